This design comes from an exercise in tuning for small area and a short achievable clock period on the open sky130 flow, not from production work.
At most, simulation tests tie the RTL to the original design; equivalence was not proved.
Order is by start time. A run may have started before the one above it ended, and the first run may already hold edits.
Not every run is shown, and edits may drop behaviour that the tests do not exercise.
The RTL of runs 2, 12, 13, 19 and 20 was laid out without a check of its function.
Power and IR drop assume default switching activity.

==> design/flow/design.v <==
module SAD_cal(rstn,clk,din,refi,cal_en,sad,sad_val);
input rstn;
input clk;
input [1023:0] din;
input [1023:0] refi;
input cal_en;
output [15:0] sad;
output sad_val;
wire [7:0] p0 = din[7:0] ^ ~refi[7:0];
wire [7:0] g0 = din[7:0] & ~refi[7:0];
wire G10_0 = g0[1] | p0[1] & g0[0];
wire G32_0 = g0[3] | p0[3] & g0[2];  wire P32_0 = p0[3] & p0[2];
wire G54_0 = g0[5] | p0[5] & g0[4];  wire P54_0 = p0[5] & p0[4];
wire G76_0 = g0[7] | p0[7] & g0[6];  wire P76_0 = p0[7] & p0[6];
wire G20_0 = g0[2] | p0[2] & G10_0;
wire G30_0 = G32_0 | P32_0 & G10_0;
wire G64_0 = g0[6] | p0[6] & G54_0;  wire P64_0 = p0[6] & P54_0;
wire G74_0 = G76_0 | P76_0 & G54_0;  wire P74_0 = P76_0 & P54_0;
wire G40_0 = g0[4] | p0[4] & G30_0;
wire G50_0 = G54_0 | P54_0 & G30_0;
wire G60_0 = G64_0 | P64_0 & G30_0;
wire gt0 = G74_0 | P74_0 & G30_0;
wire [7:0] t0 = p0 ^ {G60_0, G50_0, G40_0, G30_0, G20_0, G10_0, g0[0], 1'b0};
wire [7:0] e0 = t0 ^ {8{~gt0}};
wire [7:0] p1 = din[15:8] ^ ~refi[15:8];
wire [7:0] g1 = din[15:8] & ~refi[15:8];
wire G10_1 = g1[1] | p1[1] & g1[0];
wire G32_1 = g1[3] | p1[3] & g1[2];  wire P32_1 = p1[3] & p1[2];
wire G54_1 = g1[5] | p1[5] & g1[4];  wire P54_1 = p1[5] & p1[4];
wire G76_1 = g1[7] | p1[7] & g1[6];  wire P76_1 = p1[7] & p1[6];
wire G20_1 = g1[2] | p1[2] & G10_1;
wire G30_1 = G32_1 | P32_1 & G10_1;
wire G64_1 = g1[6] | p1[6] & G54_1;  wire P64_1 = p1[6] & P54_1;
wire G74_1 = G76_1 | P76_1 & G54_1;  wire P74_1 = P76_1 & P54_1;
wire G40_1 = g1[4] | p1[4] & G30_1;
wire G50_1 = G54_1 | P54_1 & G30_1;
wire G60_1 = G64_1 | P64_1 & G30_1;
wire gt1 = G74_1 | P74_1 & G30_1;
wire [7:0] t1 = p1 ^ {G60_1, G50_1, G40_1, G30_1, G20_1, G10_1, g1[0], 1'b0};
wire [7:0] e1 = t1 ^ {8{~gt1}};
wire m1 = p1[0] & gt1;
wire x1 = ~p1[0];
wire [7:0] p2 = din[23:16] ^ ~refi[23:16];
wire [7:0] g2 = din[23:16] & ~refi[23:16];
wire G10_2 = g2[1] | p2[1] & g2[0];
wire G32_2 = g2[3] | p2[3] & g2[2];  wire P32_2 = p2[3] & p2[2];
wire G54_2 = g2[5] | p2[5] & g2[4];  wire P54_2 = p2[5] & p2[4];
wire G76_2 = g2[7] | p2[7] & g2[6];  wire P76_2 = p2[7] & p2[6];
wire G20_2 = g2[2] | p2[2] & G10_2;
wire G30_2 = G32_2 | P32_2 & G10_2;
wire G64_2 = g2[6] | p2[6] & G54_2;  wire P64_2 = p2[6] & P54_2;
wire G74_2 = G76_2 | P76_2 & G54_2;  wire P74_2 = P76_2 & P54_2;
wire G40_2 = g2[4] | p2[4] & G30_2;
wire G50_2 = G54_2 | P54_2 & G30_2;
wire G60_2 = G64_2 | P64_2 & G30_2;
wire gt2 = G74_2 | P74_2 & G30_2;
wire [7:0] t2 = p2 ^ {G60_2, G50_2, G40_2, G30_2, G20_2, G10_2, g2[0], 1'b0};
wire [7:0] e2 = t2 ^ {8{~gt2}};
wire [7:0] p3 = din[31:24] ^ ~refi[31:24];
wire [7:0] g3 = din[31:24] & ~refi[31:24];
wire G10_3 = g3[1] | p3[1] & g3[0];
wire G32_3 = g3[3] | p3[3] & g3[2];  wire P32_3 = p3[3] & p3[2];
wire G54_3 = g3[5] | p3[5] & g3[4];  wire P54_3 = p3[5] & p3[4];
wire G76_3 = g3[7] | p3[7] & g3[6];  wire P76_3 = p3[7] & p3[6];
wire G20_3 = g3[2] | p3[2] & G10_3;
wire G30_3 = G32_3 | P32_3 & G10_3;
wire G64_3 = g3[6] | p3[6] & G54_3;  wire P64_3 = p3[6] & P54_3;
wire G74_3 = G76_3 | P76_3 & G54_3;  wire P74_3 = P76_3 & P54_3;
wire G40_3 = g3[4] | p3[4] & G30_3;
wire G50_3 = G54_3 | P54_3 & G30_3;
wire G60_3 = G64_3 | P64_3 & G30_3;
wire gt3 = G74_3 | P74_3 & G30_3;
wire [7:0] t3 = p3 ^ {G60_3, G50_3, G40_3, G30_3, G20_3, G10_3, g3[0], 1'b0};
wire [7:0] e3 = t3 ^ {8{~gt3}};
wire m3 = p3[0] & gt3;
wire x3 = ~p3[0];
wire [7:0] p4 = din[39:32] ^ ~refi[39:32];
wire [7:0] g4 = din[39:32] & ~refi[39:32];
wire G10_4 = g4[1] | p4[1] & g4[0];
wire G32_4 = g4[3] | p4[3] & g4[2];  wire P32_4 = p4[3] & p4[2];
wire G54_4 = g4[5] | p4[5] & g4[4];  wire P54_4 = p4[5] & p4[4];
wire G76_4 = g4[7] | p4[7] & g4[6];  wire P76_4 = p4[7] & p4[6];
wire G20_4 = g4[2] | p4[2] & G10_4;
wire G30_4 = G32_4 | P32_4 & G10_4;
wire G64_4 = g4[6] | p4[6] & G54_4;  wire P64_4 = p4[6] & P54_4;
wire G74_4 = G76_4 | P76_4 & G54_4;  wire P74_4 = P76_4 & P54_4;
wire G40_4 = g4[4] | p4[4] & G30_4;
wire G50_4 = G54_4 | P54_4 & G30_4;
wire G60_4 = G64_4 | P64_4 & G30_4;
wire gt4 = G74_4 | P74_4 & G30_4;
wire [7:0] t4 = p4 ^ {G60_4, G50_4, G40_4, G30_4, G20_4, G10_4, g4[0], 1'b0};
wire [7:0] e4 = t4 ^ {8{~gt4}};
wire [7:0] p5 = din[47:40] ^ ~refi[47:40];
wire [7:0] g5 = din[47:40] & ~refi[47:40];
wire G10_5 = g5[1] | p5[1] & g5[0];
wire G32_5 = g5[3] | p5[3] & g5[2];  wire P32_5 = p5[3] & p5[2];
wire G54_5 = g5[5] | p5[5] & g5[4];  wire P54_5 = p5[5] & p5[4];
wire G76_5 = g5[7] | p5[7] & g5[6];  wire P76_5 = p5[7] & p5[6];
wire G20_5 = g5[2] | p5[2] & G10_5;
wire G30_5 = G32_5 | P32_5 & G10_5;
wire G64_5 = g5[6] | p5[6] & G54_5;  wire P64_5 = p5[6] & P54_5;
wire G74_5 = G76_5 | P76_5 & G54_5;  wire P74_5 = P76_5 & P54_5;
wire G40_5 = g5[4] | p5[4] & G30_5;
wire G50_5 = G54_5 | P54_5 & G30_5;
wire G60_5 = G64_5 | P64_5 & G30_5;
wire gt5 = G74_5 | P74_5 & G30_5;
wire [7:0] t5 = p5 ^ {G60_5, G50_5, G40_5, G30_5, G20_5, G10_5, g5[0], 1'b0};
wire [7:0] e5 = t5 ^ {8{~gt5}};
wire m5 = p5[0] & gt5;
wire x5 = ~p5[0];
wire [7:0] p6 = din[55:48] ^ ~refi[55:48];
wire [7:0] g6 = din[55:48] & ~refi[55:48];
wire G10_6 = g6[1] | p6[1] & g6[0];
wire G32_6 = g6[3] | p6[3] & g6[2];  wire P32_6 = p6[3] & p6[2];
wire G54_6 = g6[5] | p6[5] & g6[4];  wire P54_6 = p6[5] & p6[4];
wire G76_6 = g6[7] | p6[7] & g6[6];  wire P76_6 = p6[7] & p6[6];
wire G20_6 = g6[2] | p6[2] & G10_6;
wire G30_6 = G32_6 | P32_6 & G10_6;
wire G64_6 = g6[6] | p6[6] & G54_6;  wire P64_6 = p6[6] & P54_6;
wire G74_6 = G76_6 | P76_6 & G54_6;  wire P74_6 = P76_6 & P54_6;
wire G40_6 = g6[4] | p6[4] & G30_6;
wire G50_6 = G54_6 | P54_6 & G30_6;
wire G60_6 = G64_6 | P64_6 & G30_6;
wire gt6 = G74_6 | P74_6 & G30_6;
wire [7:0] t6 = p6 ^ {G60_6, G50_6, G40_6, G30_6, G20_6, G10_6, g6[0], 1'b0};
wire [7:0] e6 = t6 ^ {8{~gt6}};
wire [7:0] p7 = din[63:56] ^ ~refi[63:56];
wire [7:0] g7 = din[63:56] & ~refi[63:56];
wire G10_7 = g7[1] | p7[1] & g7[0];
wire G32_7 = g7[3] | p7[3] & g7[2];  wire P32_7 = p7[3] & p7[2];
wire G54_7 = g7[5] | p7[5] & g7[4];  wire P54_7 = p7[5] & p7[4];
wire G76_7 = g7[7] | p7[7] & g7[6];  wire P76_7 = p7[7] & p7[6];
wire G20_7 = g7[2] | p7[2] & G10_7;
wire G30_7 = G32_7 | P32_7 & G10_7;
wire G64_7 = g7[6] | p7[6] & G54_7;  wire P64_7 = p7[6] & P54_7;
wire G74_7 = G76_7 | P76_7 & G54_7;  wire P74_7 = P76_7 & P54_7;
wire G40_7 = g7[4] | p7[4] & G30_7;
wire G50_7 = G54_7 | P54_7 & G30_7;
wire G60_7 = G64_7 | P64_7 & G30_7;
wire gt7 = G74_7 | P74_7 & G30_7;
wire [7:0] t7 = p7 ^ {G60_7, G50_7, G40_7, G30_7, G20_7, G10_7, g7[0], 1'b0};
wire [7:0] e7 = t7 ^ {8{~gt7}};
wire m7 = p7[0] & gt7;
wire x7 = ~p7[0];
wire [7:0] p8 = din[71:64] ^ ~refi[71:64];
wire [7:0] g8 = din[71:64] & ~refi[71:64];
wire G10_8 = g8[1] | p8[1] & g8[0];
wire G32_8 = g8[3] | p8[3] & g8[2];  wire P32_8 = p8[3] & p8[2];
wire G54_8 = g8[5] | p8[5] & g8[4];  wire P54_8 = p8[5] & p8[4];
wire G76_8 = g8[7] | p8[7] & g8[6];  wire P76_8 = p8[7] & p8[6];
wire G20_8 = g8[2] | p8[2] & G10_8;
wire G30_8 = G32_8 | P32_8 & G10_8;
wire G64_8 = g8[6] | p8[6] & G54_8;  wire P64_8 = p8[6] & P54_8;
wire G74_8 = G76_8 | P76_8 & G54_8;  wire P74_8 = P76_8 & P54_8;
wire G40_8 = g8[4] | p8[4] & G30_8;
wire G50_8 = G54_8 | P54_8 & G30_8;
wire G60_8 = G64_8 | P64_8 & G30_8;
wire gt8 = G74_8 | P74_8 & G30_8;
wire [7:0] t8 = p8 ^ {G60_8, G50_8, G40_8, G30_8, G20_8, G10_8, g8[0], 1'b0};
wire [7:0] e8 = t8 ^ {8{~gt8}};
wire [7:0] p9 = din[79:72] ^ ~refi[79:72];
wire [7:0] g9 = din[79:72] & ~refi[79:72];
wire G10_9 = g9[1] | p9[1] & g9[0];
wire G32_9 = g9[3] | p9[3] & g9[2];  wire P32_9 = p9[3] & p9[2];
wire G54_9 = g9[5] | p9[5] & g9[4];  wire P54_9 = p9[5] & p9[4];
wire G76_9 = g9[7] | p9[7] & g9[6];  wire P76_9 = p9[7] & p9[6];
wire G20_9 = g9[2] | p9[2] & G10_9;
wire G30_9 = G32_9 | P32_9 & G10_9;
wire G64_9 = g9[6] | p9[6] & G54_9;  wire P64_9 = p9[6] & P54_9;
wire G74_9 = G76_9 | P76_9 & G54_9;  wire P74_9 = P76_9 & P54_9;
wire G40_9 = g9[4] | p9[4] & G30_9;
wire G50_9 = G54_9 | P54_9 & G30_9;
wire G60_9 = G64_9 | P64_9 & G30_9;
wire gt9 = G74_9 | P74_9 & G30_9;
wire [7:0] t9 = p9 ^ {G60_9, G50_9, G40_9, G30_9, G20_9, G10_9, g9[0], 1'b0};
wire [7:0] e9 = t9 ^ {8{~gt9}};
wire m9 = p9[0] & gt9;
wire x9 = ~p9[0];
wire [7:0] p10 = din[87:80] ^ ~refi[87:80];
wire [7:0] g10 = din[87:80] & ~refi[87:80];
wire G10_10 = g10[1] | p10[1] & g10[0];
wire G32_10 = g10[3] | p10[3] & g10[2];  wire P32_10 = p10[3] & p10[2];
wire G54_10 = g10[5] | p10[5] & g10[4];  wire P54_10 = p10[5] & p10[4];
wire G76_10 = g10[7] | p10[7] & g10[6];  wire P76_10 = p10[7] & p10[6];
wire G20_10 = g10[2] | p10[2] & G10_10;
wire G30_10 = G32_10 | P32_10 & G10_10;
wire G64_10 = g10[6] | p10[6] & G54_10;  wire P64_10 = p10[6] & P54_10;
wire G74_10 = G76_10 | P76_10 & G54_10;  wire P74_10 = P76_10 & P54_10;
wire G40_10 = g10[4] | p10[4] & G30_10;
wire G50_10 = G54_10 | P54_10 & G30_10;
wire G60_10 = G64_10 | P64_10 & G30_10;
wire gt10 = G74_10 | P74_10 & G30_10;
wire [7:0] t10 = p10 ^ {G60_10, G50_10, G40_10, G30_10, G20_10, G10_10, g10[0], 1'b0};
wire [7:0] e10 = t10 ^ {8{~gt10}};
wire [7:0] p11 = din[95:88] ^ ~refi[95:88];
wire [7:0] g11 = din[95:88] & ~refi[95:88];
wire G10_11 = g11[1] | p11[1] & g11[0];
wire G32_11 = g11[3] | p11[3] & g11[2];  wire P32_11 = p11[3] & p11[2];
wire G54_11 = g11[5] | p11[5] & g11[4];  wire P54_11 = p11[5] & p11[4];
wire G76_11 = g11[7] | p11[7] & g11[6];  wire P76_11 = p11[7] & p11[6];
wire G20_11 = g11[2] | p11[2] & G10_11;
wire G30_11 = G32_11 | P32_11 & G10_11;
wire G64_11 = g11[6] | p11[6] & G54_11;  wire P64_11 = p11[6] & P54_11;
wire G74_11 = G76_11 | P76_11 & G54_11;  wire P74_11 = P76_11 & P54_11;
wire G40_11 = g11[4] | p11[4] & G30_11;
wire G50_11 = G54_11 | P54_11 & G30_11;
wire G60_11 = G64_11 | P64_11 & G30_11;
wire gt11 = G74_11 | P74_11 & G30_11;
wire [7:0] t11 = p11 ^ {G60_11, G50_11, G40_11, G30_11, G20_11, G10_11, g11[0], 1'b0};
wire [7:0] e11 = t11 ^ {8{~gt11}};
wire m11 = p11[0] & gt11;
wire x11 = ~p11[0];
wire [7:0] p12 = din[103:96] ^ ~refi[103:96];
wire [7:0] g12 = din[103:96] & ~refi[103:96];
wire G10_12 = g12[1] | p12[1] & g12[0];
wire G32_12 = g12[3] | p12[3] & g12[2];  wire P32_12 = p12[3] & p12[2];
wire G54_12 = g12[5] | p12[5] & g12[4];  wire P54_12 = p12[5] & p12[4];
wire G76_12 = g12[7] | p12[7] & g12[6];  wire P76_12 = p12[7] & p12[6];
wire G20_12 = g12[2] | p12[2] & G10_12;
wire G30_12 = G32_12 | P32_12 & G10_12;
wire G64_12 = g12[6] | p12[6] & G54_12;  wire P64_12 = p12[6] & P54_12;
wire G74_12 = G76_12 | P76_12 & G54_12;  wire P74_12 = P76_12 & P54_12;
wire G40_12 = g12[4] | p12[4] & G30_12;
wire G50_12 = G54_12 | P54_12 & G30_12;
wire G60_12 = G64_12 | P64_12 & G30_12;
wire gt12 = G74_12 | P74_12 & G30_12;
wire [7:0] t12 = p12 ^ {G60_12, G50_12, G40_12, G30_12, G20_12, G10_12, g12[0], 1'b0};
wire [7:0] e12 = t12 ^ {8{~gt12}};
wire [7:0] p13 = din[111:104] ^ ~refi[111:104];
wire [7:0] g13 = din[111:104] & ~refi[111:104];
wire G10_13 = g13[1] | p13[1] & g13[0];
wire G32_13 = g13[3] | p13[3] & g13[2];  wire P32_13 = p13[3] & p13[2];
wire G54_13 = g13[5] | p13[5] & g13[4];  wire P54_13 = p13[5] & p13[4];
wire G76_13 = g13[7] | p13[7] & g13[6];  wire P76_13 = p13[7] & p13[6];
wire G20_13 = g13[2] | p13[2] & G10_13;
wire G30_13 = G32_13 | P32_13 & G10_13;
wire G64_13 = g13[6] | p13[6] & G54_13;  wire P64_13 = p13[6] & P54_13;
wire G74_13 = G76_13 | P76_13 & G54_13;  wire P74_13 = P76_13 & P54_13;
wire G40_13 = g13[4] | p13[4] & G30_13;
wire G50_13 = G54_13 | P54_13 & G30_13;
wire G60_13 = G64_13 | P64_13 & G30_13;
wire gt13 = G74_13 | P74_13 & G30_13;
wire [7:0] t13 = p13 ^ {G60_13, G50_13, G40_13, G30_13, G20_13, G10_13, g13[0], 1'b0};
wire [7:0] e13 = t13 ^ {8{~gt13}};
wire m13 = p13[0] & gt13;
wire x13 = ~p13[0];
wire [7:0] p14 = din[119:112] ^ ~refi[119:112];
wire [7:0] g14 = din[119:112] & ~refi[119:112];
wire G10_14 = g14[1] | p14[1] & g14[0];
wire G32_14 = g14[3] | p14[3] & g14[2];  wire P32_14 = p14[3] & p14[2];
wire G54_14 = g14[5] | p14[5] & g14[4];  wire P54_14 = p14[5] & p14[4];
wire G76_14 = g14[7] | p14[7] & g14[6];  wire P76_14 = p14[7] & p14[6];
wire G20_14 = g14[2] | p14[2] & G10_14;
wire G30_14 = G32_14 | P32_14 & G10_14;
wire G64_14 = g14[6] | p14[6] & G54_14;  wire P64_14 = p14[6] & P54_14;
wire G74_14 = G76_14 | P76_14 & G54_14;  wire P74_14 = P76_14 & P54_14;
wire G40_14 = g14[4] | p14[4] & G30_14;
wire G50_14 = G54_14 | P54_14 & G30_14;
wire G60_14 = G64_14 | P64_14 & G30_14;
wire gt14 = G74_14 | P74_14 & G30_14;
wire [7:0] t14 = p14 ^ {G60_14, G50_14, G40_14, G30_14, G20_14, G10_14, g14[0], 1'b0};
wire [7:0] e14 = t14 ^ {8{~gt14}};
wire [7:0] p15 = din[127:120] ^ ~refi[127:120];
wire [7:0] g15 = din[127:120] & ~refi[127:120];
wire G10_15 = g15[1] | p15[1] & g15[0];
wire G32_15 = g15[3] | p15[3] & g15[2];  wire P32_15 = p15[3] & p15[2];
wire G54_15 = g15[5] | p15[5] & g15[4];  wire P54_15 = p15[5] & p15[4];
wire G76_15 = g15[7] | p15[7] & g15[6];  wire P76_15 = p15[7] & p15[6];
wire G20_15 = g15[2] | p15[2] & G10_15;
wire G30_15 = G32_15 | P32_15 & G10_15;
wire G64_15 = g15[6] | p15[6] & G54_15;  wire P64_15 = p15[6] & P54_15;
wire G74_15 = G76_15 | P76_15 & G54_15;  wire P74_15 = P76_15 & P54_15;
wire G40_15 = g15[4] | p15[4] & G30_15;
wire G50_15 = G54_15 | P54_15 & G30_15;
wire G60_15 = G64_15 | P64_15 & G30_15;
wire gt15 = G74_15 | P74_15 & G30_15;
wire [7:0] t15 = p15 ^ {G60_15, G50_15, G40_15, G30_15, G20_15, G10_15, g15[0], 1'b0};
wire [7:0] e15 = t15 ^ {8{~gt15}};
wire m15 = p15[0] & gt15;
wire x15 = ~p15[0];
wire [7:0] p16 = din[135:128] ^ ~refi[135:128];
wire [7:0] g16 = din[135:128] & ~refi[135:128];
wire G10_16 = g16[1] | p16[1] & g16[0];
wire G32_16 = g16[3] | p16[3] & g16[2];  wire P32_16 = p16[3] & p16[2];
wire G54_16 = g16[5] | p16[5] & g16[4];  wire P54_16 = p16[5] & p16[4];
wire G76_16 = g16[7] | p16[7] & g16[6];  wire P76_16 = p16[7] & p16[6];
wire G20_16 = g16[2] | p16[2] & G10_16;
wire G30_16 = G32_16 | P32_16 & G10_16;
wire G64_16 = g16[6] | p16[6] & G54_16;  wire P64_16 = p16[6] & P54_16;
wire G74_16 = G76_16 | P76_16 & G54_16;  wire P74_16 = P76_16 & P54_16;
wire G40_16 = g16[4] | p16[4] & G30_16;
wire G50_16 = G54_16 | P54_16 & G30_16;
wire G60_16 = G64_16 | P64_16 & G30_16;
wire gt16 = G74_16 | P74_16 & G30_16;
wire [7:0] t16 = p16 ^ {G60_16, G50_16, G40_16, G30_16, G20_16, G10_16, g16[0], 1'b0};
wire [7:0] e16 = t16 ^ {8{~gt16}};
wire [7:0] p17 = din[143:136] ^ ~refi[143:136];
wire [7:0] g17 = din[143:136] & ~refi[143:136];
wire G10_17 = g17[1] | p17[1] & g17[0];
wire G32_17 = g17[3] | p17[3] & g17[2];  wire P32_17 = p17[3] & p17[2];
wire G54_17 = g17[5] | p17[5] & g17[4];  wire P54_17 = p17[5] & p17[4];
wire G76_17 = g17[7] | p17[7] & g17[6];  wire P76_17 = p17[7] & p17[6];
wire G20_17 = g17[2] | p17[2] & G10_17;
wire G30_17 = G32_17 | P32_17 & G10_17;
wire G64_17 = g17[6] | p17[6] & G54_17;  wire P64_17 = p17[6] & P54_17;
wire G74_17 = G76_17 | P76_17 & G54_17;  wire P74_17 = P76_17 & P54_17;
wire G40_17 = g17[4] | p17[4] & G30_17;
wire G50_17 = G54_17 | P54_17 & G30_17;
wire G60_17 = G64_17 | P64_17 & G30_17;
wire gt17 = G74_17 | P74_17 & G30_17;
wire [7:0] t17 = p17 ^ {G60_17, G50_17, G40_17, G30_17, G20_17, G10_17, g17[0], 1'b0};
wire [7:0] e17 = t17 ^ {8{~gt17}};
wire m17 = p17[0] & gt17;
wire x17 = ~p17[0];
wire [7:0] p18 = din[151:144] ^ ~refi[151:144];
wire [7:0] g18 = din[151:144] & ~refi[151:144];
wire G10_18 = g18[1] | p18[1] & g18[0];
wire G32_18 = g18[3] | p18[3] & g18[2];  wire P32_18 = p18[3] & p18[2];
wire G54_18 = g18[5] | p18[5] & g18[4];  wire P54_18 = p18[5] & p18[4];
wire G76_18 = g18[7] | p18[7] & g18[6];  wire P76_18 = p18[7] & p18[6];
wire G20_18 = g18[2] | p18[2] & G10_18;
wire G30_18 = G32_18 | P32_18 & G10_18;
wire G64_18 = g18[6] | p18[6] & G54_18;  wire P64_18 = p18[6] & P54_18;
wire G74_18 = G76_18 | P76_18 & G54_18;  wire P74_18 = P76_18 & P54_18;
wire G40_18 = g18[4] | p18[4] & G30_18;
wire G50_18 = G54_18 | P54_18 & G30_18;
wire G60_18 = G64_18 | P64_18 & G30_18;
wire gt18 = G74_18 | P74_18 & G30_18;
wire [7:0] t18 = p18 ^ {G60_18, G50_18, G40_18, G30_18, G20_18, G10_18, g18[0], 1'b0};
wire [7:0] e18 = t18 ^ {8{~gt18}};
wire [7:0] p19 = din[159:152] ^ ~refi[159:152];
wire [7:0] g19 = din[159:152] & ~refi[159:152];
wire G10_19 = g19[1] | p19[1] & g19[0];
wire G32_19 = g19[3] | p19[3] & g19[2];  wire P32_19 = p19[3] & p19[2];
wire G54_19 = g19[5] | p19[5] & g19[4];  wire P54_19 = p19[5] & p19[4];
wire G76_19 = g19[7] | p19[7] & g19[6];  wire P76_19 = p19[7] & p19[6];
wire G20_19 = g19[2] | p19[2] & G10_19;
wire G30_19 = G32_19 | P32_19 & G10_19;
wire G64_19 = g19[6] | p19[6] & G54_19;  wire P64_19 = p19[6] & P54_19;
wire G74_19 = G76_19 | P76_19 & G54_19;  wire P74_19 = P76_19 & P54_19;
wire G40_19 = g19[4] | p19[4] & G30_19;
wire G50_19 = G54_19 | P54_19 & G30_19;
wire G60_19 = G64_19 | P64_19 & G30_19;
wire gt19 = G74_19 | P74_19 & G30_19;
wire [7:0] t19 = p19 ^ {G60_19, G50_19, G40_19, G30_19, G20_19, G10_19, g19[0], 1'b0};
wire [7:0] e19 = t19 ^ {8{~gt19}};
wire m19 = p19[0] & gt19;
wire x19 = ~p19[0];
wire [7:0] p20 = din[167:160] ^ ~refi[167:160];
wire [7:0] g20 = din[167:160] & ~refi[167:160];
wire G10_20 = g20[1] | p20[1] & g20[0];
wire G32_20 = g20[3] | p20[3] & g20[2];  wire P32_20 = p20[3] & p20[2];
wire G54_20 = g20[5] | p20[5] & g20[4];  wire P54_20 = p20[5] & p20[4];
wire G76_20 = g20[7] | p20[7] & g20[6];  wire P76_20 = p20[7] & p20[6];
wire G20_20 = g20[2] | p20[2] & G10_20;
wire G30_20 = G32_20 | P32_20 & G10_20;
wire G64_20 = g20[6] | p20[6] & G54_20;  wire P64_20 = p20[6] & P54_20;
wire G74_20 = G76_20 | P76_20 & G54_20;  wire P74_20 = P76_20 & P54_20;
wire G40_20 = g20[4] | p20[4] & G30_20;
wire G50_20 = G54_20 | P54_20 & G30_20;
wire G60_20 = G64_20 | P64_20 & G30_20;
wire gt20 = G74_20 | P74_20 & G30_20;
wire [7:0] t20 = p20 ^ {G60_20, G50_20, G40_20, G30_20, G20_20, G10_20, g20[0], 1'b0};
wire [7:0] e20 = t20 ^ {8{~gt20}};
wire [7:0] p21 = din[175:168] ^ ~refi[175:168];
wire [7:0] g21 = din[175:168] & ~refi[175:168];
wire G10_21 = g21[1] | p21[1] & g21[0];
wire G32_21 = g21[3] | p21[3] & g21[2];  wire P32_21 = p21[3] & p21[2];
wire G54_21 = g21[5] | p21[5] & g21[4];  wire P54_21 = p21[5] & p21[4];
wire G76_21 = g21[7] | p21[7] & g21[6];  wire P76_21 = p21[7] & p21[6];
wire G20_21 = g21[2] | p21[2] & G10_21;
wire G30_21 = G32_21 | P32_21 & G10_21;
wire G64_21 = g21[6] | p21[6] & G54_21;  wire P64_21 = p21[6] & P54_21;
wire G74_21 = G76_21 | P76_21 & G54_21;  wire P74_21 = P76_21 & P54_21;
wire G40_21 = g21[4] | p21[4] & G30_21;
wire G50_21 = G54_21 | P54_21 & G30_21;
wire G60_21 = G64_21 | P64_21 & G30_21;
wire gt21 = G74_21 | P74_21 & G30_21;
wire [7:0] t21 = p21 ^ {G60_21, G50_21, G40_21, G30_21, G20_21, G10_21, g21[0], 1'b0};
wire [7:0] e21 = t21 ^ {8{~gt21}};
wire m21 = p21[0] & gt21;
wire x21 = ~p21[0];
wire [7:0] p22 = din[183:176] ^ ~refi[183:176];
wire [7:0] g22 = din[183:176] & ~refi[183:176];
wire G10_22 = g22[1] | p22[1] & g22[0];
wire G32_22 = g22[3] | p22[3] & g22[2];  wire P32_22 = p22[3] & p22[2];
wire G54_22 = g22[5] | p22[5] & g22[4];  wire P54_22 = p22[5] & p22[4];
wire G76_22 = g22[7] | p22[7] & g22[6];  wire P76_22 = p22[7] & p22[6];
wire G20_22 = g22[2] | p22[2] & G10_22;
wire G30_22 = G32_22 | P32_22 & G10_22;
wire G64_22 = g22[6] | p22[6] & G54_22;  wire P64_22 = p22[6] & P54_22;
wire G74_22 = G76_22 | P76_22 & G54_22;  wire P74_22 = P76_22 & P54_22;
wire G40_22 = g22[4] | p22[4] & G30_22;
wire G50_22 = G54_22 | P54_22 & G30_22;
wire G60_22 = G64_22 | P64_22 & G30_22;
wire gt22 = G74_22 | P74_22 & G30_22;
wire [7:0] t22 = p22 ^ {G60_22, G50_22, G40_22, G30_22, G20_22, G10_22, g22[0], 1'b0};
wire [7:0] e22 = t22 ^ {8{~gt22}};
wire [7:0] p23 = din[191:184] ^ ~refi[191:184];
wire [7:0] g23 = din[191:184] & ~refi[191:184];
wire G10_23 = g23[1] | p23[1] & g23[0];
wire G32_23 = g23[3] | p23[3] & g23[2];  wire P32_23 = p23[3] & p23[2];
wire G54_23 = g23[5] | p23[5] & g23[4];  wire P54_23 = p23[5] & p23[4];
wire G76_23 = g23[7] | p23[7] & g23[6];  wire P76_23 = p23[7] & p23[6];
wire G20_23 = g23[2] | p23[2] & G10_23;
wire G30_23 = G32_23 | P32_23 & G10_23;
wire G64_23 = g23[6] | p23[6] & G54_23;  wire P64_23 = p23[6] & P54_23;
wire G74_23 = G76_23 | P76_23 & G54_23;  wire P74_23 = P76_23 & P54_23;
wire G40_23 = g23[4] | p23[4] & G30_23;
wire G50_23 = G54_23 | P54_23 & G30_23;
wire G60_23 = G64_23 | P64_23 & G30_23;
wire gt23 = G74_23 | P74_23 & G30_23;
wire [7:0] t23 = p23 ^ {G60_23, G50_23, G40_23, G30_23, G20_23, G10_23, g23[0], 1'b0};
wire [7:0] e23 = t23 ^ {8{~gt23}};
wire m23 = p23[0] & gt23;
wire x23 = ~p23[0];
wire [7:0] p24 = din[199:192] ^ ~refi[199:192];
wire [7:0] g24 = din[199:192] & ~refi[199:192];
wire G10_24 = g24[1] | p24[1] & g24[0];
wire G32_24 = g24[3] | p24[3] & g24[2];  wire P32_24 = p24[3] & p24[2];
wire G54_24 = g24[5] | p24[5] & g24[4];  wire P54_24 = p24[5] & p24[4];
wire G76_24 = g24[7] | p24[7] & g24[6];  wire P76_24 = p24[7] & p24[6];
wire G20_24 = g24[2] | p24[2] & G10_24;
wire G30_24 = G32_24 | P32_24 & G10_24;
wire G64_24 = g24[6] | p24[6] & G54_24;  wire P64_24 = p24[6] & P54_24;
wire G74_24 = G76_24 | P76_24 & G54_24;  wire P74_24 = P76_24 & P54_24;
wire G40_24 = g24[4] | p24[4] & G30_24;
wire G50_24 = G54_24 | P54_24 & G30_24;
wire G60_24 = G64_24 | P64_24 & G30_24;
wire gt24 = G74_24 | P74_24 & G30_24;
wire [7:0] t24 = p24 ^ {G60_24, G50_24, G40_24, G30_24, G20_24, G10_24, g24[0], 1'b0};
wire [7:0] e24 = t24 ^ {8{~gt24}};
wire [7:0] p25 = din[207:200] ^ ~refi[207:200];
wire [7:0] g25 = din[207:200] & ~refi[207:200];
wire G10_25 = g25[1] | p25[1] & g25[0];
wire G32_25 = g25[3] | p25[3] & g25[2];  wire P32_25 = p25[3] & p25[2];
wire G54_25 = g25[5] | p25[5] & g25[4];  wire P54_25 = p25[5] & p25[4];
wire G76_25 = g25[7] | p25[7] & g25[6];  wire P76_25 = p25[7] & p25[6];
wire G20_25 = g25[2] | p25[2] & G10_25;
wire G30_25 = G32_25 | P32_25 & G10_25;
wire G64_25 = g25[6] | p25[6] & G54_25;  wire P64_25 = p25[6] & P54_25;
wire G74_25 = G76_25 | P76_25 & G54_25;  wire P74_25 = P76_25 & P54_25;
wire G40_25 = g25[4] | p25[4] & G30_25;
wire G50_25 = G54_25 | P54_25 & G30_25;
wire G60_25 = G64_25 | P64_25 & G30_25;
wire gt25 = G74_25 | P74_25 & G30_25;
wire [7:0] t25 = p25 ^ {G60_25, G50_25, G40_25, G30_25, G20_25, G10_25, g25[0], 1'b0};
wire [7:0] e25 = t25 ^ {8{~gt25}};
wire m25 = p25[0] & gt25;
wire x25 = ~p25[0];
wire [7:0] p26 = din[215:208] ^ ~refi[215:208];
wire [7:0] g26 = din[215:208] & ~refi[215:208];
wire G10_26 = g26[1] | p26[1] & g26[0];
wire G32_26 = g26[3] | p26[3] & g26[2];  wire P32_26 = p26[3] & p26[2];
wire G54_26 = g26[5] | p26[5] & g26[4];  wire P54_26 = p26[5] & p26[4];
wire G76_26 = g26[7] | p26[7] & g26[6];  wire P76_26 = p26[7] & p26[6];
wire G20_26 = g26[2] | p26[2] & G10_26;
wire G30_26 = G32_26 | P32_26 & G10_26;
wire G64_26 = g26[6] | p26[6] & G54_26;  wire P64_26 = p26[6] & P54_26;
wire G74_26 = G76_26 | P76_26 & G54_26;  wire P74_26 = P76_26 & P54_26;
wire G40_26 = g26[4] | p26[4] & G30_26;
wire G50_26 = G54_26 | P54_26 & G30_26;
wire G60_26 = G64_26 | P64_26 & G30_26;
wire gt26 = G74_26 | P74_26 & G30_26;
wire [7:0] t26 = p26 ^ {G60_26, G50_26, G40_26, G30_26, G20_26, G10_26, g26[0], 1'b0};
wire [7:0] e26 = t26 ^ {8{~gt26}};
wire [7:0] p27 = din[223:216] ^ ~refi[223:216];
wire [7:0] g27 = din[223:216] & ~refi[223:216];
wire G10_27 = g27[1] | p27[1] & g27[0];
wire G32_27 = g27[3] | p27[3] & g27[2];  wire P32_27 = p27[3] & p27[2];
wire G54_27 = g27[5] | p27[5] & g27[4];  wire P54_27 = p27[5] & p27[4];
wire G76_27 = g27[7] | p27[7] & g27[6];  wire P76_27 = p27[7] & p27[6];
wire G20_27 = g27[2] | p27[2] & G10_27;
wire G30_27 = G32_27 | P32_27 & G10_27;
wire G64_27 = g27[6] | p27[6] & G54_27;  wire P64_27 = p27[6] & P54_27;
wire G74_27 = G76_27 | P76_27 & G54_27;  wire P74_27 = P76_27 & P54_27;
wire G40_27 = g27[4] | p27[4] & G30_27;
wire G50_27 = G54_27 | P54_27 & G30_27;
wire G60_27 = G64_27 | P64_27 & G30_27;
wire gt27 = G74_27 | P74_27 & G30_27;
wire [7:0] t27 = p27 ^ {G60_27, G50_27, G40_27, G30_27, G20_27, G10_27, g27[0], 1'b0};
wire [7:0] e27 = t27 ^ {8{~gt27}};
wire m27 = p27[0] & gt27;
wire x27 = ~p27[0];
wire [7:0] p28 = din[231:224] ^ ~refi[231:224];
wire [7:0] g28 = din[231:224] & ~refi[231:224];
wire G10_28 = g28[1] | p28[1] & g28[0];
wire G32_28 = g28[3] | p28[3] & g28[2];  wire P32_28 = p28[3] & p28[2];
wire G54_28 = g28[5] | p28[5] & g28[4];  wire P54_28 = p28[5] & p28[4];
wire G76_28 = g28[7] | p28[7] & g28[6];  wire P76_28 = p28[7] & p28[6];
wire G20_28 = g28[2] | p28[2] & G10_28;
wire G30_28 = G32_28 | P32_28 & G10_28;
wire G64_28 = g28[6] | p28[6] & G54_28;  wire P64_28 = p28[6] & P54_28;
wire G74_28 = G76_28 | P76_28 & G54_28;  wire P74_28 = P76_28 & P54_28;
wire G40_28 = g28[4] | p28[4] & G30_28;
wire G50_28 = G54_28 | P54_28 & G30_28;
wire G60_28 = G64_28 | P64_28 & G30_28;
wire gt28 = G74_28 | P74_28 & G30_28;
wire [7:0] t28 = p28 ^ {G60_28, G50_28, G40_28, G30_28, G20_28, G10_28, g28[0], 1'b0};
wire [7:0] e28 = t28 ^ {8{~gt28}};
wire [7:0] p29 = din[239:232] ^ ~refi[239:232];
wire [7:0] g29 = din[239:232] & ~refi[239:232];
wire G10_29 = g29[1] | p29[1] & g29[0];
wire G32_29 = g29[3] | p29[3] & g29[2];  wire P32_29 = p29[3] & p29[2];
wire G54_29 = g29[5] | p29[5] & g29[4];  wire P54_29 = p29[5] & p29[4];
wire G76_29 = g29[7] | p29[7] & g29[6];  wire P76_29 = p29[7] & p29[6];
wire G20_29 = g29[2] | p29[2] & G10_29;
wire G30_29 = G32_29 | P32_29 & G10_29;
wire G64_29 = g29[6] | p29[6] & G54_29;  wire P64_29 = p29[6] & P54_29;
wire G74_29 = G76_29 | P76_29 & G54_29;  wire P74_29 = P76_29 & P54_29;
wire G40_29 = g29[4] | p29[4] & G30_29;
wire G50_29 = G54_29 | P54_29 & G30_29;
wire G60_29 = G64_29 | P64_29 & G30_29;
wire gt29 = G74_29 | P74_29 & G30_29;
wire [7:0] t29 = p29 ^ {G60_29, G50_29, G40_29, G30_29, G20_29, G10_29, g29[0], 1'b0};
wire [7:0] e29 = t29 ^ {8{~gt29}};
wire m29 = p29[0] & gt29;
wire x29 = ~p29[0];
wire [7:0] p30 = din[247:240] ^ ~refi[247:240];
wire [7:0] g30 = din[247:240] & ~refi[247:240];
wire G10_30 = g30[1] | p30[1] & g30[0];
wire G32_30 = g30[3] | p30[3] & g30[2];  wire P32_30 = p30[3] & p30[2];
wire G54_30 = g30[5] | p30[5] & g30[4];  wire P54_30 = p30[5] & p30[4];
wire G76_30 = g30[7] | p30[7] & g30[6];  wire P76_30 = p30[7] & p30[6];
wire G20_30 = g30[2] | p30[2] & G10_30;
wire G30_30 = G32_30 | P32_30 & G10_30;
wire G64_30 = g30[6] | p30[6] & G54_30;  wire P64_30 = p30[6] & P54_30;
wire G74_30 = G76_30 | P76_30 & G54_30;  wire P74_30 = P76_30 & P54_30;
wire G40_30 = g30[4] | p30[4] & G30_30;
wire G50_30 = G54_30 | P54_30 & G30_30;
wire G60_30 = G64_30 | P64_30 & G30_30;
wire gt30 = G74_30 | P74_30 & G30_30;
wire [7:0] t30 = p30 ^ {G60_30, G50_30, G40_30, G30_30, G20_30, G10_30, g30[0], 1'b0};
wire [7:0] e30 = t30 ^ {8{~gt30}};
wire [7:0] p31 = din[255:248] ^ ~refi[255:248];
wire [7:0] g31 = din[255:248] & ~refi[255:248];
wire G10_31 = g31[1] | p31[1] & g31[0];
wire G32_31 = g31[3] | p31[3] & g31[2];  wire P32_31 = p31[3] & p31[2];
wire G54_31 = g31[5] | p31[5] & g31[4];  wire P54_31 = p31[5] & p31[4];
wire G76_31 = g31[7] | p31[7] & g31[6];  wire P76_31 = p31[7] & p31[6];
wire G20_31 = g31[2] | p31[2] & G10_31;
wire G30_31 = G32_31 | P32_31 & G10_31;
wire G64_31 = g31[6] | p31[6] & G54_31;  wire P64_31 = p31[6] & P54_31;
wire G74_31 = G76_31 | P76_31 & G54_31;  wire P74_31 = P76_31 & P54_31;
wire G40_31 = g31[4] | p31[4] & G30_31;
wire G50_31 = G54_31 | P54_31 & G30_31;
wire G60_31 = G64_31 | P64_31 & G30_31;
wire gt31 = G74_31 | P74_31 & G30_31;
wire [7:0] t31 = p31 ^ {G60_31, G50_31, G40_31, G30_31, G20_31, G10_31, g31[0], 1'b0};
wire [7:0] e31 = t31 ^ {8{~gt31}};
wire m31 = p31[0] & gt31;
wire x31 = ~p31[0];
wire [7:0] p32 = din[263:256] ^ ~refi[263:256];
wire [7:0] g32 = din[263:256] & ~refi[263:256];
wire G10_32 = g32[1] | p32[1] & g32[0];
wire G32_32 = g32[3] | p32[3] & g32[2];  wire P32_32 = p32[3] & p32[2];
wire G54_32 = g32[5] | p32[5] & g32[4];  wire P54_32 = p32[5] & p32[4];
wire G76_32 = g32[7] | p32[7] & g32[6];  wire P76_32 = p32[7] & p32[6];
wire G20_32 = g32[2] | p32[2] & G10_32;
wire G30_32 = G32_32 | P32_32 & G10_32;
wire G64_32 = g32[6] | p32[6] & G54_32;  wire P64_32 = p32[6] & P54_32;
wire G74_32 = G76_32 | P76_32 & G54_32;  wire P74_32 = P76_32 & P54_32;
wire G40_32 = g32[4] | p32[4] & G30_32;
wire G50_32 = G54_32 | P54_32 & G30_32;
wire G60_32 = G64_32 | P64_32 & G30_32;
wire gt32 = G74_32 | P74_32 & G30_32;
wire [7:0] t32 = p32 ^ {G60_32, G50_32, G40_32, G30_32, G20_32, G10_32, g32[0], 1'b0};
wire [7:0] e32 = t32 ^ {8{~gt32}};
wire [7:0] p33 = din[271:264] ^ ~refi[271:264];
wire [7:0] g33 = din[271:264] & ~refi[271:264];
wire G10_33 = g33[1] | p33[1] & g33[0];
wire G32_33 = g33[3] | p33[3] & g33[2];  wire P32_33 = p33[3] & p33[2];
wire G54_33 = g33[5] | p33[5] & g33[4];  wire P54_33 = p33[5] & p33[4];
wire G76_33 = g33[7] | p33[7] & g33[6];  wire P76_33 = p33[7] & p33[6];
wire G20_33 = g33[2] | p33[2] & G10_33;
wire G30_33 = G32_33 | P32_33 & G10_33;
wire G64_33 = g33[6] | p33[6] & G54_33;  wire P64_33 = p33[6] & P54_33;
wire G74_33 = G76_33 | P76_33 & G54_33;  wire P74_33 = P76_33 & P54_33;
wire G40_33 = g33[4] | p33[4] & G30_33;
wire G50_33 = G54_33 | P54_33 & G30_33;
wire G60_33 = G64_33 | P64_33 & G30_33;
wire gt33 = G74_33 | P74_33 & G30_33;
wire [7:0] t33 = p33 ^ {G60_33, G50_33, G40_33, G30_33, G20_33, G10_33, g33[0], 1'b0};
wire [7:0] e33 = t33 ^ {8{~gt33}};
wire m33 = p33[0] & gt33;
wire x33 = ~p33[0];
wire [7:0] p34 = din[279:272] ^ ~refi[279:272];
wire [7:0] g34 = din[279:272] & ~refi[279:272];
wire G10_34 = g34[1] | p34[1] & g34[0];
wire G32_34 = g34[3] | p34[3] & g34[2];  wire P32_34 = p34[3] & p34[2];
wire G54_34 = g34[5] | p34[5] & g34[4];  wire P54_34 = p34[5] & p34[4];
wire G76_34 = g34[7] | p34[7] & g34[6];  wire P76_34 = p34[7] & p34[6];
wire G20_34 = g34[2] | p34[2] & G10_34;
wire G30_34 = G32_34 | P32_34 & G10_34;
wire G64_34 = g34[6] | p34[6] & G54_34;  wire P64_34 = p34[6] & P54_34;
wire G74_34 = G76_34 | P76_34 & G54_34;  wire P74_34 = P76_34 & P54_34;
wire G40_34 = g34[4] | p34[4] & G30_34;
wire G50_34 = G54_34 | P54_34 & G30_34;
wire G60_34 = G64_34 | P64_34 & G30_34;
wire gt34 = G74_34 | P74_34 & G30_34;
wire [7:0] t34 = p34 ^ {G60_34, G50_34, G40_34, G30_34, G20_34, G10_34, g34[0], 1'b0};
wire [7:0] e34 = t34 ^ {8{~gt34}};
wire [7:0] p35 = din[287:280] ^ ~refi[287:280];
wire [7:0] g35 = din[287:280] & ~refi[287:280];
wire G10_35 = g35[1] | p35[1] & g35[0];
wire G32_35 = g35[3] | p35[3] & g35[2];  wire P32_35 = p35[3] & p35[2];
wire G54_35 = g35[5] | p35[5] & g35[4];  wire P54_35 = p35[5] & p35[4];
wire G76_35 = g35[7] | p35[7] & g35[6];  wire P76_35 = p35[7] & p35[6];
wire G20_35 = g35[2] | p35[2] & G10_35;
wire G30_35 = G32_35 | P32_35 & G10_35;
wire G64_35 = g35[6] | p35[6] & G54_35;  wire P64_35 = p35[6] & P54_35;
wire G74_35 = G76_35 | P76_35 & G54_35;  wire P74_35 = P76_35 & P54_35;
wire G40_35 = g35[4] | p35[4] & G30_35;
wire G50_35 = G54_35 | P54_35 & G30_35;
wire G60_35 = G64_35 | P64_35 & G30_35;
wire gt35 = G74_35 | P74_35 & G30_35;
wire [7:0] t35 = p35 ^ {G60_35, G50_35, G40_35, G30_35, G20_35, G10_35, g35[0], 1'b0};
wire [7:0] e35 = t35 ^ {8{~gt35}};
wire m35 = p35[0] & gt35;
wire x35 = ~p35[0];
wire [7:0] p36 = din[295:288] ^ ~refi[295:288];
wire [7:0] g36 = din[295:288] & ~refi[295:288];
wire G10_36 = g36[1] | p36[1] & g36[0];
wire G32_36 = g36[3] | p36[3] & g36[2];  wire P32_36 = p36[3] & p36[2];
wire G54_36 = g36[5] | p36[5] & g36[4];  wire P54_36 = p36[5] & p36[4];
wire G76_36 = g36[7] | p36[7] & g36[6];  wire P76_36 = p36[7] & p36[6];
wire G20_36 = g36[2] | p36[2] & G10_36;
wire G30_36 = G32_36 | P32_36 & G10_36;
wire G64_36 = g36[6] | p36[6] & G54_36;  wire P64_36 = p36[6] & P54_36;
wire G74_36 = G76_36 | P76_36 & G54_36;  wire P74_36 = P76_36 & P54_36;
wire G40_36 = g36[4] | p36[4] & G30_36;
wire G50_36 = G54_36 | P54_36 & G30_36;
wire G60_36 = G64_36 | P64_36 & G30_36;
wire gt36 = G74_36 | P74_36 & G30_36;
wire [7:0] t36 = p36 ^ {G60_36, G50_36, G40_36, G30_36, G20_36, G10_36, g36[0], 1'b0};
wire [7:0] e36 = t36 ^ {8{~gt36}};
wire [7:0] p37 = din[303:296] ^ ~refi[303:296];
wire [7:0] g37 = din[303:296] & ~refi[303:296];
wire G10_37 = g37[1] | p37[1] & g37[0];
wire G32_37 = g37[3] | p37[3] & g37[2];  wire P32_37 = p37[3] & p37[2];
wire G54_37 = g37[5] | p37[5] & g37[4];  wire P54_37 = p37[5] & p37[4];
wire G76_37 = g37[7] | p37[7] & g37[6];  wire P76_37 = p37[7] & p37[6];
wire G20_37 = g37[2] | p37[2] & G10_37;
wire G30_37 = G32_37 | P32_37 & G10_37;
wire G64_37 = g37[6] | p37[6] & G54_37;  wire P64_37 = p37[6] & P54_37;
wire G74_37 = G76_37 | P76_37 & G54_37;  wire P74_37 = P76_37 & P54_37;
wire G40_37 = g37[4] | p37[4] & G30_37;
wire G50_37 = G54_37 | P54_37 & G30_37;
wire G60_37 = G64_37 | P64_37 & G30_37;
wire gt37 = G74_37 | P74_37 & G30_37;
wire [7:0] t37 = p37 ^ {G60_37, G50_37, G40_37, G30_37, G20_37, G10_37, g37[0], 1'b0};
wire [7:0] e37 = t37 ^ {8{~gt37}};
wire m37 = p37[0] & gt37;
wire x37 = ~p37[0];
wire [7:0] p38 = din[311:304] ^ ~refi[311:304];
wire [7:0] g38 = din[311:304] & ~refi[311:304];
wire G10_38 = g38[1] | p38[1] & g38[0];
wire G32_38 = g38[3] | p38[3] & g38[2];  wire P32_38 = p38[3] & p38[2];
wire G54_38 = g38[5] | p38[5] & g38[4];  wire P54_38 = p38[5] & p38[4];
wire G76_38 = g38[7] | p38[7] & g38[6];  wire P76_38 = p38[7] & p38[6];
wire G20_38 = g38[2] | p38[2] & G10_38;
wire G30_38 = G32_38 | P32_38 & G10_38;
wire G64_38 = g38[6] | p38[6] & G54_38;  wire P64_38 = p38[6] & P54_38;
wire G74_38 = G76_38 | P76_38 & G54_38;  wire P74_38 = P76_38 & P54_38;
wire G40_38 = g38[4] | p38[4] & G30_38;
wire G50_38 = G54_38 | P54_38 & G30_38;
wire G60_38 = G64_38 | P64_38 & G30_38;
wire gt38 = G74_38 | P74_38 & G30_38;
wire [7:0] t38 = p38 ^ {G60_38, G50_38, G40_38, G30_38, G20_38, G10_38, g38[0], 1'b0};
wire [7:0] e38 = t38 ^ {8{~gt38}};
wire [7:0] p39 = din[319:312] ^ ~refi[319:312];
wire [7:0] g39 = din[319:312] & ~refi[319:312];
wire G10_39 = g39[1] | p39[1] & g39[0];
wire G32_39 = g39[3] | p39[3] & g39[2];  wire P32_39 = p39[3] & p39[2];
wire G54_39 = g39[5] | p39[5] & g39[4];  wire P54_39 = p39[5] & p39[4];
wire G76_39 = g39[7] | p39[7] & g39[6];  wire P76_39 = p39[7] & p39[6];
wire G20_39 = g39[2] | p39[2] & G10_39;
wire G30_39 = G32_39 | P32_39 & G10_39;
wire G64_39 = g39[6] | p39[6] & G54_39;  wire P64_39 = p39[6] & P54_39;
wire G74_39 = G76_39 | P76_39 & G54_39;  wire P74_39 = P76_39 & P54_39;
wire G40_39 = g39[4] | p39[4] & G30_39;
wire G50_39 = G54_39 | P54_39 & G30_39;
wire G60_39 = G64_39 | P64_39 & G30_39;
wire gt39 = G74_39 | P74_39 & G30_39;
wire [7:0] t39 = p39 ^ {G60_39, G50_39, G40_39, G30_39, G20_39, G10_39, g39[0], 1'b0};
wire [7:0] e39 = t39 ^ {8{~gt39}};
wire m39 = p39[0] & gt39;
wire x39 = ~p39[0];
wire [7:0] p40 = din[327:320] ^ ~refi[327:320];
wire [7:0] g40 = din[327:320] & ~refi[327:320];
wire G10_40 = g40[1] | p40[1] & g40[0];
wire G32_40 = g40[3] | p40[3] & g40[2];  wire P32_40 = p40[3] & p40[2];
wire G54_40 = g40[5] | p40[5] & g40[4];  wire P54_40 = p40[5] & p40[4];
wire G76_40 = g40[7] | p40[7] & g40[6];  wire P76_40 = p40[7] & p40[6];
wire G20_40 = g40[2] | p40[2] & G10_40;
wire G30_40 = G32_40 | P32_40 & G10_40;
wire G64_40 = g40[6] | p40[6] & G54_40;  wire P64_40 = p40[6] & P54_40;
wire G74_40 = G76_40 | P76_40 & G54_40;  wire P74_40 = P76_40 & P54_40;
wire G40_40 = g40[4] | p40[4] & G30_40;
wire G50_40 = G54_40 | P54_40 & G30_40;
wire G60_40 = G64_40 | P64_40 & G30_40;
wire gt40 = G74_40 | P74_40 & G30_40;
wire [7:0] t40 = p40 ^ {G60_40, G50_40, G40_40, G30_40, G20_40, G10_40, g40[0], 1'b0};
wire [7:0] e40 = t40 ^ {8{~gt40}};
wire [7:0] p41 = din[335:328] ^ ~refi[335:328];
wire [7:0] g41 = din[335:328] & ~refi[335:328];
wire G10_41 = g41[1] | p41[1] & g41[0];
wire G32_41 = g41[3] | p41[3] & g41[2];  wire P32_41 = p41[3] & p41[2];
wire G54_41 = g41[5] | p41[5] & g41[4];  wire P54_41 = p41[5] & p41[4];
wire G76_41 = g41[7] | p41[7] & g41[6];  wire P76_41 = p41[7] & p41[6];
wire G20_41 = g41[2] | p41[2] & G10_41;
wire G30_41 = G32_41 | P32_41 & G10_41;
wire G64_41 = g41[6] | p41[6] & G54_41;  wire P64_41 = p41[6] & P54_41;
wire G74_41 = G76_41 | P76_41 & G54_41;  wire P74_41 = P76_41 & P54_41;
wire G40_41 = g41[4] | p41[4] & G30_41;
wire G50_41 = G54_41 | P54_41 & G30_41;
wire G60_41 = G64_41 | P64_41 & G30_41;
wire gt41 = G74_41 | P74_41 & G30_41;
wire [7:0] t41 = p41 ^ {G60_41, G50_41, G40_41, G30_41, G20_41, G10_41, g41[0], 1'b0};
wire [7:0] e41 = t41 ^ {8{~gt41}};
wire m41 = p41[0] & gt41;
wire x41 = ~p41[0];
wire [7:0] p42 = din[343:336] ^ ~refi[343:336];
wire [7:0] g42 = din[343:336] & ~refi[343:336];
wire G10_42 = g42[1] | p42[1] & g42[0];
wire G32_42 = g42[3] | p42[3] & g42[2];  wire P32_42 = p42[3] & p42[2];
wire G54_42 = g42[5] | p42[5] & g42[4];  wire P54_42 = p42[5] & p42[4];
wire G76_42 = g42[7] | p42[7] & g42[6];  wire P76_42 = p42[7] & p42[6];
wire G20_42 = g42[2] | p42[2] & G10_42;
wire G30_42 = G32_42 | P32_42 & G10_42;
wire G64_42 = g42[6] | p42[6] & G54_42;  wire P64_42 = p42[6] & P54_42;
wire G74_42 = G76_42 | P76_42 & G54_42;  wire P74_42 = P76_42 & P54_42;
wire G40_42 = g42[4] | p42[4] & G30_42;
wire G50_42 = G54_42 | P54_42 & G30_42;
wire G60_42 = G64_42 | P64_42 & G30_42;
wire gt42 = G74_42 | P74_42 & G30_42;
wire [7:0] t42 = p42 ^ {G60_42, G50_42, G40_42, G30_42, G20_42, G10_42, g42[0], 1'b0};
wire [7:0] e42 = t42 ^ {8{~gt42}};
wire [7:0] p43 = din[351:344] ^ ~refi[351:344];
wire [7:0] g43 = din[351:344] & ~refi[351:344];
wire G10_43 = g43[1] | p43[1] & g43[0];
wire G32_43 = g43[3] | p43[3] & g43[2];  wire P32_43 = p43[3] & p43[2];
wire G54_43 = g43[5] | p43[5] & g43[4];  wire P54_43 = p43[5] & p43[4];
wire G76_43 = g43[7] | p43[7] & g43[6];  wire P76_43 = p43[7] & p43[6];
wire G20_43 = g43[2] | p43[2] & G10_43;
wire G30_43 = G32_43 | P32_43 & G10_43;
wire G64_43 = g43[6] | p43[6] & G54_43;  wire P64_43 = p43[6] & P54_43;
wire G74_43 = G76_43 | P76_43 & G54_43;  wire P74_43 = P76_43 & P54_43;
wire G40_43 = g43[4] | p43[4] & G30_43;
wire G50_43 = G54_43 | P54_43 & G30_43;
wire G60_43 = G64_43 | P64_43 & G30_43;
wire gt43 = G74_43 | P74_43 & G30_43;
wire [7:0] t43 = p43 ^ {G60_43, G50_43, G40_43, G30_43, G20_43, G10_43, g43[0], 1'b0};
wire [7:0] e43 = t43 ^ {8{~gt43}};
wire m43 = p43[0] & gt43;
wire x43 = ~p43[0];
wire [7:0] p44 = din[359:352] ^ ~refi[359:352];
wire [7:0] g44 = din[359:352] & ~refi[359:352];
wire G10_44 = g44[1] | p44[1] & g44[0];
wire G32_44 = g44[3] | p44[3] & g44[2];  wire P32_44 = p44[3] & p44[2];
wire G54_44 = g44[5] | p44[5] & g44[4];  wire P54_44 = p44[5] & p44[4];
wire G76_44 = g44[7] | p44[7] & g44[6];  wire P76_44 = p44[7] & p44[6];
wire G20_44 = g44[2] | p44[2] & G10_44;
wire G30_44 = G32_44 | P32_44 & G10_44;
wire G64_44 = g44[6] | p44[6] & G54_44;  wire P64_44 = p44[6] & P54_44;
wire G74_44 = G76_44 | P76_44 & G54_44;  wire P74_44 = P76_44 & P54_44;
wire G40_44 = g44[4] | p44[4] & G30_44;
wire G50_44 = G54_44 | P54_44 & G30_44;
wire G60_44 = G64_44 | P64_44 & G30_44;
wire gt44 = G74_44 | P74_44 & G30_44;
wire [7:0] t44 = p44 ^ {G60_44, G50_44, G40_44, G30_44, G20_44, G10_44, g44[0], 1'b0};
wire [7:0] e44 = t44 ^ {8{~gt44}};
wire [7:0] p45 = din[367:360] ^ ~refi[367:360];
wire [7:0] g45 = din[367:360] & ~refi[367:360];
wire G10_45 = g45[1] | p45[1] & g45[0];
wire G32_45 = g45[3] | p45[3] & g45[2];  wire P32_45 = p45[3] & p45[2];
wire G54_45 = g45[5] | p45[5] & g45[4];  wire P54_45 = p45[5] & p45[4];
wire G76_45 = g45[7] | p45[7] & g45[6];  wire P76_45 = p45[7] & p45[6];
wire G20_45 = g45[2] | p45[2] & G10_45;
wire G30_45 = G32_45 | P32_45 & G10_45;
wire G64_45 = g45[6] | p45[6] & G54_45;  wire P64_45 = p45[6] & P54_45;
wire G74_45 = G76_45 | P76_45 & G54_45;  wire P74_45 = P76_45 & P54_45;
wire G40_45 = g45[4] | p45[4] & G30_45;
wire G50_45 = G54_45 | P54_45 & G30_45;
wire G60_45 = G64_45 | P64_45 & G30_45;
wire gt45 = G74_45 | P74_45 & G30_45;
wire [7:0] t45 = p45 ^ {G60_45, G50_45, G40_45, G30_45, G20_45, G10_45, g45[0], 1'b0};
wire [7:0] e45 = t45 ^ {8{~gt45}};
wire m45 = p45[0] & gt45;
wire x45 = ~p45[0];
wire [7:0] p46 = din[375:368] ^ ~refi[375:368];
wire [7:0] g46 = din[375:368] & ~refi[375:368];
wire G10_46 = g46[1] | p46[1] & g46[0];
wire G32_46 = g46[3] | p46[3] & g46[2];  wire P32_46 = p46[3] & p46[2];
wire G54_46 = g46[5] | p46[5] & g46[4];  wire P54_46 = p46[5] & p46[4];
wire G76_46 = g46[7] | p46[7] & g46[6];  wire P76_46 = p46[7] & p46[6];
wire G20_46 = g46[2] | p46[2] & G10_46;
wire G30_46 = G32_46 | P32_46 & G10_46;
wire G64_46 = g46[6] | p46[6] & G54_46;  wire P64_46 = p46[6] & P54_46;
wire G74_46 = G76_46 | P76_46 & G54_46;  wire P74_46 = P76_46 & P54_46;
wire G40_46 = g46[4] | p46[4] & G30_46;
wire G50_46 = G54_46 | P54_46 & G30_46;
wire G60_46 = G64_46 | P64_46 & G30_46;
wire gt46 = G74_46 | P74_46 & G30_46;
wire [7:0] t46 = p46 ^ {G60_46, G50_46, G40_46, G30_46, G20_46, G10_46, g46[0], 1'b0};
wire [7:0] e46 = t46 ^ {8{~gt46}};
wire [7:0] p47 = din[383:376] ^ ~refi[383:376];
wire [7:0] g47 = din[383:376] & ~refi[383:376];
wire G10_47 = g47[1] | p47[1] & g47[0];
wire G32_47 = g47[3] | p47[3] & g47[2];  wire P32_47 = p47[3] & p47[2];
wire G54_47 = g47[5] | p47[5] & g47[4];  wire P54_47 = p47[5] & p47[4];
wire G76_47 = g47[7] | p47[7] & g47[6];  wire P76_47 = p47[7] & p47[6];
wire G20_47 = g47[2] | p47[2] & G10_47;
wire G30_47 = G32_47 | P32_47 & G10_47;
wire G64_47 = g47[6] | p47[6] & G54_47;  wire P64_47 = p47[6] & P54_47;
wire G74_47 = G76_47 | P76_47 & G54_47;  wire P74_47 = P76_47 & P54_47;
wire G40_47 = g47[4] | p47[4] & G30_47;
wire G50_47 = G54_47 | P54_47 & G30_47;
wire G60_47 = G64_47 | P64_47 & G30_47;
wire gt47 = G74_47 | P74_47 & G30_47;
wire [7:0] t47 = p47 ^ {G60_47, G50_47, G40_47, G30_47, G20_47, G10_47, g47[0], 1'b0};
wire [7:0] e47 = t47 ^ {8{~gt47}};
wire m47 = p47[0] & gt47;
wire x47 = ~p47[0];
wire [7:0] p48 = din[391:384] ^ ~refi[391:384];
wire [7:0] g48 = din[391:384] & ~refi[391:384];
wire G10_48 = g48[1] | p48[1] & g48[0];
wire G32_48 = g48[3] | p48[3] & g48[2];  wire P32_48 = p48[3] & p48[2];
wire G54_48 = g48[5] | p48[5] & g48[4];  wire P54_48 = p48[5] & p48[4];
wire G76_48 = g48[7] | p48[7] & g48[6];  wire P76_48 = p48[7] & p48[6];
wire G20_48 = g48[2] | p48[2] & G10_48;
wire G30_48 = G32_48 | P32_48 & G10_48;
wire G64_48 = g48[6] | p48[6] & G54_48;  wire P64_48 = p48[6] & P54_48;
wire G74_48 = G76_48 | P76_48 & G54_48;  wire P74_48 = P76_48 & P54_48;
wire G40_48 = g48[4] | p48[4] & G30_48;
wire G50_48 = G54_48 | P54_48 & G30_48;
wire G60_48 = G64_48 | P64_48 & G30_48;
wire gt48 = G74_48 | P74_48 & G30_48;
wire [7:0] t48 = p48 ^ {G60_48, G50_48, G40_48, G30_48, G20_48, G10_48, g48[0], 1'b0};
wire [7:0] e48 = t48 ^ {8{~gt48}};
wire [7:0] p49 = din[399:392] ^ ~refi[399:392];
wire [7:0] g49 = din[399:392] & ~refi[399:392];
wire G10_49 = g49[1] | p49[1] & g49[0];
wire G32_49 = g49[3] | p49[3] & g49[2];  wire P32_49 = p49[3] & p49[2];
wire G54_49 = g49[5] | p49[5] & g49[4];  wire P54_49 = p49[5] & p49[4];
wire G76_49 = g49[7] | p49[7] & g49[6];  wire P76_49 = p49[7] & p49[6];
wire G20_49 = g49[2] | p49[2] & G10_49;
wire G30_49 = G32_49 | P32_49 & G10_49;
wire G64_49 = g49[6] | p49[6] & G54_49;  wire P64_49 = p49[6] & P54_49;
wire G74_49 = G76_49 | P76_49 & G54_49;  wire P74_49 = P76_49 & P54_49;
wire G40_49 = g49[4] | p49[4] & G30_49;
wire G50_49 = G54_49 | P54_49 & G30_49;
wire G60_49 = G64_49 | P64_49 & G30_49;
wire gt49 = G74_49 | P74_49 & G30_49;
wire [7:0] t49 = p49 ^ {G60_49, G50_49, G40_49, G30_49, G20_49, G10_49, g49[0], 1'b0};
wire [7:0] e49 = t49 ^ {8{~gt49}};
wire m49 = p49[0] & gt49;
wire x49 = ~p49[0];
wire [7:0] p50 = din[407:400] ^ ~refi[407:400];
wire [7:0] g50 = din[407:400] & ~refi[407:400];
wire G10_50 = g50[1] | p50[1] & g50[0];
wire G32_50 = g50[3] | p50[3] & g50[2];  wire P32_50 = p50[3] & p50[2];
wire G54_50 = g50[5] | p50[5] & g50[4];  wire P54_50 = p50[5] & p50[4];
wire G76_50 = g50[7] | p50[7] & g50[6];  wire P76_50 = p50[7] & p50[6];
wire G20_50 = g50[2] | p50[2] & G10_50;
wire G30_50 = G32_50 | P32_50 & G10_50;
wire G64_50 = g50[6] | p50[6] & G54_50;  wire P64_50 = p50[6] & P54_50;
wire G74_50 = G76_50 | P76_50 & G54_50;  wire P74_50 = P76_50 & P54_50;
wire G40_50 = g50[4] | p50[4] & G30_50;
wire G50_50 = G54_50 | P54_50 & G30_50;
wire G60_50 = G64_50 | P64_50 & G30_50;
wire gt50 = G74_50 | P74_50 & G30_50;
wire [7:0] t50 = p50 ^ {G60_50, G50_50, G40_50, G30_50, G20_50, G10_50, g50[0], 1'b0};
wire [7:0] e50 = t50 ^ {8{~gt50}};
wire [7:0] p51 = din[415:408] ^ ~refi[415:408];
wire [7:0] g51 = din[415:408] & ~refi[415:408];
wire G10_51 = g51[1] | p51[1] & g51[0];
wire G32_51 = g51[3] | p51[3] & g51[2];  wire P32_51 = p51[3] & p51[2];
wire G54_51 = g51[5] | p51[5] & g51[4];  wire P54_51 = p51[5] & p51[4];
wire G76_51 = g51[7] | p51[7] & g51[6];  wire P76_51 = p51[7] & p51[6];
wire G20_51 = g51[2] | p51[2] & G10_51;
wire G30_51 = G32_51 | P32_51 & G10_51;
wire G64_51 = g51[6] | p51[6] & G54_51;  wire P64_51 = p51[6] & P54_51;
wire G74_51 = G76_51 | P76_51 & G54_51;  wire P74_51 = P76_51 & P54_51;
wire G40_51 = g51[4] | p51[4] & G30_51;
wire G50_51 = G54_51 | P54_51 & G30_51;
wire G60_51 = G64_51 | P64_51 & G30_51;
wire gt51 = G74_51 | P74_51 & G30_51;
wire [7:0] t51 = p51 ^ {G60_51, G50_51, G40_51, G30_51, G20_51, G10_51, g51[0], 1'b0};
wire [7:0] e51 = t51 ^ {8{~gt51}};
wire m51 = p51[0] & gt51;
wire x51 = ~p51[0];
wire [7:0] p52 = din[423:416] ^ ~refi[423:416];
wire [7:0] g52 = din[423:416] & ~refi[423:416];
wire G10_52 = g52[1] | p52[1] & g52[0];
wire G32_52 = g52[3] | p52[3] & g52[2];  wire P32_52 = p52[3] & p52[2];
wire G54_52 = g52[5] | p52[5] & g52[4];  wire P54_52 = p52[5] & p52[4];
wire G76_52 = g52[7] | p52[7] & g52[6];  wire P76_52 = p52[7] & p52[6];
wire G20_52 = g52[2] | p52[2] & G10_52;
wire G30_52 = G32_52 | P32_52 & G10_52;
wire G64_52 = g52[6] | p52[6] & G54_52;  wire P64_52 = p52[6] & P54_52;
wire G74_52 = G76_52 | P76_52 & G54_52;  wire P74_52 = P76_52 & P54_52;
wire G40_52 = g52[4] | p52[4] & G30_52;
wire G50_52 = G54_52 | P54_52 & G30_52;
wire G60_52 = G64_52 | P64_52 & G30_52;
wire gt52 = G74_52 | P74_52 & G30_52;
wire [7:0] t52 = p52 ^ {G60_52, G50_52, G40_52, G30_52, G20_52, G10_52, g52[0], 1'b0};
wire [7:0] e52 = t52 ^ {8{~gt52}};
wire [7:0] p53 = din[431:424] ^ ~refi[431:424];
wire [7:0] g53 = din[431:424] & ~refi[431:424];
wire G10_53 = g53[1] | p53[1] & g53[0];
wire G32_53 = g53[3] | p53[3] & g53[2];  wire P32_53 = p53[3] & p53[2];
wire G54_53 = g53[5] | p53[5] & g53[4];  wire P54_53 = p53[5] & p53[4];
wire G76_53 = g53[7] | p53[7] & g53[6];  wire P76_53 = p53[7] & p53[6];
wire G20_53 = g53[2] | p53[2] & G10_53;
wire G30_53 = G32_53 | P32_53 & G10_53;
wire G64_53 = g53[6] | p53[6] & G54_53;  wire P64_53 = p53[6] & P54_53;
wire G74_53 = G76_53 | P76_53 & G54_53;  wire P74_53 = P76_53 & P54_53;
wire G40_53 = g53[4] | p53[4] & G30_53;
wire G50_53 = G54_53 | P54_53 & G30_53;
wire G60_53 = G64_53 | P64_53 & G30_53;
wire gt53 = G74_53 | P74_53 & G30_53;
wire [7:0] t53 = p53 ^ {G60_53, G50_53, G40_53, G30_53, G20_53, G10_53, g53[0], 1'b0};
wire [7:0] e53 = t53 ^ {8{~gt53}};
wire m53 = p53[0] & gt53;
wire x53 = ~p53[0];
wire [7:0] p54 = din[439:432] ^ ~refi[439:432];
wire [7:0] g54 = din[439:432] & ~refi[439:432];
wire G10_54 = g54[1] | p54[1] & g54[0];
wire G32_54 = g54[3] | p54[3] & g54[2];  wire P32_54 = p54[3] & p54[2];
wire G54_54 = g54[5] | p54[5] & g54[4];  wire P54_54 = p54[5] & p54[4];
wire G76_54 = g54[7] | p54[7] & g54[6];  wire P76_54 = p54[7] & p54[6];
wire G20_54 = g54[2] | p54[2] & G10_54;
wire G30_54 = G32_54 | P32_54 & G10_54;
wire G64_54 = g54[6] | p54[6] & G54_54;  wire P64_54 = p54[6] & P54_54;
wire G74_54 = G76_54 | P76_54 & G54_54;  wire P74_54 = P76_54 & P54_54;
wire G40_54 = g54[4] | p54[4] & G30_54;
wire G50_54 = G54_54 | P54_54 & G30_54;
wire G60_54 = G64_54 | P64_54 & G30_54;
wire gt54 = G74_54 | P74_54 & G30_54;
wire [7:0] t54 = p54 ^ {G60_54, G50_54, G40_54, G30_54, G20_54, G10_54, g54[0], 1'b0};
wire [7:0] e54 = t54 ^ {8{~gt54}};
wire [7:0] p55 = din[447:440] ^ ~refi[447:440];
wire [7:0] g55 = din[447:440] & ~refi[447:440];
wire G10_55 = g55[1] | p55[1] & g55[0];
wire G32_55 = g55[3] | p55[3] & g55[2];  wire P32_55 = p55[3] & p55[2];
wire G54_55 = g55[5] | p55[5] & g55[4];  wire P54_55 = p55[5] & p55[4];
wire G76_55 = g55[7] | p55[7] & g55[6];  wire P76_55 = p55[7] & p55[6];
wire G20_55 = g55[2] | p55[2] & G10_55;
wire G30_55 = G32_55 | P32_55 & G10_55;
wire G64_55 = g55[6] | p55[6] & G54_55;  wire P64_55 = p55[6] & P54_55;
wire G74_55 = G76_55 | P76_55 & G54_55;  wire P74_55 = P76_55 & P54_55;
wire G40_55 = g55[4] | p55[4] & G30_55;
wire G50_55 = G54_55 | P54_55 & G30_55;
wire G60_55 = G64_55 | P64_55 & G30_55;
wire gt55 = G74_55 | P74_55 & G30_55;
wire [7:0] t55 = p55 ^ {G60_55, G50_55, G40_55, G30_55, G20_55, G10_55, g55[0], 1'b0};
wire [7:0] e55 = t55 ^ {8{~gt55}};
wire m55 = p55[0] & gt55;
wire x55 = ~p55[0];
wire [7:0] p56 = din[455:448] ^ ~refi[455:448];
wire [7:0] g56 = din[455:448] & ~refi[455:448];
wire G10_56 = g56[1] | p56[1] & g56[0];
wire G32_56 = g56[3] | p56[3] & g56[2];  wire P32_56 = p56[3] & p56[2];
wire G54_56 = g56[5] | p56[5] & g56[4];  wire P54_56 = p56[5] & p56[4];
wire G76_56 = g56[7] | p56[7] & g56[6];  wire P76_56 = p56[7] & p56[6];
wire G20_56 = g56[2] | p56[2] & G10_56;
wire G30_56 = G32_56 | P32_56 & G10_56;
wire G64_56 = g56[6] | p56[6] & G54_56;  wire P64_56 = p56[6] & P54_56;
wire G74_56 = G76_56 | P76_56 & G54_56;  wire P74_56 = P76_56 & P54_56;
wire G40_56 = g56[4] | p56[4] & G30_56;
wire G50_56 = G54_56 | P54_56 & G30_56;
wire G60_56 = G64_56 | P64_56 & G30_56;
wire gt56 = G74_56 | P74_56 & G30_56;
wire [7:0] t56 = p56 ^ {G60_56, G50_56, G40_56, G30_56, G20_56, G10_56, g56[0], 1'b0};
wire [7:0] e56 = t56 ^ {8{~gt56}};
wire [7:0] p57 = din[463:456] ^ ~refi[463:456];
wire [7:0] g57 = din[463:456] & ~refi[463:456];
wire G10_57 = g57[1] | p57[1] & g57[0];
wire G32_57 = g57[3] | p57[3] & g57[2];  wire P32_57 = p57[3] & p57[2];
wire G54_57 = g57[5] | p57[5] & g57[4];  wire P54_57 = p57[5] & p57[4];
wire G76_57 = g57[7] | p57[7] & g57[6];  wire P76_57 = p57[7] & p57[6];
wire G20_57 = g57[2] | p57[2] & G10_57;
wire G30_57 = G32_57 | P32_57 & G10_57;
wire G64_57 = g57[6] | p57[6] & G54_57;  wire P64_57 = p57[6] & P54_57;
wire G74_57 = G76_57 | P76_57 & G54_57;  wire P74_57 = P76_57 & P54_57;
wire G40_57 = g57[4] | p57[4] & G30_57;
wire G50_57 = G54_57 | P54_57 & G30_57;
wire G60_57 = G64_57 | P64_57 & G30_57;
wire gt57 = G74_57 | P74_57 & G30_57;
wire [7:0] t57 = p57 ^ {G60_57, G50_57, G40_57, G30_57, G20_57, G10_57, g57[0], 1'b0};
wire [7:0] e57 = t57 ^ {8{~gt57}};
wire m57 = p57[0] & gt57;
wire x57 = ~p57[0];
wire [7:0] p58 = din[471:464] ^ ~refi[471:464];
wire [7:0] g58 = din[471:464] & ~refi[471:464];
wire G10_58 = g58[1] | p58[1] & g58[0];
wire G32_58 = g58[3] | p58[3] & g58[2];  wire P32_58 = p58[3] & p58[2];
wire G54_58 = g58[5] | p58[5] & g58[4];  wire P54_58 = p58[5] & p58[4];
wire G76_58 = g58[7] | p58[7] & g58[6];  wire P76_58 = p58[7] & p58[6];
wire G20_58 = g58[2] | p58[2] & G10_58;
wire G30_58 = G32_58 | P32_58 & G10_58;
wire G64_58 = g58[6] | p58[6] & G54_58;  wire P64_58 = p58[6] & P54_58;
wire G74_58 = G76_58 | P76_58 & G54_58;  wire P74_58 = P76_58 & P54_58;
wire G40_58 = g58[4] | p58[4] & G30_58;
wire G50_58 = G54_58 | P54_58 & G30_58;
wire G60_58 = G64_58 | P64_58 & G30_58;
wire gt58 = G74_58 | P74_58 & G30_58;
wire [7:0] t58 = p58 ^ {G60_58, G50_58, G40_58, G30_58, G20_58, G10_58, g58[0], 1'b0};
wire [7:0] e58 = t58 ^ {8{~gt58}};
wire [7:0] p59 = din[479:472] ^ ~refi[479:472];
wire [7:0] g59 = din[479:472] & ~refi[479:472];
wire G10_59 = g59[1] | p59[1] & g59[0];
wire G32_59 = g59[3] | p59[3] & g59[2];  wire P32_59 = p59[3] & p59[2];
wire G54_59 = g59[5] | p59[5] & g59[4];  wire P54_59 = p59[5] & p59[4];
wire G76_59 = g59[7] | p59[7] & g59[6];  wire P76_59 = p59[7] & p59[6];
wire G20_59 = g59[2] | p59[2] & G10_59;
wire G30_59 = G32_59 | P32_59 & G10_59;
wire G64_59 = g59[6] | p59[6] & G54_59;  wire P64_59 = p59[6] & P54_59;
wire G74_59 = G76_59 | P76_59 & G54_59;  wire P74_59 = P76_59 & P54_59;
wire G40_59 = g59[4] | p59[4] & G30_59;
wire G50_59 = G54_59 | P54_59 & G30_59;
wire G60_59 = G64_59 | P64_59 & G30_59;
wire gt59 = G74_59 | P74_59 & G30_59;
wire [7:0] t59 = p59 ^ {G60_59, G50_59, G40_59, G30_59, G20_59, G10_59, g59[0], 1'b0};
wire [7:0] e59 = t59 ^ {8{~gt59}};
wire m59 = p59[0] & gt59;
wire x59 = ~p59[0];
wire [7:0] p60 = din[487:480] ^ ~refi[487:480];
wire [7:0] g60 = din[487:480] & ~refi[487:480];
wire G10_60 = g60[1] | p60[1] & g60[0];
wire G32_60 = g60[3] | p60[3] & g60[2];  wire P32_60 = p60[3] & p60[2];
wire G54_60 = g60[5] | p60[5] & g60[4];  wire P54_60 = p60[5] & p60[4];
wire G76_60 = g60[7] | p60[7] & g60[6];  wire P76_60 = p60[7] & p60[6];
wire G20_60 = g60[2] | p60[2] & G10_60;
wire G30_60 = G32_60 | P32_60 & G10_60;
wire G64_60 = g60[6] | p60[6] & G54_60;  wire P64_60 = p60[6] & P54_60;
wire G74_60 = G76_60 | P76_60 & G54_60;  wire P74_60 = P76_60 & P54_60;
wire G40_60 = g60[4] | p60[4] & G30_60;
wire G50_60 = G54_60 | P54_60 & G30_60;
wire G60_60 = G64_60 | P64_60 & G30_60;
wire gt60 = G74_60 | P74_60 & G30_60;
wire [7:0] t60 = p60 ^ {G60_60, G50_60, G40_60, G30_60, G20_60, G10_60, g60[0], 1'b0};
wire [7:0] e60 = t60 ^ {8{~gt60}};
wire [7:0] p61 = din[495:488] ^ ~refi[495:488];
wire [7:0] g61 = din[495:488] & ~refi[495:488];
wire G10_61 = g61[1] | p61[1] & g61[0];
wire G32_61 = g61[3] | p61[3] & g61[2];  wire P32_61 = p61[3] & p61[2];
wire G54_61 = g61[5] | p61[5] & g61[4];  wire P54_61 = p61[5] & p61[4];
wire G76_61 = g61[7] | p61[7] & g61[6];  wire P76_61 = p61[7] & p61[6];
wire G20_61 = g61[2] | p61[2] & G10_61;
wire G30_61 = G32_61 | P32_61 & G10_61;
wire G64_61 = g61[6] | p61[6] & G54_61;  wire P64_61 = p61[6] & P54_61;
wire G74_61 = G76_61 | P76_61 & G54_61;  wire P74_61 = P76_61 & P54_61;
wire G40_61 = g61[4] | p61[4] & G30_61;
wire G50_61 = G54_61 | P54_61 & G30_61;
wire G60_61 = G64_61 | P64_61 & G30_61;
wire gt61 = G74_61 | P74_61 & G30_61;
wire [7:0] t61 = p61 ^ {G60_61, G50_61, G40_61, G30_61, G20_61, G10_61, g61[0], 1'b0};
wire [7:0] e61 = t61 ^ {8{~gt61}};
wire m61 = p61[0] & gt61;
wire x61 = ~p61[0];
wire [7:0] p62 = din[503:496] ^ ~refi[503:496];
wire [7:0] g62 = din[503:496] & ~refi[503:496];
wire G10_62 = g62[1] | p62[1] & g62[0];
wire G32_62 = g62[3] | p62[3] & g62[2];  wire P32_62 = p62[3] & p62[2];
wire G54_62 = g62[5] | p62[5] & g62[4];  wire P54_62 = p62[5] & p62[4];
wire G76_62 = g62[7] | p62[7] & g62[6];  wire P76_62 = p62[7] & p62[6];
wire G20_62 = g62[2] | p62[2] & G10_62;
wire G30_62 = G32_62 | P32_62 & G10_62;
wire G64_62 = g62[6] | p62[6] & G54_62;  wire P64_62 = p62[6] & P54_62;
wire G74_62 = G76_62 | P76_62 & G54_62;  wire P74_62 = P76_62 & P54_62;
wire G40_62 = g62[4] | p62[4] & G30_62;
wire G50_62 = G54_62 | P54_62 & G30_62;
wire G60_62 = G64_62 | P64_62 & G30_62;
wire gt62 = G74_62 | P74_62 & G30_62;
wire [7:0] t62 = p62 ^ {G60_62, G50_62, G40_62, G30_62, G20_62, G10_62, g62[0], 1'b0};
wire [7:0] e62 = t62 ^ {8{~gt62}};
wire [7:0] p63 = din[511:504] ^ ~refi[511:504];
wire [7:0] g63 = din[511:504] & ~refi[511:504];
wire G10_63 = g63[1] | p63[1] & g63[0];
wire G32_63 = g63[3] | p63[3] & g63[2];  wire P32_63 = p63[3] & p63[2];
wire G54_63 = g63[5] | p63[5] & g63[4];  wire P54_63 = p63[5] & p63[4];
wire G76_63 = g63[7] | p63[7] & g63[6];  wire P76_63 = p63[7] & p63[6];
wire G20_63 = g63[2] | p63[2] & G10_63;
wire G30_63 = G32_63 | P32_63 & G10_63;
wire G64_63 = g63[6] | p63[6] & G54_63;  wire P64_63 = p63[6] & P54_63;
wire G74_63 = G76_63 | P76_63 & G54_63;  wire P74_63 = P76_63 & P54_63;
wire G40_63 = g63[4] | p63[4] & G30_63;
wire G50_63 = G54_63 | P54_63 & G30_63;
wire G60_63 = G64_63 | P64_63 & G30_63;
wire gt63 = G74_63 | P74_63 & G30_63;
wire [7:0] t63 = p63 ^ {G60_63, G50_63, G40_63, G30_63, G20_63, G10_63, g63[0], 1'b0};
wire [7:0] e63 = t63 ^ {8{~gt63}};
wire m63 = p63[0] & gt63;
wire x63 = ~p63[0];
wire [7:0] p64 = din[519:512] ^ ~refi[519:512];
wire [7:0] g64 = din[519:512] & ~refi[519:512];
wire G10_64 = g64[1] | p64[1] & g64[0];
wire G32_64 = g64[3] | p64[3] & g64[2];  wire P32_64 = p64[3] & p64[2];
wire G54_64 = g64[5] | p64[5] & g64[4];  wire P54_64 = p64[5] & p64[4];
wire G76_64 = g64[7] | p64[7] & g64[6];  wire P76_64 = p64[7] & p64[6];
wire G20_64 = g64[2] | p64[2] & G10_64;
wire G30_64 = G32_64 | P32_64 & G10_64;
wire G64_64 = g64[6] | p64[6] & G54_64;  wire P64_64 = p64[6] & P54_64;
wire G74_64 = G76_64 | P76_64 & G54_64;  wire P74_64 = P76_64 & P54_64;
wire G40_64 = g64[4] | p64[4] & G30_64;
wire G50_64 = G54_64 | P54_64 & G30_64;
wire G60_64 = G64_64 | P64_64 & G30_64;
wire gt64 = G74_64 | P74_64 & G30_64;
wire [7:0] t64 = p64 ^ {G60_64, G50_64, G40_64, G30_64, G20_64, G10_64, g64[0], 1'b0};
wire [7:0] e64 = t64 ^ {8{~gt64}};
wire [7:0] p65 = din[527:520] ^ ~refi[527:520];
wire [7:0] g65 = din[527:520] & ~refi[527:520];
wire G10_65 = g65[1] | p65[1] & g65[0];
wire G32_65 = g65[3] | p65[3] & g65[2];  wire P32_65 = p65[3] & p65[2];
wire G54_65 = g65[5] | p65[5] & g65[4];  wire P54_65 = p65[5] & p65[4];
wire G76_65 = g65[7] | p65[7] & g65[6];  wire P76_65 = p65[7] & p65[6];
wire G20_65 = g65[2] | p65[2] & G10_65;
wire G30_65 = G32_65 | P32_65 & G10_65;
wire G64_65 = g65[6] | p65[6] & G54_65;  wire P64_65 = p65[6] & P54_65;
wire G74_65 = G76_65 | P76_65 & G54_65;  wire P74_65 = P76_65 & P54_65;
wire G40_65 = g65[4] | p65[4] & G30_65;
wire G50_65 = G54_65 | P54_65 & G30_65;
wire G60_65 = G64_65 | P64_65 & G30_65;
wire gt65 = G74_65 | P74_65 & G30_65;
wire [7:0] t65 = p65 ^ {G60_65, G50_65, G40_65, G30_65, G20_65, G10_65, g65[0], 1'b0};
wire [7:0] e65 = t65 ^ {8{~gt65}};
wire m65 = p65[0] & gt65;
wire x65 = ~p65[0];
wire [7:0] p66 = din[535:528] ^ ~refi[535:528];
wire [7:0] g66 = din[535:528] & ~refi[535:528];
wire G10_66 = g66[1] | p66[1] & g66[0];
wire G32_66 = g66[3] | p66[3] & g66[2];  wire P32_66 = p66[3] & p66[2];
wire G54_66 = g66[5] | p66[5] & g66[4];  wire P54_66 = p66[5] & p66[4];
wire G76_66 = g66[7] | p66[7] & g66[6];  wire P76_66 = p66[7] & p66[6];
wire G20_66 = g66[2] | p66[2] & G10_66;
wire G30_66 = G32_66 | P32_66 & G10_66;
wire G64_66 = g66[6] | p66[6] & G54_66;  wire P64_66 = p66[6] & P54_66;
wire G74_66 = G76_66 | P76_66 & G54_66;  wire P74_66 = P76_66 & P54_66;
wire G40_66 = g66[4] | p66[4] & G30_66;
wire G50_66 = G54_66 | P54_66 & G30_66;
wire G60_66 = G64_66 | P64_66 & G30_66;
wire gt66 = G74_66 | P74_66 & G30_66;
wire [7:0] t66 = p66 ^ {G60_66, G50_66, G40_66, G30_66, G20_66, G10_66, g66[0], 1'b0};
wire [7:0] e66 = t66 ^ {8{~gt66}};
wire [7:0] p67 = din[543:536] ^ ~refi[543:536];
wire [7:0] g67 = din[543:536] & ~refi[543:536];
wire G10_67 = g67[1] | p67[1] & g67[0];
wire G32_67 = g67[3] | p67[3] & g67[2];  wire P32_67 = p67[3] & p67[2];
wire G54_67 = g67[5] | p67[5] & g67[4];  wire P54_67 = p67[5] & p67[4];
wire G76_67 = g67[7] | p67[7] & g67[6];  wire P76_67 = p67[7] & p67[6];
wire G20_67 = g67[2] | p67[2] & G10_67;
wire G30_67 = G32_67 | P32_67 & G10_67;
wire G64_67 = g67[6] | p67[6] & G54_67;  wire P64_67 = p67[6] & P54_67;
wire G74_67 = G76_67 | P76_67 & G54_67;  wire P74_67 = P76_67 & P54_67;
wire G40_67 = g67[4] | p67[4] & G30_67;
wire G50_67 = G54_67 | P54_67 & G30_67;
wire G60_67 = G64_67 | P64_67 & G30_67;
wire gt67 = G74_67 | P74_67 & G30_67;
wire [7:0] t67 = p67 ^ {G60_67, G50_67, G40_67, G30_67, G20_67, G10_67, g67[0], 1'b0};
wire [7:0] e67 = t67 ^ {8{~gt67}};
wire m67 = p67[0] & gt67;
wire x67 = ~p67[0];
wire [7:0] p68 = din[551:544] ^ ~refi[551:544];
wire [7:0] g68 = din[551:544] & ~refi[551:544];
wire G10_68 = g68[1] | p68[1] & g68[0];
wire G32_68 = g68[3] | p68[3] & g68[2];  wire P32_68 = p68[3] & p68[2];
wire G54_68 = g68[5] | p68[5] & g68[4];  wire P54_68 = p68[5] & p68[4];
wire G76_68 = g68[7] | p68[7] & g68[6];  wire P76_68 = p68[7] & p68[6];
wire G20_68 = g68[2] | p68[2] & G10_68;
wire G30_68 = G32_68 | P32_68 & G10_68;
wire G64_68 = g68[6] | p68[6] & G54_68;  wire P64_68 = p68[6] & P54_68;
wire G74_68 = G76_68 | P76_68 & G54_68;  wire P74_68 = P76_68 & P54_68;
wire G40_68 = g68[4] | p68[4] & G30_68;
wire G50_68 = G54_68 | P54_68 & G30_68;
wire G60_68 = G64_68 | P64_68 & G30_68;
wire gt68 = G74_68 | P74_68 & G30_68;
wire [7:0] t68 = p68 ^ {G60_68, G50_68, G40_68, G30_68, G20_68, G10_68, g68[0], 1'b0};
wire [7:0] e68 = t68 ^ {8{~gt68}};
wire [7:0] p69 = din[559:552] ^ ~refi[559:552];
wire [7:0] g69 = din[559:552] & ~refi[559:552];
wire G10_69 = g69[1] | p69[1] & g69[0];
wire G32_69 = g69[3] | p69[3] & g69[2];  wire P32_69 = p69[3] & p69[2];
wire G54_69 = g69[5] | p69[5] & g69[4];  wire P54_69 = p69[5] & p69[4];
wire G76_69 = g69[7] | p69[7] & g69[6];  wire P76_69 = p69[7] & p69[6];
wire G20_69 = g69[2] | p69[2] & G10_69;
wire G30_69 = G32_69 | P32_69 & G10_69;
wire G64_69 = g69[6] | p69[6] & G54_69;  wire P64_69 = p69[6] & P54_69;
wire G74_69 = G76_69 | P76_69 & G54_69;  wire P74_69 = P76_69 & P54_69;
wire G40_69 = g69[4] | p69[4] & G30_69;
wire G50_69 = G54_69 | P54_69 & G30_69;
wire G60_69 = G64_69 | P64_69 & G30_69;
wire gt69 = G74_69 | P74_69 & G30_69;
wire [7:0] t69 = p69 ^ {G60_69, G50_69, G40_69, G30_69, G20_69, G10_69, g69[0], 1'b0};
wire [7:0] e69 = t69 ^ {8{~gt69}};
wire m69 = p69[0] & gt69;
wire x69 = ~p69[0];
wire [7:0] p70 = din[567:560] ^ ~refi[567:560];
wire [7:0] g70 = din[567:560] & ~refi[567:560];
wire G10_70 = g70[1] | p70[1] & g70[0];
wire G32_70 = g70[3] | p70[3] & g70[2];  wire P32_70 = p70[3] & p70[2];
wire G54_70 = g70[5] | p70[5] & g70[4];  wire P54_70 = p70[5] & p70[4];
wire G76_70 = g70[7] | p70[7] & g70[6];  wire P76_70 = p70[7] & p70[6];
wire G20_70 = g70[2] | p70[2] & G10_70;
wire G30_70 = G32_70 | P32_70 & G10_70;
wire G64_70 = g70[6] | p70[6] & G54_70;  wire P64_70 = p70[6] & P54_70;
wire G74_70 = G76_70 | P76_70 & G54_70;  wire P74_70 = P76_70 & P54_70;
wire G40_70 = g70[4] | p70[4] & G30_70;
wire G50_70 = G54_70 | P54_70 & G30_70;
wire G60_70 = G64_70 | P64_70 & G30_70;
wire gt70 = G74_70 | P74_70 & G30_70;
wire [7:0] t70 = p70 ^ {G60_70, G50_70, G40_70, G30_70, G20_70, G10_70, g70[0], 1'b0};
wire [7:0] e70 = t70 ^ {8{~gt70}};
wire [7:0] p71 = din[575:568] ^ ~refi[575:568];
wire [7:0] g71 = din[575:568] & ~refi[575:568];
wire G10_71 = g71[1] | p71[1] & g71[0];
wire G32_71 = g71[3] | p71[3] & g71[2];  wire P32_71 = p71[3] & p71[2];
wire G54_71 = g71[5] | p71[5] & g71[4];  wire P54_71 = p71[5] & p71[4];
wire G76_71 = g71[7] | p71[7] & g71[6];  wire P76_71 = p71[7] & p71[6];
wire G20_71 = g71[2] | p71[2] & G10_71;
wire G30_71 = G32_71 | P32_71 & G10_71;
wire G64_71 = g71[6] | p71[6] & G54_71;  wire P64_71 = p71[6] & P54_71;
wire G74_71 = G76_71 | P76_71 & G54_71;  wire P74_71 = P76_71 & P54_71;
wire G40_71 = g71[4] | p71[4] & G30_71;
wire G50_71 = G54_71 | P54_71 & G30_71;
wire G60_71 = G64_71 | P64_71 & G30_71;
wire gt71 = G74_71 | P74_71 & G30_71;
wire [7:0] t71 = p71 ^ {G60_71, G50_71, G40_71, G30_71, G20_71, G10_71, g71[0], 1'b0};
wire [7:0] e71 = t71 ^ {8{~gt71}};
wire m71 = p71[0] & gt71;
wire x71 = ~p71[0];
wire [7:0] p72 = din[583:576] ^ ~refi[583:576];
wire [7:0] g72 = din[583:576] & ~refi[583:576];
wire G10_72 = g72[1] | p72[1] & g72[0];
wire G32_72 = g72[3] | p72[3] & g72[2];  wire P32_72 = p72[3] & p72[2];
wire G54_72 = g72[5] | p72[5] & g72[4];  wire P54_72 = p72[5] & p72[4];
wire G76_72 = g72[7] | p72[7] & g72[6];  wire P76_72 = p72[7] & p72[6];
wire G20_72 = g72[2] | p72[2] & G10_72;
wire G30_72 = G32_72 | P32_72 & G10_72;
wire G64_72 = g72[6] | p72[6] & G54_72;  wire P64_72 = p72[6] & P54_72;
wire G74_72 = G76_72 | P76_72 & G54_72;  wire P74_72 = P76_72 & P54_72;
wire G40_72 = g72[4] | p72[4] & G30_72;
wire G50_72 = G54_72 | P54_72 & G30_72;
wire G60_72 = G64_72 | P64_72 & G30_72;
wire gt72 = G74_72 | P74_72 & G30_72;
wire [7:0] t72 = p72 ^ {G60_72, G50_72, G40_72, G30_72, G20_72, G10_72, g72[0], 1'b0};
wire [7:0] e72 = t72 ^ {8{~gt72}};
wire [7:0] p73 = din[591:584] ^ ~refi[591:584];
wire [7:0] g73 = din[591:584] & ~refi[591:584];
wire G10_73 = g73[1] | p73[1] & g73[0];
wire G32_73 = g73[3] | p73[3] & g73[2];  wire P32_73 = p73[3] & p73[2];
wire G54_73 = g73[5] | p73[5] & g73[4];  wire P54_73 = p73[5] & p73[4];
wire G76_73 = g73[7] | p73[7] & g73[6];  wire P76_73 = p73[7] & p73[6];
wire G20_73 = g73[2] | p73[2] & G10_73;
wire G30_73 = G32_73 | P32_73 & G10_73;
wire G64_73 = g73[6] | p73[6] & G54_73;  wire P64_73 = p73[6] & P54_73;
wire G74_73 = G76_73 | P76_73 & G54_73;  wire P74_73 = P76_73 & P54_73;
wire G40_73 = g73[4] | p73[4] & G30_73;
wire G50_73 = G54_73 | P54_73 & G30_73;
wire G60_73 = G64_73 | P64_73 & G30_73;
wire gt73 = G74_73 | P74_73 & G30_73;
wire [7:0] t73 = p73 ^ {G60_73, G50_73, G40_73, G30_73, G20_73, G10_73, g73[0], 1'b0};
wire [7:0] e73 = t73 ^ {8{~gt73}};
wire m73 = p73[0] & gt73;
wire x73 = ~p73[0];
wire [7:0] p74 = din[599:592] ^ ~refi[599:592];
wire [7:0] g74 = din[599:592] & ~refi[599:592];
wire G10_74 = g74[1] | p74[1] & g74[0];
wire G32_74 = g74[3] | p74[3] & g74[2];  wire P32_74 = p74[3] & p74[2];
wire G54_74 = g74[5] | p74[5] & g74[4];  wire P54_74 = p74[5] & p74[4];
wire G76_74 = g74[7] | p74[7] & g74[6];  wire P76_74 = p74[7] & p74[6];
wire G20_74 = g74[2] | p74[2] & G10_74;
wire G30_74 = G32_74 | P32_74 & G10_74;
wire G64_74 = g74[6] | p74[6] & G54_74;  wire P64_74 = p74[6] & P54_74;
wire G74_74 = G76_74 | P76_74 & G54_74;  wire P74_74 = P76_74 & P54_74;
wire G40_74 = g74[4] | p74[4] & G30_74;
wire G50_74 = G54_74 | P54_74 & G30_74;
wire G60_74 = G64_74 | P64_74 & G30_74;
wire gt74 = G74_74 | P74_74 & G30_74;
wire [7:0] t74 = p74 ^ {G60_74, G50_74, G40_74, G30_74, G20_74, G10_74, g74[0], 1'b0};
wire [7:0] e74 = t74 ^ {8{~gt74}};
wire [7:0] p75 = din[607:600] ^ ~refi[607:600];
wire [7:0] g75 = din[607:600] & ~refi[607:600];
wire G10_75 = g75[1] | p75[1] & g75[0];
wire G32_75 = g75[3] | p75[3] & g75[2];  wire P32_75 = p75[3] & p75[2];
wire G54_75 = g75[5] | p75[5] & g75[4];  wire P54_75 = p75[5] & p75[4];
wire G76_75 = g75[7] | p75[7] & g75[6];  wire P76_75 = p75[7] & p75[6];
wire G20_75 = g75[2] | p75[2] & G10_75;
wire G30_75 = G32_75 | P32_75 & G10_75;
wire G64_75 = g75[6] | p75[6] & G54_75;  wire P64_75 = p75[6] & P54_75;
wire G74_75 = G76_75 | P76_75 & G54_75;  wire P74_75 = P76_75 & P54_75;
wire G40_75 = g75[4] | p75[4] & G30_75;
wire G50_75 = G54_75 | P54_75 & G30_75;
wire G60_75 = G64_75 | P64_75 & G30_75;
wire gt75 = G74_75 | P74_75 & G30_75;
wire [7:0] t75 = p75 ^ {G60_75, G50_75, G40_75, G30_75, G20_75, G10_75, g75[0], 1'b0};
wire [7:0] e75 = t75 ^ {8{~gt75}};
wire m75 = p75[0] & gt75;
wire x75 = ~p75[0];
wire [7:0] p76 = din[615:608] ^ ~refi[615:608];
wire [7:0] g76 = din[615:608] & ~refi[615:608];
wire G10_76 = g76[1] | p76[1] & g76[0];
wire G32_76 = g76[3] | p76[3] & g76[2];  wire P32_76 = p76[3] & p76[2];
wire G54_76 = g76[5] | p76[5] & g76[4];  wire P54_76 = p76[5] & p76[4];
wire G76_76 = g76[7] | p76[7] & g76[6];  wire P76_76 = p76[7] & p76[6];
wire G20_76 = g76[2] | p76[2] & G10_76;
wire G30_76 = G32_76 | P32_76 & G10_76;
wire G64_76 = g76[6] | p76[6] & G54_76;  wire P64_76 = p76[6] & P54_76;
wire G74_76 = G76_76 | P76_76 & G54_76;  wire P74_76 = P76_76 & P54_76;
wire G40_76 = g76[4] | p76[4] & G30_76;
wire G50_76 = G54_76 | P54_76 & G30_76;
wire G60_76 = G64_76 | P64_76 & G30_76;
wire gt76 = G74_76 | P74_76 & G30_76;
wire [7:0] t76 = p76 ^ {G60_76, G50_76, G40_76, G30_76, G20_76, G10_76, g76[0], 1'b0};
wire [7:0] e76 = t76 ^ {8{~gt76}};
wire [7:0] p77 = din[623:616] ^ ~refi[623:616];
wire [7:0] g77 = din[623:616] & ~refi[623:616];
wire G10_77 = g77[1] | p77[1] & g77[0];
wire G32_77 = g77[3] | p77[3] & g77[2];  wire P32_77 = p77[3] & p77[2];
wire G54_77 = g77[5] | p77[5] & g77[4];  wire P54_77 = p77[5] & p77[4];
wire G76_77 = g77[7] | p77[7] & g77[6];  wire P76_77 = p77[7] & p77[6];
wire G20_77 = g77[2] | p77[2] & G10_77;
wire G30_77 = G32_77 | P32_77 & G10_77;
wire G64_77 = g77[6] | p77[6] & G54_77;  wire P64_77 = p77[6] & P54_77;
wire G74_77 = G76_77 | P76_77 & G54_77;  wire P74_77 = P76_77 & P54_77;
wire G40_77 = g77[4] | p77[4] & G30_77;
wire G50_77 = G54_77 | P54_77 & G30_77;
wire G60_77 = G64_77 | P64_77 & G30_77;
wire gt77 = G74_77 | P74_77 & G30_77;
wire [7:0] t77 = p77 ^ {G60_77, G50_77, G40_77, G30_77, G20_77, G10_77, g77[0], 1'b0};
wire [7:0] e77 = t77 ^ {8{~gt77}};
wire m77 = p77[0] & gt77;
wire x77 = ~p77[0];
wire [7:0] p78 = din[631:624] ^ ~refi[631:624];
wire [7:0] g78 = din[631:624] & ~refi[631:624];
wire G10_78 = g78[1] | p78[1] & g78[0];
wire G32_78 = g78[3] | p78[3] & g78[2];  wire P32_78 = p78[3] & p78[2];
wire G54_78 = g78[5] | p78[5] & g78[4];  wire P54_78 = p78[5] & p78[4];
wire G76_78 = g78[7] | p78[7] & g78[6];  wire P76_78 = p78[7] & p78[6];
wire G20_78 = g78[2] | p78[2] & G10_78;
wire G30_78 = G32_78 | P32_78 & G10_78;
wire G64_78 = g78[6] | p78[6] & G54_78;  wire P64_78 = p78[6] & P54_78;
wire G74_78 = G76_78 | P76_78 & G54_78;  wire P74_78 = P76_78 & P54_78;
wire G40_78 = g78[4] | p78[4] & G30_78;
wire G50_78 = G54_78 | P54_78 & G30_78;
wire G60_78 = G64_78 | P64_78 & G30_78;
wire gt78 = G74_78 | P74_78 & G30_78;
wire [7:0] t78 = p78 ^ {G60_78, G50_78, G40_78, G30_78, G20_78, G10_78, g78[0], 1'b0};
wire [7:0] e78 = t78 ^ {8{~gt78}};
wire [7:0] p79 = din[639:632] ^ ~refi[639:632];
wire [7:0] g79 = din[639:632] & ~refi[639:632];
wire G10_79 = g79[1] | p79[1] & g79[0];
wire G32_79 = g79[3] | p79[3] & g79[2];  wire P32_79 = p79[3] & p79[2];
wire G54_79 = g79[5] | p79[5] & g79[4];  wire P54_79 = p79[5] & p79[4];
wire G76_79 = g79[7] | p79[7] & g79[6];  wire P76_79 = p79[7] & p79[6];
wire G20_79 = g79[2] | p79[2] & G10_79;
wire G30_79 = G32_79 | P32_79 & G10_79;
wire G64_79 = g79[6] | p79[6] & G54_79;  wire P64_79 = p79[6] & P54_79;
wire G74_79 = G76_79 | P76_79 & G54_79;  wire P74_79 = P76_79 & P54_79;
wire G40_79 = g79[4] | p79[4] & G30_79;
wire G50_79 = G54_79 | P54_79 & G30_79;
wire G60_79 = G64_79 | P64_79 & G30_79;
wire gt79 = G74_79 | P74_79 & G30_79;
wire [7:0] t79 = p79 ^ {G60_79, G50_79, G40_79, G30_79, G20_79, G10_79, g79[0], 1'b0};
wire [7:0] e79 = t79 ^ {8{~gt79}};
wire m79 = p79[0] & gt79;
wire x79 = ~p79[0];
wire [7:0] p80 = din[647:640] ^ ~refi[647:640];
wire [7:0] g80 = din[647:640] & ~refi[647:640];
wire G10_80 = g80[1] | p80[1] & g80[0];
wire G32_80 = g80[3] | p80[3] & g80[2];  wire P32_80 = p80[3] & p80[2];
wire G54_80 = g80[5] | p80[5] & g80[4];  wire P54_80 = p80[5] & p80[4];
wire G76_80 = g80[7] | p80[7] & g80[6];  wire P76_80 = p80[7] & p80[6];
wire G20_80 = g80[2] | p80[2] & G10_80;
wire G30_80 = G32_80 | P32_80 & G10_80;
wire G64_80 = g80[6] | p80[6] & G54_80;  wire P64_80 = p80[6] & P54_80;
wire G74_80 = G76_80 | P76_80 & G54_80;  wire P74_80 = P76_80 & P54_80;
wire G40_80 = g80[4] | p80[4] & G30_80;
wire G50_80 = G54_80 | P54_80 & G30_80;
wire G60_80 = G64_80 | P64_80 & G30_80;
wire gt80 = G74_80 | P74_80 & G30_80;
wire [7:0] t80 = p80 ^ {G60_80, G50_80, G40_80, G30_80, G20_80, G10_80, g80[0], 1'b0};
wire [7:0] e80 = t80 ^ {8{~gt80}};
wire [7:0] p81 = din[655:648] ^ ~refi[655:648];
wire [7:0] g81 = din[655:648] & ~refi[655:648];
wire G10_81 = g81[1] | p81[1] & g81[0];
wire G32_81 = g81[3] | p81[3] & g81[2];  wire P32_81 = p81[3] & p81[2];
wire G54_81 = g81[5] | p81[5] & g81[4];  wire P54_81 = p81[5] & p81[4];
wire G76_81 = g81[7] | p81[7] & g81[6];  wire P76_81 = p81[7] & p81[6];
wire G20_81 = g81[2] | p81[2] & G10_81;
wire G30_81 = G32_81 | P32_81 & G10_81;
wire G64_81 = g81[6] | p81[6] & G54_81;  wire P64_81 = p81[6] & P54_81;
wire G74_81 = G76_81 | P76_81 & G54_81;  wire P74_81 = P76_81 & P54_81;
wire G40_81 = g81[4] | p81[4] & G30_81;
wire G50_81 = G54_81 | P54_81 & G30_81;
wire G60_81 = G64_81 | P64_81 & G30_81;
wire gt81 = G74_81 | P74_81 & G30_81;
wire [7:0] t81 = p81 ^ {G60_81, G50_81, G40_81, G30_81, G20_81, G10_81, g81[0], 1'b0};
wire [7:0] e81 = t81 ^ {8{~gt81}};
wire m81 = p81[0] & gt81;
wire x81 = ~p81[0];
wire [7:0] p82 = din[663:656] ^ ~refi[663:656];
wire [7:0] g82 = din[663:656] & ~refi[663:656];
wire G10_82 = g82[1] | p82[1] & g82[0];
wire G32_82 = g82[3] | p82[3] & g82[2];  wire P32_82 = p82[3] & p82[2];
wire G54_82 = g82[5] | p82[5] & g82[4];  wire P54_82 = p82[5] & p82[4];
wire G76_82 = g82[7] | p82[7] & g82[6];  wire P76_82 = p82[7] & p82[6];
wire G20_82 = g82[2] | p82[2] & G10_82;
wire G30_82 = G32_82 | P32_82 & G10_82;
wire G64_82 = g82[6] | p82[6] & G54_82;  wire P64_82 = p82[6] & P54_82;
wire G74_82 = G76_82 | P76_82 & G54_82;  wire P74_82 = P76_82 & P54_82;
wire G40_82 = g82[4] | p82[4] & G30_82;
wire G50_82 = G54_82 | P54_82 & G30_82;
wire G60_82 = G64_82 | P64_82 & G30_82;
wire gt82 = G74_82 | P74_82 & G30_82;
wire [7:0] t82 = p82 ^ {G60_82, G50_82, G40_82, G30_82, G20_82, G10_82, g82[0], 1'b0};
wire [7:0] e82 = t82 ^ {8{~gt82}};
wire [7:0] p83 = din[671:664] ^ ~refi[671:664];
wire [7:0] g83 = din[671:664] & ~refi[671:664];
wire G10_83 = g83[1] | p83[1] & g83[0];
wire G32_83 = g83[3] | p83[3] & g83[2];  wire P32_83 = p83[3] & p83[2];
wire G54_83 = g83[5] | p83[5] & g83[4];  wire P54_83 = p83[5] & p83[4];
wire G76_83 = g83[7] | p83[7] & g83[6];  wire P76_83 = p83[7] & p83[6];
wire G20_83 = g83[2] | p83[2] & G10_83;
wire G30_83 = G32_83 | P32_83 & G10_83;
wire G64_83 = g83[6] | p83[6] & G54_83;  wire P64_83 = p83[6] & P54_83;
wire G74_83 = G76_83 | P76_83 & G54_83;  wire P74_83 = P76_83 & P54_83;
wire G40_83 = g83[4] | p83[4] & G30_83;
wire G50_83 = G54_83 | P54_83 & G30_83;
wire G60_83 = G64_83 | P64_83 & G30_83;
wire gt83 = G74_83 | P74_83 & G30_83;
wire [7:0] t83 = p83 ^ {G60_83, G50_83, G40_83, G30_83, G20_83, G10_83, g83[0], 1'b0};
wire [7:0] e83 = t83 ^ {8{~gt83}};
wire m83 = p83[0] & gt83;
wire x83 = ~p83[0];
wire [7:0] p84 = din[679:672] ^ ~refi[679:672];
wire [7:0] g84 = din[679:672] & ~refi[679:672];
wire G10_84 = g84[1] | p84[1] & g84[0];
wire G32_84 = g84[3] | p84[3] & g84[2];  wire P32_84 = p84[3] & p84[2];
wire G54_84 = g84[5] | p84[5] & g84[4];  wire P54_84 = p84[5] & p84[4];
wire G76_84 = g84[7] | p84[7] & g84[6];  wire P76_84 = p84[7] & p84[6];
wire G20_84 = g84[2] | p84[2] & G10_84;
wire G30_84 = G32_84 | P32_84 & G10_84;
wire G64_84 = g84[6] | p84[6] & G54_84;  wire P64_84 = p84[6] & P54_84;
wire G74_84 = G76_84 | P76_84 & G54_84;  wire P74_84 = P76_84 & P54_84;
wire G40_84 = g84[4] | p84[4] & G30_84;
wire G50_84 = G54_84 | P54_84 & G30_84;
wire G60_84 = G64_84 | P64_84 & G30_84;
wire gt84 = G74_84 | P74_84 & G30_84;
wire [7:0] t84 = p84 ^ {G60_84, G50_84, G40_84, G30_84, G20_84, G10_84, g84[0], 1'b0};
wire [7:0] e84 = t84 ^ {8{~gt84}};
wire [7:0] p85 = din[687:680] ^ ~refi[687:680];
wire [7:0] g85 = din[687:680] & ~refi[687:680];
wire G10_85 = g85[1] | p85[1] & g85[0];
wire G32_85 = g85[3] | p85[3] & g85[2];  wire P32_85 = p85[3] & p85[2];
wire G54_85 = g85[5] | p85[5] & g85[4];  wire P54_85 = p85[5] & p85[4];
wire G76_85 = g85[7] | p85[7] & g85[6];  wire P76_85 = p85[7] & p85[6];
wire G20_85 = g85[2] | p85[2] & G10_85;
wire G30_85 = G32_85 | P32_85 & G10_85;
wire G64_85 = g85[6] | p85[6] & G54_85;  wire P64_85 = p85[6] & P54_85;
wire G74_85 = G76_85 | P76_85 & G54_85;  wire P74_85 = P76_85 & P54_85;
wire G40_85 = g85[4] | p85[4] & G30_85;
wire G50_85 = G54_85 | P54_85 & G30_85;
wire G60_85 = G64_85 | P64_85 & G30_85;
wire gt85 = G74_85 | P74_85 & G30_85;
wire [7:0] t85 = p85 ^ {G60_85, G50_85, G40_85, G30_85, G20_85, G10_85, g85[0], 1'b0};
wire [7:0] e85 = t85 ^ {8{~gt85}};
wire m85 = p85[0] & gt85;
wire x85 = ~p85[0];
wire [7:0] p86 = din[695:688] ^ ~refi[695:688];
wire [7:0] g86 = din[695:688] & ~refi[695:688];
wire G10_86 = g86[1] | p86[1] & g86[0];
wire G32_86 = g86[3] | p86[3] & g86[2];  wire P32_86 = p86[3] & p86[2];
wire G54_86 = g86[5] | p86[5] & g86[4];  wire P54_86 = p86[5] & p86[4];
wire G76_86 = g86[7] | p86[7] & g86[6];  wire P76_86 = p86[7] & p86[6];
wire G20_86 = g86[2] | p86[2] & G10_86;
wire G30_86 = G32_86 | P32_86 & G10_86;
wire G64_86 = g86[6] | p86[6] & G54_86;  wire P64_86 = p86[6] & P54_86;
wire G74_86 = G76_86 | P76_86 & G54_86;  wire P74_86 = P76_86 & P54_86;
wire G40_86 = g86[4] | p86[4] & G30_86;
wire G50_86 = G54_86 | P54_86 & G30_86;
wire G60_86 = G64_86 | P64_86 & G30_86;
wire gt86 = G74_86 | P74_86 & G30_86;
wire [7:0] t86 = p86 ^ {G60_86, G50_86, G40_86, G30_86, G20_86, G10_86, g86[0], 1'b0};
wire [7:0] e86 = t86 ^ {8{~gt86}};
wire [7:0] p87 = din[703:696] ^ ~refi[703:696];
wire [7:0] g87 = din[703:696] & ~refi[703:696];
wire G10_87 = g87[1] | p87[1] & g87[0];
wire G32_87 = g87[3] | p87[3] & g87[2];  wire P32_87 = p87[3] & p87[2];
wire G54_87 = g87[5] | p87[5] & g87[4];  wire P54_87 = p87[5] & p87[4];
wire G76_87 = g87[7] | p87[7] & g87[6];  wire P76_87 = p87[7] & p87[6];
wire G20_87 = g87[2] | p87[2] & G10_87;
wire G30_87 = G32_87 | P32_87 & G10_87;
wire G64_87 = g87[6] | p87[6] & G54_87;  wire P64_87 = p87[6] & P54_87;
wire G74_87 = G76_87 | P76_87 & G54_87;  wire P74_87 = P76_87 & P54_87;
wire G40_87 = g87[4] | p87[4] & G30_87;
wire G50_87 = G54_87 | P54_87 & G30_87;
wire G60_87 = G64_87 | P64_87 & G30_87;
wire gt87 = G74_87 | P74_87 & G30_87;
wire [7:0] t87 = p87 ^ {G60_87, G50_87, G40_87, G30_87, G20_87, G10_87, g87[0], 1'b0};
wire [7:0] e87 = t87 ^ {8{~gt87}};
wire m87 = p87[0] & gt87;
wire x87 = ~p87[0];
wire [7:0] p88 = din[711:704] ^ ~refi[711:704];
wire [7:0] g88 = din[711:704] & ~refi[711:704];
wire G10_88 = g88[1] | p88[1] & g88[0];
wire G32_88 = g88[3] | p88[3] & g88[2];  wire P32_88 = p88[3] & p88[2];
wire G54_88 = g88[5] | p88[5] & g88[4];  wire P54_88 = p88[5] & p88[4];
wire G76_88 = g88[7] | p88[7] & g88[6];  wire P76_88 = p88[7] & p88[6];
wire G20_88 = g88[2] | p88[2] & G10_88;
wire G30_88 = G32_88 | P32_88 & G10_88;
wire G64_88 = g88[6] | p88[6] & G54_88;  wire P64_88 = p88[6] & P54_88;
wire G74_88 = G76_88 | P76_88 & G54_88;  wire P74_88 = P76_88 & P54_88;
wire G40_88 = g88[4] | p88[4] & G30_88;
wire G50_88 = G54_88 | P54_88 & G30_88;
wire G60_88 = G64_88 | P64_88 & G30_88;
wire gt88 = G74_88 | P74_88 & G30_88;
wire [7:0] t88 = p88 ^ {G60_88, G50_88, G40_88, G30_88, G20_88, G10_88, g88[0], 1'b0};
wire [7:0] e88 = t88 ^ {8{~gt88}};
wire [7:0] p89 = din[719:712] ^ ~refi[719:712];
wire [7:0] g89 = din[719:712] & ~refi[719:712];
wire G10_89 = g89[1] | p89[1] & g89[0];
wire G32_89 = g89[3] | p89[3] & g89[2];  wire P32_89 = p89[3] & p89[2];
wire G54_89 = g89[5] | p89[5] & g89[4];  wire P54_89 = p89[5] & p89[4];
wire G76_89 = g89[7] | p89[7] & g89[6];  wire P76_89 = p89[7] & p89[6];
wire G20_89 = g89[2] | p89[2] & G10_89;
wire G30_89 = G32_89 | P32_89 & G10_89;
wire G64_89 = g89[6] | p89[6] & G54_89;  wire P64_89 = p89[6] & P54_89;
wire G74_89 = G76_89 | P76_89 & G54_89;  wire P74_89 = P76_89 & P54_89;
wire G40_89 = g89[4] | p89[4] & G30_89;
wire G50_89 = G54_89 | P54_89 & G30_89;
wire G60_89 = G64_89 | P64_89 & G30_89;
wire gt89 = G74_89 | P74_89 & G30_89;
wire [7:0] t89 = p89 ^ {G60_89, G50_89, G40_89, G30_89, G20_89, G10_89, g89[0], 1'b0};
wire [7:0] e89 = t89 ^ {8{~gt89}};
wire m89 = p89[0] & gt89;
wire x89 = ~p89[0];
wire [7:0] p90 = din[727:720] ^ ~refi[727:720];
wire [7:0] g90 = din[727:720] & ~refi[727:720];
wire G10_90 = g90[1] | p90[1] & g90[0];
wire G32_90 = g90[3] | p90[3] & g90[2];  wire P32_90 = p90[3] & p90[2];
wire G54_90 = g90[5] | p90[5] & g90[4];  wire P54_90 = p90[5] & p90[4];
wire G76_90 = g90[7] | p90[7] & g90[6];  wire P76_90 = p90[7] & p90[6];
wire G20_90 = g90[2] | p90[2] & G10_90;
wire G30_90 = G32_90 | P32_90 & G10_90;
wire G64_90 = g90[6] | p90[6] & G54_90;  wire P64_90 = p90[6] & P54_90;
wire G74_90 = G76_90 | P76_90 & G54_90;  wire P74_90 = P76_90 & P54_90;
wire G40_90 = g90[4] | p90[4] & G30_90;
wire G50_90 = G54_90 | P54_90 & G30_90;
wire G60_90 = G64_90 | P64_90 & G30_90;
wire gt90 = G74_90 | P74_90 & G30_90;
wire [7:0] t90 = p90 ^ {G60_90, G50_90, G40_90, G30_90, G20_90, G10_90, g90[0], 1'b0};
wire [7:0] e90 = t90 ^ {8{~gt90}};
wire [7:0] p91 = din[735:728] ^ ~refi[735:728];
wire [7:0] g91 = din[735:728] & ~refi[735:728];
wire G10_91 = g91[1] | p91[1] & g91[0];
wire G32_91 = g91[3] | p91[3] & g91[2];  wire P32_91 = p91[3] & p91[2];
wire G54_91 = g91[5] | p91[5] & g91[4];  wire P54_91 = p91[5] & p91[4];
wire G76_91 = g91[7] | p91[7] & g91[6];  wire P76_91 = p91[7] & p91[6];
wire G20_91 = g91[2] | p91[2] & G10_91;
wire G30_91 = G32_91 | P32_91 & G10_91;
wire G64_91 = g91[6] | p91[6] & G54_91;  wire P64_91 = p91[6] & P54_91;
wire G74_91 = G76_91 | P76_91 & G54_91;  wire P74_91 = P76_91 & P54_91;
wire G40_91 = g91[4] | p91[4] & G30_91;
wire G50_91 = G54_91 | P54_91 & G30_91;
wire G60_91 = G64_91 | P64_91 & G30_91;
wire gt91 = G74_91 | P74_91 & G30_91;
wire [7:0] t91 = p91 ^ {G60_91, G50_91, G40_91, G30_91, G20_91, G10_91, g91[0], 1'b0};
wire [7:0] e91 = t91 ^ {8{~gt91}};
wire m91 = p91[0] & gt91;
wire x91 = ~p91[0];
wire [7:0] p92 = din[743:736] ^ ~refi[743:736];
wire [7:0] g92 = din[743:736] & ~refi[743:736];
wire G10_92 = g92[1] | p92[1] & g92[0];
wire G32_92 = g92[3] | p92[3] & g92[2];  wire P32_92 = p92[3] & p92[2];
wire G54_92 = g92[5] | p92[5] & g92[4];  wire P54_92 = p92[5] & p92[4];
wire G76_92 = g92[7] | p92[7] & g92[6];  wire P76_92 = p92[7] & p92[6];
wire G20_92 = g92[2] | p92[2] & G10_92;
wire G30_92 = G32_92 | P32_92 & G10_92;
wire G64_92 = g92[6] | p92[6] & G54_92;  wire P64_92 = p92[6] & P54_92;
wire G74_92 = G76_92 | P76_92 & G54_92;  wire P74_92 = P76_92 & P54_92;
wire G40_92 = g92[4] | p92[4] & G30_92;
wire G50_92 = G54_92 | P54_92 & G30_92;
wire G60_92 = G64_92 | P64_92 & G30_92;
wire gt92 = G74_92 | P74_92 & G30_92;
wire [7:0] t92 = p92 ^ {G60_92, G50_92, G40_92, G30_92, G20_92, G10_92, g92[0], 1'b0};
wire [7:0] e92 = t92 ^ {8{~gt92}};
wire [7:0] p93 = din[751:744] ^ ~refi[751:744];
wire [7:0] g93 = din[751:744] & ~refi[751:744];
wire G10_93 = g93[1] | p93[1] & g93[0];
wire G32_93 = g93[3] | p93[3] & g93[2];  wire P32_93 = p93[3] & p93[2];
wire G54_93 = g93[5] | p93[5] & g93[4];  wire P54_93 = p93[5] & p93[4];
wire G76_93 = g93[7] | p93[7] & g93[6];  wire P76_93 = p93[7] & p93[6];
wire G20_93 = g93[2] | p93[2] & G10_93;
wire G30_93 = G32_93 | P32_93 & G10_93;
wire G64_93 = g93[6] | p93[6] & G54_93;  wire P64_93 = p93[6] & P54_93;
wire G74_93 = G76_93 | P76_93 & G54_93;  wire P74_93 = P76_93 & P54_93;
wire G40_93 = g93[4] | p93[4] & G30_93;
wire G50_93 = G54_93 | P54_93 & G30_93;
wire G60_93 = G64_93 | P64_93 & G30_93;
wire gt93 = G74_93 | P74_93 & G30_93;
wire [7:0] t93 = p93 ^ {G60_93, G50_93, G40_93, G30_93, G20_93, G10_93, g93[0], 1'b0};
wire [7:0] e93 = t93 ^ {8{~gt93}};
wire m93 = p93[0] & gt93;
wire x93 = ~p93[0];
wire [7:0] p94 = din[759:752] ^ ~refi[759:752];
wire [7:0] g94 = din[759:752] & ~refi[759:752];
wire G10_94 = g94[1] | p94[1] & g94[0];
wire G32_94 = g94[3] | p94[3] & g94[2];  wire P32_94 = p94[3] & p94[2];
wire G54_94 = g94[5] | p94[5] & g94[4];  wire P54_94 = p94[5] & p94[4];
wire G76_94 = g94[7] | p94[7] & g94[6];  wire P76_94 = p94[7] & p94[6];
wire G20_94 = g94[2] | p94[2] & G10_94;
wire G30_94 = G32_94 | P32_94 & G10_94;
wire G64_94 = g94[6] | p94[6] & G54_94;  wire P64_94 = p94[6] & P54_94;
wire G74_94 = G76_94 | P76_94 & G54_94;  wire P74_94 = P76_94 & P54_94;
wire G40_94 = g94[4] | p94[4] & G30_94;
wire G50_94 = G54_94 | P54_94 & G30_94;
wire G60_94 = G64_94 | P64_94 & G30_94;
wire gt94 = G74_94 | P74_94 & G30_94;
wire [7:0] t94 = p94 ^ {G60_94, G50_94, G40_94, G30_94, G20_94, G10_94, g94[0], 1'b0};
wire [7:0] e94 = t94 ^ {8{~gt94}};
wire [7:0] p95 = din[767:760] ^ ~refi[767:760];
wire [7:0] g95 = din[767:760] & ~refi[767:760];
wire G10_95 = g95[1] | p95[1] & g95[0];
wire G32_95 = g95[3] | p95[3] & g95[2];  wire P32_95 = p95[3] & p95[2];
wire G54_95 = g95[5] | p95[5] & g95[4];  wire P54_95 = p95[5] & p95[4];
wire G76_95 = g95[7] | p95[7] & g95[6];  wire P76_95 = p95[7] & p95[6];
wire G20_95 = g95[2] | p95[2] & G10_95;
wire G30_95 = G32_95 | P32_95 & G10_95;
wire G64_95 = g95[6] | p95[6] & G54_95;  wire P64_95 = p95[6] & P54_95;
wire G74_95 = G76_95 | P76_95 & G54_95;  wire P74_95 = P76_95 & P54_95;
wire G40_95 = g95[4] | p95[4] & G30_95;
wire G50_95 = G54_95 | P54_95 & G30_95;
wire G60_95 = G64_95 | P64_95 & G30_95;
wire gt95 = G74_95 | P74_95 & G30_95;
wire [7:0] t95 = p95 ^ {G60_95, G50_95, G40_95, G30_95, G20_95, G10_95, g95[0], 1'b0};
wire [7:0] e95 = t95 ^ {8{~gt95}};
wire m95 = p95[0] & gt95;
wire x95 = ~p95[0];
wire [7:0] p96 = din[775:768] ^ ~refi[775:768];
wire [7:0] g96 = din[775:768] & ~refi[775:768];
wire G10_96 = g96[1] | p96[1] & g96[0];
wire G32_96 = g96[3] | p96[3] & g96[2];  wire P32_96 = p96[3] & p96[2];
wire G54_96 = g96[5] | p96[5] & g96[4];  wire P54_96 = p96[5] & p96[4];
wire G76_96 = g96[7] | p96[7] & g96[6];  wire P76_96 = p96[7] & p96[6];
wire G20_96 = g96[2] | p96[2] & G10_96;
wire G30_96 = G32_96 | P32_96 & G10_96;
wire G64_96 = g96[6] | p96[6] & G54_96;  wire P64_96 = p96[6] & P54_96;
wire G74_96 = G76_96 | P76_96 & G54_96;  wire P74_96 = P76_96 & P54_96;
wire G40_96 = g96[4] | p96[4] & G30_96;
wire G50_96 = G54_96 | P54_96 & G30_96;
wire G60_96 = G64_96 | P64_96 & G30_96;
wire gt96 = G74_96 | P74_96 & G30_96;
wire [7:0] t96 = p96 ^ {G60_96, G50_96, G40_96, G30_96, G20_96, G10_96, g96[0], 1'b0};
wire [7:0] e96 = t96 ^ {8{~gt96}};
wire [7:0] p97 = din[783:776] ^ ~refi[783:776];
wire [7:0] g97 = din[783:776] & ~refi[783:776];
wire G10_97 = g97[1] | p97[1] & g97[0];
wire G32_97 = g97[3] | p97[3] & g97[2];  wire P32_97 = p97[3] & p97[2];
wire G54_97 = g97[5] | p97[5] & g97[4];  wire P54_97 = p97[5] & p97[4];
wire G76_97 = g97[7] | p97[7] & g97[6];  wire P76_97 = p97[7] & p97[6];
wire G20_97 = g97[2] | p97[2] & G10_97;
wire G30_97 = G32_97 | P32_97 & G10_97;
wire G64_97 = g97[6] | p97[6] & G54_97;  wire P64_97 = p97[6] & P54_97;
wire G74_97 = G76_97 | P76_97 & G54_97;  wire P74_97 = P76_97 & P54_97;
wire G40_97 = g97[4] | p97[4] & G30_97;
wire G50_97 = G54_97 | P54_97 & G30_97;
wire G60_97 = G64_97 | P64_97 & G30_97;
wire gt97 = G74_97 | P74_97 & G30_97;
wire [7:0] t97 = p97 ^ {G60_97, G50_97, G40_97, G30_97, G20_97, G10_97, g97[0], 1'b0};
wire [7:0] e97 = t97 ^ {8{~gt97}};
wire m97 = p97[0] & gt97;
wire x97 = ~p97[0];
wire [7:0] p98 = din[791:784] ^ ~refi[791:784];
wire [7:0] g98 = din[791:784] & ~refi[791:784];
wire G10_98 = g98[1] | p98[1] & g98[0];
wire G32_98 = g98[3] | p98[3] & g98[2];  wire P32_98 = p98[3] & p98[2];
wire G54_98 = g98[5] | p98[5] & g98[4];  wire P54_98 = p98[5] & p98[4];
wire G76_98 = g98[7] | p98[7] & g98[6];  wire P76_98 = p98[7] & p98[6];
wire G20_98 = g98[2] | p98[2] & G10_98;
wire G30_98 = G32_98 | P32_98 & G10_98;
wire G64_98 = g98[6] | p98[6] & G54_98;  wire P64_98 = p98[6] & P54_98;
wire G74_98 = G76_98 | P76_98 & G54_98;  wire P74_98 = P76_98 & P54_98;
wire G40_98 = g98[4] | p98[4] & G30_98;
wire G50_98 = G54_98 | P54_98 & G30_98;
wire G60_98 = G64_98 | P64_98 & G30_98;
wire gt98 = G74_98 | P74_98 & G30_98;
wire [7:0] t98 = p98 ^ {G60_98, G50_98, G40_98, G30_98, G20_98, G10_98, g98[0], 1'b0};
wire [7:0] e98 = t98 ^ {8{~gt98}};
wire [7:0] p99 = din[799:792] ^ ~refi[799:792];
wire [7:0] g99 = din[799:792] & ~refi[799:792];
wire G10_99 = g99[1] | p99[1] & g99[0];
wire G32_99 = g99[3] | p99[3] & g99[2];  wire P32_99 = p99[3] & p99[2];
wire G54_99 = g99[5] | p99[5] & g99[4];  wire P54_99 = p99[5] & p99[4];
wire G76_99 = g99[7] | p99[7] & g99[6];  wire P76_99 = p99[7] & p99[6];
wire G20_99 = g99[2] | p99[2] & G10_99;
wire G30_99 = G32_99 | P32_99 & G10_99;
wire G64_99 = g99[6] | p99[6] & G54_99;  wire P64_99 = p99[6] & P54_99;
wire G74_99 = G76_99 | P76_99 & G54_99;  wire P74_99 = P76_99 & P54_99;
wire G40_99 = g99[4] | p99[4] & G30_99;
wire G50_99 = G54_99 | P54_99 & G30_99;
wire G60_99 = G64_99 | P64_99 & G30_99;
wire gt99 = G74_99 | P74_99 & G30_99;
wire [7:0] t99 = p99 ^ {G60_99, G50_99, G40_99, G30_99, G20_99, G10_99, g99[0], 1'b0};
wire [7:0] e99 = t99 ^ {8{~gt99}};
wire m99 = p99[0] & gt99;
wire x99 = ~p99[0];
wire [7:0] p100 = din[807:800] ^ ~refi[807:800];
wire [7:0] g100 = din[807:800] & ~refi[807:800];
wire G10_100 = g100[1] | p100[1] & g100[0];
wire G32_100 = g100[3] | p100[3] & g100[2];  wire P32_100 = p100[3] & p100[2];
wire G54_100 = g100[5] | p100[5] & g100[4];  wire P54_100 = p100[5] & p100[4];
wire G76_100 = g100[7] | p100[7] & g100[6];  wire P76_100 = p100[7] & p100[6];
wire G20_100 = g100[2] | p100[2] & G10_100;
wire G30_100 = G32_100 | P32_100 & G10_100;
wire G64_100 = g100[6] | p100[6] & G54_100;  wire P64_100 = p100[6] & P54_100;
wire G74_100 = G76_100 | P76_100 & G54_100;  wire P74_100 = P76_100 & P54_100;
wire G40_100 = g100[4] | p100[4] & G30_100;
wire G50_100 = G54_100 | P54_100 & G30_100;
wire G60_100 = G64_100 | P64_100 & G30_100;
wire gt100 = G74_100 | P74_100 & G30_100;
wire [7:0] t100 = p100 ^ {G60_100, G50_100, G40_100, G30_100, G20_100, G10_100, g100[0], 1'b0};
wire [7:0] e100 = t100 ^ {8{~gt100}};
wire [7:0] p101 = din[815:808] ^ ~refi[815:808];
wire [7:0] g101 = din[815:808] & ~refi[815:808];
wire G10_101 = g101[1] | p101[1] & g101[0];
wire G32_101 = g101[3] | p101[3] & g101[2];  wire P32_101 = p101[3] & p101[2];
wire G54_101 = g101[5] | p101[5] & g101[4];  wire P54_101 = p101[5] & p101[4];
wire G76_101 = g101[7] | p101[7] & g101[6];  wire P76_101 = p101[7] & p101[6];
wire G20_101 = g101[2] | p101[2] & G10_101;
wire G30_101 = G32_101 | P32_101 & G10_101;
wire G64_101 = g101[6] | p101[6] & G54_101;  wire P64_101 = p101[6] & P54_101;
wire G74_101 = G76_101 | P76_101 & G54_101;  wire P74_101 = P76_101 & P54_101;
wire G40_101 = g101[4] | p101[4] & G30_101;
wire G50_101 = G54_101 | P54_101 & G30_101;
wire G60_101 = G64_101 | P64_101 & G30_101;
wire gt101 = G74_101 | P74_101 & G30_101;
wire [7:0] t101 = p101 ^ {G60_101, G50_101, G40_101, G30_101, G20_101, G10_101, g101[0], 1'b0};
wire [7:0] e101 = t101 ^ {8{~gt101}};
wire m101 = p101[0] & gt101;
wire x101 = ~p101[0];
wire [7:0] p102 = din[823:816] ^ ~refi[823:816];
wire [7:0] g102 = din[823:816] & ~refi[823:816];
wire G10_102 = g102[1] | p102[1] & g102[0];
wire G32_102 = g102[3] | p102[3] & g102[2];  wire P32_102 = p102[3] & p102[2];
wire G54_102 = g102[5] | p102[5] & g102[4];  wire P54_102 = p102[5] & p102[4];
wire G76_102 = g102[7] | p102[7] & g102[6];  wire P76_102 = p102[7] & p102[6];
wire G20_102 = g102[2] | p102[2] & G10_102;
wire G30_102 = G32_102 | P32_102 & G10_102;
wire G64_102 = g102[6] | p102[6] & G54_102;  wire P64_102 = p102[6] & P54_102;
wire G74_102 = G76_102 | P76_102 & G54_102;  wire P74_102 = P76_102 & P54_102;
wire G40_102 = g102[4] | p102[4] & G30_102;
wire G50_102 = G54_102 | P54_102 & G30_102;
wire G60_102 = G64_102 | P64_102 & G30_102;
wire gt102 = G74_102 | P74_102 & G30_102;
wire [7:0] t102 = p102 ^ {G60_102, G50_102, G40_102, G30_102, G20_102, G10_102, g102[0], 1'b0};
wire [7:0] e102 = t102 ^ {8{~gt102}};
wire [7:0] p103 = din[831:824] ^ ~refi[831:824];
wire [7:0] g103 = din[831:824] & ~refi[831:824];
wire G10_103 = g103[1] | p103[1] & g103[0];
wire G32_103 = g103[3] | p103[3] & g103[2];  wire P32_103 = p103[3] & p103[2];
wire G54_103 = g103[5] | p103[5] & g103[4];  wire P54_103 = p103[5] & p103[4];
wire G76_103 = g103[7] | p103[7] & g103[6];  wire P76_103 = p103[7] & p103[6];
wire G20_103 = g103[2] | p103[2] & G10_103;
wire G30_103 = G32_103 | P32_103 & G10_103;
wire G64_103 = g103[6] | p103[6] & G54_103;  wire P64_103 = p103[6] & P54_103;
wire G74_103 = G76_103 | P76_103 & G54_103;  wire P74_103 = P76_103 & P54_103;
wire G40_103 = g103[4] | p103[4] & G30_103;
wire G50_103 = G54_103 | P54_103 & G30_103;
wire G60_103 = G64_103 | P64_103 & G30_103;
wire gt103 = G74_103 | P74_103 & G30_103;
wire [7:0] t103 = p103 ^ {G60_103, G50_103, G40_103, G30_103, G20_103, G10_103, g103[0], 1'b0};
wire [7:0] e103 = t103 ^ {8{~gt103}};
wire m103 = p103[0] & gt103;
wire x103 = ~p103[0];
wire [7:0] p104 = din[839:832] ^ ~refi[839:832];
wire [7:0] g104 = din[839:832] & ~refi[839:832];
wire G10_104 = g104[1] | p104[1] & g104[0];
wire G32_104 = g104[3] | p104[3] & g104[2];  wire P32_104 = p104[3] & p104[2];
wire G54_104 = g104[5] | p104[5] & g104[4];  wire P54_104 = p104[5] & p104[4];
wire G76_104 = g104[7] | p104[7] & g104[6];  wire P76_104 = p104[7] & p104[6];
wire G20_104 = g104[2] | p104[2] & G10_104;
wire G30_104 = G32_104 | P32_104 & G10_104;
wire G64_104 = g104[6] | p104[6] & G54_104;  wire P64_104 = p104[6] & P54_104;
wire G74_104 = G76_104 | P76_104 & G54_104;  wire P74_104 = P76_104 & P54_104;
wire G40_104 = g104[4] | p104[4] & G30_104;
wire G50_104 = G54_104 | P54_104 & G30_104;
wire G60_104 = G64_104 | P64_104 & G30_104;
wire gt104 = G74_104 | P74_104 & G30_104;
wire [7:0] t104 = p104 ^ {G60_104, G50_104, G40_104, G30_104, G20_104, G10_104, g104[0], 1'b0};
wire [7:0] e104 = t104 ^ {8{~gt104}};
wire [7:0] p105 = din[847:840] ^ ~refi[847:840];
wire [7:0] g105 = din[847:840] & ~refi[847:840];
wire G10_105 = g105[1] | p105[1] & g105[0];
wire G32_105 = g105[3] | p105[3] & g105[2];  wire P32_105 = p105[3] & p105[2];
wire G54_105 = g105[5] | p105[5] & g105[4];  wire P54_105 = p105[5] & p105[4];
wire G76_105 = g105[7] | p105[7] & g105[6];  wire P76_105 = p105[7] & p105[6];
wire G20_105 = g105[2] | p105[2] & G10_105;
wire G30_105 = G32_105 | P32_105 & G10_105;
wire G64_105 = g105[6] | p105[6] & G54_105;  wire P64_105 = p105[6] & P54_105;
wire G74_105 = G76_105 | P76_105 & G54_105;  wire P74_105 = P76_105 & P54_105;
wire G40_105 = g105[4] | p105[4] & G30_105;
wire G50_105 = G54_105 | P54_105 & G30_105;
wire G60_105 = G64_105 | P64_105 & G30_105;
wire gt105 = G74_105 | P74_105 & G30_105;
wire [7:0] t105 = p105 ^ {G60_105, G50_105, G40_105, G30_105, G20_105, G10_105, g105[0], 1'b0};
wire [7:0] e105 = t105 ^ {8{~gt105}};
wire m105 = p105[0] & gt105;
wire x105 = ~p105[0];
wire [7:0] p106 = din[855:848] ^ ~refi[855:848];
wire [7:0] g106 = din[855:848] & ~refi[855:848];
wire G10_106 = g106[1] | p106[1] & g106[0];
wire G32_106 = g106[3] | p106[3] & g106[2];  wire P32_106 = p106[3] & p106[2];
wire G54_106 = g106[5] | p106[5] & g106[4];  wire P54_106 = p106[5] & p106[4];
wire G76_106 = g106[7] | p106[7] & g106[6];  wire P76_106 = p106[7] & p106[6];
wire G20_106 = g106[2] | p106[2] & G10_106;
wire G30_106 = G32_106 | P32_106 & G10_106;
wire G64_106 = g106[6] | p106[6] & G54_106;  wire P64_106 = p106[6] & P54_106;
wire G74_106 = G76_106 | P76_106 & G54_106;  wire P74_106 = P76_106 & P54_106;
wire G40_106 = g106[4] | p106[4] & G30_106;
wire G50_106 = G54_106 | P54_106 & G30_106;
wire G60_106 = G64_106 | P64_106 & G30_106;
wire gt106 = G74_106 | P74_106 & G30_106;
wire [7:0] t106 = p106 ^ {G60_106, G50_106, G40_106, G30_106, G20_106, G10_106, g106[0], 1'b0};
wire [7:0] e106 = t106 ^ {8{~gt106}};
wire [7:0] p107 = din[863:856] ^ ~refi[863:856];
wire [7:0] g107 = din[863:856] & ~refi[863:856];
wire G10_107 = g107[1] | p107[1] & g107[0];
wire G32_107 = g107[3] | p107[3] & g107[2];  wire P32_107 = p107[3] & p107[2];
wire G54_107 = g107[5] | p107[5] & g107[4];  wire P54_107 = p107[5] & p107[4];
wire G76_107 = g107[7] | p107[7] & g107[6];  wire P76_107 = p107[7] & p107[6];
wire G20_107 = g107[2] | p107[2] & G10_107;
wire G30_107 = G32_107 | P32_107 & G10_107;
wire G64_107 = g107[6] | p107[6] & G54_107;  wire P64_107 = p107[6] & P54_107;
wire G74_107 = G76_107 | P76_107 & G54_107;  wire P74_107 = P76_107 & P54_107;
wire G40_107 = g107[4] | p107[4] & G30_107;
wire G50_107 = G54_107 | P54_107 & G30_107;
wire G60_107 = G64_107 | P64_107 & G30_107;
wire gt107 = G74_107 | P74_107 & G30_107;
wire [7:0] t107 = p107 ^ {G60_107, G50_107, G40_107, G30_107, G20_107, G10_107, g107[0], 1'b0};
wire [7:0] e107 = t107 ^ {8{~gt107}};
wire m107 = p107[0] & gt107;
wire x107 = ~p107[0];
wire [7:0] p108 = din[871:864] ^ ~refi[871:864];
wire [7:0] g108 = din[871:864] & ~refi[871:864];
wire G10_108 = g108[1] | p108[1] & g108[0];
wire G32_108 = g108[3] | p108[3] & g108[2];  wire P32_108 = p108[3] & p108[2];
wire G54_108 = g108[5] | p108[5] & g108[4];  wire P54_108 = p108[5] & p108[4];
wire G76_108 = g108[7] | p108[7] & g108[6];  wire P76_108 = p108[7] & p108[6];
wire G20_108 = g108[2] | p108[2] & G10_108;
wire G30_108 = G32_108 | P32_108 & G10_108;
wire G64_108 = g108[6] | p108[6] & G54_108;  wire P64_108 = p108[6] & P54_108;
wire G74_108 = G76_108 | P76_108 & G54_108;  wire P74_108 = P76_108 & P54_108;
wire G40_108 = g108[4] | p108[4] & G30_108;
wire G50_108 = G54_108 | P54_108 & G30_108;
wire G60_108 = G64_108 | P64_108 & G30_108;
wire gt108 = G74_108 | P74_108 & G30_108;
wire [7:0] t108 = p108 ^ {G60_108, G50_108, G40_108, G30_108, G20_108, G10_108, g108[0], 1'b0};
wire [7:0] e108 = t108 ^ {8{~gt108}};
wire [7:0] p109 = din[879:872] ^ ~refi[879:872];
wire [7:0] g109 = din[879:872] & ~refi[879:872];
wire G10_109 = g109[1] | p109[1] & g109[0];
wire G32_109 = g109[3] | p109[3] & g109[2];  wire P32_109 = p109[3] & p109[2];
wire G54_109 = g109[5] | p109[5] & g109[4];  wire P54_109 = p109[5] & p109[4];
wire G76_109 = g109[7] | p109[7] & g109[6];  wire P76_109 = p109[7] & p109[6];
wire G20_109 = g109[2] | p109[2] & G10_109;
wire G30_109 = G32_109 | P32_109 & G10_109;
wire G64_109 = g109[6] | p109[6] & G54_109;  wire P64_109 = p109[6] & P54_109;
wire G74_109 = G76_109 | P76_109 & G54_109;  wire P74_109 = P76_109 & P54_109;
wire G40_109 = g109[4] | p109[4] & G30_109;
wire G50_109 = G54_109 | P54_109 & G30_109;
wire G60_109 = G64_109 | P64_109 & G30_109;
wire gt109 = G74_109 | P74_109 & G30_109;
wire [7:0] t109 = p109 ^ {G60_109, G50_109, G40_109, G30_109, G20_109, G10_109, g109[0], 1'b0};
wire [7:0] e109 = t109 ^ {8{~gt109}};
wire m109 = p109[0] & gt109;
wire x109 = ~p109[0];
wire [7:0] p110 = din[887:880] ^ ~refi[887:880];
wire [7:0] g110 = din[887:880] & ~refi[887:880];
wire G10_110 = g110[1] | p110[1] & g110[0];
wire G32_110 = g110[3] | p110[3] & g110[2];  wire P32_110 = p110[3] & p110[2];
wire G54_110 = g110[5] | p110[5] & g110[4];  wire P54_110 = p110[5] & p110[4];
wire G76_110 = g110[7] | p110[7] & g110[6];  wire P76_110 = p110[7] & p110[6];
wire G20_110 = g110[2] | p110[2] & G10_110;
wire G30_110 = G32_110 | P32_110 & G10_110;
wire G64_110 = g110[6] | p110[6] & G54_110;  wire P64_110 = p110[6] & P54_110;
wire G74_110 = G76_110 | P76_110 & G54_110;  wire P74_110 = P76_110 & P54_110;
wire G40_110 = g110[4] | p110[4] & G30_110;
wire G50_110 = G54_110 | P54_110 & G30_110;
wire G60_110 = G64_110 | P64_110 & G30_110;
wire gt110 = G74_110 | P74_110 & G30_110;
wire [7:0] t110 = p110 ^ {G60_110, G50_110, G40_110, G30_110, G20_110, G10_110, g110[0], 1'b0};
wire [7:0] e110 = t110 ^ {8{~gt110}};
wire [7:0] p111 = din[895:888] ^ ~refi[895:888];
wire [7:0] g111 = din[895:888] & ~refi[895:888];
wire G10_111 = g111[1] | p111[1] & g111[0];
wire G32_111 = g111[3] | p111[3] & g111[2];  wire P32_111 = p111[3] & p111[2];
wire G54_111 = g111[5] | p111[5] & g111[4];  wire P54_111 = p111[5] & p111[4];
wire G76_111 = g111[7] | p111[7] & g111[6];  wire P76_111 = p111[7] & p111[6];
wire G20_111 = g111[2] | p111[2] & G10_111;
wire G30_111 = G32_111 | P32_111 & G10_111;
wire G64_111 = g111[6] | p111[6] & G54_111;  wire P64_111 = p111[6] & P54_111;
wire G74_111 = G76_111 | P76_111 & G54_111;  wire P74_111 = P76_111 & P54_111;
wire G40_111 = g111[4] | p111[4] & G30_111;
wire G50_111 = G54_111 | P54_111 & G30_111;
wire G60_111 = G64_111 | P64_111 & G30_111;
wire gt111 = G74_111 | P74_111 & G30_111;
wire [7:0] t111 = p111 ^ {G60_111, G50_111, G40_111, G30_111, G20_111, G10_111, g111[0], 1'b0};
wire [7:0] e111 = t111 ^ {8{~gt111}};
wire m111 = p111[0] & gt111;
wire x111 = ~p111[0];
wire [7:0] p112 = din[903:896] ^ ~refi[903:896];
wire [7:0] g112 = din[903:896] & ~refi[903:896];
wire G10_112 = g112[1] | p112[1] & g112[0];
wire G32_112 = g112[3] | p112[3] & g112[2];  wire P32_112 = p112[3] & p112[2];
wire G54_112 = g112[5] | p112[5] & g112[4];  wire P54_112 = p112[5] & p112[4];
wire G76_112 = g112[7] | p112[7] & g112[6];  wire P76_112 = p112[7] & p112[6];
wire G20_112 = g112[2] | p112[2] & G10_112;
wire G30_112 = G32_112 | P32_112 & G10_112;
wire G64_112 = g112[6] | p112[6] & G54_112;  wire P64_112 = p112[6] & P54_112;
wire G74_112 = G76_112 | P76_112 & G54_112;  wire P74_112 = P76_112 & P54_112;
wire G40_112 = g112[4] | p112[4] & G30_112;
wire G50_112 = G54_112 | P54_112 & G30_112;
wire G60_112 = G64_112 | P64_112 & G30_112;
wire gt112 = G74_112 | P74_112 & G30_112;
wire [7:0] t112 = p112 ^ {G60_112, G50_112, G40_112, G30_112, G20_112, G10_112, g112[0], 1'b0};
wire [7:0] e112 = t112 ^ {8{~gt112}};
wire [7:0] p113 = din[911:904] ^ ~refi[911:904];
wire [7:0] g113 = din[911:904] & ~refi[911:904];
wire G10_113 = g113[1] | p113[1] & g113[0];
wire G32_113 = g113[3] | p113[3] & g113[2];  wire P32_113 = p113[3] & p113[2];
wire G54_113 = g113[5] | p113[5] & g113[4];  wire P54_113 = p113[5] & p113[4];
wire G76_113 = g113[7] | p113[7] & g113[6];  wire P76_113 = p113[7] & p113[6];
wire G20_113 = g113[2] | p113[2] & G10_113;
wire G30_113 = G32_113 | P32_113 & G10_113;
wire G64_113 = g113[6] | p113[6] & G54_113;  wire P64_113 = p113[6] & P54_113;
wire G74_113 = G76_113 | P76_113 & G54_113;  wire P74_113 = P76_113 & P54_113;
wire G40_113 = g113[4] | p113[4] & G30_113;
wire G50_113 = G54_113 | P54_113 & G30_113;
wire G60_113 = G64_113 | P64_113 & G30_113;
wire gt113 = G74_113 | P74_113 & G30_113;
wire [7:0] t113 = p113 ^ {G60_113, G50_113, G40_113, G30_113, G20_113, G10_113, g113[0], 1'b0};
wire [7:0] e113 = t113 ^ {8{~gt113}};
wire m113 = p113[0] & gt113;
wire x113 = ~p113[0];
wire [7:0] p114 = din[919:912] ^ ~refi[919:912];
wire [7:0] g114 = din[919:912] & ~refi[919:912];
wire G10_114 = g114[1] | p114[1] & g114[0];
wire G32_114 = g114[3] | p114[3] & g114[2];  wire P32_114 = p114[3] & p114[2];
wire G54_114 = g114[5] | p114[5] & g114[4];  wire P54_114 = p114[5] & p114[4];
wire G76_114 = g114[7] | p114[7] & g114[6];  wire P76_114 = p114[7] & p114[6];
wire G20_114 = g114[2] | p114[2] & G10_114;
wire G30_114 = G32_114 | P32_114 & G10_114;
wire G64_114 = g114[6] | p114[6] & G54_114;  wire P64_114 = p114[6] & P54_114;
wire G74_114 = G76_114 | P76_114 & G54_114;  wire P74_114 = P76_114 & P54_114;
wire G40_114 = g114[4] | p114[4] & G30_114;
wire G50_114 = G54_114 | P54_114 & G30_114;
wire G60_114 = G64_114 | P64_114 & G30_114;
wire gt114 = G74_114 | P74_114 & G30_114;
wire [7:0] t114 = p114 ^ {G60_114, G50_114, G40_114, G30_114, G20_114, G10_114, g114[0], 1'b0};
wire [7:0] e114 = t114 ^ {8{~gt114}};
wire [7:0] p115 = din[927:920] ^ ~refi[927:920];
wire [7:0] g115 = din[927:920] & ~refi[927:920];
wire G10_115 = g115[1] | p115[1] & g115[0];
wire G32_115 = g115[3] | p115[3] & g115[2];  wire P32_115 = p115[3] & p115[2];
wire G54_115 = g115[5] | p115[5] & g115[4];  wire P54_115 = p115[5] & p115[4];
wire G76_115 = g115[7] | p115[7] & g115[6];  wire P76_115 = p115[7] & p115[6];
wire G20_115 = g115[2] | p115[2] & G10_115;
wire G30_115 = G32_115 | P32_115 & G10_115;
wire G64_115 = g115[6] | p115[6] & G54_115;  wire P64_115 = p115[6] & P54_115;
wire G74_115 = G76_115 | P76_115 & G54_115;  wire P74_115 = P76_115 & P54_115;
wire G40_115 = g115[4] | p115[4] & G30_115;
wire G50_115 = G54_115 | P54_115 & G30_115;
wire G60_115 = G64_115 | P64_115 & G30_115;
wire gt115 = G74_115 | P74_115 & G30_115;
wire [7:0] t115 = p115 ^ {G60_115, G50_115, G40_115, G30_115, G20_115, G10_115, g115[0], 1'b0};
wire [7:0] e115 = t115 ^ {8{~gt115}};
wire m115 = p115[0] & gt115;
wire x115 = ~p115[0];
wire [7:0] p116 = din[935:928] ^ ~refi[935:928];
wire [7:0] g116 = din[935:928] & ~refi[935:928];
wire G10_116 = g116[1] | p116[1] & g116[0];
wire G32_116 = g116[3] | p116[3] & g116[2];  wire P32_116 = p116[3] & p116[2];
wire G54_116 = g116[5] | p116[5] & g116[4];  wire P54_116 = p116[5] & p116[4];
wire G76_116 = g116[7] | p116[7] & g116[6];  wire P76_116 = p116[7] & p116[6];
wire G20_116 = g116[2] | p116[2] & G10_116;
wire G30_116 = G32_116 | P32_116 & G10_116;
wire G64_116 = g116[6] | p116[6] & G54_116;  wire P64_116 = p116[6] & P54_116;
wire G74_116 = G76_116 | P76_116 & G54_116;  wire P74_116 = P76_116 & P54_116;
wire G40_116 = g116[4] | p116[4] & G30_116;
wire G50_116 = G54_116 | P54_116 & G30_116;
wire G60_116 = G64_116 | P64_116 & G30_116;
wire gt116 = G74_116 | P74_116 & G30_116;
wire [7:0] t116 = p116 ^ {G60_116, G50_116, G40_116, G30_116, G20_116, G10_116, g116[0], 1'b0};
wire [7:0] e116 = t116 ^ {8{~gt116}};
wire [7:0] p117 = din[943:936] ^ ~refi[943:936];
wire [7:0] g117 = din[943:936] & ~refi[943:936];
wire G10_117 = g117[1] | p117[1] & g117[0];
wire G32_117 = g117[3] | p117[3] & g117[2];  wire P32_117 = p117[3] & p117[2];
wire G54_117 = g117[5] | p117[5] & g117[4];  wire P54_117 = p117[5] & p117[4];
wire G76_117 = g117[7] | p117[7] & g117[6];  wire P76_117 = p117[7] & p117[6];
wire G20_117 = g117[2] | p117[2] & G10_117;
wire G30_117 = G32_117 | P32_117 & G10_117;
wire G64_117 = g117[6] | p117[6] & G54_117;  wire P64_117 = p117[6] & P54_117;
wire G74_117 = G76_117 | P76_117 & G54_117;  wire P74_117 = P76_117 & P54_117;
wire G40_117 = g117[4] | p117[4] & G30_117;
wire G50_117 = G54_117 | P54_117 & G30_117;
wire G60_117 = G64_117 | P64_117 & G30_117;
wire gt117 = G74_117 | P74_117 & G30_117;
wire [7:0] t117 = p117 ^ {G60_117, G50_117, G40_117, G30_117, G20_117, G10_117, g117[0], 1'b0};
wire [7:0] e117 = t117 ^ {8{~gt117}};
wire m117 = p117[0] & gt117;
wire x117 = ~p117[0];
wire [7:0] p118 = din[951:944] ^ ~refi[951:944];
wire [7:0] g118 = din[951:944] & ~refi[951:944];
wire G10_118 = g118[1] | p118[1] & g118[0];
wire G32_118 = g118[3] | p118[3] & g118[2];  wire P32_118 = p118[3] & p118[2];
wire G54_118 = g118[5] | p118[5] & g118[4];  wire P54_118 = p118[5] & p118[4];
wire G76_118 = g118[7] | p118[7] & g118[6];  wire P76_118 = p118[7] & p118[6];
wire G20_118 = g118[2] | p118[2] & G10_118;
wire G30_118 = G32_118 | P32_118 & G10_118;
wire G64_118 = g118[6] | p118[6] & G54_118;  wire P64_118 = p118[6] & P54_118;
wire G74_118 = G76_118 | P76_118 & G54_118;  wire P74_118 = P76_118 & P54_118;
wire G40_118 = g118[4] | p118[4] & G30_118;
wire G50_118 = G54_118 | P54_118 & G30_118;
wire G60_118 = G64_118 | P64_118 & G30_118;
wire gt118 = G74_118 | P74_118 & G30_118;
wire [7:0] t118 = p118 ^ {G60_118, G50_118, G40_118, G30_118, G20_118, G10_118, g118[0], 1'b0};
wire [7:0] e118 = t118 ^ {8{~gt118}};
wire [7:0] p119 = din[959:952] ^ ~refi[959:952];
wire [7:0] g119 = din[959:952] & ~refi[959:952];
wire G10_119 = g119[1] | p119[1] & g119[0];
wire G32_119 = g119[3] | p119[3] & g119[2];  wire P32_119 = p119[3] & p119[2];
wire G54_119 = g119[5] | p119[5] & g119[4];  wire P54_119 = p119[5] & p119[4];
wire G76_119 = g119[7] | p119[7] & g119[6];  wire P76_119 = p119[7] & p119[6];
wire G20_119 = g119[2] | p119[2] & G10_119;
wire G30_119 = G32_119 | P32_119 & G10_119;
wire G64_119 = g119[6] | p119[6] & G54_119;  wire P64_119 = p119[6] & P54_119;
wire G74_119 = G76_119 | P76_119 & G54_119;  wire P74_119 = P76_119 & P54_119;
wire G40_119 = g119[4] | p119[4] & G30_119;
wire G50_119 = G54_119 | P54_119 & G30_119;
wire G60_119 = G64_119 | P64_119 & G30_119;
wire gt119 = G74_119 | P74_119 & G30_119;
wire [7:0] t119 = p119 ^ {G60_119, G50_119, G40_119, G30_119, G20_119, G10_119, g119[0], 1'b0};
wire [7:0] e119 = t119 ^ {8{~gt119}};
wire m119 = p119[0] & gt119;
wire x119 = ~p119[0];
wire [7:0] p120 = din[967:960] ^ ~refi[967:960];
wire [7:0] g120 = din[967:960] & ~refi[967:960];
wire G10_120 = g120[1] | p120[1] & g120[0];
wire G32_120 = g120[3] | p120[3] & g120[2];  wire P32_120 = p120[3] & p120[2];
wire G54_120 = g120[5] | p120[5] & g120[4];  wire P54_120 = p120[5] & p120[4];
wire G76_120 = g120[7] | p120[7] & g120[6];  wire P76_120 = p120[7] & p120[6];
wire G20_120 = g120[2] | p120[2] & G10_120;
wire G30_120 = G32_120 | P32_120 & G10_120;
wire G64_120 = g120[6] | p120[6] & G54_120;  wire P64_120 = p120[6] & P54_120;
wire G74_120 = G76_120 | P76_120 & G54_120;  wire P74_120 = P76_120 & P54_120;
wire G40_120 = g120[4] | p120[4] & G30_120;
wire G50_120 = G54_120 | P54_120 & G30_120;
wire G60_120 = G64_120 | P64_120 & G30_120;
wire gt120 = G74_120 | P74_120 & G30_120;
wire [7:0] t120 = p120 ^ {G60_120, G50_120, G40_120, G30_120, G20_120, G10_120, g120[0], 1'b0};
wire [7:0] e120 = t120 ^ {8{~gt120}};
wire [7:0] p121 = din[975:968] ^ ~refi[975:968];
wire [7:0] g121 = din[975:968] & ~refi[975:968];
wire G10_121 = g121[1] | p121[1] & g121[0];
wire G32_121 = g121[3] | p121[3] & g121[2];  wire P32_121 = p121[3] & p121[2];
wire G54_121 = g121[5] | p121[5] & g121[4];  wire P54_121 = p121[5] & p121[4];
wire G76_121 = g121[7] | p121[7] & g121[6];  wire P76_121 = p121[7] & p121[6];
wire G20_121 = g121[2] | p121[2] & G10_121;
wire G30_121 = G32_121 | P32_121 & G10_121;
wire G64_121 = g121[6] | p121[6] & G54_121;  wire P64_121 = p121[6] & P54_121;
wire G74_121 = G76_121 | P76_121 & G54_121;  wire P74_121 = P76_121 & P54_121;
wire G40_121 = g121[4] | p121[4] & G30_121;
wire G50_121 = G54_121 | P54_121 & G30_121;
wire G60_121 = G64_121 | P64_121 & G30_121;
wire gt121 = G74_121 | P74_121 & G30_121;
wire [7:0] t121 = p121 ^ {G60_121, G50_121, G40_121, G30_121, G20_121, G10_121, g121[0], 1'b0};
wire [7:0] e121 = t121 ^ {8{~gt121}};
wire m121 = p121[0] & gt121;
wire x121 = ~p121[0];
wire [7:0] p122 = din[983:976] ^ ~refi[983:976];
wire [7:0] g122 = din[983:976] & ~refi[983:976];
wire G10_122 = g122[1] | p122[1] & g122[0];
wire G32_122 = g122[3] | p122[3] & g122[2];  wire P32_122 = p122[3] & p122[2];
wire G54_122 = g122[5] | p122[5] & g122[4];  wire P54_122 = p122[5] & p122[4];
wire G76_122 = g122[7] | p122[7] & g122[6];  wire P76_122 = p122[7] & p122[6];
wire G20_122 = g122[2] | p122[2] & G10_122;
wire G30_122 = G32_122 | P32_122 & G10_122;
wire G64_122 = g122[6] | p122[6] & G54_122;  wire P64_122 = p122[6] & P54_122;
wire G74_122 = G76_122 | P76_122 & G54_122;  wire P74_122 = P76_122 & P54_122;
wire G40_122 = g122[4] | p122[4] & G30_122;
wire G50_122 = G54_122 | P54_122 & G30_122;
wire G60_122 = G64_122 | P64_122 & G30_122;
wire gt122 = G74_122 | P74_122 & G30_122;
wire [7:0] t122 = p122 ^ {G60_122, G50_122, G40_122, G30_122, G20_122, G10_122, g122[0], 1'b0};
wire [7:0] e122 = t122 ^ {8{~gt122}};
wire [7:0] p123 = din[991:984] ^ ~refi[991:984];
wire [7:0] g123 = din[991:984] & ~refi[991:984];
wire G10_123 = g123[1] | p123[1] & g123[0];
wire G32_123 = g123[3] | p123[3] & g123[2];  wire P32_123 = p123[3] & p123[2];
wire G54_123 = g123[5] | p123[5] & g123[4];  wire P54_123 = p123[5] & p123[4];
wire G76_123 = g123[7] | p123[7] & g123[6];  wire P76_123 = p123[7] & p123[6];
wire G20_123 = g123[2] | p123[2] & G10_123;
wire G30_123 = G32_123 | P32_123 & G10_123;
wire G64_123 = g123[6] | p123[6] & G54_123;  wire P64_123 = p123[6] & P54_123;
wire G74_123 = G76_123 | P76_123 & G54_123;  wire P74_123 = P76_123 & P54_123;
wire G40_123 = g123[4] | p123[4] & G30_123;
wire G50_123 = G54_123 | P54_123 & G30_123;
wire G60_123 = G64_123 | P64_123 & G30_123;
wire gt123 = G74_123 | P74_123 & G30_123;
wire [7:0] t123 = p123 ^ {G60_123, G50_123, G40_123, G30_123, G20_123, G10_123, g123[0], 1'b0};
wire [7:0] e123 = t123 ^ {8{~gt123}};
wire m123 = p123[0] & gt123;
wire x123 = ~p123[0];
wire [7:0] p124 = din[999:992] ^ ~refi[999:992];
wire [7:0] g124 = din[999:992] & ~refi[999:992];
wire G10_124 = g124[1] | p124[1] & g124[0];
wire G32_124 = g124[3] | p124[3] & g124[2];  wire P32_124 = p124[3] & p124[2];
wire G54_124 = g124[5] | p124[5] & g124[4];  wire P54_124 = p124[5] & p124[4];
wire G76_124 = g124[7] | p124[7] & g124[6];  wire P76_124 = p124[7] & p124[6];
wire G20_124 = g124[2] | p124[2] & G10_124;
wire G30_124 = G32_124 | P32_124 & G10_124;
wire G64_124 = g124[6] | p124[6] & G54_124;  wire P64_124 = p124[6] & P54_124;
wire G74_124 = G76_124 | P76_124 & G54_124;  wire P74_124 = P76_124 & P54_124;
wire G40_124 = g124[4] | p124[4] & G30_124;
wire G50_124 = G54_124 | P54_124 & G30_124;
wire G60_124 = G64_124 | P64_124 & G30_124;
wire gt124 = G74_124 | P74_124 & G30_124;
wire [7:0] t124 = p124 ^ {G60_124, G50_124, G40_124, G30_124, G20_124, G10_124, g124[0], 1'b0};
wire [7:0] e124 = t124 ^ {8{~gt124}};
wire [7:0] p125 = din[1007:1000] ^ ~refi[1007:1000];
wire [7:0] g125 = din[1007:1000] & ~refi[1007:1000];
wire G10_125 = g125[1] | p125[1] & g125[0];
wire G32_125 = g125[3] | p125[3] & g125[2];  wire P32_125 = p125[3] & p125[2];
wire G54_125 = g125[5] | p125[5] & g125[4];  wire P54_125 = p125[5] & p125[4];
wire G76_125 = g125[7] | p125[7] & g125[6];  wire P76_125 = p125[7] & p125[6];
wire G20_125 = g125[2] | p125[2] & G10_125;
wire G30_125 = G32_125 | P32_125 & G10_125;
wire G64_125 = g125[6] | p125[6] & G54_125;  wire P64_125 = p125[6] & P54_125;
wire G74_125 = G76_125 | P76_125 & G54_125;  wire P74_125 = P76_125 & P54_125;
wire G40_125 = g125[4] | p125[4] & G30_125;
wire G50_125 = G54_125 | P54_125 & G30_125;
wire G60_125 = G64_125 | P64_125 & G30_125;
wire gt125 = G74_125 | P74_125 & G30_125;
wire [7:0] t125 = p125 ^ {G60_125, G50_125, G40_125, G30_125, G20_125, G10_125, g125[0], 1'b0};
wire [7:0] e125 = t125 ^ {8{~gt125}};
wire m125 = p125[0] & gt125;
wire x125 = ~p125[0];
wire [7:0] p126 = din[1015:1008] ^ ~refi[1015:1008];
wire [7:0] g126 = din[1015:1008] & ~refi[1015:1008];
wire G10_126 = g126[1] | p126[1] & g126[0];
wire G32_126 = g126[3] | p126[3] & g126[2];  wire P32_126 = p126[3] & p126[2];
wire G54_126 = g126[5] | p126[5] & g126[4];  wire P54_126 = p126[5] & p126[4];
wire G76_126 = g126[7] | p126[7] & g126[6];  wire P76_126 = p126[7] & p126[6];
wire G20_126 = g126[2] | p126[2] & G10_126;
wire G30_126 = G32_126 | P32_126 & G10_126;
wire G64_126 = g126[6] | p126[6] & G54_126;  wire P64_126 = p126[6] & P54_126;
wire G74_126 = G76_126 | P76_126 & G54_126;  wire P74_126 = P76_126 & P54_126;
wire G40_126 = g126[4] | p126[4] & G30_126;
wire G50_126 = G54_126 | P54_126 & G30_126;
wire G60_126 = G64_126 | P64_126 & G30_126;
wire gt126 = G74_126 | P74_126 & G30_126;
wire [7:0] t126 = p126 ^ {G60_126, G50_126, G40_126, G30_126, G20_126, G10_126, g126[0], 1'b0};
wire [7:0] e126 = t126 ^ {8{~gt126}};
wire [7:0] p127 = din[1023:1016] ^ ~refi[1023:1016];
wire [7:0] g127 = din[1023:1016] & ~refi[1023:1016];
wire G10_127 = g127[1] | p127[1] & g127[0];
wire G32_127 = g127[3] | p127[3] & g127[2];  wire P32_127 = p127[3] & p127[2];
wire G54_127 = g127[5] | p127[5] & g127[4];  wire P54_127 = p127[5] & p127[4];
wire G76_127 = g127[7] | p127[7] & g127[6];  wire P76_127 = p127[7] & p127[6];
wire G20_127 = g127[2] | p127[2] & G10_127;
wire G30_127 = G32_127 | P32_127 & G10_127;
wire G64_127 = g127[6] | p127[6] & G54_127;  wire P64_127 = p127[6] & P54_127;
wire G74_127 = G76_127 | P76_127 & G54_127;  wire P74_127 = P76_127 & P54_127;
wire G40_127 = g127[4] | p127[4] & G30_127;
wire G50_127 = G54_127 | P54_127 & G30_127;
wire G60_127 = G64_127 | P64_127 & G30_127;
wire gt127 = G74_127 | P74_127 & G30_127;
wire [7:0] t127 = p127 ^ {G60_127, G50_127, G40_127, G30_127, G20_127, G10_127, g127[0], 1'b0};
wire [7:0] e127 = t127 ^ {8{~gt127}};
wire m127 = p127[0] & gt127;
wire x127 = ~p127[0];
wire s1, c2;
wire s3, c4;
wire s5, c6;
wire s7, c8;
wire s9, c10;
wire s11, c12;
wire s13, c14;
wire s15, c16;
wire s17, c18;
wire s19, c20;
wire s21, c22;
wire s23, c24;
wire s25, c26;
wire s27, c28;
wire s29, c30;
wire s31, c32;
wire s33, c34;
wire s35, c36;
wire s37, c38;
wire s39, c40;
wire s41, c42;
wire s43, c44;
wire s45, c46;
wire s47, c48;
wire s49, c50;
wire s51, c52;
wire s53, c54;
wire s55, c56;
wire s57, c58;
wire s59, c60;
wire s61, c62;
wire s63, c64;
wire s65, c66;
wire s67, c68;
wire s69, c70;
wire s71, c72;
wire s73, c74;
wire s75, c76;
wire s77, c78;
wire s79, c80;
wire s81, c82;
wire s83, c84;
wire s85, c86;
wire s87, c88;
wire s89, c90;
wire s91, c92;
wire s93, c94;
wire s95, c96;
wire s97, c98;
wire s99, c100;
wire s101, c102;
wire s103, c104;
wire s105, c106;
wire s107, c108;
wire s109, c110;
wire s111, c112;
wire s113, c114;
wire s115, c116;
wire s117, c118;
wire s119, c120;
wire s121, c122;
wire s123, c124;
wire s125, c126;
wire s127, c128;
wire s129, c130;
wire s131, c132;
wire s133, c134;
wire s135, c136;
wire s137, c138;
wire s139, c140;
wire s141, c142;
wire s143, c144;
wire s145, c146;
wire s147, c148;
wire s149, c150;
wire s151, c152;
wire s153, c154;
wire s155, c156;
wire s157, c158;
wire s159, c160;
wire s161, c162;
wire s163, c164;
wire s165, c166;
wire s167, c168;
wire s169, c170;
wire s171, c172;
wire s173, c174;
wire s175, c176;
wire s177, c178;
wire s179, c180;
wire s181, c182;
wire s183, c184;
wire s185, c186;
wire s187, c188;
wire s189, c190;
wire s191, c192;
wire s193, c194;
wire s195, c196;
wire s197, c198;
wire s199, c200;
wire s201, c202;
wire s203, c204;
wire s205, c206;
wire s207, c208;
wire s209, c210;
wire s211, c212;
wire s213, c214;
wire s215, c216;
wire s217, c218;
wire s219, c220;
wire s221, c222;
wire s223, c224;
wire s225, c226;
wire s227, c228;
wire s229, c230;
wire s231, c232;
wire s233, c234;
wire s235, c236;
wire s237, c238;
wire s239, c240;
wire s241, c242;
wire s243, c244;
wire s245, c246;
wire s247, c248;
wire s249, c250;
wire s251, c252;
wire s253, c254;
wire s255, c256;
wire s257, c258;
wire s259, c260;
wire s261, c262;
wire s263, c264;
wire s265, c266;
wire s267, c268;
wire s269, c270;
wire s271, c272;
wire s273, c274;
wire s275, c276;
wire s277, c278;
wire s279, c280;
wire s281, c282;
wire s283, c284;
wire s285, c286;
wire s287, c288;
wire s289, c290;
wire s291, c292;
wire s293, c294;
wire s295, c296;
wire s297, c298;
wire s299, c300;
wire s301, c302;
wire s303, c304;
wire s305, c306;
wire s307, c308;
wire s309, c310;
wire s311, c312;
wire s313, c314;
wire s315, c316;
wire s317, c318;
wire s319, c320;
wire s321, c322;
wire s323, c324;
wire s325, c326;
wire s327, c328;
wire s329, c330;
wire s331, c332;
wire s333, c334;
wire s335, c336;
wire s337, c338;
wire s339, c340;
wire s341, c342;
wire s343, c344;
wire s345, c346;
wire s347, c348;
wire s349, c350;
wire s351, c352;
wire s353, c354;
wire s355, c356;
wire s357, c358;
wire s359, c360;
wire s361, c362;
wire s363, c364;
wire s365, c366;
wire s367, c368;
wire s369, c370;
wire s371, c372;
wire s373, c374;
wire s375, c376;
wire s377, c378;
wire s379, c380;
wire s381, c382;
wire s383, c384;
wire s385, c386;
wire s387, c388;
wire s389, c390;
wire s391, c392;
wire s393, c394;
wire s395, c396;
wire s397, c398;
wire s399, c400;
wire s401, c402;
wire s403, c404;
wire s405, c406;
wire s407, c408;
wire s409, c410;
wire s411, c412;
wire s413, c414;
wire s415, c416;
wire s417, c418;
wire s419, c420;
wire s421, c422;
wire s423, c424;
wire s425, c426;
wire s427, c428;
wire s429, c430;
wire s431, c432;
wire s433, c434;
wire s435, c436;
wire s437, c438;
wire s439, c440;
wire s441, c442;
wire s443, c444;
wire s445, c446;
wire s447, c448;
wire s449, c450;
wire s451, c452;
wire s453, c454;
wire s455, c456;
wire s457, c458;
wire s459, c460;
wire s461, c462;
wire s463, c464;
wire s465, c466;
wire s467, c468;
wire s469, c470;
wire s471, c472;
wire s473, c474;
wire s475, c476;
wire s477, c478;
wire s479, c480;
wire s481, c482;
wire s483, c484;
wire s485, c486;
wire s487, c488;
wire s489, c490;
wire s491, c492;
wire s493, c494;
wire s495, c496;
wire s497, c498;
wire s499, c500;
wire s501, c502;
wire s503, c504;
wire s505, c506;
wire s507, c508;
wire s509, c510;
wire s511, c512;
wire s513, c514;
wire s515, c516;
wire s517, c518;
wire s519, c520;
wire s521, c522;
wire s523, c524;
wire s525, c526;
wire s527, c528;
wire s529, c530;
wire s531, c532;
wire s533, c534;
wire s535, c536;
wire s537, c538;
wire s539, c540;
wire s541, c542;
wire s543, c544;
wire s545, c546;
wire s547, c548;
wire s549, c550;
wire s551, c552;
wire s553, c554;
wire s555, c556;
wire s557, c558;
wire s559, c560;
wire s561, c562;
wire s563, c564;
wire s565, c566;
wire s567, c568;
wire s569, c570;
wire s571, c572;
wire s573, c574;
wire s575, c576;
wire s577, c578;
wire s579, c580;
wire s581, c582;
wire s583, c584;
wire s585, c586;
wire s587, c588;
wire s589, c590;
wire s591, c592;
wire s593, c594;
wire s595, c596;
wire s597, c598;
wire s599, c600;
wire s601, c602;
wire s603, c604;
wire s605, c606;
wire s607, c608;
wire s609, c610;
wire s611, c612;
wire s613, c614;
wire s615, c616;
wire s617, c618;
wire s619, c620;
wire s621, c622;
wire s623, c624;
wire s625, c626;
wire s627, c628;
wire s629, c630;
wire s631, c632;
wire s633, c634;
wire s635, c636;
wire s637, c638;
wire s639, c640;
wire s641, c642;
wire s643, c644;
wire s645, c646;
wire s647, c648;
wire s649, c650;
wire s651, c652;
wire s653, c654;
wire s655, c656;
wire s657, c658;
wire s659, c660;
wire s661, c662;
wire s663, c664;
wire s665, c666;
wire s667, c668;
wire s669, c670;
wire s671, c672;
wire s673, c674;
wire s675, c676;
wire s677, c678;
wire s679, c680;
wire s681, c682;
wire s683, c684;
wire s685, c686;
wire s687, c688;
wire s689, c690;
wire s691, c692;
wire s693, c694;
wire s695, c696;
wire s697, c698;
wire s699, c700;
wire s701, c702;
wire s703, c704;
wire s705, c706;
wire s707, c708;
wire s709, c710;
wire s711, c712;
wire s713, c714;
wire s715, c716;
wire s717, c718;
wire s719, c720;
wire s721, c722;
wire s723, c724;
wire s725, c726;
wire s727, c728;
wire s729, c730;
wire s731, c732;
wire s733, c734;
wire s735, c736;
wire s737, c738;
wire s739, c740;
wire s741, c742;
wire s743, c744;
wire s745, c746;
wire s747, c748;
wire s749, c750;
wire s751, c752;
wire s753, c754;
wire s755, c756;
wire s757, c758;
wire s759, c760;
wire s761, c762;
wire s763, c764;
wire s765, c766;
wire s767, c768;
wire s769, c770;
wire s771, c772;
wire s773, c774;
wire s775, c776;
wire s777, c778;
wire s779, c780;
wire s781, c782;
wire s783, c784;
wire s785, c786;
wire s787, c788;
wire s789, c790;
wire s791, c792;
wire s793, c794;
wire s795, c796;
wire s797, c798;
wire s799, c800;
wire s801, c802;
wire s803, c804;
wire s805, c806;
wire s807, c808;
wire s809, c810;
wire s811, c812;
wire s813, c814;
wire s815, c816;
wire s817, c818;
wire s819, c820;
wire s821, c822;
wire s823, c824;
wire s825, c826;
wire s827, c828;
wire s829, c830;
wire s831, c832;
wire s833, c834;
wire s835, c836;
wire s837, c838;
wire s839, c840;
wire s841, c842;
wire s843, c844;
wire s845, c846;
wire s847, c848;
wire s849, c850;
wire s851, c852;
wire s853, c854;
wire s855, c856;
wire s857, c858;
wire s859, c860;
wire s861, c862;
wire s863, c864;
wire s865, c866;
wire s867, c868;
wire s869, c870;
wire s871, c872;
wire s873, c874;
wire s875, c876;
wire s877, c878;
wire s879, c880;
wire s881, c882;
wire s883, c884;
wire s885, c886;
wire s887, c888;
wire s889, c890;
wire s891, c892;
wire s893, c894;
wire s895, c896;
wire s897, c898;
wire s899, c900;
wire s901, c902;
wire s903, c904;
wire s905, c906;
wire s907, c908;
wire s909, c910;
wire s911, c912;
wire s913, c914;
wire s915, c916;
wire s917, c918;
wire s919, c920;
wire s921, c922;
wire s923, c924;
wire s925, c926;
wire s927, c928;
wire s929, c930;
wire s931, c932;
wire s933, c934;
wire s935, c936;
wire s937, c938;
wire s939, c940;
wire s941, c942;
wire s943, c944;
wire s945, c946;
wire s947, c948;
wire s949, c950;
wire s951, c952;
wire s953, c954;
wire s955, c956;
wire s957, c958;
wire s959, c960;
wire s961, c962;
wire s963, c964;
wire s965, c966;
wire s967, c968;
wire s969, c970;
wire s971, c972;
wire s973, c974;
wire s975, c976;
wire s977, c978;
wire s979, c980;
wire s981, c982;
wire s983, c984;
wire s985, c986;
wire s987, c988;
wire s989, c990;
wire s991, c992;
wire s993, c994;
wire s995, c996;
wire s997, c998;
wire s999, c1000;
wire s1001, c1002;
wire s1003, c1004;
wire s1005, c1006;
wire s1007, c1008;
wire s1009, c1010;
wire s1011, c1012;
wire s1013, c1014;
wire s1015, c1016;
wire s1017, c1018;
wire s1019, c1020;
wire s1021, c1022;
wire s1023, c1024;
wire s1025, c1026;
wire s1027, c1028;
wire s1029, c1030;
wire s1031, c1032;
wire s1033, c1034;
wire s1035, c1036;
wire s1037, c1038;
wire s1039, c1040;
wire s1041, c1042;
wire s1043, c1044;
wire s1045, c1046;
wire s1047, c1048;
wire s1049, c1050;
wire s1051, c1052;
wire s1053, c1054;
wire s1055, c1056;
wire s1057, c1058;
wire s1059, c1060;
wire s1061, c1062;
wire s1063, c1064;
wire s1065, c1066;
wire s1067, c1068;
wire s1069, c1070;
wire s1071, c1072;
wire s1073, c1074;
wire s1075, c1076;
wire s1077, c1078;
wire s1079, c1080;
wire s1081, c1082;
wire s1083, c1084;
wire s1085, c1086;
wire s1087, c1088;
wire s1089, c1090;
wire s1091, c1092;
wire s1093, c1094;
wire s1095, c1096;
wire s1097, c1098;
wire s1099, c1100;
wire s1101, c1102;
wire s1103, c1104;
wire s1105, c1106;
wire s1107, c1108;
wire s1109, c1110;
wire s1111, c1112;
wire s1113, c1114;
wire s1115, c1116;
wire s1117, c1118;
wire s1119, c1120;
wire s1121, c1122;
wire s1123, c1124;
wire s1125, c1126;
wire s1127, c1128;
wire s1129, c1130;
wire s1131, c1132;
wire s1133, c1134;
wire s1135, c1136;
wire s1137, c1138;
wire s1139, c1140;
wire s1141, c1142;
wire s1143, c1144;
wire s1145, c1146;
wire s1147, c1148;
wire s1149, c1150;
wire s1151, c1152;
wire s1153, c1154;
wire s1155, c1156;
wire s1157, c1158;
wire s1159, c1160;
wire s1161, c1162;
wire s1163, c1164;
wire s1165, c1166;
wire s1167, c1168;
wire s1169, c1170;
wire s1171, c1172;
wire s1173, c1174;
wire s1175, c1176;
wire s1177, c1178;
wire s1179, c1180;
wire s1181, c1182;
wire s1183, c1184;
wire s1185, c1186;
wire s1187, c1188;
wire s1189, c1190;
wire s1191, c1192;
wire s1193, c1194;
wire s1195, c1196;
wire s1197, c1198;
wire s1199, c1200;
wire s1201, c1202;
wire s1203, c1204;
wire s1205, c1206;
wire s1207, c1208;
wire s1209, c1210;
wire s1211, c1212;
wire s1213, c1214;
wire s1215, c1216;
wire s1217, c1218;
wire s1219, c1220;
wire s1221, c1222;
wire s1223, c1224;
wire s1225, c1226;
wire s1227, c1228;
wire s1229, c1230;
wire s1231, c1232;
wire s1233, c1234;
wire s1235, c1236;
wire s1237, c1238;
wire s1239, c1240;
wire s1241, c1242;
wire s1243, c1244;
wire s1245, c1246;
wire s1247, c1248;
wire s1249, c1250;
wire s1251, c1252;
wire s1253, c1254;
wire s1255, c1256;
wire s1257, c1258;
wire s1259, c1260;
wire s1261, c1262;
wire s1263, c1264;
wire s1265, c1266;
wire s1786, c1787;
wire s1788, c1789;
wire s1790, c1791;
wire s1792, c1793;
wire s1794, c1795;
wire s1796, c1797;
wire s1798, c1799;
wire s1800, c1801;
wire s1802, c1803;
wire s1804, c1805;
wire s1806, c1807;
wire s1808, c1809;
wire s1810, c1811;
wire s1812, c1813;
wire s1814, c1815;
wire s1816, c1817;
wire s1818, c1819;
wire s1820, c1821;
wire s1822, c1823;
wire s1824, c1825;
wire s1826, c1827;
wire s1828, c1829;
wire s1830, c1831;
wire s1832, c1833;
wire s1834, c1835;
wire s1836, c1837;
wire s1838, c1839;
wire s1840, c1841;
wire s1842, c1843;
wire s1844, c1845;
wire s1846, c1847;
wire s1848, c1849;
wire s1850, c1851;
wire s1852, c1853;
wire s1854, c1855;
wire s1856, c1857;
wire s1858, c1859;
wire s1860, c1861;
wire s1862, c1863;
wire s1864, c1865;
wire s1866, c1867;
wire s1868, c1869;
wire s1870, c1871;
wire s1872, c1873;
wire s1874, c1875;
wire s1876, c1877;
wire s1878, c1879;
wire s1880, c1881;
wire s1882, c1883;
wire s1884, c1885;
wire s1886, c1887;
wire s1888, c1889;
wire s1890, c1891;
wire s1892, c1893;
wire s1894, c1895;
wire s1896, c1897;
wire s1898, c1899;
wire s1900, c1901;
wire s1902, c1903;
wire s1904, c1905;
wire s1906, c1907;
wire s1908, c1909;
wire s1910, c1911;
wire s1912, c1913;
wire s1914, c1915;
wire s1916, c1917;
wire s1918, c1919;
wire s1920, c1921;
wire s1922, c1923;
wire s1924, c1925;
wire s1926, c1927;
wire s1928, c1929;
wire s1930, c1931;
wire s1932, c1933;
wire s1934, c1935;
wire s1936, c1937;
wire s1938, c1939;
wire s1940, c1941;
wire s1942, c1943;
wire s1944, c1945;
wire s1946, c1947;
wire s1948, c1949;
wire s1950, c1951;
wire s1952, c1953;
wire s1954, c1955;
wire s1956, c1957;
wire s1958, c1959;
wire s1960, c1961;
wire s1962, c1963;
wire s1964, c1965;
wire s1966, c1967;
wire s1968, c1969;
wire s1970, c1971;
wire s1972, c1973;
wire s1974, c1975;
wire s1976, c1977;
wire s1978, c1979;
wire s1980, c1981;
wire s1982, c1983;
wire s1984, c1985;
wire s1986, c1987;
wire s1988, c1989;
wire s1990, c1991;
wire s1992, c1993;
wire s1994, c1995;
wire s1996, c1997;
wire s1998, c1999;
wire s2000, c2001;
wire s2002, c2003;
wire s2004, c2005;
wire s2006, c2007;
wire s2008, c2009;
wire s2010, c2011;
wire s2012, c2013;
wire s2014, c2015;
wire s2016, c2017;
wire s2018, c2019;
wire s2020, c2021;
wire s2022, c2023;
wire s2024, c2025;
wire s2026, c2027;
wire s2028, c2029;
wire s2030, c2031;
wire s2032, c2033;
wire s2034, c2035;
wire s2036, c2037;
wire s2038, c2039;
wire s2040, c2041;
wire s2042, c2043;
wire s2044, c2045;
wire s2046, c2047;
wire s2048, c2049;
wire s2050, c2051;
wire s2052, c2053;
wire s2054, c2055;
wire s2056, c2057;
wire s2058, c2059;
wire s2060, c2061;
wire s2062, c2063;
wire s2064, c2065;
wire s2066, c2067;
wire s2068, c2069;
wire s2070, c2071;
wire s2072, c2073;
wire s2074, c2075;
wire s2076, c2077;
wire s2078, c2079;
wire s2080, c2081;
wire s2082, c2083;
wire s2084, c2085;
wire s2086, c2087;
wire s2088, c2089;
wire s2090, c2091;
wire s2092, c2093;
wire s2094, c2095;
wire s2096, c2097;
wire s2098, c2099;
wire s2100, c2101;
wire s2102, c2103;
wire s2104, c2105;
wire s2106, c2107;
wire s2108, c2109;
wire s2110, c2111;
wire s2112, c2113;
wire s2114, c2115;
wire s2116, c2117;
wire s2118, c2119;
wire s2120, c2121;
wire s2122, c2123;
wire s2124, c2125;
wire s2126, c2127;
wire s2128, c2129;
wire s2130, c2131;
wire s2132, c2133;
wire s2134, c2135;
wire s2136, c2137;
wire s2138, c2139;
wire s2140, c2141;
wire s2142, c2143;
wire s2144, c2145;
wire s2146, c2147;
wire s2148, c2149;
wire s2150, c2151;
wire s2152, c2153;
wire s2154, c2155;
wire s2156, c2157;
wire s2158, c2159;
wire s2160, c2161;
wire s2162, c2163;
wire s2164, c2165;
wire s2166, c2167;
wire s2168, c2169;
wire s2170, c2171;
wire s2172, c2173;
wire s2174, c2175;
wire s2176, c2177;
wire s2178, c2179;
wire s2180, c2181;
wire s2182, c2183;
wire s2184, c2185;
wire s2186, c2187;
wire s2188, c2189;
wire s2190, c2191;
wire s2192, c2193;
wire s2194, c2195;
wire s2196, c2197;
wire s2198, c2199;
wire s2200, c2201;
wire s2202, c2203;
wire s2204, c2205;
wire s2206, c2207;
wire s2208, c2209;
wire s2210, c2211;
wire s2212, c2213;
wire s2214, c2215;
wire s2216, c2217;
wire s2218, c2219;
wire s2220, c2221;
wire s2222, c2223;
wire s2224, c2225;
wire s2226, c2227;
wire s2228, c2229;
wire s2230, c2231;
wire s2232, c2233;
wire s2234, c2235;
wire s2236, c2237;
wire s2238, c2239;
wire s2240, c2241;
wire s2242, c2243;
wire s2244, c2245;
wire s2246, c2247;
wire s2248, c2249;
wire s2250, c2251;
wire s2252, c2253;
wire s2254, c2255;
wire s2256, c2257;
wire s2258, c2259;
wire s2260, c2261;
wire s2262, c2263;
wire s2264, c2265;
wire s2266, c2267;
wire s2268, c2269;
wire s2270, c2271;
wire s2272, c2273;
wire s2274, c2275;
wire s2276, c2277;
wire s2278, c2279;
wire s2280, c2281;
wire s2282, c2283;
wire s2284, c2285;
wire s2286, c2287;
wire s2288, c2289;
wire s2290, c2291;
wire s2292, c2293;
wire s2294, c2295;
wire s2296, c2297;
wire s2298, c2299;
wire s2300, c2301;
wire s2302, c2303;
wire s2304, c2305;
wire s2306, c2307;
wire s2308, c2309;
wire s2310, c2311;
wire s2312, c2313;
wire s2314, c2315;
wire s2316, c2317;
wire s2318, c2319;
wire s2320, c2321;
wire s2322, c2323;
wire s2324, c2325;
wire s2326, c2327;
wire s2328, c2329;
wire s2330, c2331;
wire s2332, c2333;
wire s2334, c2335;
wire s2336, c2337;
wire s2338, c2339;
wire s2340, c2341;
wire s2342, c2343;
wire s2344, c2345;
wire s2346, c2347;
wire s2348, c2349;
wire s2350, c2351;
wire s2352, c2353;
wire s2354, c2355;
wire s2356, c2357;
wire s2358, c2359;
wire s2360, c2361;
wire s2362, c2363;
wire s2364, c2365;
wire s2366, c2367;
wire s2368, c2369;
wire s2370, c2371;
wire s2372, c2373;
wire s2374, c2375;
wire s2376, c2377;
wire s2378, c2379;
wire s2380, c2381;
wire s2382, c2383;
wire s2384, c2385;
wire s2386, c2387;
wire s2388, c2389;
wire s2390, c2391;
wire s2392, c2393;
wire s2394, c2395;
wire s2396, c2397;
wire s2398, c2399;
wire s2400, c2401;
wire s2402, c2403;
wire s2404, c2405;
wire s2406, c2407;
wire s2408, c2409;
wire s2410, c2411;
wire s2412, c2413;
wire s2414, c2415;
wire s2416, c2417;
wire s2418, c2419;
wire s2420, c2421;
wire s2422, c2423;
wire s2424, c2425;
wire s2426, c2427;
wire s2428, c2429;
wire s2430, c2431;
wire s2432, c2433;
wire s2434, c2435;
wire s2436, c2437;
wire s2438, c2439;
wire s2440, c2441;
wire s2442, c2443;
wire s2444, c2445;
wire s2446, c2447;
wire s2448, c2449;
wire s2450, c2451;
wire s2452, c2453;
wire s2454, c2455;
wire s2456, c2457;
wire s2458, c2459;
wire s2460, c2461;
wire s2462, c2463;
wire s2464, c2465;
wire s2466, c2467;
wire s2468, c2469;
wire s2470, c2471;
wire s2472, c2473;
wire s2474, c2475;
wire s2476, c2477;
wire s2478, c2479;
wire s2480, c2481;
wire s2482, c2483;
wire s2484, c2485;
wire s2486, c2487;
wire s2488, c2489;
wire s2490, c2491;
wire s2492, c2493;
wire s2494, c2495;
wire s2496, c2497;
wire s2498, c2499;
wire s2500, c2501;
wire s2502, c2503;
wire s2504, c2505;
wire s2506, c2507;
wire s2508, c2509;
wire s2510, c2511;
wire s2512, c2513;
wire s2514, c2515;
wire s2516, c2517;
wire s2518, c2519;
wire s2520, c2521;
wire s2522, c2523;
wire s2524, c2525;
wire s2526, c2527;
wire s2528, c2529;
wire s2530, c2531;
wire s2532, c2533;
wire s2534, c2535;
wire s2536, c2537;
wire s2538, c2539;
wire s2540, c2541;
wire s2542, c2543;
wire s2544, c2545;
wire s2546, c2547;
wire s2548, c2549;
wire s2550, c2551;
wire s2552, c2553;
wire s2554, c2555;
wire s2556, c2557;
wire s2558, c2559;
wire s2560, c2561;
wire s2562, c2563;
wire s2564, c2565;
wire s2566, c2567;
wire s2568, c2569;
wire s2570, c2571;
wire s2572, c2573;
wire s2574, c2575;
wire s2576, c2577;
wire s2578, c2579;
wire s2580, c2581;
wire s2582, c2583;
wire s2584, c2585;
wire s2586, c2587;
wire s2588, c2589;
wire s2590, c2591;
wire s2592, c2593;
wire s2594, c2595;
wire s2596, c2597;
wire s2598, c2599;
wire s2600, c2601;
wire s2602, c2603;
wire s2604, c2605;
wire s2606, c2607;
wire s2608, c2609;
wire s2610, c2611;
wire s2612, c2613;
wire s2614, c2615;
wire s2616, c2617;
wire s2618, c2619;
wire s2620, c2621;
wire s2622, c2623;
wire s2624, c2625;
wire s2626, c2627;
wire s2628, c2629;
wire s2630, c2631;
wire s2632, c2633;
wire s2634, c2635;
wire s2636, c2637;
wire s2638, c2639;
wire s2640, c2641;
wire s2642, c2643;
wire s2644, c2645;
wire s2646, c2647;
wire s2648, c2649;
wire s2650, c2651;
wire s2652, c2653;
wire s2654, c2655;
wire s2656, c2657;
wire s2658, c2659;
wire s2660, c2661;
wire s2662, c2663;
wire s2664, c2665;
wire s2666, c2667;
wire s2668, c2669;
wire s2670, c2671;
wire s2672, c2673;
wire s2674, c2675;
wire s2676, c2677;
wire s2678, c2679;
wire s2680, c2681;
wire s2682, c2683;
wire s2684, c2685;
wire s2686, c2687;
wire s2688, c2689;
wire s2690, c2691;
wire s2692, c2693;
wire s2694, c2695;
wire s2696, c2697;
wire s2698, c2699;
wire s2700, c2701;
wire s2702, c2703;
wire s2704, c2705;
wire s2706, c2707;
wire s2708, c2709;
wire s2710, c2711;
wire s2768, c2769;
wire s2770, c2771;
wire s2772, c2773;
wire s2774, c2775;
wire s2776, c2777;
wire s2778, c2779;
wire s2780, c2781;
wire s2782, c2783;
wire s2784, c2785;
wire s2786, c2787;
wire s2788, c2789;
wire s2790, c2791;
wire s2792, c2793;
wire s2794, c2795;
wire s2796, c2797;
wire s2798, c2799;
wire s2800, c2801;
wire s2802, c2803;
wire s2804, c2805;
wire s2806, c2807;
wire s2808, c2809;
wire s2810, c2811;
wire s2812, c2813;
wire s2814, c2815;
wire s2816, c2817;
wire s2818, c2819;
wire s2820, c2821;
wire s2822, c2823;
wire s2824, c2825;
wire s2826, c2827;
wire s2828, c2829;
wire s2830, c2831;
wire s2832, c2833;
wire s2834, c2835;
wire s2836, c2837;
wire s2838, c2839;
wire s2840, c2841;
wire s2842, c2843;
wire s2844, c2845;
assign {c2, s1} = e0[0] + gt0 + x1;
assign {c4, s3} = e2[0] + gt2 + x3;
assign {c6, s5} = e4[0] + gt4 + x5;
assign {c8, s7} = e6[0] + gt6 + x7;
assign {c10, s9} = e8[0] + gt8 + x9;
assign {c12, s11} = e10[0] + gt10 + x11;
assign {c14, s13} = e12[0] + gt12 + x13;
assign {c16, s15} = e14[0] + gt14 + x15;
assign {c18, s17} = e16[0] + gt16 + x17;
assign {c20, s19} = e18[0] + gt18 + x19;
assign {c22, s21} = e20[0] + gt20 + x21;
assign {c24, s23} = e22[0] + gt22 + x23;
assign {c26, s25} = e24[0] + gt24 + x25;
assign {c28, s27} = e26[0] + gt26 + x27;
assign {c30, s29} = e28[0] + gt28 + x29;
assign {c32, s31} = e30[0] + gt30 + x31;
assign {c34, s33} = e32[0] + gt32 + x33;
assign {c36, s35} = e34[0] + gt34 + x35;
assign {c38, s37} = e36[0] + gt36 + x37;
assign {c40, s39} = e38[0] + gt38 + x39;
assign {c42, s41} = e40[0] + gt40 + x41;
assign {c44, s43} = e42[0] + gt42 + x43;
assign {c46, s45} = e44[0] + gt44 + x45;
assign {c48, s47} = e46[0] + gt46 + x47;
assign {c50, s49} = e48[0] + gt48 + x49;
assign {c52, s51} = e50[0] + gt50 + x51;
assign {c54, s53} = e52[0] + gt52 + x53;
assign {c56, s55} = e54[0] + gt54 + x55;
assign {c58, s57} = e56[0] + gt56 + x57;
assign {c60, s59} = e58[0] + gt58 + x59;
assign {c62, s61} = e60[0] + gt60 + x61;
assign {c64, s63} = e62[0] + gt62 + x63;
assign {c66, s65} = e64[0] + gt64 + x65;
assign {c68, s67} = e66[0] + gt66 + x67;
assign {c70, s69} = e68[0] + gt68 + x69;
assign {c72, s71} = e70[0] + gt70 + x71;
assign {c74, s73} = e72[0] + gt72 + x73;
assign {c76, s75} = e74[0] + gt74 + x75;
assign {c78, s77} = e76[0] + gt76 + x77;
assign {c80, s79} = e78[0] + gt78 + x79;
assign {c82, s81} = e80[0] + gt80 + x81;
assign {c84, s83} = e82[0] + gt82 + x83;
assign {c86, s85} = e84[0] + gt84 + x85;
assign {c88, s87} = e86[0] + gt86 + x87;
assign {c90, s89} = e88[0] + gt88 + x89;
assign {c92, s91} = e90[0] + gt90 + x91;
assign {c94, s93} = e92[0] + gt92 + x93;
assign {c96, s95} = e94[0] + gt94 + x95;
assign {c98, s97} = e96[0] + gt96 + x97;
assign {c100, s99} = e98[0] + gt98 + x99;
assign {c102, s101} = e100[0] + gt100 + x101;
assign {c104, s103} = e102[0] + gt102 + x103;
assign {c106, s105} = e104[0] + gt104 + x105;
assign {c108, s107} = e106[0] + gt106 + x107;
assign {c110, s109} = e108[0] + gt108 + x109;
assign {c112, s111} = e110[0] + gt110 + x111;
assign {c114, s113} = e112[0] + gt112 + x113;
assign {c116, s115} = e114[0] + gt114 + x115;
assign {c118, s117} = e116[0] + gt116 + x117;
assign {c120, s119} = e118[0] + gt118 + x119;
assign {c122, s121} = e120[0] + gt120 + x121;
assign {c124, s123} = e122[0] + gt122 + x123;
assign {c126, s125} = e124[0] + gt124 + x125;
assign {c128, s127} = e126[0] + gt126 + x127;
assign {c130, s129} = e0[1] + m1 + e1[1];
assign {c132, s131} = e2[1] + m3 + e3[1];
assign {c134, s133} = e4[1] + m5 + e5[1];
assign {c136, s135} = e6[1] + m7 + e7[1];
assign {c138, s137} = e8[1] + m9 + e9[1];
assign {c140, s139} = e10[1] + m11 + e11[1];
assign {c142, s141} = e12[1] + m13 + e13[1];
assign {c144, s143} = e14[1] + m15 + e15[1];
assign {c146, s145} = e16[1] + m17 + e17[1];
assign {c148, s147} = e18[1] + m19 + e19[1];
assign {c150, s149} = e20[1] + m21 + e21[1];
assign {c152, s151} = e22[1] + m23 + e23[1];
assign {c154, s153} = e24[1] + m25 + e25[1];
assign {c156, s155} = e26[1] + m27 + e27[1];
assign {c158, s157} = e28[1] + m29 + e29[1];
assign {c160, s159} = e30[1] + m31 + e31[1];
assign {c162, s161} = e32[1] + m33 + e33[1];
assign {c164, s163} = e34[1] + m35 + e35[1];
assign {c166, s165} = e36[1] + m37 + e37[1];
assign {c168, s167} = e38[1] + m39 + e39[1];
assign {c170, s169} = e40[1] + m41 + e41[1];
assign {c172, s171} = e42[1] + m43 + e43[1];
assign {c174, s173} = e44[1] + m45 + e45[1];
assign {c176, s175} = e46[1] + m47 + e47[1];
assign {c178, s177} = e48[1] + m49 + e49[1];
assign {c180, s179} = e50[1] + m51 + e51[1];
assign {c182, s181} = e52[1] + m53 + e53[1];
assign {c184, s183} = e54[1] + m55 + e55[1];
assign {c186, s185} = e56[1] + m57 + e57[1];
assign {c188, s187} = e58[1] + m59 + e59[1];
assign {c190, s189} = e60[1] + m61 + e61[1];
assign {c192, s191} = e62[1] + m63 + e63[1];
assign {c194, s193} = e64[1] + m65 + e65[1];
assign {c196, s195} = e66[1] + m67 + e67[1];
assign {c198, s197} = e68[1] + m69 + e69[1];
assign {c200, s199} = e70[1] + m71 + e71[1];
assign {c202, s201} = e72[1] + m73 + e73[1];
assign {c204, s203} = e74[1] + m75 + e75[1];
assign {c206, s205} = e76[1] + m77 + e77[1];
assign {c208, s207} = e78[1] + m79 + e79[1];
assign {c210, s209} = e80[1] + m81 + e81[1];
assign {c212, s211} = e82[1] + m83 + e83[1];
assign {c214, s213} = e84[1] + m85 + e85[1];
assign {c216, s215} = e86[1] + m87 + e87[1];
assign {c218, s217} = e88[1] + m89 + e89[1];
assign {c220, s219} = e90[1] + m91 + e91[1];
assign {c222, s221} = e92[1] + m93 + e93[1];
assign {c224, s223} = e94[1] + m95 + e95[1];
assign {c226, s225} = e96[1] + m97 + e97[1];
assign {c228, s227} = e98[1] + m99 + e99[1];
assign {c230, s229} = e100[1] + m101 + e101[1];
assign {c232, s231} = e102[1] + m103 + e103[1];
assign {c234, s233} = e104[1] + m105 + e105[1];
assign {c236, s235} = e106[1] + m107 + e107[1];
assign {c238, s237} = e108[1] + m109 + e109[1];
assign {c240, s239} = e110[1] + m111 + e111[1];
assign {c242, s241} = e112[1] + m113 + e113[1];
assign {c244, s243} = e114[1] + m115 + e115[1];
assign {c246, s245} = e116[1] + m117 + e117[1];
assign {c248, s247} = e118[1] + m119 + e119[1];
assign {c250, s249} = e120[1] + m121 + e121[1];
assign {c252, s251} = e122[1] + m123 + e123[1];
assign {c254, s253} = e124[1] + m125 + e125[1];
assign {c256, s255} = e126[1] + m127 + e127[1];
assign {c258, s257} = e0[2] + e1[2] + e2[2];
assign {c260, s259} = e3[2] + e4[2] + e5[2];
assign {c262, s261} = e6[2] + e7[2] + e8[2];
assign {c264, s263} = e9[2] + e10[2] + e11[2];
assign {c266, s265} = e12[2] + e13[2] + e14[2];
assign {c268, s267} = e15[2] + e16[2] + e17[2];
assign {c270, s269} = e18[2] + e19[2] + e20[2];
assign {c272, s271} = e21[2] + e22[2] + e23[2];
assign {c274, s273} = e24[2] + e25[2] + e26[2];
assign {c276, s275} = e27[2] + e28[2] + e29[2];
assign {c278, s277} = e30[2] + e31[2] + e32[2];
assign {c280, s279} = e33[2] + e34[2] + e35[2];
assign {c282, s281} = e36[2] + e37[2] + e38[2];
assign {c284, s283} = e39[2] + e40[2] + e41[2];
assign {c286, s285} = e42[2] + e43[2] + e44[2];
assign {c288, s287} = e45[2] + e46[2] + e47[2];
assign {c290, s289} = e48[2] + e49[2] + e50[2];
assign {c292, s291} = e51[2] + e52[2] + e53[2];
assign {c294, s293} = e54[2] + e55[2] + e56[2];
assign {c296, s295} = e57[2] + e58[2] + e59[2];
assign {c298, s297} = e60[2] + e61[2] + e62[2];
assign {c300, s299} = e63[2] + e64[2] + e65[2];
assign {c302, s301} = e66[2] + e67[2] + e68[2];
assign {c304, s303} = e69[2] + e70[2] + e71[2];
assign {c306, s305} = e72[2] + e73[2] + e74[2];
assign {c308, s307} = e75[2] + e76[2] + e77[2];
assign {c310, s309} = e78[2] + e79[2] + e80[2];
assign {c312, s311} = e81[2] + e82[2] + e83[2];
assign {c314, s313} = e84[2] + e85[2] + e86[2];
assign {c316, s315} = e87[2] + e88[2] + e89[2];
assign {c318, s317} = e90[2] + e91[2] + e92[2];
assign {c320, s319} = e93[2] + e94[2] + e95[2];
assign {c322, s321} = e96[2] + e97[2] + e98[2];
assign {c324, s323} = e99[2] + e100[2] + e101[2];
assign {c326, s325} = e102[2] + e103[2] + e104[2];
assign {c328, s327} = e105[2] + e106[2] + e107[2];
assign {c330, s329} = e108[2] + e109[2] + e110[2];
assign {c332, s331} = e111[2] + e112[2] + e113[2];
assign {c334, s333} = e114[2] + e115[2] + e116[2];
assign {c336, s335} = e117[2] + e118[2] + e119[2];
assign {c338, s337} = e120[2] + e121[2] + e122[2];
assign {c340, s339} = e123[2] + e124[2] + e125[2];
assign {c342, s341} = e0[3] + e1[3] + e2[3];
assign {c344, s343} = e3[3] + e4[3] + e5[3];
assign {c346, s345} = e6[3] + e7[3] + e8[3];
assign {c348, s347} = e9[3] + e10[3] + e11[3];
assign {c350, s349} = e12[3] + e13[3] + e14[3];
assign {c352, s351} = e15[3] + e16[3] + e17[3];
assign {c354, s353} = e18[3] + e19[3] + e20[3];
assign {c356, s355} = e21[3] + e22[3] + e23[3];
assign {c358, s357} = e24[3] + e25[3] + e26[3];
assign {c360, s359} = e27[3] + e28[3] + e29[3];
assign {c362, s361} = e30[3] + e31[3] + e32[3];
assign {c364, s363} = e33[3] + e34[3] + e35[3];
assign {c366, s365} = e36[3] + e37[3] + e38[3];
assign {c368, s367} = e39[3] + e40[3] + e41[3];
assign {c370, s369} = e42[3] + e43[3] + e44[3];
assign {c372, s371} = e45[3] + e46[3] + e47[3];
assign {c374, s373} = e48[3] + e49[3] + e50[3];
assign {c376, s375} = e51[3] + e52[3] + e53[3];
assign {c378, s377} = e54[3] + e55[3] + e56[3];
assign {c380, s379} = e57[3] + e58[3] + e59[3];
assign {c382, s381} = e60[3] + e61[3] + e62[3];
assign {c384, s383} = e63[3] + e64[3] + e65[3];
assign {c386, s385} = e66[3] + e67[3] + e68[3];
assign {c388, s387} = e69[3] + e70[3] + e71[3];
assign {c390, s389} = e72[3] + e73[3] + e74[3];
assign {c392, s391} = e75[3] + e76[3] + e77[3];
assign {c394, s393} = e78[3] + e79[3] + e80[3];
assign {c396, s395} = e81[3] + e82[3] + e83[3];
assign {c398, s397} = e84[3] + e85[3] + e86[3];
assign {c400, s399} = e87[3] + e88[3] + e89[3];
assign {c402, s401} = e90[3] + e91[3] + e92[3];
assign {c404, s403} = e93[3] + e94[3] + e95[3];
assign {c406, s405} = e96[3] + e97[3] + e98[3];
assign {c408, s407} = e99[3] + e100[3] + e101[3];
assign {c410, s409} = e102[3] + e103[3] + e104[3];
assign {c412, s411} = e105[3] + e106[3] + e107[3];
assign {c414, s413} = e108[3] + e109[3] + e110[3];
assign {c416, s415} = e111[3] + e112[3] + e113[3];
assign {c418, s417} = e114[3] + e115[3] + e116[3];
assign {c420, s419} = e117[3] + e118[3] + e119[3];
assign {c422, s421} = e120[3] + e121[3] + e122[3];
assign {c424, s423} = e123[3] + e124[3] + e125[3];
assign {c426, s425} = e0[4] + e1[4] + e2[4];
assign {c428, s427} = e3[4] + e4[4] + e5[4];
assign {c430, s429} = e6[4] + e7[4] + e8[4];
assign {c432, s431} = e9[4] + e10[4] + e11[4];
assign {c434, s433} = e12[4] + e13[4] + e14[4];
assign {c436, s435} = e15[4] + e16[4] + e17[4];
assign {c438, s437} = e18[4] + e19[4] + e20[4];
assign {c440, s439} = e21[4] + e22[4] + e23[4];
assign {c442, s441} = e24[4] + e25[4] + e26[4];
assign {c444, s443} = e27[4] + e28[4] + e29[4];
assign {c446, s445} = e30[4] + e31[4] + e32[4];
assign {c448, s447} = e33[4] + e34[4] + e35[4];
assign {c450, s449} = e36[4] + e37[4] + e38[4];
assign {c452, s451} = e39[4] + e40[4] + e41[4];
assign {c454, s453} = e42[4] + e43[4] + e44[4];
assign {c456, s455} = e45[4] + e46[4] + e47[4];
assign {c458, s457} = e48[4] + e49[4] + e50[4];
assign {c460, s459} = e51[4] + e52[4] + e53[4];
assign {c462, s461} = e54[4] + e55[4] + e56[4];
assign {c464, s463} = e57[4] + e58[4] + e59[4];
assign {c466, s465} = e60[4] + e61[4] + e62[4];
assign {c468, s467} = e63[4] + e64[4] + e65[4];
assign {c470, s469} = e66[4] + e67[4] + e68[4];
assign {c472, s471} = e69[4] + e70[4] + e71[4];
assign {c474, s473} = e72[4] + e73[4] + e74[4];
assign {c476, s475} = e75[4] + e76[4] + e77[4];
assign {c478, s477} = e78[4] + e79[4] + e80[4];
assign {c480, s479} = e81[4] + e82[4] + e83[4];
assign {c482, s481} = e84[4] + e85[4] + e86[4];
assign {c484, s483} = e87[4] + e88[4] + e89[4];
assign {c486, s485} = e90[4] + e91[4] + e92[4];
assign {c488, s487} = e93[4] + e94[4] + e95[4];
assign {c490, s489} = e96[4] + e97[4] + e98[4];
assign {c492, s491} = e99[4] + e100[4] + e101[4];
assign {c494, s493} = e102[4] + e103[4] + e104[4];
assign {c496, s495} = e105[4] + e106[4] + e107[4];
assign {c498, s497} = e108[4] + e109[4] + e110[4];
assign {c500, s499} = e111[4] + e112[4] + e113[4];
assign {c502, s501} = e114[4] + e115[4] + e116[4];
assign {c504, s503} = e117[4] + e118[4] + e119[4];
assign {c506, s505} = e120[4] + e121[4] + e122[4];
assign {c508, s507} = e123[4] + e124[4] + e125[4];
assign {c510, s509} = e0[5] + e1[5] + e2[5];
assign {c512, s511} = e3[5] + e4[5] + e5[5];
assign {c514, s513} = e6[5] + e7[5] + e8[5];
assign {c516, s515} = e9[5] + e10[5] + e11[5];
assign {c518, s517} = e12[5] + e13[5] + e14[5];
assign {c520, s519} = e15[5] + e16[5] + e17[5];
assign {c522, s521} = e18[5] + e19[5] + e20[5];
assign {c524, s523} = e21[5] + e22[5] + e23[5];
assign {c526, s525} = e24[5] + e25[5] + e26[5];
assign {c528, s527} = e27[5] + e28[5] + e29[5];
assign {c530, s529} = e30[5] + e31[5] + e32[5];
assign {c532, s531} = e33[5] + e34[5] + e35[5];
assign {c534, s533} = e36[5] + e37[5] + e38[5];
assign {c536, s535} = e39[5] + e40[5] + e41[5];
assign {c538, s537} = e42[5] + e43[5] + e44[5];
assign {c540, s539} = e45[5] + e46[5] + e47[5];
assign {c542, s541} = e48[5] + e49[5] + e50[5];
assign {c544, s543} = e51[5] + e52[5] + e53[5];
assign {c546, s545} = e54[5] + e55[5] + e56[5];
assign {c548, s547} = e57[5] + e58[5] + e59[5];
assign {c550, s549} = e60[5] + e61[5] + e62[5];
assign {c552, s551} = e63[5] + e64[5] + e65[5];
assign {c554, s553} = e66[5] + e67[5] + e68[5];
assign {c556, s555} = e69[5] + e70[5] + e71[5];
assign {c558, s557} = e72[5] + e73[5] + e74[5];
assign {c560, s559} = e75[5] + e76[5] + e77[5];
assign {c562, s561} = e78[5] + e79[5] + e80[5];
assign {c564, s563} = e81[5] + e82[5] + e83[5];
assign {c566, s565} = e84[5] + e85[5] + e86[5];
assign {c568, s567} = e87[5] + e88[5] + e89[5];
assign {c570, s569} = e90[5] + e91[5] + e92[5];
assign {c572, s571} = e93[5] + e94[5] + e95[5];
assign {c574, s573} = e96[5] + e97[5] + e98[5];
assign {c576, s575} = e99[5] + e100[5] + e101[5];
assign {c578, s577} = e102[5] + e103[5] + e104[5];
assign {c580, s579} = e105[5] + e106[5] + e107[5];
assign {c582, s581} = e108[5] + e109[5] + e110[5];
assign {c584, s583} = e111[5] + e112[5] + e113[5];
assign {c586, s585} = e114[5] + e115[5] + e116[5];
assign {c588, s587} = e117[5] + e118[5] + e119[5];
assign {c590, s589} = e120[5] + e121[5] + e122[5];
assign {c592, s591} = e123[5] + e124[5] + e125[5];
assign {c594, s593} = e0[6] + e1[6] + e2[6];
assign {c596, s595} = e3[6] + e4[6] + e5[6];
assign {c598, s597} = e6[6] + e7[6] + e8[6];
assign {c600, s599} = e9[6] + e10[6] + e11[6];
assign {c602, s601} = e12[6] + e13[6] + e14[6];
assign {c604, s603} = e15[6] + e16[6] + e17[6];
assign {c606, s605} = e18[6] + e19[6] + e20[6];
assign {c608, s607} = e21[6] + e22[6] + e23[6];
assign {c610, s609} = e24[6] + e25[6] + e26[6];
assign {c612, s611} = e27[6] + e28[6] + e29[6];
assign {c614, s613} = e30[6] + e31[6] + e32[6];
assign {c616, s615} = e33[6] + e34[6] + e35[6];
assign {c618, s617} = e36[6] + e37[6] + e38[6];
assign {c620, s619} = e39[6] + e40[6] + e41[6];
assign {c622, s621} = e42[6] + e43[6] + e44[6];
assign {c624, s623} = e45[6] + e46[6] + e47[6];
assign {c626, s625} = e48[6] + e49[6] + e50[6];
assign {c628, s627} = e51[6] + e52[6] + e53[6];
assign {c630, s629} = e54[6] + e55[6] + e56[6];
assign {c632, s631} = e57[6] + e58[6] + e59[6];
assign {c634, s633} = e60[6] + e61[6] + e62[6];
assign {c636, s635} = e63[6] + e64[6] + e65[6];
assign {c638, s637} = e66[6] + e67[6] + e68[6];
assign {c640, s639} = e69[6] + e70[6] + e71[6];
assign {c642, s641} = e72[6] + e73[6] + e74[6];
assign {c644, s643} = e75[6] + e76[6] + e77[6];
assign {c646, s645} = e78[6] + e79[6] + e80[6];
assign {c648, s647} = e81[6] + e82[6] + e83[6];
assign {c650, s649} = e84[6] + e85[6] + e86[6];
assign {c652, s651} = e87[6] + e88[6] + e89[6];
assign {c654, s653} = e90[6] + e91[6] + e92[6];
assign {c656, s655} = e93[6] + e94[6] + e95[6];
assign {c658, s657} = e96[6] + e97[6] + e98[6];
assign {c660, s659} = e99[6] + e100[6] + e101[6];
assign {c662, s661} = e102[6] + e103[6] + e104[6];
assign {c664, s663} = e105[6] + e106[6] + e107[6];
assign {c666, s665} = e108[6] + e109[6] + e110[6];
assign {c668, s667} = e111[6] + e112[6] + e113[6];
assign {c670, s669} = e114[6] + e115[6] + e116[6];
assign {c672, s671} = e117[6] + e118[6] + e119[6];
assign {c674, s673} = e120[6] + e121[6] + e122[6];
assign {c676, s675} = e123[6] + e124[6] + e125[6];
assign {c678, s677} = e0[7] + e1[7] + e2[7];
assign {c680, s679} = e3[7] + e4[7] + e5[7];
assign {c682, s681} = e6[7] + e7[7] + e8[7];
assign {c684, s683} = e9[7] + e10[7] + e11[7];
assign {c686, s685} = e12[7] + e13[7] + e14[7];
assign {c688, s687} = e15[7] + e16[7] + e17[7];
assign {c690, s689} = e18[7] + e19[7] + e20[7];
assign {c692, s691} = e21[7] + e22[7] + e23[7];
assign {c694, s693} = e24[7] + e25[7] + e26[7];
assign {c696, s695} = e27[7] + e28[7] + e29[7];
assign {c698, s697} = e30[7] + e31[7] + e32[7];
assign {c700, s699} = e33[7] + e34[7] + e35[7];
assign {c702, s701} = e36[7] + e37[7] + e38[7];
assign {c704, s703} = e39[7] + e40[7] + e41[7];
assign {c706, s705} = e42[7] + e43[7] + e44[7];
assign {c708, s707} = e45[7] + e46[7] + e47[7];
assign {c710, s709} = e48[7] + e49[7] + e50[7];
assign {c712, s711} = e51[7] + e52[7] + e53[7];
assign {c714, s713} = e54[7] + e55[7] + e56[7];
assign {c716, s715} = e57[7] + e58[7] + e59[7];
assign {c718, s717} = e60[7] + e61[7] + e62[7];
assign {c720, s719} = e63[7] + e64[7] + e65[7];
assign {c722, s721} = e66[7] + e67[7] + e68[7];
assign {c724, s723} = e69[7] + e70[7] + e71[7];
assign {c726, s725} = e72[7] + e73[7] + e74[7];
assign {c728, s727} = e75[7] + e76[7] + e77[7];
assign {c730, s729} = e78[7] + e79[7] + e80[7];
assign {c732, s731} = e81[7] + e82[7] + e83[7];
assign {c734, s733} = e84[7] + e85[7] + e86[7];
assign {c736, s735} = e87[7] + e88[7] + e89[7];
assign {c738, s737} = e90[7] + e91[7] + e92[7];
assign {c740, s739} = e93[7] + e94[7] + e95[7];
assign {c742, s741} = e96[7] + e97[7] + e98[7];
assign {c744, s743} = e99[7] + e100[7] + e101[7];
assign {c746, s745} = e102[7] + e103[7] + e104[7];
assign {c748, s747} = e105[7] + e106[7] + e107[7];
assign {c750, s749} = e108[7] + e109[7] + e110[7];
assign {c752, s751} = e111[7] + e112[7] + e113[7];
assign {c754, s753} = e114[7] + e115[7] + e116[7];
assign {c756, s755} = e117[7] + e118[7] + e119[7];
assign {c758, s757} = e120[7] + e121[7] + e122[7];
assign {c760, s759} = e123[7] + e124[7] + e125[7];
assign {c762, s761} = s1 + s3 + s5;
assign {c764, s763} = s7 + s9 + s11;
assign {c766, s765} = s13 + s15 + s17;
assign {c768, s767} = s19 + s21 + s23;
assign {c770, s769} = s25 + s27 + s29;
assign {c772, s771} = s31 + s33 + s35;
assign {c774, s773} = s37 + s39 + s41;
assign {c776, s775} = s43 + s45 + s47;
assign {c778, s777} = s49 + s51 + s53;
assign {c780, s779} = s55 + s57 + s59;
assign {c782, s781} = s61 + s63 + s65;
assign {c784, s783} = s67 + s69 + s71;
assign {c786, s785} = s73 + s75 + s77;
assign {c788, s787} = s79 + s81 + s83;
assign {c790, s789} = s85 + s87 + s89;
assign {c792, s791} = s91 + s93 + s95;
assign {c794, s793} = s97 + s99 + s101;
assign {c796, s795} = s103 + s105 + s107;
assign {c798, s797} = s109 + s111 + s113;
assign {c800, s799} = s115 + s117 + s119;
assign {c802, s801} = s121 + s123 + s125;
assign {c804, s803} = c2 + c4 + c6;
assign {c806, s805} = c8 + c10 + c12;
assign {c808, s807} = c14 + c16 + c18;
assign {c810, s809} = c20 + c22 + c24;
assign {c812, s811} = c26 + c28 + c30;
assign {c814, s813} = c32 + c34 + c36;
assign {c816, s815} = c38 + c40 + c42;
assign {c818, s817} = c44 + c46 + c48;
assign {c820, s819} = c50 + c52 + c54;
assign {c822, s821} = c56 + c58 + c60;
assign {c824, s823} = c62 + c64 + c66;
assign {c826, s825} = c68 + c70 + c72;
assign {c828, s827} = c74 + c76 + c78;
assign {c830, s829} = c80 + c82 + c84;
assign {c832, s831} = c86 + c88 + c90;
assign {c834, s833} = c92 + c94 + c96;
assign {c836, s835} = c98 + c100 + c102;
assign {c838, s837} = c104 + c106 + c108;
assign {c840, s839} = c110 + c112 + c114;
assign {c842, s841} = c116 + c118 + c120;
assign {c844, s843} = c122 + c124 + c126;
assign {c846, s845} = c128 + s129 + s131;
assign {c848, s847} = s133 + s135 + s137;
assign {c850, s849} = s139 + s141 + s143;
assign {c852, s851} = s145 + s147 + s149;
assign {c854, s853} = s151 + s153 + s155;
assign {c856, s855} = s157 + s159 + s161;
assign {c858, s857} = s163 + s165 + s167;
assign {c860, s859} = s169 + s171 + s173;
assign {c862, s861} = s175 + s177 + s179;
assign {c864, s863} = s181 + s183 + s185;
assign {c866, s865} = s187 + s189 + s191;
assign {c868, s867} = s193 + s195 + s197;
assign {c870, s869} = s199 + s201 + s203;
assign {c872, s871} = s205 + s207 + s209;
assign {c874, s873} = s211 + s213 + s215;
assign {c876, s875} = s217 + s219 + s221;
assign {c878, s877} = s223 + s225 + s227;
assign {c880, s879} = s229 + s231 + s233;
assign {c882, s881} = s235 + s237 + s239;
assign {c884, s883} = s241 + s243 + s245;
assign {c886, s885} = s247 + s249 + s251;
assign {c888, s887} = e126[2] + e127[2] + c130;
assign {c890, s889} = c132 + c134 + c136;
assign {c892, s891} = c138 + c140 + c142;
assign {c894, s893} = c144 + c146 + c148;
assign {c896, s895} = c150 + c152 + c154;
assign {c898, s897} = c156 + c158 + c160;
assign {c900, s899} = c162 + c164 + c166;
assign {c902, s901} = c168 + c170 + c172;
assign {c904, s903} = c174 + c176 + c178;
assign {c906, s905} = c180 + c182 + c184;
assign {c908, s907} = c186 + c188 + c190;
assign {c910, s909} = c192 + c194 + c196;
assign {c912, s911} = c198 + c200 + c202;
assign {c914, s913} = c204 + c206 + c208;
assign {c916, s915} = c210 + c212 + c214;
assign {c918, s917} = c216 + c218 + c220;
assign {c920, s919} = c222 + c224 + c226;
assign {c922, s921} = c228 + c230 + c232;
assign {c924, s923} = c234 + c236 + c238;
assign {c926, s925} = c240 + c242 + c244;
assign {c928, s927} = c246 + c248 + c250;
assign {c930, s929} = c252 + c254 + c256;
assign {c932, s931} = s257 + s259 + s261;
assign {c934, s933} = s263 + s265 + s267;
assign {c936, s935} = s269 + s271 + s273;
assign {c938, s937} = s275 + s277 + s279;
assign {c940, s939} = s281 + s283 + s285;
assign {c942, s941} = s287 + s289 + s291;
assign {c944, s943} = s293 + s295 + s297;
assign {c946, s945} = s299 + s301 + s303;
assign {c948, s947} = s305 + s307 + s309;
assign {c950, s949} = s311 + s313 + s315;
assign {c952, s951} = s317 + s319 + s321;
assign {c954, s953} = s323 + s325 + s327;
assign {c956, s955} = s329 + s331 + s333;
assign {c958, s957} = s335 + s337 + s339;
assign {c960, s959} = e126[3] + e127[3] + c258;
assign {c962, s961} = c260 + c262 + c264;
assign {c964, s963} = c266 + c268 + c270;
assign {c966, s965} = c272 + c274 + c276;
assign {c968, s967} = c278 + c280 + c282;
assign {c970, s969} = c284 + c286 + c288;
assign {c972, s971} = c290 + c292 + c294;
assign {c974, s973} = c296 + c298 + c300;
assign {c976, s975} = c302 + c304 + c306;
assign {c978, s977} = c308 + c310 + c312;
assign {c980, s979} = c314 + c316 + c318;
assign {c982, s981} = c320 + c322 + c324;
assign {c984, s983} = c326 + c328 + c330;
assign {c986, s985} = c332 + c334 + c336;
assign {c988, s987} = c338 + c340 + s341;
assign {c990, s989} = s343 + s345 + s347;
assign {c992, s991} = s349 + s351 + s353;
assign {c994, s993} = s355 + s357 + s359;
assign {c996, s995} = s361 + s363 + s365;
assign {c998, s997} = s367 + s369 + s371;
assign {c1000, s999} = s373 + s375 + s377;
assign {c1002, s1001} = s379 + s381 + s383;
assign {c1004, s1003} = s385 + s387 + s389;
assign {c1006, s1005} = s391 + s393 + s395;
assign {c1008, s1007} = s397 + s399 + s401;
assign {c1010, s1009} = s403 + s405 + s407;
assign {c1012, s1011} = s409 + s411 + s413;
assign {c1014, s1013} = s415 + s417 + s419;
assign {c1016, s1015} = e126[4] + e127[4] + c342;
assign {c1018, s1017} = c344 + c346 + c348;
assign {c1020, s1019} = c350 + c352 + c354;
assign {c1022, s1021} = c356 + c358 + c360;
assign {c1024, s1023} = c362 + c364 + c366;
assign {c1026, s1025} = c368 + c370 + c372;
assign {c1028, s1027} = c374 + c376 + c378;
assign {c1030, s1029} = c380 + c382 + c384;
assign {c1032, s1031} = c386 + c388 + c390;
assign {c1034, s1033} = c392 + c394 + c396;
assign {c1036, s1035} = c398 + c400 + c402;
assign {c1038, s1037} = c404 + c406 + c408;
assign {c1040, s1039} = c410 + c412 + c414;
assign {c1042, s1041} = c416 + c418 + c420;
assign {c1044, s1043} = c422 + c424 + s425;
assign {c1046, s1045} = s427 + s429 + s431;
assign {c1048, s1047} = s433 + s435 + s437;
assign {c1050, s1049} = s439 + s441 + s443;
assign {c1052, s1051} = s445 + s447 + s449;
assign {c1054, s1053} = s451 + s453 + s455;
assign {c1056, s1055} = s457 + s459 + s461;
assign {c1058, s1057} = s463 + s465 + s467;
assign {c1060, s1059} = s469 + s471 + s473;
assign {c1062, s1061} = s475 + s477 + s479;
assign {c1064, s1063} = s481 + s483 + s485;
assign {c1066, s1065} = s487 + s489 + s491;
assign {c1068, s1067} = s493 + s495 + s497;
assign {c1070, s1069} = s499 + s501 + s503;
assign {c1072, s1071} = e126[5] + e127[5] + c426;
assign {c1074, s1073} = c428 + c430 + c432;
assign {c1076, s1075} = c434 + c436 + c438;
assign {c1078, s1077} = c440 + c442 + c444;
assign {c1080, s1079} = c446 + c448 + c450;
assign {c1082, s1081} = c452 + c454 + c456;
assign {c1084, s1083} = c458 + c460 + c462;
assign {c1086, s1085} = c464 + c466 + c468;
assign {c1088, s1087} = c470 + c472 + c474;
assign {c1090, s1089} = c476 + c478 + c480;
assign {c1092, s1091} = c482 + c484 + c486;
assign {c1094, s1093} = c488 + c490 + c492;
assign {c1096, s1095} = c494 + c496 + c498;
assign {c1098, s1097} = c500 + c502 + c504;
assign {c1100, s1099} = c506 + c508 + s509;
assign {c1102, s1101} = s511 + s513 + s515;
assign {c1104, s1103} = s517 + s519 + s521;
assign {c1106, s1105} = s523 + s525 + s527;
assign {c1108, s1107} = s529 + s531 + s533;
assign {c1110, s1109} = s535 + s537 + s539;
assign {c1112, s1111} = s541 + s543 + s545;
assign {c1114, s1113} = s547 + s549 + s551;
assign {c1116, s1115} = s553 + s555 + s557;
assign {c1118, s1117} = s559 + s561 + s563;
assign {c1120, s1119} = s565 + s567 + s569;
assign {c1122, s1121} = s571 + s573 + s575;
assign {c1124, s1123} = s577 + s579 + s581;
assign {c1126, s1125} = s583 + s585 + s587;
assign {c1128, s1127} = e126[6] + e127[6] + c510;
assign {c1130, s1129} = c512 + c514 + c516;
assign {c1132, s1131} = c518 + c520 + c522;
assign {c1134, s1133} = c524 + c526 + c528;
assign {c1136, s1135} = c530 + c532 + c534;
assign {c1138, s1137} = c536 + c538 + c540;
assign {c1140, s1139} = c542 + c544 + c546;
assign {c1142, s1141} = c548 + c550 + c552;
assign {c1144, s1143} = c554 + c556 + c558;
assign {c1146, s1145} = c560 + c562 + c564;
assign {c1148, s1147} = c566 + c568 + c570;
assign {c1150, s1149} = c572 + c574 + c576;
assign {c1152, s1151} = c578 + c580 + c582;
assign {c1154, s1153} = c584 + c586 + c588;
assign {c1156, s1155} = c590 + c592 + s593;
assign {c1158, s1157} = s595 + s597 + s599;
assign {c1160, s1159} = s601 + s603 + s605;
assign {c1162, s1161} = s607 + s609 + s611;
assign {c1164, s1163} = s613 + s615 + s617;
assign {c1166, s1165} = s619 + s621 + s623;
assign {c1168, s1167} = s625 + s627 + s629;
assign {c1170, s1169} = s631 + s633 + s635;
assign {c1172, s1171} = s637 + s639 + s641;
assign {c1174, s1173} = s643 + s645 + s647;
assign {c1176, s1175} = s649 + s651 + s653;
assign {c1178, s1177} = s655 + s657 + s659;
assign {c1180, s1179} = s661 + s663 + s665;
assign {c1182, s1181} = s667 + s669 + s671;
assign {c1184, s1183} = e126[7] + e127[7] + c594;
assign {c1186, s1185} = c596 + c598 + c600;
assign {c1188, s1187} = c602 + c604 + c606;
assign {c1190, s1189} = c608 + c610 + c612;
assign {c1192, s1191} = c614 + c616 + c618;
assign {c1194, s1193} = c620 + c622 + c624;
assign {c1196, s1195} = c626 + c628 + c630;
assign {c1198, s1197} = c632 + c634 + c636;
assign {c1200, s1199} = c638 + c640 + c642;
assign {c1202, s1201} = c644 + c646 + c648;
assign {c1204, s1203} = c650 + c652 + c654;
assign {c1206, s1205} = c656 + c658 + c660;
assign {c1208, s1207} = c662 + c664 + c666;
assign {c1210, s1209} = c668 + c670 + c672;
assign {c1212, s1211} = c674 + c676 + s677;
assign {c1214, s1213} = s679 + s681 + s683;
assign {c1216, s1215} = s685 + s687 + s689;
assign {c1218, s1217} = s691 + s693 + s695;
assign {c1220, s1219} = s697 + s699 + s701;
assign {c1222, s1221} = s703 + s705 + s707;
assign {c1224, s1223} = s709 + s711 + s713;
assign {c1226, s1225} = s715 + s717 + s719;
assign {c1228, s1227} = s721 + s723 + s725;
assign {c1230, s1229} = s727 + s729 + s731;
assign {c1232, s1231} = s733 + s735 + s737;
assign {c1234, s1233} = s739 + s741 + s743;
assign {c1236, s1235} = s745 + s747 + s749;
assign {c1238, s1237} = s751 + s753 + s755;
assign {c1240, s1239} = c678 + c680 + c682;
assign {c1242, s1241} = c684 + c686 + c688;
assign {c1244, s1243} = c690 + c692 + c694;
assign {c1246, s1245} = c696 + c698 + c700;
assign {c1248, s1247} = c702 + c704 + c706;
assign {c1250, s1249} = c708 + c710 + c712;
assign {c1252, s1251} = c714 + c716 + c718;
assign {c1254, s1253} = c720 + c722 + c724;
assign {c1256, s1255} = c726 + c728 + c730;
assign {c1258, s1257} = c732 + c734 + c736;
assign {c1260, s1259} = c738 + c740 + c742;
assign {c1262, s1261} = c744 + c746 + c748;
assign {c1264, s1263} = c750 + c752 + c754;
assign {c1266, s1265} = c756 + c758 + c760;
assign {c1787, s1786} = r1267 + r1268 + r1269;
assign {c1789, s1788} = r1270 + r1271 + r1272;
assign {c1791, s1790} = r1273 + r1274 + r1275;
assign {c1793, s1792} = r1276 + r1277 + r1278;
assign {c1795, s1794} = r1279 + r1280 + r1281;
assign {c1797, s1796} = r1282 + r1283 + r1284;
assign {c1799, s1798} = r1285 + r1286 + r1287;
assign {c1801, s1800} = r1289 + r1290 + r1291;
assign {c1803, s1802} = r1292 + r1293 + r1294;
assign {c1805, s1804} = r1295 + r1296 + r1297;
assign {c1807, s1806} = r1298 + r1299 + r1300;
assign {c1809, s1808} = r1301 + r1302 + r1303;
assign {c1811, s1810} = r1304 + r1305 + r1306;
assign {c1813, s1812} = r1307 + r1308 + r1309;
assign {c1815, s1814} = r1310 + r1311 + r1312;
assign {c1817, s1816} = r1313 + r1314 + r1315;
assign {c1819, s1818} = r1316 + r1317 + r1318;
assign {c1821, s1820} = r1319 + r1320 + r1321;
assign {c1823, s1822} = r1322 + r1323 + r1324;
assign {c1825, s1824} = r1325 + r1326 + r1327;
assign {c1827, s1826} = r1328 + r1329 + r1330;
assign {c1829, s1828} = r1331 + r1332 + r1333;
assign {c1831, s1830} = r1334 + r1335 + r1336;
assign {c1833, s1832} = r1337 + r1338 + r1339;
assign {c1835, s1834} = r1340 + r1341 + r1342;
assign {c1837, s1836} = r1343 + r1344 + r1345;
assign {c1839, s1838} = r1346 + r1347 + r1348;
assign {c1841, s1840} = r1349 + r1350 + r1351;
assign {c1843, s1842} = r1354 + r1355 + r1356;
assign {c1845, s1844} = r1357 + r1358 + r1359;
assign {c1847, s1846} = r1360 + r1361 + r1362;
assign {c1849, s1848} = r1363 + r1364 + r1365;
assign {c1851, s1850} = r1366 + r1367 + r1368;
assign {c1853, s1852} = r1369 + r1370 + r1371;
assign {c1855, s1854} = r1372 + r1373 + r1374;
assign {c1857, s1856} = r1375 + r1376 + r1377;
assign {c1859, s1858} = r1378 + r1379 + r1380;
assign {c1861, s1860} = r1381 + r1382 + r1383;
assign {c1863, s1862} = r1384 + r1385 + r1386;
assign {c1865, s1864} = r1387 + r1388 + r1389;
assign {c1867, s1866} = r1390 + r1391 + r1392;
assign {c1869, s1868} = r1393 + r1394 + r1395;
assign {c1871, s1870} = r1396 + r1397 + r1398;
assign {c1873, s1872} = r1399 + r1400 + r1401;
assign {c1875, s1874} = r1402 + r1403 + r1404;
assign {c1877, s1876} = r1405 + r1406 + r1407;
assign {c1879, s1878} = r1408 + r1409 + r1410;
assign {c1881, s1880} = r1411 + r1412 + r1413;
assign {c1883, s1882} = r1414 + r1415 + r1416;
assign {c1885, s1884} = r1417 + r1418 + r1419;
assign {c1887, s1886} = r1420 + r1421 + r1422;
assign {c1889, s1888} = r1423 + r1424 + r1425;
assign {c1891, s1890} = r1426 + r1427 + r1428;
assign {c1893, s1892} = r1429 + r1430 + r1431;
assign {c1895, s1894} = r1432 + r1433 + r1434;
assign {c1897, s1896} = r1435 + r1436 + r1437;
assign {c1899, s1898} = r1438 + r1439 + r1440;
assign {c1901, s1900} = r1441 + r1442 + r1443;
assign {c1903, s1902} = r1444 + r1445 + r1446;
assign {c1905, s1904} = r1447 + r1448 + r1449;
assign {c1907, s1906} = r1450 + r1451 + r1452;
assign {c1909, s1908} = r1453 + r1454 + r1455;
assign {c1911, s1910} = r1456 + r1457 + r1458;
assign {c1913, s1912} = r1459 + r1460 + r1461;
assign {c1915, s1914} = r1462 + r1463 + r1464;
assign {c1917, s1916} = r1465 + r1466 + r1467;
assign {c1919, s1918} = r1468 + r1469 + r1470;
assign {c1921, s1920} = r1471 + r1472 + r1473;
assign {c1923, s1922} = r1474 + r1475 + r1476;
assign {c1925, s1924} = r1477 + r1478 + r1479;
assign {c1927, s1926} = r1480 + r1481 + r1482;
assign {c1929, s1928} = r1483 + r1484 + r1485;
assign {c1931, s1930} = r1486 + r1487 + r1488;
assign {c1933, s1932} = r1489 + r1490 + r1491;
assign {c1935, s1934} = r1492 + r1493 + r1494;
assign {c1937, s1936} = r1495 + r1496 + r1497;
assign {c1939, s1938} = r1498 + r1499 + r1500;
assign {c1941, s1940} = r1501 + r1502 + r1503;
assign {c1943, s1942} = r1504 + r1505 + r1506;
assign {c1945, s1944} = r1507 + r1508 + r1509;
assign {c1947, s1946} = r1510 + r1511 + r1512;
assign {c1949, s1948} = r1513 + r1514 + r1515;
assign {c1951, s1950} = r1516 + r1517 + r1518;
assign {c1953, s1952} = r1519 + r1520 + r1521;
assign {c1955, s1954} = r1522 + r1523 + r1524;
assign {c1957, s1956} = r1525 + r1526 + r1527;
assign {c1959, s1958} = r1528 + r1529 + r1530;
assign {c1961, s1960} = r1531 + r1532 + r1533;
assign {c1963, s1962} = r1534 + r1535 + r1536;
assign {c1965, s1964} = r1537 + r1538 + r1539;
assign {c1967, s1966} = r1540 + r1541 + r1542;
assign {c1969, s1968} = r1543 + r1544 + r1545;
assign {c1971, s1970} = r1546 + r1547 + r1548;
assign {c1973, s1972} = r1549 + r1550 + r1551;
assign {c1975, s1974} = r1552 + r1553 + r1554;
assign {c1977, s1976} = r1556 + r1557 + r1558;
assign {c1979, s1978} = r1559 + r1560 + r1561;
assign {c1981, s1980} = r1562 + r1563 + r1564;
assign {c1983, s1982} = r1565 + r1566 + r1567;
assign {c1985, s1984} = r1568 + r1569 + r1570;
assign {c1987, s1986} = r1571 + r1572 + r1573;
assign {c1989, s1988} = r1574 + r1575 + r1576;
assign {c1991, s1990} = r1577 + r1578 + r1579;
assign {c1993, s1992} = r1580 + r1581 + r1582;
assign {c1995, s1994} = r1583 + r1584 + r1585;
assign {c1997, s1996} = r1586 + r1587 + r1588;
assign {c1999, s1998} = r1589 + r1590 + r1591;
assign {c2001, s2000} = r1592 + r1593 + r1594;
assign {c2003, s2002} = r1595 + r1596 + r1597;
assign {c2005, s2004} = r1598 + r1599 + r1600;
assign {c2007, s2006} = r1601 + r1602 + r1603;
assign {c2009, s2008} = r1604 + r1605 + r1606;
assign {c2011, s2010} = r1607 + r1608 + r1609;
assign {c2013, s2012} = r1610 + r1611 + r1612;
assign {c2015, s2014} = r1614 + r1615 + r1616;
assign {c2017, s2016} = r1617 + r1618 + r1619;
assign {c2019, s2018} = r1620 + r1621 + r1622;
assign {c2021, s2020} = r1623 + r1624 + r1625;
assign {c2023, s2022} = r1626 + r1627 + r1628;
assign {c2025, s2024} = r1629 + r1630 + r1631;
assign {c2027, s2026} = r1632 + r1633 + r1634;
assign {c2029, s2028} = r1635 + r1636 + r1637;
assign {c2031, s2030} = r1638 + r1639 + r1640;
assign {c2033, s2032} = r1641 + r1642 + r1643;
assign {c2035, s2034} = r1644 + r1645 + r1646;
assign {c2037, s2036} = r1647 + r1648 + r1649;
assign {c2039, s2038} = r1650 + r1651 + r1652;
assign {c2041, s2040} = r1653 + r1654 + r1655;
assign {c2043, s2042} = r1656 + r1657 + r1658;
assign {c2045, s2044} = r1659 + r1660 + r1661;
assign {c2047, s2046} = r1662 + r1663 + r1664;
assign {c2049, s2048} = r1665 + r1666 + r1667;
assign {c2051, s2050} = r1668 + r1669 + r1670;
assign {c2053, s2052} = r1672 + r1673 + r1674;
assign {c2055, s2054} = r1675 + r1676 + r1677;
assign {c2057, s2056} = r1678 + r1679 + r1680;
assign {c2059, s2058} = r1681 + r1682 + r1683;
assign {c2061, s2060} = r1684 + r1685 + r1686;
assign {c2063, s2062} = r1687 + r1688 + r1689;
assign {c2065, s2064} = r1690 + r1691 + r1692;
assign {c2067, s2066} = r1693 + r1694 + r1695;
assign {c2069, s2068} = r1696 + r1697 + r1698;
assign {c2071, s2070} = r1699 + r1700 + r1701;
assign {c2073, s2072} = r1702 + r1703 + r1704;
assign {c2075, s2074} = r1705 + r1706 + r1707;
assign {c2077, s2076} = r1708 + r1709 + r1710;
assign {c2079, s2078} = r1711 + r1712 + r1713;
assign {c2081, s2080} = r1714 + r1715 + r1716;
assign {c2083, s2082} = r1717 + r1718 + r1719;
assign {c2085, s2084} = r1720 + r1721 + r1722;
assign {c2087, s2086} = r1723 + r1724 + r1725;
assign {c2089, s2088} = r1726 + r1727 + r1728;
assign {c2091, s2090} = r1730 + r1731 + r1732;
assign {c2093, s2092} = r1733 + r1734 + r1735;
assign {c2095, s2094} = r1736 + r1737 + r1738;
assign {c2097, s2096} = r1739 + r1740 + r1741;
assign {c2099, s2098} = r1742 + r1743 + r1744;
assign {c2101, s2100} = r1745 + r1746 + r1747;
assign {c2103, s2102} = r1748 + r1749 + r1750;
assign {c2105, s2104} = r1751 + r1752 + r1753;
assign {c2107, s2106} = r1754 + r1755 + r1756;
assign {c2109, s2108} = r1757 + r1758 + r1759;
assign {c2111, s2110} = r1760 + r1761 + r1762;
assign {c2113, s2112} = r1763 + r1764 + r1765;
assign {c2115, s2114} = r1766 + r1767 + r1768;
assign {c2117, s2116} = r1769 + r1770 + r1771;
assign {c2119, s2118} = r1772 + r1773 + r1774;
assign {c2121, s2120} = r1775 + r1776 + r1777;
assign {c2123, s2122} = r1778 + r1779 + r1780;
assign {c2125, s2124} = r1781 + r1782 + r1783;
assign {c2127, s2126} = r1288 + s1786 + s1788;
assign {c2129, s2128} = s1790 + s1792 + s1794;
assign {c2131, s2130} = r1352 + r1353 + c1787;
assign {c2133, s2132} = c1789 + c1791 + c1793;
assign {c2135, s2134} = c1795 + c1797 + c1799;
assign {c2137, s2136} = s1800 + s1802 + s1804;
assign {c2139, s2138} = s1806 + s1808 + s1810;
assign {c2141, s2140} = s1812 + s1814 + s1816;
assign {c2143, s2142} = s1818 + s1820 + s1822;
assign {c2145, s2144} = s1824 + s1826 + s1828;
assign {c2147, s2146} = s1830 + s1832 + s1834;
assign {c2149, s2148} = s1836 + s1838 + s1840;
assign {c2151, s2150} = c1801 + c1803 + c1805;
assign {c2153, s2152} = c1807 + c1809 + c1811;
assign {c2155, s2154} = c1813 + c1815 + c1817;
assign {c2157, s2156} = c1819 + c1821 + c1823;
assign {c2159, s2158} = c1825 + c1827 + c1829;
assign {c2161, s2160} = c1831 + c1833 + c1835;
assign {c2163, s2162} = c1837 + c1839 + c1841;
assign {c2165, s2164} = s1842 + s1844 + s1846;
assign {c2167, s2166} = s1848 + s1850 + s1852;
assign {c2169, s2168} = s1854 + s1856 + s1858;
assign {c2171, s2170} = s1860 + s1862 + s1864;
assign {c2173, s2172} = s1866 + s1868 + s1870;
assign {c2175, s2174} = s1872 + s1874 + s1876;
assign {c2177, s2176} = s1878 + s1880 + s1882;
assign {c2179, s2178} = s1884 + s1886 + s1888;
assign {c2181, s2180} = c1843 + c1845 + c1847;
assign {c2183, s2182} = c1849 + c1851 + c1853;
assign {c2185, s2184} = c1855 + c1857 + c1859;
assign {c2187, s2186} = c1861 + c1863 + c1865;
assign {c2189, s2188} = c1867 + c1869 + c1871;
assign {c2191, s2190} = c1873 + c1875 + c1877;
assign {c2193, s2192} = c1879 + c1881 + c1883;
assign {c2195, s2194} = c1885 + c1887 + c1889;
assign {c2197, s2196} = c1891 + c1893 + s1894;
assign {c2199, s2198} = s1896 + s1898 + s1900;
assign {c2201, s2200} = s1902 + s1904 + s1906;
assign {c2203, s2202} = s1908 + s1910 + s1912;
assign {c2205, s2204} = s1914 + s1916 + s1918;
assign {c2207, s2206} = s1920 + s1922 + s1924;
assign {c2209, s2208} = s1926 + s1928 + s1930;
assign {c2211, s2210} = s1932 + s1934 + s1936;
assign {c2213, s2212} = r1555 + c1895 + c1897;
assign {c2215, s2214} = c1899 + c1901 + c1903;
assign {c2217, s2216} = c1905 + c1907 + c1909;
assign {c2219, s2218} = c1911 + c1913 + c1915;
assign {c2221, s2220} = c1917 + c1919 + c1921;
assign {c2223, s2222} = c1923 + c1925 + c1927;
assign {c2225, s2224} = c1929 + c1931 + c1933;
assign {c2227, s2226} = c1935 + c1937 + s1938;
assign {c2229, s2228} = s1940 + s1942 + s1944;
assign {c2231, s2230} = s1946 + s1948 + s1950;
assign {c2233, s2232} = s1952 + s1954 + s1956;
assign {c2235, s2234} = s1958 + s1960 + s1962;
assign {c2237, s2236} = s1964 + s1966 + s1968;
assign {c2239, s2238} = s1970 + s1972 + s1974;
assign {c2241, s2240} = r1613 + c1939 + c1941;
assign {c2243, s2242} = c1943 + c1945 + c1947;
assign {c2245, s2244} = c1949 + c1951 + c1953;
assign {c2247, s2246} = c1955 + c1957 + c1959;
assign {c2249, s2248} = c1961 + c1963 + c1965;
assign {c2251, s2250} = c1967 + c1969 + c1971;
assign {c2253, s2252} = c1973 + c1975 + s1976;
assign {c2255, s2254} = s1978 + s1980 + s1982;
assign {c2257, s2256} = s1984 + s1986 + s1988;
assign {c2259, s2258} = s1990 + s1992 + s1994;
assign {c2261, s2260} = s1996 + s1998 + s2000;
assign {c2263, s2262} = s2002 + s2004 + s2006;
assign {c2265, s2264} = s2008 + s2010 + s2012;
assign {c2267, s2266} = r1671 + c1977 + c1979;
assign {c2269, s2268} = c1981 + c1983 + c1985;
assign {c2271, s2270} = c1987 + c1989 + c1991;
assign {c2273, s2272} = c1993 + c1995 + c1997;
assign {c2275, s2274} = c1999 + c2001 + c2003;
assign {c2277, s2276} = c2005 + c2007 + c2009;
assign {c2279, s2278} = c2011 + c2013 + s2014;
assign {c2281, s2280} = s2016 + s2018 + s2020;
assign {c2283, s2282} = s2022 + s2024 + s2026;
assign {c2285, s2284} = s2028 + s2030 + s2032;
assign {c2287, s2286} = s2034 + s2036 + s2038;
assign {c2289, s2288} = s2040 + s2042 + s2044;
assign {c2291, s2290} = s2046 + s2048 + s2050;
assign {c2293, s2292} = r1729 + c2015 + c2017;
assign {c2295, s2294} = c2019 + c2021 + c2023;
assign {c2297, s2296} = c2025 + c2027 + c2029;
assign {c2299, s2298} = c2031 + c2033 + c2035;
assign {c2301, s2300} = c2037 + c2039 + c2041;
assign {c2303, s2302} = c2043 + c2045 + c2047;
assign {c2305, s2304} = c2049 + c2051 + s2052;
assign {c2307, s2306} = s2054 + s2056 + s2058;
assign {c2309, s2308} = s2060 + s2062 + s2064;
assign {c2311, s2310} = s2066 + s2068 + s2070;
assign {c2313, s2312} = s2072 + s2074 + s2076;
assign {c2315, s2314} = s2078 + s2080 + s2082;
assign {c2317, s2316} = s2084 + s2086 + s2088;
assign {c2319, s2318} = c2053 + c2055 + c2057;
assign {c2321, s2320} = c2059 + c2061 + c2063;
assign {c2323, s2322} = c2065 + c2067 + c2069;
assign {c2325, s2324} = c2071 + c2073 + c2075;
assign {c2327, s2326} = c2077 + c2079 + c2081;
assign {c2329, s2328} = c2083 + c2085 + c2087;
assign {c2331, s2330} = c2089 + s2090 + s2092;
assign {c2333, s2332} = s2094 + s2096 + s2098;
assign {c2335, s2334} = s2100 + s2102 + s2104;
assign {c2337, s2336} = s2106 + s2108 + s2110;
assign {c2339, s2338} = s2112 + s2114 + s2116;
assign {c2341, s2340} = r1784 + r1785 + c2091;
assign {c2343, s2342} = c2093 + c2095 + c2097;
assign {c2345, s2344} = c2099 + c2101 + c2103;
assign {c2347, s2346} = c2105 + c2107 + c2109;
assign {c2349, s2348} = c2111 + c2113 + c2115;
assign {c2351, s2350} = c2117 + s2118 + s2120;
assign {c2353, s2352} = c2119 + c2121 + c2123;
assign {c2355, s2354} = s1796 + s1798 + s2126;
assign {c2357, s2356} = c2127 + c2129 + s2130;
assign {c2359, s2358} = s2132 + s2134 + s2136;
assign {c2361, s2360} = s2138 + s2140 + s2142;
assign {c2363, s2362} = s2144 + s2146 + s2148;
assign {c2365, s2364} = s1890 + s1892 + c2131;
assign {c2367, s2366} = c2133 + c2135 + c2137;
assign {c2369, s2368} = c2139 + c2141 + c2143;
assign {c2371, s2370} = c2145 + c2147 + c2149;
assign {c2373, s2372} = s2150 + s2152 + s2154;
assign {c2375, s2374} = s2156 + s2158 + s2160;
assign {c2377, s2376} = s2162 + s2164 + s2166;
assign {c2379, s2378} = s2168 + s2170 + s2172;
assign {c2381, s2380} = s2174 + s2176 + s2178;
assign {c2383, s2382} = c2151 + c2153 + c2155;
assign {c2385, s2384} = c2157 + c2159 + c2161;
assign {c2387, s2386} = c2163 + c2165 + c2167;
assign {c2389, s2388} = c2169 + c2171 + c2173;
assign {c2391, s2390} = c2175 + c2177 + c2179;
assign {c2393, s2392} = s2180 + s2182 + s2184;
assign {c2395, s2394} = s2186 + s2188 + s2190;
assign {c2397, s2396} = s2192 + s2194 + s2196;
assign {c2399, s2398} = s2198 + s2200 + s2202;
assign {c2401, s2400} = s2204 + s2206 + s2208;
assign {c2403, s2402} = c2181 + c2183 + c2185;
assign {c2405, s2404} = c2187 + c2189 + c2191;
assign {c2407, s2406} = c2193 + c2195 + c2197;
assign {c2409, s2408} = c2199 + c2201 + c2203;
assign {c2411, s2410} = c2205 + c2207 + c2209;
assign {c2413, s2412} = c2211 + s2212 + s2214;
assign {c2415, s2414} = s2216 + s2218 + s2220;
assign {c2417, s2416} = s2222 + s2224 + s2226;
assign {c2419, s2418} = s2228 + s2230 + s2232;
assign {c2421, s2420} = s2234 + s2236 + s2238;
assign {c2423, s2422} = c2213 + c2215 + c2217;
assign {c2425, s2424} = c2219 + c2221 + c2223;
assign {c2427, s2426} = c2225 + c2227 + c2229;
assign {c2429, s2428} = c2231 + c2233 + c2235;
assign {c2431, s2430} = c2237 + c2239 + s2240;
assign {c2433, s2432} = s2242 + s2244 + s2246;
assign {c2435, s2434} = s2248 + s2250 + s2252;
assign {c2437, s2436} = s2254 + s2256 + s2258;
assign {c2439, s2438} = s2260 + s2262 + s2264;
assign {c2441, s2440} = c2241 + c2243 + c2245;
assign {c2443, s2442} = c2247 + c2249 + c2251;
assign {c2445, s2444} = c2253 + c2255 + c2257;
assign {c2447, s2446} = c2259 + c2261 + c2263;
assign {c2449, s2448} = c2265 + s2266 + s2268;
assign {c2451, s2450} = s2270 + s2272 + s2274;
assign {c2453, s2452} = s2276 + s2278 + s2280;
assign {c2455, s2454} = s2282 + s2284 + s2286;
assign {c2457, s2456} = c2267 + c2269 + c2271;
assign {c2459, s2458} = c2273 + c2275 + c2277;
assign {c2461, s2460} = c2279 + c2281 + c2283;
assign {c2463, s2462} = c2285 + c2287 + c2289;
assign {c2465, s2464} = c2291 + s2292 + s2294;
assign {c2467, s2466} = s2296 + s2298 + s2300;
assign {c2469, s2468} = s2302 + s2304 + s2306;
assign {c2471, s2470} = s2308 + s2310 + s2312;
assign {c2473, s2472} = c2293 + c2295 + c2297;
assign {c2475, s2474} = c2299 + c2301 + c2303;
assign {c2477, s2476} = c2305 + c2307 + c2309;
assign {c2479, s2478} = c2311 + c2313 + c2315;
assign {c2481, s2480} = c2317 + s2318 + s2320;
assign {c2483, s2482} = s2322 + s2324 + s2326;
assign {c2485, s2484} = s2328 + s2330 + s2332;
assign {c2487, s2486} = s2334 + s2336 + s2338;
assign {c2489, s2488} = s2122 + s2124 + c2319;
assign {c2491, s2490} = c2321 + c2323 + c2325;
assign {c2493, s2492} = c2327 + c2329 + c2331;
assign {c2495, s2494} = c2333 + c2335 + c2337;
assign {c2497, s2496} = c2339 + s2340 + s2342;
assign {c2499, s2498} = s2344 + s2346 + s2348;
assign {c2501, s2500} = c2125 + c2341 + c2343;
assign {c2503, s2502} = c2345 + c2347 + c2349;
assign {c2505, s2504} = c2355 + s2356 + s2358;
assign {c2507, s2506} = c2357 + c2359 + c2361;
assign {c2509, s2508} = c2363 + s2364 + s2366;
assign {c2511, s2510} = s2368 + s2370 + s2372;
assign {c2513, s2512} = s2374 + s2376 + s2378;
assign {c2515, s2514} = s2210 + c2365 + c2367;
assign {c2517, s2516} = c2369 + c2371 + c2373;
assign {c2519, s2518} = c2375 + c2377 + c2379;
assign {c2521, s2520} = c2381 + s2382 + s2384;
assign {c2523, s2522} = s2386 + s2388 + s2390;
assign {c2525, s2524} = s2392 + s2394 + s2396;
assign {c2527, s2526} = c2383 + c2385 + c2387;
assign {c2529, s2528} = c2389 + c2391 + c2393;
assign {c2531, s2530} = c2395 + c2397 + c2399;
assign {c2533, s2532} = c2401 + s2402 + s2404;
assign {c2535, s2534} = s2406 + s2408 + s2410;
assign {c2537, s2536} = s2412 + s2414 + s2416;
assign {c2539, s2538} = c2403 + c2405 + c2407;
assign {c2541, s2540} = c2409 + c2411 + c2413;
assign {c2543, s2542} = c2415 + c2417 + c2419;
assign {c2545, s2544} = c2421 + s2422 + s2424;
assign {c2547, s2546} = s2426 + s2428 + s2430;
assign {c2549, s2548} = s2432 + s2434 + s2436;
assign {c2551, s2550} = s2288 + s2290 + c2423;
assign {c2553, s2552} = c2425 + c2427 + c2429;
assign {c2555, s2554} = c2431 + c2433 + c2435;
assign {c2557, s2556} = c2437 + c2439 + s2440;
assign {c2559, s2558} = s2442 + s2444 + s2446;
assign {c2561, s2560} = s2448 + s2450 + s2452;
assign {c2563, s2562} = s2314 + s2316 + c2441;
assign {c2565, s2564} = c2443 + c2445 + c2447;
assign {c2567, s2566} = c2449 + c2451 + c2453;
assign {c2569, s2568} = c2455 + s2456 + s2458;
assign {c2571, s2570} = s2460 + s2462 + s2464;
assign {c2573, s2572} = s2466 + s2468 + s2470;
assign {c2575, s2574} = c2457 + c2459 + c2461;
assign {c2577, s2576} = c2463 + c2465 + c2467;
assign {c2579, s2578} = c2469 + c2471 + s2472;
assign {c2581, s2580} = s2474 + s2476 + s2478;
assign {c2583, s2582} = s2480 + s2482 + s2484;
assign {c2585, s2584} = s2350 + c2473 + c2475;
assign {c2587, s2586} = c2477 + c2479 + c2481;
assign {c2589, s2588} = c2483 + c2485 + c2487;
assign {c2591, s2590} = s2488 + s2490 + s2492;
assign {c2593, s2592} = s2494 + s2496 + s2498;
assign {c2595, s2594} = c2351 + s2352 + c2489;
assign {c2597, s2596} = c2491 + c2493 + c2495;
assign {c2599, s2598} = c2497 + c2499 + s2500;
assign {c2601, s2600} = c2353 + c2501 + c2503;
assign {c2603, s2602} = s2360 + s2362 + s2504;
assign {c2605, s2604} = s2380 + c2505 + s2506;
assign {c2607, s2606} = s2508 + s2510 + s2512;
assign {c2609, s2608} = s2398 + s2400 + c2507;
assign {c2611, s2610} = c2509 + c2511 + c2513;
assign {c2613, s2612} = s2514 + s2516 + s2518;
assign {c2615, s2614} = s2520 + s2522 + s2524;
assign {c2617, s2616} = s2418 + s2420 + c2515;
assign {c2619, s2618} = c2517 + c2519 + c2521;
assign {c2621, s2620} = c2523 + c2525 + s2526;
assign {c2623, s2622} = s2528 + s2530 + s2532;
assign {c2625, s2624} = s2438 + c2527 + c2529;
assign {c2627, s2626} = c2531 + c2533 + c2535;
assign {c2629, s2628} = c2537 + s2538 + s2540;
assign {c2631, s2630} = s2542 + s2544 + s2546;
assign {c2633, s2632} = s2454 + c2539 + c2541;
assign {c2635, s2634} = c2543 + c2545 + c2547;
assign {c2637, s2636} = c2549 + s2550 + s2552;
assign {c2639, s2638} = s2554 + s2556 + s2558;
assign {c2641, s2640} = c2551 + c2553 + c2555;
assign {c2643, s2642} = c2557 + c2559 + c2561;
assign {c2645, s2644} = s2562 + s2564 + s2566;
assign {c2647, s2646} = s2568 + s2570 + s2572;
assign {c2649, s2648} = s2486 + c2563 + c2565;
assign {c2651, s2650} = c2567 + c2569 + c2571;
assign {c2653, s2652} = c2573 + s2574 + s2576;
assign {c2655, s2654} = s2578 + s2580 + s2582;
assign {c2657, s2656} = c2575 + c2577 + c2579;
assign {c2659, s2658} = c2581 + c2583 + s2584;
assign {c2661, s2660} = s2586 + s2588 + s2590;
assign {c2663, s2662} = s2502 + c2585 + c2587;
assign {c2665, s2664} = c2589 + c2591 + c2593;
assign {c2667, s2666} = s2594 + s2596 + s2598;
assign {c2669, s2668} = c2595 + c2597 + c2599;
assign {c2671, s2670} = c2603 + s2604 + s2606;
assign {c2673, s2672} = c2605 + c2607 + s2608;
assign {c2675, s2674} = s2610 + s2612 + s2614;
assign {c2677, s2676} = s2534 + s2536 + c2609;
assign {c2679, s2678} = c2611 + c2613 + c2615;
assign {c2681, s2680} = s2616 + s2618 + s2620;
assign {c2683, s2682} = s2548 + c2617 + c2619;
assign {c2685, s2684} = c2621 + c2623 + s2624;
assign {c2687, s2686} = s2626 + s2628 + s2630;
assign {c2689, s2688} = s2560 + c2625 + c2627;
assign {c2691, s2690} = c2629 + c2631 + s2632;
assign {c2693, s2692} = s2634 + s2636 + s2638;
assign {c2695, s2694} = c2633 + c2635 + c2637;
assign {c2697, s2696} = c2639 + s2640 + s2642;
assign {c2699, s2698} = c2641 + c2643 + c2645;
assign {c2701, s2700} = c2647 + s2648 + s2650;
assign {c2703, s2702} = s2592 + c2649 + c2651;
assign {c2705, s2704} = c2653 + c2655 + s2656;
assign {c2707, s2706} = c2657 + c2659 + c2661;
assign {c2709, s2708} = s2662 + s2664 + s2666;
assign {c2711, s2710} = s2600 + c2663 + c2665;
assign {c2769, s2768} = r2737 + r2738;
assign {c2771, s2770} = r2744 + r2745;
assign {c2773, s2772} = r2750 + r2751;
assign {c2775, s2774} = r2719 + r2720 + r2721;
assign {c2777, s2776} = r2725 + r2726 + r2727;
assign {c2779, s2778} = r2728 + r2729;
assign {c2781, s2780} = r2731 + r2732 + r2733;
assign {c2783, s2782} = r2734 + r2735 + r2736;
assign {c2785, s2784} = r2739 + r2740 + r2741;
assign {c2787, s2786} = r2742 + r2743 + s2768;
assign {c2789, s2788} = r2746 + r2747 + r2748;
assign {c2791, s2790} = r2749 + c2769 + s2770;
assign {c2793, s2792} = r2752 + r2753 + r2754;
assign {c2795, s2794} = r2755 + c2771 + s2772;
assign {c2797, s2796} = r2756 + r2757 + r2758;
assign {c2799, s2798} = r2759 + c2773;
assign {c2801, s2800} = r2760 + r2761 + r2762;
assign {c2803, s2802} = r2763 + r2764;
assign {c2805, s2804} = r2765 + r2766;
assign {c2807, s2806} = r2722 + r2723;
assign {c2809, s2808} = r2730 + c2775 + s2776;
assign {c2811, s2810} = c2777 + c2779 + s2780;
assign {c2813, s2812} = c2781 + c2783 + s2784;
assign {c2815, s2814} = c2785 + c2787 + s2788;
assign {c2817, s2816} = c2789 + c2791 + s2792;
assign {c2819, s2818} = c2793 + c2795 + s2796;
assign {c2821, s2820} = c2797 + c2799 + s2800;
assign {c2823, s2822} = r2767 + c2801 + c2803;
assign {c2825, s2824} = r2716 + r2717;
assign {c2827, s2826} = r2724 + s2774 + s2806;
assign {c2829, s2828} = s2778 + c2807 + s2808;
assign {c2831, s2830} = s2782 + c2809 + s2810;
assign {c2833, s2832} = s2786 + c2811 + s2812;
assign {c2835, s2834} = s2790 + c2813 + s2814;
assign {c2837, s2836} = s2794 + c2815 + s2816;
assign {c2839, s2838} = s2798 + c2817 + s2818;
assign {c2841, s2840} = s2802 + c2819 + s2820;
assign {c2843, s2842} = s2804 + c2821 + s2822;
assign {c2845, s2844} = c2805 + c2823;
reg r1267;
reg r1268;
reg r1269;
reg r1270;
reg r1271;
reg r1272;
reg r1273;
reg r1274;
reg r1275;
reg r1276;
reg r1277;
reg r1278;
reg r1279;
reg r1280;
reg r1281;
reg r1282;
reg r1283;
reg r1284;
reg r1285;
reg r1286;
reg r1287;
reg r1288;
reg r1289;
reg r1290;
reg r1291;
reg r1292;
reg r1293;
reg r1294;
reg r1295;
reg r1296;
reg r1297;
reg r1298;
reg r1299;
reg r1300;
reg r1301;
reg r1302;
reg r1303;
reg r1304;
reg r1305;
reg r1306;
reg r1307;
reg r1308;
reg r1309;
reg r1310;
reg r1311;
reg r1312;
reg r1313;
reg r1314;
reg r1315;
reg r1316;
reg r1317;
reg r1318;
reg r1319;
reg r1320;
reg r1321;
reg r1322;
reg r1323;
reg r1324;
reg r1325;
reg r1326;
reg r1327;
reg r1328;
reg r1329;
reg r1330;
reg r1331;
reg r1332;
reg r1333;
reg r1334;
reg r1335;
reg r1336;
reg r1337;
reg r1338;
reg r1339;
reg r1340;
reg r1341;
reg r1342;
reg r1343;
reg r1344;
reg r1345;
reg r1346;
reg r1347;
reg r1348;
reg r1349;
reg r1350;
reg r1351;
reg r1352;
reg r1353;
reg r1354;
reg r1355;
reg r1356;
reg r1357;
reg r1358;
reg r1359;
reg r1360;
reg r1361;
reg r1362;
reg r1363;
reg r1364;
reg r1365;
reg r1366;
reg r1367;
reg r1368;
reg r1369;
reg r1370;
reg r1371;
reg r1372;
reg r1373;
reg r1374;
reg r1375;
reg r1376;
reg r1377;
reg r1378;
reg r1379;
reg r1380;
reg r1381;
reg r1382;
reg r1383;
reg r1384;
reg r1385;
reg r1386;
reg r1387;
reg r1388;
reg r1389;
reg r1390;
reg r1391;
reg r1392;
reg r1393;
reg r1394;
reg r1395;
reg r1396;
reg r1397;
reg r1398;
reg r1399;
reg r1400;
reg r1401;
reg r1402;
reg r1403;
reg r1404;
reg r1405;
reg r1406;
reg r1407;
reg r1408;
reg r1409;
reg r1410;
reg r1411;
reg r1412;
reg r1413;
reg r1414;
reg r1415;
reg r1416;
reg r1417;
reg r1418;
reg r1419;
reg r1420;
reg r1421;
reg r1422;
reg r1423;
reg r1424;
reg r1425;
reg r1426;
reg r1427;
reg r1428;
reg r1429;
reg r1430;
reg r1431;
reg r1432;
reg r1433;
reg r1434;
reg r1435;
reg r1436;
reg r1437;
reg r1438;
reg r1439;
reg r1440;
reg r1441;
reg r1442;
reg r1443;
reg r1444;
reg r1445;
reg r1446;
reg r1447;
reg r1448;
reg r1449;
reg r1450;
reg r1451;
reg r1452;
reg r1453;
reg r1454;
reg r1455;
reg r1456;
reg r1457;
reg r1458;
reg r1459;
reg r1460;
reg r1461;
reg r1462;
reg r1463;
reg r1464;
reg r1465;
reg r1466;
reg r1467;
reg r1468;
reg r1469;
reg r1470;
reg r1471;
reg r1472;
reg r1473;
reg r1474;
reg r1475;
reg r1476;
reg r1477;
reg r1478;
reg r1479;
reg r1480;
reg r1481;
reg r1482;
reg r1483;
reg r1484;
reg r1485;
reg r1486;
reg r1487;
reg r1488;
reg r1489;
reg r1490;
reg r1491;
reg r1492;
reg r1493;
reg r1494;
reg r1495;
reg r1496;
reg r1497;
reg r1498;
reg r1499;
reg r1500;
reg r1501;
reg r1502;
reg r1503;
reg r1504;
reg r1505;
reg r1506;
reg r1507;
reg r1508;
reg r1509;
reg r1510;
reg r1511;
reg r1512;
reg r1513;
reg r1514;
reg r1515;
reg r1516;
reg r1517;
reg r1518;
reg r1519;
reg r1520;
reg r1521;
reg r1522;
reg r1523;
reg r1524;
reg r1525;
reg r1526;
reg r1527;
reg r1528;
reg r1529;
reg r1530;
reg r1531;
reg r1532;
reg r1533;
reg r1534;
reg r1535;
reg r1536;
reg r1537;
reg r1538;
reg r1539;
reg r1540;
reg r1541;
reg r1542;
reg r1543;
reg r1544;
reg r1545;
reg r1546;
reg r1547;
reg r1548;
reg r1549;
reg r1550;
reg r1551;
reg r1552;
reg r1553;
reg r1554;
reg r1555;
reg r1556;
reg r1557;
reg r1558;
reg r1559;
reg r1560;
reg r1561;
reg r1562;
reg r1563;
reg r1564;
reg r1565;
reg r1566;
reg r1567;
reg r1568;
reg r1569;
reg r1570;
reg r1571;
reg r1572;
reg r1573;
reg r1574;
reg r1575;
reg r1576;
reg r1577;
reg r1578;
reg r1579;
reg r1580;
reg r1581;
reg r1582;
reg r1583;
reg r1584;
reg r1585;
reg r1586;
reg r1587;
reg r1588;
reg r1589;
reg r1590;
reg r1591;
reg r1592;
reg r1593;
reg r1594;
reg r1595;
reg r1596;
reg r1597;
reg r1598;
reg r1599;
reg r1600;
reg r1601;
reg r1602;
reg r1603;
reg r1604;
reg r1605;
reg r1606;
reg r1607;
reg r1608;
reg r1609;
reg r1610;
reg r1611;
reg r1612;
reg r1613;
reg r1614;
reg r1615;
reg r1616;
reg r1617;
reg r1618;
reg r1619;
reg r1620;
reg r1621;
reg r1622;
reg r1623;
reg r1624;
reg r1625;
reg r1626;
reg r1627;
reg r1628;
reg r1629;
reg r1630;
reg r1631;
reg r1632;
reg r1633;
reg r1634;
reg r1635;
reg r1636;
reg r1637;
reg r1638;
reg r1639;
reg r1640;
reg r1641;
reg r1642;
reg r1643;
reg r1644;
reg r1645;
reg r1646;
reg r1647;
reg r1648;
reg r1649;
reg r1650;
reg r1651;
reg r1652;
reg r1653;
reg r1654;
reg r1655;
reg r1656;
reg r1657;
reg r1658;
reg r1659;
reg r1660;
reg r1661;
reg r1662;
reg r1663;
reg r1664;
reg r1665;
reg r1666;
reg r1667;
reg r1668;
reg r1669;
reg r1670;
reg r1671;
reg r1672;
reg r1673;
reg r1674;
reg r1675;
reg r1676;
reg r1677;
reg r1678;
reg r1679;
reg r1680;
reg r1681;
reg r1682;
reg r1683;
reg r1684;
reg r1685;
reg r1686;
reg r1687;
reg r1688;
reg r1689;
reg r1690;
reg r1691;
reg r1692;
reg r1693;
reg r1694;
reg r1695;
reg r1696;
reg r1697;
reg r1698;
reg r1699;
reg r1700;
reg r1701;
reg r1702;
reg r1703;
reg r1704;
reg r1705;
reg r1706;
reg r1707;
reg r1708;
reg r1709;
reg r1710;
reg r1711;
reg r1712;
reg r1713;
reg r1714;
reg r1715;
reg r1716;
reg r1717;
reg r1718;
reg r1719;
reg r1720;
reg r1721;
reg r1722;
reg r1723;
reg r1724;
reg r1725;
reg r1726;
reg r1727;
reg r1728;
reg r1729;
reg r1730;
reg r1731;
reg r1732;
reg r1733;
reg r1734;
reg r1735;
reg r1736;
reg r1737;
reg r1738;
reg r1739;
reg r1740;
reg r1741;
reg r1742;
reg r1743;
reg r1744;
reg r1745;
reg r1746;
reg r1747;
reg r1748;
reg r1749;
reg r1750;
reg r1751;
reg r1752;
reg r1753;
reg r1754;
reg r1755;
reg r1756;
reg r1757;
reg r1758;
reg r1759;
reg r1760;
reg r1761;
reg r1762;
reg r1763;
reg r1764;
reg r1765;
reg r1766;
reg r1767;
reg r1768;
reg r1769;
reg r1770;
reg r1771;
reg r1772;
reg r1773;
reg r1774;
reg r1775;
reg r1776;
reg r1777;
reg r1778;
reg r1779;
reg r1780;
reg r1781;
reg r1782;
reg r1783;
reg r1784;
reg r1785;
reg r2712;
reg r2713;
reg r2714;
reg r2715;
reg r2716;
reg r2717;
reg r2718;
reg r2719;
reg r2720;
reg r2721;
reg r2722;
reg r2723;
reg r2724;
reg r2725;
reg r2726;
reg r2727;
reg r2728;
reg r2729;
reg r2730;
reg r2731;
reg r2732;
reg r2733;
reg r2734;
reg r2735;
reg r2736;
reg r2737;
reg r2738;
reg r2739;
reg r2740;
reg r2741;
reg r2742;
reg r2743;
reg r2744;
reg r2745;
reg r2746;
reg r2747;
reg r2748;
reg r2749;
reg r2750;
reg r2751;
reg r2752;
reg r2753;
reg r2754;
reg r2755;
reg r2756;
reg r2757;
reg r2758;
reg r2759;
reg r2760;
reg r2761;
reg r2762;
reg r2763;
reg r2764;
reg r2765;
reg r2766;
reg r2767;
always @(posedge clk) begin
    r1267 <= s127;
    r1268 <= s761;
    r1269 <= s763;
    r1270 <= s765;
    r1271 <= s767;
    r1272 <= s769;
    r1273 <= s771;
    r1274 <= s773;
    r1275 <= s775;
    r1276 <= s777;
    r1277 <= s779;
    r1278 <= s781;
    r1279 <= s783;
    r1280 <= s785;
    r1281 <= s787;
    r1282 <= s789;
    r1283 <= s791;
    r1284 <= s793;
    r1285 <= s795;
    r1286 <= s797;
    r1287 <= s799;
    r1288 <= s801;
    r1289 <= s253;
    r1290 <= s255;
    r1291 <= c762;
    r1292 <= c764;
    r1293 <= c766;
    r1294 <= c768;
    r1295 <= c770;
    r1296 <= c772;
    r1297 <= c774;
    r1298 <= c776;
    r1299 <= c778;
    r1300 <= c780;
    r1301 <= c782;
    r1302 <= c784;
    r1303 <= c786;
    r1304 <= c788;
    r1305 <= c790;
    r1306 <= c792;
    r1307 <= c794;
    r1308 <= c796;
    r1309 <= c798;
    r1310 <= c800;
    r1311 <= c802;
    r1312 <= s803;
    r1313 <= s805;
    r1314 <= s807;
    r1315 <= s809;
    r1316 <= s811;
    r1317 <= s813;
    r1318 <= s815;
    r1319 <= s817;
    r1320 <= s819;
    r1321 <= s821;
    r1322 <= s823;
    r1323 <= s825;
    r1324 <= s827;
    r1325 <= s829;
    r1326 <= s831;
    r1327 <= s833;
    r1328 <= s835;
    r1329 <= s837;
    r1330 <= s839;
    r1331 <= s841;
    r1332 <= s843;
    r1333 <= s845;
    r1334 <= s847;
    r1335 <= s849;
    r1336 <= s851;
    r1337 <= s853;
    r1338 <= s855;
    r1339 <= s857;
    r1340 <= s859;
    r1341 <= s861;
    r1342 <= s863;
    r1343 <= s865;
    r1344 <= s867;
    r1345 <= s869;
    r1346 <= s871;
    r1347 <= s873;
    r1348 <= s875;
    r1349 <= s877;
    r1350 <= s879;
    r1351 <= s881;
    r1352 <= s883;
    r1353 <= s885;
    r1354 <= c804;
    r1355 <= c806;
    r1356 <= c808;
    r1357 <= c810;
    r1358 <= c812;
    r1359 <= c814;
    r1360 <= c816;
    r1361 <= c818;
    r1362 <= c820;
    r1363 <= c822;
    r1364 <= c824;
    r1365 <= c826;
    r1366 <= c828;
    r1367 <= c830;
    r1368 <= c832;
    r1369 <= c834;
    r1370 <= c836;
    r1371 <= c838;
    r1372 <= c840;
    r1373 <= c842;
    r1374 <= c844;
    r1375 <= c846;
    r1376 <= c848;
    r1377 <= c850;
    r1378 <= c852;
    r1379 <= c854;
    r1380 <= c856;
    r1381 <= c858;
    r1382 <= c860;
    r1383 <= c862;
    r1384 <= c864;
    r1385 <= c866;
    r1386 <= c868;
    r1387 <= c870;
    r1388 <= c872;
    r1389 <= c874;
    r1390 <= c876;
    r1391 <= c878;
    r1392 <= c880;
    r1393 <= c882;
    r1394 <= c884;
    r1395 <= c886;
    r1396 <= s887;
    r1397 <= s889;
    r1398 <= s891;
    r1399 <= s893;
    r1400 <= s895;
    r1401 <= s897;
    r1402 <= s899;
    r1403 <= s901;
    r1404 <= s903;
    r1405 <= s905;
    r1406 <= s907;
    r1407 <= s909;
    r1408 <= s911;
    r1409 <= s913;
    r1410 <= s915;
    r1411 <= s917;
    r1412 <= s919;
    r1413 <= s921;
    r1414 <= s923;
    r1415 <= s925;
    r1416 <= s927;
    r1417 <= s929;
    r1418 <= s931;
    r1419 <= s933;
    r1420 <= s935;
    r1421 <= s937;
    r1422 <= s939;
    r1423 <= s941;
    r1424 <= s943;
    r1425 <= s945;
    r1426 <= s947;
    r1427 <= s949;
    r1428 <= s951;
    r1429 <= s953;
    r1430 <= s955;
    r1431 <= s957;
    r1432 <= s421;
    r1433 <= s423;
    r1434 <= c888;
    r1435 <= c890;
    r1436 <= c892;
    r1437 <= c894;
    r1438 <= c896;
    r1439 <= c898;
    r1440 <= c900;
    r1441 <= c902;
    r1442 <= c904;
    r1443 <= c906;
    r1444 <= c908;
    r1445 <= c910;
    r1446 <= c912;
    r1447 <= c914;
    r1448 <= c916;
    r1449 <= c918;
    r1450 <= c920;
    r1451 <= c922;
    r1452 <= c924;
    r1453 <= c926;
    r1454 <= c928;
    r1455 <= c930;
    r1456 <= c932;
    r1457 <= c934;
    r1458 <= c936;
    r1459 <= c938;
    r1460 <= c940;
    r1461 <= c942;
    r1462 <= c944;
    r1463 <= c946;
    r1464 <= c948;
    r1465 <= c950;
    r1466 <= c952;
    r1467 <= c954;
    r1468 <= c956;
    r1469 <= c958;
    r1470 <= s959;
    r1471 <= s961;
    r1472 <= s963;
    r1473 <= s965;
    r1474 <= s967;
    r1475 <= s969;
    r1476 <= s971;
    r1477 <= s973;
    r1478 <= s975;
    r1479 <= s977;
    r1480 <= s979;
    r1481 <= s981;
    r1482 <= s983;
    r1483 <= s985;
    r1484 <= s987;
    r1485 <= s989;
    r1486 <= s991;
    r1487 <= s993;
    r1488 <= s995;
    r1489 <= s997;
    r1490 <= s999;
    r1491 <= s1001;
    r1492 <= s1003;
    r1493 <= s1005;
    r1494 <= s1007;
    r1495 <= s1009;
    r1496 <= s1011;
    r1497 <= s1013;
    r1498 <= s505;
    r1499 <= s507;
    r1500 <= c960;
    r1501 <= c962;
    r1502 <= c964;
    r1503 <= c966;
    r1504 <= c968;
    r1505 <= c970;
    r1506 <= c972;
    r1507 <= c974;
    r1508 <= c976;
    r1509 <= c978;
    r1510 <= c980;
    r1511 <= c982;
    r1512 <= c984;
    r1513 <= c986;
    r1514 <= c988;
    r1515 <= c990;
    r1516 <= c992;
    r1517 <= c994;
    r1518 <= c996;
    r1519 <= c998;
    r1520 <= c1000;
    r1521 <= c1002;
    r1522 <= c1004;
    r1523 <= c1006;
    r1524 <= c1008;
    r1525 <= c1010;
    r1526 <= c1012;
    r1527 <= c1014;
    r1528 <= s1015;
    r1529 <= s1017;
    r1530 <= s1019;
    r1531 <= s1021;
    r1532 <= s1023;
    r1533 <= s1025;
    r1534 <= s1027;
    r1535 <= s1029;
    r1536 <= s1031;
    r1537 <= s1033;
    r1538 <= s1035;
    r1539 <= s1037;
    r1540 <= s1039;
    r1541 <= s1041;
    r1542 <= s1043;
    r1543 <= s1045;
    r1544 <= s1047;
    r1545 <= s1049;
    r1546 <= s1051;
    r1547 <= s1053;
    r1548 <= s1055;
    r1549 <= s1057;
    r1550 <= s1059;
    r1551 <= s1061;
    r1552 <= s1063;
    r1553 <= s1065;
    r1554 <= s1067;
    r1555 <= s1069;
    r1556 <= s589;
    r1557 <= s591;
    r1558 <= c1016;
    r1559 <= c1018;
    r1560 <= c1020;
    r1561 <= c1022;
    r1562 <= c1024;
    r1563 <= c1026;
    r1564 <= c1028;
    r1565 <= c1030;
    r1566 <= c1032;
    r1567 <= c1034;
    r1568 <= c1036;
    r1569 <= c1038;
    r1570 <= c1040;
    r1571 <= c1042;
    r1572 <= c1044;
    r1573 <= c1046;
    r1574 <= c1048;
    r1575 <= c1050;
    r1576 <= c1052;
    r1577 <= c1054;
    r1578 <= c1056;
    r1579 <= c1058;
    r1580 <= c1060;
    r1581 <= c1062;
    r1582 <= c1064;
    r1583 <= c1066;
    r1584 <= c1068;
    r1585 <= c1070;
    r1586 <= s1071;
    r1587 <= s1073;
    r1588 <= s1075;
    r1589 <= s1077;
    r1590 <= s1079;
    r1591 <= s1081;
    r1592 <= s1083;
    r1593 <= s1085;
    r1594 <= s1087;
    r1595 <= s1089;
    r1596 <= s1091;
    r1597 <= s1093;
    r1598 <= s1095;
    r1599 <= s1097;
    r1600 <= s1099;
    r1601 <= s1101;
    r1602 <= s1103;
    r1603 <= s1105;
    r1604 <= s1107;
    r1605 <= s1109;
    r1606 <= s1111;
    r1607 <= s1113;
    r1608 <= s1115;
    r1609 <= s1117;
    r1610 <= s1119;
    r1611 <= s1121;
    r1612 <= s1123;
    r1613 <= s1125;
    r1614 <= s673;
    r1615 <= s675;
    r1616 <= c1072;
    r1617 <= c1074;
    r1618 <= c1076;
    r1619 <= c1078;
    r1620 <= c1080;
    r1621 <= c1082;
    r1622 <= c1084;
    r1623 <= c1086;
    r1624 <= c1088;
    r1625 <= c1090;
    r1626 <= c1092;
    r1627 <= c1094;
    r1628 <= c1096;
    r1629 <= c1098;
    r1630 <= c1100;
    r1631 <= c1102;
    r1632 <= c1104;
    r1633 <= c1106;
    r1634 <= c1108;
    r1635 <= c1110;
    r1636 <= c1112;
    r1637 <= c1114;
    r1638 <= c1116;
    r1639 <= c1118;
    r1640 <= c1120;
    r1641 <= c1122;
    r1642 <= c1124;
    r1643 <= c1126;
    r1644 <= s1127;
    r1645 <= s1129;
    r1646 <= s1131;
    r1647 <= s1133;
    r1648 <= s1135;
    r1649 <= s1137;
    r1650 <= s1139;
    r1651 <= s1141;
    r1652 <= s1143;
    r1653 <= s1145;
    r1654 <= s1147;
    r1655 <= s1149;
    r1656 <= s1151;
    r1657 <= s1153;
    r1658 <= s1155;
    r1659 <= s1157;
    r1660 <= s1159;
    r1661 <= s1161;
    r1662 <= s1163;
    r1663 <= s1165;
    r1664 <= s1167;
    r1665 <= s1169;
    r1666 <= s1171;
    r1667 <= s1173;
    r1668 <= s1175;
    r1669 <= s1177;
    r1670 <= s1179;
    r1671 <= s1181;
    r1672 <= s757;
    r1673 <= s759;
    r1674 <= c1128;
    r1675 <= c1130;
    r1676 <= c1132;
    r1677 <= c1134;
    r1678 <= c1136;
    r1679 <= c1138;
    r1680 <= c1140;
    r1681 <= c1142;
    r1682 <= c1144;
    r1683 <= c1146;
    r1684 <= c1148;
    r1685 <= c1150;
    r1686 <= c1152;
    r1687 <= c1154;
    r1688 <= c1156;
    r1689 <= c1158;
    r1690 <= c1160;
    r1691 <= c1162;
    r1692 <= c1164;
    r1693 <= c1166;
    r1694 <= c1168;
    r1695 <= c1170;
    r1696 <= c1172;
    r1697 <= c1174;
    r1698 <= c1176;
    r1699 <= c1178;
    r1700 <= c1180;
    r1701 <= c1182;
    r1702 <= s1183;
    r1703 <= s1185;
    r1704 <= s1187;
    r1705 <= s1189;
    r1706 <= s1191;
    r1707 <= s1193;
    r1708 <= s1195;
    r1709 <= s1197;
    r1710 <= s1199;
    r1711 <= s1201;
    r1712 <= s1203;
    r1713 <= s1205;
    r1714 <= s1207;
    r1715 <= s1209;
    r1716 <= s1211;
    r1717 <= s1213;
    r1718 <= s1215;
    r1719 <= s1217;
    r1720 <= s1219;
    r1721 <= s1221;
    r1722 <= s1223;
    r1723 <= s1225;
    r1724 <= s1227;
    r1725 <= s1229;
    r1726 <= s1231;
    r1727 <= s1233;
    r1728 <= s1235;
    r1729 <= s1237;
    r1730 <= c1184;
    r1731 <= c1186;
    r1732 <= c1188;
    r1733 <= c1190;
    r1734 <= c1192;
    r1735 <= c1194;
    r1736 <= c1196;
    r1737 <= c1198;
    r1738 <= c1200;
    r1739 <= c1202;
    r1740 <= c1204;
    r1741 <= c1206;
    r1742 <= c1208;
    r1743 <= c1210;
    r1744 <= c1212;
    r1745 <= c1214;
    r1746 <= c1216;
    r1747 <= c1218;
    r1748 <= c1220;
    r1749 <= c1222;
    r1750 <= c1224;
    r1751 <= c1226;
    r1752 <= c1228;
    r1753 <= c1230;
    r1754 <= c1232;
    r1755 <= c1234;
    r1756 <= c1236;
    r1757 <= c1238;
    r1758 <= s1239;
    r1759 <= s1241;
    r1760 <= s1243;
    r1761 <= s1245;
    r1762 <= s1247;
    r1763 <= s1249;
    r1764 <= s1251;
    r1765 <= s1253;
    r1766 <= s1255;
    r1767 <= s1257;
    r1768 <= s1259;
    r1769 <= s1261;
    r1770 <= s1263;
    r1771 <= s1265;
    r1772 <= c1240;
    r1773 <= c1242;
    r1774 <= c1244;
    r1775 <= c1246;
    r1776 <= c1248;
    r1777 <= c1250;
    r1778 <= c1252;
    r1779 <= c1254;
    r1780 <= c1256;
    r1781 <= c1258;
    r1782 <= c1260;
    r1783 <= c1262;
    r1784 <= c1264;
    r1785 <= c1266;
    r2712 <= s2128;
    r2713 <= s2354;
    r2714 <= s2602;
    r2715 <= s2670;
    r2716 <= c2671;
    r2717 <= s2672;
    r2718 <= s2674;
    r2719 <= s2622;
    r2720 <= c2673;
    r2721 <= c2675;
    r2722 <= s2676;
    r2723 <= s2678;
    r2724 <= s2680;
    r2725 <= c2677;
    r2726 <= c2679;
    r2727 <= c2681;
    r2728 <= s2682;
    r2729 <= s2684;
    r2730 <= s2686;
    r2731 <= c2683;
    r2732 <= c2685;
    r2733 <= c2687;
    r2734 <= s2688;
    r2735 <= s2690;
    r2736 <= s2692;
    r2737 <= s2644;
    r2738 <= s2646;
    r2739 <= c2689;
    r2740 <= c2691;
    r2741 <= c2693;
    r2742 <= s2694;
    r2743 <= s2696;
    r2744 <= s2652;
    r2745 <= s2654;
    r2746 <= c2695;
    r2747 <= c2697;
    r2748 <= s2698;
    r2749 <= s2700;
    r2750 <= s2658;
    r2751 <= s2660;
    r2752 <= c2699;
    r2753 <= c2701;
    r2754 <= s2702;
    r2755 <= s2704;
    r2756 <= c2703;
    r2757 <= c2705;
    r2758 <= s2706;
    r2759 <= s2708;
    r2760 <= c2667;
    r2761 <= s2668;
    r2762 <= c2707;
    r2763 <= c2709;
    r2764 <= s2710;
    r2765 <= c2601;
    r2766 <= c2669;
    r2767 <= c2711;
end
wire [15:0] opa = {1'b0, c2845, c2843, c2841, c2839, c2837, c2835, c2833, c2831, c2829, c2827, c2825, r2718, r2715, r2714, r2712};
wire [15:0] opb = {1'b0, 1'b0, s2844, s2842, s2840, s2838, s2836, s2834, s2832, s2830, s2828, s2826, s2824, 1'b0, 1'b0, r2713};
wire [15:0] pp = opa ^ opb;
wire [15:0] gg = opa & opb;
wire sg0_1 = gg[1] | pp[1] & gg[0];
wire sg0_3 = gg[3] | pp[3] & gg[2];
wire sp0_3 = pp[3] & pp[2];
wire sg0_5 = gg[5] | pp[5] & gg[4];
wire sp0_5 = pp[5] & pp[4];
wire sg0_7 = gg[7] | pp[7] & gg[6];
wire sp0_7 = pp[7] & pp[6];
wire sg0_9 = gg[9] | pp[9] & gg[8];
wire sp0_9 = pp[9] & pp[8];
wire sg0_11 = gg[11] | pp[11] & gg[10];
wire sp0_11 = pp[11] & pp[10];
wire sg0_13 = gg[13] | pp[13] & gg[12];
wire sp0_13 = pp[13] & pp[12];
wire sg0_15 = gg[15] | pp[15] & gg[14];
wire sp0_15 = pp[15] & pp[14];
wire sg1_2 = gg[2] | pp[2] & sg0_1;
wire sg1_3 = sg0_3 | sp0_3 & sg0_1;
wire sg1_6 = gg[6] | pp[6] & sg0_5;
wire sp1_6 = pp[6] & sp0_5;
wire sg1_7 = sg0_7 | sp0_7 & sg0_5;
wire sp1_7 = sp0_7 & sp0_5;
wire sg1_10 = gg[10] | pp[10] & sg0_9;
wire sp1_10 = pp[10] & sp0_9;
wire sg1_11 = sg0_11 | sp0_11 & sg0_9;
wire sp1_11 = sp0_11 & sp0_9;
wire sg1_14 = gg[14] | pp[14] & sg0_13;
wire sp1_14 = pp[14] & sp0_13;
wire sg1_15 = sg0_15 | sp0_15 & sg0_13;
wire sp1_15 = sp0_15 & sp0_13;
wire sg2_4 = gg[4] | pp[4] & sg1_3;
wire sg2_5 = sg0_5 | sp0_5 & sg1_3;
wire sg2_6 = sg1_6 | sp1_6 & sg1_3;
wire sg2_7 = sg1_7 | sp1_7 & sg1_3;
wire sg2_12 = gg[12] | pp[12] & sg1_11;
wire sp2_12 = pp[12] & sp1_11;
wire sg2_13 = sg0_13 | sp0_13 & sg1_11;
wire sp2_13 = sp0_13 & sp1_11;
wire sg2_14 = sg1_14 | sp1_14 & sg1_11;
wire sp2_14 = sp1_14 & sp1_11;
wire sg2_15 = sg1_15 | sp1_15 & sg1_11;
wire sp2_15 = sp1_15 & sp1_11;
wire sg3_8 = gg[8] | pp[8] & sg2_7;
wire sg3_9 = sg0_9 | sp0_9 & sg2_7;
wire sg3_10 = sg1_10 | sp1_10 & sg2_7;
wire sg3_11 = sg1_11 | sp1_11 & sg2_7;
wire sg3_12 = sg2_12 | sp2_12 & sg2_7;
wire sg3_13 = sg2_13 | sp2_13 & sg2_7;
wire sg3_14 = sg2_14 | sp2_14 & sg2_7;
wire sg3_15 = sg2_15 | sp2_15 & sg2_7;
wire [15:0] total = {pp[15] ^ sg3_14, pp[14] ^ sg3_13, pp[13] ^ sg3_12, pp[12] ^ sg3_11, pp[11] ^ sg3_10, pp[10] ^ sg3_9, pp[9] ^ sg3_8, pp[8] ^ sg2_7, pp[7] ^ sg2_6, pp[6] ^ sg2_5, pp[5] ^ sg2_4, pp[4] ^ sg1_3, pp[3] ^ sg1_2, pp[2] ^ sg0_1, pp[1] ^ gg[0], pp[0]};
reg [15:0] total_q;
always @(posedge clk) total_q <= total;
assign sad = total_q;
reg [2:0] vld;
always @(posedge clk or negedge rstn) begin
    if (!rstn) vld <= 3'b0;
    else vld <= {vld[1:0], cal_en};
end
assign sad_val = vld[2];
endmodule
==> design/flow/run.sh <==
#!/bin/bash
# synth_recipe.tcl (not shown) runs the flow's synth.tcl, then flattens the netlist and writes it again
# the make line also repeats each setting of config.mk as NAME=value (left out here)
make -C /OpenROAD-flow-scripts/flow DESIGN_CONFIG=/design/flow/config.mk WORK_HOME=/design/flow/orfs CLKGATE_MAP_FILE= SYNTH_SCRIPT=/design/flow/synth_recipe.tcl finish
==> design/flow/config.mk <==
export PLATFORM = sky130hd
export DESIGN_NAME = SAD_cal
export DESIGN_NICKNAME = SAD_cal
export VERILOG_FILES = /design/flow/design.v
export SDC_FILE = /design/flow/constraint.sdc
export NUM_CORES = 4
export LEC_CHECK = 0
export CAP_MARGIN = 20
export CORE_MARGIN = 2
export CORE_UTILIZATION = 40
export PLACE_DENSITY = 0.6
export SLEW_MARGIN = 20
==> design/flow/constraint.sdc <==
create_clock -name core_clock -period 4.0 [get_ports {clk}]
set_input_delay 0.8000 -clock core_clock [delete_from_list [all_inputs] [get_ports {clk}]]
set_output_delay 0.8000 -clock core_clock [all_outputs]
set_load 0.01 [all_outputs]
==> run summary, run 1 <==
outcome=did not finish; Stopped at=I/O pin placement (3_2_place_iop); tool error=[ERROR PPL-0024] Number of IO pins (2068) exceeds maximum number of available positions (1728). Increase the die perimeter from 1908.26um to 2812.48um.; Starting Density=40.27%; Yosys reg bits=594; syn avg cell area=10.19 um^2; Distinct cells, synth=70; Mapped Nets=13,210; Post-Synthesis Cells=8,787; Seq/Total Area, Yosys=13.30%; ys flop type=dfxtp_1; Die Height=477.1 um; asr flop ratio synth=0.5051%; Syn. warnings=1; Die X=477.1 um; FP Rows=173; Mapped Area=89,520 um^2; EDFF count, synth=0
[cells in the mapped netlist (all sizes together) (3+ instances only)]
library cell / instances / area share, %
a21oi: 245 / 1.4
nor2b: 158 / 1.1
ha: 920 / 13
or3: 5 / 0.035
and3: 3 / 0.021
nand3b: 3 / 0.025
xnor2: 711 / 7.0
nor2: 123 / 0.52
nand2b: 101 / 0.71
nor4b: 3 / 0.029
a311oi: 3 / 0.036
o22ai: 30 / 0.46
a211o: 29 / 0.28
o211a: 4 / 0.045
o211ai: 9 / 0.075
xor2: 463 / 4.5
nor3: 28 / 0.16
nand2: 24 / 0.10
buf: 46 / 0.22
or2: 29 / 0.20
o2bb2ai: 15 / 0.27
o31ai: 82 / 1.8
o22a: 40 / 0.39
o2111ai: 4 / 0.039
o21a: 73 / 0.61
mux2: 6 / 0.075
mux2i: 185 / 2.1
a31oi: 21 / 0.15
clkbuf: 27 / 0.11
o311a: 6 / 0.067
o21bai: 122 / 1.4
a2111o: 6 / 0.075
a21o: 267 / 2.2
a211oi: 185 / 2.0
nand3: 17 / 0.095
fa: 1447 / 32
inv: 2311 / 9.7
nor4: 17 / 0.12
o21ai: 234 / 1.3
a2111oi: 93 / 0.91
dfrtp: 3 / 0.084
nor4bb: 76 / 0.85
and2: 6 / 0.042
dfxtp: 591 / 13
[logic make-up after synthesis]
family	count (synthesis)	synth area share, %
xor gates and xnor gates	1174	11.49
DFF	594	13.30
muxes	191	2.144
AOI/OAI and AO/OA	1483	13.81
buffers and inverters	2384	10.03
adders and majority gates	2367	45.22
and+or+nand+nor	594	4.012
## Run 2: large edit since run 1, in outline
design/flow/design.v: 5670 -> 7599 lines; modules unchanged: 0
  SAD_cal: edited, 5670 -> 7599 lines, shown in part
==> module SAD_cal as of run 2, first 43 of 7599 lines <==
module SAD_cal(rstn,clk,din,refi,cal_en,sad,sad_val);
input rstn;
input clk;
input [1023:0] din;
input [1023:0] refi;
input cal_en;
output [15:0] sad;
output sad_val;
wire [7:0] p0 = din[7:0] ^ ~refi[7:0];
wire [7:0] g0 = din[7:0] & ~refi[7:0];
wire G10_0 = g0[1] | p0[1] & g0[0];
wire G32_0 = g0[3] | p0[3] & g0[2];  wire P32_0 = p0[3] & p0[2];
wire G54_0 = g0[5] | p0[5] & g0[4];  wire P54_0 = p0[5] & p0[4];
wire G76_0 = g0[7] | p0[7] & g0[6];  wire P76_0 = p0[7] & p0[6];
wire G20_0 = g0[2] | p0[2] & G10_0;
wire G30_0 = G32_0 | P32_0 & G10_0;
wire G64_0 = g0[6] | p0[6] & G54_0;  wire P64_0 = p0[6] & P54_0;
wire G74_0 = G76_0 | P76_0 & G54_0;  wire P74_0 = P76_0 & P54_0;
wire G40_0 = g0[4] | p0[4] & G30_0;
wire G50_0 = G54_0 | P54_0 & G30_0;
wire G60_0 = G64_0 | P64_0 & G30_0;
wire gt0 = G74_0 | P74_0 & G30_0;
wire [7:0] t0 = p0 ^ {G60_0, G50_0, G40_0, G30_0, G20_0, G10_0, g0[0], 1'b0};
wire [7:0] e0 = t0 ^ {8{~gt0}};
wire [7:0] p1 = din[15:8] ^ ~refi[15:8];
wire [7:0] g1 = din[15:8] & ~refi[15:8];
wire G10_1 = g1[1] | p1[1] & g1[0];
wire G32_1 = g1[3] | p1[3] & g1[2];  wire P32_1 = p1[3] & p1[2];
wire G54_1 = g1[5] | p1[5] & g1[4];  wire P54_1 = p1[5] & p1[4];
wire G76_1 = g1[7] | p1[7] & g1[6];  wire P76_1 = p1[7] & p1[6];
wire G20_1 = g1[2] | p1[2] & G10_1;
wire G30_1 = G32_1 | P32_1 & G10_1;
wire G64_1 = g1[6] | p1[6] & G54_1;  wire P64_1 = p1[6] & P54_1;
wire G74_1 = G76_1 | P76_1 & G54_1;  wire P74_1 = P76_1 & P54_1;
wire G40_1 = g1[4] | p1[4] & G30_1;
wire G50_1 = G54_1 | P54_1 & G30_1;
wire G60_1 = G64_1 | P64_1 & G30_1;
wire gt1 = G74_1 | P74_1 & G30_1;
wire [7:0] t1 = p1 ^ {G60_1, G50_1, G40_1, G30_1, G20_1, G10_1, g1[0], 1'b0};
wire [7:0] e1 = t1 ^ {8{~gt1}};
wire m1 = p1[0] & gt1;
wire x1 = ~p1[0];
wire [7:0] p2 = din[23:16] ^ ~refi[23:16];
removed: design/flow/run.sh
==> design/flow/flow/run.sh (new file) <==
#!/bin/bash
# The standard layout (standard.sh), with plain buf_1 cells as the port buffers
# instead of the delay cells buffer_ports picks by default.
set -euo pipefail
export BUFFER_PORTS_ARGS="-buffer_cell sky130_fd_sc_hd__buf_1"
bash standard.sh > standard.log 2>&1
==> design/flow/standard.sh (new file) <==
#!/bin/bash
# synth_recipe.tcl (not shown) runs the flow's synth.tcl, then flattens the netlist and writes it again
# the make line also repeats each setting of config.mk as NAME=value (left out here)
make -C /OpenROAD-flow-scripts/flow DESIGN_CONFIG=/design/flow/config.mk WORK_HOME=/design/flow/orfs CLKGATE_MAP_FILE= SYNTH_SCRIPT=/design/flow/synth_recipe.tcl "${@:-finish}"
--- a/design/flow/config.mk
+++ b/design/flow/config.mk
@@ -6,7 +6,7 @@
 export NUM_CORES = 4
 export LEC_CHECK = 0
 export CAP_MARGIN = 20
-export CORE_MARGIN = 2
-export CORE_UTILIZATION = 40
+export CORE_AREA = 2 2 718 718
+export DIE_AREA = 0 0 720 720
 export PLACE_DENSITY = 0.6
 export SLEW_MARGIN = 20
==> run 2 against run 1 <==
  * The run now finishes clean
  * Synthesized area rose by 7.9%
  * Synthesized cell count rose by 9.3%
==> run summary, run 2 <==
worst path cell trace=inv_1, fa_1, inv_1, fa_1, inv_1, fa_1, inv_1, fa_1; hold path cells=3; first-pass GRT wire length=863,200 um; Distinct cells, synth=66 (-5.7%); DR vias/cell=4.273; Largest register FFs=16; Syn. warnings=1 (unchanged); wire per inst=36.39 um; slowest CP cell=fa_1; Mapped Area=96,600 um^2 (+7.9%); share of cells above drive strength 1=4.469%; Slew Viols, Final=0; Design Area, Final=119,100 um^2; Slew HR=44.45%; synth top area cells=fa_1 (30%), dfxtp_1 (20%), ha_1 (12%); most frequent cells in the layout=inv_1 (2,456), buf_1 (2,057), fa_1 (1,448), dfxtp_1 (988), ha_1 (918); post-synth top area share=30.01% (-2.4 points); final setup fails=0; clk slew on worst S/H paths=60 ps; Seq/Total Area, Yosys=20.58% (+7.3 points); CP max stage delay=930 ps; fmax=0.3000 GHz; min cycle time layout=3334 ps; ys flop type=dfxtp_1; most common cell after layout, fill and taps aside=inv_1; setup total negative slack=0 ps; area grow syn2layout=23.32%; skew final=86.40 ps; min-delay src=din[112]; largest net degree at the start of global routing=15; initial antenna violation count=880; fin crit share=83.34%; DIE AREA=518,400 um^2; vias in the first global route=81,450; asr flop ratio synth=0.4032% (-0.10 points); post-CTS setup buffers=0; crit path kind=reg -> reg; CTS Sinks=992; Largest regs=total_q (16), vld (4); Num CTS Buffers=147; CTS tree=done; outcome=no timing/DRC/antenna violations; Critical Path AT=4070 ps; Post-Synthesis Cells=9,606 (+9.3%); VDD IR-drop max=0.9859 mV; drt total wl=695,100 um; area post-placement=113,100 um^2; Die Height=720 um (+51%); r2r worst-path depth=8; crit path max fanout=1; largest register by flop count=total_q; Reg2Reg Setup Slack=670 ps; DR iter-0 viols=6,395; DRT Pass-1 Iters=7; root buf cell=clkbuf_16; fin worst setup slack=666.4 ps; synth cell count leaders=inv_1 (2,456), fa_1 (1,448), dfxtp_1 (988); MaxCap Viol Count=0; I/O pin cnt=2,068; Starting Density=18.95% (-21 points); cell taking the most area after synthesis=fa_1; r2r startpoint=r1064; crit end category=flip-flop; maximum clock insertion buffer count=4; Power Density=1016 nW/um^2; Worst setup SP type=flip-flop; EDFF count, synth=0 (unchanged); port bufs=2,067; nets=16,280; DPL Wire Length=652,300 um; Yosys reg bits=992 (+67%); RePlAce Congestion=1.108; drc violations=0; FP Rows=262 (+51%); total grt overflow=0; WP data required=4740 ps; dpl ws=184.8 ps; Mapped Nets=14,020 (+6.2%); RSZ-0062 raised after global routing=false; H-tree levels=4; Final Hold Fails=0; leakage power=0.05375 uW; via count=81,620; Hold Crit Endpoint=r768; reg-to-reg endpoint=r2796; cell with the most instances after synthesis=inv_1; Worst-Margin Slew=822.9 ps; clock latency (worst-skew pair)=890 ps; antenna-violating nets left=0; Die X=720 um (+51%); type of the worst min-delay path=in -> reg; CORE AREA=509,800 um^2; GRT Resource Usage Total=26.11%; syn avg cell area=10.06 um^2 (-1.3%)
run 2: worst max-delay path by stage:
| stage | startpoint | to | slack (ps) |
|---|---|---|---|
| detailed placement | din[240] | r1373 | 180 |
| global route | r3175 | total_q[10] | 520 |
| finish | r1064 | r2796 | 670 |
| global placement | din[240] | r1373 | 270 |
| floorplan | refi[824] | r1397 | 840 |
| CTS | r1450 | r2888 | 650 |
run 2: cell families (layout without fill, tap and decap cells):
group	Yosys count	in the layout	share of synthesized area, %
fa+ha+maj	2366	2366	41.90
xor+xnor	989	989	8.967
simple gates	1195	1195	6.716
other cells	0	396	0
mux	82	82	0.8509
buf+inv	2463	4829	9.579
compound gates	1519	1519	11.41
flops	992	992	20.58
run 2: critical path: cells and delay by family, from the launching register on:
family                   cells  cell delay [ps]
buffers and inverters        4              400
flip-flops                   1              320
adder cells (fa/ha/maj)      4             2480
run 2: power breakdown:
part           internal (uW)  switching (uW)  leakage (uW)  total, uW
clock network           8170            5760       0.00246      13900
logic                  30900           56500        0.0429      87400
registers              16500            3290       0.00838      19800
run 2: cell type report:
class                   instances  area, um^2
diodes                        396       991.0
clock buffers                 184        4123
clock inverters                79       889.6
fillers                     55880      390600
inverters                    2456        9219
multi-input cells            6151       67470
flip-flops and latches        992       19880
well taps                    6732        8423
repair buffers               2110        8137
run 2: what timing repair did:
item | 4_1_cts | 5_1_grt
hold endpoints to repair | 5 | 0
hold buffers | 2 | 0
resized for setup | 0 | 0
endpoints found under the setup margin | 0 | 0
run 2: layer usage:
metal  global-route usage [%]  part of all wire [%]  up-vias
li1                         -                     -    35780
met1                    30.79                    39    40100
met2                    42.94                    46     3777
met3                    8.661                   8.7     1597
met4                    11.83                   5.6      364
met5                        0                  0.34        -
run 2: per-stage QoR:
stage               hold slack, ps  total power, uW  utilization [%]  std cells
finish                       316.9           121100            23.37      19100
global route                 270.1           131500            23.29      18950
CTS                          218.6           124600            23.18      18700
detailed placement           315.0           110000            22.19      18440
global placement             313.3           108800            22.19      18440
floorplan                    309.6            60590                -       9606
==> run 3: too many edits to list; what changed since run 2 <==
design/flow/design.v: 7599 -> 6979 lines; modules unchanged: 0
  SAD_cal: edited, 7599 -> 6979 lines, shown in part
==> module SAD_cal as of run 3, first 43 of 6979 lines <==
module SAD_cal(rstn,clk,din,refi,cal_en,sad,sad_val);
input rstn;
input clk;
input [1023:0] din;
input [1023:0] refi;
input cal_en;
output [15:0] sad;
output sad_val;
wire [7:0] p0 = din[7:0] ^ ~refi[7:0];
wire [7:0] g0 = din[7:0] & ~refi[7:0];
wire G10_0 = g0[1] | p0[1] & g0[0];
wire G32_0 = g0[3] | p0[3] & g0[2];  wire P32_0 = p0[3] & p0[2];
wire G54_0 = g0[5] | p0[5] & g0[4];  wire P54_0 = p0[5] & p0[4];
wire G76_0 = g0[7] | p0[7] & g0[6];  wire P76_0 = p0[7] & p0[6];
wire G20_0 = g0[2] | p0[2] & G10_0;
wire G30_0 = G32_0 | P32_0 & G10_0;
wire G64_0 = g0[6] | p0[6] & G54_0;  wire P64_0 = p0[6] & P54_0;
wire G74_0 = G76_0 | P76_0 & G54_0;  wire P74_0 = P76_0 & P54_0;
wire G40_0 = g0[4] | p0[4] & G30_0;
wire G50_0 = G54_0 | P54_0 & G30_0;
wire G60_0 = G64_0 | P64_0 & G30_0;
wire gt0 = G74_0 | P74_0 & G30_0;
wire [7:0] t0 = p0 ^ {G60_0, G50_0, G40_0, G30_0, G20_0, G10_0, g0[0], 1'b0};
wire [7:0] e0 = t0 ^ {8{~gt0}};
wire [7:0] p1 = din[15:8] ^ ~refi[15:8];
wire [7:0] g1 = din[15:8] & ~refi[15:8];
wire G10_1 = g1[1] | p1[1] & g1[0];
wire G32_1 = g1[3] | p1[3] & g1[2];  wire P32_1 = p1[3] & p1[2];
wire G54_1 = g1[5] | p1[5] & g1[4];  wire P54_1 = p1[5] & p1[4];
wire G76_1 = g1[7] | p1[7] & g1[6];  wire P76_1 = p1[7] & p1[6];
wire G20_1 = g1[2] | p1[2] & G10_1;
wire G30_1 = G32_1 | P32_1 & G10_1;
wire G64_1 = g1[6] | p1[6] & G54_1;  wire P64_1 = p1[6] & P54_1;
wire G74_1 = G76_1 | P76_1 & G54_1;  wire P74_1 = P76_1 & P54_1;
wire G40_1 = g1[4] | p1[4] & G30_1;
wire G50_1 = G54_1 | P54_1 & G30_1;
wire G60_1 = G64_1 | P64_1 & G30_1;
wire gt1 = G74_1 | P74_1 & G30_1;
wire [7:0] t1 = p1 ^ {G60_1, G50_1, G40_1, G30_1, G20_1, G10_1, g1[0], 1'b0};
wire [7:0] e1 = t1 ^ {8{~gt1}};
wire m1 = p1[0] & gt1;
wire x1 = ~p1[0];
wire [7:0] p2 = din[23:16] ^ ~refi[23:16];
--- a/design/flow/config.mk
+++ b/design/flow/config.mk
@@ -9,4 +9,5 @@
 export CORE_AREA = 2 2 718 718
 export DIE_AREA = 0 0 720 720
 export PLACE_DENSITY = 0.6
+export SETUP_SLACK_MARGIN = 0.6
 export SLEW_MARGIN = 20
==> run 3 against run 2 <==
  * Still clean on timing, DRC and antenna
  * Routed wire length shrank 0.11%
  * Clock power decreased by 27%
  * Final cell count decreased by 4.9%
  * Critical endpoint is now r1658
  * Highest routed layer unchanged
==> run summary, run 3 <==
outcome=no timing/DRC/antenna violations; crit path max fanout=2 (+1); r2r startpoint=r1681; Final Hold Fails=0 (unchanged); VDD IR-drop max=0.9803 mV (-0.56%); ys flop type=dfxtp_1; Top Layer Used=met5; DR vias/cell=4.134 (-3.3%); I/O pin cnt=2,068 (unchanged); FP Rows=262 (unchanged); crit path kind=in -> reg; MaxCap Viol Count=0 (unchanged); Slew Viols, Final=0 (unchanged); clk slew on worst S/H paths=60 ps (about the same); wl on met1=262,000 um (-3.7%); DIE AREA=518,400 um^2 (unchanged); met3 wire length=69,470 um (+15%); most frequent cells in the layout=buf_1 (2,054), inv_1 (1,951), fa_1 (1,387), ha_1 (910), xnor2_1 (850); via count=75,050 (-8.0%); type of the worst min-delay path=in -> async; Power Density=882.8 nW/um^2 (-13%); EDFF count, synth=0 (unchanged); worst path cell trace=buf_1, inv_1, ha_1, fa_1, buf_4, a21oi_1, o211ai_1, buf_4, xor2_1, o21ai_0, a22o_1, fa_1, fa_1; drt total wl=694,300 um (-0.11%); most common cell after layout, fill and taps aside=buf_1; Syn. warnings=1 (unchanged); area grow syn2layout=28.33%; post-synth top area share=33.83% (+3.8 points); Largest register FFs=16 (unchanged); Die X=720 um (unchanged); port bufs=2,067 (unchanged); leakage power=0.04779 uW (-11%); Post-Synthesis Cells=8,574 (-11%); skew final=71.46 ps (-14.94 ps); final setup fails=0 (unchanged); Crit path top cell by count=fa_1; total grt overflow=0 (unchanged); Mapped Area=85,680 um^2 (-11%); Slew HR=43.67% (-0.78 points); wire per inst=38.24 um (+5.1%); filler cell count=56,450 (+1.0%); Seq/Total Area, Yosys=15.96% (-4.6 points); fmax=0.2985 GHz (-0.49%); WP data required=4700 ps (-40 ps); synth cell count leaders=inv_1 (1,958), fa_1 (1,448), ha_1 (917); DR iter-0 viols=6,040 (-5.6%); slowest CP cell=fa_1; RePlAce Congestion=1.111 (+0.28%); antenna-violating nets left=0 (unchanged); vias in the first global route=75,280 (-7.6%); CTS Sinks=682 (-31%); crit-path leading delay family=adder cells; H-tree levels=3 (-1); Num CTS Buffers=102 (-31%); CTS tree=done; cell taking the most area after synthesis=fa_1; Design Area, Final=110,000 um^2 (-7.7%); Post-Place Cells=17,610 (-4.5%); Critical Path AT=4050 ps (-20 ps); area post-placement=105,300 um^2 (-6.9%); fin crit share=83.75% (+0.41 points); initial antenna violation count=967 (+9.9%); final cell count without fillers=18,160 (-4.9%); drc violations=0 (unchanged); cell with the most instances after synthesis=inv_1; Die Height=720 um (unchanged); asr flop ratio synth=0.5865% (+0.18 points); syn avg cell area=9.994 um^2 (-0.63%); Largest regs=total_q (16), vld (4); DRT Pass-1 Iters=5 (-2); met2 WL=316,500 um (-1.6%); Distinct cells, synth=59 (-11%); synth top area cells=fa_1 (34%), dfxtp_1 (16%), ha_1 (13%); RSZ-0062 raised after global routing=false; CP max stage delay=660 ps (-270 ps); Starting Density=16.81% (-2.1 points); Mapped Nets=12,990 (-7.4%); DPL Wire Length=661,000 um (+1.3%); largest net degree at the start of global routing=15 (unchanged); largest register by flop count=total_q; GRT Resource Usage Total=26.07% (-0.040 points); Worst-Margin Slew=821.5 ps (-1.415 ps); Yosys reg bits=682 (-31%); min cycle time layout=3350 ps (+16.56 ps); CORE AREA=509,800 um^2 (unchanged); root buf cell=clkbuf_16; clock latency (worst-skew pair)=890 ps (about the same); Worst Path Buf+Inv=4 (unchanged); critical path launch point=refi[8]; crit end category=flip-flop; nets=15,400 (-5.4%); first-pass GRT wire length=849,800 um (-1.5%); share of cells above drive strength 1=7.454% (+3.0 points); Worst setup SP type=input port; maximum clock insertion buffer count=4 (unchanged)
==> run 3: logic make-up after synthesis <==
kind of cell	Yosys count	synth area share [%]
XOR/XNOR	1216	12.43
flip-flops	682	15.96
AND/OR/NAND/NOR	844	4.814
AO/OA/AOI/OAI	1336	9.605
adder cells (fa/ha/maj)	2365	47.22
multiplexers	68	0.7958
buffers and inverters	2063	9.176
==> run 3: per-stage QoR <==
stage	worst slack, ps	power, uW	utilization [%]	hold WS [ps]	setup TNS [ps]
2_1_floorplan	453.2	50710	-	309.6	0
3_3_place_gp	-434.9	86550	20.67	313.0	-11580
3_5_place_dp	-447.7	88130	20.67	318.5	-14120
4_1_cts	562.7	99000	21.39	252.9	0
5_1_grt	603.7	105600	21.49	315.5	0
6_report	649.9	97080	21.57	335.0	0
==> run 3: cell type report <==
cell class,instances,area [um^2],share of cell area [%]
repair buffers,2415,10920,9.933
flip-flops and latches,682,13670,12.43
multi-input cells,5829,65010,59.12
inverters,1958,7400,6.729
well taps,6732,8423,7.660
diodes,356,890.9,0.8101
clock buffers,119,2739,2.491
clock inverters,65,905.9,0.8238
==> run 3: layer usage <==
metal | vias up | track usage [%]
met3 | 1643 | 10.34
met5 | - | 0
met1 | 36940 | 29.72
met4 | 440 | 12.80
met2 | 3758 | 42.36
li1 | 32280 | -
==> run 3: timing repair <==
| action | CTS | global route |
|---|---|---|
| hold buffers | 2 | 0 |
| endpoints found under the hold margin | 5 | 0 |
| setup buffers | 0 | 5 |
| gates resized for setup | 3 | 6 |
| pin swaps | 0 | 3 |
| gates cloned | 0 | 0 |
| endpoints found under the setup margin | 8 | 13 |
==> run 3: path summary, 6_finish.rpt <==
kind                                to  slack (ps)  depth (start not counted)
worst min register to register   r2871         340                          0
worst min-delay path            vld[3]         340                          2
worst max-delay path             r1658         650                         13
max in group asynchronous       vld[2]        3480                          2
worst max register to register   r2676         830                          8
min in group core_clock          r2871         340                          0
==> run 3: power breakdown <==
group          leakage, uW  total [uW]  internal (uW)  switching (uW)
clock network      0.00177       10200           6140            4090
registers          0.00576       16700          12200            4470
logic               0.0403       70100          28000           42200
==> run 4, diff against run 3 <==
--- a/design/flow/config.mk
+++ b/design/flow/config.mk
@@ -9,5 +9,4 @@
 export CORE_AREA = 2 2 718 718
 export DIE_AREA = 0 0 720 720
 export PLACE_DENSITY = 0.6
-export SETUP_SLACK_MARGIN = 0.6
 export SLEW_MARGIN = 20
==> run 4 against run 3 <==
  * Via count hardly changed
  * Clock power fell by 6%
  * Sequential cell count is the same
  * Critical path type unchanged
  * Largest cell class unchanged
  * Largest power group unchanged
  * Highest routed layer unchanged
==> run summary, run 4 <==
nets=15,480 (+0.47%); DPL Wire Length=660,100 um (-0.14%); Post-Synthesis Cells=8,574 (unchanged); PostCTS Resize Cnt=0 (-3); post-synth top area share=33.83% (unchanged); Slew HR=34.70% (-9.0 points); DIE AREA=518,400 um^2 (unchanged); crit-path leading delay family=adder cells; Crit path depth=13 (unchanged); initial antenna violation count=868 (-10%); Syn. warnings=1 (unchanged); Die X=720 um (unchanged); syn avg cell area=9.994 um^2 (unchanged); CORE AREA=509,800 um^2 (unchanged); Worst setup SP type=input port; slowest CP cell=fa_1; RePlAce Congestion=1.132 (+1.9%); Worst Path Buf+Inv=4 (unchanged); antenna-violating nets left=0 (unchanged); GRT Resource Usage Total=25.99% (-0.078 points); clock latency (worst-skew pair)=880 ps (about the same); leakage power=0.04797 uW (+0.36%); asr flop ratio synth=0.5865% (unchanged); MaxCap Viol Count=0 (unchanged); most common cell after layout, fill and taps aside=buf_1; clk slew on worst S/H paths=60 ps (about the same); Num CTS Buffers=100 (-2.0%); multi-input logic area=64,150 um^2 (-1.3%); Reg area=13,670 um^2 (unchanged); H-tree levels=3 (unchanged); Final Hold Fails=0 (unchanged); Core Util, Final=21.44% (-0.14 points); skew final=103.3 ps (+31.88 ps); Post-Place Cells=17,690 (+0.45%); filler cell count=56,390 (-0.097%); Critical Path AT=4150 ps (+100 ps); most frequent cells in the layout=buf_1 (2,061), inv_1 (1,958), fa_1 (1,448), ha_1 (917), xnor2_1 (851); WP data required=4660 ps (-40 ps); DR iter-0 viols=6,084 (+0.73%); drc violations=0 (unchanged); FP Rows=262 (unchanged); Largest register FFs=16 (unchanged); CTS tree=done; fmax=0.2865 GHz (-4.0%); CTS Sinks=682 (unchanged); cell with the most instances after synthesis=inv_1; fin worst setup slack=509.4 ps (-140.4 ps); synth cell count leaders=inv_1 (1,958), fa_1 (1,448), ha_1 (917); Total Power=95,890 uW (-1.2%); final setup fails=0 (unchanged); crit path max fanout=6 (+4); VDD IR-drop max=1.054 mV (+7.6%); min cycle time layout=3491 ps (+140.4 ps); Power Density=877.6 nW/um^2 (-0.59%); vias in the first global route=75,270 (-0.015%); dpl ws=-305.2 ps (+142.5 ps); Largest regs=total_q (16), vld (4); total grt overflow=0 (unchanged); CP max stage delay=600 ps (-60 ps); EDFF count, synth=0 (unchanged); outcome=no timing/DRC/antenna violations; root buf cell=clkbuf_16; Mapped Nets=12,990 (unchanged); first-pass GRT wire length=846,900 um (-0.34%); worst hold margin=122.9 ps (-212.1 ps); DR vias/cell=4.121 (-0.30%); Seq/Total Area, Yosys=15.96% (unchanged); hold path cells=1; Mapped Area=85,680 um^2 (unchanged); r2r worst-path depth=6 (-2); ys flop type=dfxtp_1; cell taking the most area after synthesis=fa_1; Yosys reg bits=682 (unchanged); worst path cell trace=buf_1, inv_1, ha_1, fa_1, a21oi_1, o211ai_1, o21ai_0, nor2b_1, buf_4, xnor2_1, fa_1, inv_1, fa_1; Starting Density=16.81% (unchanged); largest net degree at the start of global routing=17 (+2); Crit path top cell by count=fa_1; Die Height=720 um (unchanged); crit path kind=in -> reg; synth top area cells=fa_1 (34%), dfxtp_1 (16%), ha_1 (13%); final cell count without fillers=18,230 (+0.39%); wire per inst=38.04 um (-0.53%); share of cells above drive strength 1=6.086% (-1.4 points); I/O pin cnt=2,068 (unchanged); Distinct cells, synth=59 (unchanged); via count=75,120 (+0.083%); crit end category=flip-flop; fin crit share=87.26% (+3.5 points); Slew Viols, Final=0 (unchanged); type of the worst min-delay path=in -> reg; area grow syn2layout=27.52%; maximum clock insertion buffer count=4 (unchanged); drt total wl=693,300 um (-0.15%); Worst-Margin Slew=976.3 ps (+154.8 ps); port bufs=2,067 (unchanged); RSZ-0062 raised after global routing=false; largest register by flop count=total_q; DRT Pass-1 Iters=5 (unchanged)
==> run 4: logic make-up (layout without fill, tap and decap cells) <==
logic type,Yosys count,after routing,synth area share [%]
flip-flops,682,682,15.96
AO/OA/AOI/OAI,1336,1336,9.605
AND/OR/NAND/NOR,844,844,4.814
adder cells (fa/ha/maj),2365,2365,47.22
other,0,354,0
buffers and inverters,2063,4629,9.176
XOR/XNOR,1216,1216,12.43
multiplexers,68,68,0.7958
==> run 4: final timing paths <==
kind,from,endpoint,slack (ps)
worst max-delay path,refi[176],r1337,510
worst min-delay path,cal_en,vld[0],120
worst max register to register,r1390,r2612,870
worst min register to register,r2602,r2871,330
max in group asynchronous,rstn,vld[1],3290
min in group asynchronous,rstn,vld[0],520
==> run 4: final cells by class <==
cell class	instances	area share, %
clock inverters	58	0.6481
diodes	354	0.8107
inverters	1958	6.726
flip-flops and latches	682	12.51
multi-input cells	5829	58.71
well taps	6732	7.709
clock buffers	124	2.483
repair buffers	2489	10.40
==> run 4: what timing repair did <==
item                      in CTS  in global routing
hold buffers                   1                  0
buffers inserted               0                  0
hold endpoints to repair       4                  0
==> run 4: metrics by stage <==
stage	area [um^2]	setup TNS, ps
final	109300	0
after global routing	108800	0
after CTS	108400	0
after detailed placement	104900	-19930
after global placement	104900	-19330
after floorplan	85680	0
==> run 4: power breakdown <==
group / switching [uW] / internal [uW] / total [uW]
logic: 42700 / 27400 / 70000
clock network: 4030 / 5570 / 9600
registers: 4030 / 12200 / 16300
==> run 4: metal layers <==
| metal | routed length [um] | GRT usage, % | vias up |
|---|---|---|---|
| li1 | - | - | 32450 |
| met1 | 268000 | 30.04 | 36950 |
| met2 | 311000 | 41.73 | 3815 |
| met3 | 70150 | 10.68 | 1533 |
| met4 | 41810 | 12.07 | 370 |
| met5 | 2349 | 0.3421 | - |
--- run 5: outline of the changes from run 4 ---
design/flow/design.v: 6979 -> 11043 lines; modules unchanged: 0
  SAD_cal: edited, 6979 -> 10964 lines, shown in part
  SAD_fa: new, 6 lines
  SAD_ha: new, 6 lines
  SAD_andn: new, 5 lines
  SAD_nandn: new, 5 lines
  SAD_xor: new, 5 lines
  SAD_xnor: new, 5 lines
  SAD_nand: new, 5 lines
  SAD_nor: new, 5 lines
  SAD_aoi: new, 5 lines
  SAD_oai: new, 5 lines
  SAD_inv: new, 5 lines
  SAD_absdiff: new, 22 lines, not shown
==> module SAD_cal as of run 5, first 41 of 10964 lines <==
module SAD_cal(rstn,clk,din,refi,cal_en,sad,sad_val);
input rstn;
input clk;
input [1023:0] din;
input [1023:0] refi;
input cal_en;
output [15:0] sad;
output sad_val;
wire [7:0] e0;
wire C_0, G10_0, G20_0, G32_0, G40_0, G54_0, G60_0, G76_0, P32_0, P54_0, P76_0, g5p_0, g6p_0, nG10_0, nG30_0, nG50_0, nG64_0, nG74_0, nP64_0, nP74_0, ng0_0, ng1_0, ng2_0, ng3_0, ng4_0, ng5_0, ng6_0, ng7_0, p5_0, p6_0, t1_0, t2_0, t3_0, t4_0, t5_0, t6_0, t7_0, x0_0, x1_0, x2_0, x3_0, x4_0, x5_0, x6_0, x7_0;
SAD_nandn u_ng0_0 (din[0], refi[0], ng0_0);
SAD_xor u_x0_0 (din[0], refi[0], x0_0);
SAD_nandn u_ng1_0 (din[1], refi[1], ng1_0);
SAD_xor u_x1_0 (din[1], refi[1], x1_0);
SAD_nandn u_ng2_0 (din[2], refi[2], ng2_0);
SAD_xor u_x2_0 (din[2], refi[2], x2_0);
SAD_nandn u_ng3_0 (din[3], refi[3], ng3_0);
SAD_xor u_x3_0 (din[3], refi[3], x3_0);
SAD_nandn u_ng4_0 (din[4], refi[4], ng4_0);
SAD_xor u_x4_0 (din[4], refi[4], x4_0);
SAD_nandn u_ng5_0 (din[5], refi[5], ng5_0);
SAD_xor u_x5_0 (din[5], refi[5], x5_0);
SAD_nandn u_ng6_0 (din[6], refi[6], ng6_0);
SAD_xor u_x6_0 (din[6], refi[6], x6_0);
SAD_nandn u_ng7_0 (din[7], refi[7], ng7_0);
SAD_xor u_x7_0 (din[7], refi[7], x7_0);
SAD_oai u_G10_0 (x1_0, ng0_0, ng1_0, G10_0);
SAD_oai u_G32_0 (x3_0, ng2_0, ng3_0, G32_0);
SAD_oai u_G54_0 (x5_0, ng4_0, ng5_0, G54_0);
SAD_oai u_G76_0 (x7_0, ng6_0, ng7_0, G76_0);
SAD_nor u_P32_0 (x3_0, x2_0, P32_0);
SAD_nor u_P54_0 (x5_0, x4_0, P54_0);
SAD_nor u_P76_0 (x7_0, x6_0, P76_0);
SAD_aoi u_nG30_0 (P32_0, G10_0, G32_0, nG30_0);
SAD_aoi u_nG74_0 (P76_0, G54_0, G76_0, nG74_0);
SAD_nand u_nP74_0 (P76_0, P54_0, nP74_0);
SAD_inv u_nG10_0 (G10_0, nG10_0);
SAD_oai u_G20_0 (x2_0, nG10_0, ng2_0, G20_0);
SAD_oai u_G40_0 (x4_0, nG30_0, ng4_0, G40_0);
SAD_oai u_C_0 (nP74_0, nG30_0, nG74_0, C_0);
SAD_inv u_g6p_0 (ng6_0, g6p_0);
==> module SAD_fa as of run 5 <==
module SAD_fa(a, b, c, s, co);
input a, b, c;
output s, co;
assign s = ~(~a ^ b ^ c);
assign co = ~((~a & ~b) | (~a & ~c) | (~b & ~c));
endmodule
==> module SAD_ha as of run 5 <==
module SAD_ha(a, b, s, co);
input a, b;
output s, co;
assign s = ~(~a ^ b);
assign co = ~(~a | ~b);
endmodule
==> module SAD_andn as of run 5 <==
module SAD_andn(a, b, y);
input a, b;
output y;
assign y = a & ~b;
endmodule
==> module SAD_nandn as of run 5 <==
module SAD_nandn(a, b, y);
input a, b;
output y;
assign y = ~(a & ~b);
endmodule
==> module SAD_xor as of run 5 <==
module SAD_xor(a, b, y);
input a, b;
output y;
assign y = a ^ b;
endmodule
==> module SAD_xnor as of run 5 <==
module SAD_xnor(a, b, y);
input a, b;
output y;
assign y = ~(a ^ b);
endmodule
==> module SAD_nand as of run 5 <==
module SAD_nand(a, b, y);
input a, b;
output y;
assign y = ~(a & b);
endmodule
==> module SAD_nor as of run 5 <==
module SAD_nor(a, b, y);
input a, b;
output y;
assign y = ~(a | b);
endmodule
==> module SAD_aoi as of run 5 <==
module SAD_aoi(a1, a2, b1, y);
input a1, a2, b1;
output y;
assign y = ~((a1 & a2) | b1);
endmodule
==> module SAD_oai as of run 5 <==
module SAD_oai(a1, a2, b1, y);
input a1, a2, b1;
output y;
assign y = ~((a1 | a2) & b1);
endmodule
==> module SAD_inv as of run 5 <==
module SAD_inv(a, y);
input a;
output y;
assign y = ~a;
endmodule
--- a/design/flow/config.mk
+++ b/design/flow/config.mk
@@ -10,3 +10,4 @@
 export DIE_AREA = 0 0 720 720
 export PLACE_DENSITY = 0.6
 export SLEW_MARGIN = 20
+export SYNTH_HIERARCHICAL = 1
==> run 5 against run 4 <==
  * Now fails the layout checks on antenna violations
  * Via count is 0.72% lower
  * Total power is 8.5% higher
  * Fmax is 3.6% higher
  * Final cell count is 0.43% higher
  * Synthesized cell count is 1.8% higher
  * Non-clock buffer count is 207 lower
  * Count of clock-buffer cells in the layout is 5 higher
==> run summary, run 5 <==
outcome=finished with violations; violated checks=antenna violations; Yosys reg bits=682 (unchanged); CTS Sinks=682 (unchanged); port bufs=2,067 (unchanged); largest register by flop count=total_q; Largest register FFs=16 (unchanged); Largest regs=total_q (16), vld (4); worst hold margin=128.4 ps (+5.502 ps); most common cell after layout, fill and taps aside=buf_1; WP data required=4680 ps (+20 ps); final setup fails=0 (unchanged); Num CTS Buffers=103 (+3.0%); critical path launch point=refi[505]; Final Hold Fails=0 (unchanged); Post-Synthesis Cells=8,730 (+1.8%); Die Height=720 um (unchanged); r2r startpoint=r1685; synth top area cells=fa_1 (27%), xnor2_1 (17%), dfxtp_1 (16%); antenna-violating nets left=1 (+1); Reg2Reg Setup Slack=1040 ps (+170 ps); RePlAce Congestion=1.181 (+4.3%); Slew Viols, Final=0 (unchanged); initial antenna violation count=871 (+0.35%); Mapped Nets=11,930 (-8.2%); total grt overflow=0 (unchanged); vias in the first global route=73,420 (-2.5%); Reg area=13,670 um^2 (unchanged); Critical Path AT=4050 ps (-100 ps); multi-input logic area=69,320 um^2 (+8.1%); H-tree levels=3 (unchanged); nets=14,320 (-7.5%); syn avg cell area=9.698 um^2 (-3.0%); Distinct cells, synth=30 (-49%); largest net degree at the start of global routing=19 (+2); via count=74,570 (-0.72%); min cycle time layout=3368 ps (-122.4 ps); crit path max fanout=4 (-2); fmax=0.2969 GHz (+3.6%); fin crit share=84.20% (-3.1 points); Slew HR=25.96% (-8.7 points); first-pass GRT wire length=822,300 um (-2.9%); CTS tree=done; drt total wl=669,300 um (-3.5%); final cell count without fillers=18,300 (+0.43%); Die X=720 um (unchanged); drc violations=0 (unchanged); crit path capture=r1665; wire per inst=36.56 um (-3.9%); leakage power=0.03754 uW (-22%); fin worst setup slack=631.8 ps (+122.4 ps); r2r worst-path depth=4 (-2); filler cell count=56,420 (+0.044%); ys flop type=dfxtp_1; Seq/Total Area, Yosys=16.15% (+0.19 points); cell with the most instances after synthesis=xnor2_1; EDFF count, synth=0 (unchanged); Power Density=972.4 nW/um^2 (+11%); DIE AREA=518,400 um^2 (unchanged); share of cells above drive strength 1=8.180% (+2.1 points); VDD IR-drop max=0.8258 mV (-22%); DR iter-0 viols=5,364 (-12%); GRT Resource Usage Total=25.00% (-0.99 points); reg-to-reg endpoint=r2676; DR vias/cell=4.074 (-1.1%); clock latency (worst-skew pair)=900 ps (+20 ps); clk slew on worst S/H paths=60 ps (about the same); FP Rows=262 (unchanged); crit path kind=in -> reg; RSZ-0062 raised after global routing=false; CORE AREA=509,800 um^2 (unchanged); asr flop ratio synth=0.5865% (unchanged); most frequent cells in the layout=buf_1 (2,065), xnor2_1 (1,668), xor2_1 (1,475), fa_1 (1,128), nand2b_1 (1,024); Core Util, Final=20.99% (-0.44 points); synth cell count leaders=xnor2_1 (1,668), xor2_1 (1,475), fa_1 (1,128); dpl ws=-378.2 ps (-73.00 ps); Starting Density=16.61% (-0.20 points); Worst-Margin Slew=1103 ps (+126.9 ps); I/O pin cnt=2,068 (unchanged); Mapped Area=84,660 um^2 (-1.2%); crit end category=flip-flop; type of the worst min-delay path=in -> reg; setup total negative slack=0 ps (unchanged); skew final=97.73 ps (-5.607 ps); Syn. warnings=7 (+6); cell taking the most area after synthesis=fa_1; DPL Wire Length=632,600 um (-4.2%); root buf cell=clkbuf_16; Worst setup SP type=input port; area grow syn2layout=26.39%; maximum clock insertion buffer count=4 (unchanged); post-synth top area share=26.67% (-7.2 points); MaxCap Viol Count=0 (unchanged); PostCTS Resize Cnt=0 (unchanged); DRT Pass-1 Iters=6 (+1); Post-Place Cells=17,740 (+0.29%)
## run 5: area by class of cell
type                    instances  area share, %
well taps                    6732          7.872
clock inverters                58         0.6315
diodes                        374         0.8747
inverters                     450          1.579
multi-input cells            7597          64.78
flip-flops and latches        682          12.78
repair buffers               2282          8.851
clock buffers                 129          2.631
## run 5: worst max-delay path, stage by stage
cell	delay [ps]
buf_1	360
xor2_1	260
o21ai_1	170
a21oi_2	280
o21ai_1	170
a21oi_2	160
xor2_1	600
xnor2_1	210
fa_1	590
fa_1	420
## run 5: layer usage
metal	vias to the layer above	GRT usage (%)	wire length (um)
met4	368	9.861	33060
met5	-	0	2661
met1	36140	28.08	250600
met3	1586	8.796	61150
li1	32910	-	-
met2	3567	43.10	321800
## run 5: kinds of logic (layout without fill, tap and decap cells)
logic type / Yosys count / in the layout / synth area share (%)
AO/OA/AOI/OAI: 1553 / 1553 / 11.51
XOR/XNOR: 3143 / 3143 / 32.52
adder cells (fa/ha/maj): 1149 / 1149 / 26.98
buffers and inverters: 451 / 2919 / 2.008
flip-flops: 682 / 682 / 16.15
other: 0 / 374 / 0
AND/OR/NAND/NOR: 1752 / 1752 / 10.83
## run 5: repair_timing
action	CTS	global route
buffers inserted	0	0
hold buffers	1	0
hold endpoints to repair	4	0
endpoints found under the setup margin	0	0
## run 5: per-module statistics from Yosys (local to each module, per instance), excerpt
module,cells,times used,cell area [um^2],flops+latches
SAD_inv,1,448,3.754,0
SAD_xnor,1,1664,8.758,0
SAD_xor,1,1472,8.758,0
SAD_aoi,1,512,8.758,0
SAD_ha,1,8,12.51,0
SAD_nand,1,256,3.754,0
SAD_nandn,1,1024,6.256,0
SAD_cal,747,1,14190,682
SAD_fa,1,1127,20.02,0
SAD_nor,1,448,3.754,0
## run 5: stage by stage
step                      area (um^2)  total power (uW)
after floorplan                 84660             53490
after global placement         102500             95810
after detailed placement       102500             96490
after CTS                      106000            106800
after global routing           106400            112300
final                          107000            104100
## run 5: power breakdown
part           switching [uW]  total, uW  leakage [uW]  internal [uW]
logic                   46400      77200        0.0301          30800
registers                4560      17100       0.00577          12600
clock network            4140       9760       0.00170           5620
total                   55100     104000        0.0375          48900
## run 5: worst min-delay path by stage
stage	startpoint	endpoint	slack, ps	cells past startpoint
after global placement	r2603	r2872	310	0
final	cal_en	vld[0]	130	1
after floorplan	r2602	r2871	310	0
after global routing	cal_en	vld[0]	60	1
after detailed placement	r2603	r2872	310	0
after CTS	cal_en	vld[0]	30	1
==> run 6, diff against run 5 <==
==> design/flow/flow/run.sh (replaced) <==
#!/bin/bash
# The standard layout (standard.sh), with plain buf_1 cells as the port buffers
# instead of the delay cells buffer_ports picks by default, and the I/O pins
# allowed on every routing track of the die's edge so that the die can be smaller.
set -euo pipefail
export BUFFER_PORTS_ARGS="-buffer_cell sky130_fd_sc_hd__buf_1"
export PLACE_PINS_ARGS="-min_distance 1 -min_distance_in_tracks"
bash standard.sh > standard.log 2>&1
--- a/design/flow/config.mk
+++ b/design/flow/config.mk
@@ -6,8 +6,8 @@
 export NUM_CORES = 4
 export LEC_CHECK = 0
 export CAP_MARGIN = 20
-export CORE_AREA = 2 2 718 718
-export DIE_AREA = 0 0 720 720
-export PLACE_DENSITY = 0.6
+export CORE_AREA = 2 2 418 418
+export DIE_AREA = 0 0 420 420
+export PLACE_DENSITY = 0.7
 export SLEW_MARGIN = 20
 export SYNTH_HIERARCHICAL = 1
==> run 6 against run 5 <==
  * The flow now stops in global routing (5_1_grt)
  * Synthesized cell count unchanged
  * Synthesized area unchanged
==> run summary, run 6 <==
outcome=did not finish; Stopped at=global routing (5_1_grt); tool error=[ERROR GRT-0116] Global routing finished with congestion. Check the congestion regions in the DRC Viewer.; largest net degree at the start of global routing=15; CTS Sinks=682 (unchanged); PostCTS Resize Cnt=0 (unchanged); ys flop type=dfxtp_1; EDFF count, synth=0 (unchanged); Die X=420 um (-42%); asr flop ratio synth=0.5865% (unchanged); root buf cell=clkbuf_16; Yosys reg bits=682 (unchanged); post-synth top area share=26.67% (unchanged); port bufs=2,067 (unchanged); DPL Wire Length=354,100 um (-44%); H-tree levels=3 (unchanged); Num CTS Buffers=75 (-27%); syn avg cell area=9.698 um^2 (unchanged); post-CTS setup buffers=0 (unchanged); synth top area cells=fa_1 (27%), xnor2_1 (17%), dfxtp_1 (16%); RePlAce Congestion=1.193 (+1.0%); Post-Synthesis Cells=8,730 (unchanged); Hold Buf Count CTS=1 (unchanged); Die Height=420 um (-42%); Seq/Total Area, Yosys=16.15% (unchanged); Syn. warnings=7 (unchanged); Distinct cells, synth=30 (unchanged); synth cell count leaders=xnor2_1 (1,668), xor2_1 (1,475), fa_1 (1,128); maximum clock insertion buffer count=3 (-1); Mapped Area=84,660 um^2 (unchanged); Starting Density=49.30% (+33 points); cell taking the most area after synthesis=fa_1; I/O pin cnt=2,068 (unchanged); dpl ws=-35.12 ps (+343.1 ps); FP Rows=152 (-42%); cell with the most instances after synthesis=xnor2_1; Mapped Nets=11,930 (unchanged)
[run 6: worst max path at each step]
stage,slack (ps),end,startpoint,cells after the start
2_1_floorplan,700,r1418,refi[1],7
3_3_place_gp,-30,r1707,refi[321],8
3_5_place_dp,-40,r1343,refi[464],9
4_1_cts,670,r1343,refi[464],9
[run 6: cells by family after synthesis]
logic type | after synthesis | share of synthesized area [%]
AND/OR/NAND/NOR | 1752 | 10.83
adder cells (fa/ha/maj) | 1149 | 26.98
buffers and inverters | 451 | 2.008
AO/OA/AOI/OAI | 1553 | 11.51
flip-flops | 682 | 16.15
XOR/XNOR | 3143 | 32.52
[run 6: power by group through the flow]
stage / Sequential, uW / Combinational (uW) / Clock (uW)
floorplan: 14300 / 39200 / 0
CTS: 16300 / 66900 / 7450
global placement: 16500 / 64400 / 0
detailed placement: 16400 / 66400 / 0
[run 6: per-stage QoR]
| step | hold WS (ps) | area, um^2 | total power [uW] | std cells |
|---|---|---|---|---|
| CTS | 195.8 | 98800 | 90710 | 13360 |
| global placement | 314.9 | 96210 | 80860 | 13230 |
| detailed placement | 314.7 | 96240 | 82770 | 13230 |
| floorplan | 309.6 | 84660 | 53490 | 8730 |
[run 6: Yosys stat by module, one instance, submodules excluded]
| module | flops+latches | times used | area (um^2) | cells inside |
|---|---|---|---|---|
| SAD_aoi | 0 | 512 | 8.758 | 1 |
| SAD_cal | 682 | 1 | 14190 | 747 |
| SAD_fa | 0 | 1127 | 20.02 | 1 |
| SAD_ha | 0 | 8 | 12.51 | 1 |
| SAD_inv | 0 | 448 | 3.754 | 1 |
| SAD_nand | 0 | 256 | 3.754 | 1 |
| SAD_nandn | 0 | 1024 | 6.256 | 1 |
| SAD_nor | 0 | 448 | 3.754 | 1 |
| SAD_oai | 0 | 1024 | 5.005 | 1 |
| SAD_xnor | 0 | 1664 | 8.758 | 1 |
| SAD_xor | 0 | 1472 | 8.758 | 1 |
==> run 7, diff against run 6 <==
--- a/design/flow/config.mk
+++ b/design/flow/config.mk
@@ -6,8 +6,8 @@
 export NUM_CORES = 4
 export LEC_CHECK = 0
 export CAP_MARGIN = 20
-export CORE_AREA = 2 2 418 418
-export DIE_AREA = 0 0 420 420
-export PLACE_DENSITY = 0.7
+export CORE_AREA = 2 2 478 478
+export DIE_AREA = 0 0 480 480
+export PLACE_DENSITY = 0.6
 export SLEW_MARGIN = 20
 export SYNTH_HIERARCHICAL = 1
==> run 7 against run 6 <==
  * Synthesized cell count unchanged
  * The run again fails in global routing (5_1_grt)
  * Synthesized area unchanged
==> run summary, run 7 <==
Stopped at=global routing (5_1_grt); Post-Synthesis Cells=8,730 (unchanged); Mapped Nets=11,930 (unchanged); port bufs=2,067 (unchanged); cell with the most instances after synthesis=xnor2_1; Syn. warnings=7 (unchanged); DPL Wire Length=379,900 um (+7.3%); Die X=480 um (+14%); syn avg cell area=9.698 um^2 (unchanged); EDFF count, synth=0 (unchanged); CTS Sinks=682 (unchanged); FP Rows=174 (+14%); synth cell count leaders=xnor2_1 (1,668), xor2_1 (1,475), fa_1 (1,128); I/O pin cnt=2,068 (unchanged); tool error=[ERROR GRT-0116] Global routing finished with congestion. Check the congestion regions in the DRC Viewer.; Starting Density=37.61% (-12 points); outcome=did not finish; largest net degree at the start of global routing=16; Mapped Area=84,660 um^2 (unchanged); root buf cell=clkbuf_16; cell taking the most area after synthesis=fa_1; Num CTS Buffers=80 (+6.7%); Yosys reg bits=682 (unchanged); Die Height=480 um (+14%); Post-Place Cells=13,910 (+5.1%); RePlAce Congestion=1.082 (-9.3%); PostCTS Resize Cnt=0 (unchanged); synth top area cells=fa_1 (27%), xnor2_1 (17%), dfxtp_1 (16%); post-synth top area share=26.67% (unchanged); maximum clock insertion buffer count=3 (unchanged); H-tree levels=3 (unchanged); ys flop type=dfxtp_1; asr flop ratio synth=0.5865% (unchanged); Seq/Total Area, Yosys=16.15% (unchanged); Distinct cells, synth=30 (unchanged)
-- run 7: stage by stage --
step	cell area (um^2)	utilization (%)	setup WS, ps	total power, uW
after floorplan	84660	-	697.3	53490
after global placement	97050	43.11	29.48	83090
after detailed placement	97060	43.12	5.174	84000
after CTS	99870	44.37	732.6	92350
-- run 7: worst min-delay path by stage --
stage | startpoint | endpoint | slack (ps)
4_1_cts | cal_en | vld[0] | 170
3_3_place_gp | r2603 | r2872 | 310
2_1_floorplan | r2602 | r2871 | 310
3_5_place_dp | r2603 | r2872 | 320
-- run 7: logic make-up after synthesis --
| family | after synthesis | share of synthesized area [%] |
|---|---|---|
| and+or+nand+nor | 1752 | 10.83 |
| AOI/OAI and AO/OA | 1553 | 11.51 |
| xor gates and xnor gates | 3143 | 32.52 |
| DFF | 682 | 16.15 |
| adders and majority gates | 1149 | 26.98 |
| buffers and inverters | 451 | 2.008 |
-- run 7: timing repair --
item / CTS
hold endpoints to repair: 4
buffers inserted: 0
hold buffers: 1
-- run 7: power by group through the flow --
stage          Sequential (uW)  Clock, uW  Combinational (uW)
3_5_place_dp             16800          0               67200
3_3_place_gp             16800          0               66300
4_1_cts                  16700       8000               67700
2_1_floorplan            14300          0               39200
-- run 7: per-module statistics from Yosys, one instance, submodules excluded, excerpt --
module	flops+latches	times used	cells	area, um^2
SAD_fa	0	1127	1	20.02
SAD_ha	0	8	1	12.51
SAD_xor	0	1472	1	8.758
SAD_aoi	0	512	1	8.758
SAD_nandn	0	1024	1	6.256
SAD_oai	0	1024	1	5.005
SAD_inv	0	448	1	3.754
SAD_nor	0	448	1	3.754
==> run 8, diff against run 7 <==
--- a/design/flow/flow/run.sh
+++ b/design/flow/flow/run.sh
@@ -5,4 +5,5 @@
 set -euo pipefail
 export BUFFER_PORTS_ARGS="-buffer_cell sky130_fd_sc_hd__buf_1"
 export PLACE_PINS_ARGS="-min_distance 1 -min_distance_in_tracks"
+export ROUTING_LAYER_ADJUSTMENT=0.10
 bash standard.sh > standard.log 2>&1
==> run 8 against run 7 <==
  * The run again fails in global routing (5_1_grt)
  * Synthesized cell count unchanged
  * Synthesized area unchanged
==> run summary, run 8 <==
cell taking the most area after synthesis=fa_1; largest net degree at the start of global routing=16; FP Rows=174 (unchanged); RePlAce Congestion=1.082 (unchanged); port bufs=2,067 (unchanged); asr flop ratio synth=0.5865% (unchanged); Die X=480 um (unchanged); syn avg cell area=9.698 um^2 (unchanged); PostCTS Resize Cnt=0 (unchanged); Stopped at=global routing (5_1_grt); post-synth top area share=26.67% (unchanged); Mapped Area=84,660 um^2 (unchanged); synth cell count leaders=xnor2_1 (1,668), xor2_1 (1,475), fa_1 (1,128); Num CTS Buffers=80 (unchanged); EDFF count, synth=0 (unchanged); maximum clock insertion buffer count=3 (unchanged); cell with the most instances after synthesis=xnor2_1; Mapped Nets=11,930 (unchanged); Yosys reg bits=682 (unchanged); I/O pin cnt=2,068 (unchanged); Post-Synthesis Cells=8,730 (unchanged); synth top area cells=fa_1 (27%), xnor2_1 (17%), dfxtp_1 (16%); ys flop type=dfxtp_1; Die Height=480 um (unchanged); Distinct cells, synth=30 (unchanged); DPL Wire Length=379,900 um (unchanged); Syn. warnings=7 (unchanged); Seq/Total Area, Yosys=16.15% (unchanged); outcome=did not finish; root buf cell=clkbuf_16; CTS Sinks=682 (unchanged); tool error=[ERROR GRT-0116] Global routing finished with congestion. Check the congestion regions in the DRC Viewer.; H-tree levels=3 (unchanged); Starting Density=37.61% (unchanged)
## run 8: cell counts after synthesis
No cell type changed its count.
## run 8: metrics by stage
stage	total power, uW	hold slack [ps]	setup slack [ps]	instances	cell area, um^2
4_1_cts	92350	173.7	732.6	14060	99870
3_5_place_dp	84000	317.5	5.174	13910	97060
3_3_place_gp	83090	313.2	29.48	13910	97050
2_1_floorplan	53490	309.6	697.3	8730	84660
## run 8: how the worst min path moves through the flow
| stage | slack, ps | depth (start not counted) | to | startpoint |
|---|---|---|---|---|
| after CTS | 170 | 1 | vld[0] | cal_en |
| after global placement | 310 | 0 | r2872 | r2603 |
| after floorplan | 310 | 0 | r2871 | r2602 |
| after detailed placement | 320 | 0 | r2872 | r2603 |
## run 8: power by group through the flow
stage	logic, uW	clock network (uW)	registers [uW]
after CTS	67700	8000	16700
after detailed placement	67200	0	16800
after global placement	66300	0	16800
after floorplan	39200	0	14300
## run 8: modules after synthesis, one instance, submodules excluded
module,cells inside,flip-flops and latches
SAD_aoi,1,0
SAD_cal,747,682
SAD_fa,1,0
SAD_ha,1,0
SAD_inv,1,0
SAD_nand,1,0
SAD_nandn,1,0
SAD_nor,1,0
SAD_oai,1,0
SAD_xnor,1,0
SAD_xor,1,0
## run 8: timing repair
item | CTS
buffers inserted | 0
endpoints found under the hold margin | 4
hold buffers | 1
## run 8: kinds of logic after synthesis
| group | after synthesis | share of synthesized area, % |
|---|---|---|
| AOI/OAI and AO/OA | 1553 | 11.51 |
| buffers and inverters | 451 | 2.008 |
| adders and majority gates | 1149 | 26.98 |
| and+or+nand+nor | 1752 | 10.83 |
| DFF | 682 | 16.15 |
| xor gates and xnor gates | 3143 | 32.52 |
==> run 9, diff against run 8 <==
--- a/design/flow/config.mk
+++ b/design/flow/config.mk
@@ -6,7 +6,7 @@
 export NUM_CORES = 4
 export LEC_CHECK = 0
 export CAP_MARGIN = 20
-export CORE_AREA = 2 2 478 478
+export CORE_AREA = 12 12 468 468
 export DIE_AREA = 0 0 480 480
 export PLACE_DENSITY = 0.6
 export SLEW_MARGIN = 20
==> run 9 against run 8 <==
  * Now clean on timing, DRC and antenna
  * Synthesized cell count is the same
  * Synthesized area is the same
==> run summary, run 9 <==
RSZ-0062 raised after global routing=false; register share of total power=17.6%; leakage power=0.03672 uW; share of cells above drive strength 1=7.067%; VDD IR-drop max=1.147 mV; nets=14,200; Power Density=934.3 nW/um^2; Syn. warnings=7 (unchanged); vias in the first global route=75,740; Mapped Nets=11,930 (unchanged); Starting Density=40.93% (+3.3 points); Synth Area in XOR/XNOR=32.52% (unchanged); RePlAce Congestion=1.054 (-2.5%); Die Height=480 um (unchanged); Mapped Area=84,660 um^2 (unchanged); synth cell count leaders=xnor2_1 (1,668), xor2_1 (1,475), fa_1 (1,128); Largest register FFs=16; Final Hold Fails=0; r2r startpoint=r1731; Clock Power Share=8.2%; CORE AREA=206,900 um^2; total grt overflow=0; wire per inst=30.70 um; Reg2Reg Setup Slack=1110 ps; Core Util, Final=48.43%; area grow syn2layout=18.33%; crit end category=flip-flop; Synth Area in Compound Gates=11.51% (unchanged); asr flop ratio synth=0.5865% (unchanged); Post-Place Cells=13,630 (-2.0%); cell with the most instances after synthesis=xnor2_1; largest net degree at the start of global routing=15; final cell count without fillers=14,020; simple-gate portion of the synthesized area=10.83% (unchanged); EDFF count, synth=0 (unchanged); Largest regs=total_q (16), vld (4); crit path max fanout=8; critical path launch point=refi[505]; Post-Synthesis Cells=8,730 (unchanged); outcome=no timing/DRC/antenna violations; drc violations=0; crit path kind=in -> reg; largest register by flop count=total_q; first-pass GRT wire length=581,100 um; mux contribution to synthesized area=0% (unchanged); Slew Viols, Final=0; most common cell after layout, fill and taps aside=buf_1; r2r worst-path depth=4; Combinational Power Share=74.1%; fmax=0.3032 GHz; Distinct cells, synth=30 (unchanged); port bufs=2,067 (unchanged); final setup fails=0; type of the worst min-delay path=in -> reg; CTS Sinks=682 (unchanged); crit path capture=r1425; via count=72,570; sw frac=50.53%; Post-Synth Adder-Cell Area=26.98% (unchanged); GRT Resource Usage Total=35.96%; fin crit share=82.45%; Slew HR=25.42%; P_sw=47,290 uW; skew final=34.54 ps; Worst setup SP type=input port; clock latency (worst-skew pair)=690 ps; min cycle time layout=3298 ps; DPL Wire Length=398,600 um (+4.9%); root buf cell=clkbuf_16; reg-to-reg endpoint=r2688; cell taking the most area after synthesis=fa_1; initial antenna violation count=319; maximum clock insertion buffer count=3 (unchanged); main combinational cell family by area after synthesis=XOR/XNOR gates; internal power=46,300 uW; I/O pin cnt=2,068 (unchanged); syn avg cell area=9.698 um^2 (unchanged); MaxCap Viol Count=0; synth top area cells=fa_1 (27%), xnor2_1 (17%), dfxtp_1 (16%); DR iter-0 viols=5,505; DR vias/cell=5.175; DRT Pass-1 Iters=5; FP Rows=167 (-4.0%); Seq/Total Area, Yosys=16.15% (unchanged); Worst-Margin Slew=1111 ps; most frequent cells in the layout=buf_1 (2,067), xnor2_1 (1,668), xor2_1 (1,475), fa_1 (1,128), nand2b_1 (1,024); setup total negative slack=0 ps; Die X=480 um (unchanged); CTS tree=done; multi-input logic area=69,320 um^2; ys flop type=dfxtp_1; clk slew on worst S/H paths=70 ps; dpl ws=38.12 ps (+32.94 ps); antenna-violating nets left=0; H-tree levels=3 (unchanged); Num CTS Buffers=80 (unchanged); post-synth top area share=26.67% (unchanged); filler cell count=20,090; fin worst setup slack=701.9 ps; DIE AREA=230,400 um^2; drt total wl=430,500 um; Yosys reg bits=682 (unchanged); WP data required=4560 ps; Critical Path AT=3860 ps; Reg area=13,670 um^2
[run 9: cell counts after synthesis]
Identical to the previous run, type by type.
[run 9: power groups by stage]
stage               Combinational [uW]  Clock [uW]  Sequential [uW]
detailed placement               68300           0            16600
CTS                              68900        7770            16500
global route                     75700        8040            16700
global placement                 67300           0            16700
finish                           69400        7700            16500
floorplan                        39200           0            14300
[run 9: critical path: stages]
cell and delay (ps):
buf_1 100, xor2_1 180, o21ai_1 310, a21oi_2 140, o21ai_1 680, xnor2_1 220
fa_1 920, fa_1 490
[run 9: worst min-delay path by stage]
stage | slack [ps] | start | to | depth (start not counted)
2_1_floorplan | 310 | r2602 | r2871 | 0
3_3_place_gp | 310 | r2603 | r2872 | 0
3_5_place_dp | 320 | r2603 | r2872 | 0
4_1_cts | 190 | cal_en | vld[0] | 1
5_1_grt | 210 | cal_en | vld[0] | 1
6_report | 230 | cal_en | vld[0] | 1
[run 9: final cells by class]
type	count	area share, %
multi-input cells	7597	69.20
repair buffers	2193	8.754
flip-flops and latches	682	13.65
clock buffers	105	2.225
clock inverters	39	0.4696
well taps	2704	3.377
diodes	254	0.6345
inverters	450	1.686
[run 9: metrics by stage]
step	total power (uW)	cell area (um^2)	hold slack (ps)
floorplan	53490	84660	309.6
global placement	84030	96790	313.5
detailed placement	84880	96810	322.0
CTS	93190	99520	186.4
global route	100400	100000	205.0
finish	93590	100200	228.6
[run 9: per-module statistics from Yosys, one instance, submodules excluded]
module     cells  flip-flops and latches  copies in the design
SAD_nandn      1                       0                  1024
SAD_fa         1                       0                  1127
SAD_xor        1                       0                  1472
SAD_inv        1                       0                   448
SAD_nand       1                       0                   256
SAD_xnor       1                       0                  1664
SAD_aoi        1                       0                   512
SAD_nor        1                       0                   448
SAD_ha         1                       0                     8
SAD_oai        1                       0                  1024
SAD_cal      747                     682                     1
[run 9: logic make-up (layout without fill, tap and decap cells)]
logic type	after synthesis	after routing
XOR/XNOR	3143	3143
other	0	254
AO/OA/AOI/OAI	1553	1553
buffers and inverters	451	2787
AND/OR/NAND/NOR	1752	1752
adder cells (fa/ha/maj)	1149	1149
flip-flops	682	682
[run 9: per-layer routing]
| metal | wire length [um] | GRT usage, % | vias up |
|---|---|---|---|
| li1 | - | - | 32470 |
| met2 | 192600 | 56.29 | 3550 |
| met1 | 161200 | 41.19 | 35350 |
| met4 | 35540 | 25.67 | 78 |
| met3 | 40640 | 11.38 | 1131 |
| met5 | 533 | 2.099 | - |
[run 9: repair_timing]
action | CTS | global route
setup endpoints to repair | 0 | 0
buffers inserted | 0 | 0
endpoints found under the hold margin | 4 | 0
hold buffers | 1 | 0
gates resized for setup | 0 | 0
==> run 10, diff against run 9 <==
==> design/flow/flow/run.sh (replaced) <==
#!/bin/bash
# The standard layout (standard.sh), with plain buf_1 cells as the port buffers
# instead of the delay cells buffer_ports picks by default.
set -euo pipefail
export BUFFER_PORTS_ARGS="-buffer_cell sky130_fd_sc_hd__buf_1"
bash standard.sh > standard.log 2>&1
--- a/design/flow/config.mk
+++ b/design/flow/config.mk
@@ -6,8 +6,9 @@
 export NUM_CORES = 4
 export LEC_CHECK = 0
 export CAP_MARGIN = 20
-export CORE_AREA = 12 12 468 468
-export DIE_AREA = 0 0 480 480
+export CORE_AREA = 2 2 718 718
+export DIE_AREA = 0 0 720 720
 export PLACE_DENSITY = 0.6
+export SETUP_SLACK_MARGIN = 0.5
 export SLEW_MARGIN = 20
 export SYNTH_HIERARCHICAL = 1
==> run 10 against run 9 <==
  * Still clean
  * Fmax increased by 0.30%
  * Utilization is 27 points lower
  * Via count increased by 2.5%
  * Total power rose by 11%
  * Synthesized area is the same
  * Cell area increased by 6.8%
  * Die area is 130% higher
  * Sequential power grew 4%
  * Critical path depth is the same
  * Count of clock-buffer cells in the layout is 24 higher
  * Sequential share of layout area fell by 0.87 points
  * Largest power group unchanged
==> run summary, run 10 <==
H-tree levels=3 (unchanged); syn avg cell area=9.698 um^2 (unchanged); Syn. warnings=7 (unchanged); maximum clock insertion buffer count=4 (+1); drt total wl=669,000 um (+55%); DPL Wire Length=632,600 um (+59%); first-pass GRT wire length=822,300 um (+42%); Largest register FFs=16 (unchanged); CP max stage delay=890 ps (-30 ps); I/O pin cnt=2,068 (unchanged); worst path cell trace=buf_1, xor2_1, o21ai_1, a21oi_2, o21ai_1, xnor2_1, fa_1, fa_1; crit path max fanout=8 (unchanged); Worst Path Buf+Inv=1 (unchanged); Slew HR=25.32% (-0.096 points); most frequent cells in the layout=buf_1 (2,065), xnor2_1 (1,667), xor2_1 (1,474), fa_1 (1,128), nand2b_1 (1,024); Final Hold Fails=0 (unchanged); final setup fails=0 (unchanged); cell with the most instances after synthesis=xnor2_1; crit path kind=in -> reg; worst hold margin=131.0 ps (-97.65 ps); skew final=95.77 ps (+61.22 ps); Post-Synthesis Cells=8,730 (unchanged); drc violations=0 (unchanged); clock latency (worst-skew pair)=900 ps (+210 ps); CTS Sinks=682 (unchanged); largest register by flop count=total_q; nets=14,320 (+0.79%); Distinct cells, synth=30 (unchanged); Yosys reg bits=682 (unchanged); CORE AREA=509,800 um^2 (+150%); Largest regs=total_q (16), vld (4); via count=74,410 (+2.5%); area grow syn2layout=26.35%; initial antenna violation count=871 (+170%); synth cell count leaders=xnor2_1 (1,668), xor2_1 (1,475), fa_1 (1,128); antenna-violating nets left=0 (unchanged); ys flop type=dfxtp_1; post-CTS setup buffers=0 (unchanged); Mapped Nets=11,930 (unchanged); CTS tree=done; MaxCap Viol Count=0 (unchanged); largest net degree at the start of global routing=19 (+4); min cycle time layout=3288 ps (-9.913 ps); synth top area cells=fa_1 (27%), xnor2_1 (17%), dfxtp_1 (16%); DRT Pass-1 Iters=6 (+1); DR iter-0 viols=5,282 (-4.1%); RSZ-0062 raised after global routing=true; Total Power=104,000 uW (+11%); Die Height=720 um (+50%); cell taking the most area after synthesis=fa_1; Design Area, Final=107,000 um^2 (+6.8%); Mapped Area=84,660 um^2 (unchanged); crit-path leading delay family=compound AO/OA/AOI/OAI gates; Power Density=972.7 nW/um^2 (+4.1%); FP Rows=262 (+57%); Starting Density=16.61% (-24 points); fmax=0.3041 GHz (+0.30%); post-synth top area share=26.67% (unchanged); VDD IR-drop max=0.8534 mV (-26%); total grt overflow=0 (unchanged); most common cell after layout, fill and taps aside=buf_1; wire per inst=36.59 um (+19%); Worst-Margin Slew=1113 ps (+1.430 ps); Critical Path AT=3970 ps (+110 ps); clk slew on worst S/H paths=60 ps (about the same); GRT Resource Usage Total=25.00% (-11 points); Slew Viols, Final=0 (unchanged); dpl ws=-378.2 ps (-416.3 ps); port bufs=2,067 (unchanged); vias in the first global route=73,420 (-3.1%); Die X=720 um (+50%); DR vias/cell=4.070 (-21%); fin worst setup slack=711.8 ps (+9.913 ps); type of the worst min-delay path=in -> reg; crit end category=flip-flop; slowest CP cell=o21ai_1; root buf cell=clkbuf_16; fin crit share=82.21% (-0.25 points); WP data required=4680 ps (+120 ps); RePlAce Congestion=1.181 (+12%); EDFF count, synth=0 (unchanged); leakage power=0.03755 uW (+2.3%); DIE AREA=518,400 um^2 (+130%); Seq/Total Area, Yosys=16.15% (unchanged); area post-placement=102,500 um^2 (+5.9%); outcome=no timing/DRC/antenna violations; asr flop ratio synth=0.5865% (unchanged); Worst setup SP type=input port; Num CTS Buffers=103 (+29%); share of cells above drive strength 1=8.198% (+1.1 points)
run 10: cell counts after synthesis:
Identical to the previous run, type by type.
run 10: routing by layer:
metal,vias up,track usage (%),routed length [um],part of all wire [%]
li1,32880,-,-,-
met1,36060,28.08,251100,38
met2,3532,43.10,322200,48
met3,1566,8.796,60550,9.1
met4,370,9.861,32570,4.9
met5,-,0,2617,0.39
run 10: area by class of cell:
| class | count | area (um^2) |
|---|---|---|
| fill | 56420 | 402800 |
| multi-input combinational | 7597 | 69340 |
| sequential | 682 | 13670 |
| timing repair buffer | 2282 | 9470 |
| tap | 6732 | 8423 |
| clock buffer | 129 | 2815 |
| inverter | 450 | 1689 |
| antenna | 351 | 878.3 |
| clock inverter | 58 | 675.6 |
run 10: Yosys stat by module, one instance, submodules excluded, a selection:
module     area, um^2  cells inside  times used  flip-flops and latches
SAD_nandn       6.256             1        1024                       0
SAD_nand        3.754             1         256                       0
SAD_oai         5.005             1        1024                       0
SAD_fa          20.02             1        1127                       0
SAD_aoi         8.758             1         512                       0
SAD_nor         3.754             1         448                       0
run 10: worst paths after layout:
path	cells after the start	slack, ps	endpoint	startpoint
max	8	710	r1665	refi[489]
min	1	130	vld[0]	cal_en
max reg2reg	4	1030	r2676	r1689
min reg2reg	0	330	r2872	r2603
max in group asynchronous	2	3450	vld[1]	rstn
min in group asynchronous	2	360	vld[3]	rstn
run 10: cells by family after synthesis:
group / Yosys count / share of synthesized area, %
buf+inv: 451 / 2.008
xor+xnor: 3143 / 32.52
simple gates: 1752 / 10.83
compound gates: 1553 / 11.51
flops: 682 / 16.15
fa+ha+maj: 1149 / 26.98
run 10: what timing repair did:
item	CTS	global route
resized for setup	0	3
setup endpoints to repair	0	7
hold buffers	1	0
hold endpoints to repair	4	0
run 10: through the flow:
step | util (%) | setup TNS, ps | std cells
floorplan | - | 0 | 8730
global placement | 20.11 | -13460 | 17740
detailed placement | 20.12 | -5029 | 17740
CTS | 20.80 | 0 | 17930
global route | 20.89 | 0 | 18080
finish | 20.98 | 0 | 18280
run 10: power breakdown:
| part | internal, uW | total (uW) | switching (uW) |
|---|---|---|---|
| logic | 30800 | 77200 | 46400 |
| registers | 12600 | 17100 | 4550 |
| clock network | 5620 | 9750 | 4140 |
| total | 49000 | 104000 | 55100 |
==> run 11, diff against run 10 <==
==> design/flow/flow/run.sh (replaced) <==
#!/bin/bash
# The standard layout (standard.sh), with plain buf_1 cells as the port buffers
# instead of the delay cells buffer_ports picks by default, and the I/O pins
# allowed on every routing track of the die's edge so that the die can be smaller.
set -euo pipefail
export BUFFER_PORTS_ARGS="-buffer_cell sky130_fd_sc_hd__buf_1"
export PLACE_PINS_ARGS="-min_distance 1 -min_distance_in_tracks"
export ROUTING_LAYER_ADJUSTMENT=0.10
bash standard.sh > standard.log 2>&1
--- a/design/flow/config.mk
+++ b/design/flow/config.mk
@@ -6,8 +6,8 @@
 export NUM_CORES = 4
 export LEC_CHECK = 0
 export CAP_MARGIN = 20
-export CORE_AREA = 2 2 718 718
-export DIE_AREA = 0 0 720 720
+export CORE_AREA = 12 12 468 468
+export DIE_AREA = 0 0 480 480
 export PLACE_DENSITY = 0.6
 export SETUP_SLACK_MARGIN = 0.5
 export SLEW_MARGIN = 20
==> run 11 against run 10 <==
  * Clock power down 21%
  * Register-to-register slack improved by 80 ps
  * Routed wire length decreased by 36%
  * Synthesized cell count did not move
  * Non-clock buffer count decreased by 89
  * Synthesized area is the same
  * Worst setup slack got worse by 9.9 ps
  * Sequential share of layout area rose by 0.87 points
  * Total power is 10% lower
  * Final cell count shrank 23%
  * Highest routed layer unchanged
  * Cell area is 6.3% lower
  * Global-route usage rose by 11 points
==> run summary, run 11 <==
wire per inst=30.70 um (-16%); multi-input logic area=69,320 um^2 (about the same); nets=14,200 (-0.78%); Starting Density=40.93% (+24 points); DIE AREA=230,400 um^2 (-56%); Num CTS Buffers=80 (-22%); cell with the most instances after synthesis=xnor2_1; asr flop ratio synth=0.5865% (unchanged); area grow syn2layout=18.33%; cell taking the most area after synthesis=fa_1; syn avg cell area=9.698 um^2 (unchanged); Power Density=934.3 nW/um^2 (-4.0%); total grt overflow=0 (unchanged); clk slew on worst S/H paths=70 ps (about the same); DPL Wire Length=398,600 um (-37%); met3 wire length=40,640 um (-33%); RePlAce Congestion=1.054 (-11%); maximum clock insertion buffer count=3 (-1); Syn. warnings=7 (unchanged); Reg area=13,670 um^2 (unchanged); initial antenna violation count=319 (-63%); drc violations=0 (unchanged); type of the worst min-delay path=in -> reg; Die Height=480 um (-33%); fin crit share=82.45% (+0.25 points); WP data required=4560 ps (-120 ps); Slew Viols, Final=0 (unchanged); outcome=no timing/DRC/antenna violations; GRT Resource Usage Total=35.96% (+11 points); CORE AREA=206,900 um^2 (-59%); Hold Crit Endpoint=vld[0]; Final Hold Fails=0 (unchanged); fmax=0.3032 GHz (-0.30%); met2 WL=192,600 um (-40%); crit end category=flip-flop; skew final=34.54 ps (-61.22 ps); final setup fails=0 (unchanged); drt total wl=430,500 um (-36%); largest register by flop count=total_q; area post-placement=96,810 um^2 (-5.6%); DR vias/cell=5.175 (+27%); Mapped Area=84,660 um^2 (unchanged); MaxCap Viol Count=0 (unchanged); synth top area cells=fa_1 (27%), xnor2_1 (17%), dfxtp_1 (16%); antenna-violating nets left=0 (unchanged); via count=72,570 (-2.5%); Reg2Reg Setup Slack=1110 ps (+80 ps); ys flop type=dfxtp_1; share of cells above drive strength 1=7.067% (-1.1 points); root buf cell=clkbuf_16; leakage power=0.03672 uW (-2.2%); clock latency (worst-skew pair)=690 ps (-210 ps); most frequent cells in the layout=buf_1 (2,067), xnor2_1 (1,668), xor2_1 (1,475), fa_1 (1,128), nand2b_1 (1,024); Worst-Margin Slew=1111 ps (-1.430 ps); Largest register FFs=16 (unchanged); Critical Path AT=3860 ps (-110 ps); wl on met1=161,200 um (-36%); most common cell after layout, fill and taps aside=buf_1; r2r startpoint=r1731; DRT Pass-1 Iters=5 (-1); RSZ-0062 raised after global routing=false; Design Area, Final=100,200 um^2 (-6.3%); Slew HR=25.42% (+0.096 points); synth cell count leaders=xnor2_1 (1,668), xor2_1 (1,475), fa_1 (1,128); I/O pin cnt=2,068 (unchanged); VDD IR-drop max=1.147 mV (+34%); first-pass GRT wire length=581,100 um (-29%); min-delay src=cal_en; Seq/Total Area, Yosys=16.15% (unchanged); crit path kind=in -> reg; crit path max fanout=8 (unchanged); H-tree levels=3 (unchanged); FP Rows=167 (-36%); Worst setup SP type=input port; CTS tree=done; port bufs=2,067 (unchanged); filler cell count=20,090 (-64%); reg-to-reg endpoint=r2688; vias in the first global route=75,740 (+3.2%); CTS Sinks=682 (unchanged); Post-Synthesis Cells=8,730 (unchanged); Largest regs=total_q (16), vld (4); post-synth top area share=26.67% (unchanged); r2r worst-path depth=4 (unchanged); Distinct cells, synth=30 (unchanged); largest net degree at the start of global routing=15 (-4); EDFF count, synth=0 (unchanged); Mapped Nets=11,930 (unchanged); Die X=480 um (-33%); hold path cells=1 (unchanged); Top Layer Used=met5; min cycle time layout=3298 ps (+9.913 ps); Yosys reg bits=682 (unchanged); DR iter-0 viols=5,505 (+4.2%); worst hold margin=228.6 ps (+97.65 ps)
run 11: what timing repair did:
item                                    4_1_cts  5_1_grt
hold buffers                                  1        0
endpoints found under the hold margin         4        0
buffers inserted                              0        0
endpoints found under the setup margin        0        0
gates resized for setup                       0        0
run 11: kinds of logic after synthesis:
family,Yosys count,share of synthesized area (%)
compound gates,1553,11.51
xor+xnor,3143,32.52
fa+ha+maj,1149,26.98
buf+inv,451,2.008
flops,682,16.15
simple gates,1752,10.83
run 11: routing by layer:
layer,GRT usage (%),up-vias
li1,-,32470
met1,41.19,35350
met3,11.38,1131
met4,25.67,78
met5,2.099,-
met2,56.29,3550
run 11: area by class of cell:
cell class,count,share of cell area (%)
multi-input combinational,7597,69.20
sequential,682,13.65
timing repair buffer,2193,8.754
tap,2704,3.377
clock buffer,105,2.225
inverter,450,1.686
antenna,254,0.6345
clock inverter,39,0.4696
run 11: Yosys stat by module (local to each module, per instance), a selection:
| module | copies in the design | flops+latches | cells | cell area [um^2] |
|---|---|---|---|---|
| SAD_inv | 448 | 0 | 1 | 3.754 |
| SAD_fa | 1127 | 0 | 1 | 20.02 |
| SAD_oai | 1024 | 0 | 1 | 5.005 |
| SAD_xnor | 1664 | 0 | 1 | 8.758 |
| SAD_cal | 1 | 682 | 747 | 14190 |
| SAD_aoi | 512 | 0 | 1 | 8.758 |
| SAD_nand | 256 | 0 | 1 | 3.754 |
run 11: worst max-delay path: stages:
cell,delay [ps]
buf_1,100
xor2_1,180
o21ai_1,310
a21oi_2,140
o21ai_1,680
xnor2_1,220
fa_1,920
fa_1,490
run 11: stage by stage:
stage          utilization [%]  TNS, ps  worst slack [ps]  std cells  power [uW]
2_1_floorplan                -        0             697.3       8730       53490
5_1_grt                  48.35        0             608.9      13960      100400
3_5_place_dp             46.80        0             38.12      13630       84880
6_report                 48.43        0             701.9      14020       93590
3_3_place_gp             46.79   -51.64            -51.64      13630       84030
4_1_cts                  48.11        0             761.3      13770       93190
run 11: power breakdown:
part           switching, uW  internal [uW]  leakage (uW)
Combinational          40100          29300        0.0296
Sequential              3940          12600       0.00577
Clock                   3290           4420       0.00132
run 11: how the worst max path moves through the flow:
stage,start,endpoint,slack [ps]
final,refi[505],r1425,700
after global routing,refi[504],r1425,610
after CTS,refi[505],r1425,760
after detailed placement,refi[505],r1425,40
after global placement,refi[704],r1427,-50
after floorplan,refi[1],r1418,700
==> run 12: too many edits to list; what changed since run 11 <==
design/flow/design.v: 11043 -> 11365 lines; modules unchanged: 12
  SAD_cal: edited, 10964 -> 11286 lines, shown in part
==> module SAD_cal, changes in run 12, first 28 of 4416 lines <==
@@ -7,7 +7,7 @@
 output [15:0] sad;
 output sad_val;
 wire [7:0] e0;
-wire C_0, G10_0, G20_0, G32_0, G40_0, G54_0, G60_0, G76_0, P32_0, P54_0, P76_0, g5p_0, g6p_0, nG10_0, nG30_0, nG50_0, nG64_0, nG74_0, nP64_0, nP74_0, ng0_0, ng1_0, ng2_0, ng3_0, ng4_0, ng5_0, ng6_0, ng7_0, p5_0, p6_0, t1_0, t2_0, t3_0, t4_0, t5_0, t6_0, t7_0, x0_0, x1_0, x2_0, x3_0, x4_0, x5_0, x6_0, x7_0;
+wire C_0, Cb_0, G10_0, G20_0, G32_0, G40_0, G54_0, G60_0, G76_0, P32_0, P54_0, P76_0, g5p_0, g6p_0, nG10_0, nG30_0, nG50_0, nG64_0, nG74_0, nP64_0, nP74_0, ng0_0, ng1_0, ng2_0, ng3_0, ng4_0, ng5_0, ng6_0, ng7_0, p5_0, p6_0, t1_0, t2_0, t3_0, t4_0, t5_0, t6_0, t7_0, x0_0, x1_0, x2_0, x3_0, x4_0, x5_0, x6_0, x7_0;
 SAD_nandn u_ng0_0 (din[0], refi[0], ng0_0);
 SAD_xor u_x0_0 (din[0], refi[0], x0_0);
 SAD_nandn u_ng1_0 (din[1], refi[1], ng1_0);
@@ -53,16 +53,17 @@
 SAD_xnor u_t5_0 (x5_0, G40_0, t5_0);
 SAD_xor u_t6_0 (x6_0, nG50_0, t6_0);
 SAD_xnor u_t7_0 (x7_0, G60_0, t7_0);
+SAD_oai u_Cb_0 (nP74_0, nG30_0, nG74_0, Cb_0);
 SAD_xor u_e0_0 (x0_0, C_0, e0[0]);
 SAD_xnor u_e0_1 (t1_0, C_0, e0[1]);
 SAD_xnor u_e0_2 (t2_0, C_0, e0[2]);
 SAD_xnor u_e0_3 (t3_0, C_0, e0[3]);
-SAD_xnor u_e0_4 (t4_0, C_0, e0[4]);
-SAD_xnor u_e0_5 (t5_0, C_0, e0[5]);
-SAD_xnor u_e0_6 (t6_0, C_0, e0[6]);
-SAD_xnor u_e0_7 (t7_0, C_0, e0[7]);
+SAD_xnor u_e0_4 (t4_0, Cb_0, e0[4]);
+SAD_xnor u_e0_5 (t5_0, Cb_0, e0[5]);
+SAD_xnor u_e0_6 (t6_0, Cb_0, e0[6]);
+SAD_xnor u_e0_7 (t7_0, Cb_0, e0[7]);
 wire [7:0] e1;
-wire C_1, G10_1, G20_1, G32_1, G40_1, G54_1, G60_1, G76_1, P32_1, P54_1, P76_1, g5p_1, g6p_1, nG10_1, nG30_1, nG50_1, nG64_1, nG74_1, nP64_1, nP74_1, ng0_1, ng1_1, ng2_1, ng3_1, ng4_1, ng5_1, ng6_1, ng7_1, p5_1, p6_1, t1_1, t2_1, t3_1, t4_1, t5_1, t6_1, t7_1, x0_1, x1_1, x2_1, x3_1, x4_1, x5_1, x6_1, x7_1;
==> design/flow/flow/run.sh (replaced) <==
#!/bin/bash
# The standard layout (standard.sh) with three changes to how the layout is made:
#  - plain buf_1 cells as the port buffers instead of the delay cells buffer_ports picks;
#  - I/O pins allowed on every routing track of the die's edge, so the die can be smaller;
#  - the clock pin placed first (io_pre.tcl) in a stretch of edge kept free of other pins,
#    because the clock net's wider-spacing routing rule clashes with pins one track away.
set -euo pipefail
export BUFFER_PORTS_ARGS="-buffer_cell sky130_fd_sc_hd__buf_1"
export PLACE_PINS_ARGS="-min_distance 1 -min_distance_in_tracks -exclude top:225-255"
export PRE_IO_PLACEMENT_TCL="$PWD/flow/io_pre.tcl"
export ROUTING_LAYER_ADJUSTMENT=0.10
bash standard.sh > standard.log 2>&1
==> design/flow/flow/io_pre.tcl (new file) <==
# Clock pin in the middle of the top edge; place_pins keeps other pins out of top:225-255.
place_pin -pin_name clk -layer met2 -location {240 480} -pin_size {0.14 0.97} -force_to_die_boundary
--- a/design/flow/config.mk
+++ b/design/flow/config.mk
@@ -9,6 +9,6 @@
 export CORE_AREA = 12 12 468 468
 export DIE_AREA = 0 0 480 480
 export PLACE_DENSITY = 0.6
-export SETUP_SLACK_MARGIN = 0.5
+export SETUP_SLACK_MARGIN = 1.0
 export SLEW_MARGIN = 20
 export SYNTH_HIERARCHICAL = 1
==> run 12 against run 11 <==
  * Register-to-register slack improved by 380 ps
  * Cell area increased by 3.2%
  * Final cell count increased by 1.3%
  * Critical path type unchanged
  * Hold slack lost 10 ps
  * Synthesized cell count grew 2.6%
  * Utilization is 1.5 points higher
  * Synthesized area up 3.1%
  * Global-route usage up 0.19 points
  * Total power is 8.7% lower
  * Critical path depth grew 2
  * First-iteration DRC count increased by 0.93%
  * Routed wire length grew 0.12%
==> run summary, run 12 <==
outcome=no timing/DRC/antenna violations; Slew HR=42.26% (+17 points); Mapped Area=87,260 um^2 (+3.1%); total grt overflow=0 (unchanged); FP Rows=167 (unchanged); syn avg cell area=9.744 um^2 (+0.47%); DR vias/cell=5.194 (+0.37%); type of the worst min-delay path=in -> reg; Starting Density=42.18% (+1.3 points); reg-to-reg endpoint=r2509; cell taking the most area after synthesis=fa_1; Slew Viols, Final=0 (unchanged); Distinct cells, synth=32 (+6.7%); fin worst setup slack=1049 ps (+347.1 ps); drc violations=0 (unchanged); root buf cell=clkbuf_16; Reg2Reg Setup Slack=1490 ps (+380 ps); DR iter-0 viols=5,556 (+0.93%); H-tree levels=3 (unchanged); antenna-violating nets left=0 (unchanged); RePlAce Congestion=1.079 (+2.3%); Worst-Margin Slew=859.9 ps (-251.4 ps); hold path cells=1 (unchanged); most common cell after layout, fill and taps aside=buf_1; skew final=29.76 ps (-4.778 ps); EDFF count, synth=0 (unchanged); I/O pin cnt=2,067 (-0.048%); first-pass GRT wire length=582,700 um (+0.29%); Worst setup SP type=input port; VDD IR-drop max=0.7135 mV (-38%); Core Util, Final=49.96% (+1.5 points); nets=14,380 (+1.2%); CTS tree=done; crit path kind=in -> reg; asr flop ratio synth=0.6410% (+0.055 points); ys flop type=dfxtp_1; setup total negative slack=0 ps (unchanged); min-delay src=cal_en; post-synth top area share=25.90% (-0.77 points); WP data required=4560 ps (about the same); RSZ-0062 raised after global routing=true; CORE AREA=206,900 um^2 (unchanged); Power Density=826.9 nW/um^2 (-11%); most frequent cells in the layout=buf_1 (2,066), xnor2_1 (1,665), xor2_1 (1,457), fa_1 (1,126), o21ai_1 (1,044); DRT Pass-1 Iters=5 (unchanged); synth top area cells=fa_1 (26%), dfxtp_1 (18%), xnor2_1 (17%); Die X=480 um (unchanged); port bufs=2,067 (unchanged); min cycle time layout=2951 ps (-347.1 ps); Critical Path AT=3510 ps (-350 ps); largest register by flop count=total_q; slowest CP cell=fa_1; MaxCap Viol Count=0 (unchanged); GRT Resource Usage Total=36.14% (+0.19 points); cell with the most instances after synthesis=xnor2_1; DIE AREA=230,400 um^2 (unchanged); share of cells above drive strength 1=7.737% (+0.67 points); CTS Sinks=780 (+14%); r2r worst-path depth=3 (-1); Largest register FFs=16 (unchanged); dpl ws=234.1 ps (+196.0 ps); crit path max fanout=5 (-3); fin crit share=73.78% (-8.7 points); vias in the first global route=76,260 (+0.68%); maximum clock insertion buffer count=3 (unchanged); Syn. warnings=7 (unchanged); leakage power=0.03784 uW (+3.0%); Seq/Total Area, Yosys=17.92% (+1.8 points); clock latency (worst-skew pair)=710 ps (+20 ps); worst path cell trace=buf_1, xor2_1, o21ai_1, a21oi_2, o21ai_1, a21oi_2, xor2_1, xnor2_1, fa_1, fa_1; synth cell count leaders=xnor2_1 (1,667), xor2_1 (1,476), o21ai_1 (1,153); Mapped Nets=12,160 (+1.9%); initial antenna violation count=320 (+0.31%); via count=73,810 (+1.7%); Die Height=480 um (unchanged); r2r startpoint=r1318; area grow syn2layout=18.43% (about the same); Largest regs=total_q (16), vld (5); wire per inst=30.33 um (-1.2%); Hold Crit Endpoint=vld[0]; Post-Synthesis Cells=8,956 (+2.6%); Final Hold Fails=0 (unchanged); largest net degree at the start of global routing=14 (-1); Yosys reg bits=780 (+14%); drt total wl=431,000 um (+0.12%); fmax=0.3389 GHz (+12%); clk slew on worst S/H paths=60 ps (about the same); CP max stage delay=540 ps (-380 ps); crit end category=flip-flop; Num CTS Buffers=92 (+15%); DPL Wire Length=399,100 um (+0.12%); final setup fails=0 (unchanged)
run 12: cell types whose count changed after synthesis, moves of 2 or more:
cell / before / now
o21ai_1: 1025 / 1153
dfxtp_1: 678 / 775
a21oi_1: 4 / 7
nand2_1: 260 / 258
ha_1: 21 / 19
nor2_1: 454 / 450
nand2b_1: 1024 / 1028
nor3_1: 3 / 0
and3_1: 0 / 2
a21oi_2: 515 / 512
nor2b_1: 4 / 2
o21ai_0: 1 / 4
a211o_1: 0 / 2
run 12: per-layer routing:
metal  GRT usage, %  vias up  wire [um]
met4          25.74      118      36000
met1          40.71    35730     159300
met5         0.4828        -        782
li1               -    33240          -
met2          58.32     3597     198000
met3          10.51     1127      36950
run 12: cell type report:
type	instances	area [um^2]
diodes	247	618.1
clock inverters	48	556.8
repair buffers	2133	8270
fillers	19890	103500
flip-flops and latches	780	15640
inverters	449	1685
well taps	2704	3383
multi-input cells	7725	70590
clock buffers	123	2610
run 12: Yosys stat by module (local to each module, per instance), a selection:
module,area (um^2),times used,flip-flops and latches,cells inside
SAD_nandn,6.256,1024,0,1
SAD_oai,5.005,1152,0,1
SAD_nand,3.754,256,0,1
SAD_xor,8.758,1472,0,1
SAD_nor,3.754,448,0,1
SAD_aoi,8.758,512,0,1
SAD_fa,20.02,1128,0,1
SAD_inv,3.754,448,0,1
SAD_ha,12.51,7,0,1
run 12: worst max-delay path by stage:
stage / start / endpoint / slack [ps] / cells past startpoint
detailed placement: din[475] / r1737 / 230 / 11
floorplan: refi[73] / r1659 / 970 / 9
CTS: din[489] / r1723 / 1020 / 8
global placement: din[475] / r1737 / 280 / 11
global route: refi[609] / r1426 / 990 / 8
finish: din[641] / r1667 / 1050 / 10
run 12: logic make-up after synthesis:
family | Yosys count | share of synthesized area (%)
AOI/OAI and AO/OA | 1685 | 11.90
xor gates and xnor gates | 3143 | 31.55
adders and majority gates | 1148 | 26.17
buffers and inverters | 451 | 1.950
DFF | 780 | 17.92
and+or+nand+nor | 1749 | 10.51
run 12: timing repair:
item                                    4_1_cts  5_1_grt
hold buffers                                  1        0
endpoints found under the hold margin         5        0
resized for setup                             1       46
buffers inserted                              0        3
pin swaps                                     0        6
endpoints found under the setup margin        1       46
run 12: worst max-delay path, delay by kind of cell:
family	cells	cell delay (ps)
adders and majority gates	2	1000
AOI/OAI and AO/OA	4	1000
buffers and inverters	1	110
xor gates and xnor gates	3	590
run 12: power by group:
group	switching, uW	total (uW)	internal (uW)
Sequential	4270	18000	13700
Clock	3690	8830	5150
Combinational	34400	58600	24200
run 12: metrics by stage:
stage               cell area (um^2)  power (uW)  instances  hold slack, ps
floorplan                      87640       47430       8956           309.6
global placement               99240       75030      13790           313.0
detailed placement             99240       75840      13790           312.1
CTS                           102400       85090      13960           189.4
global route                  103200       91000      14140           209.8
finish                        103400       85460      14210           218.5
==> run 13, diff against run 12 <==
--- a/design/flow/config.mk
+++ b/design/flow/config.mk
@@ -9,6 +9,6 @@
 export CORE_AREA = 12 12 468 468
 export DIE_AREA = 0 0 480 480
 export PLACE_DENSITY = 0.6
-export SETUP_SLACK_MARGIN = 1.0
+export SETUP_SLACK_MARGIN = 1.5
 export SLEW_MARGIN = 20
 export SYNTH_HIERARCHICAL = 1
==> run 13 against run 12 <==
  * Clock skew up 43 ps
  * Via count up 6.6%
  * Hold slack better by 0.71 ps
  * Die area unchanged
  * Utilization up 15 points
  * Global-route usage about the same
  * Critical path type unchanged
  * Critical endpoint is now r1542
  * Largest power group unchanged
==> run summary, run 13 <==
GRT Resource Usage Total=36.12% (about the same); DRT Pass-1 Iters=5 (unchanged); Starting Density=42.18% (unchanged); Die Height=480 um (unchanged); r2r startpoint=r1594; outcome=no timing/DRC/antenna violations; leakage power=0.05145 uW (+36%); Critical Path AT=3660 ps (+150 ps); Yosys reg bits=780 (unchanged); antenna-violating nets left=0 (unchanged); asr flop ratio synth=0.6410% (unchanged); Core Util, Final=64.57% (+15 points); CTS Sinks=780 (unchanged); nets=15,300 (+6.4%); Worst Path Buf+Inv=2 (+1); most common cell after layout, fill and taps aside=buf_1; Slew HR=14.84% (-27 points); Mapped Nets=12,160 (unchanged); crit path max fanout=5 (unchanged); Num CTS Buffers=88 (-4.3%); DR iter-0 viols=5,349 (-3.7%); root buf cell=clkbuf_16; r2r worst-path depth=3 (unchanged); clk slew on worst S/H paths=60 ps (about the same); Post-Synthesis Cells=8,956 (unchanged); Crit path depth=9 (-1); Largest register FFs=16 (unchanged); crit end category=flip-flop; critical path launch point=din[964]; Distinct cells, synth=32 (unchanged); Crit path top cell by count=fa_2; fmax=0.3347 GHz (-1.2%); area post-placement=105,600 um^2 (+6.4%); Syn. warnings=7 (unchanged); worst path cell trace=buf_1, xor2_1, nor2_1, nand2_1, o21ai_4, buf_4, xnor2_2, fa_2, fa_2; DR vias/cell=5.214 (+0.38%); dpl ws=342.5 ps (+108.4 ps); ys flop type=dfxtp_1; Worst setup SP type=input port; VDD IR-drop max=0.8101 mV (+14%); Largest regs=total_q (16), vld (5); first-pass GRT wire length=589,300 um (+1.1%); share of cells above drive strength 1=42.51% (+35 points); largest register by flop count=total_q; total grt overflow=0 (unchanged); initial antenna violation count=249 (-22%); Mapped Area=87,260 um^2 (unchanged); drt total wl=448,800 um (+4.1%); fin crit share=74.69% (+0.92 points); Worst-Margin Slew=1273 ps (+413.1 ps); crit-path leading delay family=adder cells; largest net degree at the start of global routing=16 (+2); crit path kind=in -> reg; FP Rows=167 (unchanged); CORE AREA=206,900 um^2 (unchanged); clock latency (worst-skew pair)=730 ps (+20 ps); drc violations=0 (unchanged); synth top area cells=fa_1 (26%), dfxtp_1 (18%), xnor2_1 (17%); synth cell count leaders=xnor2_1 (1,667), xor2_1 (1,476), o21ai_1 (1,153); MaxCap Viol Count=0 (unchanged); RePlAce Congestion=1.040 (-3.6%); post-synth top area share=25.90% (unchanged); wire per inst=29.73 um (-2.0%); I/O pin cnt=2,067 (unchanged); DPL Wire Length=391,000 um (-2.0%); maximum clock insertion buffer count=3 (unchanged); CTS tree=done; final setup fails=0 (unchanged); CP max stage delay=590 ps (+50 ps); setup total negative slack=0 ps (unchanged); area grow syn2layout=53.06%; EDFF count, synth=0 (unchanged); cell with the most instances after synthesis=xnor2_1; type of the worst min-delay path=in -> reg; Power Density=702.5 nW/um^2 (-15%); via count=78,710 (+6.6%); port bufs=2,067 (unchanged); min-delay src=cal_en; vias in the first global route=80,340 (+5.4%); Slew Viols, Final=0 (unchanged); cell taking the most area after synthesis=fa_1; RSZ-0062 raised after global routing=true; slowest CP cell=buf_1; Seq/Total Area, Yosys=17.92% (unchanged); WP data required=4670 ps (+110 ps); Die X=480 um (unchanged); Final Hold Fails=0 (unchanged); DIE AREA=230,400 um^2 (unchanged); fin worst setup slack=1012 ps (-36.62 ps); H-tree levels=3 (unchanged); hold path cells=1 (unchanged); syn avg cell area=9.744 um^2 (unchanged); skew final=73.01 ps (+43.24 ps); most frequent cells in the layout=buf_1 (1,180), xnor2_1 (1,163), nand2b_1 (925), buf_4 (918), fa_1 (832); Design Area, Final=133,600 um^2 (+29%); min cycle time layout=2988 ps (+36.62 ps)
-- run 13: cell types whose count changed in the layout (fill, tap and decap cells not counted), moves of 343 or more --
cell / delta
xor2_1: -809
buf_4: +854
xnor2_2: +474
xor2_2: +617
o21ai_4: +343
clkbuf_2: +474
o21ai_1: -594
xnor2_1: -502
buf_1: -886
-- run 13: final cells by class --
| type | instances | area [um^2] |
|---|---|---|
| multi-input cells | 7725 | 90690 |
| fillers | 16790 | 73300 |
| repair buffers | 3058 | 18450 |
| flip-flops and latches | 780 | 15640 |
| well taps | 2704 | 3383 |
| clock buffers | 114 | 2470 |
| inverters | 449 | 1685 |
| clock inverters | 46 | 693.2 |
| diodes | 219 | 548.0 |
-- run 13: where the power goes --
| part | total [uW] | leakage, uW | internal (uW) | switching (uW) |
|---|---|---|---|---|
| registers | 17900 | 0.00660 | 13700 | 4210 |
| logic | 67100 | 0.0433 | 29100 | 38000 |
| clock network | 8790 | 0.00153 | 5090 | 3700 |
| total | 93800 | 0.0515 | 47900 | 45900 |
-- run 13: kinds of logic (layout without fill, tap and decap cells) --
family	after synthesis	in the layout	share of synthesized area, %
adders and majority gates	1148	1148	26.17
xor gates and xnor gates	3143	3143	31.55
buffers and inverters	451	3667	1.950
and+or+nand+nor	1749	1749	10.51
AOI/OAI and AO/OA	1685	1685	11.90
DFF	780	780	17.92
other	0	219	0
-- run 13: per-layer routing --
metal / share of wire, % / track usage [%]
met4: 8.2 / 24.28
met2: 46 / 58.22
met5: 0.12 / 1.175
met1: 36 / 41.42
met3: 9.0 / 10.30
-- run 13: timing repair --
action / in CTS / in global routing
setup endpoints to repair: 345 / 366
gates cloned: 0 / 0
hold buffers: 1 / 0
pin swaps: 700 / 1447
buffers inserted: 415 / 561
gates resized for setup: 1094 / 2559
hold endpoints to repair: 5 / 0
-- run 13: per-module statistics from Yosys (local to each module, per instance), a selection --
module    times used  cells  flip-flops and latches
SAD_cal            1    845                     780
SAD_nand         256      1                       0
SAD_nor          448      1                       0
SAD_inv          448      1                       0
SAD_oai         1152      1                       0
SAD_aoi          512      1                       0
-- run 13: final timing paths --
kind                          end  slack [ps]
hold reg to reg             r2993         320
setup reg to reg            r2582        1490
setup / recovery            r1542        1010
hold / removal             vld[0]         220
min in group asynchronous  vld[3]         510
max in group asynchronous  vld[4]        3290
-- run 13: stage by stage --
| step | cells | total power [uW] | hold WS (ps) |
|---|---|---|---|
| global route | 15050 | 99450 | 219.5 |
| finish | 15100 | 93830 | 219.3 |
| floorplan | 8956 | 48360 | 309.6 |
| CTS | 14320 | 89110 | 182.3 |
| global placement | 13740 | 77100 | 312.1 |
| detailed placement | 13740 | 77780 | 313.8 |
--- run 14: outline of the changes from run 13 ---
design/flow/design.v: 11365 -> 11171 lines; modules unchanged: 12
  SAD_cal: edited, 11286 -> 11092 lines, shown in part
==> module SAD_cal, changes in run 14, first 89 of 1214 lines <==
@@ -8422,149 +8422,149 @@
 wire s2498, c2499;
 wire s2500, c2501;
 wire s2502, c2503;
-wire s2664, c2665;
-wire s2666, c2667;
-wire s2668, c2669;
-wire s2670, c2671;
-wire s2672, c2673;
-wire s2674, c2675;
-wire s2676, c2677;
-wire s2678, c2679;
-wire s2680, c2681;
-wire s2682, c2683;
-wire s2684, c2685;
-wire s2686, c2687;
-wire s2688, c2689;
-wire s2690, c2691;
-wire s2692, c2693;
-wire s2694, c2695;
-wire s2696, c2697;
-wire s2698, c2699;
-wire s2700, c2701;
-wire s2702, c2703;
-wire s2704, c2705;
-wire s2706, c2707;
-wire s2708, c2709;
-wire s2710, c2711;
-wire s2712, c2713;
-wire s2714, c2715;
-wire s2716, c2717;
-wire s2718, c2719;
-wire s2720, c2721;
-wire s2722, c2723;
-wire s2724, c2725;
-wire s2726, c2727;
-wire s2728, c2729;
-wire s2730, c2731;
-wire s2732, c2733;
-wire s2734, c2735;
-wire s2736, c2737;
-wire s2738, c2739;
-wire s2740, c2741;
-wire s2742, c2743;
-wire s2744, c2745;
-wire s2746, c2747;
-wire s2748, c2749;
-wire s2750, c2751;
-wire s2752, c2753;
-wire s2754, c2755;
-wire s2756, c2757;
-wire s2758, c2759;
-wire s2760, c2761;
-wire s2762, c2763;
-wire s2764, c2765;
-wire s2766, c2767;
-wire s2768, c2769;
-wire s2770, c2771;
-wire s2772, c2773;
-wire s2774, c2775;
-wire s2776, c2777;
-wire s2778, c2779;
-wire s2780, c2781;
-wire s2782, c2783;
-wire s2784, c2785;
-wire s2786, c2787;
-wire s2788, c2789;
-wire s2790, c2791;
-wire s2792, c2793;
-wire s2794, c2795;
-wire s2796, c2797;
-wire s2798, c2799;
-wire s2800, c2801;
-wire s2802, c2803;
-wire s2804, c2805;
-wire s2806, c2807;
-wire s2808, c2809;
-wire s2810, c2811;
-wire s2812, c2813;
-wire s2814, c2815;
-wire s2816, c2817;
-wire s2818, c2819;
-wire s2820, c2821;
-wire s2822, c2823;
-wire s2824, c2825;
-wire s2826, c2827;
-wire s2828, c2829;
-wire s2830, c2831;
-wire s2832, c2833;
--- a/design/flow/config.mk
+++ b/design/flow/config.mk
@@ -9,6 +9,6 @@
 export CORE_AREA = 12 12 468 468
 export DIE_AREA = 0 0 480 480
 export PLACE_DENSITY = 0.6
-export SETUP_SLACK_MARGIN = 1.5
+export SETUP_SLACK_MARGIN = 1.0
 export SLEW_MARGIN = 20
 export SYNTH_HIERARCHICAL = 1
==> run 14 against run 13 <==
  * Still clean
  * Fmax is 0.13% lower
  * Clock skew is 39 ps lower
  * Clock power is 8.5% lower
  * Total power is 0.59% higher
  * Synthesized area is 2.2% lower
==> run summary, run 14 <==
CORE AREA=206,900 um^2 (unchanged); DR iter-0 viols=5,848 (+9.3%); DR vias/cell=5.229 (+0.30%); clk slew on worst S/H paths=60 ps (about the same); fmax=0.3343 GHz (-0.13%); Largest register FFs=16 (unchanged); nets=14,260 (-6.8%); Num CTS Buffers=81 (-8.0%); crit path kind=in -> reg; Reg2Reg Setup Slack=1060 ps (-430 ps); synth cell count leaders=xnor2_1 (1,668), xor2_1 (1,475), o21ai_1 (1,153); leakage power=0.03675 uW (-29%); Largest regs=total_q (16), vld (4); VDD IR-drop max=0.9252 mV (+14%); drc violations=0 (unchanged); Slew HR=48.19% (+33 points); worst hold margin=203.7 ps (-15.55 ps); Total Power=94,380 uW (+0.59%); Slew Viols, Final=0 (unchanged); maximum clock insertion buffer count=3 (unchanged); Hold Crit Endpoint=vld[0]; port bufs=2,067 (unchanged); ys flop type=dfxtp_1; I/O pin cnt=2,067 (unchanged); r2r startpoint=r1360; Critical Path AT=3550 ps (-110 ps); skew final=34.36 ps (-38.65 ps); Worst-Margin Slew=772.0 ps (-501.1 ps); most common cell after layout, fill and taps aside=buf_1; initial antenna violation count=358 (+44%); syn avg cell area=9.630 um^2 (-1.2%); r2r worst-path depth=4 (+1); largest net degree at the start of global routing=16 (unchanged); Distinct cells, synth=30 (-6.3%); Die X=480 um (unchanged); wire per inst=31.29 um (+5.2%); Yosys reg bits=682 (-13%); RePlAce Congestion=1.074 (+3.3%); type of the worst min-delay path=in -> reg; asr flop ratio synth=0.5865% (-0.055 points); Die Height=480 um (unchanged); Final Hold Fails=0 (unchanged); Starting Density=41.24% (-0.95 points); FP Rows=167 (unchanged); CTS Sinks=682 (-13%); GRT Resource Usage Total=36.83% (+0.71 points); Worst setup SP type=input port; Mapped Nets=12,060 (-0.80%); synth top area cells=fa_1 (26%), xnor2_1 (17%), dfxtp_1 (16%); RSZ-0062 raised after global routing=true; crit path max fanout=5 (unchanged); H-tree levels=3 (unchanged); reg-to-reg endpoint=r2612; antenna-violating nets left=0 (unchanged); WP data required=4560 ps (-110 ps); area grow syn2layout=18.39%; vias in the first global route=75,520 (-6.0%); Mapped Area=85,300 um^2 (-2.2%); share of cells above drive strength 1=7.526% (-35 points); final setup fails=0 (unchanged); most frequent cells in the layout=buf_1 (2,065), xnor2_1 (1,664), xor2_1 (1,462), fa_1 (1,126), o21ai_1 (1,046); EDFF count, synth=0 (unchanged); Post-Place Cells=13,670 (-0.48%); DPL Wire Length=409,000 um (+4.6%); DIE AREA=230,400 um^2 (unchanged); root buf cell=clkbuf_16; setup total negative slack=0 ps (unchanged); Seq/Total Area, Yosys=16.03% (-1.9 points); fin worst setup slack=1008 ps (-3.970 ps); DRT Pass-1 Iters=5 (unchanged); final cell count without fillers=14,080 (-6.7%); dpl ws=72.39 ps (-270.2 ps); total grt overflow=0 (unchanged); min cycle time layout=2992 ps (+3.970 ps); cell with the most instances after synthesis=xnor2_1; post-synth top area share=26.47% (+0.57 points); first-pass GRT wire length=591,400 um (+0.36%); cell taking the most area after synthesis=fa_1; Syn. warnings=7 (unchanged); outcome=no timing/DRC/antenna violations; drt total wl=440,600 um (-1.8%); clock latency (worst-skew pair)=710 ps (-20 ps); via count=73,640 (-6.4%); CTS tree=done; hold path cells=1 (unchanged); Post-Synthesis Cells=8,858 (-1.1%); largest register by flop count=total_q; crit end category=flip-flop; min-delay src=cal_en; fin crit share=74.79% (+0.099 points); Power Density=934.5 nW/um^2 (+33%); MaxCap Viol Count=0 (unchanged)
[run 14: changes by cell type in the layout (fill, tap and decap cells not counted), moves of 294 or more]
cell      delta
o21ai_1    +596
xnor2_1    +501
xnor2_2    -472
xor2_2     -623
buf_4      -869
buf_1      +885
clkbuf_2   -473
fa_1       +294
o21ai_4    -342
xor2_1     +814
fa_2       -295
[run 14: cells by family after synthesis]
| kind of cell | after synthesis | share of synthesized area, % |
|---|---|---|
| buffers and inverters | 451 | 1.993 |
| and+or+nand+nor | 1752 | 10.75 |
| DFF | 682 | 16.03 |
| adders and majority gates | 1149 | 26.78 |
| AOI/OAI and AO/OA | 1681 | 12.17 |
| xor gates and xnor gates | 3143 | 32.27 |
[run 14: per-module statistics from Yosys (local to each module, per instance)]
module / flops+latches / cells / copies in the design / area (um^2)
SAD_cal: 682 / 747 / 1 / 14190
SAD_inv: 0 / 1 / 448 / 3.754
SAD_nandn: 0 / 1 / 1024 / 6.256
SAD_aoi: 0 / 1 / 512 / 8.758
SAD_nand: 0 / 1 / 256 / 3.754
SAD_ha: 0 / 1 / 8 / 12.51
SAD_xnor: 0 / 1 / 1664 / 8.758
SAD_nor: 0 / 1 / 448 / 3.754
SAD_oai: 0 / 1 / 1152 / 5.005
SAD_fa: 0 / 1 / 1127 / 20.02
SAD_xor: 0 / 1 / 1472 / 8.758
[run 14: critical path: stages]
cell	delay, ps
buf_1	90
nand2b_1	180
o21ai_1	370
a21oi_2	90
buf_4	200
o21ai_1	520
xnor2_1	270
fa_1	530
fa_1	480
[run 14: worst max path at each step]
stage,from,to,slack [ps],cells past startpoint
CTS,refi[512],r1665,1000,11
global placement,refi[513],r1665,90,11
global route,din[498],r1665,940,10
detailed placement,refi[512],r1665,70,11
finish,refi[520],r1425,1010,9
floorplan,refi[73],r1659,970,9
[run 14: final cells by class]
cell class	count	area, um^2
Inverter	450	1689
Antenna cell	255	638.1
Timing Repair Buffer	2117	8139
Multi-Input combinational cell	7725	70620
Sequential cell	682	13670
Clock buffer	96	2183
Fill cell	20160	105900
Tap cell	2704	3383
Clock inverter	52	665.6
[run 14: report_power, final]
group / internal, uW / switching [uW]
logic: 29400 / 40600
clock network: 4580 / 3470
registers: 12600 / 3720
[run 14: what timing repair did]
item,4_1_cts,5_1_grt
pin swaps,0,6
cloned,0,0
setup endpoints to repair,4,42
endpoints found under the hold margin,4,0
hold buffers,1,0
resized for setup,4,46
buffers inserted,0,4
[run 14: metrics by stage]
stage               cell area (um^2)  util, %
detailed placement             97140    46.96
floorplan                      85670        -
global route                  100800    48.73
CTS                           100000    48.35
global placement               97140    46.96
finish                        101000    48.82
[run 14: routing by layer]
metal	GRT usage, %	part of all wire (%)	up-vias
met5	0.2939	0.18	-
met4	25.74	8.0	120
met3	10.44	8.8	1162
met2	59.00	46	3686
met1	42.21	37	35840
li1	-	-	32830
==> run 15, diff against run 14 <==
--- a/design/flow/flow/run.sh
+++ b/design/flow/flow/run.sh
@@ -6,7 +6,7 @@
 #    because the clock net's wider-spacing routing rule clashes with pins one track away.
 set -euo pipefail
 export BUFFER_PORTS_ARGS="-buffer_cell sky130_fd_sc_hd__buf_1"
-export PLACE_PINS_ARGS="-min_distance 1 -min_distance_in_tracks -exclude top:225-255"
+export PLACE_PINS_ARGS="-min_distance 1 -min_distance_in_tracks -exclude top:205-235"
 export PRE_IO_PLACEMENT_TCL="$PWD/flow/io_pre.tcl"
 export ROUTING_LAYER_ADJUSTMENT=0.10
 bash standard.sh > standard.log 2>&1
==> design/flow/flow/io_pre.tcl (replaced) <==
# Clock pin in the middle of the top edge; place_pins keeps other pins out of top:205-235.
place_pin -pin_name clk -layer met2 -location {220 440} -pin_size {0.14 0.97} -force_to_die_boundary
--- a/design/flow/config.mk
+++ b/design/flow/config.mk
@@ -6,9 +6,9 @@
 export NUM_CORES = 4
 export LEC_CHECK = 0
 export CAP_MARGIN = 20
-export CORE_AREA = 12 12 468 468
-export DIE_AREA = 0 0 480 480
-export PLACE_DENSITY = 0.6
+export CORE_AREA = 12 12 428 428
+export DIE_AREA = 0 0 440 440
+export PLACE_DENSITY = 0.65
 export SETUP_SLACK_MARGIN = 1.0
 export SLEW_MARGIN = 20
 export SYNTH_HIERARCHICAL = 1
==> run 15 against run 14 <==
  * Clock skew fell by 7.4 ps
  * Global-route usage rose by 4.1 points
  * Die area fell by 16%
  * Count of clock-buffer cells in the layout rose by 4
  * Total power fell by 0.36%
  * First-iteration DRC count rose by 2.0%
==> run summary, run 15 <==
Design Area, Final=100,500 um^2 (-0.44%); Slew HR=47.76% (-0.43 points); I/O pin cnt=2,067 (unchanged); min-delay src=cal_en; clock latency (worst-skew pair)=690 ps (-20 ps); setup total negative slack=0 ps (unchanged); wire per inst=29.96 um (-4.2%); critical path launch point=din[496]; vias in the first global route=76,140 (+0.82%); cell taking the most area after synthesis=fa_1; Post-Synthesis Cells=8,858 (unchanged); FP Rows=152 (-9.0%); Slew Viols, Final=0 (unchanged); cell with the most instances after synthesis=xnor2_1; RePlAce Congestion=1.082 (+0.75%); post-synth top area share=26.47% (unchanged); Syn. warnings=7 (unchanged); Seq/Total Area, Yosys=16.03% (unchanged); Final Hold Fails=0 (unchanged); most frequent cells in the layout=buf_1 (2,067), xnor2_1 (1,665), xor2_1 (1,460), fa_1 (1,126), o21ai_1 (1,039); MaxCap Viol Count=0 (unchanged); Die Height=440 um (-8.3%); DPL Wire Length=376,100 um (-8.0%); EDFF count, synth=0 (unchanged); ys flop type=dfxtp_1; most common cell after layout, fill and taps aside=buf_1; share of cells above drive strength 1=7.487% (-0.039 points); fin crit share=75.11% (+0.32 points); Reg2Reg Setup Slack=1120 ps (+60 ps); syn avg cell area=9.630 um^2 (unchanged); RSZ-0062 raised after global routing=true; busiest grt layer=met2; H-tree levels=3 (unchanged); hold path cells=1 (unchanged); via count=74,170 (+0.73%); skew final=27.00 ps (-7.357 ps); Worst setup SP type=input port; GR Util met1=44.20% (+2.0 points); type of the worst min-delay path=in -> reg; Worst-Margin Slew=780.9 ps (+8.951 ps); outcome=no timing/DRC/antenna violations; asr flop ratio synth=0.5865% (unchanged); largest register by flop count=total_q; antenna-violating nets left=0 (unchanged); crit end category=flip-flop; r2r startpoint=r1360; Hold Crit Endpoint=vld[0]; drt total wl=410,300 um (-6.9%); DR vias/cell=5.416 (+3.6%); largest net degree at the start of global routing=15 (-1); first-pass GRT wire length=557,100 um (-5.8%); reg-to-reg endpoint=r2612; DRT Pass-1 Iters=6 (+1); synth top area cells=fa_1 (26%), xnor2_1 (17%), dfxtp_1 (16%); CORE AREA=171,700 um^2 (-17%); area grow syn2layout=17.87%; Yosys reg bits=682 (unchanged); Largest regs=total_q (16), vld (4); final setup fails=0 (unchanged); DR iter-0 viols=5,964 (+2.0%); Mapped Nets=12,060 (unchanged); crit path max fanout=5 (unchanged); Mapped Area=85,300 um^2 (unchanged); Distinct cells, synth=30 (unchanged); VDD IR-drop max=1.065 mV (+15%); DIE AREA=193,600 um^2 (-16%); met2 Usage GRT=64.62% (+5.6 points); Core Util, Final=58.55% (+9.7 points); drc violations=0 (unchanged); GRT Resource Usage Total=40.96% (+4.1 points); nets=14,250 (-0.070%); min cycle time layout=3004 ps (+12.62 ps); leakage power=0.03674 uW (about the same); Num CTS Buffers=81 (unchanged); Power Density=935.3 nW/um^2 (about the same); fmax=0.3329 GHz (-0.42%); Starting Density=49.67% (+8.4 points); initial antenna violation count=324 (-9.5%); WP data required=4560 ps (about the same); maximum clock insertion buffer count=3 (unchanged); total grt overflow=0 (unchanged); crit path kind=in -> reg; synth cell count leaders=xnor2_1 (1,668), xor2_1 (1,475), o21ai_1 (1,153); CTS Sinks=682 (unchanged); Largest register FFs=16 (unchanged); CTS tree=done; Die X=440 um (-8.3%); clk slew on worst S/H paths=60 ps (about the same); area post-placement=96,580 um^2 (-0.58%); Critical Path AT=3570 ps (+20 ps); r2r worst-path depth=4 (unchanged); port bufs=2,067 (unchanged); root buf cell=clkbuf_16; worst hold margin=244.2 ps (+40.51 ps); met3 usage=14.07% (+3.6 points)
-- run 15: cell counts after synthesis --
Identical to the previous run, type by type.
-- run 15: how the worst max path moves through the flow --
stage	end	cells past startpoint
floorplan	r1659	9
global placement	r1665	10
detailed placement	r1662	10
CTS	r1669	10
global route	r1665	10
finish	r1665	10
-- run 15: cell type report --
class,instances,area [um^2]
Tap cell,2310,2890
Inverter,450,1689
Fill cell,15680,71190
Antenna cell,273,683.2
Timing Repair Buffer,2107,8061
Clock buffer,100,2241
Sequential cell,682,13670
Multi-Input combinational cell,7725,70630
Clock inverter,49,676.9
-- run 15: cells by family after synthesis --
kind of cell / Yosys count / synth area share [%]
flops: 682 / 16.03
fa+ha+maj: 1149 / 26.78
simple gates: 1752 / 10.75
buf+inv: 451 / 1.993
compound gates: 1681 / 12.17
xor+xnor: 3143 / 32.27
-- run 15: worst max-delay path, cell delays in order --
cell      delay, ps
buf_1           250
nand2b_1        140
o21ai_1         410
a21oi_4         180
o21ai_1         260
a21oi_2          90
xor2_1          180
xnor2_1         220
fa_1            530
fa_1            490
-- run 15: through the flow --
stage | power (uW) | cells | setup slack [ps]
after global routing | 100100 | 13620 | 944.9
final | 94040 | 13700 | 995.8
after detailed placement | 84060 | 13270 | 252.2
after global placement | 82400 | 13270 | 306.0
after CTS | 92620 | 13420 | 1002
after floorplan | 53650 | 8858 | 972.8
-- run 15: power breakdown --
group	total (uW)	leakage, uW	switching [uW]	internal [uW]
combinational	69800	0.0296	40300	29500
clock	8160	0.00142	3280	4870
sequential	16100	0.00577	3540	12600
-- run 15: Yosys stat by module, one instance, submodules excluded, excerpt --
| module | cell area [um^2] | flip-flops and latches |
|---|---|---|
| SAD_oai | 5.005 | 0 |
| SAD_nand | 3.754 | 0 |
| SAD_inv | 3.754 | 0 |
| SAD_nandn | 6.256 | 0 |
| SAD_ha | 12.51 | 0 |
| SAD_fa | 20.02 | 0 |
| SAD_xnor | 8.758 | 0 |
| SAD_aoi | 8.758 | 0 |
| SAD_cal | 14190 | 682 |
| SAD_nor | 3.754 | 0 |
-- run 15: layer usage --
layer	share of wire, %	vias up
li1	-	32830
met1	35	35890
met2	45	4064
met3	10	1302
met4	9.7	84
met5	0.13	-
-- run 15: timing repair --
item | CTS | global route
setup endpoints to repair | 2 | 56
buffers inserted | 0 | 3
hold buffers | 1 | 0
pin swaps | 0 | 6
hold endpoints to repair | 4 | 0
gates resized for setup | 2 | 51
==> run 16, diff against run 15 <==
--- a/design/flow/flow/run.sh
+++ b/design/flow/flow/run.sh
@@ -6,7 +6,7 @@
 #    because the clock net's wider-spacing routing rule clashes with pins one track away.
 set -euo pipefail
 export BUFFER_PORTS_ARGS="-buffer_cell sky130_fd_sc_hd__buf_1"
-export PLACE_PINS_ARGS="-min_distance 1 -min_distance_in_tracks -exclude top:205-235"
+export PLACE_PINS_ARGS="-min_distance 1 -min_distance_in_tracks -exclude top:225-255"
 export PRE_IO_PLACEMENT_TCL="$PWD/flow/io_pre.tcl"
 export ROUTING_LAYER_ADJUSTMENT=0.10
 bash standard.sh > standard.log 2>&1
==> design/flow/flow/io_pre.tcl (replaced) <==
# Clock pin in the middle of the top edge; place_pins keeps other pins out of top:225-255.
place_pin -pin_name clk -layer met2 -location {240 480} -pin_size {0.14 0.97} -force_to_die_boundary
--- a/design/flow/config.mk
+++ b/design/flow/config.mk
@@ -6,9 +6,9 @@
 export NUM_CORES = 4
 export LEC_CHECK = 0
 export CAP_MARGIN = 20
-export CORE_AREA = 12 12 428 428
-export DIE_AREA = 0 0 440 440
-export PLACE_DENSITY = 0.65
+export CORE_AREA = 12 12 468 468
+export DIE_AREA = 0 0 480 480
+export PLACE_DENSITY = 0.75
 export SETUP_SLACK_MARGIN = 1.0
 export SLEW_MARGIN = 20
 export SYNTH_HIERARCHICAL = 1
==> run 16 against run 15 <==
  * Largest power group unchanged
  * Clock power is 0.6% lower
  * Worst setup slack better by 64 ps
  * Global-route usage is 6.2 points lower
  * Largest cell class unchanged
  * Highest routed layer unchanged
  * Hold slack got worse by 38 ps
==> run summary, run 16 <==
outcome=no timing/DRC/antenna violations; sw frac=49.68% (-0.41 points); GRT Resource Usage Total=34.77% (-6.2 points); Largest register FFs=16 (unchanged); Starting Density=41.24% (-8.4 points); via count=73,200 (-1.3%); cell with the most instances after synthesis=xnor2_1; DR vias/cell=5.193 (-4.1%); Worst Path Buf+Inv=1 (unchanged); filler cell count=20,060 (+28%); internal power=46,510 uW (-0.90%); most common cell after layout, fill and taps aside=buf_1; final setup fails=0 (unchanged); share of cells above drive strength 1=7.220% (-0.27 points); Clock Power Share=8.8% (about the same); H-tree levels=3 (unchanged); VDD IR-drop max=0.9806 mV (-7.9%); most frequent cells in the layout=buf_1 (2,066), xnor2_1 (1,666), xor2_1 (1,469), fa_1 (1,127), o21ai_1 (1,052); port bufs=2,067 (unchanged); Crit path depth=10 (unchanged); maximum clock insertion buffer count=3 (unchanged); Worst setup SP type=input port; Yosys reg bits=682 (unchanged); RSZ-0062 raised after global routing=true; CORE AREA=206,900 um^2 (+20%); ys flop type=dfxtp_1; post-CTS setup buffers=0 (unchanged); crit path kind=in -> reg; I/O pin cnt=2,067 (unchanged); multi-input logic area=70,400 um^2 (-0.33%); drc violations=0 (unchanged); crit end category=flip-flop; min cycle time layout=2940 ps (-64.05 ps); Total Power=92,420 uW (-1.7%); Num CTS Buffers=80 (-1.2%); root buf cell=clkbuf_16; Combinational Power Share=73.7% (-0.5 points); register share of total power=17.5% (+0.4 points); Critical Path AT=3490 ps (-80 ps); MaxCap Viol Count=0 (unchanged); fmax=0.3401 GHz (+2.2%); FP Rows=167 (+9.9%); area grow syn2layout=18.17%; slowest CP cell=fa_1; asr flop ratio synth=0.5865% (unchanged); DIE AREA=230,400 um^2 (+19%); skew final=30.37 ps (+3.368 ps); Worst-Margin Slew=905.1 ps (+124.2 ps); wire per inst=29.48 um (-1.6%); largest net degree at the start of global routing=15 (unchanged); Syn. warnings=7 (unchanged); synth cell count leaders=xnor2_1 (1,668), xor2_1 (1,475), o21ai_1 (1,153); Largest regs=total_q (16), vld (4); first-pass GRT wire length=560,400 um (+0.59%); synth top area cells=fa_1 (26%), xnor2_1 (17%), dfxtp_1 (16%); fin crit share=73.50% (-1.6 points); largest register by flop count=total_q; crit path max fanout=5 (unchanged); WP data required=4550 ps (about the same); clk slew on worst S/H paths=60 ps (about the same); syn avg cell area=9.630 um^2 (unchanged); Reg area=13,670 um^2 (unchanged); r2r worst-path depth=4 (unchanged); initial antenna violation count=350 (+8.0%); Final Hold Fails=0 (unchanged); DR iter-0 viols=6,396 (+7.2%); RePlAce Congestion=1.104 (+2.0%); clock latency (worst-skew pair)=700 ps (about the same); leakage power=0.03668 uW (-0.18%); type of the worst min-delay path=in -> reg; DPL Wire Length=380,100 um (+1.1%); CTS tree=done; Mapped Nets=12,060 (unchanged); hold path cells=1 (unchanged); Slew HR=39.46% (-8.3 points); total grt overflow=0 (unchanged); nets=14,240 (-0.028%); crit-path leading delay family=adder cells; Die Height=480 um (+9.1%); Seq/Total Area, Yosys=16.03% (unchanged); Distinct cells, synth=30 (unchanged); post-synth top area share=26.47% (unchanged); vias in the first global route=74,120 (-2.7%); CP max stage delay=630 ps (+100 ps); setup total negative slack=0 ps (unchanged); P_sw=45,920 uW (-2.5%); Power Density=916.9 nW/um^2 (-2.0%); worst path cell trace=buf_1, xor2_1, nor2_1, a21oi_2, o21ai_1, a21oi_2, xor2_1, xnor2_1, fa_1, fa_1; EDFF count, synth=0 (unchanged); Post-Synthesis Cells=8,858 (unchanged); DRT Pass-1 Iters=6 (unchanged); cell taking the most area after synthesis=fa_1; CTS Sinks=682 (unchanged); drt total wl=415,500 um (+1.3%); antenna-violating nets left=0 (unchanged); Die X=480 um (+9.1%); Mapped Area=85,300 um^2 (unchanged); Slew Viols, Final=0 (unchanged)
==> run 16: cell counts after synthesis <==
Identical to the previous run, type by type.
==> run 16: kinds of logic (layout without fill, tap and decap cells) <==
family                     after synthesis  after routing  share of synthesized area (%)
AOI/OAI and AO/OA                     1681           1681                          12.17
other                                    0            284                              0
DFF                                    682            682                          16.03
and+or+nand+nor                       1752           1752                          10.75
adders and majority gates             1149           1149                          26.78
xor gates and xnor gates              3143           3143                          32.27
buffers and inverters                  451           2701                          1.993
==> run 16: path summary, 6_finish.rpt <==
path / startpoint / end / slack [ps]
max reg2reg: r1381 / r2612 / 1160
min reg2reg: r2603 / r2872 / 330
min: cal_en / vld[0] / 210
min in group asynchronous: rstn / vld[0] / 470
max in group asynchronous: rstn / vld[2] / 3350
max: din[2] / r1658 / 1060
==> run 16: per-stage QoR <==
stage | hold slack (ps) | util, % | instances | setup slack, ps | cell area [um^2]
final | 206.5 | 48.73 | 14100 | 1060 | 100800
after global routing | 195.9 | 48.62 | 14010 | 997.0 | 100600
after CTS | 164.0 | 48.33 | 13810 | 1057 | 99990
after detailed placement | 314.7 | 46.93 | 13660 | 333.4 | 97070
after global placement | 310.4 | 46.93 | 13660 | 354.1 | 97070
after floorplan | 309.6 | - | 8858 | 972.8 | 85670
==> run 16: routing by layer <==
metal	wire length, um	vias up	global-route usage [%]	part of all wire, %
met2	184400	3932	53.81	44
li1	-	32880	-	-
met3	43360	1299	12.76	10
met5	762	-	0.5248	0.18
met4	39200	116	28.40	9.4
met1	147900	34970	38.00	36
==> run 16: worst register-to-register path, cell delays in order (launching register included) <==
cell and delay, ps:
dfxtp_1 500, fa_1 580, fa_1 700, fa_1 470
fa_1 450
==> run 16: layout make-up <==
type                    count  area share, %
multi-input cells        7725          69.84
flip-flops and latches    682          13.56
repair buffers           2104          7.977
well taps                2704          3.356
clock buffers              99          2.156
inverters                 450          1.676
clock inverters            48         0.7237
diodes                    284         0.7051
==> run 16: Yosys stat by module (local to each module, per instance), a selection <==
| module | area (um^2) | cells inside |
|---|---|---|
| SAD_inv | 3.754 | 1 |
| SAD_xnor | 8.758 | 1 |
| SAD_aoi | 8.758 | 1 |
| SAD_fa | 20.02 | 1 |
| SAD_ha | 12.51 | 1 |
| SAD_nandn | 6.256 | 1 |
| SAD_nor | 3.754 | 1 |
| SAD_oai | 5.005 | 1 |
| SAD_xor | 8.758 | 1 |
| SAD_cal | 14190 | 747 |
==> run 16: power by group through the flow <==
stage / logic, uW / clock network (uW) / registers, uW
2_1_floorplan: 39300 / 0 / 14300
3_3_place_gp: 65400 / 0 / 16400
3_5_place_dp: 67000 / 0 / 16400
4_1_cts: 67600 / 8230 / 16300
5_1_grt: 74800 / 8540 / 16500
6_report: 68100 / 8110 / 16200
==> run 16: what timing repair did <==
item / 4_1_cts / 5_1_grt
endpoints found under the setup margin: 0 / 21
hold buffers: 1 / 0
endpoints found under the hold margin: 4 / 0
gates resized for setup: 0 / 16
## Run 17: large edit since run 16, in outline
design/flow/design.v: 11171 -> 12079 lines; modules unchanged: 12
  SAD_cal: edited, 11092 -> 12000 lines, shown in part
==> module SAD_cal, changes in run 17, first 99 of 5881 lines <==
@@ -7810,761 +7810,761 @@
 wire s755, c756;
 wire s757, c758;
 wire s759, c760;
-wire s761, c762;
-wire s763, c764;
-wire s765, c766;
-wire s767, c768;
-wire s769, c770;
-wire s771, c772;
-wire s773, c774;
-wire s775, c776;
-wire s777, c778;
-wire s779, c780;
-wire s781, c782;
-wire s783, c784;
-wire s785, c786;
-wire s787, c788;
-wire s789, c790;
-wire s791, c792;
-wire s793, c794;
-wire s795, c796;
-wire s797, c798;
-wire s799, c800;
-wire s801, c802;
-wire s803, c804;
-wire s805, c806;
-wire s807, c808;
-wire s809, c810;
-wire s811, c812;
-wire s813, c814;
-wire s815, c816;
-wire s817, c818;
-wire s819, c820;
-wire s821, c822;
-wire s823, c824;
-wire s825, c826;
-wire s827, c828;
-wire s829, c830;
-wire s831, c832;
-wire s833, c834;
-wire s835, c836;
-wire s837, c838;
-wire s839, c840;
-wire s841, c842;
-wire s843, c844;
-wire s845, c846;
-wire s847, c848;
-wire s849, c850;
-wire s851, c852;
-wire s853, c854;
-wire s855, c856;
-wire s857, c858;
-wire s859, c860;
-wire s861, c862;
-wire s863, c864;
-wire s865, c866;
-wire s867, c868;
-wire s869, c870;
-wire s871, c872;
-wire s873, c874;
-wire s875, c876;
-wire s877, c878;
-wire s879, c880;
-wire s881, c882;
-wire s883, c884;
-wire s885, c886;
-wire s887, c888;
-wire s889, c890;
-wire s891, c892;
-wire s893, c894;
-wire s895, c896;
-wire s897, c898;
-wire s899, c900;
-wire s901, c902;
-wire s903, c904;
-wire s905, c906;
-wire s907, c908;
-wire s909, c910;
-wire s911, c912;
-wire s913, c914;
-wire s915, c916;
-wire s917, c918;
-wire s919, c920;
-wire s921, c922;
-wire s923, c924;
-wire s925, c926;
-wire s927, c928;
-wire s929, c930;
-wire s931, c932;
-wire s933, c934;
-wire s935, c936;
-wire s937, c938;
-wire s939, c940;
-wire s941, c942;
-wire s943, c944;
-wire s945, c946;
-wire s947, c948;
-wire s949, c950;
==> run 17 against run 16 <==
  * Still clean
  * Clock power grew 47%
  * Synthesized area grew 11%
  * Via count grew 2.5%
  * Sequential share of layout area grew 7.1 points
  * Fmax grew 12%
  * Count of clock-buffer cells in the layout grew 50
  * Clock skew grew 30 ps
  * Die area is the same
  * Register-to-register slack gained 220 ps
  * Non-clock buffer count shrank 24
  * Combinational power grew 0.6%
  * Critical path type is now reg -> reg
==> run summary, run 17 <==
min cycle time layout=2623 ps (-316.9 ps); I/O pin cnt=2,067 (unchanged); Clock Power Share=11.5% (+2.7 points); maximum clock insertion buffer count=3 (unchanged); Post-Synth Adder-Cell Area=24.20% (-2.6 points); wire per inst=28.18 um (-4.4%); RePlAce Congestion=1.071 (-3.0%); total grt overflow=0 (unchanged); CORE AREA=206,900 um^2 (unchanged); first-pass GRT wire length=560,600 um (about the same); root buf cell=clkbuf_16; Critical Path AT=3250 ps (-240 ps); Synth Area in Compound Gates=11.00% (-1.2 points); Mapped Area=94,410 um^2 (+11%); antenna-violating nets left=0 (unchanged); RSZ-0062 raised after global routing=false; simple-gate portion of the synthesized area=9.714% (-1.0 points); Post-Place Cells=14,100 (+3.2%); Worst-Margin Slew=852.0 ps (-53.09 ps); Final Hold Fails=0 (unchanged); DRT Pass-1 Iters=8 (+2); Yosys reg bits=1,137 (+67%); largest register by flop count=total_q; cell with the most instances after synthesis=xnor2_1; leakage power=0.04088 uW (+11%); synth cell count leaders=xnor2_1 (1,668), xor2_1 (1,475), o21ai_1 (1,153); internal power=52,600 uW (+13%); H-tree levels=3 (unchanged); vias in the first global route=77,060 (+4.0%); register share of total power=22.5% (+5.0 points); Mapped Nets=12,510 (+3.8%); DR vias/cell=5.167 (-0.49%); crit-path leading delay family=adder cells; fmax=0.3812 GHz (+12%); Num CTS Buffers=117 (+46%); main combinational cell family by area after synthesis=XOR/XNOR gates; post-synth top area share=24.00% (-2.5 points); Slew Viols, Final=0 (unchanged); Design Area, Final=110,400 um^2 (+9.5%); EDFF count, synth=0 (unchanged); DR iter-0 viols=5,315 (-17%); Synth Area in XOR/XNOR=29.16% (-3.1 points); ys flop type=dfxtp_1; clock latency (worst-skew pair)=770 ps (+70 ps); type of the worst min-delay path=in -> reg; P_sw=51,020 uW (+11%); fin crit share=65.58% (-7.9 points); post-CTS setup buffers=0 (unchanged); final cell count without fillers=14,520 (+3.0%); clk slew on worst S/H paths=70 ps (about the same); CTS tree=done; initial antenna violation count=247 (-29%); largest net degree at the start of global routing=19 (+4); DIE AREA=230,400 um^2 (unchanged); Syn. warnings=7 (unchanged); VDD IR-drop max=0.7404 mV (-24%); Post-Synthesis Cells=9,313 (+5.1%); Worst Path Buf+Inv=0 (-1); Power Density=938.7 nW/um^2 (+2.4%); Distinct cells, synth=30 (unchanged); Core Util, Final=53.36% (+4.6 points); Starting Density=45.64% (+4.4 points); via count=75,050 (+2.5%); final setup fails=0 (unchanged); slowest CP cell=fa_1; crit end category=flip-flop; nets=14,710 (+3.3%); cell taking the most area after synthesis=dfxtp_1; asr flop ratio synth=0.4398% (-0.15 points); worst path cell trace=ha_1, fa_1, ha_1, nand2_1, or3_1, nand2_1, fa_1; skew final=60.57 ps (+30.21 ps); drt total wl=409,300 um (-1.5%); sw frac=49.24% (-0.44 points); outcome=no timing/DRC/antenna violations; Worst setup SP type=flip-flop; DPL Wire Length=371,100 um (-2.4%); area post-placement=105,600 um^2 (+8.8%); most common cell after layout, fill and taps aside=buf_1; most frequent cells in the layout=buf_1 (2,067), xnor2_1 (1,668), xor2_1 (1,475), o21ai_1 (1,153), dfxtp_1 (1,132); Largest regs=total_q (16), vld (5); Seq/Total Area, Yosys=24.13% (+8.1 points); area grow syn2layout=16.92%; Die Height=480 um (unchanged); WP data required=4630 ps (+80 ps); synth top area cells=dfxtp_1 (24%), fa_1 (24%), xnor2_1 (15%); MaxCap Viol Count=0 (unchanged); share of cells above drive strength 1=6.380% (-0.84 points); GRT Resource Usage Total=34.29% (-0.48 points); syn avg cell area=10.14 um^2 (+5.3%); crit path max fanout=4 (-1); CTS Sinks=1,137 (+67%); port bufs=2,067 (unchanged); Largest register FFs=16 (unchanged); FP Rows=167 (unchanged); Die X=480 um (unchanged); CP max stage delay=440 ps (-190 ps); drc violations=0 (unchanged); Slew HR=42.82% (+3.4 points); PostCTS Resize Cnt=0 (unchanged); mux contribution to synthesized area=0% (unchanged); crit path kind=reg -> reg; setup total negative slack=0 ps (unchanged); Combinational Power Share=66.1% (-7.6 points)
-- run 17: worst register-to-register path, stage by stage (launching register included) --
cell and delay, ps:
dfxtp_1 300, ha_1 310, fa_1 440, ha_1 360, nand2_1 60, or3_1 390, nand2_1 200, fa_1 430
-- run 17: kinds of logic after synthesis --
logic type               count (synthesis)
AO/OA/AOI/OAI                         1681
XOR/XNOR                              3143
adder cells (fa/ha/maj)               1149
buffers and inverters                  451
flip-flops                            1137
AND/OR/NAND/NOR                       1752
-- run 17: worst paths after layout --
kind / from / endpoint / slack (ps) / cells past startpoint
max reg2reg: r3337 / total_q[8] / 1380 / 7
max in group asynchronous: rstn / vld[2] / 3360 / 2
max: r3337 / total_q[8] / 1380 / 7
min in group asynchronous: rstn / vld[4] / 440 / 2
min: cal_en / vld[0] / 180 / 1
min reg2reg: r3160 / r3327 / 330 / 0
-- run 17: timing repair --
action,4_1_cts,5_1_grt
hold endpoints to repair,5,0
hold buffers,1,0
endpoints found under the setup margin,0,0
-- run 17: per-module statistics from Yosys (local to each module, per instance) --
module / area, um^2 / flops+latches / copies in the design / cells
SAD_oai: 5.005 / 0 / 1152 / 1
SAD_aoi: 8.758 / 0 / 512 / 1
SAD_nand: 3.754 / 0 / 256 / 1
SAD_fa: 20.02 / 0 / 1127 / 1
SAD_xnor: 8.758 / 0 / 1664 / 1
SAD_xor: 8.758 / 0 / 1472 / 1
SAD_ha: 12.51 / 0 / 8 / 1
SAD_nandn: 6.256 / 0 / 1024 / 1
SAD_nor: 3.754 / 0 / 448 / 1
SAD_cal: 23310 / 1137 / 1 / 1202
SAD_inv: 3.754 / 0 / 448 / 1
-- run 17: final cells by class --
type                       instances  area (um^2)
clock buffer                     149         3279
tap                             2704         3383
antenna                          205        513.0
clock inverter                    73        950.9
multi-input combinational       7725        69930
sequential                      1137        22790
inverter                         450         1689
fill                           19230        96470
timing repair buffer            2080         7859
-- run 17: stage by stage --
| stage | setup slack (ps) | total power [uW] | hold slack (ps) |
|---|---|---|---|
| floorplan | 1458 | 55640 | 309.6 |
| global placement | 768.3 | 89150 | 311.7 |
| detailed placement | 746.1 | 91370 | 315.0 |
| CTS | 1368 | 104200 | 121.9 |
| global route | 1272 | 110500 | 138.7 |
| finish | 1377 | 103600 | 175.9 |
-- run 17: per-layer routing --
| layer | up-vias | part of all wire, % | routed length (um) | GRT usage (%) |
|---|---|---|---|---|
| li1 | 34200 | - | - | - |
| met1 | 36100 | 38 | 155300 | 39.55 |
| met2 | 3464 | 46 | 187200 | 54.91 |
| met3 | 1192 | 8.9 | 36510 | 10.69 |
| met4 | 92 | 7.2 | 29620 | 21.59 |
| met5 | - | 0.15 | 628 | 1.469 |
-- run 17: power by group through the flow --
stage / sequential [uW] / combinational, uW / clock [uW]
floorplan: 21800 / 33900 / 0
global placement: 23400 / 65800 / 0
detailed placement: 23500 / 67900 / 0
CTS: 23300 / 68900 / 12000
global route: 23800 / 74100 / 12500
finish: 23300 / 68500 / 11900
==> run 18, diff against run 17 <==
--- a/design/flow/config.mk
+++ b/design/flow/config.mk
@@ -10,5 +10,5 @@
 export DIE_AREA = 0 0 480 480
 export PLACE_DENSITY = 0.75
 export SETUP_SLACK_MARGIN = 1.0
-export SLEW_MARGIN = 20
+export SLEW_MARGIN = 60
 export SYNTH_HIERARCHICAL = 1
==> run 18 against run 17 <==
  * Total power down 0.14%
  * Combinational power about the same
  * Via count up 0.27%
  * Count of clock-buffer cells in the layout up 8
  * First-iteration DRC count up 4.9%
  * Sequential share of layout area about the same
  * Register-to-register slack about the same
  * Still clean on timing, DRC and antenna
==> run summary, run 18 <==
outcome=no timing/DRC/antenna violations; Largest regs=total_q (16), vld (5); crit path capture=total_q[10]; Critical Path AT=3250 ps (about the same); crit-path leading delay family=adder cells; root buf cell=clkbuf_16; post-CTS setup buffers=0 (unchanged); CTS Sinks=1,137 (unchanged); DPL Wire Length=371,100 um (about the same); largest register by flop count=total_q; min cycle time layout=2629 ps (+5.290 ps); WP data required=4620 ps (about the same); clock latency (worst-skew pair)=770 ps (about the same); Die Height=480 um (unchanged); DR vias/cell=5.187 (+0.37%); final cell count without fillers=14,510 (-0.10%); Worst setup SP type=flip-flop; synth cell count leaders=xnor2_1 (1,668), xor2_1 (1,475), o21ai_1 (1,153); asr flop ratio synth=0.4398% (unchanged); most frequent cells in the layout=buf_1 (2,066), xnor2_1 (1,668), xor2_1 (1,470), dfxtp_1 (1,132), fa_1 (1,128); cell with the most instances after synthesis=xnor2_1; Starting Density=45.64% (unchanged); maximum clock insertion buffer count=3 (unchanged); Post-Place Cells=14,100 (unchanged); wl on met1=155,300 um (about the same); initial antenna violation count=236 (-4.5%); wire per inst=28.30 um (+0.40%); via count=75,250 (+0.27%); Num CTS Buffers=115 (-1.7%); final setup fails=0 (unchanged); slowest CP cell=fa_1; area grow syn2layout=17.04%; total grt overflow=0 (unchanged); crit path max fanout=4 (unchanged); clk slew on worst S/H paths=60 ps (about the same); largest net degree at the start of global routing=18 (-1); Reg2Reg Setup Slack=1370 ps (about the same); crit path kind=reg -> reg; Crit path depth=8 (+1); type of the worst min-delay path=in -> reg; cell taking the most area after synthesis=dfxtp_1; Worst-Margin Slew=663.2 ps (-188.8 ps); ys flop type=dfxtp_1; reg-to-reg endpoint=total_q[10]; Yosys reg bits=1,137 (unchanged); PostCTS Resize Cnt=0 (unchanged); drc violations=0 (unchanged); fmax=0.3804 GHz (-0.20%); CP max stage delay=450 ps (about the same); VDD IR-drop max=0.6951 mV (-6.1%); vias in the first global route=77,030 (-0.035%); Post-Synthesis Cells=9,313 (unchanged); DRT Pass-1 Iters=6 (-2); Power Density=936.4 nW/um^2 (-0.24%); Syn. warnings=7 (unchanged); EDFF count, synth=0 (unchanged); r2r worst-path depth=8 (+1); synth top area cells=dfxtp_1 (24%), fa_1 (24%), xnor2_1 (15%); CORE AREA=206,900 um^2 (unchanged); r2r startpoint=r3337; MaxCap Viol Count=0 (unchanged); Final Hold Fails=0 (unchanged); syn avg cell area=10.14 um^2 (unchanged); crit end category=flip-flop; drt total wl=410,500 um (+0.29%); DR iter-0 viols=5,573 (+4.9%); Distinct cells, synth=30 (unchanged); H-tree levels=3 (unchanged); Mapped Nets=12,510 (unchanged); met3 wire length=37,300 um (+2.2%); share of cells above drive strength 1=6.841% (+0.46 points); setup total negative slack=0 ps (unchanged); most common cell after layout, fill and taps aside=buf_1; DIE AREA=230,400 um^2 (unchanged); post-synth top area share=24.00% (unchanged); skew final=66.75 ps (+6.180 ps); first-pass GRT wire length=561,800 um (+0.21%); worst path cell trace=ha_1, fa_1, ha_1, nand2_1, or3_1, nand2_1, a2111oi_0, nor3_1; RSZ-0062 raised after global routing=false; Slew HR=55.64% (+13 points); filler cell count=19,170 (-0.32%); port bufs=2,067 (unchanged); CTS tree=done; fin crit share=65.71% (+0.13 points); Mapped Area=94,410 um^2 (unchanged); antenna-violating nets left=0 (unchanged); GRT Resource Usage Total=34.34% (+0.053 points); Worst Path Buf+Inv=0 (unchanged); met2 WL=187,200 um (about the same); FP Rows=167 (unchanged); Top Layer Used=met5; Seq/Total Area, Yosys=24.13% (unchanged); nets=14,710 (-0.014%); Largest register FFs=16 (unchanged); leakage power=0.04085 uW (about the same); I/O pin cnt=2,067 (unchanged); critical path launch point=r3337; RePlAce Congestion=1.071 (unchanged); Die X=480 um (unchanged); Slew Viols, Final=0 (unchanged)
run 18: stage by stage:
stage	setup WS (ps)	utilization [%]	cell area, um^2	total power, uW	hold WS, ps
3_5_place_dp	766.2	51.15	105800	91450	315.0
3_3_place_gp	768.3	51.07	105600	89150	311.7
2_1_floorplan	1458	-	94410	55640	309.6
6_report	1371	53.42	110500	103500	153.4
4_1_cts	1363	53.12	109900	104000	91.50
5_1_grt	1220	53.36	110400	110300	110.6
run 18: cells by family (layout without fill, tap and decap cells):
kind of cell | count (synthesis) | count (layout) | synth area share [%]
xor gates and xnor gates | 3143 | 3143 | 29.16
DFF | 1137 | 1137 | 24.13
adders and majority gates | 1149 | 1149 | 24.20
AOI/OAI and AO/OA | 1681 | 1681 | 11.00
and+or+nand+nor | 1752 | 1752 | 9.714
buffers and inverters | 451 | 2744 | 1.801
other | 0 | 198 | 0
run 18: worst min-delay path by stage:
stage                     startpoint  endpoint  slack (ps)  depth (start not counted)
after floorplan                r2610     r3158         310                          0
after global placement         r3159     r3326         310                          0
after detailed placement       r3160     r3327         310                          0
after CTS                     cal_en    vld[0]          90                          1
after global routing          cal_en    vld[0]         110                          1
final                         cal_en    vld[0]         150                          1
run 18: per-module statistics from Yosys, one instance, submodules excluded, excerpt:
module | cell area (um^2) | copies in the design | flip-flops and latches
SAD_aoi | 8.758 | 512 | 0
SAD_cal | 23310 | 1 | 1137
SAD_nandn | 6.256 | 1024 | 0
SAD_oai | 5.005 | 1152 | 0
SAD_xor | 8.758 | 1472 | 0
SAD_nand | 3.754 | 256 | 0
SAD_ha | 12.51 | 8 | 0
run 18: routing by layer:
layer	up-vias	track usage, %
met5	-	1.196
met4	96	21.29
met3	1254	10.18
met2	3491	55.14
met1	36190	39.98
li1	34220	-
run 18: cell type report:
class	instances	area (um^2)	share of cell area, %
antenna	198	495.5	0.4484
clock buffer	157	3287	2.975
clock inverter	57	779.5	0.7054
inverter	450	1689	1.529
multi-input combinational	7725	70220	63.55
sequential	1137	22790	20.62
tap	2704	3383	3.062
timing repair buffer	2080	7860	7.113
run 18: report_power, final:
| group | switching, uW | total (uW) | internal, uW |
|---|---|---|---|
| Sequential | 4220 | 23200 | 19000 |
| Combinational | 41900 | 68700 | 26900 |
| Clock | 4940 | 11500 | 6590 |
run 18: repair_timing:
item | in CTS | in global routing
endpoints found under the hold margin | 5 | 0
setup endpoints to repair | 0 | 0
hold buffers | 1 | 0
--- run 19: outline of the changes from run 18 ---
design/flow/design.v: 12079 -> 12207 lines; modules unchanged: 12
  SAD_cal: edited, 12000 -> 12128 lines, shown in part
==> module SAD_cal, changes in run 19, first 27 of 3141 lines <==
@@ -7,7 +7,7 @@
 output [15:0] sad;
 output sad_val;
 wire [7:0] e0;
-wire C_0, Cb_0, G10_0, G20_0, G32_0, G40_0, G54_0, G60_0, G76_0, P32_0, P54_0, P76_0, g5p_0, g6p_0, nG10_0, nG30_0, nG50_0, nG64_0, nG74_0, nP64_0, nP74_0, ng0_0, ng1_0, ng2_0, ng3_0, ng4_0, ng5_0, ng6_0, ng7_0, p5_0, p6_0, t1_0, t2_0, t3_0, t4_0, t5_0, t6_0, t7_0, x0_0, x1_0, x2_0, x3_0, x4_0, x5_0, x6_0, x7_0;
+wire C_0, Cb_0, Cc_0, G10_0, G20_0, G32_0, G40_0, G54_0, G60_0, G76_0, P32_0, P54_0, P76_0, g5p_0, g6p_0, nG10_0, nG30_0, nG50_0, nG64_0, nG74_0, nP64_0, nP74_0, ng0_0, ng1_0, ng2_0, ng3_0, ng4_0, ng5_0, ng6_0, ng7_0, p5_0, p6_0, t1_0, t2_0, t3_0, t4_0, t5_0, t6_0, t7_0, x0_0, x1_0, x2_0, x3_0, x4_0, x5_0, x6_0, x7_0;
 SAD_nandn u_ng0_0 (din[0], refi[0], ng0_0);
 SAD_xor u_x0_0 (din[0], refi[0], x0_0);
 SAD_nandn u_ng1_0 (din[1], refi[1], ng1_0);
@@ -54,16 +54,17 @@
 SAD_xor u_t6_0 (x6_0, nG50_0, t6_0);
 SAD_xnor u_t7_0 (x7_0, G60_0, t7_0);
 SAD_oai u_Cb_0 (nP74_0, nG30_0, nG74_0, Cb_0);
+SAD_oai u_Cc_0 (nP74_0, nG30_0, nG74_0, Cc_0);
 SAD_xor u_e0_0 (x0_0, C_0, e0[0]);
 SAD_xnor u_e0_1 (t1_0, C_0, e0[1]);
 SAD_xnor u_e0_2 (t2_0, C_0, e0[2]);
-SAD_xnor u_e0_3 (t3_0, C_0, e0[3]);
+SAD_xnor u_e0_3 (t3_0, Cb_0, e0[3]);
 SAD_xnor u_e0_4 (t4_0, Cb_0, e0[4]);
 SAD_xnor u_e0_5 (t5_0, Cb_0, e0[5]);
-SAD_xnor u_e0_6 (t6_0, Cb_0, e0[6]);
-SAD_xnor u_e0_7 (t7_0, Cb_0, e0[7]);
+SAD_xnor u_e0_6 (t6_0, Cc_0, e0[6]);
+SAD_xnor u_e0_7 (t7_0, Cc_0, e0[7]);
 wire [7:0] e1;
-wire C_1, Cb_1, G10_1, G20_1, G32_1, G40_1, G54_1, G60_1, G76_1, P32_1, P54_1, P76_1, g5p_1, g6p_1, nG10_1, nG30_1, nG50_1, nG64_1, nG74_1, nP64_1, nP74_1, ng0_1, ng1_1, ng2_1, ng3_1, ng4_1, ng5_1, ng6_1, ng7_1, p5_1, p6_1, t1_1, t2_1, t3_1, t4_1, t5_1, t6_1, t7_1, x0_1, x1_1, x2_1, x3_1, x4_1, x5_1, x6_1, x7_1;
--- a/design/flow/config.mk
+++ b/design/flow/config.mk
@@ -10,5 +10,5 @@
 export DIE_AREA = 0 0 480 480
 export PLACE_DENSITY = 0.75
 export SETUP_SLACK_MARGIN = 1.0
-export SLEW_MARGIN = 60
+export SLEW_MARGIN = 20
 export SYNTH_HIERARCHICAL = 1
==> run 19 against run 18 <==
  * Fmax shrank 6.4%
  * Still clean
  * Critical path depth unchanged
  * Worst setup slack lost 180 ps
  * Non-clock buffer count fell by 8
  * Register-to-register slack lost 180 ps
  * Die area did not move
  * Highest routed layer unchanged
  * Sequential power is essentially flat
  * Clock power about the same
  * Routed wire length increased by 1.7%
==> run summary, run 19 <==
outcome=no timing/DRC/antenna violations; H-tree levels=3 (unchanged); post-CTS setup buffers=0 (unchanged); Final Hold Fails=0 (unchanged); Mapped Area=95,050 um^2 (+0.68%); Die X=480 um (unchanged); synth top area cells=dfxtp_1 (24%), fa_1 (24%), xnor2_1 (15%); Largest register FFs=16 (unchanged); Seq/Total Area, Yosys=23.97% (-0.16 points); maximum clock insertion buffer count=3 (unchanged); internal power=52,850 uW (+0.75%); EDFF count, synth=0 (unchanged); share of cells above drive strength 1=6.164% (-0.68 points); CORE AREA=206,900 um^2 (unchanged); PostCTS Resize Cnt=0 (unchanged); Slew HR=38.79% (-17 points); Starting Density=45.95% (+0.31 points); Clock Power Share=11.2% (about the same); wire per inst=28.45 um (+0.54%); fmax=0.3562 GHz (-6.4%); Critical Path AT=3380 ps (+130 ps); total grt overflow=0 (unchanged); Post-Place Cells=14,220 (+0.85%); type of the worst min-delay path=in -> reg; register share of total power=22.3% (-0.2 points); I/O pin cnt=2,067 (unchanged); most frequent cells in the layout=buf_1 (2,067), xnor2_1 (1,668), xor2_1 (1,475), o21ai_1 (1,281), dfxtp_1 (1,132); nets=14,830 (+0.83%); Syn. warnings=7 (unchanged); clock latency (worst-skew pair)=760 ps (about the same); setup total negative slack=0 ps (unchanged); largest net degree at the start of global routing=18 (unchanged); Mapped Nets=12,640 (+1.0%); RSZ-0062 raised after global routing=false; Worst Path Buf+Inv=0 (unchanged); CTS tree=done; sw frac=49.37% (+0.069 points); CP max stage delay=460 ps (about the same); most common cell after layout, fill and taps aside=buf_1; RePlAce Congestion=1.099 (+2.6%); DR iter-0 viols=6,230 (+12%); Die Height=480 um (unchanged); fin worst setup slack=1193 ps (-178.8 ps); largest register by flop count=total_q; min cycle time layout=2807 ps (+178.8 ps); initial antenna violation count=308 (+31%); clk slew on worst S/H paths=70 ps (about the same); antenna-violating nets left=0 (unchanged); GRT Resource Usage Total=34.93% (+0.58 points); crit path kind=reg -> reg; Largest regs=total_q (16), vld (5); final cell count without fillers=14,680 (+1.2%); fin crit share=70.18% (+4.5 points); first-pass GRT wire length=567,500 um (+1.0%); ys flop type=dfxtp_1; cell taking the most area after synthesis=dfxtp_1; VDD IR-drop max=0.7914 mV (+14%); Worst setup SP type=flip-flop; via count=76,890 (+2.2%); Worst-Margin Slew=918.2 ps (+255.0 ps); P_sw=51,540 uW (+1.0%); DRT Pass-1 Iters=6 (unchanged); DR vias/cell=5.237 (+0.97%); vias in the first global route=78,400 (+1.8%); FP Rows=167 (unchanged); area grow syn2layout=16.74%; root buf cell=clkbuf_16; Num CTS Buffers=117 (+1.7%); crit path max fanout=4 (unchanged); crit end category=flip-flop; worst path cell trace=ha_1, fa_1, ha_1, nand2_1, or3_1, nand2_1, a2111oi_0, nor3_1; slowest CP cell=fa_1; syn avg cell area=10.07 um^2 (-0.69%); MaxCap Viol Count=0 (unchanged); crit-path leading delay family=adder cells; Distinct cells, synth=30 (unchanged); Yosys reg bits=1,137 (unchanged); DPL Wire Length=374,500 um (+0.90%); Post-Synthesis Cells=9,441 (+1.4%); dpl ws=780.7 ps (+14.44 ps); post-synth top area share=23.84% (-0.16 points); cell with the most instances after synthesis=xnor2_1; port bufs=2,067 (unchanged); drc violations=0 (unchanged); asr flop ratio synth=0.4398% (unchanged); Power Density=940.8 nW/um^2 (+0.47%); final setup fails=0 (unchanged); Combinational Power Share=66.5% (about the same); DIE AREA=230,400 um^2 (unchanged); filler cell count=19,170 (+0.0052%); synth cell count leaders=xnor2_1 (1,668), xor2_1 (1,475), o21ai_1 (1,281); Slew Viols, Final=0 (unchanged); leakage power=0.04090 uW (+0.11%); WP data required=4570 ps (-50 ps); skew final=58.73 ps (-8.026 ps); CTS Sinks=1,137 (unchanged); drt total wl=417,700 um (+1.7%)
==> run 19: what timing repair did <==
| action | CTS | global route |
|---|---|---|
| endpoints found under the setup margin | 0 | 0 |
| endpoints found under the hold margin | 5 | 0 |
| hold buffers | 1 | 0 |
==> run 19: final cells by class <==
class,instances,area (um^2),area share (%)
multi-input combinational,7853,70570,63.59
sequential,1137,22790,20.53
timing repair buffer,2072,7799,7.028
tap,2704,3383,3.049
clock buffer,152,3259,2.937
inverter,450,1689,1.522
clock inverter,65,857.1,0.7724
antenna,250,625.6,0.5638
==> run 19: kinds of logic after synthesis <==
logic type / count (synthesis) / synth area share, %
AOI/OAI and AO/OA: 1809 / 11.60
adders and majority gates: 1149 / 24.03
and+or+nand+nor: 1752 / 9.648
buffers and inverters: 451 / 1.789
xor gates and xnor gates: 3143 / 28.96
DFF: 1137 / 23.97
==> run 19: power groups by stage <==
stage	clock [uW]	sequential, uW	combinational (uW)
after floorplan	0	21800	34000
after global placement	0	23300	65900
after detailed placement	0	23400	68200
after CTS	11800	23300	69300
after global routing	12300	23800	74500
final	11700	23200	69400
==> run 19: stage by stage <==
stage	hold slack [ps]	power, uW	instance area [um^2]	utilization [%]
finish	153.7	104400	111000	53.64
global route	143.1	110600	110700	53.53
CTS	92.77	104400	110300	53.34
detailed placement	312.1	91580	106200	51.35
global placement	313.2	89240	106200	51.35
floorplan	309.6	55750	95050	-
==> run 19: modules after synthesis (local to each module, per instance), excerpt <==
module | area (um^2) | copies in the design
SAD_ha | 12.51 | 8
SAD_inv | 3.754 | 448
SAD_fa | 20.02 | 1127
SAD_nor | 3.754 | 448
SAD_cal | 23310 | 1
SAD_nand | 3.754 | 256
SAD_xnor | 8.758 | 1664
SAD_oai | 5.005 | 1280
SAD_nandn | 6.256 | 1024
SAD_xor | 8.758 | 1472
==> run 19: per-layer routing <==
layer	vias up	part of all wire (%)	GRT usage (%)
li1	34760	-	-
met1	36790	37	39.13
met2	3805	45	54.90
met3	1427	9.6	11.78
met4	108	8.5	25.80
met5	-	0.20	1.301
==> run 19: worst paths after layout <==
kind	slack, ps	cells after the start	startpoint	end
max	1190	8	r3337	total_q[10]
min	150	1	cal_en	vld[0]
max reg2reg	1190	8	r3337	total_q[10]
min reg2reg	330	0	r3160	r3327
max in group asynchronous	3360	2	rstn	vld[1]
min in group asynchronous	430	2	rstn	vld[0]
--- run 20: outline of the changes from run 19 ---
design/flow/design.v: 12207 -> 12063 lines; modules unchanged: 12
  SAD_cal: edited, 12128 -> 11984 lines, shown in part
==> module SAD_cal, changes in run 20, first 27 of 3312 lines <==
@@ -7,7 +7,7 @@
 output [15:0] sad;
 output sad_val;
 wire [7:0] e0;
-wire C_0, Cb_0, Cc_0, G10_0, G20_0, G32_0, G40_0, G54_0, G60_0, G76_0, P32_0, P54_0, P76_0, g5p_0, g6p_0, nG10_0, nG30_0, nG50_0, nG64_0, nG74_0, nP64_0, nP74_0, ng0_0, ng1_0, ng2_0, ng3_0, ng4_0, ng5_0, ng6_0, ng7_0, p5_0, p6_0, t1_0, t2_0, t3_0, t4_0, t5_0, t6_0, t7_0, x0_0, x1_0, x2_0, x3_0, x4_0, x5_0, x6_0, x7_0;
+wire C_0, Cb_0, G10_0, G20_0, G32_0, G40_0, G54_0, G60_0, G76_0, P32_0, P54_0, P76_0, g5p_0, g6p_0, nG10_0, nG30_0, nG50_0, nG64_0, nG74_0, nP64_0, nP74_0, ng0_0, ng1_0, ng2_0, ng3_0, ng4_0, ng5_0, ng6_0, ng7_0, p5_0, p6_0, t1_0, t2_0, t3_0, t4_0, t5_0, t6_0, t7_0, x0_0, x1_0, x2_0, x3_0, x4_0, x5_0, x6_0, x7_0;
 SAD_nandn u_ng0_0 (din[0], refi[0], ng0_0);
 SAD_xor u_x0_0 (din[0], refi[0], x0_0);
 SAD_nandn u_ng1_0 (din[1], refi[1], ng1_0);
@@ -54,17 +54,16 @@
 SAD_xor u_t6_0 (x6_0, nG50_0, t6_0);
 SAD_xnor u_t7_0 (x7_0, G60_0, t7_0);
 SAD_oai u_Cb_0 (nP74_0, nG30_0, nG74_0, Cb_0);
-SAD_oai u_Cc_0 (nP74_0, nG30_0, nG74_0, Cc_0);
 SAD_xor u_e0_0 (x0_0, C_0, e0[0]);
 SAD_xnor u_e0_1 (t1_0, C_0, e0[1]);
 SAD_xnor u_e0_2 (t2_0, C_0, e0[2]);
-SAD_xnor u_e0_3 (t3_0, Cb_0, e0[3]);
+SAD_xnor u_e0_3 (t3_0, C_0, e0[3]);
 SAD_xnor u_e0_4 (t4_0, Cb_0, e0[4]);
 SAD_xnor u_e0_5 (t5_0, Cb_0, e0[5]);
-SAD_xnor u_e0_6 (t6_0, Cc_0, e0[6]);
-SAD_xnor u_e0_7 (t7_0, Cc_0, e0[7]);
+SAD_xnor u_e0_6 (t6_0, Cb_0, e0[6]);
+SAD_xnor u_e0_7 (t7_0, Cb_0, e0[7]);
 wire [7:0] e1;
-wire C_1, Cb_1, Cc_1, G10_1, G20_1, G32_1, G40_1, G54_1, G60_1, G76_1, P32_1, P54_1, P76_1, g5p_1, g6p_1, nG10_1, nG30_1, nG50_1, nG64_1, nG74_1, nP64_1, nP74_1, ng0_1, ng1_1, ng2_1, ng3_1, ng4_1, ng5_1, ng6_1, ng7_1, p5_1, p6_1, t1_1, t2_1, t3_1, t4_1, t5_1, t6_1, t7_1, x0_1, x1_1, x2_1, x3_1, x4_1, x5_1, x6_1, x7_1;
==> run 20 against run 19 <==
  * Total power decreased by 0.64%
  * Synthesized area decreased by 0.85%
  * Synthesized cell count decreased by 1.4%
  * Sequential power about the same
  * Count of clock-buffer cells in the layout increased by 18
  * Sequential cell count decreased by 8
  * Fmax increased by 10%
  * Hold slack improved by 11 ps
  * Via count decreased by 1.8%
  * Global-route usage decreased by 0.055 points
  * Critical path type is now in -> reg
  * Critical endpoint is now r1404
  * Largest cell class unchanged
==> run summary, run 20 <==
outcome=no timing/DRC/antenna violations; cell taking the most area after synthesis=fa_1; DRT Pass-1 Iters=6 (unchanged); vias in the first global route=77,990 (-0.52%); via count=75,500 (-1.8%); Worst-Margin Slew=868.7 ps (-49.45 ps); RSZ-0062 raised after global routing=false; Slew HR=41.70% (+2.9 points); Distinct cells, synth=32 (+6.7%); DIE AREA=230,400 um^2 (unchanged); post-synth top area share=23.98% (+0.14 points); Worst setup SP type=input port; Yosys reg bits=1,129 (-0.70%); VDD IR-drop max=0.8781 mV (+11%); Post-Synthesis Cells=9,305 (-1.4%); initial antenna violation count=270 (-12%); Reg area=22,630 um^2 (-0.70%); maximum clock insertion buffer count=3 (unchanged); largest register by flop count=total_q; Largest register FFs=16 (unchanged); Slew Viols, Final=0 (unchanged); CTS tree=done; type of the worst min-delay path=in -> reg; FP Rows=167 (unchanged); main combinational cell family by area after synthesis=XOR/XNOR gates; share of cells above drive strength 1=6.331% (+0.17 points); Mapped Area=94,250 um^2 (-0.85%); clock latency (worst-skew pair)=750 ps (about the same); r2r worst-path depth=3 (-5); crit end category=flip-flop; Synth Area in Compound Gates=11.02% (-0.58 points); Critical Path AT=3170 ps (-210 ps); EDFF count, synth=0 (unchanged); ys flop type=dfxtp_1; synth top area cells=fa_1 (24%), dfxtp_1 (24%), xnor2_1 (15%); reg-to-reg endpoint=r2810; drc violations=0 (unchanged); hold path cells=1 (unchanged); crit path kind=in -> reg; PostCTS Resize Cnt=0 (unchanged); Starting Density=45.56% (-0.39 points); RePlAce Congestion=1.080 (-1.8%); DR vias/cell=5.185 (-1.0%); root buf cell=clkbuf_16; Die Height=480 um (unchanged); wire per inst=28.46 um (about the same); multi-input logic area=69,920 um^2 (-0.91%); synth cell count leaders=xnor2_1 (1,667), xor2_1 (1,476), o21ai_1 (1,153); Largest regs=total_q (16), vld (5); cell with the most instances after synthesis=xnor2_1; Final Hold Fails=0 (unchanged); Syn. warnings=7 (unchanged); antenna-violating nets left=0 (unchanged); largest net degree at the start of global routing=17 (-1); r2r startpoint=r1441; mux contribution to synthesized area=0% (unchanged); nets=14,700 (-0.87%); DPL Wire Length=374,400 um (about the same); GRT Resource Usage Total=34.87% (-0.055 points); port bufs=2,067 (unchanged); MaxCap Viol Count=0 (unchanged); drt total wl=414,500 um (-0.77%); final setup fails=0 (unchanged); Post-Synth Adder-Cell Area=24.23% (+0.20 points); area post-placement=105,500 um^2 (-0.71%); WP data required=4630 ps (+60 ps); Num CTS Buffers=119 (+1.7%); Reg2Reg Setup Slack=1530 ps (+340 ps); Mapped Nets=12,500 (-1.1%); crit path max fanout=5 (+1); Power Density=940.9 nW/um^2 (about the same); CORE AREA=206,900 um^2 (unchanged); asr flop ratio synth=0.4429% (+0.0031 points); min cycle time layout=2546 ps (-261.1 ps); Design Area, Final=110,300 um^2 (-0.65%); Die X=480 um (unchanged); first-pass GRT wire length=569,700 um (+0.39%); DR iter-0 viols=6,061 (-2.7%); skew final=33.05 ps (-25.68 ps); simple-gate portion of the synthesized area=9.729% (+0.081 points); total grt overflow=0 (unchanged); clk slew on worst S/H paths=70 ps (about the same); Core Util, Final=53.30% (-0.35 points); setup total negative slack=0 ps (unchanged); most frequent cells in the layout=buf_1 (2,067), xnor2_1 (1,667), xor2_1 (1,476), o21ai_1 (1,153), fa_1 (1,129); area grow syn2layout=16.98%; H-tree levels=3 (unchanged); Seq/Total Area, Yosys=24.01% (+0.035 points); Hold Crit Endpoint=vld[0]; I/O pin cnt=2,067 (unchanged); CTS Sinks=1,129 (-0.70%); fmax=0.3927 GHz (+10%); min-delay src=cal_en; Synth Area in XOR/XNOR=29.21% (+0.25 points); filler cell count=19,130 (-0.23%); leakage power=0.04076 uW (-0.34%); most common cell after layout, fill and taps aside=buf_1; syn avg cell area=10.13 um^2 (+0.60%); fin crit share=63.65% (-6.5 points)
[run 20: changes by cell type after synthesis, sizes merged, moves of 3 or more]
cell and change:
nor3 -3, dfxtp -8, nand2b +4, o21ai -125, and3 +3, nor2 -4
[run 20: worst max path at each step]
stage,slack (ps),startpoint,endpoint
4_1_cts,1530,r1441,r2810
3_3_place_gp,830,refi[336],r910
5_1_grt,1180,refi[984],r1404
3_5_place_dp,760,refi[832],r941
6_report,1450,refi[984],r1404
2_1_floorplan,1460,refi[1],r1363
[run 20: per-module statistics from Yosys (local to each module, per instance)]
module,cells inside,times used,flops+latches,area [um^2]
SAD_xnor,1,1664,0,8.758
SAD_cal,1194,1,1129,23130
SAD_fa,1,1128,0,20.02
SAD_xor,1,1472,0,8.758
SAD_nandn,1,1024,0,6.256
SAD_nor,1,448,0,3.754
SAD_inv,1,448,0,3.754
SAD_aoi,1,512,0,8.758
SAD_nand,1,256,0,3.754
SAD_oai,1,1152,0,5.005
SAD_ha,1,7,0,12.51
[run 20: critical path: stages]
cell and delay (ps):
buf_1 90, nand2b_1 180, o21ai_1 670, a21oi_2 230
o21ai_1 290, a21oi_2 90, xor2_1 180, xnor2_1 160
fa_1 480
[run 20: metrics by stage]
| stage | instances | hold WS, ps | worst slack (ps) | power [uW] |
|---|---|---|---|---|
| after global routing | 14490 | 131.4 | 1184 | 110500 |
| final | 14560 | 164.7 | 1454 | 103700 |
| after CTS | 14310 | 111.3 | 1531 | 104200 |
| after global placement | 14090 | 310.9 | 825.1 | 89260 |
| after floorplan | 9305 | 309.6 | 1458 | 55470 |
| after detailed placement | 14090 | 312.1 | 759.5 | 91390 |
[run 20: per-layer routing]
layer | share of wire [%] | GRT usage [%] | vias up | wire (um)
met5 | 0.14 | 0.5877 | - | 564
met3 | 9.4 | 11.35 | 1249 | 38800
li1 | - | - | 34230 | -
met4 | 7.9 | 23.60 | 82 | 32900
met1 | 38 | 40.18 | 36330 | 155900
met2 | 45 | 54.86 | 3613 | 186300
[run 20: area by class of cell]
type                            instances  area share (%)
Timing Repair Buffer                 2079           7.121
Sequential cell                      1129           20.52
Antenna cell                          249          0.5652
Clock buffer                          170           3.214
Clock inverter                         57          0.5595
Inverter                              449           1.529
Multi-Input combinational cell       7725           63.42
Tap cell                             2704           3.069
[run 20: cell families after synthesis]
logic type | Yosys count
adder cells (fa/ha/maj) | 1148
AO/OA/AOI/OAI | 1685
AND/OR/NAND/NOR | 1749
buffers and inverters | 451
XOR/XNOR | 3143
flip-flops | 1129
[run 20: report_power, final]
part | total, uW | leakage (uW) | switching [uW] | internal [uW]
Sequential | 23200 | 0.00954 | 4240 | 18900
Combinational | 68800 | 0.0292 | 41900 | 26900
Clock | 11700 | 0.00203 | 5060 | 6670
[run 20: timing repair]
action	in CTS	in global routing
endpoints found under the hold margin	5	0
hold buffers	1	0
setup buffers	0	0
endpoints found under the setup margin	0	0
==> run 21: too many edits to list; what changed since run 20 <==
design/flow/design.v: 12063 -> 12191 lines; modules unchanged: 12
  SAD_cal: edited, 11984 -> 12112 lines, shown in part
==> module SAD_cal, changes in run 21, first 27 of 3141 lines <==
@@ -7,7 +7,7 @@
 output [15:0] sad;
 output sad_val;
 wire [7:0] e0;
-wire C_0, Cb_0, G10_0, G20_0, G32_0, G40_0, G54_0, G60_0, G76_0, P32_0, P54_0, P76_0, g5p_0, g6p_0, nG10_0, nG30_0, nG50_0, nG64_0, nG74_0, nP64_0, nP74_0, ng0_0, ng1_0, ng2_0, ng3_0, ng4_0, ng5_0, ng6_0, ng7_0, p5_0, p6_0, t1_0, t2_0, t3_0, t4_0, t5_0, t6_0, t7_0, x0_0, x1_0, x2_0, x3_0, x4_0, x5_0, x6_0, x7_0;
+wire C_0, Cb_0, Cc_0, G10_0, G20_0, G32_0, G40_0, G54_0, G60_0, G76_0, P32_0, P54_0, P76_0, g5p_0, g6p_0, nG10_0, nG30_0, nG50_0, nG64_0, nG74_0, nP64_0, nP74_0, ng0_0, ng1_0, ng2_0, ng3_0, ng4_0, ng5_0, ng6_0, ng7_0, p5_0, p6_0, t1_0, t2_0, t3_0, t4_0, t5_0, t6_0, t7_0, x0_0, x1_0, x2_0, x3_0, x4_0, x5_0, x6_0, x7_0;
 SAD_nandn u_ng0_0 (din[0], refi[0], ng0_0);
 SAD_xor u_x0_0 (din[0], refi[0], x0_0);
 SAD_nandn u_ng1_0 (din[1], refi[1], ng1_0);
@@ -54,16 +54,17 @@
 SAD_xor u_t6_0 (x6_0, nG50_0, t6_0);
 SAD_xnor u_t7_0 (x7_0, G60_0, t7_0);
 SAD_oai u_Cb_0 (nP74_0, nG30_0, nG74_0, Cb_0);
+SAD_oai u_Cc_0 (nP74_0, nG30_0, nG74_0, Cc_0);
 SAD_xor u_e0_0 (x0_0, C_0, e0[0]);
 SAD_xnor u_e0_1 (t1_0, C_0, e0[1]);
 SAD_xnor u_e0_2 (t2_0, C_0, e0[2]);
-SAD_xnor u_e0_3 (t3_0, C_0, e0[3]);
+SAD_xnor u_e0_3 (t3_0, Cb_0, e0[3]);
 SAD_xnor u_e0_4 (t4_0, Cb_0, e0[4]);
 SAD_xnor u_e0_5 (t5_0, Cb_0, e0[5]);
-SAD_xnor u_e0_6 (t6_0, Cb_0, e0[6]);
-SAD_xnor u_e0_7 (t7_0, Cb_0, e0[7]);
+SAD_xnor u_e0_6 (t6_0, Cc_0, e0[6]);
+SAD_xnor u_e0_7 (t7_0, Cc_0, e0[7]);
 wire [7:0] e1;
-wire C_1, Cb_1, G10_1, G20_1, G32_1, G40_1, G54_1, G60_1, G76_1, P32_1, P54_1, P76_1, g5p_1, g6p_1, nG10_1, nG30_1, nG50_1, nG64_1, nG74_1, nP64_1, nP74_1, ng0_1, ng1_1, ng2_1, ng3_1, ng4_1, ng5_1, ng6_1, ng7_1, p5_1, p6_1, t1_1, t2_1, t3_1, t4_1, t5_1, t6_1, t7_1, x0_1, x1_1, x2_1, x3_1, x4_1, x5_1, x6_1, x7_1;
==> run 21 against run 20 <==
  * Largest cell class unchanged
  * Still clean on timing, DRC and antenna
  * Register-to-register slack lost 50 ps
  * Count of clock-buffer cells in the layout shrank 19
  * Clock power about the same
  * Total power increased by 0.86%
  * Die area is the same
  * Sequential share of layout area is 0.10 points lower
  * Routed wire length up 1.2%
  * Via count up 2.2%
  * First-iteration DRC count is 2.6% higher
  * Final cell count is 0.95% higher
==> run summary, run 21 <==
drc violations=0 (unchanged); clock latency (worst-skew pair)=760 ps (about the same); post-CTS setup buffers=0 (unchanged); internal power=52,930 uW (+0.83%); via count=77,160 (+2.2%); DPL Wire Length=372,800 um (-0.42%); share of cells above drive strength 1=6.152% (-0.18 points); synth cell count leaders=xnor2_1 (1,667), xor2_1 (1,476), o21ai_1 (1,281); cell taking the most area after synthesis=fa_1; Combinational Power Share=66.9% (+0.5 points); type of the worst min-delay path=in -> reg; crit end category=flip-flop; area grow syn2layout=16.78%; most frequent cells in the layout=buf_1 (2,067), xnor2_1 (1,667), xor2_1 (1,476), o21ai_1 (1,281), fa_1 (1,129); Mapped Area=94,890 um^2 (+0.68%); Die X=480 um (unchanged); Reg area=22,630 um^2 (unchanged); Starting Density=45.87% (+0.31 points); outcome=no timing/DRC/antenna violations; Syn. warnings=7 (unchanged); largest register by flop count=total_q; filler cell count=19,120 (-0.047%); clk slew on worst S/H paths=70 ps (about the same); initial antenna violation count=343 (+27%); final setup fails=0 (unchanged); Worst-Margin Slew=1064 ps (+194.9 ps); syn avg cell area=10.06 um^2 (-0.69%); nets=14,820 (+0.79%); largest net degree at the start of global routing=17 (unchanged); Final Hold Fails=0 (unchanged); crit path kind=reg -> reg; CTS Sinks=1,129 (unchanged); Slew Viols, Final=0 (unchanged); Die Height=480 um (unchanged); MaxCap Viol Count=0 (unchanged); first-pass GRT wire length=571,600 um (+0.33%); min cycle time layout=2523 ps (-23.59 ps); DRT Pass-1 Iters=6 (unchanged); Post-Place Cells=14,200 (+0.84%); Post-Synthesis Cells=9,433 (+1.4%); fmax=0.3964 GHz (+0.94%); setup total negative slack=0 ps (unchanged); Largest regs=total_q (16), vld (5); Critical Path AT=3140 ps (-30 ps); H-tree levels=3 (unchanged); asr flop ratio synth=0.4429% (unchanged); synth top area cells=fa_1 (24%), dfxtp_1 (24%), xnor2_1 (15%); register share of total power=22.0% (-0.3 points); sw frac=49.42% (about the same); most common cell after layout, fill and taps aside=buf_1; maximum clock insertion buffer count=3 (unchanged); DR vias/cell=5.249 (+1.2%); cell with the most instances after synthesis=xnor2_1; EDFF count, synth=0 (unchanged); Clock Power Share=11.1% (-0.2 points); drt total wl=419,200 um (+1.2%); Worst setup SP type=flip-flop; WP data required=4620 ps (about the same); total grt overflow=0 (unchanged); Mapped Nets=12,630 (+1.0%); CORE AREA=206,900 um^2 (unchanged); vias in the first global route=77,950 (-0.049%); VDD IR-drop max=0.8164 mV (-7.0%); Seq/Total Area, Yosys=23.84% (-0.16 points); port bufs=2,067 (unchanged); final cell count without fillers=14,700 (+0.95%); Num CTS Buffers=117 (-1.7%); GRT Resource Usage Total=35.20% (+0.33 points); area post-placement=106,000 um^2 (+0.54%); P_sw=51,700 uW (+0.90%); skew final=42.64 ps (+9.591 ps); I/O pin cnt=2,067 (unchanged); RSZ-0062 raised after global routing=false; FP Rows=167 (unchanged); Slew HR=28.85% (-13 points); Distinct cells, synth=32 (unchanged); DIE AREA=230,400 um^2 (unchanged); crit path max fanout=1 (-4); CTS tree=done; leakage power=0.04082 uW (+0.16%); Design Area, Final=110,800 um^2 (+0.51%); Yosys reg bits=1,129 (unchanged); RePlAce Congestion=1.145 (+6.0%); post-synth top area share=23.82% (-0.16 points); fin crit share=63.06% (-0.59 points); Power Density=944.2 nW/um^2 (+0.35%); antenna-violating nets left=0 (unchanged); Largest register FFs=16 (unchanged); multi-input logic area=70,560 um^2 (+0.92%); ys flop type=dfxtp_1; wire per inst=28.52 um (+0.20%); root buf cell=clkbuf_16; DR iter-0 viols=6,219 (+2.6%)
-- run 21: cell types whose count changed after synthesis --
cell / previous run / this run
o21ai_1: 1153 / 1281
-- run 21: layer usage --
| layer | up-vias | track usage [%] | part of all wire [%] |
|---|---|---|---|
| met3 | 1494 | 12.54 | 10 |
| met2 | 4026 | 54.13 | 44 |
| met4 | 130 | 25.96 | 8.8 |
| li1 | 34780 | - | - |
| met5 | - | 1.134 | 0.20 |
| met1 | 36740 | 40.05 | 37 |
-- run 21: what timing repair did --
item,4_1_cts,5_1_grt
resized for setup,0,0
hold endpoints to repair,5,0
hold buffers,1,0
-- run 21: logic make-up (layout without fill, tap and decap cells) --
group	after synthesis	count (layout)	synth area share, %
other	0	276	0
buffers and inverters	451	2738	1.793
XOR/XNOR	3143	3143	29.01
adder cells (fa/ha/maj)	1148	1148	24.07
AO/OA/AOI/OAI	1813	1813	11.62
AND/OR/NAND/NOR	1749	1749	9.664
flip-flops	1129	1129	23.84
-- run 21: through the flow --
step	util (%)	hold WS (ps)	setup slack, ps	total power (uW)
CTS	53.24	108.5	1478	104600
global placement	51.25	312.9	805.8	89260
global route	53.44	132.9	1364	110800
finish	53.57	152.7	1477	104600
detailed placement	51.25	321.2	780.1	91470
floorplan	-	309.6	1450	55580
-- run 21: critical path: stages, from the launching register on --
cell and delay (ps):
dfxtp_1 360, fa_1 570, fa_1 900, fa_1 560
-- run 21: per-module statistics from Yosys, one instance, submodules excluded --
| module | flops+latches | cell area, um^2 | times used | cells inside |
|---|---|---|---|---|
| SAD_oai | 0 | 5.005 | 1280 | 1 |
| SAD_cal | 1129 | 23130 | 1 | 1194 |
| SAD_aoi | 0 | 8.758 | 512 | 1 |
| SAD_xor | 0 | 8.758 | 1472 | 1 |
| SAD_nand | 0 | 3.754 | 256 | 1 |
| SAD_nor | 0 | 3.754 | 448 | 1 |
| SAD_xnor | 0 | 8.758 | 1664 | 1 |
| SAD_fa | 0 | 20.02 | 1128 | 1 |
| SAD_nandn | 0 | 6.256 | 1024 | 1 |
| SAD_ha | 0 | 12.51 | 7 | 1 |
| SAD_inv | 0 | 3.754 | 448 | 1 |
-- run 21: worst paths after layout --
kind / start / end / slack [ps] / cells past startpoint
max: r974 / r2647 / 1480 / 3
min: cal_en / vld[0] / 150 / 1
max reg2reg: r974 / r2647 / 1480 / 3
min reg2reg: r3160 / r3343 / 330 / 0
max in group asynchronous: rstn / vld[0] / 3360 / 2
min in group asynchronous: rstn / vld[1] / 440 / 2
-- run 21: final cells by class --
class                      count  area share [%]
clock buffer                 151           2.948
tap                         2704           3.053
antenna                      276          0.6233
sequential                  1129           20.42
timing repair buffer        2069           7.017
inverter                     449           1.521
multi-input combinational   7853           63.68
clock inverter                69          0.7441
-- run 21: power groups by stage --
stage	clock (uW)	sequential (uW)	combinational, uW
CTS	11700	23100	69800
global placement	0	23100	66200
global route	12200	23600	75000
detailed placement	0	23200	68300
finish	11600	23000	70000
floorplan	0	21700	33900
==> run 22, diff against run 21 <==
--- a/design/flow/config.mk
+++ b/design/flow/config.mk
@@ -8,7 +8,7 @@
 export CAP_MARGIN = 20
 export CORE_AREA = 12 12 468 468
 export DIE_AREA = 0 0 480 480
-export PLACE_DENSITY = 0.75
+export PLACE_DENSITY = 0.85
 export SETUP_SLACK_MARGIN = 1.0
 export SLEW_MARGIN = 20
 export SYNTH_HIERARCHICAL = 1
==> run 22 against run 21 <==
  * Worst setup slack lost 50 ps
  * Critical endpoint is now r1396
  * Largest power group unchanged
  * First-iteration DRC count grew 15%
  * Largest cell class unchanged
  * Non-clock buffer count shrank 1
  * Still clean
  * Register-to-register slack gained 40 ps
  * Fmax shrank 1.9%
  * Final cell count is essentially flat
  * Synthesized cell count is the same
  * Total power grew 1.2%
  * Count of clock-buffer cells in the layout shrank 6
  * Critical path type is now in -> reg
==> run summary, run 22 <==
outcome=no timing/DRC/antenna violations; drc violations=0 (unchanged); post-synth top area share=23.82% (unchanged); drt total wl=440,900 um (+5.2%); Worst-Margin Slew=824.8 ps (-238.8 ps); root buf cell=clkbuf_16; met3 usage=12.64% (+0.10 points); filler cell count=18,790 (-1.7%); main combinational cell family by area after synthesis=XOR/XNOR gates; CTS tree=done; Critical Path AT=3190 ps (+50 ps); DIE AREA=230,400 um^2 (unchanged); synth top area cells=fa_1 (24%), dfxtp_1 (24%), xnor2_1 (15%); Total Power=105,900 uW (+1.2%); CORE AREA=206,900 um^2 (unchanged); crit path kind=in -> reg; simple-gate portion of the synthesized area=9.664% (unchanged); Final Hold Fails=0 (unchanged); Slew Viols, Final=0 (unchanged); largest register by flop count=total_q; leakage power=0.04084 uW (about the same); ys flop type=dfxtp_1; hold path cells=1 (unchanged); largest net degree at the start of global routing=18 (+1); Largest register FFs=16 (unchanged); area grow syn2layout=16.88% (about the same); initial antenna violation count=375 (+9.3%); Num CTS Buffers=113 (-3.4%); GRT Resource Usage Total=36.82% (+1.6 points); Post-Synth Adder-Cell Area=24.07% (unchanged); Starting Density=45.87% (unchanged); skew final=49.17 ps (+6.530 ps); Power Density=954.8 nW/um^2 (+1.1%); nets=14,810 (-0.034%); Synth Area in Compound Gates=11.62% (unchanged); mux contribution to synthesized area=0% (unchanged); FP Rows=167 (unchanged); fmax=0.3888 GHz (-1.9%); share of cells above drive strength 1=6.070% (-0.082 points); r2r worst-path depth=4 (+1); asr flop ratio synth=0.4429% (unchanged); Largest regs=total_q (16), vld (5); Seq/Total Area, Yosys=23.84% (unchanged); Mapped Nets=12,630 (unchanged); crit end category=flip-flop; via count=78,580 (+1.8%); first-pass GRT wire length=595,600 um (+4.2%); vias in the first global route=79,670 (+2.2%); Slew HR=44.83% (+16 points); DR iter-0 viols=7,170 (+15%); met2 Usage GRT=57.95% (+3.8 points); antenna-violating nets left=0 (unchanged); WP data required=4620 ps (about the same); maximum clock insertion buffer count=3 (unchanged); Die X=480 um (unchanged); RePlAce Congestion=1.156 (+0.99%); min cycle time layout=2572 ps (+49.62 ps); cell with the most instances after synthesis=xnor2_1; busiest grt layer=met2; final setup fails=0 (unchanged); Mapped Area=94,890 um^2 (unchanged); syn avg cell area=10.06 um^2 (unchanged); Worst setup SP type=input port; fin crit share=64.31% (+1.2 points); VDD IR-drop max=0.7440 mV (-8.9%); wire per inst=29.96 um (+5.1%); RSZ-0062 raised after global routing=false; MaxCap Viol Count=0 (unchanged); DRT Pass-1 Iters=8 (+2); DR vias/cell=5.341 (+1.8%); Yosys reg bits=1,129 (unchanged); most frequent cells in the layout=buf_1 (2,067), xnor2_1 (1,667), xor2_1 (1,476), o21ai_1 (1,281), fa_1 (1,129); EDFF count, synth=0 (unchanged); synth cell count leaders=xnor2_1 (1,667), xor2_1 (1,476), o21ai_1 (1,281); most common cell after layout, fill and taps aside=buf_1; crit path max fanout=6 (+5); PostCTS Resize Cnt=0 (unchanged); cell taking the most area after synthesis=fa_1; type of the worst min-delay path=in -> reg; setup total negative slack=0 ps (unchanged); I/O pin cnt=2,067 (unchanged); Synth Area in XOR/XNOR=29.01% (unchanged); H-tree levels=3 (unchanged); Hold Buf Count CTS=1 (unchanged); GR Util met1=40.31% (+0.26 points); DPL Wire Length=395,200 um (+6.0%); Die Height=480 um (unchanged); Syn. warnings=7 (unchanged); clock latency (worst-skew pair)=770 ps (about the same); clk slew on worst S/H paths=70 ps (about the same); Distinct cells, synth=32 (unchanged); port bufs=2,067 (unchanged); total grt overflow=0 (unchanged); post-CTS setup buffers=0 (unchanged); Post-Synthesis Cells=9,433 (unchanged); CTS Sinks=1,129 (unchanged)
==> run 22: kinds of logic (layout without fill, tap and decap cells) <==
family,count (synthesis),count (layout)
xor+xnor,3143,3143
compound gates,1813,1813
simple gates,1749,1749
fa+ha+maj,1148,1148
flops,1129,1129
buf+inv,451,2731
other cells,0,296
==> run 22: critical path: stages <==
cell and delay (ps):
buf_1 90, nand2b_1 170, o21ai_1 640, a21oi_2 230, o21ai_1 290, a21oi_2 90, xor2_1 170, xnor2_1 240
fa_1 480
==> run 22: area by class of cell <==
class | count | area [um^2] | area share, %
diodes | 296 | 740.7 | 0.6679
clock buffers | 145 | 3109 | 2.804
inverters | 449 | 1685 | 1.520
flip-flops and latches | 1129 | 22630 | 20.40
repair buffers | 2068 | 7769 | 7.005
multi-input cells | 7853 | 70560 | 63.62
well taps | 2704 | 3383 | 3.051
clock inverters | 69 | 1028 | 0.9274
==> run 22: layer usage <==
layer / vias to the layer above / wire length [um]
met5: - / 849
met4: 132 / 42340
met3: 1593 / 43660
met2: 4329 / 198000
met1: 37730 / 156000
li1: 34800 / -
==> run 22: power by group <==
part,switching [uW],internal [uW]
Clock,4960,6800
Combinational,43100,27700
Sequential,4360,18900
Total,52500,53400
==> run 22: path summary, 6_finish.rpt <==
path,startpoint,endpoint,slack (ps)
min reg2reg,r3160,r3343,330
max,refi[808],r1396,1430
min in group asynchronous,rstn,vld[4],410
max reg2reg,r3170,r3349,1520
min,cal_en,vld[0],150
max in group asynchronous,rstn,vld[3],3380
==> run 22: metrics by stage <==
| step | cells | hold slack, ps | util (%) | cell area [um^2] | setup slack (ps) |
|---|---|---|---|---|---|
| floorplan | 9433 | 309.6 | - | 94890 | 1450 |
| global placement | 14200 | 312.1 | 51.25 | 106000 | 861.0 |
| detailed placement | 14200 | 312.1 | 51.25 | 106000 | 816.5 |
| CTS | 14420 | 102.2 | 53.26 | 110200 | 1538 |
| global route | 14610 | 118.8 | 53.49 | 110700 | 1318 |
| finish | 14710 | 147.6 | 53.61 | 110900 | 1428 |
==> run 22: Yosys stat by module, one instance, submodules excluded <==
module | cells | flip-flops and latches | area (um^2) | copies in the design
SAD_aoi | 1 | 0 | 8.758 | 512
SAD_cal | 1194 | 1129 | 23130 | 1
SAD_fa | 1 | 0 | 20.02 | 1128
SAD_ha | 1 | 0 | 12.51 | 7
SAD_inv | 1 | 0 | 3.754 | 448
SAD_nand | 1 | 0 | 3.754 | 256
SAD_nandn | 1 | 0 | 6.256 | 1024
SAD_nor | 1 | 0 | 3.754 | 448
SAD_oai | 1 | 0 | 5.005 | 1280
SAD_xnor | 1 | 0 | 8.758 | 1664
SAD_xor | 1 | 0 | 8.758 | 1472

-- port drivers added, routing unchanged --
The results above use ideal ports. As a check the final layouts listed here were re-extracted and re-timed, cells and wires unchanged. Step 1: set_driving_cell puts a clkbuf_16 on clk and a buf_2 on each other input, an assumption about the parent block. Step 2 times the ports against the registers' clock, not the clock port: input delays grow and output delays shrink by t, the midpoint of the rising clock arrivals with the driver on. Slacks: ideal ports / drivers / drivers and shift; pairs: ideal ports / drivers.
run | t (ns) | slack for setup (ns) | hold WS [ns] | clock arrival spread, ns | worst slew at a driven data input, ns
run 2 | 0.958 | 0.666 / 0.666 / 0.123 | 0.317 / 0.243 / 0.326 | 0.089 / 0.089 | 0.59
run 3 | 0.942 | 0.650 / 0.575 / -0.367 | 0.335 / 0.279 / 0.335 | 0.091 / 0.092 | 0.46
run 4 | 0.932 | 0.509 / 0.365 / -0.567 | 0.123 / 0.065 / 0.326 | 0.107 / 0.108 | 0.64
run 5 | 0.958 | 0.632 / 0.431 / -0.527 | 0.128 / 0.116 / 0.326 | 0.098 / 0.098 | 0.57
run 9 | 0.770 | 0.702 / 0.601 / -0.169 | 0.229 / 0.178 / 0.332 | 0.042 / 0.041 | 0.50
run 10 | 0.956 | 0.712 / 0.514 / -0.442 | 0.131 / 0.117 / 0.326 | 0.096 / 0.096 | 0.60
run 11 | 0.770 | 0.702 / 0.601 / -0.169 | 0.229 / 0.178 / 0.332 | 0.042 / 0.041 | 0.50
run 12 | 0.770 | 1.049 / 1.036 / 0.266 | 0.219 / 0.195 / 0.328 | 0.032 / 0.031 | 0.36
run 13 | 0.760 | 1.012 / 1.031 / 0.270 | 0.219 / 0.217 / 0.324 | 0.079 / 0.079 | 0.28
run 14 | 0.772 | 1.008 / 0.920 / 0.147 | 0.204 / 0.195 / 0.333 | 0.039 / 0.039 | 0.33
run 15 | 0.752 | 0.996 / 0.874 / 0.122 | 0.244 / 0.211 / 0.315 | 0.032 / 0.032 | 0.41
run 16 | 0.748 | 1.060 / 1.009 / 0.261 | 0.206 / 0.216 / 0.326 | 0.032 / 0.032 | 0.44
run 17 | 0.802 | 1.377 / 1.377 / 0.666 | 0.176 / 0.148 / 0.328 | 0.062 / 0.061 | 0.36
run 18 | 0.802 | 1.371 / 1.371 / 0.723 | 0.153 / 0.133 / 0.328 | 0.068 / 0.067 | 0.39
run 19 | 0.796 | 1.193 / 1.150 / 0.353 | 0.154 / 0.142 / 0.327 | 0.063 / 0.063 | 0.40
run 20 | 0.808 | 1.454 / 1.492 / 0.684 | 0.165 / 0.134 / 0.326 | 0.034 / 0.034 | 0.31
run 21 | 0.814 | 1.477 / 1.458 / 0.668 | 0.153 / 0.125 / 0.330 | 0.043 / 0.043 | 0.38
run 22 | 0.813 | 1.428 / 1.457 / 0.644 | 0.148 / 0.141 / 0.327 | 0.060 / 0.060 | 0.39
For run 5, which loses most, drivers alone change the setup slack by -0.201 ns; drivers and shift together by -1.159 ns.
